From an optimization exercise on the open Yosys and OpenROAD flow, aimed at small area, a short achievable clock period and few clock cycles per item; shortcuts taken in it are not production practice. At most, simulation tests tie the RTL to the original design; equivalence was not proved. Order is by start time. A run may have started before the one above it ended, and the first run may already hold edits. Some runs may be left out. An edit can pass the tests and still lose a function that they never use. Only the layout flow was run in runs 2 to 7, 11, 16, 18, 20 and 22; the RTL was not checked for function there. No activity file was given, so power comes from the tool's default toggle rates.

`flow/run.sh`:
```
#!/bin/bash
# synth_recipe.tcl (not shown) runs the flow's synth.tcl, then flattens the netlist and writes it again
# the make line also repeats each setting of config.mk as NAME=value (left out here)
make -C /OpenROAD-flow-scripts/flow DESIGN_CONFIG=/design/flow/config.mk WORK_HOME=/design/flow/orfs CLKGATE_MAP_FILE= SYNTH_SCRIPT=/design/flow/synth_recipe.tcl finish
```
`flow/config.mk`:
```
export PLATFORM = sky130hd
export DESIGN_NAME = unidad_math
export DESIGN_NICKNAME = unidad_math
export VERILOG_FILES = /design/flow/design.v
export SDC_FILE = /design/flow/constraint.sdc
export NUM_CORES = 4
export LEC_CHECK = 0
export CAP_MARGIN = 20
export CORE_MARGIN = 2
export CORE_UTILIZATION = 45
export PLACE_DENSITY = 0.6
export SLEW_MARGIN = 20
```
`flow/constraint.sdc`:
```
create_clock -name core_clock -period 8.0 [get_ports {clk}]
set_input_delay 1.6000 -clock core_clock [delete_from_list [all_inputs] [get_ports {clk}]]
set_output_delay 1.6000 -clock core_clock [all_outputs]
set_load 0.01 [all_outputs]
```
`flow/design.v`:
```
module multiplicador (
    input  logic        clk,
    input  logic        rst_n,
    input  logic        iniciar,
    input  logic [15:0] operando_a,
    input  logic [15:0] operando_b,
    output logic [31:0] producto,
    output logic        terminado
);
    logic [15:0] b_temp;
    logic [4:0]  contador;
    logic        ocupado;
    always_ff @(posedge clk) begin
        if (!rst_n) begin
            terminado <= 0; ocupado <= 0; producto <= 0; b_temp <= 0; contador <= 0;
        end else begin
            if (iniciar && !ocupado) begin
                b_temp   <= operando_b;
                producto <= 0;
                ocupado  <= 1;
                terminado <= 0;
                contador <= 0;
            end else if (ocupado) begin
                if (contador == 16) begin
                    terminado <= 1;
                    ocupado   <= 0;
                end else begin
                    if (b_temp[0]) begin
                        producto <= producto + (32'(operando_a) << contador);
                    end
                    b_temp   <= b_temp >> 1;
                    contador <= contador + 1;
                end
            end
        end
    end
endmodule
module divisor (
    input  logic        clk,
    input  logic        rst_n,
    input  logic        iniciar,
    input  logic [15:0] dividendo,
    input  logic [15:0] divisor,
    output logic [31:0] cociente,
    output logic        terminado
);
    typedef enum logic [2:0] {REPOSO, INICIO, DESPLAZAR, VERIFICAR, CHECK_FIN, FIN} estados_t;
    estados_t estado;
    logic [31:0] reg_a;
    logic [15:0] reg_b;
    logic [4:0]  iteracion;
    logic [15:0] diferencia;
    assign diferencia = reg_a[31:16] - reg_b;
    always_ff @(posedge clk) begin
        if (!rst_n) begin
            terminado <= 0; cociente <= 0; estado <= REPOSO;
            reg_a <= 0; reg_b <= 0; iteracion <= 0;
        end else begin
            case (estado)
                REPOSO: begin
                    terminado <= 0;
                    if (iniciar) estado <= INICIO;
                end
                INICIO: begin
                    reg_a <= {16'b0, dividendo};
                    reg_b <= divisor;
                    iteracion <= 16;
                    estado <= DESPLAZAR;
                end
                DESPLAZAR: begin
                    reg_a <= reg_a << 1;
                    iteracion <= iteracion - 1;
                    estado <= VERIFICAR;
                end
                VERIFICAR: begin
                    if (reg_a[31:16] >= reg_b) begin
                        reg_a[31:16] <= reg_a[31:16] - reg_b;
                        reg_a[0] <= 1;  
                    end
                    estado <= CHECK_FIN;
                end
                CHECK_FIN: begin
                    if (iteracion == 0) estado <= FIN;
                    else estado <= DESPLAZAR;
                end
                FIN: begin
                    cociente <= reg_a;
                    terminado <= 1;
                    estado <= REPOSO;
                end
            endcase
        end
    end
endmodule
module raiz (
    input  logic        clk,
    input  logic        rst_n,
    input  logic        iniciar,
    input  logic [15:0] radicando,
    output logic [15:0] raiz_res,
    output logic        terminado
);
    logic [31:0] op_actual;
    logic [15:0] raiz_temp;
    logic [15:0] uno;
    logic        ocupado;
    always_ff @(posedge clk) begin
        if (!rst_n) begin
            terminado <= 0; ocupado <= 0; raiz_res <= 0;
        end else begin
            if (iniciar && !ocupado) begin
                op_actual <= radicando;
                raiz_temp <= 0;
                uno <= 1 << 14;  
                ocupado <= 1;
                terminado <= 0;
            end else if (ocupado) begin
                if (uno != 0) begin
                    if (op_actual >= (raiz_temp + uno)) begin
                        op_actual <= op_actual - (raiz_temp + uno);
                        raiz_temp <= (raiz_temp >> 1) + uno;
                    end else begin
                        raiz_temp <= raiz_temp >> 1;
                    end
                    uno <= uno >> 2;
                end else begin
                    raiz_res <= raiz_temp;
                    terminado <= 1;
                    ocupado <= 0;
                end
            end
        end
    end
endmodule
module bcd (
    input  logic        clk,
    input  logic        rst_n,
    input  logic        iniciar,
    input  logic [15:0] binario,
    output logic [19:0] bcd_salida,
    output logic        terminado
);
    logic [35:0] registro;
    logic [4:0]  contador;
    logic        ocupado;
    always_ff @(posedge clk) begin
        logic [35:0] temp;
        if (!rst_n) begin
            terminado <= 0; ocupado <= 0; contador <= 0; registro <= 0; bcd_salida <= 0;
        end else begin
            if (iniciar && !ocupado) begin
                registro <= {20'd0, binario};
                contador <= 0;
                ocupado  <= 1;
                terminado <= 0;
            end else if (ocupado) begin
                if (contador == 16) begin
                    bcd_salida <= registro[35:16];
                    terminado  <= 1;
                    ocupado    <= 0;
                end else begin
                    temp = registro;
                    if (temp[19:16] >= 5) temp[19:16] += 3;
                    if (temp[23:20] >= 5) temp[23:20] += 3;
                    if (temp[27:24] >= 5) temp[27:24] += 3;
                    if (temp[31:28] >= 5) temp[31:28] += 3;
                    if (temp[35:32] >= 5) temp[35:32] += 3;
                    registro <= temp << 1;
                    contador <= contador + 1;
                end
            end
        end
    end
endmodule
module unidad_math (
    input  logic        clk,
    input  logic        rst_n,
    input  logic        start,
    input  logic [1:0]  op,        
    input  logic [15:0] a,
    input  logic [15:0] b,
    output logic [31:0] result,
    output logic        done
);
    typedef enum logic [1:0] {IDLE, LAUNCH, GUARD, WAIT} st_t;
    st_t st;
    logic [1:0]  op_r;
    logic [15:0] a_r, b_r;
    logic        s_mult, s_div, s_raiz, s_bcd;
    logic [31:0] r_mult, r_div;
    logic [15:0] r_raiz;
    logic [19:0] r_bcd;
    logic        f_mult, f_div, f_raiz, f_bcd;
    multiplicador u_mult (.clk(clk), .rst_n(rst_n), .iniciar(s_mult), .operando_a(a_r), .operando_b(b_r), .producto(r_mult), .terminado(f_mult));
    divisor       u_div  (.clk(clk), .rst_n(rst_n), .iniciar(s_div),  .dividendo(a_r),  .divisor(b_r),    .cociente(r_div),  .terminado(f_div));
    raiz          u_raiz (.clk(clk), .rst_n(rst_n), .iniciar(s_raiz), .radicando(a_r),  .raiz_res(r_raiz), .terminado(f_raiz));
    bcd           u_conv (.clk(clk), .rst_n(rst_n), .iniciar(s_bcd),  .binario(a_r),    .bcd_salida(r_bcd), .terminado(f_bcd));
    always_ff @(posedge clk) begin
        if (!rst_n) begin
            st <= IDLE; done <= 0; result <= 0;
            op_r <= 0; a_r <= 0; b_r <= 0;
            s_mult <= 0; s_div <= 0; s_raiz <= 0; s_bcd <= 0;
        end else begin
            done <= 0;
            s_mult <= 0; s_div <= 0; s_raiz <= 0; s_bcd <= 0;
            case (st)
                IDLE: if (start) begin
                    op_r <= op; a_r <= a; b_r <= b; st <= LAUNCH;
                end
                LAUNCH: begin
                    case (op_r)
                        2'd0: s_mult <= 1;
                        2'd1: s_div  <= 1;
                        2'd2: s_raiz <= 1;
                        default: s_bcd <= 1;
                    endcase
                    st <= GUARD;
                end
                GUARD: st <= WAIT;
                default: begin
                    case (op_r)
                        2'd0: if (f_mult) begin result <= r_mult; done <= 1; st <= IDLE; end
                        2'd1: if (f_div)  begin result <= r_div;  done <= 1; st <= IDLE; end
                        2'd2: if (f_raiz) begin result <= {16'b0, r_raiz}; done <= 1; st <= IDLE; end
                        default: if (f_bcd) begin result <= {12'b0, r_bcd}; done <= 1; st <= IDLE; end
                    endcase
                end
            endcase
        end
    end
endmodule
```
==> results of run 1 <==
[layout make-up]
| class | count | area [um^2] |
|---|---|---|
| clock inverters | 20 | 208 |
| repair buffers | 95 | 893 |
| flip-flops and latches | 354 | 7650 |
| inverters | 66 | 253 |
| multi-input cells | 1894 | 11200 |
| clock buffers | 56 | 1200 |
| well taps | 585 | 732 |
| fillers | 4144 | 20900 |
[cells by family (layout without fill, tap and decap cells)]
kind of cell,count (synthesis),in the layout
AOI/OAI and AO/OA,674,674
xor gates and xnor gates,81,81
adders and majority gates,108,108
buffers and inverters,214,237
DFF,354,354
muxes,64,64
and+or+nand+nor,967,967
[sequential cells by signal, summed over array words and instances (netlist names), 8 cells and up]
name and count:
u_raiz.op_actual 32, u_raiz.raiz_temp 16, u_raiz.uno 8, b_r 16, u_mult.b_temp 16, a_r 16
u_conv.registro 36, result 32, u_div.cociente 32, u_mult.producto 32, u_div.reg_b 16, u_div.reg_a 32
u_raiz.raiz_res 16, u_conv.bcd_salida 20
[worst register-to-register path, stage by stage (launching register included)]
cell	delay (ps)
sky130_fd_sc_hd__edfxtp_1	460
sky130_fd_sc_hd__ha_1	360
sky130_fd_sc_hd__a31oi_1	300
sky130_fd_sc_hd__o21bai_1	150
sky130_fd_sc_hd__a31oi_1	290
sky130_fd_sc_hd__o21bai_1	140
sky130_fd_sc_hd__a31oi_1	280
sky130_fd_sc_hd__o21bai_1	140
sky130_fd_sc_hd__xnor2_1	140
sky130_fd_sc_hd__ha_1	380
sky130_fd_sc_hd__and3_1	220
sky130_fd_sc_hd__nand4_1	120
sky130_fd_sc_hd__or4_4	540
sky130_fd_sc_hd__a31oi_4	330
sky130_fd_sc_hd__nor2_4	180
sky130_fd_sc_hd__a21boi_2	410
sky130_fd_sc_hd__buf_4	430
[per-layer routing]
metal | share of wire | vias to the layer above
met1 | 0.47 | 8526
met4 | 0.020 | 0
met5 | 0 | -
met3 | 0.055 | 67
li1 | - | 8710
met2 | 0.45 | 435
[stage by stage]
| step | setup slack [ps] | total power (W) | cell area [um^2] |
|---|---|---|---|
| floorplan | 1490 | 0.00269 | 19600 |
| global placement | 2980 | 0.00293 | 20700 |
| detailed placement | 2840 | 0.00294 | 20700 |
| CTS | 2810 | 0.00492 | 22100 |
| global route | 2420 | 0.00511 | 22100 |
| finish | 2780 | 0.00489 | 22100 |
[cells in the final DEF (no fill, tap or decap), types with 25 or more instances in the layout]
cell / synthesis / final
sky130_fd_sc_hd__nor2_1: 244 / 243
sky130_fd_sc_hd__or3_1: 28 / 27
sky130_fd_sc_hd__xnor2_1: 42 / 42
sky130_fd_sc_hd__nand3_1: 41 / 41
sky130_fd_sc_hd__o21ai_0: 101 / 101
sky130_fd_sc_hd__xor2_1: 39 / 39
sky130_fd_sc_hd__a22oi_1: 31 / 31
sky130_fd_sc_hd__a311oi_1: 31 / 31
sky130_fd_sc_hd__a21oi_1: 311 / 311
sky130_fd_sc_hd__dfxtp_1: 298 / 298
sky130_fd_sc_hd__clkdlybuf4s50_1: 0 / 69
sky130_fd_sc_hd__ha_1: 105 / 104
sky130_fd_sc_hd__inv_1: 61 / 61
sky130_fd_sc_hd__buf_4: 1 / 25
sky130_fd_sc_hd__clkbuf_16: 0 / 44
sky130_fd_sc_hd__mux2i_1: 54 / 54
sky130_fd_sc_hd__nor3_1: 47 / 46
sky130_fd_sc_hd__nand2_1: 468 / 466
sky130_fd_sc_hd__a21o_1: 25 / 25
sky130_fd_sc_hd__a31oi_1: 29 / 29
sky130_fd_sc_hd__edfxtp_1: 56 / 56
[path summary, 6_finish.rpt]
check	startpoint	slack (ps)	cells past startpoint	endpoint
max reg2reg	u_raiz.raiz_temp[2]	2780	16	u_raiz.op_actual[19]
max	u_raiz.raiz_temp[2]	2780	16	u_raiz.op_actual[19]
min reg2reg	u_conv.registro[6]	450	2	u_conv.registro[6]
min	u_conv.registro[6]	450	2	u_conv.registro[6]
[power by group through the flow]
stage | Combinational [W] | Sequential [W] | Clock [W]
finish | 0.000869 | 0.00205 | 0.00197
global route | 0.000974 | 0.00207 | 0.00207
CTS | 0.000863 | 0.00205 | 0.00200
detailed placement | 0.000857 | 0.00209 | 0
global placement | 0.000841 | 0.00208 | 0
floorplan | 0.000671 | 0.00202 | 0
==> impl_metrics.xml, run 1 <==
<?xml version="1.0" encoding="UTF-8"?>
<metrics>
  <group name="outcome">
    <metric name="status" unit="">timing/DRC/antenna clean</metric>
  </group>
  <group name="die">
    <metric name="dieHeight" unit="um">213</metric>
    <metric name="number_of_placed_i_o_pins" unit="">70</metric>
    <metric name="fp.dieArea" unit="um^2">45300</metric>
    <metric name="coreArea" unit="um^2">43100</metric>
    <metric name="initial_core_utilization" unit="">0.456</metric>
    <metric name="fp-row-count" unit="">76</metric>
    <metric name="dieWidth" unit="um">213</metric>
  </group>
  <group name="pwr">
    <metric name="internal_power_summed_over_all_cells" unit="W">0.00337</metric>
    <metric name="pwr-share-comb" unit="">0.178</metric>
    <metric name="ir_worst_vdd" unit="uV">153</metric>
    <metric name="power.leakage" unit="nW">8.14</metric>
    <metric name="power_switching" unit="W">0.00152</metric>
    <metric name="power_dens_cells" unit="nW/um^2">221</metric>
    <metric name="switching_share" unit="">0.310</metric>
    <metric name="power_frac_clock" unit="">0.402</metric>
    <metric name="seq_power_share" unit="">0.420</metric>
  </group>
  <group name="sta">
    <metric name="setup_viol_count_final" unit="">0</metric>
    <metric name="timing_max_transition_violations_final" unit="">0</metric>
    <metric name="timing.final.hold_violations" unit="">0</metric>
    <metric name="worst_slew_margin_rel" unit="">0.309</metric>
    <metric name="setup_repair_after_global_routing_missed_its_margin" unit="">no</metric>
    <metric name="timing_worst_slew_pin_value" unit="ps">1040</metric>
    <metric name="min_period" unit="ps">5220</metric>
    <metric name="worst_clock_skew" unit="ps">21.5</metric>
    <metric name="upper_clock_frequency_limit" unit="MHz">191</metric>
    <metric name="hold-worst-slack" unit="ps">452</metric>
    <metric name="final.period_utilization" unit="">0.653</metric>
    <metric name="fin_setup_tns" unit="ps">0</metric>
  </group>
  <group name="setup_path">
    <metric name="crit_required" unit="ps">8230</metric>
    <metric name="crit_path_cell_trace" unit="">ha_1 &gt; a31oi_1 &gt; o21bai_1 &gt; a31oi_1 &gt; o21bai_1 &gt; a31oi_1 &gt; o21bai_1 &gt; xnor2_1 &gt; ha_1 &gt; and3_1 &gt; nand4_1 &gt; or4_4 &gt; a31oi_4 &gt; nor2_4 &gt; a21boi_2 &gt; buf_4</metric>
    <metric name="crit_path_top_delay_cell" unit="">sky130_fd_sc_hd__or4_4</metric>
    <metric name="worst_path_dominant_cell_family" unit="">compound AO/OA/AOI/OAI gates</metric>
    <metric name="start_kind" unit="">flip-flop</metric>
    <metric name="critPathArrivalTime" unit="ps">5460</metric>
    <metric name="critPathCaptureType" unit="">flip-flop</metric>
    <metric name="max_incr_delay_on_cp" unit="ps">540</metric>
    <metric name="worstSetupPathType" unit="">reg2reg</metric>
    <metric name="critical_path_buf_inv_count" unit="">1</metric>
    <metric name="critical_path_peak_fanout" unit="">26</metric>
  </group>
  <group name="synthesis">
    <metric name="synthesized_area_fraction_occupied_by_and_or_nand_nor_cells" unit="">0.215</metric>
    <metric name="synth_area" unit="um^2">19600</metric>
    <metric name="synth-seq-area-share" unit="">0.389</metric>
    <metric name="synth.area.mux_share" unit="">0.0361</metric>
    <metric name="synth-seq-cells" unit="">354</metric>
    <metric name="netlist.top_cell.by_area" unit="">sky130_fd_sc_hd__dfxtp_1</metric>
    <metric name="mappedNetlistNets" unit="">2607</metric>
    <metric name="yosysTopAreaCellShare" unit="">0.304</metric>
    <metric name="post_synth.cell_area_avg" unit="um^2">7.98</metric>
    <metric name="synthMostInstantiatedCell" unit="">sky130_fd_sc_hd__nand2_1</metric>
    <metric name="synthTopCellsByCount" unit="">468 x sky130_fd_sc_hd__nand2_1, 311 x sky130_fd_sc_hd__a21oi_1, 298 x sky130_fd_sc_hd__dfxtp_1</metric>
    <metric name="synth-edff-count" unit="">56</metric>
    <metric name="synth_top_family_by_area" unit="">simple AND/OR/NAND/NOR gates</metric>
    <metric name="post_synth_num_cell_types" unit="">85</metric>
    <metric name="ys_top_cells_by_area" unit="">sky130_fd_sc_hd__dfxtp_1 30%, sky130_fd_sc_hd__nand2_1 8.9%, sky130_fd_sc_hd__edfxtp_1 8.6%, sky130_fd_sc_hd__a21oi_1 7.9%, sky130_fd_sc_hd__ha_1 6.7%</metric>
    <metric name="synth_xor_xnor_area_share" unit="">0.0361</metric>
    <metric name="dominantRegCellSynth" unit="">sky130_fd_sc_hd__dfxtp_1</metric>
    <metric name="synth_compound_area_frac" unit="">0.212</metric>
    <metric name="number_of_cells_produced_by_synthesis" unit="">2462</metric>
    <metric name="synthAdderAreaFrac" unit="">0.0699</metric>
    <metric name="synthArstFlopShare" unit="">0</metric>
    <metric name="yosys_warnings" unit="">5</metric>
  </group>
  <group name="grt">
    <metric name="globalRouteMet2Util" unit="">0.407</metric>
    <metric name="grt_pass1_vias" unit="">16147</metric>
    <metric name="grt_most_used_layer" unit="">met2</metric>
    <metric name="first_pass_grt_wire_length" unit="mm">91.2</metric>
    <metric name="grt_max_degree" unit="">141</metric>
    <metric name="total_global_route_track_usage" unit="">0.258</metric>
    <metric name="antenna_violations_before_repair" unit="">0</metric>
    <metric name="met1_usage" unit="">0.372</metric>
    <metric name="grt-ovfl-total" unit="">0</metric>
    <metric name="global_route.usage.met3" unit="">0.0353</metric>
  </group>
  <group name="placed_design">
    <metric name="dp.cells" unit="">2994</metric>
    <metric name="gp_congestion" unit="">0.888</metric>
    <metric name="dp_hpwl" unit="mm">41.1</metric>
    <metric name="port-buffer-count" unit="">69</metric>
  </group>
  <group name="finish">
    <metric name="drive_above_1_share" unit="">0.0527</metric>
    <metric name="instances_no_fill" unit="">3070</metric>
    <metric name="nets" unit="">2599</metric>
    <metric name="antennaDiodeCount" unit="">0</metric>
    <metric name="utilization" unit="">0.514</metric>
    <metric name="area.growth.synth_to_final" unit="%">12.7</metric>
  </group>
  <group name="drt">
    <metric name="post_drt_via_cell_ratio" unit="">5.78</metric>
    <metric name="antenna_violating_nets_post_route" unit="">0</metric>
    <metric name="totalWireLength" unit="mm">58.9</metric>
    <metric name="drt_first_iter_violations" unit="">1631</metric>
    <metric name="routed_wire_length_per_instance" unit="um">19.2</metric>
    <metric name="remaining_drc_errors" unit="">0</metric>
    <metric name="drt_first_pass_iters" unit="">8</metric>
    <metric name="routed_vias" unit="">17738</metric>
  </group>
  <group name="clock_network">
    <metric name="cts-buffers-inserted" unit="">43</metric>
    <metric name="cts_tree" unit="">done</metric>
    <metric name="cts_htree_levels" unit="">2</metric>
    <metric name="clock_tree.buffer_depth" unit="">3</metric>
    <metric name="clk_transition_reported_paths" unit="ps">60</metric>
    <metric name="cts_root_buffer_type" unit="">sky130_fd_sc_hd__clkbuf_16</metric>
    <metric name="clkLatencyLatePin" unit="ps">580</metric>
    <metric name="number_of_buffers_added_for_setup_after_cts" unit="">0</metric>
    <metric name="numClockSinks" unit="">354</metric>
    <metric name="postCtsHoldBufs" unit="">0</metric>
    <metric name="post_cts_resized" unit="">0</metric>
  </group>
  <group name="worst_hold_path">
    <metric name="worstHoldPathType" unit="">reg2reg</metric>
  </group>
  <group name="run">
    <metric name="drv.max_cap_violation_count" unit="">0</metric>
  </group>
</metrics>
Testbench counts, summed over its fixed seeds: cycles 549,048, items 16,000.
==> run 2: changes to the inputs <==
==> flow/design.v (replaced) <==
module unidad_math (
    input  logic        clk,
    input  logic        rst_n,
    input  logic        start,
    input  logic [1:0]  op,        
    input  logic [15:0] a,
    input  logic [15:0] b,
    output logic [31:0] result,
    output logic        done
);
    logic [31:0] R;       
    logic [15:0] A;       
    logic [1:0]  op_r;
    logic [3:0]  cnt;
    logic        busy;
    logic [16:0] m_sum;
    assign m_sum = {1'b0, R[31:16]} + (R[0] ? {1'b0, A} : 17'd0);
    logic [17:0] d_dif;
    logic        d_ge;
    assign d_dif = {1'b0, R[31:15]} - {2'b00, A};
    assign d_ge  = ~d_dif[17];
    logic [10:0] s_x;
    logic [10:0] s_dif;
    logic        s_ge;
    assign s_x   = {R[24:16], A[15:14]};
    assign s_dif = s_x - {1'b0, R[7:0], 2'b01};
    assign s_ge  = (s_x >= {1'b0, R[7:0], 2'b01});
    function automatic logic [19:0] dabble(input logic [19:0] d, input logic bit_in);
        logic [19:0] t;
        t = d;
        for (int k = 0; k < 5; k++)
            if (t[4*k +: 4] >= 4'd5) t[4*k +: 4] = t[4*k +: 4] + 4'd3;
        dabble = {t[18:0], bit_in};
    endfunction
    logic [19:0] b_d;
    always_comb begin
        b_d = R[19:0];
        for (int i = 0; i < 4; i++) b_d = dabble(b_d, A[15 - i]);
    end
    always_ff @(posedge clk) begin
        if (!rst_n) begin
            busy <= 1'b0;
            done <= 1'b0;
        end else begin
            done <= 1'b0;
            if (start) begin
                busy <= 1'b1;
                op_r <= op;
                case (op)
                    2'd0: begin R <= {16'd0, b}; A <= a; cnt <= 4'd15; end
                    2'd1: begin R <= {16'd0, a}; A <= b; cnt <= 4'd15; end
                    2'd2: begin R <= 32'd0;      A <= a; cnt <= 4'd7;  end
                    default: begin R <= 32'd0;   A <= a; cnt <= 4'd3;  end
                endcase
            end else if (busy) begin
                cnt <= cnt - 4'd1;
                if (cnt == 4'd0) begin
                    busy <= 1'b0;
                    done <= 1'b1;
                end
                case (op_r)
                    2'd0: R <= {m_sum, R[15:1]};
                    2'd1: R <= {(d_ge ? d_dif[15:0] : R[30:15]), R[14:0], d_ge};
                    2'd2: begin
                        R[26:16] <= (cnt == 4'd0) ? 11'd0 : (s_ge ? s_dif : s_x);
                        R[7:0]   <= {R[6:0], s_ge};
                        A        <= {A[13:0], 2'b00};
                    end
                    default: begin
                        R[19:0] <= b_d;
                        A       <= {A[11:0], 4'b0000};
                    end
                endcase
            end
        end
    end
    assign result = R;
endmodule
==> impl_metrics.xml, run 2 <==
<?xml version="1.0" encoding="UTF-8"?>
<metrics>
  <group name="outcome">
    <metric name="status" unit="">timing/DRC/antenna clean</metric>
  </group>
  <group name="synthesis">
    <metric name="synth_area" unit="um^2">7640</metric>
    <metric name="yosysTopAreaCellShare" unit="">0.212</metric>
    <metric name="synth-seq-cells" unit="">56</metric>
    <metric name="synthTopCellsByCount" unit="">95 x sky130_fd_sc_hd__nor2_1, 77 x sky130_fd_sc_hd__a21oi_1, 71 x sky130_fd_sc_hd__nand2_1</metric>
    <metric name="post_synth_num_cell_types" unit="">89</metric>
    <metric name="synthMostInstantiatedCell" unit="">sky130_fd_sc_hd__nor2_1</metric>
    <metric name="synth_compound_area_frac" unit="">0.309</metric>
    <metric name="number_of_cells_produced_by_synthesis" unit="">946</metric>
    <metric name="yosys_warnings" unit="">1</metric>
    <metric name="synth_xor_xnor_area_share" unit="">0.0601</metric>
    <metric name="dominantRegCellSynth" unit="">sky130_fd_sc_hd__edfxtp_1</metric>
    <metric name="synth-edff-count" unit="">54</metric>
    <metric name="synthesized_area_fraction_occupied_by_and_or_nand_nor_cells" unit="">0.160</metric>
    <metric name="ys_top_cells_by_area" unit="">sky130_fd_sc_hd__edfxtp_1 21%, sky130_fd_sc_hd__ha_1 11%, sky130_fd_sc_hd__mux2i_1 5.9%, sky130_fd_sc_hd__a21oi_1 5.0%, sky130_fd_sc_hd__nor2_1 4.7%</metric>
    <metric name="synth-seq-area-share" unit="">0.217</metric>
    <metric name="mappedNetlistNets" unit="">1054</metric>
    <metric name="netlist.top_cell.by_area" unit="">sky130_fd_sc_hd__edfxtp_1</metric>
    <metric name="synthAdderAreaFrac" unit="">0.118</metric>
    <metric name="post_synth.cell_area_avg" unit="um^2">8.08</metric>
    <metric name="synth_top_family_by_area" unit="">compound AO/OA/AOI/OAI gates</metric>
    <metric name="synthArstFlopShare" unit="">0</metric>
    <metric name="synth.area.mux_share" unit="">0.0773</metric>
  </group>
  <group name="drt">
    <metric name="drt_first_pass_iters" unit="">5</metric>
    <metric name="totalWireLength" unit="mm">22.2</metric>
    <metric name="antenna_violating_nets_post_route" unit="">0</metric>
    <metric name="drt_first_iter_violations" unit="">467</metric>
    <metric name="routed_wire_length_per_instance" unit="um">18.4</metric>
    <metric name="remaining_drc_errors" unit="">0</metric>
    <metric name="routed_vias" unit="">7164</metric>
    <metric name="post_drt_via_cell_ratio" unit="">5.94</metric>
  </group>
  <group name="setup_path">
    <metric name="crit_required" unit="ps">8050</metric>
    <metric name="worst_path_dominant_cell_family" unit="">compound AO/OA/AOI/OAI gates</metric>
    <metric name="critPathArrivalTime" unit="ps">4480</metric>
    <metric name="critical_path_peak_fanout" unit="">18</metric>
    <metric name="critPathCaptureType" unit="">flip-flop</metric>
    <metric name="crit_path_top_delay_cell" unit="">sky130_fd_sc_hd__inv_1</metric>
    <metric name="rr_startpoint" unit="">R[0]</metric>
    <metric name="critical_path_buf_inv_count" unit="">4</metric>
    <metric name="max_incr_delay_on_cp" unit="ps">580</metric>
    <metric name="worstSetupPathType" unit="">reg2reg</metric>
    <metric name="crit_path_cell_trace" unit="">inv_1 &gt; ha_1 &gt; and2b_4 &gt; or3_4 &gt; and2_4 &gt; clkinv_2 &gt; ha_1 &gt; inv_1 &gt; o21ai_0 &gt; a211oi_1 &gt; nor2_1 &gt; inv_1 &gt; ha_1 &gt; a31oi_1 &gt; o21ai_0 &gt; a21boi_1 &gt; a21oi_2 &gt; nor2_2 &gt; xnor2_1 &gt; o31ai_2</metric>
    <metric name="start_kind" unit="">flip-flop</metric>
    <metric name="timing.critical_path.from" unit="">R[0]</metric>
  </group>
  <group name="finish">
    <metric name="max_flop_register" unit="">R</metric>
    <metric name="area.growth.synth_to_final" unit="%">13.0</metric>
    <metric name="top_regs" unit="">R (32), A (16), cnt (4)</metric>
    <metric name="fin_area" unit="um^2">8640</metric>
    <metric name="drive_above_1_share" unit="">0.0791</metric>
    <metric name="final_common_cell" unit="">sky130_fd_sc_hd__nor2_1</metric>
    <metric name="largest_register_ff_count" unit="">32</metric>
    <metric name="antennaDiodeCount" unit="">0</metric>
    <metric name="nets" unit="">1093</metric>
    <metric name="mostFrequentLayoutCells" unit="">95 x sky130_fd_sc_hd__nor2_1, 77 x sky130_fd_sc_hd__a21oi_1, 71 x sky130_fd_sc_hd__nand2_1, 69 x sky130_fd_sc_hd__ha_1, 68 x sky130_fd_sc_hd__clkdlybuf4s50_1</metric>
  </group>
  <group name="clock_network">
    <metric name="number_of_buffers_added_for_setup_after_cts" unit="">0</metric>
    <metric name="cts_root_buffer_type" unit="">sky130_fd_sc_hd__clkbuf_16</metric>
    <metric name="post_cts_resized" unit="">0</metric>
    <metric name="cts-buffers-inserted" unit="">5</metric>
    <metric name="numClockSinks" unit="">56</metric>
    <metric name="clk_transition_reported_paths" unit="ps">80</metric>
    <metric name="cts_htree_levels" unit="">2</metric>
    <metric name="clkLatencyLatePin" unit="ps">310</metric>
    <metric name="clock_tree.buffer_depth" unit="">2</metric>
    <metric name="cts_tree" unit="">done</metric>
    <metric name="postCtsHoldBufs" unit="">0</metric>
  </group>
  <group name="placed_design">
    <metric name="port-buffer-count" unit="">69</metric>
    <metric name="dp_hpwl" unit="mm">17.2</metric>
    <metric name="gp_congestion" unit="">0.873</metric>
    <metric name="placed_cell_area" unit="um^2">8470</metric>
  </group>
  <group name="die">
    <metric name="coreArea" unit="um^2">16600</metric>
    <metric name="initial_core_utilization" unit="">0.461</metric>
    <metric name="fp-row-count" unit="">47</metric>
    <metric name="fp.dieArea" unit="um^2">18000</metric>
    <metric name="dieWidth" unit="um">134</metric>
    <metric name="dieHeight" unit="um">134</metric>
    <metric name="number_of_placed_i_o_pins" unit="">70</metric>
  </group>
  <group name="sta">
    <metric name="timing.final.hold_violations" unit="">0</metric>
    <metric name="timing_worst_slew_pin_value" unit="ps">1090</metric>
    <metric name="setup_viol_count_final" unit="">0</metric>
    <metric name="worst_clock_skew" unit="ps">6.85</metric>
    <metric name="upper_clock_frequency_limit" unit="MHz">226</metric>
    <metric name="timing_max_transition_violations_final" unit="">0</metric>
    <metric name="final.period_utilization" unit="">0.554</metric>
    <metric name="setup_repair_after_global_routing_missed_its_margin" unit="">no</metric>
    <metric name="min_period" unit="ps">4430</metric>
    <metric name="worst_slew_margin_rel" unit="">0.268</metric>
    <metric name="fin_setup_tns" unit="ps">0</metric>
  </group>
  <group name="grt">
    <metric name="grt-ovfl-total" unit="">0</metric>
    <metric name="total_global_route_track_usage" unit="">0.248</metric>
    <metric name="antenna_violations_before_repair" unit="">0</metric>
    <metric name="first_pass_grt_wire_length" unit="mm">35.2</metric>
    <metric name="grt_max_degree" unit="">61</metric>
    <metric name="grt_pass1_vias" unit="">6575</metric>
  </group>
  <group name="run">
    <metric name="drv.max_cap_violation_count" unit="">0</metric>
  </group>
  <group name="pwr">
    <metric name="power_dens_cells" unit="nW/um^2">226</metric>
    <metric name="ir_worst_vdd" unit="uV">170</metric>
    <metric name="power.leakage" unit="nW">3.56</metric>
  </group>
  <group name="worst_hold_path">
    <metric name="worstHoldPathType" unit="">reg2reg</metric>
    <metric name="min-delay-start" unit="">busy</metric>
  </group>
</metrics>
-- run 2: cell families (layout without fill, tap and decap cells) --
kind of cell | Yosys count | in the layout
and+or+nand+nor | 262 | 262
DFF | 56 | 56
xor gates and xnor gates | 46 | 46
adders and majority gates | 71 | 71
AOI/OAI and AO/OA | 345 | 345
muxes | 56 | 56
buffers and inverters | 110 | 150
-- run 2: path summary, 6_finish.rpt --
path                              to  slack [ps]  depth (start not counted)
worst max register to register  R[5]        3570                         20
worst min register to register  done         510                          2
worst max-delay path            R[5]        3570                         20
worst min-delay path            done         510                          2
-- run 2: tightest hold or removal path: cells and delay by family, from the launching register on --
kind / cells / cell delay [ps]
flops: 1 / 320
simple gates: 2 / 150
-- run 2: layer usage --
| layer | global-route usage | wire length [um] | up-vias |
|---|---|---|---|
| li1 | - | - | 3567 |
| met1 | 0.370 | 11000 | 3347 |
| met2 | 0.376 | 9390 | 224 |
| met3 | 0.0348 | 1420 | 26 |
| met4 | 0.0632 | 440 | 0 |
| met5 | 0 | 0 | - |
-- run 2: through the flow --
stage	setup WS, ps	hold WS (ps)	power [W]	std cells	utilization
after floorplan	4050	442	0.00140	946	-
after global placement	3800	496	0.00167	1198	0.510
after detailed placement	3650	498	0.00168	1198	0.510
after CTS	3610	513	0.00195	1206	0.521
after global routing	3310	545	0.00211	1206	0.521
final	3570	514	0.00196	1206	0.521
-- run 2: cell type report --
type | count | area, um^2
fill | 1653 | 7950
clock inverter | 3 | 47.5
multi-input combinational | 780 | 5550
clock buffer | 5 | 125
inverter | 67 | 253
timing repair buffer | 75 | 731
sequential | 56 | 1660
tap | 220 | 275
-- run 2: report_power, final --
part	leakage [nW]	switching [W]	total, W	internal [W]
Sequential	0.533	0.0000557	0.000421	0.000365
Combinational	2.95	0.000715	0.00127	0.000551
Clock	0.0840	0.000119	0.000268	0.000149
==> run 3: changes to the inputs <==
--- a/flow/config.mk
+++ b/flow/config.mk
@@ -9,4 +9,5 @@
 export CORE_MARGIN = 2
 export CORE_UTILIZATION = 45
 export PLACE_DENSITY = 0.6
+export SETUP_SLACK_MARGIN = 5
 export SLEW_MARGIN = 20
==> impl_metrics.xml, run 3 <==
<?xml version="1.0" encoding="UTF-8"?>
<metrics>
  <group name="synthesis">
    <metric name="number_of_cells_produced_by_synthesis" unit="">946</metric>
    <metric name="post_synth.cell_area_avg" unit="um^2">8.08</metric>
    <metric name="synth_area" unit="um^2">7640</metric>
    <metric name="dominantRegCellSynth" unit="">sky130_fd_sc_hd__edfxtp_1</metric>
    <metric name="mappedNetlistNets" unit="">1054</metric>
    <metric name="yosysTopAreaCellShare" unit="">0.212</metric>
    <metric name="ys_top_cells_by_area" unit="">sky130_fd_sc_hd__edfxtp_1 21%, sky130_fd_sc_hd__ha_1 11%, sky130_fd_sc_hd__mux2i_1 5.9%, sky130_fd_sc_hd__a21oi_1 5.0%, sky130_fd_sc_hd__nor2_1 4.7%</metric>
    <metric name="synthTopCellsByCount" unit="">95 x sky130_fd_sc_hd__nor2_1, 77 x sky130_fd_sc_hd__a21oi_1, 71 x sky130_fd_sc_hd__nand2_1</metric>
    <metric name="synthArstFlopShare" unit="">0</metric>
    <metric name="synth-seq-cells" unit="">56</metric>
    <metric name="synth-edff-count" unit="">54</metric>
    <metric name="post_synth_num_cell_types" unit="">89</metric>
    <metric name="netlist.top_cell.by_area" unit="">sky130_fd_sc_hd__edfxtp_1</metric>
    <metric name="yosys_warnings" unit="">1</metric>
    <metric name="synthMostInstantiatedCell" unit="">sky130_fd_sc_hd__nor2_1</metric>
    <metric name="synth-seq-area-share" unit="">0.217</metric>
  </group>
  <group name="drt">
    <metric name="met1_length" unit="mm">12.6</metric>
    <metric name="routed_vias" unit="">8222</metric>
    <metric name="antenna_violating_nets_post_route" unit="">0</metric>
    <metric name="remaining_drc_errors" unit="">0</metric>
    <metric name="met3RoutedLength" unit="mm">1.78</metric>
    <metric name="drt_first_pass_iters" unit="">7</metric>
    <metric name="post_drt_via_cell_ratio" unit="">5.99</metric>
    <metric name="drt_first_iter_violations" unit="">641</metric>
    <metric name="met2WireLength" unit="mm">12.4</metric>
    <metric name="routed_wire_length_per_instance" unit="um">19.9</metric>
    <metric name="routed.top_layer" unit="">met4</metric>
    <metric name="totalWireLength" unit="mm">27.4</metric>
  </group>
  <group name="sta">
    <metric name="fin_setup_tns" unit="ps">0</metric>
    <metric name="worst_clock_skew" unit="ps">7.56</metric>
    <metric name="final.period_utilization" unit="">0.468</metric>
    <metric name="upper_clock_frequency_limit" unit="MHz">267</metric>
    <metric name="min_period" unit="ps">3750</metric>
    <metric name="timing_max_transition_violations_final" unit="">0</metric>
    <metric name="timing.final.hold_violations" unit="">0</metric>
    <metric name="worst_slew_margin_rel" unit="">0.361</metric>
    <metric name="timing_worst_slew_pin_value" unit="ps">951</metric>
    <metric name="hold-worst-slack" unit="ps">516</metric>
    <metric name="setup_viol_count_final" unit="">0</metric>
    <metric name="setup_repair_after_global_routing_missed_its_margin" unit="">yes</metric>
  </group>
  <group name="finish">
    <metric name="drive_above_1_share" unit="">0.347</metric>
    <metric name="top_regs" unit="">R (32), A (16), cnt (4)</metric>
    <metric name="layout.area.seq" unit="um^2">1660</metric>
    <metric name="final_common_cell" unit="">sky130_fd_sc_hd__buf_4</metric>
    <metric name="antennaDiodeCount" unit="">0</metric>
    <metric name="largest_register_ff_count" unit="">32</metric>
    <metric name="nets" unit="">1260</metric>
    <metric name="mostFrequentLayoutCells" unit="">125 x sky130_fd_sc_hd__buf_4, 82 x sky130_fd_sc_hd__nor2_1, 66 x sky130_fd_sc_hd__nand2_1, 60 x sky130_fd_sc_hd__a21oi_1, 54 x sky130_fd_sc_hd__edfxtp_1</metric>
    <metric name="max_flop_register" unit="">R</metric>
    <metric name="fill_cells" unit="">1344</metric>
    <metric name="area.growth.synth_to_final" unit="%">45.8</metric>
    <metric name="area_used_by_multi_input_combinational_logic" unit="um^2">6640</metric>
  </group>
  <group name="grt">
    <metric name="first_pass_grt_wire_length" unit="mm">40.8</metric>
    <metric name="antenna_violations_before_repair" unit="">0</metric>
    <metric name="grt-ovfl-total" unit="">0</metric>
    <metric name="total_global_route_track_usage" unit="">0.287</metric>
    <metric name="grt_max_degree" unit="">82</metric>
    <metric name="grt_pass1_vias" unit="">7562</metric>
  </group>
  <group name="outcome">
    <metric name="status" unit="">timing/DRC/antenna clean</metric>
  </group>
  <group name="setup_path">
    <metric name="critPathMostFrequentCell" unit="">sky130_fd_sc_hd__ha_2</metric>
    <metric name="critical_path_peak_fanout" unit="">4</metric>
    <metric name="worst_path_dominant_cell_family" unit="">compound AO/OA/AOI/OAI gates</metric>
    <metric name="crit_required" unit="ps">8140</metric>
    <metric name="crit_path_top_delay_cell" unit="">sky130_fd_sc_hd__edfxtp_1</metric>
    <metric name="critical_path_buf_inv_count" unit="">2</metric>
    <metric name="critPathCaptureType" unit="">flip-flop</metric>
    <metric name="start_kind" unit="">flip-flop</metric>
    <metric name="crit_path_cell_trace" unit="">o21ai_0 &gt; nor3_2 &gt; a21oi_2 &gt; buf_6 &gt; inv_2 &gt; ha_2 &gt; nand2b_4 &gt; a21boi_4 &gt; xnor2_2 &gt; ha_2 &gt; nor2b_4 &gt; o21ai_4 &gt; xnor2_2 &gt; ha_2 &gt; nand2b_4 &gt; a21bo_4 &gt; or2_1 &gt; a311oi_1</metric>
    <metric name="critPathArrivalTime" unit="ps">3880</metric>
    <metric name="worstSetupPathType" unit="">reg2reg</metric>
    <metric name="max_incr_delay_on_cp" unit="ps">490</metric>
  </group>
  <group name="pwr">
    <metric name="ir_worst_vdd" unit="uV">231</metric>
    <metric name="switching_share" unit="">0.446</metric>
    <metric name="power_dens_cells" unit="nW/um^2">244</metric>
    <metric name="internal_power_summed_over_all_cells" unit="W">0.00150</metric>
    <metric name="power.leakage" unit="nW">4.66</metric>
    <metric name="power_frac_clock" unit="">0.089</metric>
    <metric name="power_switching" unit="W">0.00121</metric>
    <metric name="pwr-share-comb" unit="">0.765</metric>
    <metric name="seq_power_share" unit="">0.146</metric>
  </group>
  <group name="placed_design">
    <metric name="port-buffer-count" unit="">69</metric>
    <metric name="dp_hpwl" unit="mm">17.5</metric>
    <metric name="gp_congestion" unit="">0.864</metric>
  </group>
  <group name="clock_network">
    <metric name="cts-buffers-inserted" unit="">5</metric>
    <metric name="cts_tree" unit="">done</metric>
    <metric name="numClockSinks" unit="">56</metric>
    <metric name="clock_tree.buffer_depth" unit="">2</metric>
    <metric name="cts_htree_levels" unit="">2</metric>
    <metric name="cts_root_buffer_type" unit="">sky130_fd_sc_hd__clkbuf_16</metric>
    <metric name="clkLatencyLatePin" unit="ps">310</metric>
    <metric name="clk_transition_reported_paths" unit="ps">80</metric>
  </group>
  <group name="die">
    <metric name="dieWidth" unit="um">134</metric>
    <metric name="coreArea" unit="um^2">16600</metric>
    <metric name="dieHeight" unit="um">134</metric>
    <metric name="fp.dieArea" unit="um^2">18000</metric>
    <metric name="fp-row-count" unit="">47</metric>
    <metric name="number_of_placed_i_o_pins" unit="">70</metric>
    <metric name="initial_core_utilization" unit="">0.461</metric>
  </group>
  <group name="worst_hold_path">
    <metric name="worstHoldPathType" unit="">reg2reg</metric>
  </group>
  <group name="run">
    <metric name="drv.max_cap_violation_count" unit="">0</metric>
  </group>
</metrics>
[run 3: cell count changes in the layout (fill, tap and decap cells not counted), moves of 22 or more]
cell / change
sky130_fd_sc_hd__buf_4: +119
sky130_fd_sc_hd__buf_6: +37
sky130_fd_sc_hd__ha_1: -29
sky130_fd_sc_hd__o21ai_0: -24
sky130_fd_sc_hd__inv_1: -22
[run 3: metrics by stage]
stage,total power (W),util,std cells,worst slack [ps],instance area [um^2]
after CTS,0.00244,0.627,1332,4350,10400
final,0.00271,0.672,1373,4250,11100
after global routing,0.00287,0.672,1373,4110,11100
after floorplan,0.00153,-,946,4260,8000
after global placement,0.00181,0.530,1198,3910,8800
after detailed placement,0.00183,0.530,1198,3870,8800
[run 3: cell families (layout without fill, tap and decap cells)]
group	Yosys count	count (layout)	share of synthesized area
flip-flops	56	56	0.217
multiplexers	56	56	0.0773
XOR/XNOR	46	46	0.0601
adder cells (fa/ha/maj)	71	71	0.118
buffers and inverters	110	313	0.0580
AO/OA/AOI/OAI	345	348	0.309
AND/OR/NAND/NOR	262	263	0.160
[run 3: power by group through the flow]
stage | Clock, W | Combinational, W | Sequential, W
finish | 0.000240 | 0.00208 | 0.000397
global route | 0.000250 | 0.00222 | 0.000400
global placement | 0 | 0.00138 | 0.000428
CTS | 0.000241 | 0.00180 | 0.000397
detailed placement | 0 | 0.00140 | 0.000429
floorplan | 0 | 0.00112 | 0.000408
[run 3: final cells by class]
type                       count  share of cell area
clock buffer                   5              0.0112
multi-input combinational    784               0.596
timing repair buffer         238               0.193
tap                          220              0.0247
inverter                      67              0.0245
sequential                    56               0.149
clock inverter                 3             0.00202
[run 3: what timing repair did]
action | in CTS | in global routing
gates cloned | 1 | 3
pin swaps | 66 | 54
gates resized for setup | 139 | 100
buffers inserted | 125 | 38
hold buffers | 0 | 0
setup endpoints to repair | 104 | 59
[run 3: worst paths after layout]
check        start     to  slack [ps]  cells after the start
max          R[12]  R[18]        4250                     18
min           busy   done         520                      2
max reg2reg  R[12]  R[18]        4250                     18
min reg2reg   busy   done         520                      2
[run 3: per-layer routing]
metal  global-route usage  vias to the layer above
met4               0.0749                        0
met3               0.0446                       36
met1                0.409                     3942
met2                0.455                      309
li1                     -                     3935
met5                    0                        -
[run 3: worst min-delay path, cell delays in order (launching register included)]
cell,delay (ps)
sky130_fd_sc_hd__dfxtp_1,320
sky130_fd_sc_hd__nand2_1,90
sky130_fd_sc_hd__nor3_1,70
==> run 4: changes to the inputs <==
==> flow/design.v (replaced) <==
module unidad_math (
    input  logic        clk,
    input  logic        rst_n,
    input  logic        start,
    input  logic [1:0]  op,        
    input  logic [15:0] a,
    input  logic [15:0] b,
    output logic [31:0] result,
    output logic        done
);
    logic [31:0] R;       
    logic [15:0] A;       
    logic [1:0]  op_r;
    logic [2:0]  cnt;
    logic        busy;
    logic        sub;
    logic [18:0] X, P, Q, S1, S2, S3, cs_s, cs_c;
    assign sub = op_r[0];
    assign X   = sub ? {1'b0, R[31:14]} : {3'b000, R[31:16]};
    assign P   = {3'b000, A} ^ {19{sub}};
    assign Q   = {2'b00, A, 1'b0} ^ {19{sub}};
    assign S1  = X + P + {18'd0, sub};
    assign S2  = X + Q + {18'd0, sub};
    assign cs_s = X ^ P ^ Q;
    assign cs_c = {((X[17:0] & P[17:0]) | (X[17:0] & Q[17:0]) | (P[17:0] & Q[17:0])), sub};
    assign S3  = cs_s + cs_c + {18'd0, sub};
    logic [17:0] m_hi;
    always_comb
        case (R[1:0])
            2'd0: m_hi = X[17:0];
            2'd1: m_hi = S1[17:0];
            2'd2: m_hi = S2[17:0];
            default: m_hi = S3[17:0];
        endcase
    logic [1:0]  d_q;
    logic [15:0] d_r;
    always_comb begin
        if (!S3[18])      begin d_q = 2'd3; d_r = S3[15:0]; end
        else if (!S2[18]) begin d_q = 2'd2; d_r = S2[15:0]; end
        else if (!S1[18]) begin d_q = 2'd1; d_r = S1[15:0]; end
        else              begin d_q = 2'd0; d_r = X[15:0];  end
    end
    logic [10:0] s_x, s_t;
    logic [11:0] s_dif;
    logic        s_ge;
    assign s_x   = {R[24:16], A[15:14]};
    assign s_t   = {1'b0, R[7:0], 2'b01};
    assign s_dif = {1'b0, s_x} - {1'b0, s_t};
    assign s_ge  = ~s_dif[11];
    function automatic logic [19:0] dabble(input logic [19:0] d, input logic bit_in);
        logic [19:0] t;
        t = d;
        for (int k = 0; k < 5; k++)
            if (t[4*k +: 4] >= 4'd5) t[4*k +: 4] = t[4*k +: 4] + 4'd3;
        dabble = {t[18:0], bit_in};
    endfunction
    logic [19:0] b_d;
    always_comb begin
        b_d = R[19:0];
        for (int i = 0; i < 4; i++) b_d = dabble(b_d, A[15 - i]);
    end
    always_ff @(posedge clk) begin
        if (!rst_n) begin
            busy <= 1'b0;
            done <= 1'b0;
        end else begin
            done <= 1'b0;
            if (start) begin
                busy <= 1'b1;
                op_r <= op;
                case (op)
                    2'd0: begin R <= {16'd0, b}; A <= a; cnt <= 3'd7; end
                    2'd1: begin R <= {16'd0, a}; A <= b; cnt <= 3'd7; end
                    2'd2: begin R <= 32'd0;      A <= a; cnt <= 3'd7; end
                    default: begin R <= 32'd0;   A <= a; cnt <= 3'd3; end
                endcase
            end else if (busy) begin
                cnt <= cnt - 3'd1;
                if (cnt == 3'd0) begin
                    busy <= 1'b0;
                    done <= 1'b1;
                end
                case (op_r)
                    2'd0: R <= {m_hi, R[15:2]};
                    2'd1: R <= {d_r, R[13:0], d_q};
                    2'd2: begin
                        R[24:16] <= (cnt == 3'd0) ? 9'd0 : (s_ge ? s_dif[8:0] : s_x[8:0]);
                        R[7:0]   <= {R[6:0], s_ge};
                        A        <= {A[13:0], 2'b00};
                    end
                    default: begin
                        R[19:0] <= b_d;
                        A       <= {A[11:0], 4'b0000};
                    end
                endcase
            end
        end
    end
    assign result = R;
endmodule
==> impl_metrics.xml, run 4 <==
<?xml version="1.0" encoding="UTF-8"?>
<metrics>
  <group name="placed_design">
    <metric name="port-buffer-count" unit="">69</metric>
    <metric name="dp_hpwl" unit="mm">29.1</metric>
    <metric name="gp_congestion" unit="">0.984</metric>
    <metric name="dp.cells" unit="">1667</metric>
    <metric name="preCtsSetupSlack" unit="ps">2630</metric>
  </group>
  <group name="synthesis">
    <metric name="netlist.top_cell.by_area" unit="">sky130_fd_sc_hd__edfxtp_1</metric>
    <metric name="ys_top_cells_by_area" unit="">sky130_fd_sc_hd__edfxtp_1 15%, sky130_fd_sc_hd__ha_1 11%, sky130_fd_sc_hd__mux2i_1 5.8%, sky130_fd_sc_hd__a21oi_1 4.8%, sky130_fd_sc_hd__nand2_1 4.2%</metric>
    <metric name="number_of_cells_produced_by_synthesis" unit="">1341</metric>
    <metric name="mappedNetlistNets" unit="">1481</metric>
    <metric name="synth-edff-count" unit="">53</metric>
    <metric name="synthArstFlopShare" unit="">0</metric>
    <metric name="post_synth_num_cell_types" unit="">99</metric>
    <metric name="synth-seq-cells" unit="">55</metric>
    <metric name="synth-seq-area-share" unit="">0.154</metric>
    <metric name="synthTopCellsByCount" unit="">117 x sky130_fd_sc_hd__nand2_1, 101 x sky130_fd_sc_hd__a21oi_1, 90 x sky130_fd_sc_hd__nor2_1</metric>
    <metric name="post_synth.cell_area_avg" unit="um^2">7.89</metric>
    <metric name="synth_area" unit="um^2">10600</metric>
    <metric name="yosysTopAreaCellShare" unit="">0.150</metric>
    <metric name="yosys_warnings" unit="">1</metric>
    <metric name="dominantRegCellSynth" unit="">sky130_fd_sc_hd__edfxtp_1</metric>
    <metric name="synthMostInstantiatedCell" unit="">sky130_fd_sc_hd__nand2_1</metric>
  </group>
  <group name="pwr">
    <metric name="ir_worst_vdd" unit="uV">117</metric>
    <metric name="power_dens_cells" unit="nW/um^2">262</metric>
    <metric name="power.leakage" unit="nW">6.10</metric>
  </group>
  <group name="finish">
    <metric name="area.growth.synth_to_final" unit="%">44.2</metric>
    <metric name="nets" unit="">1696</metric>
    <metric name="area_used_by_multi_input_combinational_logic" unit="um^2">10200</metric>
    <metric name="final_common_cell" unit="">sky130_fd_sc_hd__buf_4</metric>
    <metric name="mostFrequentLayoutCells" unit="">166 x sky130_fd_sc_hd__buf_4, 111 x sky130_fd_sc_hd__nand2_1, 81 x sky130_fd_sc_hd__a21oi_1, 77 x sky130_fd_sc_hd__nor2_1, 57 x sky130_fd_sc_hd__o21ai_0</metric>
    <metric name="fill_cells" unit="">1935</metric>
    <metric name="drive_above_1_share" unit="">0.337</metric>
    <metric name="largest_register_ff_count" unit="">32</metric>
    <metric name="top_regs" unit="">R (32), A (16), cnt (3)</metric>
    <metric name="utilization" unit="">0.656</metric>
    <metric name="instances_no_fill" unit="">1876</metric>
    <metric name="layout.area.seq" unit="um^2">1630</metric>
    <metric name="max_flop_register" unit="">R</metric>
    <metric name="antennaDiodeCount" unit="">0</metric>
  </group>
  <group name="sta">
    <metric name="postLayoutSetupSlackWorst" unit="ps">3850</metric>
    <metric name="upper_clock_frequency_limit" unit="MHz">241</metric>
    <metric name="setup_viol_count_final" unit="">0</metric>
    <metric name="timing.final.hold_violations" unit="">0</metric>
    <metric name="timing_max_transition_violations_final" unit="">0</metric>
    <metric name="setup_repair_after_global_routing_missed_its_margin" unit="">yes</metric>
    <metric name="min_period" unit="ps">4150</metric>
    <metric name="worst_clock_skew" unit="ps">12.6</metric>
    <metric name="final.period_utilization" unit="">0.519</metric>
    <metric name="timing_worst_slew_pin_value" unit="ps">960</metric>
    <metric name="worst_slew_margin_rel" unit="">0.357</metric>
    <metric name="fin_setup_tns" unit="ps">0</metric>
  </group>
  <group name="drt">
    <metric name="drt_first_pass_iters" unit="">6</metric>
    <metric name="post_drt_via_cell_ratio" unit="">6.46</metric>
    <metric name="drt_first_iter_violations" unit="">1553</metric>
    <metric name="antenna_violating_nets_post_route" unit="">0</metric>
    <metric name="remaining_drc_errors" unit="">0</metric>
    <metric name="routed_vias" unit="">12116</metric>
    <metric name="routed_wire_length_per_instance" unit="um">23.3</metric>
    <metric name="totalWireLength" unit="mm">43.7</metric>
  </group>
  <group name="die">
    <metric name="initial_core_utilization" unit="">0.455</metric>
    <metric name="number_of_placed_i_o_pins" unit="">70</metric>
    <metric name="coreArea" unit="um^2">23300</metric>
    <metric name="fp-row-count" unit="">56</metric>
    <metric name="dieWidth" unit="um">157</metric>
    <metric name="dieHeight" unit="um">157</metric>
    <metric name="fp.dieArea" unit="um^2">24700</metric>
  </group>
  <group name="clock_network">
    <metric name="cts-buffers-inserted" unit="">5</metric>
    <metric name="clock_tree.buffer_depth" unit="">2</metric>
    <metric name="cts_root_buffer_type" unit="">sky130_fd_sc_hd__clkbuf_16</metric>
    <metric name="cts_htree_levels" unit="">2</metric>
    <metric name="numClockSinks" unit="">55</metric>
    <metric name="clkLatencyLatePin" unit="ps">320</metric>
    <metric name="cts_tree" unit="">done</metric>
    <metric name="clk_transition_reported_paths" unit="ps">90</metric>
  </group>
  <group name="grt">
    <metric name="grt-ovfl-total" unit="">0</metric>
    <metric name="antenna_violations_before_repair" unit="">0</metric>
    <metric name="total_global_route_track_usage" unit="">0.332</metric>
    <metric name="first_pass_grt_wire_length" unit="mm">63.9</metric>
    <metric name="grt_pass1_vias" unit="">11113</metric>
    <metric name="grt_max_degree" unit="">58</metric>
  </group>
  <group name="setup_path">
    <metric name="worstSetupPathType" unit="">reg2reg</metric>
    <metric name="critPathArrivalTime" unit="ps">4280</metric>
    <metric name="start_kind" unit="">flip-flop</metric>
    <metric name="crit_required" unit="ps">8130</metric>
    <metric name="critPathCaptureType" unit="">flip-flop</metric>
    <metric name="critical_path_peak_fanout" unit="">5</metric>
  </group>
  <group name="worst_hold_path">
    <metric name="worstHoldPathType" unit="">reg2reg</metric>
  </group>
  <group name="run">
    <metric name="drv.max_cap_violation_count" unit="">0</metric>
  </group>
  <group name="outcome">
    <metric name="status" unit="">timing/DRC/antenna clean</metric>
  </group>
</metrics>
==> run 4: cell type report <==
type / instances / share of cell area
sequential: 55 / 0.107
multi-input combinational: 1149 / 0.669
tap: 319 / 0.0262
timing repair buffer: 282 / 0.171
inverter: 63 / 0.0162
clock buffer: 5 / 0.00820
clock inverter: 3 / 0.00221
==> run 4: kinds of logic after synthesis <==
group / synth area share
compound gates: 0.339
fa+ha+maj: 0.133
mux: 0.0825
buf+inv: 0.0521
flops: 0.154
xor+xnor: 0.0661
simple gates: 0.174
==> run 4: metrics by stage <==
step / total power [W] / hold WS [ps] / cell area (um^2)
after floorplan: 0.00219 / 477 / 11100
after global routing: 0.00423 / 593 / 15300
after CTS: 0.00347 / 558 / 13900
after detailed placement: 0.00273 / 539 / 11900
final: 0.00400 / 563 / 15300
after global placement: 0.00273 / 538 / 11900
==> run 4: timing repair <==
action	in CTS	in global routing
gates resized for setup	190	156
hold endpoints to repair	0	0
buffers inserted	135	64
hold buffers	0	0
endpoints found under the setup margin	124	69
pin swaps	66	82
gates cloned	0	2
==> run 4: worst max-delay path: stages (launching register included) <==
cell and delay, ps:
sky130_fd_sc_hd__edfxtp_1 510, sky130_fd_sc_hd__buf_12 190, sky130_fd_sc_hd__buf_12 140, sky130_fd_sc_hd__buf_8 120, sky130_fd_sc_hd__xor2_4 200, sky130_fd_sc_hd__fa_1 540, sky130_fd_sc_hd__ha_4 210, sky130_fd_sc_hd__a211oi_4 290
sky130_fd_sc_hd__o21ai_4 130, sky130_fd_sc_hd__a31oi_4 240, sky130_fd_sc_hd__a31oi_4 120, sky130_fd_sc_hd__mux2i_2 180, sky130_fd_sc_hd__or2_4 260, sky130_fd_sc_hd__or3b_1 360, sky130_fd_sc_hd__o211a_1 160, sky130_fd_sc_hd__a2111oi_4 290
==> run 4: final timing paths <==
path / from / slack, ps / to / cells after the start
max: op_r[0] / 3850 / R[23] / 15
min: cnt[0] / 560 / cnt[0] / 1
max reg2reg: op_r[0] / 3850 / R[23] / 15
min reg2reg: cnt[0] / 560 / cnt[0] / 1
==> run 4: per-layer routing <==
metal | share of wire | up-vias | track usage | wire [um]
met3 | 0.090 | 108 | 0.0465 | 3920
met4 | 0.031 | 0 | 0.0879 | 1370
met1 | 0.43 | 5843 | 0.475 | 18700
li1 | - | 5540 | - | -
met5 | 0 | - | 0 | 0
met2 | 0.45 | 625 | 0.524 | 19700
==> run 4: report_power, final <==
group,leakage [nW],internal (W),switching [W]
Clock,0.0776,0.000122,0.000135
Combinational,5.50,0.00152,0.00181
Sequential,0.524,0.000362,0.0000496
==> run 5: changes to the inputs <==
==> flow/design.v (replaced) <==
module unidad_math (
    input  logic        clk,
    input  logic        rst_n,
    input  logic        start,
    input  logic [1:0]  op,        
    input  logic [15:0] a,
    input  logic [15:0] b,
    output logic [31:0] result,
    output logic        done
);
    logic [31:0] R;       
    logic [15:0] A;       
    logic [1:0]  op_r;
    logic [2:0]  cnt;
    logic        busy;
    logic        sub, sq;
    logic [18:0] X, P, Q2, Q3, S1, S2, S3, cs_s, cs_c;
    logic [11:0] q_p, q_q2, q_q3;
    assign sub  = op_r[0] ^ op_r[1];
    assign sq   = op_r[1];
    assign q_p  = {1'b0, R[7:0], 3'b001};
    assign q_q2 = {R[7:0], 4'b0100};
    assign q_q3 = {R[7:0], 4'b1000};
    always_comb begin
        case (op_r)
            2'd1:    X = {1'b0, R[31:14]};
            2'd2:    X = {8'd0, R[22:16], A[15:12]};
            default: X = {3'b000, R[31:16]};
        endcase
    end
    assign P   = (sq ? {7'd0, q_p}  : {3'b000, A})       ^ {19{sub}};
    assign Q2  = (sq ? {7'd0, q_q2} : {2'b00, A, 1'b0})  ^ {19{sub}};
    assign Q3  = (sq ? {7'd0, q_q3} : {2'b00, A, 1'b0})  ^ {19{sub}};
    assign S1  = X + P  + {18'd0, sub};
    assign S2  = X + Q2 + {18'd0, sub};
    assign cs_s = X ^ P ^ Q3;
    assign cs_c = {((X[17:0] & P[17:0]) | (X[17:0] & Q3[17:0]) | (P[17:0] & Q3[17:0])), sub};
    assign S3  = cs_s + cs_c + {18'd0, sub};
    logic [17:0] m_hi;
    always_comb
        case (R[1:0])
            2'd0: m_hi = X[17:0];
            2'd1: m_hi = S1[17:0];
            2'd2: m_hi = S2[17:0];
            default: m_hi = S3[17:0];
        endcase
    logic [1:0]  d_q;
    logic [15:0] d_r;
    always_comb begin
        if (!S3[18])      begin d_q = 2'd3; d_r = S3[15:0]; end
        else if (!S2[18]) begin d_q = 2'd2; d_r = S2[15:0]; end
        else if (!S1[18]) begin d_q = 2'd1; d_r = S1[15:0]; end
        else              begin d_q = 2'd0; d_r = X[15:0];  end
    end
    function automatic logic [19:0] dabble(input logic [19:0] d, input logic bit_in);
        logic [19:0] t;
        t = d;
        for (int k = 0; k < 5; k++)
            if (t[4*k +: 4] >= 4'd5) t[4*k +: 4] = t[4*k +: 4] + 4'd3;
        dabble = {t[18:0], bit_in};
    endfunction
    logic [19:0] b_d;
    always_comb begin
        b_d = R[19:0];
        for (int i = 0; i < 4; i++) b_d = dabble(b_d, A[15 - i]);
    end
    logic [1:0] l_dq, l_dr;
    always_comb begin
        l_dq = 2'd0; l_dr = a[15:14];
        if (b[15:2] == 14'd0)
            case (b[1:0])
                2'd0: begin l_dq = 2'd3;              l_dr = a[15:14]; end
                2'd1: begin l_dq = a[15:14];          l_dr = 2'd0; end
                2'd2: begin l_dq = {1'b0, a[15]};     l_dr = {1'b0, a[14]}; end
                default: begin l_dq = {1'b0, &a[15:14]}; l_dr = &a[15:14] ? 2'd0 : a[15:14]; end
            endcase
    end
    logic [1:0] l_sq;
    logic [2:0] l_sr;
    always_comb begin
        if (a[15:12] >= 4'd9)      begin l_sq = 2'd3; l_sr = 3'(a[15:12] - 4'd9); end
        else if (a[15:12] >= 4'd4) begin l_sq = 2'd2; l_sr = 3'(a[15:12] - 4'd4); end
        else if (a[15:12] >= 4'd1) begin l_sq = 2'd1; l_sr = 3'(a[15:12] - 4'd1); end
        else                       begin l_sq = 2'd0; l_sr = 3'd0; end
    end
    logic [3:0] l_b;
    assign l_b = (a[15:13] >= 3'd5) ? {1'b0, a[15:13]} + 4'd3 : {1'b0, a[15:13]};
    always_ff @(posedge clk) begin
        if (!rst_n) begin
            busy <= 1'b0;
            done <= 1'b0;
        end else begin
            done <= 1'b0;
            if (start) begin
                busy <= 1'b1;
                op_r <= op;
                case (op)
                    2'd0: begin R <= {16'd0, b};                    A <= a;               cnt <= 3'd7; end
                    2'd1: begin R <= {14'd0, l_dr, a[13:0], l_dq};  A <= b;               cnt <= 3'd6; end
                    2'd2: begin R <= {13'd0, l_sr, 14'd0, l_sq};    A <= {a[11:0], 4'd0}; cnt <= 3'd2; end
                    default: begin R <= {27'd0, l_b, a[12]};        A <= {a[11:0], 4'd0}; cnt <= 3'd2; end
                endcase
            end else if (busy) begin
                cnt <= cnt - 3'd1;
                if (cnt == 3'd0) begin
                    busy <= 1'b0;
                    done <= 1'b1;
                end
                case (op_r)
                    2'd0: R <= {m_hi, R[15:2]};
                    2'd1: R <= {d_r, R[13:0], d_q};
                    2'd2: begin
                        R[22:16] <= (cnt == 3'd0) ? 7'd0 : d_r[6:0];
                        R[7:0]   <= {R[5:0], d_q};
                        A        <= {A[11:0], 4'd0};
                    end
                    default: begin
                        R[19:0] <= b_d;
                        A       <= {A[11:0], 4'd0};
                    end
                endcase
            end
        end
    end
    assign result = R;
endmodule
--- a/flow/config.mk
+++ b/flow/config.mk
@@ -9,5 +9,4 @@
 export CORE_MARGIN = 2
 export CORE_UTILIZATION = 45
 export PLACE_DENSITY = 0.6
-export SETUP_SLACK_MARGIN = 5
 export SLEW_MARGIN = 20
==> impl_metrics.xml, run 5 <==
<?xml version="1.0" encoding="UTF-8"?>
<metrics>
  <group name="grt">
    <metric name="grt_pass1_vias" unit="">9732</metric>
    <metric name="grt_max_degree" unit="">56</metric>
    <metric name="antenna_violations_before_repair" unit="">0</metric>
    <metric name="grt-ovfl-total" unit="">0</metric>
    <metric name="first_pass_grt_wire_length" unit="mm">56.8</metric>
    <metric name="total_global_route_track_usage" unit="">0.297</metric>
  </group>
  <group name="finish">
    <metric name="largest_register_ff_count" unit="">32</metric>
    <metric name="layout.area.seq" unit="um^2">1630</metric>
    <metric name="max_flop_register" unit="">R</metric>
    <metric name="drive_above_1_share" unit="">0.0615</metric>
    <metric name="nets" unit="">1501</metric>
    <metric name="area_used_by_multi_input_combinational_logic" unit="um^2">8230</metric>
    <metric name="utilization" unit="">0.504</metric>
    <metric name="area.growth.synth_to_final" unit="%">9.28</metric>
    <metric name="mostFrequentLayoutCells" unit="">133 x sky130_fd_sc_hd__nand2_1, 103 x sky130_fd_sc_hd__ha_1, 91 x sky130_fd_sc_hd__a21oi_1, 87 x sky130_fd_sc_hd__nor2_1, 79 x sky130_fd_sc_hd__inv_1</metric>
    <metric name="final_common_cell" unit="">sky130_fd_sc_hd__nand2_1</metric>
    <metric name="top_regs" unit="">R (32), A (16), cnt (3)</metric>
    <metric name="antennaDiodeCount" unit="">0</metric>
    <metric name="fill_cells" unit="">2256</metric>
  </group>
  <group name="drt">
    <metric name="antenna_violating_nets_post_route" unit="">0</metric>
    <metric name="drt_first_pass_iters" unit="">5</metric>
    <metric name="routed_wire_length_per_instance" unit="um">22.1</metric>
    <metric name="drt_first_iter_violations" unit="">1354</metric>
    <metric name="routed_vias" unit="">10762</metric>
    <metric name="remaining_drc_errors" unit="">0</metric>
    <metric name="totalWireLength" unit="mm">36.8</metric>
    <metric name="post_drt_via_cell_ratio" unit="">6.48</metric>
  </group>
  <group name="synthesis">
    <metric name="netlist.top_cell.by_area" unit="">sky130_fd_sc_hd__edfxtp_1</metric>
    <metric name="post_synth.cell_area_avg" unit="um^2">7.87</metric>
    <metric name="post_synth_num_cell_types" unit="">105</metric>
    <metric name="synthesized_area_fraction_occupied_by_and_or_nand_nor_cells" unit="">0.187</metric>
    <metric name="synth-edff-count" unit="">53</metric>
    <metric name="synth-seq-area-share" unit="">0.155</metric>
    <metric name="number_of_cells_produced_by_synthesis" unit="">1335</metric>
    <metric name="synthAdderAreaFrac" unit="">0.147</metric>
    <metric name="synth_area" unit="um^2">10500</metric>
    <metric name="synth_xor_xnor_area_share" unit="">0.0732</metric>
    <metric name="synth-seq-cells" unit="">55</metric>
    <metric name="yosysTopAreaCellShare" unit="">0.151</metric>
    <metric name="yosys_warnings" unit="">1</metric>
    <metric name="synthArstFlopShare" unit="">0</metric>
    <metric name="synthTopCellsByCount" unit="">133 x sky130_fd_sc_hd__nand2_1, 104 x sky130_fd_sc_hd__ha_1, 91 x sky130_fd_sc_hd__a21oi_1</metric>
    <metric name="synthMostInstantiatedCell" unit="">sky130_fd_sc_hd__nand2_1</metric>
    <metric name="dominantRegCellSynth" unit="">sky130_fd_sc_hd__edfxtp_1</metric>
    <metric name="synth.area.mux_share" unit="">0.0444</metric>
    <metric name="synth_compound_area_frac" unit="">0.332</metric>
    <metric name="ys_top_cells_by_area" unit="">sky130_fd_sc_hd__edfxtp_1 15%, sky130_fd_sc_hd__ha_1 12%, sky130_fd_sc_hd__xnor2_1 5.2%, sky130_fd_sc_hd__nand2_1 4.7%, sky130_fd_sc_hd__a21oi_1 4.3%</metric>
    <metric name="synth_top_family_by_area" unit="">compound AO/OA/AOI/OAI gates</metric>
    <metric name="mappedNetlistNets" unit="">1488</metric>
  </group>
  <group name="worst_hold_path">
    <metric name="whs_path_depth" unit="">1</metric>
    <metric name="min-delay-start" unit="">cnt[0]</metric>
    <metric name="hold-path-endpoint" unit="">cnt[0]</metric>
    <metric name="worstHoldPathType" unit="">reg2reg</metric>
  </group>
  <group name="sta">
    <metric name="hold-worst-slack" unit="ps">608</metric>
    <metric name="upper_clock_frequency_limit" unit="MHz">149</metric>
    <metric name="timing_worst_slew_pin_value" unit="ps">1080</metric>
    <metric name="worst_slew_margin_rel" unit="">0.282</metric>
    <metric name="setup_repair_after_global_routing_missed_its_margin" unit="">no</metric>
    <metric name="timing.final.hold_violations" unit="">0</metric>
    <metric name="fin_setup_tns" unit="ps">0</metric>
    <metric name="setup_viol_count_final" unit="">0</metric>
    <metric name="worst_clock_skew" unit="ps">14.2</metric>
    <metric name="final.period_utilization" unit="">0.837</metric>
    <metric name="postLayoutSetupSlackWorst" unit="ps">1300</metric>
    <metric name="timing_max_transition_violations_final" unit="">0</metric>
    <metric name="min_period" unit="ps">6700</metric>
  </group>
  <group name="die">
    <metric name="dieHeight" unit="um">157</metric>
    <metric name="dieWidth" unit="um">157</metric>
    <metric name="number_of_placed_i_o_pins" unit="">70</metric>
    <metric name="fp.dieArea" unit="um^2">24600</metric>
    <metric name="coreArea" unit="um^2">22800</metric>
    <metric name="fp-row-count" unit="">55</metric>
    <metric name="initial_core_utilization" unit="">0.462</metric>
  </group>
  <group name="pwr">
    <metric name="power_dens_cells" unit="nW/um^2">351</metric>
    <metric name="power.leakage" unit="nW">4.72</metric>
    <metric name="ir_worst_vdd" unit="uV">220</metric>
  </group>
  <group name="outcome">
    <metric name="status" unit="">timing/DRC/antenna clean</metric>
  </group>
  <group name="run">
    <metric name="drv.max_cap_violation_count" unit="">0</metric>
  </group>
  <group name="clock_network">
    <metric name="number_of_buffers_added_for_setup_after_cts" unit="">0</metric>
    <metric name="clock_tree.buffer_depth" unit="">2</metric>
    <metric name="cts_htree_levels" unit="">2</metric>
    <metric name="cts_root_buffer_type" unit="">sky130_fd_sc_hd__clkbuf_16</metric>
    <metric name="post_cts_resized" unit="">0</metric>
    <metric name="postCtsHoldBufs" unit="">0</metric>
    <metric name="clk_transition_reported_paths" unit="ps">80</metric>
    <metric name="cts-buffers-inserted" unit="">5</metric>
    <metric name="clkLatencyLatePin" unit="ps">310</metric>
    <metric name="cts_tree" unit="">done</metric>
    <metric name="numClockSinks" unit="">55</metric>
  </group>
  <group name="setup_path">
    <metric name="worst-r2r-cell-count" unit="">17</metric>
    <metric name="critical_path_peak_fanout" unit="">28</metric>
    <metric name="worstSetupPathType" unit="">reg2reg</metric>
    <metric name="timing.critical_path.from" unit="">op_r[1]</metric>
    <metric name="critical_path_buf_inv_count" unit="">3</metric>
    <metric name="worst_path_dominant_cell_family" unit="">compound AO/OA/AOI/OAI gates</metric>
    <metric name="crit_required" unit="ps">8050</metric>
    <metric name="max_incr_delay_on_cp" unit="ps">920</metric>
    <metric name="start_kind" unit="">flip-flop</metric>
    <metric name="crit_path_cell_trace" unit="">inv_1 &gt; ha_2 &gt; inv_2 &gt; a21boi_0 &gt; ha_1 &gt; xnor2_1 &gt; inv_1 &gt; fa_1 &gt; nor2b_1 &gt; o2111a_1 &gt; o21ai_1 &gt; a21oi_2 &gt; a31oi_2 &gt; xnor2_1 &gt; nor2_1 &gt; a32oi_1 &gt; o21ai_0</metric>
    <metric name="regToRegSetupSlack" unit="ps">1300</metric>
    <metric name="crit_path_top_delay_cell" unit="">sky130_fd_sc_hd__edfxtp_1</metric>
    <metric name="critPathCaptureType" unit="">flip-flop</metric>
    <metric name="rr_startpoint" unit="">op_r[1]</metric>
    <metric name="rr_endpoint" unit="">R[30]</metric>
    <metric name="critPathArrivalTime" unit="ps">6750</metric>
  </group>
  <group name="placed_design">
    <metric name="preCtsSetupSlack" unit="ps">1490</metric>
    <metric name="dp_hpwl" unit="mm">28.8</metric>
    <metric name="port-buffer-count" unit="">69</metric>
    <metric name="gp_congestion" unit="">0.968</metric>
  </group>
</metrics>
-- run 5: cell types whose count changed in the layout (fill, tap and decap cells not counted), moves of 22 or more --
cell,before,now
sky130_fd_sc_hd__a22oi_1,5,42
sky130_fd_sc_hd__buf_4,166,10
sky130_fd_sc_hd__buf_6,26,0
sky130_fd_sc_hd__clkdlybuf4s50_1,41,68
sky130_fd_sc_hd__ha_1,50,103
sky130_fd_sc_hd__ha_4,28,0
sky130_fd_sc_hd__inv_1,35,79
sky130_fd_sc_hd__inv_2,25,2
sky130_fd_sc_hd__mux2i_1,56,32
sky130_fd_sc_hd__nand2_1,111,133
sky130_fd_sc_hd__xnor2_1,32,62
-- run 5: worst max path at each step --
stage	end	cells past startpoint
2_1_floorplan	R[17]	26
3_3_place_gp	R[5]	24
3_5_place_dp	R[6]	23
4_1_cts	R[5]	24
5_1_grt	R[6]	23
6_report	R[30]	17
-- run 5: kinds of logic after synthesis --
group                      Yosys count
DFF                                 55
xor gates and xnor gates            87
muxes                               44
and+or+nand+nor                    399
AOI/OAI and AO/OA                  479
adders and majority gates          116
buffers and inverters              155
-- run 5: area by class of cell --
class                           count  area share
Clock buffer                        7      0.0115
Multi-Input combinational cell   1125       0.717
Inverter                           81      0.0265
Timing Repair Buffer               80      0.0667
Sequential cell                    55       0.142
Clock inverter                      1     0.00261
Tap cell                          313      0.0341
-- run 5: power breakdown --
group          internal (W)  switching, W  total, W  leakage [nW]
clock              0.000149      0.000115  0.000264        0.0781
combinational       0.00135       0.00196   0.00331          4.11
sequential         0.000379     0.0000849  0.000464         0.527
-- run 5: per-layer routing --
metal	GRT usage	share of wire
met5	0	0
met1	0.446	0.46
met2	0.444	0.43
met3	0.0440	0.088
met4	0.0703	0.026
-- run 5: through the flow --
stage | cells | total power (W) | cell area, um^2
floorplan | 1335 | 0.00289 | 10500
global placement | 1653 | 0.00367 | 11300
detailed placement | 1654 | 0.00368 | 11300
CTS | 1662 | 0.00396 | 11500
global route | 1662 | 0.00437 | 11500
finish | 1662 | 0.00403 | 11500
==> run 6: changes to the inputs <==
--- a/flow/config.mk
+++ b/flow/config.mk
@@ -9,4 +9,5 @@
 export CORE_MARGIN = 2
 export CORE_UTILIZATION = 45
 export PLACE_DENSITY = 0.6
+export SETUP_SLACK_MARGIN = 3
 export SLEW_MARGIN = 20
==> impl_metrics.xml, run 6 <==
<?xml version="1.0" encoding="UTF-8"?>
<metrics>
  <group name="outcome">
    <metric name="status" unit="">timing/DRC/antenna clean</metric>
  </group>
  <group name="clock_network">
    <metric name="cts_htree_levels" unit="">2</metric>
    <metric name="clock_tree.buffer_depth" unit="">2</metric>
    <metric name="numClockSinks" unit="">55</metric>
    <metric name="cts_tree" unit="">done</metric>
    <metric name="clk_transition_reported_paths" unit="ps">80</metric>
    <metric name="postCtsHoldBufs" unit="">0</metric>
    <metric name="cts_root_buffer_type" unit="">sky130_fd_sc_hd__clkbuf_16</metric>
    <metric name="clkLatencyLatePin" unit="ps">320</metric>
    <metric name="cts-buffers-inserted" unit="">5</metric>
  </group>
  <group name="sta">
    <metric name="timing.final.hold_violations" unit="">0</metric>
    <metric name="upper_clock_frequency_limit" unit="MHz">203</metric>
    <metric name="setup_viol_count_final" unit="">0</metric>
    <metric name="fin_setup_tns" unit="ps">0</metric>
    <metric name="min_period" unit="ps">4930</metric>
    <metric name="worst_clock_skew" unit="ps">13.3</metric>
    <metric name="timing_worst_slew_pin_value" unit="ps">1120</metric>
    <metric name="timing_max_transition_violations_final" unit="">0</metric>
    <metric name="setup_repair_after_global_routing_missed_its_margin" unit="">yes</metric>
    <metric name="final.period_utilization" unit="">0.616</metric>
    <metric name="worst_slew_margin_rel" unit="">0.248</metric>
  </group>
  <group name="synthesis">
    <metric name="yosys_warnings" unit="">1</metric>
    <metric name="number_of_cells_produced_by_synthesis" unit="">1335</metric>
    <metric name="post_synth_num_cell_types" unit="">105</metric>
    <metric name="yosysTopAreaCellShare" unit="">0.151</metric>
    <metric name="synth-seq-area-share" unit="">0.155</metric>
    <metric name="netlist.top_cell.by_area" unit="">sky130_fd_sc_hd__edfxtp_1</metric>
    <metric name="dominantRegCellSynth" unit="">sky130_fd_sc_hd__edfxtp_1</metric>
    <metric name="synthTopCellsByCount" unit="">133 x sky130_fd_sc_hd__nand2_1, 104 x sky130_fd_sc_hd__ha_1, 91 x sky130_fd_sc_hd__a21oi_1</metric>
    <metric name="synthArstFlopShare" unit="">0</metric>
    <metric name="synth-edff-count" unit="">53</metric>
    <metric name="synthMostInstantiatedCell" unit="">sky130_fd_sc_hd__nand2_1</metric>
    <metric name="ys_top_cells_by_area" unit="">sky130_fd_sc_hd__edfxtp_1 15%, sky130_fd_sc_hd__ha_1 12%, sky130_fd_sc_hd__xnor2_1 5.2%, sky130_fd_sc_hd__nand2_1 4.7%, sky130_fd_sc_hd__a21oi_1 4.3%</metric>
    <metric name="mappedNetlistNets" unit="">1488</metric>
    <metric name="synth_area" unit="um^2">10500</metric>
    <metric name="post_synth.cell_area_avg" unit="um^2">7.87</metric>
    <metric name="synth-seq-cells" unit="">55</metric>
  </group>
  <group name="finish">
    <metric name="drive_above_1_share" unit="">0.166</metric>
    <metric name="area.growth.synth_to_final" unit="%">20.2</metric>
    <metric name="nets" unit="">1573</metric>
    <metric name="mostFrequentLayoutCells" unit="">131 x sky130_fd_sc_hd__nand2_1, 87 x sky130_fd_sc_hd__ha_1, 86 x sky130_fd_sc_hd__nor2_1, 83 x sky130_fd_sc_hd__a21oi_1, 77 x sky130_fd_sc_hd__buf_4</metric>
    <metric name="final_common_cell" unit="">sky130_fd_sc_hd__nand2_1</metric>
    <metric name="top_regs" unit="">R (32), A (16), cnt (3)</metric>
    <metric name="largest_register_ff_count" unit="">32</metric>
    <metric name="max_flop_register" unit="">R</metric>
    <metric name="fill_cells" unit="">2122</metric>
    <metric name="antennaDiodeCount" unit="">0</metric>
    <metric name="utilization" unit="">0.555</metric>
  </group>
  <group name="setup_path">
    <metric name="crit_required" unit="ps">8070</metric>
    <metric name="start_kind" unit="">flip-flop</metric>
    <metric name="critPathCaptureType" unit="">flip-flop</metric>
    <metric name="timing.critical_path.from" unit="">R[1]</metric>
    <metric name="worstSetupPathType" unit="">reg2reg</metric>
    <metric name="critical_path_peak_fanout" unit="">4</metric>
    <metric name="critPathArrivalTime" unit="ps">5000</metric>
    <metric name="rr_startpoint" unit="">R[1]</metric>
    <metric name="worst-r2r-cell-count" unit="">25</metric>
    <metric name="regToRegSetupSlack" unit="ps">3070</metric>
    <metric name="rr_endpoint" unit="">R[5]</metric>
  </group>
  <group name="worst_hold_path">
    <metric name="whs_path_depth" unit="">2</metric>
    <metric name="hold-path-endpoint" unit="">done</metric>
    <metric name="worstHoldPathType" unit="">reg2reg</metric>
    <metric name="min-delay-start" unit="">busy</metric>
  </group>
  <group name="run">
    <metric name="drv.max_cap_violation_count" unit="">0</metric>
  </group>
  <group name="drt">
    <metric name="remaining_drc_errors" unit="">0</metric>
    <metric name="post_drt_via_cell_ratio" unit="">6.39</metric>
    <metric name="routed_wire_length_per_instance" unit="um">22.4</metric>
    <metric name="drt_first_pass_iters" unit="">5</metric>
    <metric name="drt_first_iter_violations" unit="">1120</metric>
    <metric name="antenna_violating_nets_post_route" unit="">0</metric>
    <metric name="totalWireLength" unit="mm">38.8</metric>
    <metric name="routed_vias" unit="">11085</metric>
  </group>
  <group name="grt">
    <metric name="first_pass_grt_wire_length" unit="mm">58.2</metric>
    <metric name="total_global_route_track_usage" unit="">0.307</metric>
    <metric name="grt_max_degree" unit="">43</metric>
    <metric name="grt_pass1_vias" unit="">9985</metric>
    <metric name="grt-ovfl-total" unit="">0</metric>
    <metric name="antenna_violations_before_repair" unit="">0</metric>
  </group>
  <group name="die">
    <metric name="initial_core_utilization" unit="">0.462</metric>
    <metric name="dieHeight" unit="um">157</metric>
    <metric name="dieWidth" unit="um">157</metric>
    <metric name="fp.dieArea" unit="um^2">24600</metric>
    <metric name="coreArea" unit="um^2">22800</metric>
    <metric name="number_of_placed_i_o_pins" unit="">70</metric>
    <metric name="fp-row-count" unit="">55</metric>
  </group>
  <group name="pwr">
    <metric name="ir_worst_vdd" unit="uV">191</metric>
    <metric name="finalPower" unit="W">0.00443</metric>
    <metric name="power_dens_cells" unit="nW/um^2">350</metric>
    <metric name="power.leakage" unit="nW">5.20</metric>
  </group>
  <group name="placed_design">
    <metric name="dp_hpwl" unit="mm">29.0</metric>
    <metric name="gp_congestion" unit="">0.961</metric>
    <metric name="port-buffer-count" unit="">69</metric>
  </group>
</metrics>
-- run 6: changes by cell type in the layout (fill, tap and decap cells not counted), sizes merged --
cell	previous run	this run
clkinv	0	2
buf	12	82
inv	81	80
clkinvlp	0	1
-- run 6: critical path, cell delays in order, from the launching register on --
cell and delay, ps:
sky130_fd_sc_hd__edfxtp_1 420, sky130_fd_sc_hd__inv_1 170, sky130_fd_sc_hd__ha_4 160, sky130_fd_sc_hd__buf_4 100, sky130_fd_sc_hd__nand2b_4 120, sky130_fd_sc_hd__a211o_1 200
sky130_fd_sc_hd__nand2_4 100, sky130_fd_sc_hd__ha_4 170, sky130_fd_sc_hd__nor2b_2 170, sky130_fd_sc_hd__or4_4 540, sky130_fd_sc_hd__o211ai_4 230, sky130_fd_sc_hd__inv_2 60
sky130_fd_sc_hd__ha_2 190, sky130_fd_sc_hd__nor2b_4 140, sky130_fd_sc_hd__a2111oi_4 330, sky130_fd_sc_hd__or3_4 240, sky130_fd_sc_hd__xnor2_4 140, sky130_fd_sc_hd__inv_2 80
sky130_fd_sc_hd__ha_2 190, sky130_fd_sc_hd__nor2b_2 150, sky130_fd_sc_hd__nor2b_1 70, sky130_fd_sc_hd__o31ai_1 90, sky130_fd_sc_hd__o311a_1 270, sky130_fd_sc_hd__xor2_1 160
sky130_fd_sc_hd__a211o_1 150, sky130_fd_sc_hd__o21ai_2 50
-- run 6: cells by family after synthesis --
family | share of synthesized area
flip-flops | 0.155
AO/OA/AOI/OAI | 0.332
XOR/XNOR | 0.0732
adder cells (fa/ha/maj) | 0.147
AND/OR/NAND/NOR | 0.187
multiplexers | 0.0444
buffers and inverters | 0.0622
-- run 6: layer usage --
| metal | vias to the layer above | track usage | wire, um |
|---|---|---|---|
| met4 | 0 | 0.0708 | 863 |
| met3 | 72 | 0.0795 | 4460 |
| met5 | - | 0 | 0 |
| met2 | 596 | 0.467 | 16900 |
| met1 | 5234 | 0.433 | 16600 |
| li1 | 5183 | - | - |
-- run 6: report_power, final --
part           total (W)  leakage, nW  switching [W]  internal [W]
sequential      0.000451        0.527      0.0000727      0.000379
clock           0.000268       0.0838       0.000120      0.000148
combinational    0.00371         4.59        0.00210       0.00161
total            0.00443         5.20        0.00229       0.00214
-- run 6: worst max path at each step --
stage                     slack, ps    end
after floorplan                3000   R[5]
after global placement         1740  R[31]
after detailed placement       1600  R[31]
after CTS                      3000   R[5]
after global routing           2900   R[5]
final                          3070   R[5]
-- run 6: area by class of cell --
cell class	count	area, um^2	area share
Inverter	81	313	0.0247
Timing Repair Buffer	152	1360	0.107
Clock buffer	5	125	0.00990
Sequential cell	55	1630	0.129
Tap cell	313	392	0.0310
Clock inverter	3	43.8	0.00346
Multi-Input combinational cell	1125	8780	0.694
-- run 6: through the flow --
| stage | instances | hold slack (ps) | setup slack, ps | instance area, um^2 |
|---|---|---|---|---|
| final | 1734 | 550 | 3070 | 12600 |
| after global routing | 1734 | 564 | 2900 | 12600 |
| after CTS | 1687 | 540 | 3000 | 12000 |
| after detailed placement | 1652 | 530 | 1600 | 11400 |
| after global placement | 1652 | 525 | 1740 | 11400 |
| after floorplan | 1335 | 462 | 3000 | 10700 |
-- run 6: timing repair --
item | in CTS | in global routing
endpoints found under the setup margin | 31 | 28
pin swaps | 6 | 25
buffers inserted | 27 | 46
gates cloned | 0 | 1
gates resized for setup | 27 | 67
==> run 7: changes to the inputs <==
--- a/flow/config.mk
+++ b/flow/config.mk
@@ -9,5 +9,5 @@
 export CORE_MARGIN = 2
 export CORE_UTILIZATION = 45
 export PLACE_DENSITY = 0.6
-export SETUP_SLACK_MARGIN = 3
+export SETUP_SLACK_MARGIN = 4
 export SLEW_MARGIN = 20
==> impl_metrics.xml, run 7 <==
<?xml version="1.0" encoding="UTF-8"?>
<metrics>
  <group name="grt">
    <metric name="grt-ovfl-total" unit="">0</metric>
    <metric name="first_pass_grt_wire_length" unit="mm">66.9</metric>
    <metric name="antenna_violations_before_repair" unit="">0</metric>
    <metric name="total_global_route_track_usage" unit="">0.353</metric>
    <metric name="grt_pass1_vias" unit="">11566</metric>
    <metric name="grt_max_degree" unit="">59</metric>
  </group>
  <group name="synthesis">
    <metric name="dominantRegCellSynth" unit="">sky130_fd_sc_hd__edfxtp_1</metric>
    <metric name="netlist.top_cell.by_area" unit="">sky130_fd_sc_hd__edfxtp_1</metric>
    <metric name="synthAdderAreaFrac" unit="">0.147</metric>
    <metric name="synth_top_family_by_area" unit="">compound AO/OA/AOI/OAI gates</metric>
    <metric name="yosys_warnings" unit="">1</metric>
    <metric name="post_synth_num_cell_types" unit="">105</metric>
    <metric name="mappedNetlistNets" unit="">1488</metric>
    <metric name="synth_xor_xnor_area_share" unit="">0.0732</metric>
    <metric name="post_synth.cell_area_avg" unit="um^2">7.87</metric>
    <metric name="synthMostInstantiatedCell" unit="">sky130_fd_sc_hd__nand2_1</metric>
    <metric name="number_of_cells_produced_by_synthesis" unit="">1335</metric>
    <metric name="synth.area.mux_share" unit="">0.0444</metric>
    <metric name="synth_compound_area_frac" unit="">0.332</metric>
    <metric name="yosysTopAreaCellShare" unit="">0.151</metric>
    <metric name="ys_top_cells_by_area" unit="">sky130_fd_sc_hd__edfxtp_1 15%, sky130_fd_sc_hd__ha_1 12%, sky130_fd_sc_hd__xnor2_1 5.2%, sky130_fd_sc_hd__nand2_1 4.7%, sky130_fd_sc_hd__a21oi_1 4.3%</metric>
    <metric name="synthesized_area_fraction_occupied_by_and_or_nand_nor_cells" unit="">0.187</metric>
    <metric name="synth-seq-cells" unit="">55</metric>
    <metric name="synth-edff-count" unit="">53</metric>
    <metric name="synthTopCellsByCount" unit="">133 x sky130_fd_sc_hd__nand2_1, 104 x sky130_fd_sc_hd__ha_1, 91 x sky130_fd_sc_hd__a21oi_1</metric>
    <metric name="synth-seq-area-share" unit="">0.155</metric>
    <metric name="synth_area" unit="um^2">10500</metric>
    <metric name="synthArstFlopShare" unit="">0</metric>
  </group>
  <group name="setup_path">
    <metric name="critPathMostFrequentCell" unit="">sky130_fd_sc_hd__buf_6</metric>
    <metric name="max_incr_delay_on_cp" unit="ps">410</metric>
    <metric name="regToRegSetupSlack" unit="ps">3090</metric>
    <metric name="start_kind" unit="">flip-flop</metric>
    <metric name="critPathCaptureType" unit="">flip-flop</metric>
    <metric name="critical_path_buf_inv_count" unit="">6</metric>
    <metric name="worst-r2r-cell-count" unit="">26</metric>
    <metric name="timing.critical_path.from" unit="">R[0]</metric>
    <metric name="worst_path_dominant_cell_family" unit="">compound AO/OA/AOI/OAI gates</metric>
    <metric name="rr_startpoint" unit="">R[0]</metric>
    <metric name="crit_required" unit="ps">8090</metric>
    <metric name="critical_path_peak_fanout" unit="">4</metric>
    <metric name="critPathArrivalTime" unit="ps">5000</metric>
    <metric name="worstSetupPathType" unit="">reg2reg</metric>
    <metric name="rr_endpoint" unit="">R[2]</metric>
    <metric name="crit_path_top_delay_cell" unit="">sky130_fd_sc_hd__edfxtp_1</metric>
  </group>
  <group name="die">
    <metric name="coreArea" unit="um^2">22800</metric>
    <metric name="fp-row-count" unit="">55</metric>
    <metric name="initial_core_utilization" unit="">0.462</metric>
    <metric name="dieWidth" unit="um">157</metric>
    <metric name="number_of_placed_i_o_pins" unit="">70</metric>
    <metric name="dieHeight" unit="um">157</metric>
    <metric name="fp.dieArea" unit="um^2">24600</metric>
  </group>
  <group name="finish">
    <metric name="fin_area" unit="um^2">15700</metric>
    <metric name="final_common_cell" unit="">sky130_fd_sc_hd__buf_4</metric>
    <metric name="utilization" unit="">0.688</metric>
    <metric name="largest_register_ff_count" unit="">32</metric>
    <metric name="area.growth.synth_to_final" unit="%">49.0</metric>
    <metric name="top_regs" unit="">R (32), A (16), cnt (3)</metric>
    <metric name="antennaDiodeCount" unit="">0</metric>
    <metric name="nets" unit="">1733</metric>
    <metric name="max_flop_register" unit="">R</metric>
    <metric name="mostFrequentLayoutCells" unit="">196 x sky130_fd_sc_hd__buf_4, 126 x sky130_fd_sc_hd__nand2_1, 78 x sky130_fd_sc_hd__nor2_1, 68 x sky130_fd_sc_hd__clkdlybuf4s50_1, 64 x sky130_fd_sc_hd__a21oi_1</metric>
    <metric name="drive_above_1_share" unit="">0.373</metric>
  </group>
  <group name="sta">
    <metric name="fin_setup_tns" unit="ps">0</metric>
    <metric name="worst_clock_skew" unit="ps">7.97</metric>
    <metric name="setup_repair_after_global_routing_missed_its_margin" unit="">yes</metric>
    <metric name="upper_clock_frequency_limit" unit="MHz">204</metric>
    <metric name="timing.final.hold_violations" unit="">0</metric>
    <metric name="timing_max_transition_violations_final" unit="">0</metric>
    <metric name="final.period_utilization" unit="">0.614</metric>
    <metric name="worst_slew_margin_rel" unit="">0.349</metric>
    <metric name="timing_worst_slew_pin_value" unit="ps">973</metric>
    <metric name="hold-worst-slack" unit="ps">602</metric>
    <metric name="min_period" unit="ps">4910</metric>
    <metric name="postLayoutSetupSlackWorst" unit="ps">3090</metric>
    <metric name="setup_viol_count_final" unit="">0</metric>
  </group>
  <group name="clock_network">
    <metric name="numClockSinks" unit="">55</metric>
    <metric name="clkLatencyLatePin" unit="ps">330</metric>
    <metric name="clock_tree.buffer_depth" unit="">2</metric>
    <metric name="clk_transition_reported_paths" unit="ps">90</metric>
    <metric name="cts_tree" unit="">done</metric>
    <metric name="cts-buffers-inserted" unit="">5</metric>
    <metric name="cts_htree_levels" unit="">2</metric>
    <metric name="cts_root_buffer_type" unit="">sky130_fd_sc_hd__clkbuf_16</metric>
  </group>
  <group name="placed_design">
    <metric name="placed_cell_area" unit="um^2">11900</metric>
    <metric name="port-buffer-count" unit="">69</metric>
    <metric name="dp_hpwl" unit="mm">29.6</metric>
    <metric name="preCtsSetupSlack" unit="ps">1840</metric>
    <metric name="gp_congestion" unit="">0.970</metric>
  </group>
  <group name="drt">
    <metric name="routed_vias" unit="">12216</metric>
    <metric name="remaining_drc_errors" unit="">0</metric>
    <metric name="drt_first_iter_violations" unit="">1702</metric>
    <metric name="routed_wire_length_per_instance" unit="um">23.8</metric>
    <metric name="drt_first_pass_iters" unit="">6</metric>
    <metric name="totalWireLength" unit="mm">45.2</metric>
    <metric name="antenna_violating_nets_post_route" unit="">0</metric>
    <metric name="post_drt_via_cell_ratio" unit="">6.45</metric>
  </group>
  <group name="worst_hold_path">
    <metric name="min-delay-start" unit="">cnt[0]</metric>
    <metric name="whs_path_depth" unit="">1</metric>
    <metric name="worstHoldPathType" unit="">reg2reg</metric>
    <metric name="hold-path-endpoint" unit="">cnt[0]</metric>
  </group>
  <group name="pwr">
    <metric name="power.leakage" unit="nW">6.35</metric>
    <metric name="power_dens_cells" unit="nW/um^2">378</metric>
    <metric name="ir_worst_vdd" unit="uV">315</metric>
  </group>
  <group name="outcome">
    <metric name="status" unit="">timing/DRC/antenna clean</metric>
  </group>
  <group name="run">
    <metric name="drv.max_cap_violation_count" unit="">0</metric>
  </group>
</metrics>
==> run 7: cell counts after synthesis <==
No cell type changed its count.
==> run 7: cells by family after synthesis <==
kind of cell	count (synthesis)
XOR/XNOR	87
AND/OR/NAND/NOR	399
flip-flops	55
buffers and inverters	155
adder cells (fa/ha/maj)	116
multiplexers	44
AO/OA/AOI/OAI	479
==> run 7: metrics by stage <==
step,power (W),std cells
6_report,0.00592,1894
3_3_place_gp,0.00388,1657
5_1_grt,0.00625,1894
2_1_floorplan,0.00311,1335
3_5_place_dp,0.00389,1657
4_1_cts,0.00527,1853
==> run 7: timing repair <==
action / in CTS / in global routing
buffers inserted: 184 / 41
hold endpoints to repair: 0 / 0
gates cloned: 4 / 0
endpoints found under the setup margin: 32 / 32
hold buffers: 0 / 0
pin swaps: 132 / 80
gates resized for setup: 277 / 70
==> run 7: how the worst max path moves through the flow <==
stage | to | slack, ps | depth (start not counted)
after floorplan | R[5] | 3110 | 25
after global placement | R[19] | 2010 | 16
after detailed placement | R[19] | 1840 | 16
after CTS | R[5] | 3300 | 24
after global routing | R[5] | 2900 | 27
final | R[2] | 3090 | 26
==> run 7: final cells by class <==
type,count,area (um^2)
Multi-Input combinational cell,1126,10300
Fill cell,1775,7110
Timing Repair Buffer,311,2830
Sequential cell,55,1630
Tap cell,313,392
Inverter,81,337
Clock buffer,5,125
Clock inverter,3,25.0
==> run 7: worst reg2reg max path, delay by kind of cell (launching register included) <==
kind            cells  cell delay (ps)
mux                 1              120
xor+xnor            2              380
fa+ha+maj           4              730
compound gates      6             1410
simple gates        7              880
buf+inv             6              740
flops               1              410
==> run 7: report_power, final <==
| part | switching, W | total, W | leakage (nW) | internal (W) |
|---|---|---|---|---|
| sequential | 0.0000698 | 0.000448 | 0.527 | 0.000379 |
| clock | 0.000138 | 0.000258 | 0.0708 | 0.000120 |
| combinational | 0.00271 | 0.00521 | 5.75 | 0.00250 |
==> run 7: metal layers <==
metal | part of all wire | track usage | up-vias
li1 | - | - | 5501
met1 | 0.42 | 0.481 | 5843
met2 | 0.44 | 0.546 | 716
met4 | 0.045 | 0.132 | 0
met3 | 0.10 | 0.0775 | 156
met5 | 0 | 0 | -
==> run 8: changes to the inputs <==
==> flow/design.v (replaced) <==
module unidad_math (
    input  logic        clk,
    input  logic        rst_n,
    input  logic        start,
    input  logic [1:0]  op,        
    input  logic [15:0] a,
    input  logic [15:0] b,
    output logic [31:0] result,
    output logic        done
);
    logic [31:0] R;       
    logic [15:0] A;       
    logic        f_mul, f_div, f_sq, f_bcd;    
    logic [2:0]  cnt;
    logic        busy;
    logic [18:0] X, P, Q2, Q3, S1, S2, S3, cs_s, cs_c;
    logic        sub;
    assign sub = f_div | f_sq;
    always_comb begin
        X = {3'b000, R[31:16]};
        if (f_div) X = {1'b0, R[31:14]};
        if (f_sq)  X = {8'd0, R[22:16], A[15:12]};
    end
    always_comb begin
        if (f_sq) begin
            P  = ~{8'd0, R[7:0], 3'b001};
            Q2 = ~{7'd0, R[7:0], 4'b0100};
            Q3 = ~{7'd0, R[7:0], 4'b1000};
        end else if (f_div) begin
            P  = {3'b111, A};
            Q2 = {2'b11, A, 1'b1};
            Q3 = {2'b11, A, 1'b1};
        end else begin
            P  = {3'b000, A & {16{R[0]}}};
            Q2 = {2'b00, A & {16{R[1]}}, 1'b0};
            Q3 = {2'b00, A & {16{R[1]}}, 1'b0};
        end
    end
    assign S1   = X + P  + {18'd0, sub};
    assign S2   = X + Q2 + {18'd0, sub};
    assign cs_s = X ^ P ^ Q3;
    assign cs_c = {((X[17:0] & P[17:0]) | (X[17:0] & Q3[17:0]) | (P[17:0] & Q3[17:0])), sub};
    assign S3   = cs_s + cs_c + {18'd0, sub};
    logic [1:0]  d_q;
    logic [15:0] d_r;
    always_comb begin
        if (!S3[18])      begin d_q = 2'd3; d_r = S3[15:0]; end
        else if (!S2[18]) begin d_q = 2'd2; d_r = S2[15:0]; end
        else if (!S1[18]) begin d_q = 2'd1; d_r = S1[15:0]; end
        else              begin d_q = 2'd0; d_r = X[15:0];  end
    end
    function automatic logic [3:0] add3(input logic [3:0] d);
        logic ge5;
        ge5 = d[3] | (d[2] & (d[1] | d[0]));
        add3 = {ge5,
                (d[2] & ~d[1] & ~d[0]) | (d[3] & d[0]),
                (~d[2] & d[1]) | (d[1] & d[0]) | (d[3] & ~d[0]),
                d[0] ^ ge5};
    endfunction
    function automatic logic [19:0] dabble(input logic [19:0] d, input logic bit_in);
        dabble = {d[18:16], add3(d[15:12]), add3(d[11:8]), add3(d[7:4]), add3(d[3:0]), bit_in};
    endfunction
    logic [19:0] b_d;
    always_comb begin
        b_d = R[19:0];
        for (int i = 0; i < 4; i++) b_d = dabble(b_d, A[15 - i]);
    end
    logic [1:0] l_dq, l_dr;
    always_comb begin
        l_dq = 2'd0; l_dr = a[15:14];
        if (b[15:2] == 14'd0)
            case (b[1:0])
                2'd0: begin l_dq = 2'd3;              l_dr = a[15:14]; end
                2'd1: begin l_dq = a[15:14];          l_dr = 2'd0; end
                2'd2: begin l_dq = {1'b0, a[15]};     l_dr = {1'b0, a[14]}; end
                default: begin l_dq = {1'b0, &a[15:14]}; l_dr = &a[15:14] ? 2'd0 : a[15:14]; end
            endcase
    end
    logic [1:0] l_sq;
    logic [2:0] l_sr;
    always_comb begin
        if (a[15:12] >= 4'd9)      begin l_sq = 2'd3; l_sr = 3'(a[15:12] - 4'd9); end
        else if (a[15:12] >= 4'd4) begin l_sq = 2'd2; l_sr = 3'(a[15:12] - 4'd4); end
        else if (a[15:12] >= 4'd1) begin l_sq = 2'd1; l_sr = 3'(a[15:12] - 4'd1); end
        else                       begin l_sq = 2'd0; l_sr = 3'd0; end
    end
    logic [3:0] l_b;
    assign l_b = add3({1'b0, a[15:13]});
    always_ff @(posedge clk) begin
        if (!rst_n) begin
            busy <= 1'b0;
            done <= 1'b0;
        end else begin
            done <= busy && !start && cnt == 3'd0;
            if (start)              busy <= 1'b1;
            else if (cnt == 3'd0)   busy <= 1'b0;
        end
    end
    always_ff @(posedge clk) begin
        cnt <= cnt - 3'd1;
        if (start) begin
            f_mul <= op == 2'd0;
            f_div <= op == 2'd1;
            f_sq  <= op == 2'd2;
            f_bcd <= op == 2'd3;
            case (op)
                2'd0: begin R <= {16'd0, b};                    A <= a;               cnt <= 3'd7; end
                2'd1: begin R <= {14'd0, l_dr, a[13:0], l_dq};  A <= ~b;              cnt <= 3'd6; end
                2'd2: begin R <= {13'd0, l_sr, 14'd0, l_sq};    A <= {a[11:0], 4'd0}; cnt <= 3'd2; end
                default: begin R <= {27'd0, l_b, a[12]};        A <= {a[11:0], 4'd0}; cnt <= 3'd2; end
            endcase
        end else begin
            if (f_mul)      R <= {S3[17:0], R[15:2]};
            else if (f_div) R <= {d_r, R[13:0], d_q};
            else if (f_sq)  R <= {9'd0, (cnt == 3'd0) ? 7'd0 : d_r[6:0], 8'd0, R[5:0], d_q};
            else            R <= {12'd0, b_d};
            if (f_sq | f_bcd) A <= {A[11:0], 4'd0};
        end
    end
    assign result = R;
endmodule
--- a/flow/config.mk
+++ b/flow/config.mk
@@ -9,5 +9,5 @@
 export CORE_MARGIN = 2
 export CORE_UTILIZATION = 45
 export PLACE_DENSITY = 0.6
-export SETUP_SLACK_MARGIN = 4
+export SETUP_SLACK_MARGIN = 3
 export SLEW_MARGIN = 20
==> impl_metrics.xml, run 8 <==
<?xml version="1.0" encoding="UTF-8"?>
<metrics>
  <group name="setup_path">
    <metric name="critPathCaptureType" unit="">flip-flop</metric>
    <metric name="max_incr_delay_on_cp" unit="ps">510</metric>
    <metric name="crit_path_cell_trace" unit="">buf_6 &gt; or2_2 &gt; a21oi_1 &gt; inv_1 &gt; fa_1 &gt; fa_1 &gt; a211oi_1 &gt; o21ai_0 &gt; a21oi_2 &gt; o21ai_1 &gt; mux2i_1 &gt; and2_1 &gt; nor2_1 &gt; inv_1 &gt; o221ai_1</metric>
    <metric name="critical_path_peak_fanout" unit="">33</metric>
    <metric name="critPathArrivalTime" unit="ps">4960</metric>
    <metric name="worstSetupPathType" unit="">reg2reg</metric>
    <metric name="crit_path_top_delay_cell" unit="">sky130_fd_sc_hd__fa_1</metric>
    <metric name="start_kind" unit="">flip-flop</metric>
    <metric name="crit_required" unit="ps">8260</metric>
  </group>
  <group name="clock_network">
    <metric name="cts_tree" unit="">done</metric>
    <metric name="cts_htree_levels" unit="">3</metric>
    <metric name="cts_root_buffer_type" unit="">sky130_fd_sc_hd__clkbuf_16</metric>
    <metric name="clkLatencyLatePin" unit="ps">340</metric>
    <metric name="cts-buffers-inserted" unit="">9</metric>
    <metric name="clock_tree.buffer_depth" unit="">2</metric>
    <metric name="clk_transition_reported_paths" unit="ps">60</metric>
    <metric name="numClockSinks" unit="">57</metric>
    <metric name="postCtsHoldBufs" unit="">0</metric>
  </group>
  <group name="placed_design">
    <metric name="gp_congestion" unit="">0.907</metric>
    <metric name="dp_hpwl" unit="mm">22.4</metric>
    <metric name="dp.cells" unit="">1467</metric>
    <metric name="port-buffer-count" unit="">69</metric>
  </group>
  <group name="synthesis">
    <metric name="number_of_cells_produced_by_synthesis" unit="">1201</metric>
    <metric name="yosysTopAreaCellShare" unit="">0.0851</metric>
    <metric name="synth_area" unit="um^2">8700</metric>
    <metric name="synthTopCellsByCount" unit="">126 x sky130_fd_sc_hd__nand2_1, 123 x sky130_fd_sc_hd__a21oi_1, 113 x sky130_fd_sc_hd__nor2_1</metric>
    <metric name="synth-edff-count" unit="">20</metric>
    <metric name="mappedNetlistNets" unit="">1313</metric>
    <metric name="synthMostInstantiatedCell" unit="">sky130_fd_sc_hd__nand2_1</metric>
    <metric name="yosys_warnings" unit="">1</metric>
    <metric name="synth-seq-cells" unit="">57</metric>
    <metric name="ys_top_cells_by_area" unit="">sky130_fd_sc_hd__dfxtp_1 8.5%, sky130_fd_sc_hd__ha_1 7.9%, sky130_fd_sc_hd__a21oi_1 7.1%, sky130_fd_sc_hd__edfxtp_1 6.9%, sky130_fd_sc_hd__nand2_1 5.4%</metric>
    <metric name="dominantRegCellSynth" unit="">sky130_fd_sc_hd__dfxtp_1</metric>
    <metric name="synthArstFlopShare" unit="">0</metric>
    <metric name="post_synth.cell_area_avg" unit="um^2">7.24</metric>
    <metric name="netlist.top_cell.by_area" unit="">sky130_fd_sc_hd__dfxtp_1</metric>
    <metric name="synth-seq-area-share" unit="">0.154</metric>
    <metric name="post_synth_num_cell_types" unit="">83</metric>
  </group>
  <group name="drt">
    <metric name="post_drt_via_cell_ratio" unit="">6.13</metric>
    <metric name="drt_first_iter_violations" unit="">840</metric>
    <metric name="drt_first_pass_iters" unit="">7</metric>
    <metric name="totalWireLength" unit="mm">29.4</metric>
    <metric name="routed_vias" unit="">9127</metric>
    <metric name="routed_wire_length_per_instance" unit="um">19.7</metric>
    <metric name="antenna_violating_nets_post_route" unit="">0</metric>
    <metric name="remaining_drc_errors" unit="">0</metric>
  </group>
  <group name="grt">
    <metric name="grt_pass1_vias" unit="">8201</metric>
    <metric name="total_global_route_track_usage" unit="">0.289</metric>
    <metric name="grt-ovfl-total" unit="">0</metric>
    <metric name="grt_max_degree" unit="">64</metric>
    <metric name="first_pass_grt_wire_length" unit="mm">46.3</metric>
    <metric name="antenna_violations_before_repair" unit="">0</metric>
  </group>
  <group name="finish">
    <metric name="layout.area.seq" unit="um^2">1340</metric>
    <metric name="instances_no_fill" unit="">1490</metric>
    <metric name="area_used_by_multi_input_combinational_logic" unit="um^2">6860</metric>
    <metric name="largest_register_ff_count" unit="">32</metric>
    <metric name="fill_cells" unit="">1873</metric>
    <metric name="nets" unit="">1337</metric>
    <metric name="top_regs" unit="">R (32), A (16), cnt (3)</metric>
    <metric name="antennaDiodeCount" unit="">0</metric>
    <metric name="drive_above_1_share" unit="">0.0618</metric>
    <metric name="final_common_cell" unit="">sky130_fd_sc_hd__nand2_1</metric>
    <metric name="mostFrequentLayoutCells" unit="">126 x sky130_fd_sc_hd__nand2_1, 121 x sky130_fd_sc_hd__a21oi_1, 110 x sky130_fd_sc_hd__nor2_1, 91 x sky130_fd_sc_hd__o21ai_0, 67 x sky130_fd_sc_hd__clkdlybuf4s50_1</metric>
    <metric name="max_flop_register" unit="">R</metric>
    <metric name="area.growth.synth_to_final" unit="%">13.6</metric>
    <metric name="utilization" unit="">0.525</metric>
  </group>
  <group name="sta">
    <metric name="timing.final.hold_violations" unit="">0</metric>
    <metric name="setup_viol_count_final" unit="">0</metric>
    <metric name="upper_clock_frequency_limit" unit="MHz">213</metric>
    <metric name="timing_worst_slew_pin_value" unit="ps">983</metric>
    <metric name="min_period" unit="ps">4700</metric>
    <metric name="final.period_utilization" unit="">0.587</metric>
    <metric name="worst_slew_margin_rel" unit="">0.336</metric>
    <metric name="worst_clock_skew" unit="ps">8.86</metric>
    <metric name="fin_setup_tns" unit="ps">0</metric>
    <metric name="timing_max_transition_violations_final" unit="">0</metric>
    <metric name="hold-worst-slack" unit="ps">443</metric>
    <metric name="setup_repair_after_global_routing_missed_its_margin" unit="">no</metric>
  </group>
  <group name="die">
    <metric name="dieHeight" unit="um">143</metric>
    <metric name="fp-row-count" unit="">50</metric>
    <metric name="coreArea" unit="um^2">18800</metric>
    <metric name="initial_core_utilization" unit="">0.462</metric>
    <metric name="dieWidth" unit="um">143</metric>
    <metric name="fp.dieArea" unit="um^2">20500</metric>
    <metric name="number_of_placed_i_o_pins" unit="">70</metric>
  </group>
  <group name="worst_hold_path">
    <metric name="worstHoldPathType" unit="">reg2reg</metric>
  </group>
  <group name="run">
    <metric name="drv.max_cap_violation_count" unit="">0</metric>
  </group>
  <group name="pwr">
    <metric name="power.leakage" unit="nW">4.06</metric>
    <metric name="ir_worst_vdd" unit="uV">151</metric>
    <metric name="finalPower" unit="W">0.00318</metric>
    <metric name="power_dens_cells" unit="nW/um^2">321</metric>
  </group>
  <group name="outcome">
    <metric name="status" unit="">timing/DRC/antenna clean</metric>
  </group>
</metrics>
==> run 8: changes by cell type in the layout (fill, tap and decap cells not counted), sizes merged, moves of 17 or more <==
cell    previous run  this run
a21oi             95       124
a221oi            23         6
a22oi             43        11
a31oi             32        10
buf              242        18
dfxtp              2        37
edfxtp            53        20
ha               104        55
inv               82        58
nor2              87       113
xnor2             64        39
==> run 8: final cells by class <==
type | instances | share of cell area
Clock inverter | 4 | 0.00519
Tap cell | 260 | 0.0329
Timing Repair inverter | 1 | 0.000506
Inverter | 59 | 0.0228
Clock buffer | 12 | 0.0259
Sequential cell | 57 | 0.136
Timing Repair Buffer | 85 | 0.0830
Multi-Input combinational cell | 1012 | 0.694
==> run 8: critical path: cells and delay by family, from the launching register on <==
family	cells	cell delay [ps]
AOI/OAI and AO/OA	6	1540
and+or+nand+nor	3	1090
adders and majority gates	2	970
buffers and inverters	3	430
DFF	1	410
muxes	1	170
==> run 8: worst paths after layout <==
check | startpoint | endpoint | slack, ps | depth (start not counted)
worst max register to register | f_div | R[24] | 3300 | 15
worst max-delay path | f_div | R[24] | 3300 | 15
worst min register to register | busy | done | 440 | 2
worst min-delay path | busy | done | 440 | 2
==> run 8: timing repair <==
action                     CTS  global route
setup buffers                0             6
hold endpoints to repair     0             0
gates resized for setup      3             6
pin swaps                    0             1
setup endpoints to repair   18            17
gates cloned                 1             0
==> run 8: report_power, final <==
group	switching (W)	internal, W	leakage, nW
clock network	0.000154	0.000258	0.149
logic	0.00134	0.000935	3.39
registers	0.000129	0.000363	0.519
total	0.00162	0.00156	4.06
==> run 8: cell families (layout without fill, tap and decap cells) <==
kind of cell             after synthesis  in the layout  share of synthesized area
AO/OA/AOI/OAI                        423            423                      0.315
AND/OR/NAND/NOR                      406            406                      0.224
buffers and inverters                132            161                     0.0594
adder cells (fa/ha/maj)               76             76                      0.126
multiplexers                          57             57                     0.0689
flip-flops                            57             57                      0.154
XOR/XNOR                              50             50                     0.0525
==> run 8: stage by stage <==
step	area, um^2	setup WS [ps]
floorplan	8700	3610
global placement	9490	2810
detailed placement	9490	2690
CTS	9810	3070
global route	9890	2980
finish	9890	3300
==> run 8: routing by layer <==
| metal | wire length, um | GRT usage | part of all wire |
|---|---|---|---|
| met1 | 14100 | 0.439 | 0.48 |
| met2 | 12800 | 0.433 | 0.44 |
| met5 | 0 | 0 | 0 |
| met4 | 467 | 0.0646 | 0.016 |
| met3 | 1990 | 0.0342 | 0.068 |
Testbench counts for the RTL of run 8, summed over its fixed seeds: cycles 134,524, items 16,000.
==> run 9: changes to the inputs <==
--- a/flow/config.mk
+++ b/flow/config.mk
@@ -9,5 +9,5 @@
 export CORE_MARGIN = 2
 export CORE_UTILIZATION = 45
 export PLACE_DENSITY = 0.6
-export SETUP_SLACK_MARGIN = 3
+export SETUP_SLACK_MARGIN = 5
 export SLEW_MARGIN = 20
==> impl_metrics.xml, run 9 <==
<?xml version="1.0" encoding="UTF-8"?>
<metrics>
  <group name="die">
    <metric name="dieWidth" unit="um">143</metric>
    <metric name="fp.dieArea" unit="um^2">20500</metric>
    <metric name="fp-row-count" unit="">50</metric>
    <metric name="number_of_placed_i_o_pins" unit="">70</metric>
    <metric name="coreArea" unit="um^2">18800</metric>
    <metric name="initial_core_utilization" unit="">0.462</metric>
    <metric name="dieHeight" unit="um">143</metric>
  </group>
  <group name="worst_hold_path">
    <metric name="worstHoldPathType" unit="">reg2reg</metric>
    <metric name="whs_path_depth" unit="">2</metric>
  </group>
  <group name="setup_path">
    <metric name="critical_path_buf_inv_count" unit="">3</metric>
    <metric name="critPathCaptureType" unit="">flip-flop</metric>
    <metric name="worstSetupPathType" unit="">reg2reg</metric>
    <metric name="max_incr_delay_on_cp" unit="ps">510</metric>
    <metric name="crit_required" unit="ps">8190</metric>
    <metric name="start_kind" unit="">flip-flop</metric>
    <metric name="regToRegSetupSlack" unit="ps">4000</metric>
    <metric name="crit_end" unit="">R[0]</metric>
    <metric name="critPathMostFrequentCell" unit="">sky130_fd_sc_hd__a21oi_4</metric>
    <metric name="rr_endpoint" unit="">R[0]</metric>
    <metric name="worst_path_dominant_cell_family" unit="">compound AO/OA/AOI/OAI gates</metric>
    <metric name="worst-r2r-cell-count" unit="">16</metric>
    <metric name="critical_path_cell_count" unit="">16</metric>
    <metric name="timing.critical_path.from" unit="">f_div</metric>
    <metric name="rr_startpoint" unit="">f_div</metric>
    <metric name="crit_path_cell_trace" unit="">buf_6 &gt; buf_12 &gt; or2_4 &gt; a21oi_4 &gt; inv_2 &gt; fa_1 &gt; fa_2 &gt; a211oi_4 &gt; o21ai_2 &gt; a21oi_4 &gt; o21ai_4 &gt; a21o_1 &gt; a21o_4 &gt; or3_1 &gt; o211ai_1 &gt; a22oi_1</metric>
    <metric name="critical_path_peak_fanout" unit="">6</metric>
    <metric name="crit_path_top_delay_cell" unit="">sky130_fd_sc_hd__fa_1</metric>
    <metric name="critPathArrivalTime" unit="ps">4190</metric>
  </group>
  <group name="synthesis">
    <metric name="yosysTopAreaCellShare" unit="">0.0851</metric>
    <metric name="synth-seq-area-share" unit="">0.154</metric>
    <metric name="synthTopCellsByCount" unit="">126 x sky130_fd_sc_hd__nand2_1, 123 x sky130_fd_sc_hd__a21oi_1, 113 x sky130_fd_sc_hd__nor2_1</metric>
    <metric name="synth_top_family_by_area" unit="">compound AO/OA/AOI/OAI gates</metric>
    <metric name="post_synth_num_cell_types" unit="">83</metric>
    <metric name="synthesized_area_fraction_occupied_by_and_or_nand_nor_cells" unit="">0.224</metric>
    <metric name="dominantRegCellSynth" unit="">sky130_fd_sc_hd__dfxtp_1</metric>
    <metric name="mappedNetlistNets" unit="">1313</metric>
    <metric name="number_of_cells_produced_by_synthesis" unit="">1201</metric>
    <metric name="synth-edff-count" unit="">20</metric>
    <metric name="synthArstFlopShare" unit="">0</metric>
    <metric name="yosys_warnings" unit="">1</metric>
    <metric name="synth-seq-cells" unit="">57</metric>
    <metric name="netlist.top_cell.by_area" unit="">sky130_fd_sc_hd__dfxtp_1</metric>
    <metric name="synthMostInstantiatedCell" unit="">sky130_fd_sc_hd__nand2_1</metric>
    <metric name="post_synth.cell_area_avg" unit="um^2">7.24</metric>
    <metric name="synth_area" unit="um^2">8700</metric>
    <metric name="synth_xor_xnor_area_share" unit="">0.0525</metric>
    <metric name="ys_top_cells_by_area" unit="">sky130_fd_sc_hd__dfxtp_1 8.5%, sky130_fd_sc_hd__ha_1 7.9%, sky130_fd_sc_hd__a21oi_1 7.1%, sky130_fd_sc_hd__edfxtp_1 6.9%, sky130_fd_sc_hd__nand2_1 5.4%</metric>
    <metric name="synth.area.mux_share" unit="">0.0689</metric>
    <metric name="synthAdderAreaFrac" unit="">0.126</metric>
    <metric name="synth_compound_area_frac" unit="">0.315</metric>
  </group>
  <group name="sta">
    <metric name="worst_slew_margin_rel" unit="">0.248</metric>
    <metric name="final.period_utilization" unit="">0.501</metric>
    <metric name="timing.final.hold_violations" unit="">0</metric>
    <metric name="setup_viol_count_final" unit="">0</metric>
    <metric name="timing_worst_slew_pin_value" unit="ps">1110</metric>
    <metric name="setup_repair_after_global_routing_missed_its_margin" unit="">yes</metric>
    <metric name="fin_setup_tns" unit="ps">0</metric>
    <metric name="min_period" unit="ps">4000</metric>
    <metric name="upper_clock_frequency_limit" unit="MHz">250</metric>
    <metric name="worst_clock_skew" unit="ps">11.6</metric>
    <metric name="timing_max_transition_violations_final" unit="">0</metric>
  </group>
  <group name="pwr">
    <metric name="power_frac_clock" unit="">0.105</metric>
    <metric name="internal_power_summed_over_all_cells" unit="W">0.00189</metric>
    <metric name="pwr-share-comb" unit="">0.767</metric>
    <metric name="power_dens_cells" unit="nW/um^2">333</metric>
    <metric name="switching_share" unit="">0.497</metric>
    <metric name="ir_worst_vdd" unit="uV">158</metric>
    <metric name="seq_power_share" unit="">0.127</metric>
    <metric name="power.leakage" unit="nW">4.63</metric>
    <metric name="power_switching" unit="W">0.00187</metric>
  </group>
  <group name="clock_network">
    <metric name="numClockSinks" unit="">57</metric>
    <metric name="cts-buffers-inserted" unit="">9</metric>
    <metric name="clkLatencyLatePin" unit="ps">340</metric>
    <metric name="clk_transition_reported_paths" unit="ps">60</metric>
    <metric name="postCtsHoldBufs" unit="">0</metric>
    <metric name="cts_tree" unit="">done</metric>
    <metric name="cts_root_buffer_type" unit="">sky130_fd_sc_hd__clkbuf_16</metric>
    <metric name="cts_htree_levels" unit="">3</metric>
    <metric name="clock_tree.buffer_depth" unit="">2</metric>
  </group>
  <group name="drt">
    <metric name="remaining_drc_errors" unit="">0</metric>
    <metric name="routed_wire_length_per_instance" unit="um">20.4</metric>
    <metric name="routed_vias" unit="">9781</metric>
    <metric name="drt_first_iter_violations" unit="">919</metric>
    <metric name="drt_first_pass_iters" unit="">6</metric>
    <metric name="post_drt_via_cell_ratio" unit="">6.25</metric>
    <metric name="antenna_violating_nets_post_route" unit="">0</metric>
    <metric name="totalWireLength" unit="mm">31.9</metric>
  </group>
  <group name="grt">
    <metric name="antenna_violations_before_repair" unit="">0</metric>
    <metric name="grt_max_degree" unit="">64</metric>
    <metric name="grt_pass1_vias" unit="">8723</metric>
    <metric name="first_pass_grt_wire_length" unit="mm">48.4</metric>
    <metric name="grt-ovfl-total" unit="">0</metric>
    <metric name="total_global_route_track_usage" unit="">0.303</metric>
  </group>
  <group name="placed_design">
    <metric name="dp_hpwl" unit="mm">22.3</metric>
    <metric name="gp_congestion" unit="">0.937</metric>
    <metric name="port-buffer-count" unit="">69</metric>
  </group>
  <group name="finish">
    <metric name="area_used_by_multi_input_combinational_logic" unit="um^2">7540</metric>
    <metric name="fill_cells" unit="">1692</metric>
    <metric name="top_regs" unit="">R (32), A (16), cnt (3)</metric>
    <metric name="layout.area.seq" unit="um^2">1400</metric>
    <metric name="nets" unit="">1411</metric>
    <metric name="antennaDiodeCount" unit="">0</metric>
    <metric name="max_flop_register" unit="">R</metric>
    <metric name="utilization" unit="">0.599</metric>
    <metric name="mostFrequentLayoutCells" unit="">120 x sky130_fd_sc_hd__nand2_1, 113 x sky130_fd_sc_hd__a21oi_1, 98 x sky130_fd_sc_hd__nor2_1, 73 x sky130_fd_sc_hd__buf_4, 66 x sky130_fd_sc_hd__o21ai_0</metric>
    <metric name="final_common_cell" unit="">sky130_fd_sc_hd__nand2_1</metric>
    <metric name="area.growth.synth_to_final" unit="%">29.7</metric>
    <metric name="drive_above_1_share" unit="">0.209</metric>
    <metric name="largest_register_ff_count" unit="">32</metric>
  </group>
  <group name="outcome">
    <metric name="status" unit="">timing/DRC/antenna clean</metric>
  </group>
  <group name="run">
    <metric name="drv.max_cap_violation_count" unit="">0</metric>
  </group>
</metrics>
run 9: layout make-up:
type	count	area share
multi-input cells	1015	0.668
repair buffers	156	0.132
flip-flops and latches	57	0.124
well taps	260	0.0288
clock buffers	11	0.0215
inverters	59	0.0200
clock inverters	5	0.00499
repair inverters	1	0.000444
run 9: power groups by stage:
stage	registers, W	clock network [W]	logic [W]
after global routing	0.000485	0.000410	0.00310
after global placement	0.000496	0	0.00221
after floorplan	0.000431	0	0.00168
after detailed placement	0.000494	0	0.00220
after CTS	0.000489	0.000395	0.00253
final	0.000478	0.000396	0.00288
run 9: kinds of logic (layout without fill, tap and decap cells):
logic type,count (synthesis),after routing
AOI/OAI and AO/OA,423,423
adders and majority gates,76,76
buffers and inverters,132,232
xor gates and xnor gates,50,50
and+or+nand+nor,406,409
muxes,57,57
DFF,57,57
run 9: how the worst min path moves through the flow:
stage	startpoint	to
5_1_grt	busy	done
6_report	busy	done
4_1_cts	busy	done
3_3_place_gp	busy	done
2_1_floorplan	cnt[0]	cnt[0]
3_5_place_dp	busy	done
run 9: repair_timing:
item | 4_1_cts | 5_1_grt
resized for setup | 138 | 70
cloned | 5 | 2
pin swaps | 37 | 41
setup endpoints to repair | 69 | 33
setup buffers | 42 | 36
run 9: tightest hold or removal path, stage by stage (launching register included):
cell,delay [ps]
sky130_fd_sc_hd__dfxtp_1,300
sky130_fd_sc_hd__nand2_1,50
sky130_fd_sc_hd__nor3_1,30
run 9: stage by stage:
| stage | cells | total power, W | hold WS [ps] | cell area (um^2) | setup slack, ps |
|---|---|---|---|---|---|
| 2_1_floorplan | 1201 | 0.00211 | 411 | 8870 | 4160 |
| 3_3_place_gp | 1463 | 0.00270 | 425 | 9530 | 2970 |
| 3_5_place_dp | 1463 | 0.00270 | 430 | 9530 | 2890 |
| 4_1_cts | 1526 | 0.00341 | 438 | 10700 | 4140 |
| 5_1_grt | 1564 | 0.00400 | 449 | 11300 | 3820 |
| 6_report | 1564 | 0.00375 | 432 | 11300 | 4000 |
run 9: per-layer routing:
layer | vias up | GRT usage | wire, um
met2 | 425 | 0.468 | 14100
met4 | 0 | 0.0875 | 869
li1 | 4624 | - | -
met3 | 67 | 0.0476 | 2670
met1 | 4665 | 0.436 | 14200
met5 | - | 0 | 0
==> run 10: changes to the inputs <==
--- a/flow/config.mk
+++ b/flow/config.mk
@@ -9,5 +9,5 @@
 export CORE_MARGIN = 2
 export CORE_UTILIZATION = 45
 export PLACE_DENSITY = 0.6
-export SETUP_SLACK_MARGIN = 5
+export SETUP_SLACK_MARGIN = 4
 export SLEW_MARGIN = 20
==> impl_metrics.xml, run 10 <==
<?xml version="1.0" encoding="UTF-8"?>
<metrics>
  <group name="finish">
    <metric name="fin_area" unit="um^2">10900</metric>
    <metric name="area.growth.synth_to_final" unit="%">25.0</metric>
    <metric name="fill_cells" unit="">1769</metric>
    <metric name="max_flop_register" unit="">R</metric>
    <metric name="final_common_cell" unit="">sky130_fd_sc_hd__nand2_1</metric>
    <metric name="largest_register_ff_count" unit="">32</metric>
    <metric name="nets" unit="">1389</metric>
    <metric name="drive_above_1_share" unit="">0.163</metric>
    <metric name="mostFrequentLayoutCells" unit="">121 x sky130_fd_sc_hd__nand2_1, 116 x sky130_fd_sc_hd__a21oi_1, 100 x sky130_fd_sc_hd__nor2_1, 68 x sky130_fd_sc_hd__o21ai_0, 67 x sky130_fd_sc_hd__clkdlybuf4s50_1</metric>
    <metric name="utilization" unit="">0.577</metric>
    <metric name="top_regs" unit="">R (32), A (16), cnt (3)</metric>
  </group>
  <group name="sta">
    <metric name="fin_setup_tns" unit="ps">0</metric>
    <metric name="upper_clock_frequency_limit" unit="MHz">247</metric>
    <metric name="timing_max_transition_violations_final" unit="">0</metric>
    <metric name="setup_repair_after_global_routing_missed_its_margin" unit="">yes</metric>
    <metric name="worst_clock_skew" unit="ps">5.42</metric>
    <metric name="worst_slew_margin_rel" unit="">0.437</metric>
    <metric name="min_period" unit="ps">4050</metric>
    <metric name="timing_worst_slew_pin_value" unit="ps">838</metric>
    <metric name="setup_viol_count_final" unit="">0</metric>
    <metric name="postLayoutSetupSlackWorst" unit="ps">3950</metric>
    <metric name="final.period_utilization" unit="">0.507</metric>
    <metric name="timing.final.hold_violations" unit="">0</metric>
  </group>
  <group name="synthesis">
    <metric name="yosys_warnings" unit="">1</metric>
    <metric name="netlist.top_cell.by_area" unit="">sky130_fd_sc_hd__dfxtp_1</metric>
    <metric name="ys_top_cells_by_area" unit="">sky130_fd_sc_hd__dfxtp_1 8.5%, sky130_fd_sc_hd__ha_1 7.9%, sky130_fd_sc_hd__a21oi_1 7.1%, sky130_fd_sc_hd__edfxtp_1 6.9%, sky130_fd_sc_hd__nand2_1 5.4%</metric>
    <metric name="synth-seq-cells" unit="">57</metric>
    <metric name="synth-edff-count" unit="">20</metric>
    <metric name="synth_area" unit="um^2">8700</metric>
    <metric name="post_synth_num_cell_types" unit="">83</metric>
    <metric name="dominantRegCellSynth" unit="">sky130_fd_sc_hd__dfxtp_1</metric>
    <metric name="synth-seq-area-share" unit="">0.154</metric>
    <metric name="post_synth.cell_area_avg" unit="um^2">7.24</metric>
    <metric name="synthArstFlopShare" unit="">0</metric>
    <metric name="mappedNetlistNets" unit="">1313</metric>
    <metric name="yosysTopAreaCellShare" unit="">0.0851</metric>
    <metric name="number_of_cells_produced_by_synthesis" unit="">1201</metric>
    <metric name="synthMostInstantiatedCell" unit="">sky130_fd_sc_hd__nand2_1</metric>
    <metric name="synthTopCellsByCount" unit="">126 x sky130_fd_sc_hd__nand2_1, 123 x sky130_fd_sc_hd__a21oi_1, 113 x sky130_fd_sc_hd__nor2_1</metric>
  </group>
  <group name="drt">
    <metric name="drt_first_iter_violations" unit="">881</metric>
    <metric name="routed_vias" unit="">9640</metric>
    <metric name="post_drt_via_cell_ratio" unit="">6.25</metric>
    <metric name="antenna_violating_nets_post_route" unit="">0</metric>
    <metric name="routed_wire_length_per_instance" unit="um">20.5</metric>
    <metric name="totalWireLength" unit="mm">31.7</metric>
    <metric name="drt_first_pass_iters" unit="">5</metric>
    <metric name="remaining_drc_errors" unit="">0</metric>
  </group>
  <group name="worst_hold_path">
    <metric name="hold-path-endpoint" unit="">done</metric>
    <metric name="worstHoldPathType" unit="">reg2reg</metric>
    <metric name="min-delay-start" unit="">busy</metric>
    <metric name="whs_path_depth" unit="">2</metric>
  </group>
  <group name="die">
    <metric name="dieWidth" unit="um">143</metric>
    <metric name="coreArea" unit="um^2">18800</metric>
    <metric name="fp.dieArea" unit="um^2">20500</metric>
    <metric name="fp-row-count" unit="">50</metric>
    <metric name="initial_core_utilization" unit="">0.462</metric>
    <metric name="number_of_placed_i_o_pins" unit="">70</metric>
    <metric name="dieHeight" unit="um">143</metric>
  </group>
  <group name="setup_path">
    <metric name="rr_startpoint" unit="">f_div</metric>
    <metric name="worst-r2r-cell-count" unit="">15</metric>
    <metric name="rr_endpoint" unit="">R[23]</metric>
    <metric name="critPathArrivalTime" unit="ps">4320</metric>
    <metric name="regToRegSetupSlack" unit="ps">3950</metric>
    <metric name="crit_required" unit="ps">8270</metric>
    <metric name="critPathCaptureType" unit="">flip-flop</metric>
    <metric name="critical_path_peak_fanout" unit="">8</metric>
    <metric name="start_kind" unit="">flip-flop</metric>
    <metric name="worstSetupPathType" unit="">reg2reg</metric>
  </group>
  <group name="grt">
    <metric name="grt_pass1_vias" unit="">8472</metric>
    <metric name="first_pass_grt_wire_length" unit="mm">48.0</metric>
    <metric name="grt-ovfl-total" unit="">0</metric>
    <metric name="grt_max_degree" unit="">64</metric>
    <metric name="total_global_route_track_usage" unit="">0.304</metric>
    <metric name="antenna_violations_before_repair" unit="">0</metric>
  </group>
  <group name="clock_network">
    <metric name="clk_transition_reported_paths" unit="ps">60</metric>
    <metric name="clkLatencyLatePin" unit="ps">340</metric>
    <metric name="cts_tree" unit="">done</metric>
    <metric name="cts-buffers-inserted" unit="">9</metric>
    <metric name="cts_htree_levels" unit="">3</metric>
    <metric name="clock_tree.buffer_depth" unit="">2</metric>
    <metric name="numClockSinks" unit="">57</metric>
    <metric name="postCtsHoldBufs" unit="">0</metric>
    <metric name="cts_root_buffer_type" unit="">sky130_fd_sc_hd__clkbuf_16</metric>
  </group>
  <group name="run">
    <metric name="drv.max_cap_violation_count" unit="">0</metric>
  </group>
  <group name="outcome">
    <metric name="status" unit="">timing/DRC/antenna clean</metric>
  </group>
  <group name="pwr">
    <metric name="finalPower" unit="W">0.00361</metric>
    <metric name="ir_worst_vdd" unit="uV">231</metric>
    <metric name="power_dens_cells" unit="nW/um^2">332</metric>
    <metric name="power.leakage" unit="nW">4.39</metric>
  </group>
  <group name="placed_design">
    <metric name="gp_congestion" unit="">0.931</metric>
    <metric name="preCtsSetupSlack" unit="ps">3120</metric>
    <metric name="port-buffer-count" unit="">69</metric>
    <metric name="placed_cell_area" unit="um^2">9500</metric>
    <metric name="dp_hpwl" unit="mm">22.9</metric>
  </group>
</metrics>
run 10: cell counts after synthesis:
No cell type changed its count.
run 10: area by class of cell:
type / instances / area, um^2 / area share
multi-input cells: 1014 / 7420 / 0.682
flip-flops and latches: 57 / 1350 / 0.124
repair buffers: 136 / 1280 / 0.118
well taps: 260 / 325 / 0.0299
clock buffers: 11 / 233 / 0.0214
inverters: 59 / 221 / 0.0204
clock inverters: 4 / 46.3 / 0.00426
diodes: 1 / 2.50 / 0.000230
run 10: cells by family after synthesis:
| logic type | Yosys count | share of synthesized area |
|---|---|---|
| mux | 57 | 0.0689 |
| flops | 57 | 0.154 |
| buf+inv | 132 | 0.0594 |
| compound gates | 423 | 0.315 |
| simple gates | 406 | 0.224 |
| xor+xnor | 50 | 0.0525 |
| fa+ha+maj | 76 | 0.126 |
run 10: per-stage QoR:
step,hold slack (ps),instances
floorplan,411,1201
global placement,427,1467
detailed placement,430,1467
CTS,437,1508
global route,487,1541
finish,434,1542
run 10: how the worst max path moves through the flow:
stage | to | start | slack, ps
2_1_floorplan | R[0] | f_div | 4000
3_3_place_gp | R[24] | f_div | 3210
3_5_place_dp | R[24] | f_div | 3120
4_1_cts | R[24] | f_div | 3990
5_1_grt | R[27] | f_div | 3780
6_report | R[23] | f_div | 3950
run 10: timing repair:
item,in CTS,in global routing
setup endpoints to repair,18,17
gates resized for setup,81,77
cloned,4,0
pin swaps,18,36
buffers inserted,22,33
run 10: power by group:
part | switching, W | leakage, nW | total, W | internal [W]
combinational | 0.00154 | 3.74 | 0.00273 | 0.00118
sequential | 0.000133 | 0.520 | 0.000498 | 0.000365
clock | 0.000151 | 0.133 | 0.000389 | 0.000238
total | 0.00183 | 4.39 | 0.00361 | 0.00178
run 10: layer usage:
metal,global-route usage,part of all wire,vias up
met5,0,0,-
met4,0.0855,0.023,0
met3,0.0577,0.083,46
met2,0.445,0.44,431
met1,0.450,0.45,4598
li1,-,-,4565
run 10: worst max-delay path, cell delays in order (launching register included):
cell	delay, ps
sky130_fd_sc_hd__edfxtp_1	520
sky130_fd_sc_hd__buf_12	210
sky130_fd_sc_hd__or2_4	270
sky130_fd_sc_hd__a21oi_4	170
sky130_fd_sc_hd__inv_2	60
sky130_fd_sc_hd__fa_2	510
sky130_fd_sc_hd__fa_2	420
sky130_fd_sc_hd__a211oi_4	260
sky130_fd_sc_hd__o21ai_2	110
sky130_fd_sc_hd__a21oi_4	270
sky130_fd_sc_hd__o21ai_4	130
sky130_fd_sc_hd__a21o_1	180
sky130_fd_sc_hd__a21o_4	250
sky130_fd_sc_hd__or3_1	350
sky130_fd_sc_hd__o311a_1	130
sky130_fd_sc_hd__o22ai_1	120
==> run 11: changes to the inputs <==
--- a/flow/design.v
+++ b/flow/design.v
@@ -10,37 +10,27 @@
 );
     logic [31:0] R;       
     logic [15:0] A;       
-    logic        f_mul, f_div, f_sq, f_bcd;    
+    logic        f_mul, f_div, f_sq, f_sub;    
     logic [2:0]  cnt;
     logic        busy;
     logic [18:0] X, P, Q2, Q3, S1, S2, S3, cs_s, cs_c;
-    logic        sub;
-    assign sub = f_div | f_sq;
-    always_comb begin
-        X = {3'b000, R[31:16]};
-        if (f_div) X = {1'b0, R[31:14]};
-        if (f_sq)  X = {8'd0, R[22:16], A[15:12]};
-    end
-    always_comb begin
-        if (f_sq) begin
-            P  = ~{8'd0, R[7:0], 3'b001};
-            Q2 = ~{7'd0, R[7:0], 4'b0100};
-            Q3 = ~{7'd0, R[7:0], 4'b1000};
-        end else if (f_div) begin
-            P  = {3'b111, A};
-            Q2 = {2'b11, A, 1'b1};
-            Q3 = {2'b11, A, 1'b1};
-        end else begin
-            P  = {3'b000, A & {16{R[0]}}};
-            Q2 = {2'b00, A & {16{R[1]}}, 1'b0};
-            Q3 = {2'b00, A & {16{R[1]}}, 1'b0};
-        end
-    end
-    assign S1   = X + P  + {18'd0, sub};
-    assign S2   = X + Q2 + {18'd0, sub};
+    assign X  = f_mul ? {3'b000, R[31:16]} : {1'b0, R[31:14]};
+    assign P  = {{3{f_sub}}, A};
+    assign Q2 = {{2{f_sub}}, A[15:3], f_sq ? 4'b1011 : {A[2:0], f_sub}};
+    assign Q3 = {{2{f_sub}}, A[15:3], f_sq ? 4'b0111 : {A[2:0], f_sub}};
+    assign S1   = X + P  + {18'd0, f_sub};
+    assign S2   = X + Q2 + {18'd0, f_sub};
     assign cs_s = X ^ P ^ Q3;
-    assign cs_c = {((X[17:0] & P[17:0]) | (X[17:0] & Q3[17:0]) | (P[17:0] & Q3[17:0])), sub};
-    assign S3   = cs_s + cs_c + {18'd0, sub};
+    assign cs_c = {((X[17:0] & P[17:0]) | (X[17:0] & Q3[17:0]) | (P[17:0] & Q3[17:0])), f_sub};
+    assign S3   = cs_s + cs_c + {18'd0, f_sub};
+    logic [17:0] m_hi;
+    always_comb
+        case (R[1:0])
+            2'd0: m_hi = X[17:0];
+            2'd1: m_hi = S1[17:0];
+            2'd2: m_hi = S2[17:0];
+            default: m_hi = S3[17:0];
+        endcase
     logic [1:0]  d_q;
     logic [15:0] d_r;
     always_comb begin
@@ -102,19 +92,20 @@
             f_mul <= op == 2'd0;
             f_div <= op == 2'd1;
             f_sq  <= op == 2'd2;
-            f_bcd <= op == 2'd3;
+            f_sub <= op == 2'd1 || op == 2'd2;
             case (op)
-                2'd0: begin R <= {16'd0, b};                    A <= a;               cnt <= 3'd7; end
-                2'd1: begin R <= {14'd0, l_dr, a[13:0], l_dq};  A <= ~b;              cnt <= 3'd6; end
-                2'd2: begin R <= {13'd0, l_sr, 14'd0, l_sq};    A <= {a[11:0], 4'd0}; cnt <= 3'd2; end
-                default: begin R <= {27'd0, l_b, a[12]};        A <= {a[11:0], 4'd0}; cnt <= 3'd2; end
+                2'd0: begin R <= {16'd0, b};                         A <= a;               cnt <= 3'd7; end
+                2'd1: begin R <= {14'd0, l_dr, a[13:0], l_dq};       A <= ~b;              cnt <= 3'd6; end
+                2'd2: begin R <= {11'd0, l_sr, a[11:0], 6'd0};       A <= ~{11'd0, l_sq, 3'b001}; cnt <= 3'd2; end
+                default: begin R <= {27'd0, l_b, a[12]};             A <= {a[11:0], 4'd0}; cnt <= 3'd2; end
             endcase
         end else begin
-            if (f_mul)      R <= {S3[17:0], R[15:2]};
+            if (f_mul)      R <= {m_hi, R[15:2]};
             else if (f_div) R <= {d_r, R[13:0], d_q};
-            else if (f_sq)  R <= {9'd0, (cnt == 3'd0) ? 7'd0 : d_r[6:0], 8'd0, R[5:0], d_q};
+            else if (f_sq)  R <= (cnt == 3'd0) ? {24'd0, ~A[8:3], d_q} : {d_r[13:0], R[13:0], 4'd0};
             else            R <= {12'd0, b_d};
-            if (f_sq | f_bcd) A <= {A[11:0], 4'd0};
+            if (f_sq)       A <= {A[15:11], A[8:3], ~d_q, A[2:0]};
+            else if (!f_mul && !f_div) A <= {A[11:0], 4'd0};
         end
     end
     assign result = R;
==> impl_metrics.xml, run 11 <==
<?xml version="1.0" encoding="UTF-8"?>
<metrics>
  <group name="sta">
    <metric name="postLayoutSetupSlackWorst" unit="ps">3920</metric>
    <metric name="timing.final.hold_violations" unit="">0</metric>
    <metric name="setup_repair_after_global_routing_missed_its_margin" unit="">yes</metric>
    <metric name="timing_worst_slew_pin_value" unit="ps">961</metric>
    <metric name="setup_viol_count_final" unit="">0</metric>
    <metric name="worst_clock_skew" unit="ps">8.68</metric>
    <metric name="timing_max_transition_violations_final" unit="">0</metric>
    <metric name="min_period" unit="ps">4080</metric>
    <metric name="upper_clock_frequency_limit" unit="MHz">245</metric>
    <metric name="final.period_utilization" unit="">0.510</metric>
    <metric name="fin_setup_tns" unit="ps">0</metric>
    <metric name="worst_slew_margin_rel" unit="">0.359</metric>
  </group>
  <group name="drt">
    <metric name="routed_wire_length_per_instance" unit="um">23.5</metric>
    <metric name="post_drt_via_cell_ratio" unit="">6.82</metric>
    <metric name="antenna_violating_nets_post_route" unit="">0</metric>
    <metric name="totalWireLength" unit="mm">38.4</metric>
    <metric name="drt_first_pass_iters" unit="">9</metric>
    <metric name="remaining_drc_errors" unit="">0</metric>
    <metric name="drt_first_iter_violations" unit="">1412</metric>
    <metric name="routed_vias" unit="">11131</metric>
  </group>
  <group name="synthesis">
    <metric name="post_synth_num_cell_types" unit="">92</metric>
    <metric name="synthMostInstantiatedCell" unit="">sky130_fd_sc_hd__a21oi_1</metric>
    <metric name="synth-seq-area-share" unit="">0.139</metric>
    <metric name="mappedNetlistNets" unit="">1418</metric>
    <metric name="synth-seq-cells" unit="">57</metric>
    <metric name="post_synth.cell_area_avg" unit="um^2">7.42</metric>
    <metric name="synthArstFlopShare" unit="">0</metric>
    <metric name="yosys_warnings" unit="">1</metric>
    <metric name="synth-edff-count" unit="">20</metric>
    <metric name="synthTopCellsByCount" unit="">135 x sky130_fd_sc_hd__a21oi_1, 117 x sky130_fd_sc_hd__nand2_1, 88 x sky130_fd_sc_hd__o21ai_0</metric>
    <metric name="yosysTopAreaCellShare" unit="">0.0778</metric>
    <metric name="dominantRegCellSynth" unit="">sky130_fd_sc_hd__dfxtp_1</metric>
    <metric name="synth_area" unit="um^2">9650</metric>
    <metric name="netlist.top_cell.by_area" unit="">sky130_fd_sc_hd__ha_1</metric>
    <metric name="number_of_cells_produced_by_synthesis" unit="">1301</metric>
    <metric name="ys_top_cells_by_area" unit="">sky130_fd_sc_hd__ha_1 7.8%, sky130_fd_sc_hd__dfxtp_1 7.7%, sky130_fd_sc_hd__a21oi_1 7.0%, sky130_fd_sc_hd__edfxtp_1 6.2%, sky130_fd_sc_hd__o21ai_0 4.6%</metric>
  </group>
  <group name="setup_path">
    <metric name="critical_path_peak_fanout" unit="">8</metric>
    <metric name="critPathArrivalTime" unit="ps">4280</metric>
    <metric name="crit_path_top_delay_cell" unit="">sky130_fd_sc_hd__fa_1</metric>
    <metric name="timing.critical_path.from" unit="">f_mul</metric>
    <metric name="crit_required" unit="ps">8200</metric>
    <metric name="crit_path_cell_trace" unit="">buf_6 &gt; buf_12 &gt; buf_16 &gt; mux2_4 &gt; fa_1 &gt; ha_4 &gt; a21oi_2 &gt; o21ai_0 &gt; a21oi_2 &gt; a21oi_4 &gt; or3_4 &gt; and2_4 &gt; a311o_1 &gt; nand3_1 &gt; nand3_1</metric>
    <metric name="regToRegSetupSlack" unit="ps">3920</metric>
    <metric name="worst-r2r-cell-count" unit="">15</metric>
    <metric name="max_incr_delay_on_cp" unit="ps">610</metric>
    <metric name="crit_end" unit="">R[19]</metric>
    <metric name="start_kind" unit="">flip-flop</metric>
    <metric name="critPathCaptureType" unit="">flip-flop</metric>
    <metric name="worstSetupPathType" unit="">reg2reg</metric>
    <metric name="rr_startpoint" unit="">f_mul</metric>
    <metric name="rr_endpoint" unit="">R[19]</metric>
  </group>
  <group name="die">
    <metric name="number_of_placed_i_o_pins" unit="">70</metric>
    <metric name="fp.dieArea" unit="um^2">22600</metric>
    <metric name="initial_core_utilization" unit="">0.459</metric>
    <metric name="fp-row-count" unit="">53</metric>
    <metric name="coreArea" unit="um^2">21000</metric>
    <metric name="dieHeight" unit="um">150</metric>
    <metric name="dieWidth" unit="um">150</metric>
  </group>
  <group name="clock_network">
    <metric name="clkLatencyLatePin" unit="ps">340</metric>
    <metric name="clk_transition_reported_paths" unit="ps">50</metric>
    <metric name="postCtsHoldBufs" unit="">0</metric>
    <metric name="cts_htree_levels" unit="">3</metric>
    <metric name="cts_root_buffer_type" unit="">sky130_fd_sc_hd__clkbuf_16</metric>
    <metric name="cts_tree" unit="">done</metric>
    <metric name="numClockSinks" unit="">57</metric>
    <metric name="clock_tree.buffer_depth" unit="">2</metric>
    <metric name="cts-buffers-inserted" unit="">9</metric>
  </group>
  <group name="worst_hold_path">
    <metric name="worstHoldPathType" unit="">reg2reg</metric>
  </group>
  <group name="grt">
    <metric name="grt_pass1_vias" unit="">9772</metric>
    <metric name="total_global_route_track_usage" unit="">0.328</metric>
    <metric name="grt_max_degree" unit="">67</metric>
    <metric name="first_pass_grt_wire_length" unit="mm">57.2</metric>
    <metric name="antenna_violations_before_repair" unit="">1</metric>
    <metric name="grt-ovfl-total" unit="">0</metric>
  </group>
  <group name="placed_design">
    <metric name="gp_congestion" unit="">0.976</metric>
    <metric name="preCtsSetupSlack" unit="ps">2690</metric>
    <metric name="dp.cells" unit="">1566</metric>
    <metric name="dp_hpwl" unit="mm">27.6</metric>
    <metric name="port-buffer-count" unit="">69</metric>
  </group>
  <group name="finish">
    <metric name="area.growth.synth_to_final" unit="%">22.2</metric>
    <metric name="max_flop_register" unit="">R</metric>
    <metric name="drive_above_1_share" unit="">0.160</metric>
    <metric name="largest_register_ff_count" unit="">32</metric>
    <metric name="top_regs" unit="">R (32), A (16), cnt (3)</metric>
    <metric name="mostFrequentLayoutCells" unit="">121 x sky130_fd_sc_hd__a21oi_1, 115 x sky130_fd_sc_hd__nand2_1, 83 x sky130_fd_sc_hd__o21ai_0, 83 x sky130_fd_sc_hd__nor2_1, 68 x sky130_fd_sc_hd__clkdlybuf4s50_1</metric>
    <metric name="utilization" unit="">0.561</metric>
    <metric name="nets" unit="">1468</metric>
    <metric name="instances_no_fill" unit="">1632</metric>
    <metric name="final_common_cell" unit="">sky130_fd_sc_hd__a21oi_1</metric>
  </group>
  <group name="pwr">
    <metric name="power.leakage" unit="nW">4.58</metric>
    <metric name="power_dens_cells" unit="nW/um^2">361</metric>
    <metric name="seq_power_share" unit="">0.120</metric>
    <metric name="pwr-share-comb" unit="">0.786</metric>
    <metric name="internal_power_summed_over_all_cells" unit="W">0.00200</metric>
    <metric name="ir_worst_vdd" unit="uV">176</metric>
    <metric name="switching_share" unit="">0.530</metric>
    <metric name="power_switching" unit="W">0.00226</metric>
    <metric name="power_frac_clock" unit="">0.094</metric>
    <metric name="finalPower" unit="W">0.00426</metric>
  </group>
  <group name="outcome">
    <metric name="status" unit="">timing/DRC/antenna clean</metric>
  </group>
  <group name="run">
    <metric name="drv.max_cap_violation_count" unit="">0</metric>
  </group>
</metrics>
run 11: through the flow:
step	hold slack, ps	instance area [um^2]
after detailed placement	428	10400
after CTS	436	11100
after global routing	463	11800
after floorplan	415	9700
after global placement	422	10400
final	435	11800
run 11: worst max-delay path: cells and delay by family (launching register included):
family / cells / cell delay, ps
multiplexers: 1 / 340
AO/OA/AOI/OAI: 5 / 890
AND/OR/NAND/NOR: 4 / 970
buffers and inverters: 3 / 430
flip-flops: 1 / 460
adder cells (fa/ha/maj): 2 / 850
run 11: how the worst min path moves through the flow:
stage               start    to  slack [ps]  cells past startpoint
floorplan            busy  done         410                      2
global placement     busy  done         420                      2
detailed placement   busy  done         430                      2
CTS                  busy  done         440                      2
global route         busy  done         460                      2
finish               busy  done         440                      2
run 11: power groups by stage:
stage | combinational [W] | clock, W | sequential, W
final | 0.00335 | 0.000400 | 0.000512
after floorplan | 0.00206 | 0 | 0.000446
after global routing | 0.00359 | 0.000415 | 0.000521
after detailed placement | 0.00277 | 0 | 0.000503
after CTS | 0.00294 | 0.000401 | 0.000502
after global placement | 0.00278 | 0 | 0.000506
run 11: final cells by class:
class / instances / area, um^2
clock inverters: 6 / 67.6
inverters: 71 / 278
multi-input cells: 1084 / 8300
clock buffers: 10 / 239
fillers: 2029 / 9220
repair buffers: 128 / 1220
flip-flops and latches: 57 / 1350
diodes: 1 / 2.50
well taps: 275 / 344
run 11: layer usage:
metal	up-vias	part of all wire	global-route usage
li1	5068	-	-
met1	5283	0.43	0.483
met2	673	0.43	0.476
met3	107	0.11	0.0700
met4	0	0.034	0.0986
met5	-	0	0
run 11: timing repair:
item | in CTS | in global routing
buffers inserted | 8 | 35
setup endpoints to repair | 23 | 29
cloned | 4 | 2
pin swaps | 8 | 41
resized for setup | 60 | 80
run 11: logic make-up (layout without fill, tap and decap cells):
logic type / count (synthesis) / count (layout) / share of synthesized area
compound gates: 522 / 522 / 0.372
xor+xnor: 55 / 55 / 0.0499
fa+ha+maj: 86 / 86 / 0.126
buf+inv: 163 / 215 / 0.0702
flops: 57 / 57 / 0.139
mux: 44 / 44 / 0.0581
other cells: 0 / 1 / 0
simple gates: 374 / 377 / 0.185
==> run 12: changes to the inputs <==
==> flow/design.v: back to that of run 8 <==
==> flow/flow/run.sh (new file) <==
#!/bin/bash
# The standard layout, with the port buffers as plain buf_4 cells instead of
# the delay-cell buffers buffer_ports picks by default.
set -euo pipefail
export BUFFER_PORTS_ARGS="-buffer_cell sky130_fd_sc_hd__buf_4"
bash standard.sh > standard.log 2>&1
==> flow/standard.sh (new file) <==
#!/bin/bash
# synth_recipe.tcl (not shown) runs the flow's synth.tcl, then flattens the netlist and writes it again
# the make line also repeats each setting of config.mk as NAME=value (left out here)
make -C /OpenROAD-flow-scripts/flow DESIGN_CONFIG=/design/flow/config.mk WORK_HOME=/design/flow/orfs CLKGATE_MAP_FILE= SYNTH_SCRIPT=/design/flow/synth_recipe.tcl "${@:-finish}"
removed: flow/run.sh
==> impl_metrics.xml, run 12 <==
<?xml version="1.0" encoding="UTF-8"?>
<metrics>
  <group name="synthesis">
    <metric name="number_of_cells_produced_by_synthesis" unit="">1201</metric>
    <metric name="synth-seq-area-share" unit="">0.154</metric>
    <metric name="yosys_warnings" unit="">1</metric>
    <metric name="synth-seq-cells" unit="">57</metric>
    <metric name="synthArstFlopShare" unit="">0</metric>
    <metric name="post_synth.cell_area_avg" unit="um^2">7.24</metric>
    <metric name="synth_area" unit="um^2">8700</metric>
    <metric name="mappedNetlistNets" unit="">1313</metric>
    <metric name="ys_top_cells_by_area" unit="">sky130_fd_sc_hd__dfxtp_1 8.5%, sky130_fd_sc_hd__ha_1 7.9%, sky130_fd_sc_hd__a21oi_1 7.1%, sky130_fd_sc_hd__edfxtp_1 6.9%, sky130_fd_sc_hd__nand2_1 5.4%</metric>
    <metric name="post_synth_num_cell_types" unit="">83</metric>
    <metric name="netlist.top_cell.by_area" unit="">sky130_fd_sc_hd__dfxtp_1</metric>
    <metric name="synth-edff-count" unit="">20</metric>
    <metric name="synthTopCellsByCount" unit="">126 x sky130_fd_sc_hd__nand2_1, 123 x sky130_fd_sc_hd__a21oi_1, 113 x sky130_fd_sc_hd__nor2_1</metric>
    <metric name="dominantRegCellSynth" unit="">sky130_fd_sc_hd__dfxtp_1</metric>
    <metric name="synthMostInstantiatedCell" unit="">sky130_fd_sc_hd__nand2_1</metric>
    <metric name="yosysTopAreaCellShare" unit="">0.0851</metric>
  </group>
  <group name="finish">
    <metric name="mostFrequentLayoutCells" unit="">123 x sky130_fd_sc_hd__nand2_1, 116 x sky130_fd_sc_hd__a21oi_1, 110 x sky130_fd_sc_hd__buf_4, 100 x sky130_fd_sc_hd__nor2_1, 70 x sky130_fd_sc_hd__o21ai_0</metric>
    <metric name="top_regs" unit="">R (32), A (16), cnt (3)</metric>
    <metric name="nets" unit="">1377</metric>
    <metric name="fill_cells" unit="">1815</metric>
    <metric name="final_common_cell" unit="">sky130_fd_sc_hd__nand2_1</metric>
    <metric name="largest_register_ff_count" unit="">32</metric>
    <metric name="max_flop_register" unit="">R</metric>
    <metric name="antennaDiodeCount" unit="">0</metric>
    <metric name="instances_no_fill" unit="">1530</metric>
    <metric name="layout.area.seq" unit="um^2">1360</metric>
    <metric name="area_used_by_multi_input_combinational_logic" unit="um^2">7190</metric>
    <metric name="area.growth.synth_to_final" unit="%">19.8</metric>
    <metric name="drive_above_1_share" unit="">0.193</metric>
  </group>
  <group name="clock_network">
    <metric name="cts_root_buffer_type" unit="">sky130_fd_sc_hd__clkbuf_16</metric>
    <metric name="numClockSinks" unit="">57</metric>
    <metric name="clkLatencyLatePin" unit="ps">330</metric>
    <metric name="cts_tree" unit="">done</metric>
    <metric name="clk_transition_reported_paths" unit="ps">50</metric>
    <metric name="cts_htree_levels" unit="">3</metric>
    <metric name="clock_tree.buffer_depth" unit="">2</metric>
    <metric name="cts-buffers-inserted" unit="">9</metric>
    <metric name="postCtsHoldBufs" unit="">0</metric>
  </group>
  <group name="grt">
    <metric name="total_global_route_track_usage" unit="">0.290</metric>
    <metric name="globalRouteMet2Util" unit="">0.425</metric>
    <metric name="grt-ovfl-total" unit="">0</metric>
    <metric name="first_pass_grt_wire_length" unit="mm">46.2</metric>
    <metric name="grt_most_used_layer" unit="">met1</metric>
    <metric name="global_route.usage.met3" unit="">0.0456</metric>
    <metric name="grt_pass1_vias" unit="">8145</metric>
    <metric name="met1_usage" unit="">0.433</metric>
    <metric name="antenna_violations_before_repair" unit="">0</metric>
    <metric name="grt_max_degree" unit="">64</metric>
  </group>
  <group name="setup_path">
    <metric name="start_kind" unit="">flip-flop</metric>
    <metric name="critical_path_peak_fanout" unit="">9</metric>
    <metric name="crit_required" unit="ps">8170</metric>
    <metric name="worstSetupPathType" unit="">reg2reg</metric>
    <metric name="critPathCaptureType" unit="">flip-flop</metric>
    <metric name="critPathArrivalTime" unit="ps">4240</metric>
  </group>
  <group name="pwr">
    <metric name="power.leakage" unit="nW">4.42</metric>
    <metric name="ir_worst_vdd" unit="uV">160</metric>
    <metric name="power_dens_cells" unit="nW/um^2">330</metric>
  </group>
  <group name="sta">
    <metric name="min_period" unit="ps">4060</metric>
    <metric name="upper_clock_frequency_limit" unit="MHz">246</metric>
    <metric name="setup_viol_count_final" unit="">0</metric>
    <metric name="fin_setup_tns" unit="ps">0</metric>
    <metric name="final.period_utilization" unit="">0.508</metric>
    <metric name="timing_max_transition_violations_final" unit="">0</metric>
    <metric name="timing_worst_slew_pin_value" unit="ps">860</metric>
    <metric name="timing.final.hold_violations" unit="">0</metric>
    <metric name="worst_slew_margin_rel" unit="">0.419</metric>
    <metric name="worst_clock_skew" unit="ps">7.84</metric>
    <metric name="setup_repair_after_global_routing_missed_its_margin" unit="">yes</metric>
  </group>
  <group name="drt">
    <metric name="routed_vias" unit="">9512</metric>
    <metric name="drt_first_pass_iters" unit="">8</metric>
    <metric name="remaining_drc_errors" unit="">0</metric>
    <metric name="post_drt_via_cell_ratio" unit="">6.22</metric>
    <metric name="antenna_violating_nets_post_route" unit="">0</metric>
    <metric name="drt_first_iter_violations" unit="">956</metric>
    <metric name="routed_wire_length_per_instance" unit="um">20.3</metric>
    <metric name="totalWireLength" unit="mm">31.0</metric>
  </group>
  <group name="die">
    <metric name="fp.dieArea" unit="um^2">20500</metric>
    <metric name="fp-row-count" unit="">50</metric>
    <metric name="initial_core_utilization" unit="">0.462</metric>
    <metric name="coreArea" unit="um^2">18800</metric>
    <metric name="number_of_placed_i_o_pins" unit="">70</metric>
    <metric name="dieWidth" unit="um">143</metric>
    <metric name="dieHeight" unit="um">143</metric>
  </group>
  <group name="placed_design">
    <metric name="dp_hpwl" unit="mm">22.4</metric>
    <metric name="gp_congestion" unit="">0.966</metric>
    <metric name="port-buffer-count" unit="">69</metric>
    <metric name="dp.cells" unit="">1462</metric>
  </group>
  <group name="run">
    <metric name="drv.max_cap_violation_count" unit="">0</metric>
  </group>
  <group name="outcome">
    <metric name="status" unit="">timing/DRC/antenna clean</metric>
  </group>
  <group name="worst_hold_path">
    <metric name="worstHoldPathType" unit="">reg2reg</metric>
  </group>
</metrics>
run 12: cell count changes in the layout (fill, tap and decap cells not counted), sizes merged, moves of 11 or more:
| cell | previous run | this run |
|---|---|---|
| a221oi | 22 | 6 |
| clkdlybuf4s50 | 68 | 0 |
| nor2 | 85 | 113 |
| o211ai | 25 | 11 |
| a222oi | 11 | 0 |
| a21oi | 136 | 124 |
| a31oi | 22 | 10 |
| mux2i | 23 | 43 |
| xor2 | 22 | 11 |
| buf | 57 | 121 |
| nand3 | 34 | 18 |
run 12: power by group:
| part | leakage, nW | total (W) | internal [W] | switching, W |
|---|---|---|---|---|
| Sequential | 0.520 | 0.000503 | 0.000366 | 0.000137 |
| Combinational | 3.76 | 0.00255 | 0.00108 | 0.00147 |
| Clock | 0.140 | 0.000384 | 0.000249 | 0.000135 |
| Total | 4.42 | 0.00344 | 0.00169 | 0.00174 |
run 12: metrics by stage:
stage | area [um^2] | utilization | power, W | hold WS [ps] | setup slack [ps]
2_1_floorplan | 8720 | - | 0.00207 | 411 | 4000
3_3_place_gp | 9300 | 0.494 | 0.00267 | 427 | 3310
3_5_place_dp | 9300 | 0.494 | 0.00266 | 429 | 3200
4_1_cts | 9810 | 0.521 | 0.00312 | 437 | 3990
5_1_grt | 10400 | 0.553 | 0.00368 | 446 | 3820
6_report | 10400 | 0.553 | 0.00344 | 435 | 3940
run 12: what timing repair did:
item,4_1_cts,5_1_grt
cloned,2,2
endpoints found under the setup margin,18,18
gates resized for setup,43,81
pin swaps,7,25
endpoints found under the hold margin,0,0
setup buffers,11,36
run 12: final cells by class:
| class | count | share of cell area |
|---|---|---|
| inverters | 59 | 0.0215 |
| well taps | 260 | 0.0312 |
| flip-flops and latches | 57 | 0.130 |
| multi-input cells | 1014 | 0.690 |
| clock inverters | 3 | 0.00408 |
| repair buffers | 124 | 0.0991 |
| clock buffers | 13 | 0.0240 |
run 12: cells by family (layout without fill, tap and decap cells):
family          Yosys count  after routing  synth area share
compound gates          423            423             0.315
buf+inv                 132            199            0.0594
mux                      57             57            0.0689
flops                    57             57             0.154
simple gates            406            408             0.224
xor+xnor                 50             50            0.0525
fa+ha+maj                76             76             0.126
run 12: worst paths after layout:
kind,end,cells after the start,start,slack [ps]
setup / recovery,R[0],14,f_div,3940
hold / removal,done,2,busy,430
setup reg to reg,R[0],14,f_div,3940
hold reg to reg,done,2,busy,430
run 12: worst max-delay path: stages (launching register included):
cell and delay [ps]:
sky130_fd_sc_hd__edfxtp_1 460, sky130_fd_sc_hd__buf_12 200, sky130_fd_sc_hd__or2_4 310, sky130_fd_sc_hd__a21o_1 230
sky130_fd_sc_hd__fa_1 530, sky130_fd_sc_hd__fa_2 410, sky130_fd_sc_hd__a211oi_4 290, sky130_fd_sc_hd__o21ai_2 110
sky130_fd_sc_hd__a21oi_4 270, sky130_fd_sc_hd__o21ai_4 100, sky130_fd_sc_hd__a21o_1 190, sky130_fd_sc_hd__a21o_4 260
sky130_fd_sc_hd__or3_1 350, sky130_fd_sc_hd__o211ai_1 100, sky130_fd_sc_hd__a22oi_1 80
run 12: routing by layer:
layer | wire length (um) | part of all wire
met1 | 14000 | 0.45
met2 | 13400 | 0.43
met3 | 2660 | 0.086
met4 | 1010 | 0.032
met5 | 0 | 0
Testbench counts for the RTL of run 12, summed over its fixed seeds: cycles 134,524, items 16,000.
==> run 13: changes to the inputs <==
--- a/flow/config.mk
+++ b/flow/config.mk
@@ -9,5 +9,5 @@
 export CORE_MARGIN = 2
 export CORE_UTILIZATION = 45
 export PLACE_DENSITY = 0.6
-export SETUP_SLACK_MARGIN = 4
+export SETUP_SLACK_MARGIN = 3.5
 export SLEW_MARGIN = 20
==> impl_metrics.xml, run 13 <==
<?xml version="1.0" encoding="UTF-8"?>
<metrics>
  <group name="synthesis">
    <metric name="synthTopCellsByCount" unit="">126 x sky130_fd_sc_hd__nand2_1, 123 x sky130_fd_sc_hd__a21oi_1, 113 x sky130_fd_sc_hd__nor2_1</metric>
    <metric name="synthArstFlopShare" unit="">0</metric>
    <metric name="synth_area" unit="um^2">8700</metric>
    <metric name="yosysTopAreaCellShare" unit="">0.0851</metric>
    <metric name="mappedNetlistNets" unit="">1313</metric>
    <metric name="netlist.top_cell.by_area" unit="">sky130_fd_sc_hd__dfxtp_1</metric>
    <metric name="number_of_cells_produced_by_synthesis" unit="">1201</metric>
    <metric name="yosys_warnings" unit="">1</metric>
    <metric name="synth-seq-area-share" unit="">0.154</metric>
    <metric name="synth-edff-count" unit="">20</metric>
    <metric name="post_synth_num_cell_types" unit="">83</metric>
    <metric name="synth-seq-cells" unit="">57</metric>
    <metric name="ys_top_cells_by_area" unit="">sky130_fd_sc_hd__dfxtp_1 8.5%, sky130_fd_sc_hd__ha_1 7.9%, sky130_fd_sc_hd__a21oi_1 7.1%, sky130_fd_sc_hd__edfxtp_1 6.9%, sky130_fd_sc_hd__nand2_1 5.4%</metric>
    <metric name="post_synth.cell_area_avg" unit="um^2">7.24</metric>
    <metric name="dominantRegCellSynth" unit="">sky130_fd_sc_hd__dfxtp_1</metric>
    <metric name="synthMostInstantiatedCell" unit="">sky130_fd_sc_hd__nand2_1</metric>
  </group>
  <group name="sta">
    <metric name="worst_slew_margin_rel" unit="">0.296</metric>
    <metric name="setup_repair_after_global_routing_missed_its_margin" unit="">no</metric>
    <metric name="timing_worst_slew_pin_value" unit="ps">1040</metric>
    <metric name="min_period" unit="ps">4330</metric>
    <metric name="timing_max_transition_violations_final" unit="">0</metric>
    <metric name="timing.final.hold_violations" unit="">0</metric>
    <metric name="fin_setup_tns" unit="ps">0</metric>
    <metric name="postLayoutSetupSlackWorst" unit="ps">3670</metric>
    <metric name="setup_viol_count_final" unit="">0</metric>
    <metric name="upper_clock_frequency_limit" unit="MHz">231</metric>
    <metric name="worst_clock_skew" unit="ps">11.0</metric>
    <metric name="final.period_utilization" unit="">0.542</metric>
  </group>
  <group name="finish">
    <metric name="nets" unit="">1336</metric>
    <metric name="final_common_cell" unit="">sky130_fd_sc_hd__nand2_1</metric>
    <metric name="drive_above_1_share" unit="">0.121</metric>
    <metric name="antennaDiodeCount" unit="">0</metric>
    <metric name="top_regs" unit="">R (32), A (16), cnt (3)</metric>
    <metric name="area.growth.synth_to_final" unit="%">12.0</metric>
    <metric name="max_flop_register" unit="">R</metric>
    <metric name="mostFrequentLayoutCells" unit="">126 x sky130_fd_sc_hd__nand2_1, 120 x sky130_fd_sc_hd__a21oi_1, 109 x sky130_fd_sc_hd__nor2_1, 85 x sky130_fd_sc_hd__o21ai_0, 80 x sky130_fd_sc_hd__buf_4</metric>
    <metric name="largest_register_ff_count" unit="">32</metric>
  </group>
  <group name="pwr">
    <metric name="power_switching" unit="W">0.00162</metric>
    <metric name="switching_share" unit="">0.515</metric>
    <metric name="ir_worst_vdd" unit="uV">155</metric>
    <metric name="power_frac_clock" unit="">0.125</metric>
    <metric name="pwr-share-comb" unit="">0.716</metric>
    <metric name="power.leakage" unit="nW">4.13</metric>
    <metric name="seq_power_share" unit="">0.158</metric>
    <metric name="power_dens_cells" unit="nW/um^2">323</metric>
    <metric name="internal_power_summed_over_all_cells" unit="W">0.00153</metric>
  </group>
  <group name="placed_design">
    <metric name="port-buffer-count" unit="">69</metric>
    <metric name="gp_congestion" unit="">0.937</metric>
    <metric name="dp_hpwl" unit="mm">22.1</metric>
    <metric name="preCtsSetupSlack" unit="ps">2670</metric>
  </group>
  <group name="grt">
    <metric name="grt_pass1_vias" unit="">8146</metric>
    <metric name="total_global_route_track_usage" unit="">0.282</metric>
    <metric name="grt_max_degree" unit="">64</metric>
    <metric name="first_pass_grt_wire_length" unit="mm">45.2</metric>
    <metric name="antenna_violations_before_repair" unit="">0</metric>
    <metric name="grt-ovfl-total" unit="">0</metric>
  </group>
  <group name="clock_network">
    <metric name="numClockSinks" unit="">57</metric>
    <metric name="clock_tree.buffer_depth" unit="">2</metric>
    <metric name="cts_root_buffer_type" unit="">sky130_fd_sc_hd__clkbuf_16</metric>
    <metric name="postCtsHoldBufs" unit="">0</metric>
    <metric name="clk_transition_reported_paths" unit="ps">60</metric>
    <metric name="cts-buffers-inserted" unit="">9</metric>
    <metric name="clkLatencyLatePin" unit="ps">340</metric>
    <metric name="cts_tree" unit="">done</metric>
    <metric name="cts_htree_levels" unit="">3</metric>
  </group>
  <group name="die">
    <metric name="coreArea" unit="um^2">18800</metric>
    <metric name="number_of_placed_i_o_pins" unit="">70</metric>
    <metric name="initial_core_utilization" unit="">0.462</metric>
    <metric name="dieHeight" unit="um">143</metric>
    <metric name="fp.dieArea" unit="um^2">20500</metric>
    <metric name="fp-row-count" unit="">50</metric>
    <metric name="dieWidth" unit="um">143</metric>
  </group>
  <group name="drt">
    <metric name="routed_wire_length_per_instance" unit="um">19.6</metric>
    <metric name="routed_vias" unit="">9155</metric>
    <metric name="antenna_violating_nets_post_route" unit="">0</metric>
    <metric name="post_drt_via_cell_ratio" unit="">6.15</metric>
    <metric name="drt_first_iter_violations" unit="">812</metric>
    <metric name="drt_first_pass_iters" unit="">5</metric>
    <metric name="remaining_drc_errors" unit="">0</metric>
    <metric name="totalWireLength" unit="mm">29.1</metric>
  </group>
  <group name="setup_path">
    <metric name="critPathCaptureType" unit="">flip-flop</metric>
    <metric name="critPathMostFrequentCell" unit="">sky130_fd_sc_hd__a21o_1</metric>
    <metric name="crit_path_top_delay_cell" unit="">sky130_fd_sc_hd__fa_1</metric>
    <metric name="critical_path_buf_inv_count" unit="">1</metric>
    <metric name="worst_path_dominant_cell_family" unit="">compound AO/OA/AOI/OAI gates</metric>
    <metric name="crit_path_cell_trace" unit="">buf_12 &gt; or2_2 &gt; a21o_1 &gt; fa_1 &gt; fa_1 &gt; a211oi_2 &gt; o21ai_0 &gt; a21oi_2 &gt; o21ai_1 &gt; a21o_1 &gt; a21o_1 &gt; or3_1 &gt; o211ai_1 &gt; a22oi_1</metric>
    <metric name="regToRegSetupSlack" unit="ps">3670</metric>
    <metric name="critPathArrivalTime" unit="ps">4520</metric>
    <metric name="max_incr_delay_on_cp" unit="ps">540</metric>
    <metric name="crit_required" unit="ps">8180</metric>
    <metric name="worstSetupPathType" unit="">reg2reg</metric>
    <metric name="critical_path_peak_fanout" unit="">35</metric>
    <metric name="start_kind" unit="">flip-flop</metric>
  </group>
  <group name="worst_hold_path">
    <metric name="worstHoldPathType" unit="">reg2reg</metric>
  </group>
  <group name="outcome">
    <metric name="status" unit="">timing/DRC/antenna clean</metric>
  </group>
  <group name="run">
    <metric name="drv.max_cap_violation_count" unit="">0</metric>
  </group>
</metrics>
==> run 13: cell count changes in the layout (fill, tap and decap cells not counted), moves of 5 or more <==
cell | previous run | this run
sky130_fd_sc_hd__buf_4 | 110 | 80
sky130_fd_sc_hd__buf_6 | 9 | 0
sky130_fd_sc_hd__dfxtp_1 | 28 | 33
sky130_fd_sc_hd__ha_1 | 49 | 55
sky130_fd_sc_hd__nor2_1 | 100 | 109
sky130_fd_sc_hd__nor2_2 | 9 | 2
sky130_fd_sc_hd__o21ai_0 | 70 | 85
sky130_fd_sc_hd__o21ai_2 | 12 | 1
==> run 13: power groups by stage <==
stage / logic (W) / registers (W) / clock network, W
global route: 0.00247 / 0.000510 / 0.000407
CTS: 0.00220 / 0.000495 / 0.000395
floorplan: 0.00163 / 0.000431 / 0
detailed placement: 0.00214 / 0.000500 / 0
global placement: 0.00216 / 0.000502 / 0
finish: 0.00226 / 0.000499 / 0.000394
==> run 13: worst min-delay path, delay by kind of cell (launching register included) <==
kind,cells,cell delay (ps)
flops,1,310
simple gates,2,80
==> run 13: repair_timing <==
action                                 4_1_cts  5_1_grt
endpoints found under the hold margin        0        0
pin swaps                                    3        1
setup endpoints to repair                   18       17
setup buffers                                7        3
gates cloned                                 2        0
gates resized for setup                     10       20
==> run 13: cell families (layout without fill, tap and decap cells) <==
family | Yosys count | count (layout) | synth area share
xor+xnor | 50 | 50 | 0.0525
compound gates | 423 | 423 | 0.315
mux | 57 | 57 | 0.0689
buf+inv | 132 | 159 | 0.0594
fa+ha+maj | 76 | 76 | 0.126
flops | 57 | 57 | 0.154
simple gates | 406 | 407 | 0.224
==> run 13: final cells by class <==
type / instances / area (um^2)
clock buffer: 10 / 229
clock inverter: 6 / 65.1
fill: 1887 / 9090
inverter: 59 / 225
multi-input combinational: 1013 / 6890
sequential: 57 / 1350
tap: 260 / 325
timing repair buffer: 83 / 656
timing repair inverter: 1 / 5.00
==> run 13: layer usage <==
metal	wire length (um)	track usage	vias up
met4	449	0.0625	0
met5	0	0	-
li1	-	-	4455
met1	13800	0.418	4356
met2	12900	0.439	310
met3	2030	0.0315	34
==> run 13: through the flow <==
step	utilization	hold slack [ps]	std cells	instance area [um^2]	power [W]
after CTS	0.514	435	1486	9680	0.00309
after detailed placement	0.493	428	1461	9280	0.00264
after global routing	0.517	470	1489	9740	0.00338
after floorplan	-	411	1201	8700	0.00206
after global placement	0.493	427	1461	9280	0.00266
final	0.517	434	1489	9740	0.00315
==> run 13: worst paths after layout <==
path | start | to | depth (start not counted)
hold / removal | busy | done | 2
hold reg to reg | busy | done | 2
setup reg to reg | f_div | R[0] | 14
setup / recovery | f_div | R[0] | 14
==> run 14: changes to the inputs <==
--- a/flow/config.mk
+++ b/flow/config.mk
@@ -9,5 +9,5 @@
 export CORE_MARGIN = 2
 export CORE_UTILIZATION = 45
 export PLACE_DENSITY = 0.6
-export SETUP_SLACK_MARGIN = 3.5
+export SETUP_SLACK_MARGIN = 4.5
 export SLEW_MARGIN = 20
==> impl_metrics.xml, run 14 <==
<?xml version="1.0" encoding="UTF-8"?>
<metrics>
  <group name="clock_network">
    <metric name="clock_tree.buffer_depth" unit="">2</metric>
    <metric name="postCtsHoldBufs" unit="">0</metric>
    <metric name="clkLatencyLatePin" unit="ps">350</metric>
    <metric name="cts_tree" unit="">done</metric>
    <metric name="numClockSinks" unit="">57</metric>
    <metric name="cts-buffers-inserted" unit="">9</metric>
    <metric name="clk_transition_reported_paths" unit="ps">60</metric>
    <metric name="cts_root_buffer_type" unit="">sky130_fd_sc_hd__clkbuf_16</metric>
    <metric name="cts_htree_levels" unit="">3</metric>
  </group>
  <group name="grt">
    <metric name="grt-ovfl-total" unit="">0</metric>
    <metric name="first_pass_grt_wire_length" unit="mm">47.3</metric>
    <metric name="globalRouteMet2Util" unit="">0.453</metric>
    <metric name="global_route.usage.met3" unit="">0.0641</metric>
    <metric name="grt_pass1_vias" unit="">8542</metric>
    <metric name="antenna_violations_before_repair" unit="">0</metric>
    <metric name="grt_max_degree" unit="">64</metric>
    <metric name="met1_usage" unit="">0.420</metric>
    <metric name="grt_most_used_layer" unit="">met2</metric>
    <metric name="total_global_route_track_usage" unit="">0.298</metric>
  </group>
  <group name="finish">
    <metric name="fin_area" unit="um^2">10900</metric>
    <metric name="largest_register_ff_count" unit="">32</metric>
    <metric name="area.growth.synth_to_final" unit="%">24.8</metric>
    <metric name="max_flop_register" unit="">R</metric>
    <metric name="top_regs" unit="">R (32), A (16), cnt (3)</metric>
    <metric name="drive_above_1_share" unit="">0.233</metric>
    <metric name="mostFrequentLayoutCells" unit="">129 x sky130_fd_sc_hd__buf_4, 117 x sky130_fd_sc_hd__nand2_1, 112 x sky130_fd_sc_hd__a21oi_1, 102 x sky130_fd_sc_hd__nor2_1, 66 x sky130_fd_sc_hd__o21ai_0</metric>
    <metric name="nets" unit="">1395</metric>
    <metric name="final_common_cell" unit="">sky130_fd_sc_hd__buf_4</metric>
    <metric name="antennaDiodeCount" unit="">0</metric>
  </group>
  <group name="die">
    <metric name="dieHeight" unit="um">143</metric>
    <metric name="dieWidth" unit="um">143</metric>
    <metric name="number_of_placed_i_o_pins" unit="">70</metric>
    <metric name="fp-row-count" unit="">50</metric>
    <metric name="fp.dieArea" unit="um^2">20500</metric>
    <metric name="initial_core_utilization" unit="">0.462</metric>
    <metric name="coreArea" unit="um^2">18800</metric>
  </group>
  <group name="drt">
    <metric name="routed_wire_length_per_instance" unit="um">20.3</metric>
    <metric name="routed_vias" unit="">9630</metric>
    <metric name="remaining_drc_errors" unit="">0</metric>
    <metric name="totalWireLength" unit="mm">31.4</metric>
    <metric name="post_drt_via_cell_ratio" unit="">6.22</metric>
    <metric name="drt_first_iter_violations" unit="">941</metric>
    <metric name="antenna_violating_nets_post_route" unit="">0</metric>
    <metric name="drt_first_pass_iters" unit="">5</metric>
  </group>
  <group name="pwr">
    <metric name="power_dens_cells" unit="nW/um^2">344</metric>
    <metric name="power.leakage" unit="nW">4.55</metric>
    <metric name="finalPower" unit="W">0.00374</metric>
    <metric name="ir_worst_vdd" unit="uV">175</metric>
  </group>
  <group name="setup_path">
    <metric name="start_kind" unit="">flip-flop</metric>
    <metric name="critPathCaptureType" unit="">flip-flop</metric>
    <metric name="crit_required" unit="ps">8280</metric>
    <metric name="max_incr_delay_on_cp" unit="ps">530</metric>
    <metric name="worstSetupPathType" unit="">reg2reg</metric>
    <metric name="crit_path_cell_trace" unit="">buf_12 &gt; buf_12 &gt; nor2_4 &gt; nor2_4 &gt; buf_6 &gt; nand2_1 &gt; nand2_2 &gt; fa_1 &gt; ha_4 &gt; nand4_1 &gt; nor2_2 &gt; a21oi_4 &gt; o21ai_4 &gt; buf_6 &gt; mux2i_4 &gt; and2_4 &gt; nand2_4 &gt; a211o_1 &gt; nand2_1</metric>
    <metric name="crit_path_top_delay_cell" unit="">sky130_fd_sc_hd__fa_1</metric>
    <metric name="critical_path_peak_fanout" unit="">8</metric>
    <metric name="critPathArrivalTime" unit="ps">4210</metric>
  </group>
  <group name="sta">
    <metric name="min_period" unit="ps">3930</metric>
    <metric name="fin_setup_tns" unit="ps">0</metric>
    <metric name="setup_viol_count_final" unit="">0</metric>
    <metric name="worst_slew_margin_rel" unit="">0.311</metric>
    <metric name="timing_worst_slew_pin_value" unit="ps">1020</metric>
    <metric name="worst_clock_skew" unit="ps">10.6</metric>
    <metric name="upper_clock_frequency_limit" unit="MHz">254</metric>
    <metric name="timing_max_transition_violations_final" unit="">0</metric>
    <metric name="setup_repair_after_global_routing_missed_its_margin" unit="">yes</metric>
    <metric name="timing.final.hold_violations" unit="">0</metric>
    <metric name="postLayoutSetupSlackWorst" unit="ps">4070</metric>
    <metric name="final.period_utilization" unit="">0.491</metric>
  </group>
  <group name="synthesis">
    <metric name="synth-edff-count" unit="">20</metric>
    <metric name="ys_top_cells_by_area" unit="">sky130_fd_sc_hd__dfxtp_1 8.5%, sky130_fd_sc_hd__ha_1 7.9%, sky130_fd_sc_hd__a21oi_1 7.1%, sky130_fd_sc_hd__edfxtp_1 6.9%, sky130_fd_sc_hd__nand2_1 5.4%</metric>
    <metric name="synth-seq-area-share" unit="">0.154</metric>
    <metric name="synth-seq-cells" unit="">57</metric>
    <metric name="synthMostInstantiatedCell" unit="">sky130_fd_sc_hd__nand2_1</metric>
    <metric name="dominantRegCellSynth" unit="">sky130_fd_sc_hd__dfxtp_1</metric>
    <metric name="synthArstFlopShare" unit="">0</metric>
    <metric name="post_synth.cell_area_avg" unit="um^2">7.24</metric>
    <metric name="mappedNetlistNets" unit="">1313</metric>
    <metric name="number_of_cells_produced_by_synthesis" unit="">1201</metric>
    <metric name="netlist.top_cell.by_area" unit="">sky130_fd_sc_hd__dfxtp_1</metric>
    <metric name="synthTopCellsByCount" unit="">126 x sky130_fd_sc_hd__nand2_1, 123 x sky130_fd_sc_hd__a21oi_1, 113 x sky130_fd_sc_hd__nor2_1</metric>
    <metric name="post_synth_num_cell_types" unit="">83</metric>
    <metric name="yosysTopAreaCellShare" unit="">0.0851</metric>
    <metric name="synth_area" unit="um^2">8700</metric>
    <metric name="yosys_warnings" unit="">1</metric>
  </group>
  <group name="placed_design">
    <metric name="port-buffer-count" unit="">69</metric>
    <metric name="preCtsSetupSlack" unit="ps">2910</metric>
    <metric name="gp_congestion" unit="">0.979</metric>
    <metric name="dp_hpwl" unit="mm">22.1</metric>
    <metric name="placed_cell_area" unit="um^2">9360</metric>
  </group>
  <group name="worst_hold_path">
    <metric name="worstHoldPathType" unit="">reg2reg</metric>
  </group>
  <group name="run">
    <metric name="drv.max_cap_violation_count" unit="">0</metric>
  </group>
  <group name="outcome">
    <metric name="status" unit="">timing/DRC/antenna clean</metric>
  </group>
</metrics>
## run 14: cell counts after synthesis
No cell type changed its count.
## run 14: critical path, delay by kind of cell, from the launching register on
kind / cells / cell delay [ps]
AO/OA/AOI/OAI: 3 / 510
flip-flops: 1 / 430
AND/OR/NAND/NOR: 9 / 1270
buffers and inverters: 4 / 590
multiplexers: 1 / 250
adder cells (fa/ha/maj): 2 / 830
## run 14: path summary, 6_finish.rpt
check                           startpoint    end  slack (ps)  cells past startpoint
worst max register to register       f_div  R[30]        4070                     19
worst min-delay path                  busy   done         430                      2
worst max-delay path                 f_div  R[30]        4070                     19
worst min register to register        busy   done         430                      2
## run 14: cells by family after synthesis
group,after synthesis,share of synthesized area
buffers and inverters,132,0.0594
flip-flops,57,0.154
AO/OA/AOI/OAI,423,0.315
adder cells (fa/ha/maj),76,0.126
XOR/XNOR,50,0.0525
AND/OR/NAND/NOR,406,0.224
multiplexers,57,0.0689
## run 14: layer usage
metal,vias up,share of wire
met1,4556,0.45
li1,4596,-
met3,65,0.085
met5,-,0
met2,413,0.44
met4,0,0.030
## run 14: cell type report
type / count / area [um^2]
Multi-Input combinational cell: 1014 / 7470
Tap cell: 260 / 325
Inverter: 59 / 225
Clock buffer: 11 / 253
Timing Repair Buffer: 141 / 1170
Clock inverter: 5 / 61.3
Sequential cell: 57 / 1350
Timing Repair inverter: 1 / 5.00
Fill cell: 1752 / 7970
## run 14: through the flow
stage | instances | util | hold WS (ps)
2_1_floorplan | 1201 | - | 411
6_report | 1548 | 0.577 | 432
3_3_place_gp | 1461 | 0.497 | 426
5_1_grt | 1548 | 0.577 | 466
3_5_place_dp | 1461 | 0.497 | 430
4_1_cts | 1536 | 0.562 | 438
## run 14: power breakdown
| part | leakage (nW) | total (W) | switching [W] | internal, W |
|---|---|---|---|---|
| combinational | 3.88 | 0.00282 | 0.00156 | 0.00126 |
| clock | 0.153 | 0.000419 | 0.000159 | 0.000260 |
| sequential | 0.520 | 0.000499 | 0.000134 | 0.000365 |
## run 14: what timing repair did
item | 4_1_cts | 5_1_grt
buffers inserted | 55 | 12
pin swaps | 41 | 38
endpoints found under the hold margin | 0 | 0
gates resized for setup | 112 | 44
setup endpoints to repair | 19 | 18
gates cloned | 4 | 0
==> run 15: changes to the inputs <==
--- a/flow/config.mk
+++ b/flow/config.mk
@@ -7,7 +7,7 @@
 export LEC_CHECK = 0
 export CAP_MARGIN = 20
 export CORE_MARGIN = 2
-export CORE_UTILIZATION = 45
-export PLACE_DENSITY = 0.6
-export SETUP_SLACK_MARGIN = 4.5
+export CORE_UTILIZATION = 65
+export PLACE_DENSITY = 0.75
+export SETUP_SLACK_MARGIN = 4
 export SLEW_MARGIN = 20
==> impl_metrics.xml, run 15 <==
<?xml version="1.0" encoding="UTF-8"?>
<metrics>
  <group name="outcome">
    <metric name="status" unit="">timing/DRC/antenna clean</metric>
  </group>
  <group name="die">
    <metric name="initial_core_utilization" unit="">0.662</metric>
    <metric name="dieHeight" unit="um">120</metric>
    <metric name="coreArea" unit="um^2">13100</metric>
    <metric name="fp-row-count" unit="">42</metric>
    <metric name="fp.dieArea" unit="um^2">14300</metric>
    <metric name="dieWidth" unit="um">120</metric>
    <metric name="number_of_placed_i_o_pins" unit="">70</metric>
  </group>
  <group name="finish">
    <metric name="instances_no_fill" unit="">1417</metric>
    <metric name="utilization" unit="">0.758</metric>
    <metric name="mostFrequentLayoutCells" unit="">124 x sky130_fd_sc_hd__nand2_1, 119 x sky130_fd_sc_hd__a21oi_1, 100 x sky130_fd_sc_hd__nor2_1, 89 x sky130_fd_sc_hd__buf_4, 76 x sky130_fd_sc_hd__o21ai_0</metric>
    <metric name="max_flop_register" unit="">R</metric>
    <metric name="final_common_cell" unit="">sky130_fd_sc_hd__nand2_1</metric>
    <metric name="fin_area" unit="um^2">9960</metric>
    <metric name="top_regs" unit="">R (32), A (16), cnt (3)</metric>
    <metric name="area.growth.synth_to_final" unit="%">14.4</metric>
    <metric name="largest_register_ff_count" unit="">32</metric>
    <metric name="antennaDiodeCount" unit="">0</metric>
    <metric name="drive_above_1_share" unit="">0.159</metric>
    <metric name="nets" unit="">1348</metric>
  </group>
  <group name="placed_design">
    <metric name="dp.cells" unit="">1378</metric>
    <metric name="port-buffer-count" unit="">69</metric>
    <metric name="placed_cell_area" unit="um^2">9200</metric>
    <metric name="gp_congestion" unit="">0.970</metric>
    <metric name="dp_hpwl" unit="mm">20.8</metric>
    <metric name="preCtsSetupSlack" unit="ps">2800</metric>
  </group>
  <group name="sta">
    <metric name="min_period" unit="ps">4020</metric>
    <metric name="timing_worst_slew_pin_value" unit="ps">902</metric>
    <metric name="fin_setup_tns" unit="ps">0</metric>
    <metric name="worst_slew_margin_rel" unit="">0.398</metric>
    <metric name="worst_clock_skew" unit="ps">6.40</metric>
    <metric name="upper_clock_frequency_limit" unit="MHz">249</metric>
    <metric name="timing_max_transition_violations_final" unit="">0</metric>
    <metric name="postLayoutSetupSlackWorst" unit="ps">3980</metric>
    <metric name="timing.final.hold_violations" unit="">0</metric>
    <metric name="setup_viol_count_final" unit="">0</metric>
    <metric name="final.period_utilization" unit="">0.502</metric>
    <metric name="setup_repair_after_global_routing_missed_its_margin" unit="">yes</metric>
  </group>
  <group name="synthesis">
    <metric name="synth-seq-cells" unit="">57</metric>
    <metric name="post_synth_num_cell_types" unit="">83</metric>
    <metric name="synth-edff-count" unit="">20</metric>
    <metric name="yosysTopAreaCellShare" unit="">0.0851</metric>
    <metric name="dominantRegCellSynth" unit="">sky130_fd_sc_hd__dfxtp_1</metric>
    <metric name="netlist.top_cell.by_area" unit="">sky130_fd_sc_hd__dfxtp_1</metric>
    <metric name="synthMostInstantiatedCell" unit="">sky130_fd_sc_hd__nand2_1</metric>
    <metric name="yosys_warnings" unit="">1</metric>
    <metric name="synth_area" unit="um^2">8700</metric>
    <metric name="synth-seq-area-share" unit="">0.154</metric>
    <metric name="post_synth.cell_area_avg" unit="um^2">7.24</metric>
    <metric name="synthTopCellsByCount" unit="">126 x sky130_fd_sc_hd__nand2_1, 123 x sky130_fd_sc_hd__a21oi_1, 113 x sky130_fd_sc_hd__nor2_1</metric>
    <metric name="number_of_cells_produced_by_synthesis" unit="">1201</metric>
    <metric name="mappedNetlistNets" unit="">1313</metric>
    <metric name="synthArstFlopShare" unit="">0</metric>
    <metric name="ys_top_cells_by_area" unit="">sky130_fd_sc_hd__dfxtp_1 8.5%, sky130_fd_sc_hd__ha_1 7.9%, sky130_fd_sc_hd__a21oi_1 7.1%, sky130_fd_sc_hd__edfxtp_1 6.9%, sky130_fd_sc_hd__nand2_1 5.4%</metric>
  </group>
  <group name="grt">
    <metric name="antenna_violations_before_repair" unit="">0</metric>
    <metric name="met1_usage" unit="">0.582</metric>
    <metric name="first_pass_grt_wire_length" unit="mm">45.5</metric>
    <metric name="grt_max_degree" unit="">64</metric>
    <metric name="grt_pass1_vias" unit="">8646</metric>
    <metric name="global_route.usage.met3" unit="">0.0651</metric>
    <metric name="globalRouteMet2Util" unit="">0.591</metric>
    <metric name="total_global_route_track_usage" unit="">0.399</metric>
    <metric name="grt_most_used_layer" unit="">met2</metric>
    <metric name="grt-ovfl-total" unit="">0</metric>
  </group>
  <group name="setup_path">
    <metric name="crit_path_cell_trace" unit="">buf_12 &gt; or2_4 &gt; a21oi_4 &gt; inv_1 &gt; fa_1 &gt; fa_2 &gt; a211oi_2 &gt; o21ai_1 &gt; a21oi_2 &gt; o21ai_4 &gt; a21o_1 &gt; a21o_4 &gt; or3_1 &gt; o211ai_1 &gt; a22oi_1</metric>
    <metric name="critPathArrivalTime" unit="ps">4200</metric>
    <metric name="start_kind" unit="">flip-flop</metric>
    <metric name="rr_startpoint" unit="">f_div</metric>
    <metric name="critical_path_cell_count" unit="">15</metric>
    <metric name="critPathCaptureType" unit="">flip-flop</metric>
    <metric name="critical_path_buf_inv_count" unit="">2</metric>
    <metric name="crit_required" unit="ps">8180</metric>
    <metric name="rr_endpoint" unit="">R[0]</metric>
    <metric name="crit_path_top_delay_cell" unit="">sky130_fd_sc_hd__fa_1</metric>
    <metric name="critical_path_peak_fanout" unit="">13</metric>
    <metric name="max_incr_delay_on_cp" unit="ps">490</metric>
    <metric name="worstSetupPathType" unit="">reg2reg</metric>
    <metric name="regToRegSetupSlack" unit="ps">3980</metric>
    <metric name="worst-r2r-cell-count" unit="">15</metric>
    <metric name="worst_path_dominant_cell_family" unit="">compound AO/OA/AOI/OAI gates</metric>
  </group>
  <group name="pwr">
    <metric name="power_dens_cells" unit="nW/um^2">329</metric>
    <metric name="power.leakage" unit="nW">4.24</metric>
    <metric name="ir_worst_vdd" unit="uV">323</metric>
  </group>
  <group name="clock_network">
    <metric name="postCtsHoldBufs" unit="">0</metric>
    <metric name="clkLatencyLatePin" unit="ps">340</metric>
    <metric name="clock_tree.buffer_depth" unit="">2</metric>
    <metric name="cts_htree_levels" unit="">3</metric>
    <metric name="numClockSinks" unit="">57</metric>
    <metric name="cts_tree" unit="">done</metric>
    <metric name="cts-buffers-inserted" unit="">9</metric>
    <metric name="cts_root_buffer_type" unit="">sky130_fd_sc_hd__clkbuf_16</metric>
    <metric name="clk_transition_reported_paths" unit="ps">60</metric>
  </group>
  <group name="drt">
    <metric name="remaining_drc_errors" unit="">0</metric>
    <metric name="routed_vias" unit="">9595</metric>
    <metric name="post_drt_via_cell_ratio" unit="">6.77</metric>
    <metric name="routed_wire_length_per_instance" unit="um">20.2</metric>
    <metric name="antenna_violating_nets_post_route" unit="">0</metric>
    <metric name="totalWireLength" unit="mm">28.7</metric>
    <metric name="drt_first_pass_iters" unit="">6</metric>
    <metric name="drt_first_iter_violations" unit="">1297</metric>
  </group>
  <group name="worst_hold_path">
    <metric name="worstHoldPathType" unit="">reg2reg</metric>
    <metric name="whs_path_depth" unit="">2</metric>
    <metric name="hold-path-endpoint" unit="">done</metric>
    <metric name="min-delay-start" unit="">busy</metric>
  </group>
  <group name="run">
    <metric name="drv.max_cap_violation_count" unit="">0</metric>
  </group>
</metrics>
-- run 15: tightest hold or removal path, delay by kind of cell (launching register included) --
family | cells | cell delay (ps)
DFF | 1 | 300
and+or+nand+nor | 2 | 80
-- run 15: metal layers --
layer  routed length, um  part of all wire
met1               12100              0.42
met2               12400              0.43
met3                3070              0.11
met4                1060             0.037
met5                   0                 0
-- run 15: final cells by class --
| cell class | count | area (um^2) |
|---|---|---|
| flip-flops and latches | 57 | 1360 |
| multi-input cells | 1013 | 7080 |
| clock buffers | 10 | 229 |
| repair buffers | 95 | 786 |
| clock inverters | 6 | 58.8 |
| inverters | 59 | 225 |
| well taps | 176 | 220 |
| fillers | 1053 | 3180 |
| repair inverters | 1 | 5.00 |
-- run 15: worst max path at each step --
stage / from / slack, ps / to
after floorplan: f_div / 4000 / R[0]
after global placement: f_sq / 2930 / R[24]
after detailed placement: f_sq / 2800 / R[24]
after CTS: f_div / 3980 / R[0]
after global routing: f_div / 3850 / R[0]
final: f_div / 3980 / R[0]
-- run 15: report_power, final --
| group | total (W) | internal [W] | switching [W] |
|---|---|---|---|
| Sequential | 0.000490 | 0.000366 | 0.000125 |
| Combinational | 0.00239 | 0.000987 | 0.00141 |
| Clock | 0.000388 | 0.000239 | 0.000149 |
-- run 15: what timing repair did --
action / in CTS / in global routing
gates cloned: 3 / 0
pin swaps: 12 / 8
setup endpoints to repair: 18 / 17
resized for setup: 45 / 40
buffers inserted: 18 / 2
-- run 15: logic make-up after synthesis --
family / share of synthesized area
multiplexers: 0.0689
AO/OA/AOI/OAI: 0.315
buffers and inverters: 0.0594
XOR/XNOR: 0.0525
flip-flops: 0.154
adder cells (fa/ha/maj): 0.126
AND/OR/NAND/NOR: 0.224
-- run 15: per-stage QoR --
step | hold WS [ps] | power (W)
after CTS | 437 | 0.00310
after global routing | 473 | 0.00348
after global placement | 427 | 0.00258
final | 430 | 0.00327
after detailed placement | 427 | 0.00262
after floorplan | 411 | 0.00207
==> run 16: changes to the inputs <==
--- a/flow/design.v
+++ b/flow/design.v
@@ -11,31 +11,16 @@
     logic [31:0] R;       
     logic [15:0] A;       
     logic        f_mul, f_div, f_sq, f_bcd;    
+    logic        g0, g1;   
     logic [2:0]  cnt;
     logic        busy;
     logic [18:0] X, P, Q2, Q3, S1, S2, S3, cs_s, cs_c;
     logic        sub;
     assign sub = f_div | f_sq;
-    always_comb begin
-        X = {3'b000, R[31:16]};
-        if (f_div) X = {1'b0, R[31:14]};
-        if (f_sq)  X = {8'd0, R[22:16], A[15:12]};
-    end
-    always_comb begin
-        if (f_sq) begin
-            P  = ~{8'd0, R[7:0], 3'b001};
-            Q2 = ~{7'd0, R[7:0], 4'b0100};
-            Q3 = ~{7'd0, R[7:0], 4'b1000};
-        end else if (f_div) begin
-            P  = {3'b111, A};
-            Q2 = {2'b11, A, 1'b1};
-            Q3 = {2'b11, A, 1'b1};
-        end else begin
-            P  = {3'b000, A & {16{R[0]}}};
-            Q2 = {2'b00, A & {16{R[1]}}, 1'b0};
-            Q3 = {2'b00, A & {16{R[1]}}, 1'b0};
-        end
-    end
+    assign X  = f_mul ? {3'b000, R[31:16]} : {1'b0, R[31:14]};
+    assign P  = {{3{sub}}, A & {16{g0}}};
+    assign Q2 = {{2{sub}}, A[15:3] & {13{g1}}, f_sq ? 4'b1011 : {A[2:0] & {3{g1}}, sub}};
+    assign Q3 = {{2{sub}}, A[15:3] & {13{g1}}, f_sq ? 4'b0111 : {A[2:0] & {3{g1}}, sub}};
     assign S1   = X + P  + {18'd0, sub};
     assign S2   = X + Q2 + {18'd0, sub};
     assign cs_s = X ^ P ^ Q3;
@@ -103,18 +88,23 @@
             f_div <= op == 2'd1;
             f_sq  <= op == 2'd2;
             f_bcd <= op == 2'd3;
+            g0    <= op != 2'd0 || b[0];
+            g1    <= op != 2'd0 || b[1];
             case (op)
                 2'd0: begin R <= {16'd0, b};                    A <= a;               cnt <= 3'd7; end
                 2'd1: begin R <= {14'd0, l_dr, a[13:0], l_dq};  A <= ~b;              cnt <= 3'd6; end
-                2'd2: begin R <= {13'd0, l_sr, 14'd0, l_sq};    A <= {a[11:0], 4'd0}; cnt <= 3'd2; end
+                2'd2: begin R <= {11'd0, l_sr, a[11:0], 6'd0};  A <= ~{11'd0, l_sq, 3'b001}; cnt <= 3'd2; end
                 default: begin R <= {27'd0, l_b, a[12]};        A <= {a[11:0], 4'd0}; cnt <= 3'd2; end
             endcase
         end else begin
+            g0 <= !f_mul || R[2];
+            g1 <= !f_mul || R[3];
             if (f_mul)      R <= {S3[17:0], R[15:2]};
             else if (f_div) R <= {d_r, R[13:0], d_q};
-            else if (f_sq)  R <= {9'd0, (cnt == 3'd0) ? 7'd0 : d_r[6:0], 8'd0, R[5:0], d_q};
+            else if (f_sq)  R <= (cnt == 3'd0) ? {24'd0, ~A[8:3], d_q} : {d_r[13:0], R[13:0], 4'd0};
             else            R <= {12'd0, b_d};
-            if (f_sq | f_bcd) A <= {A[11:0], 4'd0};
+            if (f_sq)       A <= {A[15:11], A[8:3], ~d_q, A[2:0]};
+            else if (f_bcd) A <= {A[11:0], 4'd0};
         end
     end
     assign result = R;
--- a/flow/config.mk
+++ b/flow/config.mk
@@ -7,7 +7,7 @@
 export LEC_CHECK = 0
 export CAP_MARGIN = 20
 export CORE_MARGIN = 2
-export CORE_UTILIZATION = 65
-export PLACE_DENSITY = 0.75
+export CORE_UTILIZATION = 45
+export PLACE_DENSITY = 0.6
 export SETUP_SLACK_MARGIN = 4
 export SLEW_MARGIN = 20
==> impl_metrics.xml, run 16 <==
<?xml version="1.0" encoding="UTF-8"?>
<metrics>
  <group name="setup_path">
    <metric name="critPathCaptureType" unit="">flip-flop</metric>
    <metric name="crit_required" unit="ps">8270</metric>
    <metric name="start_kind" unit="">flip-flop</metric>
    <metric name="critPathArrivalTime" unit="ps">4260</metric>
    <metric name="critical_path_peak_fanout" unit="">9</metric>
    <metric name="worstSetupPathType" unit="">reg2reg</metric>
  </group>
  <group name="placed_design">
    <metric name="dp_hpwl" unit="mm">27.3</metric>
    <metric name="preCtsSetupSlack" unit="ps">2890</metric>
    <metric name="port-buffer-count" unit="">69</metric>
    <metric name="gp_congestion" unit="">0.948</metric>
  </group>
  <group name="drt">
    <metric name="met1_length" unit="mm">15.7</metric>
    <metric name="post_drt_via_cell_ratio" unit="">6.78</metric>
    <metric name="routed.top_layer" unit="">met4</metric>
    <metric name="met2WireLength" unit="mm">17.0</metric>
    <metric name="routed_vias" unit="">10941</metric>
    <metric name="routed_wire_length_per_instance" unit="um">23.3</metric>
    <metric name="met3RoutedLength" unit="mm">3.75</metric>
    <metric name="drt_first_pass_iters" unit="">6</metric>
    <metric name="drt_first_iter_violations" unit="">1012</metric>
    <metric name="totalWireLength" unit="mm">37.6</metric>
    <metric name="antenna_violating_nets_post_route" unit="">0</metric>
    <metric name="remaining_drc_errors" unit="">0</metric>
  </group>
  <group name="die">
    <metric name="number_of_placed_i_o_pins" unit="">70</metric>
    <metric name="coreArea" unit="um^2">20400</metric>
    <metric name="initial_core_utilization" unit="">0.462</metric>
    <metric name="fp.dieArea" unit="um^2">22200</metric>
    <metric name="dieWidth" unit="um">149</metric>
    <metric name="dieHeight" unit="um">149</metric>
    <metric name="fp-row-count" unit="">52</metric>
  </group>
  <group name="sta">
    <metric name="timing_max_transition_violations_final" unit="">0</metric>
    <metric name="timing.final.hold_violations" unit="">0</metric>
    <metric name="timing_worst_slew_pin_value" unit="ps">945</metric>
    <metric name="final.period_utilization" unit="">0.499</metric>
    <metric name="worst_clock_skew" unit="ps">9.88</metric>
    <metric name="fin_setup_tns" unit="ps">0</metric>
    <metric name="min_period" unit="ps">3990</metric>
    <metric name="setup_repair_after_global_routing_missed_its_margin" unit="">yes</metric>
    <metric name="upper_clock_frequency_limit" unit="MHz">250</metric>
    <metric name="worst_slew_margin_rel" unit="">0.363</metric>
    <metric name="setup_viol_count_final" unit="">0</metric>
    <metric name="postLayoutSetupSlackWorst" unit="ps">4010</metric>
  </group>
  <group name="clock_network">
    <metric name="cts_tree" unit="">done</metric>
    <metric name="clkLatencyLatePin" unit="ps">350</metric>
    <metric name="cts-buffers-inserted" unit="">9</metric>
    <metric name="clk_transition_reported_paths" unit="ps">60</metric>
    <metric name="cts_htree_levels" unit="">3</metric>
    <metric name="clock_tree.buffer_depth" unit="">2</metric>
    <metric name="cts_root_buffer_type" unit="">sky130_fd_sc_hd__clkbuf_16</metric>
    <metric name="numClockSinks" unit="">59</metric>
  </group>
  <group name="finish">
    <metric name="antennaDiodeCount" unit="">0</metric>
    <metric name="max_flop_register" unit="">R</metric>
    <metric name="largest_register_ff_count" unit="">32</metric>
    <metric name="area_used_by_multi_input_combinational_logic" unit="um^2">8010</metric>
    <metric name="mostFrequentLayoutCells" unit="">115 x sky130_fd_sc_hd__buf_4, 103 x sky130_fd_sc_hd__a21oi_1, 95 x sky130_fd_sc_hd__nor2_1, 89 x sky130_fd_sc_hd__nand2_1, 84 x sky130_fd_sc_hd__o21ai_0</metric>
    <metric name="final_common_cell" unit="">sky130_fd_sc_hd__buf_4</metric>
    <metric name="nets" unit="">1449</metric>
    <metric name="fill_cells" unit="">1942</metric>
    <metric name="top_regs" unit="">R (32), A (16), cnt (3)</metric>
    <metric name="area.growth.synth_to_final" unit="%">21.2</metric>
    <metric name="drive_above_1_share" unit="">0.208</metric>
    <metric name="layout.area.seq" unit="um^2">1390</metric>
    <metric name="utilization" unit="">0.560</metric>
  </group>
  <group name="synthesis">
    <metric name="synth-seq-area-share" unit="">0.146</metric>
    <metric name="yosys_warnings" unit="">1</metric>
    <metric name="post_synth.cell_area_avg" unit="um^2">7.34</metric>
    <metric name="netlist.top_cell.by_area" unit="">sky130_fd_sc_hd__dfxtp_1</metric>
    <metric name="synth-edff-count" unit="">20</metric>
    <metric name="synthTopCellsByCount" unit="">113 x sky130_fd_sc_hd__a21oi_1, 98 x sky130_fd_sc_hd__nor2_1, 91 x sky130_fd_sc_hd__nand2_1, 91 x sky130_fd_sc_hd__o21ai_0, 68 x sky130_fd_sc_hd__clkbuf_1</metric>
    <metric name="ys_top_cells_by_area" unit="">sky130_fd_sc_hd__dfxtp_1 8.3%, sky130_fd_sc_hd__ha_1 7.2%, sky130_fd_sc_hd__edfxtp_1 6.4%, sky130_fd_sc_hd__a21oi_1 6.0%, sky130_fd_sc_hd__o21ai_0 4.8%</metric>
    <metric name="synthArstFlopShare" unit="">0</metric>
    <metric name="synth-seq-cells" unit="">59</metric>
    <metric name="synthMostInstantiatedCell" unit="">sky130_fd_sc_hd__a21oi_1</metric>
    <metric name="synth_area" unit="um^2">9440</metric>
    <metric name="post_synth_num_cell_types" unit="">91</metric>
    <metric name="mappedNetlistNets" unit="">1396</metric>
    <metric name="number_of_cells_produced_by_synthesis" unit="">1286</metric>
    <metric name="dominantRegCellSynth" unit="">sky130_fd_sc_hd__dfxtp_1</metric>
    <metric name="yosysTopAreaCellShare" unit="">0.0827</metric>
  </group>
  <group name="grt">
    <metric name="grt_max_degree" unit="">55</metric>
    <metric name="grt-ovfl-total" unit="">0</metric>
    <metric name="grt_pass1_vias" unit="">9887</metric>
    <metric name="total_global_route_track_usage" unit="">0.327</metric>
    <metric name="first_pass_grt_wire_length" unit="mm">56.5</metric>
    <metric name="antenna_violations_before_repair" unit="">0</metric>
  </group>
  <group name="pwr">
    <metric name="ir_worst_vdd" unit="uV">167</metric>
    <metric name="power.leakage" unit="nW">4.74</metric>
    <metric name="power_dens_cells" unit="nW/um^2">383</metric>
  </group>
  <group name="outcome">
    <metric name="status" unit="">timing/DRC/antenna clean</metric>
  </group>
  <group name="run">
    <metric name="drv.max_cap_violation_count" unit="">0</metric>
  </group>
  <group name="worst_hold_path">
    <metric name="worstHoldPathType" unit="">reg2reg</metric>
  </group>
</metrics>
## run 16: layout make-up
class,count,area share
Clock inverter,5,0.00558
Tap cell,270,0.0295
Multi-Input combinational cell,1070,0.700
Inverter,71,0.0237
Clock buffer,11,0.0241
Sequential cell,59,0.122
Timing Repair Buffer,128,0.0957
## run 16: worst paths after layout
path	startpoint	end	slack [ps]	cells past startpoint
worst max register to register	f_mul	R[19]	4010	16
worst max-delay path	f_mul	R[19]	4010	16
worst min register to register	busy	done	440	2
worst min-delay path	busy	done	440	2
## run 16: kinds of logic (layout without fill, tap and decap cells)
family | Yosys count | count (layout) | synth area share
buffers and inverters | 158 | 215 | 0.0667
muxes | 56 | 56 | 0.0615
and+or+nand+nor | 392 | 392 | 0.205
DFF | 59 | 59 | 0.146
AOI/OAI and AO/OA | 496 | 497 | 0.360
xor gates and xnor gates | 48 | 48 | 0.0445
adders and majority gates | 77 | 77 | 0.116
## run 16: what timing repair did
item,in CTS,in global routing
resized for setup,54,92
gates cloned,2,2
pin swaps,5,19
buffers inserted,17,30
endpoints found under the hold margin,0,0
setup endpoints to repair,20,19
hold buffers,0,0
## run 16: power breakdown
part	leakage [nW]	internal, W	total [W]	switching [W]
Clock	0.163	0.000282	0.000449	0.000167
Combinational	4.05	0.00143	0.00339	0.00197
Sequential	0.532	0.000382	0.000544	0.000162
Total	4.74	0.00209	0.00438	0.00229
## run 16: stage by stage
stage	cell area (um^2)	instances	hold slack, ps	total power (W)
after detailed placement	10000	1547	435	0.00325
after global routing	11400	1614	468	0.00462
after CTS	10800	1582	444	0.00388
after floorplan	9440	1286	411	0.00246
after global placement	10000	1547	432	0.00325
final	11400	1614	441	0.00438
## run 16: worst max-delay path: stages, from the launching register on
cell	delay, ps
sky130_fd_sc_hd__edfxtp_1	450
sky130_fd_sc_hd__buf_6	160
sky130_fd_sc_hd__buf_6	120
sky130_fd_sc_hd__clkbuf_16	150
sky130_fd_sc_hd__mux2_2	320
sky130_fd_sc_hd__fa_1	490
sky130_fd_sc_hd__ha_4	310
sky130_fd_sc_hd__o21ai_0	80
sky130_fd_sc_hd__nand2b_1	180
sky130_fd_sc_hd__o2111ai_2	210
sky130_fd_sc_hd__or2_4	300
sky130_fd_sc_hd__o211a_4	300
sky130_fd_sc_hd__buf_4	160
sky130_fd_sc_hd__nor2_8	170
sky130_fd_sc_hd__o211a_1	200
sky130_fd_sc_hd__o21ai_1	70
sky130_fd_sc_hd__a41oi_1	230
## run 16: layer usage
layer | global-route usage | vias up
met2 | 0.513 | 651
li1 | - | 4995
met5 | 0 | -
met3 | 0.0520 | 93
met4 | 0.113 | 0
met1 | 0.456 | 5202
==> run 17: changes to the inputs <==
==> flow/design.v: back to that of run 8 <==
--- a/flow/config.mk
+++ b/flow/config.mk
@@ -5,9 +5,10 @@
 export SDC_FILE = /design/flow/constraint.sdc
 export NUM_CORES = 4
 export LEC_CHECK = 0
+export ABC_AREA = 1
 export CAP_MARGIN = 20
 export CORE_MARGIN = 2
-export CORE_UTILIZATION = 45
-export PLACE_DENSITY = 0.6
+export CORE_UTILIZATION = 70
+export PLACE_DENSITY = 0.8
 export SETUP_SLACK_MARGIN = 4
 export SLEW_MARGIN = 20
==> impl_metrics.xml, run 17 <==
<?xml version="1.0" encoding="UTF-8"?>
<metrics>
  <group name="sta">
    <metric name="worst_clock_skew" unit="ps">14.3</metric>
    <metric name="timing_worst_slew_pin_value" unit="ps">1140</metric>
    <metric name="postLayoutSetupSlackWorst" unit="ps">3990</metric>
    <metric name="timing_max_transition_violations_final" unit="">0</metric>
    <metric name="timing.final.hold_violations" unit="">0</metric>
    <metric name="min_period" unit="ps">4010</metric>
    <metric name="setup_viol_count_final" unit="">0</metric>
    <metric name="worst_slew_margin_rel" unit="">0.240</metric>
    <metric name="final.period_utilization" unit="">0.501</metric>
    <metric name="setup_repair_after_global_routing_missed_its_margin" unit="">yes</metric>
    <metric name="upper_clock_frequency_limit" unit="MHz">249</metric>
    <metric name="fin_setup_tns" unit="ps">0</metric>
  </group>
  <group name="drt">
    <metric name="drt_first_iter_violations" unit="">1488</metric>
    <metric name="drt_first_pass_iters" unit="">10</metric>
    <metric name="totalWireLength" unit="mm">30.2</metric>
    <metric name="remaining_drc_errors" unit="">0</metric>
    <metric name="routed_wire_length_per_instance" unit="um">21.1</metric>
    <metric name="antenna_violating_nets_post_route" unit="">0</metric>
    <metric name="post_drt_via_cell_ratio" unit="">6.77</metric>
    <metric name="routed_vias" unit="">9681</metric>
  </group>
  <group name="placed_design">
    <metric name="dp_hpwl" unit="mm">22.3</metric>
    <metric name="port-buffer-count" unit="">69</metric>
    <metric name="gp_congestion" unit="">1.13</metric>
    <metric name="preCtsSetupSlack" unit="ps">3270</metric>
  </group>
  <group name="pwr">
    <metric name="power_frac_clock" unit="">0.085</metric>
    <metric name="power_dens_cells" unit="nW/um^2">366</metric>
    <metric name="ir_worst_vdd" unit="uV">340</metric>
    <metric name="power.leakage" unit="nW">4.35</metric>
    <metric name="pwr-share-comb" unit="">0.781</metric>
    <metric name="internal_power_summed_over_all_cells" unit="W">0.00144</metric>
    <metric name="switching_share" unit="">0.574</metric>
    <metric name="power_switching" unit="W">0.00193</metric>
    <metric name="seq_power_share" unit="">0.134</metric>
  </group>
  <group name="die">
    <metric name="dieWidth" unit="um">110</metric>
    <metric name="fp.dieArea" unit="um^2">12100</metric>
    <metric name="coreArea" unit="um^2">10900</metric>
    <metric name="dieHeight" unit="um">110</metric>
    <metric name="number_of_placed_i_o_pins" unit="">70</metric>
    <metric name="initial_core_utilization" unit="">0.721</metric>
    <metric name="fp-row-count" unit="">38</metric>
  </group>
  <group name="clock_network">
    <metric name="clock_tree.buffer_depth" unit="">2</metric>
    <metric name="cts_tree" unit="">done</metric>
    <metric name="clkLatencyLatePin" unit="ps">360</metric>
    <metric name="cts-buffers-inserted" unit="">9</metric>
    <metric name="cts_htree_levels" unit="">3</metric>
    <metric name="numClockSinks" unit="">57</metric>
    <metric name="clk_transition_reported_paths" unit="ps">80</metric>
    <metric name="cts_root_buffer_type" unit="">sky130_fd_sc_hd__clkbuf_8</metric>
  </group>
  <group name="finish">
    <metric name="mostFrequentLayoutCells" unit="">277 x sky130_fd_sc_hd__nand2_1, 150 x sky130_fd_sc_hd__inv_1, 125 x sky130_fd_sc_hd__a21oi_1, 85 x sky130_fd_sc_hd__buf_4, 75 x sky130_fd_sc_hd__nand3_1</metric>
    <metric name="largest_register_ff_count" unit="">32</metric>
    <metric name="nets" unit="">1398</metric>
    <metric name="antennaDiodeCount" unit="">0</metric>
    <metric name="layout.area.seq" unit="um^2">1340</metric>
    <metric name="final_common_cell" unit="">sky130_fd_sc_hd__nand2_1</metric>
    <metric name="max_flop_register" unit="">R</metric>
    <metric name="drive_above_1_share" unit="">0.183</metric>
    <metric name="top_regs" unit="">R (32), A (16), cnt (3)</metric>
    <metric name="area.growth.synth_to_final" unit="%">17.2</metric>
    <metric name="fill_cells" unit="">702</metric>
    <metric name="area_used_by_multi_input_combinational_logic" unit="um^2">6010</metric>
  </group>
  <group name="setup_path">
    <metric name="crit_required" unit="ps">8220</metric>
    <metric name="worstSetupPathType" unit="">reg2reg</metric>
    <metric name="critPathCaptureType" unit="">flip-flop</metric>
    <metric name="start_kind" unit="">flip-flop</metric>
    <metric name="critPathArrivalTime" unit="ps">4230</metric>
    <metric name="critical_path_peak_fanout" unit="">14</metric>
  </group>
  <group name="synthesis">
    <metric name="yosys_warnings" unit="">1</metric>
    <metric name="synthMostInstantiatedCell" unit="">sky130_fd_sc_hd__nand2_1</metric>
    <metric name="synth-seq-area-share" unit="">0.171</metric>
    <metric name="number_of_cells_produced_by_synthesis" unit="">1221</metric>
    <metric name="synthArstFlopShare" unit="">0</metric>
    <metric name="yosysTopAreaCellShare" unit="">0.132</metric>
    <metric name="mappedNetlistNets" unit="">1333</metric>
    <metric name="dominantRegCellSynth" unit="">sky130_fd_sc_hd__dfxtp_1</metric>
    <metric name="synthTopCellsByCount" unit="">277 x sky130_fd_sc_hd__nand2_1, 153 x sky130_fd_sc_hd__inv_1, 143 x sky130_fd_sc_hd__a21oi_1</metric>
    <metric name="netlist.top_cell.by_area" unit="">sky130_fd_sc_hd__nand2_1</metric>
    <metric name="synth-edff-count" unit="">20</metric>
    <metric name="ys_top_cells_by_area" unit="">sky130_fd_sc_hd__nand2_1 13%, sky130_fd_sc_hd__dfxtp_1 9.4%, sky130_fd_sc_hd__a21oi_1 9.1%, sky130_fd_sc_hd__ha_1 8.8%, sky130_fd_sc_hd__edfxtp_1 7.6%</metric>
    <metric name="post_synth_num_cell_types" unit="">64</metric>
    <metric name="post_synth.cell_area_avg" unit="um^2">6.43</metric>
    <metric name="synth_area" unit="um^2">7860</metric>
    <metric name="synth-seq-cells" unit="">57</metric>
  </group>
  <group name="grt">
    <metric name="antenna_violations_before_repair" unit="">0</metric>
    <metric name="total_global_route_track_usage" unit="">0.483</metric>
    <metric name="grt_max_degree" unit="">59</metric>
    <metric name="grt-ovfl-total" unit="">0</metric>
    <metric name="grt_pass1_vias" unit="">8321</metric>
    <metric name="first_pass_grt_wire_length" unit="mm">43.7</metric>
  </group>
  <group name="worst_hold_path">
    <metric name="worstHoldPathType" unit="">reg2reg</metric>
  </group>
  <group name="outcome">
    <metric name="status" unit="">timing/DRC/antenna clean</metric>
  </group>
  <group name="run">
    <metric name="drv.max_cap_violation_count" unit="">0</metric>
  </group>
</metrics>
==> run 17: cell count changes after synthesis, sizes merged, moves of 22 or more <==
cell	change
nor3	-24
a21oi	+32
a31oi	-25
o22ai	+24
a21o	-25
inv	+115
nand3	+40
nand2	+204
nor2	-54
mux2i	-43
nor2b	-22
and2	-24
clkbuf	-45
==> run 17: critical path: stages (launching register included) <==
cell	delay, ps
sky130_fd_sc_hd__edfxtp_1	400
sky130_fd_sc_hd__buf_4	150
sky130_fd_sc_hd__nor2_1	80
sky130_fd_sc_hd__inv_4	200
sky130_fd_sc_hd__nand2_1	80
sky130_fd_sc_hd__a21oi_1	370
sky130_fd_sc_hd__inv_1	110
sky130_fd_sc_hd__fa_1	510
sky130_fd_sc_hd__inv_1	50
sky130_fd_sc_hd__ha_2	370
sky130_fd_sc_hd__nand2_1	100
sky130_fd_sc_hd__nor2_1	210
sky130_fd_sc_hd__nand2_1	90
sky130_fd_sc_hd__nand2_1	60
sky130_fd_sc_hd__nand2_1	60
sky130_fd_sc_hd__nand3_2	130
sky130_fd_sc_hd__nor2_2	80
sky130_fd_sc_hd__nor2_4	240
sky130_fd_sc_hd__a21oi_1	80
sky130_fd_sc_hd__o21ai_1	190
sky130_fd_sc_hd__o21ai_1	150
sky130_fd_sc_hd__nand2_1	90
sky130_fd_sc_hd__a21oi_1	60
==> run 17: power groups by stage <==
stage / Combinational [W] / Sequential, W / Clock, W
2_1_floorplan: 0.00166 / 0.000432 / 0
3_3_place_gp: 0.00222 / 0.000445 / 0
3_5_place_dp: 0.00226 / 0.000446 / 0
4_1_cts: 0.00232 / 0.000440 / 0.000281
5_1_grt: 0.00282 / 0.000450 / 0.000291
6_report: 0.00263 / 0.000452 / 0.000285
==> run 17: stage by stage <==
step | cell area (um^2) | total power (W) | instances | util | hold slack (ps)
floorplan | 7860 | 0.00210 | 1221 | - | 411
global placement | 8390 | 0.00267 | 1394 | 0.771 | 427
detailed placement | 8390 | 0.00270 | 1394 | 0.771 | 442
CTS | 8710 | 0.00304 | 1416 | 0.800 | 444
global route | 9210 | 0.00356 | 1431 | 0.845 | 462
finish | 9210 | 0.00337 | 1431 | 0.845 | 444
==> run 17: layer usage <==
layer  share of wire  wire length (um)  track usage
met3            0.18              5400        0.197
met1            0.36             10900        0.642
met4           0.055              1650        0.174
met5               0                 0            0
met2            0.41             12200        0.702
==> run 17: final timing paths <==
path / from / end / slack (ps) / cells past startpoint
min reg2reg: busy / done / 440 / 2
max: f_div / R[20] / 3990 / 22
max reg2reg: f_div / R[20] / 3990 / 22
min: busy / done / 440 / 2
==> run 17: cell type report <==
class,count,area share
repair inverters,2,0.00190
well taps,140,0.0190
clock buffers,9,0.0135
flip-flops and latches,57,0.146
multi-input cells,942,0.653
inverters,185,0.0803
repair buffers,89,0.0776
clock inverters,7,0.00843
==> run 17: what timing repair did <==
| item | 4_1_cts | 5_1_grt |
|---|---|---|
| gates cloned | 1 | 3 |
| pin swaps | 2 | 7 |
| buffers inserted | 5 | 12 |
| setup endpoints to repair | 18 | 17 |
| hold buffers | 0 | 0 |
| gates resized for setup | 19 | 77 |
==> run 17: kinds of logic after synthesis <==
family | after synthesis | synth area share
adders and majority gates | 75 | 0.139
DFF | 57 | 0.171
and+or+nand+nor | 458 | 0.259
xor gates and xnor gates | 39 | 0.0435
AOI/OAI and AO/OA | 368 | 0.276
buffers and inverters | 223 | 0.111
muxes | 1 | 0.00143
Testbench counts for the RTL of run 17, summed over its fixed seeds: cycles 134,524, items 16,000.
==> run 18: changes to the inputs <==
--- a/flow/design.v
+++ b/flow/design.v
@@ -13,7 +13,7 @@
     logic        f_mul, f_div, f_sq, f_bcd;    
     logic [2:0]  cnt;
     logic        busy;
-    logic [18:0] X, P, Q2, Q3, S1, S2, S3, cs_s, cs_c;
+    logic [18:0] X, P, Q2, Q3, W, S1, S2, S3, cs_s, cs_c, cs2_s, cs2_c;
     logic        sub;
     assign sub = f_div | f_sq;
     always_comb begin
@@ -40,7 +40,10 @@
     assign S2   = X + Q2 + {18'd0, sub};
     assign cs_s = X ^ P ^ Q3;
     assign cs_c = {((X[17:0] & P[17:0]) | (X[17:0] & Q3[17:0]) | (P[17:0] & Q3[17:0])), sub};
-    assign S3   = cs_s + cs_c + {18'd0, sub};
+    assign W    = {1'b0, A & {16{R[2] & f_mul}}, 2'b00};
+    assign cs2_s = cs_s ^ cs_c ^ W;
+    assign cs2_c = {((cs_s[17:0] & cs_c[17:0]) | (cs_s[17:0] & W[17:0]) | (cs_c[17:0] & W[17:0])), sub};
+    assign S3   = cs2_s + cs2_c;
     logic [1:0]  d_q;
     logic [15:0] d_r;
     always_comb begin
@@ -104,13 +107,13 @@
             f_sq  <= op == 2'd2;
             f_bcd <= op == 2'd3;
             case (op)
-                2'd0: begin R <= {16'd0, b};                    A <= a;               cnt <= 3'd7; end
+                2'd0: begin R <= {1'b0, a & {16{b[0]}}, b[15:1]}; A <= a;             cnt <= 3'd4; end
                 2'd1: begin R <= {14'd0, l_dr, a[13:0], l_dq};  A <= ~b;              cnt <= 3'd6; end
                 2'd2: begin R <= {13'd0, l_sr, 14'd0, l_sq};    A <= {a[11:0], 4'd0}; cnt <= 3'd2; end
                 default: begin R <= {27'd0, l_b, a[12]};        A <= {a[11:0], 4'd0}; cnt <= 3'd2; end
             endcase
         end else begin
-            if (f_mul)      R <= {S3[17:0], R[15:2]};
+            if (f_mul)      R <= {S3, R[15:3]};
             else if (f_div) R <= {d_r, R[13:0], d_q};
             else if (f_sq)  R <= {9'd0, (cnt == 3'd0) ? 7'd0 : d_r[6:0], 8'd0, R[5:0], d_q};
             else            R <= {12'd0, b_d};
==> impl_metrics.xml, run 18 <==
<?xml version="1.0" encoding="UTF-8"?>
<metrics>
  <group name="synthesis">
    <metric name="synth-edff-count" unit="">20</metric>
    <metric name="post_synth.cell_area_avg" unit="um^2">6.42</metric>
    <metric name="synth_area" unit="um^2">8450</metric>
    <metric name="post_synth_num_cell_types" unit="">59</metric>
    <metric name="number_of_cells_produced_by_synthesis" unit="">1317</metric>
    <metric name="synth-seq-area-share" unit="">0.159</metric>
    <metric name="dominantRegCellSynth" unit="">sky130_fd_sc_hd__dfxtp_1</metric>
    <metric name="synth-seq-cells" unit="">57</metric>
    <metric name="synthTopCellsByCount" unit="">307 x sky130_fd_sc_hd__nand2_1, 193 x sky130_fd_sc_hd__inv_1, 119 x sky130_fd_sc_hd__a21oi_1</metric>
    <metric name="netlist.top_cell.by_area" unit="">sky130_fd_sc_hd__nand2_1</metric>
    <metric name="yosys_warnings" unit="">1</metric>
    <metric name="synthArstFlopShare" unit="">0</metric>
    <metric name="ys_top_cells_by_area" unit="">sky130_fd_sc_hd__nand2_1 14%, sky130_fd_sc_hd__dfxtp_1 8.8%, sky130_fd_sc_hd__ha_1 8.7%, sky130_fd_sc_hd__inv_1 8.6%, sky130_fd_sc_hd__fa_1 8.5%</metric>
    <metric name="synthMostInstantiatedCell" unit="">sky130_fd_sc_hd__nand2_1</metric>
    <metric name="mappedNetlistNets" unit="">1449</metric>
    <metric name="yosysTopAreaCellShare" unit="">0.136</metric>
  </group>
  <group name="die">
    <metric name="initial_core_utilization" unit="">0.709</metric>
    <metric name="fp-row-count" unit="">40</metric>
    <metric name="dieWidth" unit="um">114</metric>
    <metric name="dieHeight" unit="um">114</metric>
    <metric name="number_of_placed_i_o_pins" unit="">70</metric>
  </group>
  <group name="clock_network">
    <metric name="cts_htree_levels" unit="">3</metric>
    <metric name="clock_tree.buffer_depth" unit="">2</metric>
    <metric name="numClockSinks" unit="">57</metric>
    <metric name="postCtsHoldBufs" unit="">0</metric>
    <metric name="cts-buffers-inserted" unit="">9</metric>
    <metric name="cts_root_buffer_type" unit="">sky130_fd_sc_hd__clkbuf_16</metric>
  </group>
  <group name="placed_design">
    <metric name="port-buffer-count" unit="">69</metric>
    <metric name="preCtsSetupSlack" unit="ps">2120</metric>
    <metric name="dp_hpwl" unit="mm">23.7</metric>
    <metric name="gp_congestion" unit="">1.10</metric>
  </group>
  <group name="grt">
    <metric name="total_global_route_track_usage" unit="">0.755</metric>
    <metric name="grt-ovfl-total" unit="">17</metric>
    <metric name="grt_max_degree" unit="">48</metric>
  </group>
  <group name="outcome">
    <metric name="flow.first_error" unit="">[ERROR GRT-0232] Routing congestion too high. Check the congestion heatmap in the GUI.</metric>
    <metric name="flow.stopped_at" unit="">global routing (5_1_grt)</metric>
    <metric name="status" unit="">aborted with a tool error</metric>
  </group>
  <group name="sta">
    <metric name="repair-timing-grt-worst-ep" unit="">R[19]$_DFF_P_/D</metric>
    <metric name="timing.repair.worst_endpoint_type" unit="">sequential cell input</metric>
  </group>
</metrics>
[run 18: layer usage]
layer / GRT usage / overflow
met1: 0.758 / 0
met2: 0.919 / 7
met3: 0.607 / 0
met4: 0.729 / 10
met5: 0.329 / 0
[run 18: cells by family after synthesis]
kind of cell	synth area share
adder cells (fa/ha/maj)	0.173
buffers and inverters	0.114
flip-flops	0.159
AO/OA/AOI/OAI	0.255
AND/OR/NAND/NOR	0.256
XOR/XNOR	0.0432
[run 18: power groups by stage]
| stage | combinational, W | sequential [W] | clock [W] |
|---|---|---|---|
| 3_5_place_dp | 0.00279 | 0.000455 | 0 |
| 2_1_floorplan | 0.00207 | 0.000446 | 0 |
| 4_1_cts | 0.00332 | 0.000452 | 0.000403 |
| 3_3_place_gp | 0.00273 | 0.000453 | 0 |
[run 18: worst max path at each step]
stage               start    end  slack, ps  cells after the start
floorplan           f_div  R[31]       4030                     21
global placement     f_sq  R[19]       2340                     22
detailed placement   f_sq  R[19]       2120                     22
CTS                 f_div   R[0]       3850                     24
[run 18: stage by stage]
step / instances / cell area (um^2) / util / hold slack (ps)
after floorplan: 1317 / 8470 / - / 386
after CTS: 1555 / 10200 / 0.860 / 412
after global placement: 1496 / 9000 / 0.755 / 394
after detailed placement: 1496 / 9000 / 0.755 / 403
[run 18: timing repair]
item	CTS
resized for setup	144
cloned	8
pin swaps	28
endpoints found under the setup margin	20
setup buffers	35
==> run 19: changes to the inputs <==
--- a/flow/design.v
+++ b/flow/design.v
@@ -13,7 +13,7 @@
     logic        f_mul, f_div, f_sq, f_bcd;    
     logic [2:0]  cnt;
     logic        busy;
-    logic [18:0] X, P, Q2, Q3, W, S1, S2, S3, cs_s, cs_c, cs2_s, cs2_c;
+    logic [18:0] X, P, Q2, Q3, S1, S2, S3, cs_s, cs_c;
     logic        sub;
     assign sub = f_div | f_sq;
     always_comb begin
@@ -40,10 +40,7 @@
     assign S2   = X + Q2 + {18'd0, sub};
     assign cs_s = X ^ P ^ Q3;
     assign cs_c = {((X[17:0] & P[17:0]) | (X[17:0] & Q3[17:0]) | (P[17:0] & Q3[17:0])), sub};
-    assign W    = {1'b0, A & {16{R[2] & f_mul}}, 2'b00};
-    assign cs2_s = cs_s ^ cs_c ^ W;
-    assign cs2_c = {((cs_s[17:0] & cs_c[17:0]) | (cs_s[17:0] & W[17:0]) | (cs_c[17:0] & W[17:0])), sub};
-    assign S3   = cs2_s + cs2_c;
+    assign S3   = cs_s + cs_c + {18'd0, sub};
     logic [1:0]  d_q;
     logic [15:0] d_r;
     always_comb begin
@@ -107,13 +104,13 @@
             f_sq  <= op == 2'd2;
             f_bcd <= op == 2'd3;
             case (op)
-                2'd0: begin R <= {1'b0, a & {16{b[0]}}, b[15:1]}; A <= a;             cnt <= 3'd4; end
+                2'd0: begin R <= {16'd0, b};                    A <= a;               cnt <= 3'd7; end
                 2'd1: begin R <= {14'd0, l_dr, a[13:0], l_dq};  A <= ~b;              cnt <= 3'd6; end
                 2'd2: begin R <= {13'd0, l_sr, 14'd0, l_sq};    A <= {a[11:0], 4'd0}; cnt <= 3'd2; end
                 default: begin R <= {27'd0, l_b, a[12]};        A <= {a[11:0], 4'd0}; cnt <= 3'd2; end
             endcase
         end else begin
-            if (f_mul)      R <= {S3, R[15:3]};
+            if (f_mul)      R <= {S3[17:0], R[15:2]};
             else if (f_div) R <= {d_r, R[13:0], d_q};
             else if (f_sq)  R <= {9'd0, (cnt == 3'd0) ? 7'd0 : d_r[6:0], 8'd0, R[5:0], d_q};
             else            R <= {12'd0, b_d};
--- a/flow/config.mk
+++ b/flow/config.mk
@@ -8,7 +8,7 @@
 export ABC_AREA = 1
 export CAP_MARGIN = 20
 export CORE_MARGIN = 2
-export CORE_UTILIZATION = 70
-export PLACE_DENSITY = 0.8
+export CORE_UTILIZATION = 45
+export PLACE_DENSITY = 0.6
 export SETUP_SLACK_MARGIN = 4
 export SLEW_MARGIN = 20
==> impl_metrics.xml, run 19 <==
<?xml version="1.0" encoding="UTF-8"?>
<metrics>
  <group name="grt">
    <metric name="total_global_route_track_usage" unit="">0.326</metric>
    <metric name="first_pass_grt_wire_length" unit="mm">45.5</metric>
    <metric name="grt_max_degree" unit="">59</metric>
    <metric name="grt_pass1_vias" unit="">8137</metric>
    <metric name="grt-ovfl-total" unit="">0</metric>
    <metric name="antenna_violations_before_repair" unit="">0</metric>
  </group>
  <group name="placed_design">
    <metric name="preCtsSetupSlack" unit="ps">2880</metric>
    <metric name="port-buffer-count" unit="">69</metric>
    <metric name="dp_hpwl" unit="mm">23.5</metric>
    <metric name="gp_congestion" unit="">0.955</metric>
  </group>
  <group name="clock_network">
    <metric name="clock_tree.buffer_depth" unit="">2</metric>
    <metric name="clk_transition_reported_paths" unit="ps">60</metric>
    <metric name="cts_root_buffer_type" unit="">sky130_fd_sc_hd__clkbuf_16</metric>
    <metric name="cts_tree" unit="">done</metric>
    <metric name="clkLatencyLatePin" unit="ps">350</metric>
    <metric name="cts-buffers-inserted" unit="">9</metric>
    <metric name="numClockSinks" unit="">57</metric>
    <metric name="postCtsHoldBufs" unit="">0</metric>
    <metric name="cts_htree_levels" unit="">3</metric>
  </group>
  <group name="sta">
    <metric name="fin_setup_tns" unit="ps">0</metric>
    <metric name="upper_clock_frequency_limit" unit="MHz">255</metric>
    <metric name="timing.final.hold_violations" unit="">0</metric>
    <metric name="timing_worst_slew_pin_value" unit="ps">1150</metric>
    <metric name="worst_slew_margin_rel" unit="">0.230</metric>
    <metric name="min_period" unit="ps">3930</metric>
    <metric name="final.period_utilization" unit="">0.491</metric>
    <metric name="worst_clock_skew" unit="ps">8.84</metric>
    <metric name="postLayoutSetupSlackWorst" unit="ps">4070</metric>
    <metric name="timing_max_transition_violations_final" unit="">0</metric>
    <metric name="hold-worst-slack" unit="ps">435</metric>
    <metric name="setup_repair_after_global_routing_missed_its_margin" unit="">yes</metric>
    <metric name="setup_viol_count_final" unit="">0</metric>
  </group>
  <group name="synthesis">
    <metric name="yosys_warnings" unit="">1</metric>
    <metric name="ys_top_cells_by_area" unit="">sky130_fd_sc_hd__nand2_1 13%, sky130_fd_sc_hd__dfxtp_1 9.4%, sky130_fd_sc_hd__a21oi_1 9.1%, sky130_fd_sc_hd__ha_1 8.8%, sky130_fd_sc_hd__edfxtp_1 7.6%</metric>
    <metric name="netlist.top_cell.by_area" unit="">sky130_fd_sc_hd__nand2_1</metric>
    <metric name="post_synth.cell_area_avg" unit="um^2">6.43</metric>
    <metric name="mappedNetlistNets" unit="">1333</metric>
    <metric name="synth-edff-count" unit="">20</metric>
    <metric name="synth-seq-area-share" unit="">0.171</metric>
    <metric name="synthMostInstantiatedCell" unit="">sky130_fd_sc_hd__nand2_1</metric>
    <metric name="synthArstFlopShare" unit="">0</metric>
    <metric name="synthTopCellsByCount" unit="">277 x sky130_fd_sc_hd__nand2_1, 153 x sky130_fd_sc_hd__inv_1, 143 x sky130_fd_sc_hd__a21oi_1</metric>
    <metric name="synth-seq-cells" unit="">57</metric>
    <metric name="yosysTopAreaCellShare" unit="">0.132</metric>
    <metric name="dominantRegCellSynth" unit="">sky130_fd_sc_hd__dfxtp_1</metric>
    <metric name="number_of_cells_produced_by_synthesis" unit="">1221</metric>
    <metric name="synth_area" unit="um^2">7860</metric>
    <metric name="post_synth_num_cell_types" unit="">64</metric>
  </group>
  <group name="die">
    <metric name="fp-row-count" unit="">48</metric>
    <metric name="dieHeight" unit="um">136</metric>
    <metric name="fp.dieArea" unit="um^2">18500</metric>
    <metric name="number_of_placed_i_o_pins" unit="">70</metric>
    <metric name="dieWidth" unit="um">136</metric>
    <metric name="coreArea" unit="um^2">17200</metric>
    <metric name="initial_core_utilization" unit="">0.457</metric>
  </group>
  <group name="pwr">
    <metric name="power_dens_cells" unit="nW/um^2">364</metric>
    <metric name="finalPower" unit="W">0.00356</metric>
    <metric name="ir_worst_vdd" unit="uV">321</metric>
    <metric name="power.leakage" unit="nW">4.58</metric>
  </group>
  <group name="finish">
    <metric name="area.growth.synth_to_final" unit="%">24.4</metric>
    <metric name="largest_register_ff_count" unit="">32</metric>
    <metric name="mostFrequentLayoutCells" unit="">275 x sky130_fd_sc_hd__nand2_1, 149 x sky130_fd_sc_hd__inv_1, 121 x sky130_fd_sc_hd__a21oi_1, 109 x sky130_fd_sc_hd__buf_4, 75 x sky130_fd_sc_hd__nand3_1</metric>
    <metric name="final_common_cell" unit="">sky130_fd_sc_hd__nand2_1</metric>
    <metric name="max_flop_register" unit="">R</metric>
    <metric name="antennaDiodeCount" unit="">0</metric>
    <metric name="nets" unit="">1426</metric>
    <metric name="drive_above_1_share" unit="">0.214</metric>
    <metric name="top_regs" unit="">R (32), A (16), cnt (3)</metric>
  </group>
  <group name="setup_path">
    <metric name="rr_endpoint" unit="">R[27]</metric>
    <metric name="rr_startpoint" unit="">f_div</metric>
    <metric name="worst-r2r-cell-count" unit="">22</metric>
    <metric name="worstSetupPathType" unit="">reg2reg</metric>
    <metric name="critical_path_peak_fanout" unit="">8</metric>
    <metric name="crit_required" unit="ps">8210</metric>
    <metric name="start_kind" unit="">flip-flop</metric>
    <metric name="regToRegSetupSlack" unit="ps">4070</metric>
    <metric name="critPathArrivalTime" unit="ps">4140</metric>
    <metric name="critPathCaptureType" unit="">flip-flop</metric>
  </group>
  <group name="drt">
    <metric name="routed_wire_length_per_instance" unit="um">19.9</metric>
    <metric name="drt_first_iter_violations" unit="">982</metric>
    <metric name="antenna_violating_nets_post_route" unit="">0</metric>
    <metric name="post_drt_via_cell_ratio" unit="">5.85</metric>
    <metric name="routed_vias" unit="">9036</metric>
    <metric name="remaining_drc_errors" unit="">0</metric>
    <metric name="drt_first_pass_iters" unit="">5</metric>
    <metric name="totalWireLength" unit="mm">30.8</metric>
  </group>
  <group name="worst_hold_path">
    <metric name="whs_path_depth" unit="">1</metric>
    <metric name="min-delay-start" unit="">cnt[0]</metric>
    <metric name="hold-path-endpoint" unit="">cnt[0]</metric>
    <metric name="worstHoldPathType" unit="">reg2reg</metric>
  </group>
  <group name="run">
    <metric name="drv.max_cap_violation_count" unit="">0</metric>
  </group>
  <group name="outcome">
    <metric name="status" unit="">timing/DRC/antenna clean</metric>
  </group>
</metrics>
==> run 19: cell types whose count changed after synthesis, moves of 16 or more <==
cell | previous run | this run
sky130_fd_sc_hd__a21oi_1 | 119 | 143
sky130_fd_sc_hd__fa_1 | 36 | 20
sky130_fd_sc_hd__inv_1 | 193 | 153
sky130_fd_sc_hd__inv_2 | 7 | 28
sky130_fd_sc_hd__nand2_1 | 307 | 277
sky130_fd_sc_hd__nor2_1 | 94 | 43
sky130_fd_sc_hd__o21ai_0 | 99 | 69
sky130_fd_sc_hd__o21ai_1 | 22 | 43
==> run 19: power by group <==
group          switching [W]  internal, W
registers          0.0000814     0.000364
clock network       0.000165     0.000231
logic                0.00168      0.00104
total                0.00192      0.00163
==> run 19: how the worst max path moves through the flow <==
stage | cells past startpoint | slack [ps] | to | start
after detailed placement | 22 | 2880 | R[17] | f_sq
after CTS | 17 | 3990 | R[31] | f_div
after global placement | 22 | 2930 | R[17] | f_sq
final | 22 | 4070 | R[27] | f_div
after global routing | 24 | 3970 | R[27] | f_div
after floorplan | 21 | 4200 | R[25] | f_sq
==> run 19: cells by family (layout without fill, tap and decap cells) <==
group | Yosys count | after routing | share of synthesized area
simple gates | 458 | 459 | 0.259
compound gates | 368 | 368 | 0.276
buf+inv | 223 | 320 | 0.111
fa+ha+maj | 75 | 75 | 0.139
flops | 57 | 57 | 0.171
xor+xnor | 39 | 39 | 0.0435
mux | 1 | 1 | 0.00143
==> run 19: layout make-up <==
class                      instances  area (um^2)
clock buffer                      10          250
clock inverter                     6         47.5
fill                            1751         7410
inverter                         185          737
multi-input combinational        942         6120
sequential                        57         1340
tap                              225          282
timing repair buffer             117          975
timing repair inverter             2         15.0
==> run 19: per-layer routing <==
layer	part of all wire	GRT usage	vias up
met5	0	0	-
met4	0.028	0.103	0
met3	0.097	0.0701	56
met2	0.43	0.478	417
met1	0.45	0.475	4210
li1	-	-	4353
==> run 19: worst max-delay path, stage by stage (launching register included) <==
cell	delay (ps)
sky130_fd_sc_hd__edfxtp_1	480
sky130_fd_sc_hd__buf_6	180
sky130_fd_sc_hd__nor2_8	160
sky130_fd_sc_hd__clkinv_8	140
sky130_fd_sc_hd__o22ai_4	230
sky130_fd_sc_hd__inv_2	50
sky130_fd_sc_hd__fa_1	500
sky130_fd_sc_hd__inv_2	50
sky130_fd_sc_hd__ha_4	290
sky130_fd_sc_hd__nand2_4	60
sky130_fd_sc_hd__nor3_4	230
sky130_fd_sc_hd__and2_4	210
sky130_fd_sc_hd__nand4_1	160
sky130_fd_sc_hd__nand3_4	180
sky130_fd_sc_hd__nor2_4	60
sky130_fd_sc_hd__nor2_4	240
sky130_fd_sc_hd__buf_8	180
sky130_fd_sc_hd__buf_4	110
sky130_fd_sc_hd__nand2_1	50
sky130_fd_sc_hd__nand2_1	50
sky130_fd_sc_hd__inv_1	50
sky130_fd_sc_hd__nand2_1	50
sky130_fd_sc_hd__a21oi_1	50
==> run 19: metrics by stage <==
step / utilization / std cells / area [um^2]
after global placement: 0.495 / 1480 / 8500
after CTS: 0.524 / 1504 / 9000
final: 0.569 / 1544 / 9770
after global routing: 0.569 / 1544 / 9770
after detailed placement: 0.495 / 1480 / 8500
after floorplan: - / 1221 / 7860
==> run 19: what timing repair did <==
action | 4_1_cts | 5_1_grt
resized for setup | 37 | 91
pin swaps | 2 | 30
setup buffers | 7 | 36
endpoints found under the setup margin | 18 | 17
gates cloned | 1 | 4
Testbench counts for the RTL of run 19, summed over its fixed seeds: cycles 134,524, items 16,000.
==> run 20: changes to the inputs <==
--- a/flow/design.v
+++ b/flow/design.v
@@ -63,7 +63,7 @@
     logic [19:0] b_d;
     always_comb begin
         b_d = R[19:0];
-        for (int i = 0; i < 4; i++) b_d = dabble(b_d, A[15 - i]);
+        for (int i = 0; i < 6; i++) b_d = dabble(b_d, A[15 - i]);
     end
     logic [1:0] l_dq, l_dr;
     always_comb begin
@@ -107,14 +107,15 @@
                 2'd0: begin R <= {16'd0, b};                    A <= a;               cnt <= 3'd7; end
                 2'd1: begin R <= {14'd0, l_dr, a[13:0], l_dq};  A <= ~b;              cnt <= 3'd6; end
                 2'd2: begin R <= {13'd0, l_sr, 14'd0, l_sq};    A <= {a[11:0], 4'd0}; cnt <= 3'd2; end
-                default: begin R <= {27'd0, l_b, a[12]};        A <= {a[11:0], 4'd0}; cnt <= 3'd2; end
+                default: begin R <= {27'd0, l_b, a[12]};        A <= {a[11:0], 4'd0}; cnt <= 3'd1; end
             endcase
         end else begin
             if (f_mul)      R <= {S3[17:0], R[15:2]};
             else if (f_div) R <= {d_r, R[13:0], d_q};
             else if (f_sq)  R <= {9'd0, (cnt == 3'd0) ? 7'd0 : d_r[6:0], 8'd0, R[5:0], d_q};
             else            R <= {12'd0, b_d};
-            if (f_sq | f_bcd) A <= {A[11:0], 4'd0};
+            if (f_sq)       A <= {A[11:0], 4'd0};
+            else if (f_bcd) A <= {A[9:0], 6'd0};
         end
     end
     assign result = R;
--- a/flow/config.mk
+++ b/flow/config.mk
@@ -8,7 +8,7 @@
 export ABC_AREA = 1
 export CAP_MARGIN = 20
 export CORE_MARGIN = 2
-export CORE_UTILIZATION = 45
-export PLACE_DENSITY = 0.6
+export CORE_UTILIZATION = 60
+export PLACE_DENSITY = 0.72
 export SETUP_SLACK_MARGIN = 4
 export SLEW_MARGIN = 20
==> impl_metrics.xml, run 20 <==
<?xml version="1.0" encoding="UTF-8"?>
<metrics>
  <group name="outcome">
    <metric name="status" unit="">timing/DRC/antenna clean</metric>
  </group>
  <group name="synthesis">
    <metric name="synthArstFlopShare" unit="">0</metric>
    <metric name="netlist.top_cell.by_area" unit="">sky130_fd_sc_hd__nand2_1</metric>
    <metric name="synth_area" unit="um^2">8220</metric>
    <metric name="synth-edff-count" unit="">20</metric>
    <metric name="synth-seq-cells" unit="">57</metric>
    <metric name="yosys_warnings" unit="">1</metric>
    <metric name="synth-seq-area-share" unit="">0.163</metric>
    <metric name="synth_xor_xnor_area_share" unit="">0.0458</metric>
    <metric name="dominantRegCellSynth" unit="">sky130_fd_sc_hd__dfxtp_1</metric>
    <metric name="number_of_cells_produced_by_synthesis" unit="">1292</metric>
    <metric name="mappedNetlistNets" unit="">1409</metric>
    <metric name="synthAdderAreaFrac" unit="">0.141</metric>
    <metric name="synth_compound_area_frac" unit="">0.273</metric>
    <metric name="ys_top_cells_by_area" unit="">sky130_fd_sc_hd__nand2_1 14%, sky130_fd_sc_hd__dfxtp_1 9.0%, sky130_fd_sc_hd__ha_1 9.0%, sky130_fd_sc_hd__inv_1 7.8%, sky130_fd_sc_hd__edfxtp_1 7.3%</metric>
    <metric name="synth.area.mux_share" unit="">0</metric>
    <metric name="synthesized_area_fraction_occupied_by_and_or_nand_nor_cells" unit="">0.266</metric>
    <metric name="synthMostInstantiatedCell" unit="">sky130_fd_sc_hd__nand2_1</metric>
    <metric name="yosysTopAreaCellShare" unit="">0.142</metric>
    <metric name="synthTopCellsByCount" unit="">312 x sky130_fd_sc_hd__nand2_1, 170 x sky130_fd_sc_hd__inv_1, 112 x sky130_fd_sc_hd__a21oi_1</metric>
    <metric name="post_synth.cell_area_avg" unit="um^2">6.37</metric>
    <metric name="synth_top_family_by_area" unit="">compound AO/OA/AOI/OAI gates</metric>
    <metric name="post_synth_num_cell_types" unit="">52</metric>
  </group>
  <group name="pwr">
    <metric name="power_dens_cells" unit="nW/um^2">415</metric>
    <metric name="power_frac_clock" unit="">0.097</metric>
    <metric name="ir_worst_vdd" unit="uV">223</metric>
    <metric name="seq_power_share" unit="">0.114</metric>
    <metric name="internal_power_summed_over_all_cells" unit="W">0.00181</metric>
    <metric name="power.leakage" unit="nW">4.71</metric>
    <metric name="power_switching" unit="W">0.00231</metric>
    <metric name="pwr-share-comb" unit="">0.789</metric>
    <metric name="finalPower" unit="W">0.00412</metric>
    <metric name="switching_share" unit="">0.561</metric>
  </group>
  <group name="grt">
    <metric name="globalRouteMet2Util" unit="">0.571</metric>
    <metric name="grt_pass1_vias" unit="">8539</metric>
    <metric name="antenna_violations_before_repair" unit="">0</metric>
    <metric name="total_global_route_track_usage" unit="">0.389</metric>
    <metric name="grt-ovfl-total" unit="">0</metric>
    <metric name="global_route.usage.met3" unit="">0.0916</metric>
    <metric name="grt_max_degree" unit="">41</metric>
    <metric name="first_pass_grt_wire_length" unit="mm">44.3</metric>
    <metric name="grt_most_used_layer" unit="">met2</metric>
    <metric name="met1_usage" unit="">0.549</metric>
  </group>
  <group name="clock_network">
    <metric name="cts_htree_levels" unit="">3</metric>
    <metric name="clk_transition_reported_paths" unit="ps">60</metric>
    <metric name="postCtsHoldBufs" unit="">0</metric>
    <metric name="numClockSinks" unit="">57</metric>
    <metric name="clock_tree.buffer_depth" unit="">2</metric>
    <metric name="cts_root_buffer_type" unit="">sky130_fd_sc_hd__clkbuf_16</metric>
    <metric name="cts_tree" unit="">done</metric>
    <metric name="cts-buffers-inserted" unit="">9</metric>
    <metric name="clkLatencyLatePin" unit="ps">340</metric>
  </group>
  <group name="die">
    <metric name="coreArea" unit="um^2">13300</metric>
    <metric name="number_of_placed_i_o_pins" unit="">70</metric>
    <metric name="fp-row-count" unit="">42</metric>
    <metric name="initial_core_utilization" unit="">0.619</metric>
    <metric name="dieWidth" unit="um">121</metric>
    <metric name="dieHeight" unit="um">121</metric>
    <metric name="fp.dieArea" unit="um^2">14700</metric>
  </group>
  <group name="setup_path">
    <metric name="critPathCaptureType" unit="">flip-flop</metric>
    <metric name="rr_startpoint" unit="">f_sq</metric>
    <metric name="regToRegSetupSlack" unit="ps">3750</metric>
    <metric name="max_incr_delay_on_cp" unit="ps">460</metric>
    <metric name="rr_endpoint" unit="">R[16]</metric>
    <metric name="critical_path_peak_fanout" unit="">24</metric>
    <metric name="crit_path_top_delay_cell" unit="">sky130_fd_sc_hd__edfxtp_1</metric>
    <metric name="timing.critical_path.from" unit="">f_sq</metric>
    <metric name="start_kind" unit="">flip-flop</metric>
    <metric name="worst-r2r-cell-count" unit="">26</metric>
    <metric name="crit_required" unit="ps">8240</metric>
    <metric name="critPathArrivalTime" unit="ps">4490</metric>
    <metric name="worstSetupPathType" unit="">reg2reg</metric>
  </group>
  <group name="sta">
    <metric name="timing.final.hold_violations" unit="">0</metric>
    <metric name="min_period" unit="ps">4250</metric>
    <metric name="worst_slew_margin_rel" unit="">0.503</metric>
    <metric name="setup_repair_after_global_routing_missed_its_margin" unit="">yes</metric>
    <metric name="fin_setup_tns" unit="ps">0</metric>
    <metric name="timing_max_transition_violations_final" unit="">0</metric>
    <metric name="upper_clock_frequency_limit" unit="MHz">235</metric>
    <metric name="setup_viol_count_final" unit="">0</metric>
    <metric name="timing_worst_slew_pin_value" unit="ps">738</metric>
    <metric name="postLayoutSetupSlackWorst" unit="ps">3750</metric>
    <metric name="worst_clock_skew" unit="ps">8.41</metric>
    <metric name="final.period_utilization" unit="">0.531</metric>
  </group>
  <group name="placed_design">
    <metric name="dp_hpwl" unit="mm">21.2</metric>
    <metric name="port-buffer-count" unit="">69</metric>
    <metric name="gp_congestion" unit="">0.986</metric>
    <metric name="preCtsSetupSlack" unit="ps">2260</metric>
    <metric name="dp.cells" unit="">1498</metric>
  </group>
  <group name="worst_hold_path">
    <metric name="hold-path-endpoint" unit="">done</metric>
    <metric name="worstHoldPathType" unit="">reg2reg</metric>
    <metric name="min-delay-start" unit="">busy</metric>
    <metric name="whs_path_depth" unit="">2</metric>
  </group>
  <group name="finish">
    <metric name="mostFrequentLayoutCells" unit="">297 x sky130_fd_sc_hd__nand2_1, 160 x sky130_fd_sc_hd__inv_1, 109 x sky130_fd_sc_hd__buf_4, 98 x sky130_fd_sc_hd__a21oi_1, 65 x sky130_fd_sc_hd__o21ai_0</metric>
    <metric name="utilization" unit="">0.747</metric>
    <metric name="final_common_cell" unit="">sky130_fd_sc_hd__nand2_1</metric>
    <metric name="instances_no_fill" unit="">1562</metric>
    <metric name="antennaDiodeCount" unit="">0</metric>
    <metric name="largest_register_ff_count" unit="">32</metric>
    <metric name="top_regs" unit="">R (32), A (16), cnt (3)</metric>
    <metric name="fill_cells" unit="">1119</metric>
    <metric name="drive_above_1_share" unit="">0.209</metric>
    <metric name="area.growth.synth_to_final" unit="%">20.7</metric>
    <metric name="nets" unit="">1498</metric>
    <metric name="max_flop_register" unit="">R</metric>
  </group>
  <group name="drt">
    <metric name="remaining_drc_errors" unit="">0</metric>
    <metric name="routed_wire_length_per_instance" unit="um">18.9</metric>
    <metric name="totalWireLength" unit="mm">29.5</metric>
    <metric name="post_drt_via_cell_ratio" unit="">6.21</metric>
    <metric name="drt_first_pass_iters" unit="">9</metric>
    <metric name="drt_first_iter_violations" unit="">1327</metric>
    <metric name="antenna_violating_nets_post_route" unit="">0</metric>
    <metric name="routed_vias" unit="">9706</metric>
  </group>
  <group name="run">
    <metric name="drv.max_cap_violation_count" unit="">0</metric>
  </group>
</metrics>
[run 20: cell count changes after synthesis, sizes merged, moves of 8 or more]
| cell | change |
|---|---|
| o211ai | +9 |
| a22oi | +15 |
| nand2 | +49 |
| inv | +9 |
| o22ai | +15 |
| a21oi | -31 |
| nor2 | +9 |
| o21ai | -8 |
[run 20: worst max-delay path by stage]
stage,endpoint
3_5_place_dp,R[17]
5_1_grt,R[16]
4_1_cts,R[25]
2_1_floorplan,R[22]
6_report,R[16]
3_3_place_gp,R[17]
[run 20: final cells by class]
| cell class | count | area [um^2] | share of cell area |
|---|---|---|---|
| Inverter | 193 | 767 | 0.0772 |
| Tap cell | 176 | 220 | 0.0222 |
| Timing Repair inverter | 3 | 22.5 | 0.00227 |
| Sequential cell | 57 | 1340 | 0.135 |
| Timing Repair Buffer | 112 | 856 | 0.0862 |
| Clock buffer | 13 | 282 | 0.0284 |
| Clock inverter | 3 | 21.3 | 0.00214 |
| Multi-Input combinational cell | 1005 | 6420 | 0.646 |
[run 20: through the flow]
stage | hold WS [ps] | cell area (um^2)
global placement | 428 | 8800
detailed placement | 436 | 8800
floorplan | 420 | 8230
CTS | 444 | 9670
finish | 442 | 9930
global route | 495 | 9930
[run 20: cell families (layout without fill, tap and decap cells)]
family	after synthesis	count (layout)
simple gates	506	511
compound gates	371	371
buf+inv	235	324
fa+ha+maj	80	80
flops	57	57
xor+xnor	43	43
[run 20: critical path: cells and delay by family, from the launching register on]
kind | cells | cell delay (ps)
adders and majority gates | 1 | 390
and+or+nand+nor | 15 | 1750
AOI/OAI and AO/OA | 4 | 670
buffers and inverters | 6 | 850
DFF | 1 | 460
[run 20: timing repair]
action / 4_1_cts / 5_1_grt
resized for setup: 68 / 50
pin swaps: 25 / 22
cloned: 6 / 2
endpoints found under the setup margin: 18 / 18
buffers inserted: 33 / 7
[run 20: per-layer routing]
| metal | up-vias | share of wire |
|---|---|---|
| met5 | - | 0 |
| met4 | 0 | 0.048 |
| met3 | 147 | 0.12 |
| met2 | 613 | 0.42 |
| met1 | 4355 | 0.41 |
| li1 | 4591 | - |
[run 20: power by group through the flow]
| stage | combinational (W) | sequential, W | clock (W) |
|---|---|---|---|
| floorplan | 0.00217 | 0.000452 | 0 |
| global placement | 0.00280 | 0.000465 | 0 |
| detailed placement | 0.00283 | 0.000466 | 0 |
| CTS | 0.00305 | 0.000461 | 0.000391 |
| global route | 0.00358 | 0.000471 | 0.000405 |
| finish | 0.00325 | 0.000470 | 0.000398 |
==> run 21: changes to the inputs <==
--- a/flow/design.v
+++ b/flow/design.v
@@ -63,7 +63,7 @@
     logic [19:0] b_d;
     always_comb begin
         b_d = R[19:0];
-        for (int i = 0; i < 6; i++) b_d = dabble(b_d, A[15 - i]);
+        for (int i = 0; i < 4; i++) b_d = dabble(b_d, A[15 - i]);
     end
     logic [1:0] l_dq, l_dr;
     always_comb begin
@@ -107,15 +107,14 @@
                 2'd0: begin R <= {16'd0, b};                    A <= a;               cnt <= 3'd7; end
                 2'd1: begin R <= {14'd0, l_dr, a[13:0], l_dq};  A <= ~b;              cnt <= 3'd6; end
                 2'd2: begin R <= {13'd0, l_sr, 14'd0, l_sq};    A <= {a[11:0], 4'd0}; cnt <= 3'd2; end
-                default: begin R <= {27'd0, l_b, a[12]};        A <= {a[11:0], 4'd0}; cnt <= 3'd1; end
+                default: begin R <= {27'd0, l_b, a[12]};        A <= {a[11:0], 4'd0}; cnt <= 3'd2; end
             endcase
         end else begin
             if (f_mul)      R <= {S3[17:0], R[15:2]};
             else if (f_div) R <= {d_r, R[13:0], d_q};
             else if (f_sq)  R <= {9'd0, (cnt == 3'd0) ? 7'd0 : d_r[6:0], 8'd0, R[5:0], d_q};
             else            R <= {12'd0, b_d};
-            if (f_sq)       A <= {A[11:0], 4'd0};
-            else if (f_bcd) A <= {A[9:0], 6'd0};
+            if (f_sq | f_bcd) A <= {A[11:0], 4'd0};
         end
     end
     assign result = R;
==> impl_metrics.xml, run 21 <==
<?xml version="1.0" encoding="UTF-8"?>
<metrics>
  <group name="outcome">
    <metric name="status" unit="">timing/DRC/antenna clean</metric>
  </group>
  <group name="clock_network">
    <metric name="clkLatencyLatePin" unit="ps">340</metric>
    <metric name="cts_tree" unit="">done</metric>
    <metric name="numClockSinks" unit="">57</metric>
    <metric name="cts_htree_levels" unit="">3</metric>
    <metric name="cts_root_buffer_type" unit="">sky130_fd_sc_hd__clkbuf_16</metric>
    <metric name="cts-buffers-inserted" unit="">9</metric>
    <metric name="clock_tree.buffer_depth" unit="">2</metric>
    <metric name="clk_transition_reported_paths" unit="ps">60</metric>
  </group>
  <group name="die">
    <metric name="dieHeight" unit="um">118</metric>
    <metric name="coreArea" unit="um^2">12700</metric>
    <metric name="dieWidth" unit="um">118</metric>
    <metric name="fp.dieArea" unit="um^2">14000</metric>
    <metric name="number_of_placed_i_o_pins" unit="">70</metric>
    <metric name="fp-row-count" unit="">41</metric>
    <metric name="initial_core_utilization" unit="">0.617</metric>
  </group>
  <group name="worst_hold_path">
    <metric name="min-delay-start" unit="">cnt[0]</metric>
    <metric name="whs_path_depth" unit="">1</metric>
    <metric name="worstHoldPathType" unit="">reg2reg</metric>
    <metric name="hold-path-endpoint" unit="">cnt[0]</metric>
  </group>
  <group name="synthesis">
    <metric name="synthArstFlopShare" unit="">0</metric>
    <metric name="synthTopCellsByCount" unit="">277 x sky130_fd_sc_hd__nand2_1, 153 x sky130_fd_sc_hd__inv_1, 143 x sky130_fd_sc_hd__a21oi_1</metric>
    <metric name="post_synth_num_cell_types" unit="">64</metric>
    <metric name="yosysTopAreaCellShare" unit="">0.132</metric>
    <metric name="synthMostInstantiatedCell" unit="">sky130_fd_sc_hd__nand2_1</metric>
    <metric name="synth_area" unit="um^2">7860</metric>
    <metric name="synthAdderAreaFrac" unit="">0.139</metric>
    <metric name="mappedNetlistNets" unit="">1333</metric>
    <metric name="ys_top_cells_by_area" unit="">sky130_fd_sc_hd__nand2_1 13%, sky130_fd_sc_hd__dfxtp_1 9.4%, sky130_fd_sc_hd__a21oi_1 9.1%, sky130_fd_sc_hd__ha_1 8.8%, sky130_fd_sc_hd__edfxtp_1 7.6%</metric>
    <metric name="number_of_cells_produced_by_synthesis" unit="">1221</metric>
    <metric name="synth_compound_area_frac" unit="">0.276</metric>
    <metric name="dominantRegCellSynth" unit="">sky130_fd_sc_hd__dfxtp_1</metric>
    <metric name="netlist.top_cell.by_area" unit="">sky130_fd_sc_hd__nand2_1</metric>
    <metric name="yosys_warnings" unit="">1</metric>
    <metric name="synth.area.mux_share" unit="">0.00143</metric>
    <metric name="synth-edff-count" unit="">20</metric>
    <metric name="synth_top_family_by_area" unit="">compound AO/OA/AOI/OAI gates</metric>
    <metric name="synth_xor_xnor_area_share" unit="">0.0435</metric>
    <metric name="synthesized_area_fraction_occupied_by_and_or_nand_nor_cells" unit="">0.259</metric>
    <metric name="synth-seq-cells" unit="">57</metric>
    <metric name="synth-seq-area-share" unit="">0.171</metric>
    <metric name="post_synth.cell_area_avg" unit="um^2">6.43</metric>
  </group>
  <group name="finish">
    <metric name="final_common_cell" unit="">sky130_fd_sc_hd__nand2_1</metric>
    <metric name="antennaDiodeCount" unit="">0</metric>
    <metric name="area.growth.synth_to_final" unit="%">20.8</metric>
    <metric name="utilization" unit="">0.746</metric>
    <metric name="layout.area.seq" unit="um^2">1340</metric>
    <metric name="nets" unit="">1407</metric>
    <metric name="fin_area" unit="um^2">9490</metric>
    <metric name="mostFrequentLayoutCells" unit="">277 x sky130_fd_sc_hd__nand2_1, 148 x sky130_fd_sc_hd__inv_1, 120 x sky130_fd_sc_hd__a21oi_1, 93 x sky130_fd_sc_hd__buf_4, 75 x sky130_fd_sc_hd__nand3_1</metric>
    <metric name="fill_cells" unit="">1085</metric>
    <metric name="top_regs" unit="">R (32), A (16), cnt (3)</metric>
    <metric name="max_flop_register" unit="">R</metric>
    <metric name="area_used_by_multi_input_combinational_logic" unit="um^2">6070</metric>
    <metric name="drive_above_1_share" unit="">0.192</metric>
    <metric name="largest_register_ff_count" unit="">32</metric>
  </group>
  <group name="drt">
    <metric name="routed_wire_length_per_instance" unit="um">20.3</metric>
    <metric name="post_drt_via_cell_ratio" unit="">6.34</metric>
    <metric name="routed_vias" unit="">9326</metric>
    <metric name="drt_first_iter_violations" unit="">1408</metric>
    <metric name="drt_first_pass_iters" unit="">8</metric>
    <metric name="totalWireLength" unit="mm">29.8</metric>
    <metric name="antenna_violating_nets_post_route" unit="">0</metric>
    <metric name="remaining_drc_errors" unit="">0</metric>
  </group>
  <group name="setup_path">
    <metric name="critical_path_buf_inv_count" unit="">5</metric>
    <metric name="regToRegSetupSlack" unit="ps">3980</metric>
    <metric name="critPathMostFrequentCell" unit="">sky130_fd_sc_hd__nand2_1</metric>
    <metric name="max_incr_delay_on_cp" unit="ps">560</metric>
    <metric name="critPathCaptureType" unit="">flip-flop</metric>
    <metric name="timing.critical_path.from" unit="">f_div</metric>
    <metric name="crit_path_cell_trace" unit="">nor2_4 &gt; clkinv_4 &gt; a21oi_1 &gt; inv_1 &gt; fa_1 &gt; fa_1 &gt; nand4_1 &gt; nand3_4 &gt; nand2_1 &gt; clkinv_1 &gt; nor2_4 &gt; inv_6 &gt; o21ai_0 &gt; inv_1 &gt; nand2_1 &gt; nand2_1 &gt; nand2_1 &gt; nand2_1</metric>
    <metric name="crit_path_top_delay_cell" unit="">sky130_fd_sc_hd__edfxtp_1</metric>
    <metric name="worst_path_dominant_cell_family" unit="">simple AND/OR/NAND/NOR gates</metric>
    <metric name="critical_path_peak_fanout" unit="">21</metric>
    <metric name="crit_required" unit="ps">8220</metric>
    <metric name="rr_endpoint" unit="">R[17]</metric>
    <metric name="start_kind" unit="">flip-flop</metric>
    <metric name="rr_startpoint" unit="">f_div</metric>
    <metric name="critPathArrivalTime" unit="ps">4230</metric>
    <metric name="worstSetupPathType" unit="">reg2reg</metric>
    <metric name="worst-r2r-cell-count" unit="">18</metric>
  </group>
  <group name="sta">
    <metric name="fin_setup_tns" unit="ps">0</metric>
    <metric name="timing.final.hold_violations" unit="">0</metric>
    <metric name="setup_repair_after_global_routing_missed_its_margin" unit="">yes</metric>
    <metric name="min_period" unit="ps">4020</metric>
    <metric name="setup_viol_count_final" unit="">0</metric>
    <metric name="worst_clock_skew" unit="ps">5.99</metric>
    <metric name="worst_slew_margin_rel" unit="">0.165</metric>
    <metric name="final.period_utilization" unit="">0.502</metric>
    <metric name="timing_max_transition_violations_final" unit="">0</metric>
    <metric name="timing_worst_slew_pin_value" unit="ps">1250</metric>
    <metric name="upper_clock_frequency_limit" unit="MHz">249</metric>
  </group>
  <group name="grt">
    <metric name="antenna_violations_before_repair" unit="">0</metric>
    <metric name="total_global_route_track_usage" unit="">0.404</metric>
    <metric name="grt-ovfl-total" unit="">0</metric>
    <metric name="first_pass_grt_wire_length" unit="mm">44.1</metric>
    <metric name="grt_max_degree" unit="">59</metric>
    <metric name="grt_pass1_vias" unit="">8055</metric>
  </group>
  <group name="placed_design">
    <metric name="placed_cell_area" unit="um^2">8440</metric>
    <metric name="gp_congestion" unit="">1.08</metric>
    <metric name="dp_hpwl" unit="mm">22.6</metric>
    <metric name="port-buffer-count" unit="">69</metric>
  </group>
  <group name="pwr">
    <metric name="power_dens_cells" unit="nW/um^2">369</metric>
    <metric name="ir_worst_vdd" unit="uV">354</metric>
    <metric name="finalPower" unit="W">0.00350</metric>
    <metric name="power.leakage" unit="nW">4.47</metric>
  </group>
  <group name="run">
    <metric name="drv.max_cap_violation_count" unit="">0</metric>
  </group>
</metrics>
## run 21: changes by cell type after synthesis, moves of 11 or more
cell,previous run,this run
sky130_fd_sc_hd__nand2_1,312,277
sky130_fd_sc_hd__a21oi_1,112,143
sky130_fd_sc_hd__inv_1,170,153
sky130_fd_sc_hd__nand2_2,30,14
sky130_fd_sc_hd__a22oi_1,19,5
sky130_fd_sc_hd__nor2_1,56,43
sky130_fd_sc_hd__o22ai_1,50,38
sky130_fd_sc_hd__o211ai_1,22,11
## run 21: kinds of logic (layout without fill, tap and decap cells)
logic type      count (synthesis)  count (layout)
mux                             1               1
compound gates                368             368
flops                          57              57
xor+xnor                       39              39
fa+ha+maj                      75              75
buf+inv                       223             301
simple gates                  458             459
## run 21: metal layers
metal | track usage | wire length [um] | share of wire | up-vias
met3 | 0.129 | 4580 | 0.15 | 106
met2 | 0.564 | 12200 | 0.41 | 726
met1 | 0.588 | 11900 | 0.40 | 4176
li1 | - | - | - | 4318
met5 | 0 | 0 | 0 | -
met4 | 0.123 | 1160 | 0.039 | 0
## run 21: layout make-up
type,instances,share of cell area
multi-input combinational,942,0.640
timing repair inverter,1,0.000791
sequential,57,0.141
clock inverter,5,0.00686
tap,172,0.0227
clock buffer,11,0.0290
inverter,185,0.0761
timing repair buffer,99,0.0835
## run 21: metrics by stage
step	worst slack (ps)	hold slack, ps	instances
after CTS	4030	441	1449
final	3980	436	1472
after floorplan	4200	411	1221
after global placement	3250	430	1427
after global routing	3860	446	1472
after detailed placement	3170	432	1427
## run 21: what timing repair did
item | CTS | global route
hold buffers | 0 | 0
pin swaps | 3 | 21
gates cloned | 1 | 2
gates resized for setup | 21 | 80
setup endpoints to repair | 18 | 17
buffers inserted | 5 | 21
## run 21: worst max-delay path by stage
stage,to,slack (ps),cells after the start
floorplan,R[25],4200,21
global placement,R[17],3250,20
detailed placement,R[17],3170,22
CTS,R[31],4030,17
global route,R[23],3860,22
finish,R[17],3980,18
## run 21: where the power goes
group | switching (W) | internal (W) | total [W]
sequential | 0.0000855 | 0.000363 | 0.000449
combinational | 0.00164 | 0.000970 | 0.00261
clock | 0.000158 | 0.000282 | 0.000440
total | 0.00188 | 0.00162 | 0.00350
Testbench counts for the RTL of run 21, summed over its fixed seeds: cycles 134,524, items 16,000.
==> run 22: changes to the inputs <==
--- a/flow/design.v
+++ b/flow/design.v
@@ -13,7 +13,7 @@
     logic        f_mul, f_div, f_sq, f_bcd;    
     logic [2:0]  cnt;
     logic        busy;
-    logic [18:0] X, P, Q2, Q3, S1, S2, S3, cs_s, cs_c;
+    logic [18:0] X, P, Q2, Q3, W, S1, S2, S3, cs_s, cs_c, cs2_s, cs2_c;
     logic        sub;
     assign sub = f_div | f_sq;
     always_comb begin
@@ -40,7 +40,10 @@
     assign S2   = X + Q2 + {18'd0, sub};
     assign cs_s = X ^ P ^ Q3;
     assign cs_c = {((X[17:0] & P[17:0]) | (X[17:0] & Q3[17:0]) | (P[17:0] & Q3[17:0])), sub};
-    assign S3   = cs_s + cs_c + {18'd0, sub};
+    assign W    = {1'b0, A & {16{R[2] & f_mul}}, 2'b00};
+    assign cs2_s = cs_s ^ cs_c ^ W;
+    assign cs2_c = {((cs_s[17:0] & cs_c[17:0]) | (cs_s[17:0] & W[17:0]) | (cs_c[17:0] & W[17:0])), sub};
+    assign S3   = cs2_s + cs2_c;
     logic [1:0]  d_q;
     logic [15:0] d_r;
     always_comb begin
@@ -104,13 +107,13 @@
             f_sq  <= op == 2'd2;
             f_bcd <= op == 2'd3;
             case (op)
-                2'd0: begin R <= {16'd0, b};                    A <= a;               cnt <= 3'd7; end
+                2'd0: begin R <= {1'b0, a & {16{b[0]}}, b[15:1]}; A <= a;             cnt <= 3'd4; end
                 2'd1: begin R <= {14'd0, l_dr, a[13:0], l_dq};  A <= ~b;              cnt <= 3'd6; end
                 2'd2: begin R <= {13'd0, l_sr, 14'd0, l_sq};    A <= {a[11:0], 4'd0}; cnt <= 3'd2; end
                 default: begin R <= {27'd0, l_b, a[12]};        A <= {a[11:0], 4'd0}; cnt <= 3'd2; end
             endcase
         end else begin
-            if (f_mul)      R <= {S3[17:0], R[15:2]};
+            if (f_mul)      R <= {S3, R[15:3]};
             else if (f_div) R <= {d_r, R[13:0], d_q};
             else if (f_sq)  R <= {9'd0, (cnt == 3'd0) ? 7'd0 : d_r[6:0], 8'd0, R[5:0], d_q};
             else            R <= {12'd0, b_d};
==> impl_metrics.xml, run 22 <==
<?xml version="1.0" encoding="UTF-8"?>
<metrics>
  <group name="grt">
    <metric name="met1_usage" unit="">0.586</metric>
    <metric name="first_pass_grt_wire_length" unit="mm">54.0</metric>
    <metric name="total_global_route_track_usage" unit="">0.480</metric>
    <metric name="antenna_violations_before_repair" unit="">0</metric>
    <metric name="grt_max_degree" unit="">48</metric>
    <metric name="grt_pass1_vias" unit="">9721</metric>
    <metric name="global_route.usage.met3" unit="">0.228</metric>
    <metric name="globalRouteMet2Util" unit="">0.680</metric>
    <metric name="grt-ovfl-total" unit="">0</metric>
    <metric name="grt_most_used_layer" unit="">met2</metric>
  </group>
  <group name="placed_design">
    <metric name="dp_hpwl" unit="mm">24.4</metric>
    <metric name="preCtsSetupSlack" unit="ps">2050</metric>
    <metric name="gp_congestion" unit="">1.00</metric>
    <metric name="port-buffer-count" unit="">69</metric>
  </group>
  <group name="setup_path">
    <metric name="worst_path_dominant_cell_family" unit="">simple AND/OR/NAND/NOR gates</metric>
    <metric name="critPathCaptureType" unit="">flip-flop</metric>
    <metric name="start_kind" unit="">flip-flop</metric>
    <metric name="critical_path_buf_inv_count" unit="">3</metric>
    <metric name="crit_path_top_delay_cell" unit="">sky130_fd_sc_hd__a21oi_1</metric>
    <metric name="crit_required" unit="ps">8280</metric>
    <metric name="critical_path_peak_fanout" unit="">7</metric>
    <metric name="worstSetupPathType" unit="">reg2reg</metric>
    <metric name="crit_path_cell_trace" unit="">nor2_4 &gt; clkinv_4 &gt; a21oi_1 &gt; a21oi_1 &gt; fa_1 &gt; fa_1 &gt; ha_4 &gt; nand2_1 &gt; nor2_2 &gt; nand2_1 &gt; o211ai_1 &gt; nand2_1 &gt; nand3_2 &gt; nand2_4 &gt; nand2_8 &gt; buf_12 &gt; clkinvlp_4 &gt; nand2_1 &gt; nand3_1 &gt; o21ai_1 &gt; nand2_1 &gt; nand2_1</metric>
    <metric name="critPathMostFrequentCell" unit="">sky130_fd_sc_hd__nand2_1</metric>
    <metric name="max_incr_delay_on_cp" unit="ps">630</metric>
    <metric name="critPathArrivalTime" unit="ps">5170</metric>
    <metric name="timing.critical_path.from" unit="">R[1]</metric>
    <metric name="rr_startpoint" unit="">R[1]</metric>
  </group>
  <group name="pwr">
    <metric name="seq_power_share" unit="">0.088</metric>
    <metric name="finalPower" unit="W">0.00532</metric>
    <metric name="power.leakage" unit="nW">5.25</metric>
    <metric name="switching_share" unit="">0.553</metric>
    <metric name="ir_worst_vdd" unit="uV">296</metric>
    <metric name="power_switching" unit="W">0.00294</metric>
    <metric name="power_frac_clock" unit="">0.075</metric>
    <metric name="power_dens_cells" unit="nW/um^2">476</metric>
    <metric name="internal_power_summed_over_all_cells" unit="W">0.00237</metric>
    <metric name="pwr-share-comb" unit="">0.837</metric>
  </group>
  <group name="sta">
    <metric name="worst_slew_margin_rel" unit="">0.341</metric>
    <metric name="setup_repair_after_global_routing_missed_its_margin" unit="">yes</metric>
    <metric name="timing_worst_slew_pin_value" unit="ps">981</metric>
    <metric name="fin_setup_tns" unit="ps">0</metric>
    <metric name="worst_clock_skew" unit="ps">9.35</metric>
    <metric name="setup_viol_count_final" unit="">0</metric>
    <metric name="timing.final.hold_violations" unit="">0</metric>
    <metric name="upper_clock_frequency_limit" unit="MHz">204</metric>
    <metric name="hold-worst-slack" unit="ps">409</metric>
    <metric name="final.period_utilization" unit="">0.612</metric>
    <metric name="postLayoutSetupSlackWorst" unit="ps">3110</metric>
    <metric name="timing_max_transition_violations_final" unit="">0</metric>
    <metric name="min_period" unit="ps">4890</metric>
  </group>
  <group name="die">
    <metric name="dieWidth" unit="um">123</metric>
    <metric name="coreArea" unit="um^2">13800</metric>
    <metric name="dieHeight" unit="um">123</metric>
    <metric name="fp.dieArea" unit="um^2">15000</metric>
    <metric name="fp-row-count" unit="">43</metric>
    <metric name="number_of_placed_i_o_pins" unit="">70</metric>
    <metric name="initial_core_utilization" unit="">0.611</metric>
  </group>
  <group name="outcome">
    <metric name="status" unit="">timing/DRC/antenna clean</metric>
  </group>
  <group name="finish">
    <metric name="max_flop_register" unit="">R</metric>
    <metric name="drive_above_1_share" unit="">0.260</metric>
    <metric name="antennaDiodeCount" unit="">0</metric>
    <metric name="final_common_cell" unit="">sky130_fd_sc_hd__nand2_1</metric>
    <metric name="largest_register_ff_count" unit="">32</metric>
    <metric name="top_regs" unit="">R (32), A (16), cnt (3)</metric>
    <metric name="nets" unit="">1595</metric>
    <metric name="mostFrequentLayoutCells" unit="">284 x sky130_fd_sc_hd__nand2_1, 176 x sky130_fd_sc_hd__inv_1, 147 x sky130_fd_sc_hd__buf_4, 94 x sky130_fd_sc_hd__a21oi_1, 84 x sky130_fd_sc_hd__nor2_1</metric>
    <metric name="utilization" unit="">0.808</metric>
    <metric name="area.growth.synth_to_final" unit="%">32.3</metric>
    <metric name="fill_cells" unit="">952</metric>
  </group>
  <group name="clock_network">
    <metric name="numClockSinks" unit="">57</metric>
    <metric name="clock_tree.buffer_depth" unit="">2</metric>
    <metric name="clk_transition_reported_paths" unit="ps">50</metric>
    <metric name="cts_root_buffer_type" unit="">sky130_fd_sc_hd__clkbuf_16</metric>
    <metric name="cts_tree" unit="">done</metric>
    <metric name="postCtsHoldBufs" unit="">0</metric>
    <metric name="cts_htree_levels" unit="">3</metric>
    <metric name="clkLatencyLatePin" unit="ps">350</metric>
    <metric name="cts-buffers-inserted" unit="">9</metric>
  </group>
  <group name="synthesis">
    <metric name="synth-seq-cells" unit="">57</metric>
    <metric name="post_synth_num_cell_types" unit="">59</metric>
    <metric name="mappedNetlistNets" unit="">1449</metric>
    <metric name="netlist.top_cell.by_area" unit="">sky130_fd_sc_hd__nand2_1</metric>
    <metric name="synth_area" unit="um^2">8450</metric>
    <metric name="synthTopCellsByCount" unit="">307 x sky130_fd_sc_hd__nand2_1, 193 x sky130_fd_sc_hd__inv_1, 119 x sky130_fd_sc_hd__a21oi_1</metric>
    <metric name="synthMostInstantiatedCell" unit="">sky130_fd_sc_hd__nand2_1</metric>
    <metric name="ys_top_cells_by_area" unit="">sky130_fd_sc_hd__nand2_1 14%, sky130_fd_sc_hd__dfxtp_1 8.8%, sky130_fd_sc_hd__ha_1 8.7%, sky130_fd_sc_hd__inv_1 8.6%, sky130_fd_sc_hd__fa_1 8.5%</metric>
    <metric name="dominantRegCellSynth" unit="">sky130_fd_sc_hd__dfxtp_1</metric>
    <metric name="synthArstFlopShare" unit="">0</metric>
    <metric name="synth-edff-count" unit="">20</metric>
    <metric name="yosys_warnings" unit="">1</metric>
    <metric name="yosysTopAreaCellShare" unit="">0.136</metric>
    <metric name="post_synth.cell_area_avg" unit="um^2">6.42</metric>
    <metric name="number_of_cells_produced_by_synthesis" unit="">1317</metric>
    <metric name="synth-seq-area-share" unit="">0.159</metric>
  </group>
  <group name="drt">
    <metric name="remaining_drc_errors" unit="">0</metric>
    <metric name="routed_vias" unit="">11013</metric>
    <metric name="totalWireLength" unit="mm">38.2</metric>
    <metric name="antenna_violating_nets_post_route" unit="">0</metric>
    <metric name="drt_first_pass_iters" unit="">12</metric>
    <metric name="drt_first_iter_violations" unit="">2050</metric>
    <metric name="post_drt_via_cell_ratio" unit="">6.68</metric>
    <metric name="routed_wire_length_per_instance" unit="um">23.2</metric>
  </group>
  <group name="run">
    <metric name="drv.max_cap_violation_count" unit="">0</metric>
  </group>
  <group name="worst_hold_path">
    <metric name="min-delay-start" unit="">cnt[0]</metric>
    <metric name="worstHoldPathType" unit="">reg2reg</metric>
  </group>
</metrics>
run 22: changes by cell type after synthesis, sizes merged, moves of 13 or more:
cell	previous run	this run
nand2	296	321
nand3	80	66
o221ai	10	23
fa	20	36
inv	182	201
nor2	47	96
a21oi	145	121
run 22: cell type report:
cell class	count	area, um^2	area share
Clock buffer	9	225	0.0202
Clock inverter	7	77.6	0.00694
Inverter	206	846	0.0757
Multi-Input combinational cell	1018	7040	0.630
Sequential cell	57	1340	0.120
Tap cell	180	225	0.0202
Timing Repair Buffer	165	1370	0.123
Timing Repair inverter	6	43.8	0.00392
run 22: per-layer routing:
layer | vias to the layer above | share of wire
met5 | - | 0.0016
met2 | 1028 | 0.41
met3 | 332 | 0.17
li1 | 4715 | -
met4 | 2 | 0.083
met1 | 4936 | 0.34
run 22: path summary, 6_finish.rpt:
| kind | to | slack [ps] | cells past startpoint |
|---|---|---|---|
| worst max-delay path | R[21] | 3110 | 22 |
| worst min-delay path | cnt[0] | 410 | 1 |
| worst max register to register | R[21] | 3110 | 22 |
| worst min register to register | cnt[0] | 410 | 1 |
run 22: cell families (layout without fill, tap and decap cells):
kind of cell	Yosys count	in the layout	synth area share
buf+inv	245	393	0.114
flops	57	57	0.159
compound gates	365	365	0.255
simple gates	515	518	0.256
xor+xnor	40	40	0.0432
fa+ha+maj	95	95	0.173
run 22: metrics by stage:
| step | cells | instance area, um^2 |
|---|---|---|
| 5_1_grt | 1648 | 11200 |
| 3_3_place_gp | 1529 | 9040 |
| 3_5_place_dp | 1529 | 9040 |
| 2_1_floorplan | 1317 | 8470 |
| 4_1_cts | 1615 | 10600 |
| 6_report | 1648 | 11200 |
run 22: what timing repair did:
action | CTS | global route
setup buffers | 62 | 32
pin swaps | 31 | 48
endpoints found under the setup margin | 20 | 18
gates resized for setup | 163 | 79
cloned | 8 | 1
run 22: power groups by stage:
| stage | sequential, W | combinational (W) | clock [W] |
|---|---|---|---|
| after global routing | 0.000469 | 0.00464 | 0.000407 |
| after global placement | 0.000458 | 0.00278 | 0 |
| after detailed placement | 0.000458 | 0.00280 | 0 |
| after floorplan | 0.000446 | 0.00207 | 0 |
| final | 0.000468 | 0.00445 | 0.000399 |
| after CTS | 0.000453 | 0.00354 | 0.000391 |
==> run 23: changes to the inputs <==
--- a/flow/design.v
+++ b/flow/design.v
@@ -13,7 +13,7 @@
     logic        f_mul, f_div, f_sq, f_bcd;    
     logic [2:0]  cnt;
     logic        busy;
-    logic [18:0] X, P, Q2, Q3, W, S1, S2, S3, cs_s, cs_c, cs2_s, cs2_c;
+    logic [18:0] X, P, Q2, Q3, S1, S2, S3, cs_s, cs_c;
     logic        sub;
     assign sub = f_div | f_sq;
     always_comb begin
@@ -40,10 +40,7 @@
     assign S2   = X + Q2 + {18'd0, sub};
     assign cs_s = X ^ P ^ Q3;
     assign cs_c = {((X[17:0] & P[17:0]) | (X[17:0] & Q3[17:0]) | (P[17:0] & Q3[17:0])), sub};
-    assign W    = {1'b0, A & {16{R[2] & f_mul}}, 2'b00};
-    assign cs2_s = cs_s ^ cs_c ^ W;
-    assign cs2_c = {((cs_s[17:0] & cs_c[17:0]) | (cs_s[17:0] & W[17:0]) | (cs_c[17:0] & W[17:0])), sub};
-    assign S3   = cs2_s + cs2_c;
+    assign S3   = cs_s + cs_c + {18'd0, sub};
     logic [1:0]  d_q;
     logic [15:0] d_r;
     always_comb begin
@@ -107,13 +104,13 @@
             f_sq  <= op == 2'd2;
             f_bcd <= op == 2'd3;
             case (op)
-                2'd0: begin R <= {1'b0, a & {16{b[0]}}, b[15:1]}; A <= a;             cnt <= 3'd4; end
+                2'd0: begin R <= {16'd0, b};                    A <= a;               cnt <= 3'd7; end
                 2'd1: begin R <= {14'd0, l_dr, a[13:0], l_dq};  A <= ~b;              cnt <= 3'd6; end
                 2'd2: begin R <= {13'd0, l_sr, 14'd0, l_sq};    A <= {a[11:0], 4'd0}; cnt <= 3'd2; end
                 default: begin R <= {27'd0, l_b, a[12]};        A <= {a[11:0], 4'd0}; cnt <= 3'd2; end
             endcase
         end else begin
-            if (f_mul)      R <= {S3, R[15:3]};
+            if (f_mul)      R <= {S3[17:0], R[15:2]};
             else if (f_div) R <= {d_r, R[13:0], d_q};
             else if (f_sq)  R <= {9'd0, (cnt == 3'd0) ? 7'd0 : d_r[6:0], 8'd0, R[5:0], d_q};
             else            R <= {12'd0, b_d};
--- a/flow/config.mk
+++ b/flow/config.mk
@@ -8,7 +8,7 @@
 export ABC_AREA = 1
 export CAP_MARGIN = 20
 export CORE_MARGIN = 2
-export CORE_UTILIZATION = 60
-export PLACE_DENSITY = 0.72
-export SETUP_SLACK_MARGIN = 4
+export CORE_UTILIZATION = 45
+export PLACE_DENSITY = 0.6
+export SETUP_SLACK_MARGIN = 5
 export SLEW_MARGIN = 20
==> impl_metrics.xml, run 23 <==
<?xml version="1.0" encoding="UTF-8"?>
<metrics>
  <group name="drt">
    <metric name="drt_first_pass_iters" unit="">5</metric>
    <metric name="antenna_violating_nets_post_route" unit="">0</metric>
    <metric name="routed_wire_length_per_instance" unit="um">20.9</metric>
    <metric name="remaining_drc_errors" unit="">0</metric>
    <metric name="post_drt_via_cell_ratio" unit="">5.96</metric>
    <metric name="totalWireLength" unit="mm">32.9</metric>
    <metric name="drt_first_iter_violations" unit="">1157</metric>
    <metric name="routed_vias" unit="">9390</metric>
  </group>
  <group name="placed_design">
    <metric name="placed_cell_area" unit="um^2">8740</metric>
    <metric name="gp_congestion" unit="">0.997</metric>
    <metric name="port-buffer-count" unit="">69</metric>
    <metric name="dp_hpwl" unit="mm">24.5</metric>
    <metric name="dp.cells" unit="">1479</metric>
  </group>
  <group name="setup_path">
    <metric name="max_incr_delay_on_cp" unit="ps">580</metric>
    <metric name="rr_startpoint" unit="">f_div</metric>
    <metric name="regToRegSetupSlack" unit="ps">4210</metric>
    <metric name="critical_path_peak_fanout" unit="">6</metric>
    <metric name="critPathArrivalTime" unit="ps">4000</metric>
    <metric name="crit_required" unit="ps">8210</metric>
    <metric name="crit_path_cell_trace" unit="">buf_6 &gt; nor2_4 &gt; clkinvlp_4 &gt; buf_4 &gt; nand2_1 &gt; nand2_1 &gt; fa_1 &gt; ha_4 &gt; a21oi_2 &gt; o21ai_2 &gt; a21oi_2 &gt; nand3_4 &gt; nand2_4 &gt; inv_4 &gt; nor2_4 &gt; buf_12 &gt; inv_8 &gt; or2_0 &gt; nand3_1 &gt; a21oi_1</metric>
    <metric name="crit_path_top_delay_cell" unit="">sky130_fd_sc_hd__fa_1</metric>
    <metric name="start_kind" unit="">flip-flop</metric>
    <metric name="worst-r2r-cell-count" unit="">20</metric>
    <metric name="worstSetupPathType" unit="">reg2reg</metric>
    <metric name="timing.critical_path.from" unit="">f_div</metric>
    <metric name="rr_endpoint" unit="">R[25]</metric>
    <metric name="critPathCaptureType" unit="">flip-flop</metric>
  </group>
  <group name="grt">
    <metric name="grt_pass1_vias" unit="">8297</metric>
    <metric name="total_global_route_track_usage" unit="">0.354</metric>
    <metric name="first_pass_grt_wire_length" unit="mm">48.8</metric>
    <metric name="grt-ovfl-total" unit="">0</metric>
    <metric name="grt_max_degree" unit="">60</metric>
    <metric name="antenna_violations_before_repair" unit="">1</metric>
  </group>
  <group name="finish">
    <metric name="instances_no_fill" unit="">1576</metric>
    <metric name="antennaDiodeCount" unit="">0</metric>
    <metric name="top_regs" unit="">R (32), A (16), cnt (3)</metric>
    <metric name="nets" unit="">1458</metric>
    <metric name="largest_register_ff_count" unit="">32</metric>
    <metric name="final_common_cell" unit="">sky130_fd_sc_hd__nand2_1</metric>
    <metric name="mostFrequentLayoutCells" unit="">264 x sky130_fd_sc_hd__nand2_1, 141 x sky130_fd_sc_hd__inv_1, 126 x sky130_fd_sc_hd__buf_4, 108 x sky130_fd_sc_hd__a21oi_1, 70 x sky130_fd_sc_hd__nand3_1</metric>
    <metric name="fin_area" unit="um^2">10400</metric>
    <metric name="max_flop_register" unit="">R</metric>
    <metric name="utilization" unit="">0.605</metric>
    <metric name="drive_above_1_share" unit="">0.274</metric>
    <metric name="area.growth.synth_to_final" unit="%">32.3</metric>
  </group>
  <group name="clock_network">
    <metric name="clock_tree.buffer_depth" unit="">2</metric>
    <metric name="clkLatencyLatePin" unit="ps">350</metric>
    <metric name="cts-buffers-inserted" unit="">9</metric>
    <metric name="cts_root_buffer_type" unit="">sky130_fd_sc_hd__clkbuf_16</metric>
    <metric name="clk_transition_reported_paths" unit="ps">60</metric>
    <metric name="postCtsHoldBufs" unit="">0</metric>
    <metric name="cts_tree" unit="">done</metric>
    <metric name="cts_htree_levels" unit="">3</metric>
    <metric name="numClockSinks" unit="">57</metric>
  </group>
  <group name="synthesis">
    <metric name="synthTopCellsByCount" unit="">277 x sky130_fd_sc_hd__nand2_1, 153 x sky130_fd_sc_hd__inv_1, 143 x sky130_fd_sc_hd__a21oi_1</metric>
    <metric name="mappedNetlistNets" unit="">1333</metric>
    <metric name="post_synth.cell_area_avg" unit="um^2">6.43</metric>
    <metric name="dominantRegCellSynth" unit="">sky130_fd_sc_hd__dfxtp_1</metric>
    <metric name="yosys_warnings" unit="">1</metric>
    <metric name="synth_area" unit="um^2">7860</metric>
    <metric name="synthMostInstantiatedCell" unit="">sky130_fd_sc_hd__nand2_1</metric>
    <metric name="yosysTopAreaCellShare" unit="">0.132</metric>
    <metric name="synthArstFlopShare" unit="">0</metric>
    <metric name="number_of_cells_produced_by_synthesis" unit="">1221</metric>
    <metric name="synth-edff-count" unit="">20</metric>
    <metric name="netlist.top_cell.by_area" unit="">sky130_fd_sc_hd__nand2_1</metric>
    <metric name="synth-seq-area-share" unit="">0.171</metric>
    <metric name="synth-seq-cells" unit="">57</metric>
    <metric name="ys_top_cells_by_area" unit="">sky130_fd_sc_hd__nand2_1 13%, sky130_fd_sc_hd__dfxtp_1 9.4%, sky130_fd_sc_hd__a21oi_1 9.1%, sky130_fd_sc_hd__ha_1 8.8%, sky130_fd_sc_hd__edfxtp_1 7.6%</metric>
    <metric name="post_synth_num_cell_types" unit="">64</metric>
  </group>
  <group name="sta">
    <metric name="worst_slew_margin_rel" unit="">0.383</metric>
    <metric name="upper_clock_frequency_limit" unit="MHz">264</metric>
    <metric name="timing.final.hold_violations" unit="">0</metric>
    <metric name="fin_setup_tns" unit="ps">0</metric>
    <metric name="setup_viol_count_final" unit="">0</metric>
    <metric name="worst_clock_skew" unit="ps">16.4</metric>
    <metric name="min_period" unit="ps">3790</metric>
    <metric name="timing_worst_slew_pin_value" unit="ps">924</metric>
    <metric name="setup_repair_after_global_routing_missed_its_margin" unit="">yes</metric>
    <metric name="final.period_utilization" unit="">0.474</metric>
    <metric name="timing_max_transition_violations_final" unit="">0</metric>
  </group>
  <group name="pwr">
    <metric name="power.leakage" unit="nW">4.78</metric>
    <metric name="power_dens_cells" unit="nW/um^2">369</metric>
    <metric name="ir_worst_vdd" unit="uV">267</metric>
  </group>
  <group name="die">
    <metric name="coreArea" unit="um^2">17200</metric>
    <metric name="fp.dieArea" unit="um^2">18500</metric>
    <metric name="number_of_placed_i_o_pins" unit="">70</metric>
    <metric name="initial_core_utilization" unit="">0.457</metric>
    <metric name="dieHeight" unit="um">136</metric>
    <metric name="dieWidth" unit="um">136</metric>
    <metric name="fp-row-count" unit="">48</metric>
  </group>
  <group name="worst_hold_path">
    <metric name="whs_path_depth" unit="">2</metric>
    <metric name="hold-path-endpoint" unit="">done</metric>
    <metric name="worstHoldPathType" unit="">reg2reg</metric>
    <metric name="min-delay-start" unit="">busy</metric>
  </group>
  <group name="outcome">
    <metric name="status" unit="">timing/DRC/antenna clean</metric>
  </group>
  <group name="run">
    <metric name="drv.max_cap_violation_count" unit="">0</metric>
  </group>
</metrics>
[run 23: changes by cell type after synthesis, sizes merged, moves of 4 or more]
cell    delta
o221ai    -13
a21oi     +24
a22oi      -4
nor3       -4
fa        -16
inv       -19
o21ai      -7
nand2     -25
nand4      +4
nor2      -49
nand3     +14
o32ai      +4
ha         -4
[run 23: cell type report]
type / instances / area (um^2)
timing repair buffer: 143 / 1220
multi-input combinational: 943 / 6480
clock buffer: 10 / 229
inverter: 185 / 749
timing repair inverter: 7 / 55.1
clock inverter: 6 / 33.8
fill: 1674 / 6790
sequential: 57 / 1340
tap: 225 / 282
[run 23: timing repair]
| item | 4_1_cts | 5_1_grt |
|---|---|---|
| pin swaps | 33 | 36 |
| gates cloned | 10 | 1 |
| resized for setup | 113 | 56 |
| setup buffers | 48 | 22 |
| endpoints found under the setup margin | 48 | 26 |
[run 23: cell families (layout without fill, tap and decap cells)]
kind of cell | count (synthesis) | in the layout | synth area share
flip-flops | 57 | 57 | 0.171
buffers and inverters | 223 | 351 | 0.111
XOR/XNOR | 39 | 39 | 0.0435
AND/OR/NAND/NOR | 458 | 460 | 0.259
multiplexers | 1 | 1 | 0.00143
AO/OA/AOI/OAI | 368 | 368 | 0.276
adder cells (fa/ha/maj) | 75 | 75 | 0.139
[run 23: power breakdown]
| group | total [W] | internal [W] | switching, W |
|---|---|---|---|
| clock network | 0.000355 | 0.000207 | 0.000148 |
| logic | 0.00302 | 0.00119 | 0.00183 |
| registers | 0.000456 | 0.000364 | 0.0000915 |
| total | 0.00383 | 0.00176 | 0.00206 |
[run 23: worst max path at each step]
| stage | endpoint | slack (ps) |
|---|---|---|
| 2_1_floorplan | R[25] | 4540 |
| 6_report | R[25] | 4210 |
| 4_1_cts | R[17] | 4300 |
| 5_1_grt | R[17] | 4130 |
| 3_5_place_dp | R[17] | 3400 |
| 3_3_place_gp | R[17] | 3360 |
[run 23: worst max-delay path: cells and delay by family, from the launching register on]
family	cells	cell delay [ps]
flops	1	390
compound gates	4	540
buf+inv	6	800
simple gates	8	1090
fa+ha+maj	2	820
[run 23: per-layer routing]
layer	part of all wire	global-route usage	up-vias	wire, um
li1	-	-	4425	-
met1	0.46	0.529	4343	15000
met2	0.41	0.491	556	13400
met3	0.10	0.0947	66	3440
met4	0.031	0.105	0	1000
met5	0	0	-	0
[run 23: per-stage QoR]
| stage | hold WS [ps] | setup WS (ps) | power (W) |
|---|---|---|---|
| 6_report | 436 | 4210 | 0.00383 |
| 5_1_grt | 476 | 4130 | 0.00408 |
| 4_1_cts | 447 | 4300 | 0.00356 |
| 3_5_place_dp | 438 | 3400 | 0.00284 |
| 3_3_place_gp | 432 | 3360 | 0.00286 |
| 2_1_floorplan | 411 | 4540 | 0.00220 |
Testbench counts for the RTL of run 23, summed over its fixed seeds: cycles 134,524, items 16,000.
==> run 24: changes to the inputs <==
--- a/flow/config.mk
+++ b/flow/config.mk
@@ -10,5 +10,5 @@
 export CORE_MARGIN = 2
 export CORE_UTILIZATION = 45
 export PLACE_DENSITY = 0.6
-export SETUP_SLACK_MARGIN = 5
+export SETUP_SLACK_MARGIN = 3.5
 export SLEW_MARGIN = 20
==> impl_metrics.xml, run 24 <==
<?xml version="1.0" encoding="UTF-8"?>
<metrics>
  <group name="outcome">
    <metric name="status" unit="">timing/DRC/antenna clean</metric>
  </group>
  <group name="grt">
    <metric name="antenna_violations_before_repair" unit="">0</metric>
    <metric name="grt-ovfl-total" unit="">0</metric>
    <metric name="total_global_route_track_usage" unit="">0.325</metric>
    <metric name="first_pass_grt_wire_length" unit="mm">45.3</metric>
    <metric name="grt_pass1_vias" unit="">8155</metric>
    <metric name="grt_max_degree" unit="">59</metric>
  </group>
  <group name="die">
    <metric name="coreArea" unit="um^2">17200</metric>
    <metric name="initial_core_utilization" unit="">0.457</metric>
    <metric name="number_of_placed_i_o_pins" unit="">70</metric>
    <metric name="fp.dieArea" unit="um^2">18500</metric>
    <metric name="dieWidth" unit="um">136</metric>
    <metric name="dieHeight" unit="um">136</metric>
    <metric name="fp-row-count" unit="">48</metric>
  </group>
  <group name="synthesis">
    <metric name="post_synth_num_cell_types" unit="">64</metric>
    <metric name="yosys_warnings" unit="">1</metric>
    <metric name="synth-edff-count" unit="">20</metric>
    <metric name="post_synth.cell_area_avg" unit="um^2">6.43</metric>
    <metric name="netlist.top_cell.by_area" unit="">sky130_fd_sc_hd__nand2_1</metric>
    <metric name="number_of_cells_produced_by_synthesis" unit="">1221</metric>
    <metric name="synth-seq-cells" unit="">57</metric>
    <metric name="synthTopCellsByCount" unit="">277 x sky130_fd_sc_hd__nand2_1, 153 x sky130_fd_sc_hd__inv_1, 143 x sky130_fd_sc_hd__a21oi_1</metric>
    <metric name="synthArstFlopShare" unit="">0</metric>
    <metric name="mappedNetlistNets" unit="">1333</metric>
    <metric name="dominantRegCellSynth" unit="">sky130_fd_sc_hd__dfxtp_1</metric>
    <metric name="yosysTopAreaCellShare" unit="">0.132</metric>
    <metric name="synth_area" unit="um^2">7860</metric>
    <metric name="ys_top_cells_by_area" unit="">sky130_fd_sc_hd__nand2_1 13%, sky130_fd_sc_hd__dfxtp_1 9.4%, sky130_fd_sc_hd__a21oi_1 9.1%, sky130_fd_sc_hd__ha_1 8.8%, sky130_fd_sc_hd__edfxtp_1 7.6%</metric>
    <metric name="synth-seq-area-share" unit="">0.171</metric>
    <metric name="synthMostInstantiatedCell" unit="">sky130_fd_sc_hd__nand2_1</metric>
  </group>
  <group name="sta">
    <metric name="upper_clock_frequency_limit" unit="MHz">232</metric>
    <metric name="final.period_utilization" unit="">0.539</metric>
    <metric name="fin_setup_tns" unit="ps">0</metric>
    <metric name="worst_clock_skew" unit="ps">9.62</metric>
    <metric name="timing.final.hold_violations" unit="">0</metric>
    <metric name="worst_slew_margin_rel" unit="">0.222</metric>
    <metric name="setup_repair_after_global_routing_missed_its_margin" unit="">yes</metric>
    <metric name="setup_viol_count_final" unit="">0</metric>
    <metric name="timing_worst_slew_pin_value" unit="ps">1160</metric>
    <metric name="hold-worst-slack" unit="ps">434</metric>
    <metric name="min_period" unit="ps">4310</metric>
    <metric name="timing_max_transition_violations_final" unit="">0</metric>
  </group>
  <group name="drt">
    <metric name="totalWireLength" unit="mm">29.6</metric>
    <metric name="drt_first_pass_iters" unit="">5</metric>
    <metric name="antenna_violating_nets_post_route" unit="">0</metric>
    <metric name="post_drt_via_cell_ratio" unit="">5.80</metric>
    <metric name="remaining_drc_errors" unit="">0</metric>
    <metric name="routed_wire_length_per_instance" unit="um">19.7</metric>
    <metric name="drt_first_iter_violations" unit="">829</metric>
    <metric name="routed_vias" unit="">8717</metric>
  </group>
  <group name="setup_path">
    <metric name="critPathArrivalTime" unit="ps">4520</metric>
    <metric name="worst-r2r-cell-count" unit="">20</metric>
    <metric name="start_kind" unit="">flip-flop</metric>
    <metric name="worstSetupPathType" unit="">reg2reg</metric>
    <metric name="crit_required" unit="ps">8210</metric>
    <metric name="critical_path_peak_fanout" unit="">9</metric>
    <metric name="critPathCaptureType" unit="">flip-flop</metric>
  </group>
  <group name="finish">
    <metric name="mostFrequentLayoutCells" unit="">277 x sky130_fd_sc_hd__nand2_1, 151 x sky130_fd_sc_hd__inv_1, 135 x sky130_fd_sc_hd__a21oi_1, 77 x sky130_fd_sc_hd__buf_4, 76 x sky130_fd_sc_hd__nand3_1</metric>
    <metric name="drive_above_1_share" unit="">0.152</metric>
    <metric name="max_flop_register" unit="">R</metric>
    <metric name="area.growth.synth_to_final" unit="%">14.4</metric>
    <metric name="fin_area" unit="um^2">8980</metric>
    <metric name="top_regs" unit="">R (32), A (16), cnt (3)</metric>
    <metric name="fill_cells" unit="">1836</metric>
    <metric name="antennaDiodeCount" unit="">0</metric>
    <metric name="largest_register_ff_count" unit="">32</metric>
    <metric name="final_common_cell" unit="">sky130_fd_sc_hd__nand2_1</metric>
    <metric name="nets" unit="">1386</metric>
  </group>
  <group name="clock_network">
    <metric name="numClockSinks" unit="">57</metric>
    <metric name="clkLatencyLatePin" unit="ps">360</metric>
    <metric name="cts_tree" unit="">done</metric>
    <metric name="cts-buffers-inserted" unit="">9</metric>
    <metric name="clock_tree.buffer_depth" unit="">2</metric>
    <metric name="clk_transition_reported_paths" unit="ps">60</metric>
    <metric name="cts_htree_levels" unit="">3</metric>
    <metric name="cts_root_buffer_type" unit="">sky130_fd_sc_hd__clkbuf_16</metric>
  </group>
  <group name="pwr">
    <metric name="power_dens_cells" unit="nW/um^2">358</metric>
    <metric name="finalPower" unit="W">0.00322</metric>
    <metric name="ir_worst_vdd" unit="uV">312</metric>
    <metric name="power.leakage" unit="nW">4.30</metric>
  </group>
  <group name="worst_hold_path">
    <metric name="worstHoldPathType" unit="">reg2reg</metric>
    <metric name="whs_path_depth" unit="">1</metric>
  </group>
  <group name="placed_design">
    <metric name="port-buffer-count" unit="">69</metric>
    <metric name="dp_hpwl" unit="mm">23.5</metric>
    <metric name="gp_congestion" unit="">0.955</metric>
    <metric name="placed_cell_area" unit="um^2">8500</metric>
  </group>
  <group name="run">
    <metric name="drv.max_cap_violation_count" unit="">0</metric>
  </group>
</metrics>
==> run 24: cell counts after synthesis <==
Identical to the previous run, type by type.
==> run 24: power by group <==
| group | total, W | switching (W) | internal (W) |
|---|---|---|---|
| Sequential | 0.000443 | 0.0000794 | 0.000363 |
| Clock | 0.000395 | 0.000165 | 0.000231 |
| Combinational | 0.00238 | 0.00154 | 0.000837 |
==> run 24: path summary, 6_finish.rpt <==
kind | startpoint | to | slack [ps]
hold / removal | cnt[0] | cnt[0] | 430
setup reg to reg | f_div | R[20] | 3690
setup / recovery | f_div | R[20] | 3690
hold reg to reg | cnt[0] | cnt[0] | 430
==> run 24: area by class of cell <==
| type | instances | area [um^2] | share of cell area |
|---|---|---|---|
| Sequential cell | 57 | 1340 | 0.149 |
| Clock inverter | 6 | 47.5 | 0.00529 |
| Tap cell | 225 | 282 | 0.0313 |
| Multi-Input combinational cell | 942 | 5760 | 0.641 |
| Timing Repair Buffer | 78 | 589 | 0.0656 |
| Clock buffer | 10 | 250 | 0.0279 |
| Timing Repair inverter | 1 | 7.51 | 0.000836 |
| Inverter | 185 | 707 | 0.0787 |
==> run 24: critical path, stage by stage, from the launching register on <==
cell                         delay (ps)
sky130_fd_sc_hd__edfxtp_1           540
sky130_fd_sc_hd__buf_4              210
sky130_fd_sc_hd__nor2_4             180
sky130_fd_sc_hd__clkinvlp_4         230
sky130_fd_sc_hd__a21oi_2            290
sky130_fd_sc_hd__fa_1               460
sky130_fd_sc_hd__inv_1               80
sky130_fd_sc_hd__ha_1               260
sky130_fd_sc_hd__a21oi_1            200
sky130_fd_sc_hd__o31ai_1            140
sky130_fd_sc_hd__a21oi_2            280
sky130_fd_sc_hd__nand3_2            250
sky130_fd_sc_hd__nand2_1            120
sky130_fd_sc_hd__clkinv_1            90
sky130_fd_sc_hd__nor2_4             170
sky130_fd_sc_hd__buf_4              240
sky130_fd_sc_hd__a21oi_1             60
sky130_fd_sc_hd__o21ai_1            120
sky130_fd_sc_hd__o21ai_1             90
sky130_fd_sc_hd__nand2_1             90
sky130_fd_sc_hd__a21oi_1             60
==> run 24: through the flow <==
stage	util	setup WS, ps	instances
5_1_grt	0.523	3500	1504
3_3_place_gp	0.495	2930	1480
6_report	0.523	3690	1504
3_5_place_dp	0.495	2880	1480
4_1_cts	0.516	3500	1501
2_1_floorplan	-	4200	1221
==> run 24: per-layer routing <==
layer / up-vias / wire, um / global-route usage
met5: - / 0 / 0
met4: 0 / 773 / 0.110
met3: 47 / 2530 / 0.0824
met2: 331 / 12500 / 0.473
met1: 4062 / 13900 / 0.464
li1: 4277 / - / -
==> run 24: cell families after synthesis <==
family	share of synthesized area
mux	0.00143
flops	0.171
compound gates	0.276
buf+inv	0.111
simple gates	0.259
xor+xnor	0.0435
fa+ha+maj	0.139
==> run 24: what timing repair did <==
action | 4_1_cts | 5_1_grt
gates cloned | 1 | 1
endpoints found under the setup margin | 17 | 16
hold buffers | 0 | 0
setup buffers | 4 | 2
pin swaps | 2 | 0
resized for setup | 5 | 28
==> run 25: changes to the inputs <==
--- a/flow/design.v
+++ b/flow/design.v
@@ -11,11 +11,13 @@
     logic [31:0] R;       
     logic [15:0] A;       
     logic        f_mul, f_div, f_sq, f_bcd;    
+    logic        f_sub;                        
+    logic [1:0]  op_r;                         
     logic [2:0]  cnt;
     logic        busy;
     logic [18:0] X, P, Q2, Q3, S1, S2, S3, cs_s, cs_c;
     logic        sub;
-    assign sub = f_div | f_sq;
+    assign sub = f_sub;
     always_comb begin
         X = {3'b000, R[31:16]};
         if (f_div) X = {1'b0, R[31:14]};
@@ -103,6 +105,8 @@
             f_div <= op == 2'd1;
             f_sq  <= op == 2'd2;
             f_bcd <= op == 2'd3;
+            f_sub <= op == 2'd1 || op == 2'd2;
+            op_r  <= op;
             case (op)
                 2'd0: begin R <= {16'd0, b};                    A <= a;               cnt <= 3'd7; end
                 2'd1: begin R <= {14'd0, l_dr, a[13:0], l_dq};  A <= ~b;              cnt <= 3'd6; end
@@ -110,11 +114,13 @@
                 default: begin R <= {27'd0, l_b, a[12]};        A <= {a[11:0], 4'd0}; cnt <= 3'd2; end
             endcase
         end else begin
-            if (f_mul)      R <= {S3[17:0], R[15:2]};
-            else if (f_div) R <= {d_r, R[13:0], d_q};
-            else if (f_sq)  R <= {9'd0, (cnt == 3'd0) ? 7'd0 : d_r[6:0], 8'd0, R[5:0], d_q};
-            else            R <= {12'd0, b_d};
-            if (f_sq | f_bcd) A <= {A[11:0], 4'd0};
+            case (op_r)
+                2'd0: R <= {S3[17:0], R[15:2]};
+                2'd1: R <= {d_r, R[13:0], d_q};
+                2'd2: R <= {9'd0, (cnt == 3'd0) ? 7'd0 : d_r[6:0], 8'd0, R[5:0], d_q};
+                default: R <= {12'd0, b_d};
+            endcase
+            if (op_r[1]) A <= {A[11:0], 4'd0};
         end
     end
     assign result = R;
--- a/flow/config.mk
+++ b/flow/config.mk
@@ -10,5 +10,5 @@
 export CORE_MARGIN = 2
 export CORE_UTILIZATION = 45
 export PLACE_DENSITY = 0.6
-export SETUP_SLACK_MARGIN = 3.5
+export SETUP_SLACK_MARGIN = 4
 export SLEW_MARGIN = 20
==> impl_metrics.xml, run 25 <==
<?xml version="1.0" encoding="UTF-8"?>
<metrics>
  <group name="outcome">
    <metric name="status" unit="">timing/DRC/antenna clean</metric>
  </group>
  <group name="die">
    <metric name="dieWidth" unit="um">138</metric>
    <metric name="initial_core_utilization" unit="">0.463</metric>
    <metric name="fp.dieArea" unit="um^2">19000</metric>
    <metric name="fp-row-count" unit="">48</metric>
    <metric name="dieHeight" unit="um">138</metric>
    <metric name="coreArea" unit="um^2">17400</metric>
    <metric name="number_of_placed_i_o_pins" unit="">70</metric>
  </group>
  <group name="synthesis">
    <metric name="dominantRegCellSynth" unit="">sky130_fd_sc_hd__dfxtp_1</metric>
    <metric name="synthArstFlopShare" unit="">0</metric>
    <metric name="netlist.top_cell.by_area" unit="">sky130_fd_sc_hd__nand2_1</metric>
    <metric name="post_synth_num_cell_types" unit="">53</metric>
    <metric name="synth_area" unit="um^2">8070</metric>
    <metric name="synth-seq-area-share" unit="">0.170</metric>
    <metric name="yosys_warnings" unit="">1</metric>
    <metric name="synth-edff-count" unit="">21</metric>
    <metric name="synthTopCellsByCount" unit="">298 x sky130_fd_sc_hd__nand2_1, 198 x sky130_fd_sc_hd__inv_1, 118 x sky130_fd_sc_hd__a21oi_1</metric>
    <metric name="post_synth.cell_area_avg" unit="um^2">6.34</metric>
    <metric name="number_of_cells_produced_by_synthesis" unit="">1272</metric>
    <metric name="yosysTopAreaCellShare" unit="">0.139</metric>
    <metric name="synthMostInstantiatedCell" unit="">sky130_fd_sc_hd__nand2_1</metric>
    <metric name="ys_top_cells_by_area" unit="">sky130_fd_sc_hd__nand2_1 14%, sky130_fd_sc_hd__ha_1 9.3%, sky130_fd_sc_hd__inv_1 9.2%, sky130_fd_sc_hd__dfxtp_1 9.2%, sky130_fd_sc_hd__edfxtp_1 7.8%</metric>
    <metric name="synth-seq-cells" unit="">58</metric>
    <metric name="mappedNetlistNets" unit="">1391</metric>
  </group>
  <group name="sta">
    <metric name="timing_worst_slew_pin_value" unit="ps">985</metric>
    <metric name="setup_viol_count_final" unit="">0</metric>
    <metric name="min_period" unit="ps">3870</metric>
    <metric name="worst_slew_margin_rel" unit="">0.341</metric>
    <metric name="fin_setup_tns" unit="ps">0</metric>
    <metric name="upper_clock_frequency_limit" unit="MHz">259</metric>
    <metric name="hold-worst-slack" unit="ps">436</metric>
    <metric name="timing.final.hold_violations" unit="">0</metric>
    <metric name="timing_max_transition_violations_final" unit="">0</metric>
    <metric name="setup_repair_after_global_routing_missed_its_margin" unit="">yes</metric>
    <metric name="worst_clock_skew" unit="ps">5.95</metric>
    <metric name="final.period_utilization" unit="">0.483</metric>
  </group>
  <group name="pwr">
    <metric name="power_dens_cells" unit="nW/um^2">357</metric>
    <metric name="power.leakage" unit="nW">4.67</metric>
    <metric name="ir_worst_vdd" unit="uV">158</metric>
  </group>
  <group name="placed_design">
    <metric name="dp_hpwl" unit="mm">23.6</metric>
    <metric name="port-buffer-count" unit="">69</metric>
    <metric name="gp_congestion" unit="">0.994</metric>
  </group>
  <group name="finish">
    <metric name="layout.area.seq" unit="um^2">1370</metric>
    <metric name="final_common_cell" unit="">sky130_fd_sc_hd__nand2_1</metric>
    <metric name="area.growth.synth_to_final" unit="%">21.6</metric>
    <metric name="drive_above_1_share" unit="">0.188</metric>
    <metric name="top_regs" unit="">R (32), A (16), cnt (3)</metric>
    <metric name="max_flop_register" unit="">R</metric>
    <metric name="area_used_by_multi_input_combinational_logic" unit="um^2">6150</metric>
    <metric name="largest_register_ff_count" unit="">32</metric>
    <metric name="mostFrequentLayoutCells" unit="">293 x sky130_fd_sc_hd__nand2_1, 188 x sky130_fd_sc_hd__inv_1, 111 x sky130_fd_sc_hd__a21oi_1, 109 x sky130_fd_sc_hd__buf_4, 89 x sky130_fd_sc_hd__o21ai_0</metric>
    <metric name="fill_cells" unit="">1752</metric>
    <metric name="antennaDiodeCount" unit="">0</metric>
    <metric name="nets" unit="">1479</metric>
  </group>
  <group name="setup_path">
    <metric name="rr_startpoint" unit="">f_div</metric>
    <metric name="crit_path_cell_trace" unit="">inv_1 &gt; nor2_4 &gt; inv_4 &gt; o21a_1 &gt; inv_1 &gt; fa_1 &gt; inv_1 &gt; fa_1 &gt; inv_1 &gt; nand3_1 &gt; nand2_4 &gt; nand2_1 &gt; nand2_1 &gt; nand2_1 &gt; nand2_4 &gt; clkinv_8 &gt; o21ai_0 &gt; nor2_1 &gt; o211ai_1 &gt; a21oi_1</metric>
    <metric name="critPathCaptureType" unit="">flip-flop</metric>
    <metric name="crit_path_top_delay_cell" unit="">sky130_fd_sc_hd__edfxtp_1</metric>
    <metric name="max_incr_delay_on_cp" unit="ps">520</metric>
    <metric name="start_kind" unit="">flip-flop</metric>
    <metric name="worst-r2r-cell-count" unit="">20</metric>
    <metric name="critPathArrivalTime" unit="ps">4080</metric>
    <metric name="critical_path_peak_fanout" unit="">23</metric>
    <metric name="rr_endpoint" unit="">R[21]</metric>
    <metric name="crit_required" unit="ps">8220</metric>
    <metric name="critPathMostFrequentCell" unit="">sky130_fd_sc_hd__inv_1</metric>
    <metric name="timing.critical_path.from" unit="">f_div</metric>
    <metric name="regToRegSetupSlack" unit="ps">4130</metric>
    <metric name="worstSetupPathType" unit="">reg2reg</metric>
  </group>
  <group name="clock_network">
    <metric name="clk_transition_reported_paths" unit="ps">60</metric>
    <metric name="cts_root_buffer_type" unit="">sky130_fd_sc_hd__clkbuf_16</metric>
    <metric name="clkLatencyLatePin" unit="ps">350</metric>
    <metric name="numClockSinks" unit="">58</metric>
    <metric name="cts_htree_levels" unit="">3</metric>
    <metric name="postCtsHoldBufs" unit="">0</metric>
    <metric name="cts_tree" unit="">done</metric>
    <metric name="cts-buffers-inserted" unit="">9</metric>
    <metric name="clock_tree.buffer_depth" unit="">2</metric>
  </group>
  <group name="grt">
    <metric name="grt_pass1_vias" unit="">8363</metric>
    <metric name="first_pass_grt_wire_length" unit="mm">45.6</metric>
    <metric name="grt-ovfl-total" unit="">0</metric>
    <metric name="antenna_violations_before_repair" unit="">0</metric>
    <metric name="total_global_route_track_usage" unit="">0.319</metric>
    <metric name="grt_max_degree" unit="">45</metric>
  </group>
  <group name="drt">
    <metric name="drt_first_pass_iters" unit="">6</metric>
    <metric name="routed_vias" unit="">9125</metric>
    <metric name="remaining_drc_errors" unit="">0</metric>
    <metric name="totalWireLength" unit="mm">30.5</metric>
    <metric name="antenna_violating_nets_post_route" unit="">0</metric>
    <metric name="post_drt_via_cell_ratio" unit="">5.74</metric>
    <metric name="drt_first_iter_violations" unit="">962</metric>
    <metric name="routed_wire_length_per_instance" unit="um">19.2</metric>
  </group>
  <group name="worst_hold_path">
    <metric name="hold-path-endpoint" unit="">cnt[0]</metric>
    <metric name="min-delay-start" unit="">cnt[0]</metric>
    <metric name="worstHoldPathType" unit="">reg2reg</metric>
    <metric name="whs_path_depth" unit="">1</metric>
  </group>
  <group name="run">
    <metric name="drv.max_cap_violation_count" unit="">0</metric>
  </group>
</metrics>
run 25: cell count changes after synthesis, sizes merged, moves of 8 or more:
cell / before / now
nor2: 47 / 62
o21bai: 5 / 13
a21oi: 145 / 119
nand3: 80 / 67
a32oi: 0 / 9
inv: 182 / 214
nand2: 296 / 319
run 25: metrics by stage:
| stage | util | setup WS [ps] | cells | total power [W] | area [um^2] |
|---|---|---|---|---|---|
| finish | 0.563 | 4130 | 1590 | 0.00351 | 9810 |
| global route | 0.563 | 3950 | 1590 | 0.00379 | 9810 |
| CTS | 0.539 | 4010 | 1570 | 0.00330 | 9380 |
| detailed placement | 0.501 | 2500 | 1532 | 0.00280 | 8730 |
| global placement | 0.501 | 2460 | 1532 | 0.00281 | 8730 |
| floorplan | - | 4330 | 1272 | 0.00216 | 8070 |
run 25: area by class of cell:
cell class,count,area share
tap,225,0.0287
clock buffer,14,0.0270
sequential,58,0.140
clock inverter,2,0.00357
timing repair inverter,1,0.000765
inverter,217,0.0867
timing repair buffer,112,0.0869
multi-input combinational,961,0.626
run 25: timing repair:
action	4_1_cts	5_1_grt
pin swaps	3	13
setup endpoints to repair	18	18
buffers inserted	21	19
gates resized for setup	45	54
cloned	1	1
run 25: worst max-delay path: cells and delay by family, from the launching register on:
kind                     cells  cell delay, ps
AND/OR/NAND/NOR              8             970
AO/OA/AOI/OAI                4             850
buffers and inverters        6             720
adder cells (fa/ha/maj)      2             660
flip-flops                   1             520
run 25: logic make-up (layout without fill, tap and decap cells):
| family | count (synthesis) | count (layout) | synth area share |
|---|---|---|---|
| AO/OA/AOI/OAI | 358 | 358 | 0.262 |
| XOR/XNOR | 38 | 38 | 0.0413 |
| adder cells (fa/ha/maj) | 82 | 82 | 0.148 |
| buffers and inverters | 254 | 346 | 0.121 |
| flip-flops | 58 | 58 | 0.170 |
| AND/OR/NAND/NOR | 482 | 483 | 0.258 |
run 25: worst max-delay path by stage:
| stage | slack [ps] | to |
|---|---|---|
| after floorplan | 4330 | R[30] |
| after global placement | 2460 | R[16] |
| after detailed placement | 2500 | R[16] |
| after CTS | 4010 | R[30] |
| after global routing | 3950 | R[23] |
| final | 4130 | R[21] |
run 25: power breakdown:
part / switching [W] / total [W] / internal (W)
logic: 0.00166 / 0.00263 / 0.000974
registers: 0.0000892 / 0.000465 / 0.000376
clock network: 0.000149 / 0.000409 / 0.000260
total: 0.00190 / 0.00351 / 0.00161
run 25: per-layer routing:
layer	part of all wire	GRT usage	vias to the layer above
met3	0.090	0.0735	60
met5	0	0	-
met1	0.45	0.444	4223
met2	0.43	0.489	404
met4	0.030	0.0975	0
li1	-	-	4438
Testbench counts for the RTL of run 25, summed over its fixed seeds: cycles 134,524, items 16,000.
==> run 26: changes to the inputs <==
--- a/flow/config.mk
+++ b/flow/config.mk
@@ -8,7 +8,7 @@
 export ABC_AREA = 1
 export CAP_MARGIN = 20
 export CORE_MARGIN = 2
-export CORE_UTILIZATION = 45
-export PLACE_DENSITY = 0.6
-export SETUP_SLACK_MARGIN = 4
+export CORE_UTILIZATION = 50
+export PLACE_DENSITY = 0.65
+export SETUP_SLACK_MARGIN = 4.25
 export SLEW_MARGIN = 20
==> impl_metrics.xml, run 26 <==
<?xml version="1.0" encoding="UTF-8"?>
<metrics>
  <group name="outcome">
    <metric name="status" unit="">timing/DRC/antenna clean</metric>
  </group>
  <group name="synthesis">
    <metric name="netlist.top_cell.by_area" unit="">sky130_fd_sc_hd__nand2_1</metric>
    <metric name="synth-seq-cells" unit="">58</metric>
    <metric name="yosysTopAreaCellShare" unit="">0.139</metric>
    <metric name="mappedNetlistNets" unit="">1391</metric>
    <metric name="post_synth.cell_area_avg" unit="um^2">6.34</metric>
    <metric name="synthArstFlopShare" unit="">0</metric>
    <metric name="number_of_cells_produced_by_synthesis" unit="">1272</metric>
    <metric name="dominantRegCellSynth" unit="">sky130_fd_sc_hd__dfxtp_1</metric>
    <metric name="synth-seq-area-share" unit="">0.170</metric>
    <metric name="synthTopCellsByCount" unit="">298 x sky130_fd_sc_hd__nand2_1, 198 x sky130_fd_sc_hd__inv_1, 118 x sky130_fd_sc_hd__a21oi_1</metric>
    <metric name="synth_area" unit="um^2">8070</metric>
    <metric name="post_synth_num_cell_types" unit="">53</metric>
    <metric name="synthMostInstantiatedCell" unit="">sky130_fd_sc_hd__nand2_1</metric>
    <metric name="synth-edff-count" unit="">21</metric>
    <metric name="yosys_warnings" unit="">1</metric>
    <metric name="ys_top_cells_by_area" unit="">sky130_fd_sc_hd__nand2_1 14%, sky130_fd_sc_hd__ha_1 9.3%, sky130_fd_sc_hd__inv_1 9.2%, sky130_fd_sc_hd__dfxtp_1 9.2%, sky130_fd_sc_hd__edfxtp_1 7.8%</metric>
  </group>
  <group name="die">
    <metric name="dieWidth" unit="um">131</metric>
    <metric name="dieHeight" unit="um">131</metric>
    <metric name="fp-row-count" unit="">46</metric>
    <metric name="fp.dieArea" unit="um^2">17200</metric>
    <metric name="coreArea" unit="um^2">15800</metric>
    <metric name="initial_core_utilization" unit="">0.510</metric>
    <metric name="number_of_placed_i_o_pins" unit="">70</metric>
  </group>
  <group name="setup_path">
    <metric name="regToRegSetupSlack" unit="ps">4120</metric>
    <metric name="rr_startpoint" unit="">f_div</metric>
    <metric name="worst-r2r-cell-count" unit="">24</metric>
    <metric name="critPathArrivalTime" unit="ps">4090</metric>
    <metric name="rr_endpoint" unit="">R[30]</metric>
    <metric name="crit_end" unit="">R[30]</metric>
    <metric name="crit_path_top_delay_cell" unit="">sky130_fd_sc_hd__fa_1</metric>
    <metric name="critPathCaptureType" unit="">flip-flop</metric>
    <metric name="critical_path_peak_fanout" unit="">6</metric>
    <metric name="crit_path_cell_trace" unit="">buf_6 &gt; nor2_4 &gt; clkinvlp_4 &gt; buf_12 &gt; o22ai_4 &gt; inv_2 &gt; fa_1 &gt; inv_2 &gt; ha_4 &gt; nand2_2 &gt; inv_2 &gt; nand3_4 &gt; nor2_4 &gt; nand4_1 &gt; nand3_2 &gt; nand2_4 &gt; nand2_4 &gt; clkinvlp_4 &gt; buf_12 &gt; buf_4 &gt; nand2_1 &gt; nand2_1 &gt; nand2_1 &gt; a21oi_2</metric>
    <metric name="crit_required" unit="ps">8210</metric>
    <metric name="max_incr_delay_on_cp" unit="ps">570</metric>
    <metric name="worstSetupPathType" unit="">reg2reg</metric>
    <metric name="start_kind" unit="">flip-flop</metric>
    <metric name="timing.critical_path.from" unit="">f_div</metric>
  </group>
  <group name="pwr">
    <metric name="ir_worst_vdd" unit="uV">174</metric>
    <metric name="power_dens_cells" unit="nW/um^2">373</metric>
    <metric name="power.leakage" unit="nW">4.91</metric>
    <metric name="finalPower" unit="W">0.00391</metric>
  </group>
  <group name="drt">
    <metric name="remaining_drc_errors" unit="">0</metric>
    <metric name="drt_first_pass_iters" unit="">6</metric>
    <metric name="drt_first_iter_violations" unit="">934</metric>
    <metric name="routed_wire_length_per_instance" unit="um">20.2</metric>
    <metric name="routed_vias" unit="">9656</metric>
    <metric name="post_drt_via_cell_ratio" unit="">5.99</metric>
    <metric name="antenna_violating_nets_post_route" unit="">0</metric>
    <metric name="totalWireLength" unit="mm">32.6</metric>
  </group>
  <group name="clock_network">
    <metric name="clock_tree.buffer_depth" unit="">2</metric>
    <metric name="cts_root_buffer_type" unit="">sky130_fd_sc_hd__clkbuf_16</metric>
    <metric name="clkLatencyLatePin" unit="ps">350</metric>
    <metric name="clk_transition_reported_paths" unit="ps">50</metric>
    <metric name="cts_tree" unit="">done</metric>
    <metric name="postCtsHoldBufs" unit="">0</metric>
    <metric name="numClockSinks" unit="">58</metric>
    <metric name="cts_htree_levels" unit="">3</metric>
    <metric name="cts-buffers-inserted" unit="">9</metric>
  </group>
  <group name="grt">
    <metric name="first_pass_grt_wire_length" unit="mm">46.2</metric>
    <metric name="grt_pass1_vias" unit="">8430</metric>
    <metric name="grt_max_degree" unit="">44</metric>
    <metric name="total_global_route_track_usage" unit="">0.360</metric>
    <metric name="antenna_violations_before_repair" unit="">0</metric>
    <metric name="grt-ovfl-total" unit="">0</metric>
  </group>
  <group name="sta">
    <metric name="setup_repair_after_global_routing_missed_its_margin" unit="">yes</metric>
    <metric name="worst_slew_margin_rel" unit="">0.446</metric>
    <metric name="upper_clock_frequency_limit" unit="MHz">258</metric>
    <metric name="hold-worst-slack" unit="ps">451</metric>
    <metric name="min_period" unit="ps">3880</metric>
    <metric name="worst_clock_skew" unit="ps">12.2</metric>
    <metric name="postLayoutSetupSlackWorst" unit="ps">4120</metric>
    <metric name="final.period_utilization" unit="">0.485</metric>
    <metric name="fin_setup_tns" unit="ps">0</metric>
    <metric name="timing_worst_slew_pin_value" unit="ps">827</metric>
    <metric name="timing.final.hold_violations" unit="">0</metric>
    <metric name="setup_viol_count_final" unit="">0</metric>
    <metric name="timing_max_transition_violations_final" unit="">0</metric>
  </group>
  <group name="finish">
    <metric name="area.growth.synth_to_final" unit="%">29.9</metric>
    <metric name="drive_above_1_share" unit="">0.250</metric>
    <metric name="final_common_cell" unit="">sky130_fd_sc_hd__nand2_1</metric>
    <metric name="mostFrequentLayoutCells" unit="">286 x sky130_fd_sc_hd__nand2_1, 178 x sky130_fd_sc_hd__inv_1, 125 x sky130_fd_sc_hd__buf_4, 101 x sky130_fd_sc_hd__a21oi_1, 81 x sky130_fd_sc_hd__o21ai_0</metric>
    <metric name="top_regs" unit="">R (32), A (16), cnt (3)</metric>
    <metric name="antennaDiodeCount" unit="">0</metric>
    <metric name="nets" unit="">1510</metric>
    <metric name="largest_register_ff_count" unit="">32</metric>
    <metric name="max_flop_register" unit="">R</metric>
    <metric name="instances_no_fill" unit="">1612</metric>
  </group>
  <group name="placed_design">
    <metric name="port-buffer-count" unit="">69</metric>
    <metric name="dp.cells" unit="">1523</metric>
    <metric name="preCtsSetupSlack" unit="ps">2730</metric>
    <metric name="dp_hpwl" unit="mm">24.4</metric>
    <metric name="gp_congestion" unit="">1.01</metric>
  </group>
  <group name="run">
    <metric name="drv.max_cap_violation_count" unit="">0</metric>
  </group>
  <group name="worst_hold_path">
    <metric name="worstHoldPathType" unit="">reg2reg</metric>
  </group>
</metrics>
## run 26: cell counts after synthesis
No cell type changed its count.
## run 26: cell families after synthesis
kind of cell               after synthesis  synth area share
xor gates and xnor gates                38            0.0413
DFF                                     58             0.170
adders and majority gates               82             0.148
and+or+nand+nor                        482             0.258
buffers and inverters                  254             0.121
AOI/OAI and AO/OA                      358             0.262
## run 26: power by group
group | switching (W) | internal, W
clock | 0.000143 | 0.000246
combinational | 0.00183 | 0.00121
sequential | 0.000101 | 0.000377
## run 26: layout make-up
cell class,instances,area [um^2]
flip-flops and latches,58,1380
clock buffers,10,239
fillers,1444,5350
repair buffers,140,1150
clock inverters,6,53.8
inverters,217,852
multi-input cells,963,6520
well taps,216,270
repair inverters,2,16.3
## run 26: timing repair
action | 4_1_cts | 5_1_grt
pin swaps | 19 | 60
resized for setup | 102 | 87
cloned | 3 | 3
buffers inserted | 38 | 29
setup endpoints to repair | 18 | 18
## run 26: metal layers
layer	track usage	vias to the layer above	wire length, um
met5	0	-	0
li1	-	4536	-
met1	0.456	4405	12700
met3	0.0603	150	2970
met2	0.564	565	14600
met4	0.242	0	2350
## run 26: worst min-delay path by stage
| stage | startpoint | to | slack (ps) | cells past startpoint |
|---|---|---|---|---|
| floorplan | cnt[0] | cnt[0] | 410 | 1 |
| global placement | cnt[0] | cnt[0] | 430 | 1 |
| detailed placement | cnt[0] | cnt[0] | 450 | 1 |
| CTS | cnt[0] | cnt[0] | 460 | 1 |
| global route | cnt[0] | cnt[0] | 490 | 1 |
| finish | cnt[0] | cnt[0] | 450 | 1 |
## run 26: worst max-delay path: cells and delay by family, from the launching register on
kind                       cells  cell delay, ps
and+or+nand+nor               11            1020
AOI/OAI and AO/OA              2             250
buffers and inverters          9            1160
adders and majority gates      2             840
DFF                            1             460
## run 26: stage by stage
stage	utilization	area (um^2)
2_1_floorplan	-	8070
3_3_place_gp	0.551	8720
3_5_place_dp	0.551	8720
4_1_cts	0.622	9850
5_1_grt	0.662	10500
6_report	0.662	10500
==> run 27: changes to the inputs <==
==> flow/flow/run.sh (replaced) <==
#!/bin/bash
# The standard layout, with the port buffers as plain buf_1 cells instead of
# the delay-cell buffers buffer_ports picks by default.
set -euo pipefail
export BUFFER_PORTS_ARGS="-buffer_cell sky130_fd_sc_hd__buf_1"
bash standard.sh > standard.log 2>&1
--- a/flow/config.mk
+++ b/flow/config.mk
@@ -8,7 +8,7 @@
 export ABC_AREA = 1
 export CAP_MARGIN = 20
 export CORE_MARGIN = 2
-export CORE_UTILIZATION = 50
-export PLACE_DENSITY = 0.65
-export SETUP_SLACK_MARGIN = 4.25
+export CORE_UTILIZATION = 45
+export PLACE_DENSITY = 0.6
+export SETUP_SLACK_MARGIN = 4
 export SLEW_MARGIN = 20
==> impl_metrics.xml, run 27 <==
<?xml version="1.0" encoding="UTF-8"?>
<metrics>
  <group name="setup_path">
    <metric name="rr_startpoint" unit="">f_sq</metric>
    <metric name="crit_end" unit="">R[23]</metric>
    <metric name="regToRegSetupSlack" unit="ps">4050</metric>
    <metric name="worstSetupPathType" unit="">reg2reg</metric>
    <metric name="worst_path_dominant_cell_family" unit="">adder cells</metric>
    <metric name="critPathArrivalTime" unit="ps">4220</metric>
    <metric name="critical_path_cell_count" unit="">17</metric>
    <metric name="worst-r2r-cell-count" unit="">17</metric>
    <metric name="critical_path_peak_fanout" unit="">14</metric>
    <metric name="rr_endpoint" unit="">R[23]</metric>
    <metric name="critPathCaptureType" unit="">flip-flop</metric>
    <metric name="critical_path_buf_inv_count" unit="">5</metric>
    <metric name="crit_path_top_delay_cell" unit="">sky130_fd_sc_hd__fa_1</metric>
    <metric name="crit_required" unit="ps">8270</metric>
    <metric name="start_kind" unit="">flip-flop</metric>
    <metric name="max_incr_delay_on_cp" unit="ps">510</metric>
    <metric name="timing.critical_path.from" unit="">f_sq</metric>
    <metric name="crit_path_cell_trace" unit="">buf_12 &gt; buf_12 &gt; nor2_4 &gt; inv_4 &gt; o21a_1 &gt; fa_1 &gt; fa_1 &gt; o21ai_4 &gt; nand3_1 &gt; nand2_1 &gt; nand2_2 &gt; nand2_4 &gt; clkinvlp_4 &gt; buf_4 &gt; nor2_1 &gt; o211ai_1 &gt; a21oi_1</metric>
  </group>
  <group name="clock_network">
    <metric name="cts_root_buffer_type" unit="">sky130_fd_sc_hd__clkbuf_16</metric>
    <metric name="cts-buffers-inserted" unit="">9</metric>
    <metric name="numClockSinks" unit="">58</metric>
    <metric name="clk_transition_reported_paths" unit="ps">60</metric>
    <metric name="cts_htree_levels" unit="">3</metric>
    <metric name="cts_tree" unit="">done</metric>
    <metric name="postCtsHoldBufs" unit="">0</metric>
    <metric name="clkLatencyLatePin" unit="ps">350</metric>
    <metric name="clock_tree.buffer_depth" unit="">2</metric>
  </group>
  <group name="finish">
    <metric name="drive_above_1_share" unit="">0.170</metric>
    <metric name="instances_no_fill" unit="">1616</metric>
    <metric name="final_common_cell" unit="">sky130_fd_sc_hd__nand2_1</metric>
    <metric name="antennaDiodeCount" unit="">0</metric>
    <metric name="top_regs" unit="">R (32), A (16), cnt (3)</metric>
    <metric name="area.growth.synth_to_final" unit="%">23.6</metric>
    <metric name="utilization" unit="">0.573</metric>
    <metric name="nets" unit="">1505</metric>
    <metric name="layout.area.seq" unit="um^2">1370</metric>
    <metric name="mostFrequentLayoutCells" unit="">291 x sky130_fd_sc_hd__nand2_1, 182 x sky130_fd_sc_hd__inv_1, 107 x sky130_fd_sc_hd__a21oi_1, 89 x sky130_fd_sc_hd__o21ai_0, 68 x sky130_fd_sc_hd__buf_1</metric>
    <metric name="largest_register_ff_count" unit="">32</metric>
    <metric name="max_flop_register" unit="">R</metric>
    <metric name="fill_cells" unit="">1725</metric>
    <metric name="area_used_by_multi_input_combinational_logic" unit="um^2">6300</metric>
  </group>
  <group name="synthesis">
    <metric name="synthMostInstantiatedCell" unit="">sky130_fd_sc_hd__nand2_1</metric>
    <metric name="yosysTopAreaCellShare" unit="">0.139</metric>
    <metric name="post_synth.cell_area_avg" unit="um^2">6.34</metric>
    <metric name="yosys_warnings" unit="">1</metric>
    <metric name="ys_top_cells_by_area" unit="">sky130_fd_sc_hd__nand2_1 14%, sky130_fd_sc_hd__ha_1 9.3%, sky130_fd_sc_hd__inv_1 9.2%, sky130_fd_sc_hd__dfxtp_1 9.2%, sky130_fd_sc_hd__edfxtp_1 7.8%</metric>
    <metric name="number_of_cells_produced_by_synthesis" unit="">1272</metric>
    <metric name="mappedNetlistNets" unit="">1391</metric>
    <metric name="synth-seq-cells" unit="">58</metric>
    <metric name="dominantRegCellSynth" unit="">sky130_fd_sc_hd__dfxtp_1</metric>
    <metric name="synth_area" unit="um^2">8070</metric>
    <metric name="post_synth_num_cell_types" unit="">53</metric>
    <metric name="netlist.top_cell.by_area" unit="">sky130_fd_sc_hd__nand2_1</metric>
    <metric name="synth-edff-count" unit="">21</metric>
    <metric name="synth-seq-area-share" unit="">0.170</metric>
    <metric name="synthTopCellsByCount" unit="">298 x sky130_fd_sc_hd__nand2_1, 198 x sky130_fd_sc_hd__inv_1, 118 x sky130_fd_sc_hd__a21oi_1</metric>
    <metric name="synthArstFlopShare" unit="">0</metric>
  </group>
  <group name="grt">
    <metric name="grt_max_degree" unit="">44</metric>
    <metric name="grt-ovfl-total" unit="">0</metric>
    <metric name="antenna_violations_before_repair" unit="">0</metric>
    <metric name="first_pass_grt_wire_length" unit="mm">45.8</metric>
    <metric name="total_global_route_track_usage" unit="">0.318</metric>
    <metric name="grt_pass1_vias" unit="">8335</metric>
  </group>
  <group name="drt">
    <metric name="drt_first_iter_violations" unit="">915</metric>
    <metric name="totalWireLength" unit="mm">31.2</metric>
    <metric name="post_drt_via_cell_ratio" unit="">5.82</metric>
    <metric name="antenna_violating_nets_post_route" unit="">0</metric>
    <metric name="remaining_drc_errors" unit="">0</metric>
    <metric name="routed_vias" unit="">9407</metric>
    <metric name="routed_wire_length_per_instance" unit="um">19.3</metric>
    <metric name="drt_first_pass_iters" unit="">5</metric>
  </group>
  <group name="placed_design">
    <metric name="gp_congestion" unit="">0.965</metric>
    <metric name="dp.cells" unit="">1535</metric>
    <metric name="port-buffer-count" unit="">69</metric>
    <metric name="dp_hpwl" unit="mm">23.2</metric>
  </group>
  <group name="pwr">
    <metric name="internal_power_summed_over_all_cells" unit="W">0.00167</metric>
    <metric name="ir_worst_vdd" unit="uV">144</metric>
    <metric name="power_switching" unit="W">0.00197</metric>
    <metric name="power.leakage" unit="nW">4.58</metric>
    <metric name="pwr-share-comb" unit="">0.760</metric>
    <metric name="finalPower" unit="W">0.00364</metric>
    <metric name="seq_power_share" unit="">0.127</metric>
    <metric name="switching_share" unit="">0.542</metric>
    <metric name="power_frac_clock" unit="">0.113</metric>
    <metric name="power_dens_cells" unit="nW/um^2">365</metric>
  </group>
  <group name="die">
    <metric name="fp.dieArea" unit="um^2">19000</metric>
    <metric name="coreArea" unit="um^2">17400</metric>
    <metric name="dieWidth" unit="um">138</metric>
    <metric name="initial_core_utilization" unit="">0.463</metric>
    <metric name="fp-row-count" unit="">48</metric>
    <metric name="number_of_placed_i_o_pins" unit="">70</metric>
    <metric name="dieHeight" unit="um">138</metric>
  </group>
  <group name="sta">
    <metric name="timing.final.hold_violations" unit="">0</metric>
    <metric name="worst_slew_margin_rel" unit="">0.391</metric>
    <metric name="min_period" unit="ps">3950</metric>
    <metric name="timing_worst_slew_pin_value" unit="ps">910</metric>
    <metric name="setup_viol_count_final" unit="">0</metric>
    <metric name="fin_setup_tns" unit="ps">0</metric>
    <metric name="upper_clock_frequency_limit" unit="MHz">253</metric>
    <metric name="setup_repair_after_global_routing_missed_its_margin" unit="">yes</metric>
    <metric name="final.period_utilization" unit="">0.494</metric>
    <metric name="timing_max_transition_violations_final" unit="">0</metric>
    <metric name="worst_clock_skew" unit="ps">12.1</metric>
  </group>
  <group name="worst_hold_path">
    <metric name="worstHoldPathType" unit="">reg2reg</metric>
  </group>
  <group name="run">
    <metric name="drv.max_cap_violation_count" unit="">0</metric>
  </group>
  <group name="outcome">
    <metric name="status" unit="">timing/DRC/antenna clean</metric>
  </group>
</metrics>
run 27: worst min path at each step:
stage,cells after the start,from,to
final,2,busy,busy
after CTS,2,busy,busy
after detailed placement,2,busy,busy
after global placement,1,cnt[0],cnt[0]
after global routing,2,busy,done
after floorplan,1,cnt[0],cnt[0]
run 27: what timing repair did:
action                                  4_1_cts  5_1_grt
pin swaps                                     2       23
gates resized for setup                      42       93
cloned                                        2        4
setup buffers                                11       48
endpoints found under the setup margin       18       18
run 27: stage by stage:
step	worst slack (ps)	hold slack [ps]	cell area, um^2
global route	3880	484	9970
global placement	2850	435	8500
finish	4050	455	9970
floorplan	4330	411	8070
CTS	3970	457	9070
detailed placement	2850	449	8500
run 27: cell families after synthesis:
group | synth area share
and+or+nand+nor | 0.258
adders and majority gates | 0.148
xor gates and xnor gates | 0.0413
buffers and inverters | 0.121
AOI/OAI and AO/OA | 0.262
DFF | 0.170
run 27: power by group through the flow:
stage	Combinational (W)	Sequential [W]	Clock, W
6_report	0.00277	0.000464	0.000410
5_1_grt	0.00304	0.000469	0.000421
4_1_cts	0.00237	0.000459	0.000410
3_5_place_dp	0.00228	0.000464	0
3_3_place_gp	0.00229	0.000464	0
2_1_floorplan	0.00171	0.000453	0
run 27: metal layers:
metal | vias to the layer above | part of all wire | GRT usage
li1 | 4504 | - | -
met2 | 466 | 0.43 | 0.489
met1 | 4368 | 0.45 | 0.448
met4 | 0 | 0.026 | 0.0760
met3 | 69 | 0.096 | 0.0804
met5 | - | 0 | 0
run 27: area by class of cell:
class | count | area share
multi-input cells | 963 | 0.631
flip-flops and latches | 58 | 0.138
inverters | 217 | 0.0857
repair buffers | 136 | 0.0856
well taps | 225 | 0.0282
clock buffers | 12 | 0.0257
clock inverters | 4 | 0.00502
repair inverters | 1 | 0.000753
run 27: worst min-delay path, stage by stage (launching register included):
cell	delay (ps)
sky130_fd_sc_hd__dfxtp_1	300
sky130_fd_sc_hd__nand2_1	60
sky130_fd_sc_hd__a21oi_1	50
==> run 28: changes to the inputs <==
==> flow/flow/run.sh (replaced) <==
#!/bin/bash
# The standard layout, with the port buffers as plain buf_2 cells instead of
# the delay-cell buffers buffer_ports picks by default.
set -euo pipefail
export BUFFER_PORTS_ARGS="-buffer_cell sky130_fd_sc_hd__buf_2"
bash standard.sh > standard.log 2>&1
==> impl_metrics.xml, run 28 <==
<?xml version="1.0" encoding="UTF-8"?>
<metrics>
  <group name="outcome">
    <metric name="status" unit="">timing/DRC/antenna clean</metric>
  </group>
  <group name="die">
    <metric name="fp-row-count" unit="">48</metric>
    <metric name="dieHeight" unit="um">138</metric>
    <metric name="coreArea" unit="um^2">17400</metric>
    <metric name="fp.dieArea" unit="um^2">19000</metric>
    <metric name="initial_core_utilization" unit="">0.463</metric>
    <metric name="number_of_placed_i_o_pins" unit="">70</metric>
    <metric name="dieWidth" unit="um">138</metric>
  </group>
  <group name="finish">
    <metric name="top_regs" unit="">R (32), A (16), cnt (3)</metric>
    <metric name="max_flop_register" unit="">R</metric>
    <metric name="drive_above_1_share" unit="">0.189</metric>
    <metric name="final_common_cell" unit="">sky130_fd_sc_hd__nand2_1</metric>
    <metric name="nets" unit="">1482</metric>
    <metric name="instances_no_fill" unit="">1594</metric>
    <metric name="area.growth.synth_to_final" unit="%">20.2</metric>
    <metric name="mostFrequentLayoutCells" unit="">292 x sky130_fd_sc_hd__nand2_1, 191 x sky130_fd_sc_hd__inv_1, 108 x sky130_fd_sc_hd__a21oi_1, 80 x sky130_fd_sc_hd__o21ai_0, 70 x sky130_fd_sc_hd__buf_2</metric>
    <metric name="fin_area" unit="um^2">9700</metric>
    <metric name="largest_register_ff_count" unit="">32</metric>
  </group>
  <group name="synthesis">
    <metric name="synthArstFlopShare" unit="">0</metric>
    <metric name="post_synth_num_cell_types" unit="">53</metric>
    <metric name="synthMostInstantiatedCell" unit="">sky130_fd_sc_hd__nand2_1</metric>
    <metric name="synth_area" unit="um^2">8070</metric>
    <metric name="number_of_cells_produced_by_synthesis" unit="">1272</metric>
    <metric name="ys_top_cells_by_area" unit="">sky130_fd_sc_hd__nand2_1 14%, sky130_fd_sc_hd__ha_1 9.3%, sky130_fd_sc_hd__inv_1 9.2%, sky130_fd_sc_hd__dfxtp_1 9.2%, sky130_fd_sc_hd__edfxtp_1 7.8%</metric>
    <metric name="yosys_warnings" unit="">1</metric>
    <metric name="synth-seq-cells" unit="">58</metric>
    <metric name="dominantRegCellSynth" unit="">sky130_fd_sc_hd__dfxtp_1</metric>
    <metric name="synth-edff-count" unit="">21</metric>
    <metric name="synth-seq-area-share" unit="">0.170</metric>
    <metric name="mappedNetlistNets" unit="">1391</metric>
    <metric name="synthTopCellsByCount" unit="">298 x sky130_fd_sc_hd__nand2_1, 198 x sky130_fd_sc_hd__inv_1, 118 x sky130_fd_sc_hd__a21oi_1</metric>
    <metric name="yosysTopAreaCellShare" unit="">0.139</metric>
    <metric name="netlist.top_cell.by_area" unit="">sky130_fd_sc_hd__nand2_1</metric>
    <metric name="post_synth.cell_area_avg" unit="um^2">6.34</metric>
  </group>
  <group name="drt">
    <metric name="drt_first_iter_violations" unit="">770</metric>
    <metric name="totalWireLength" unit="mm">30.3</metric>
    <metric name="antenna_violating_nets_post_route" unit="">0</metric>
    <metric name="remaining_drc_errors" unit="">0</metric>
    <metric name="routed_wire_length_per_instance" unit="um">19.0</metric>
    <metric name="post_drt_via_cell_ratio" unit="">5.76</metric>
    <metric name="drt_first_pass_iters" unit="">5</metric>
    <metric name="routed_vias" unit="">9175</metric>
  </group>
  <group name="placed_design">
    <metric name="gp_congestion" unit="">0.972</metric>
    <metric name="port-buffer-count" unit="">69</metric>
    <metric name="dp.cells" unit="">1533</metric>
    <metric name="placed_cell_area" unit="um^2">8570</metric>
    <metric name="dp_hpwl" unit="mm">23.3</metric>
  </group>
  <group name="setup_path">
    <metric name="critical_path_peak_fanout" unit="">11</metric>
    <metric name="rr_endpoint" unit="">R[31]</metric>
    <metric name="critPathCaptureType" unit="">flip-flop</metric>
    <metric name="critPathArrivalTime" unit="ps">4180</metric>
    <metric name="crit_required" unit="ps">8260</metric>
    <metric name="worst-r2r-cell-count" unit="">21</metric>
    <metric name="timing.critical_path.from" unit="">f_sq</metric>
    <metric name="rr_startpoint" unit="">f_sq</metric>
    <metric name="regToRegSetupSlack" unit="ps">4080</metric>
    <metric name="start_kind" unit="">flip-flop</metric>
    <metric name="worstSetupPathType" unit="">reg2reg</metric>
  </group>
  <group name="run">
    <metric name="drv.max_cap_violation_count" unit="">0</metric>
  </group>
  <group name="pwr">
    <metric name="internal_power_summed_over_all_cells" unit="W">0.00160</metric>
    <metric name="pwr-share-comb" unit="">0.752</metric>
    <metric name="power_dens_cells" unit="nW/um^2">362</metric>
    <metric name="ir_worst_vdd" unit="uV">169</metric>
    <metric name="finalPower" unit="W">0.00351</metric>
    <metric name="seq_power_share" unit="">0.132</metric>
    <metric name="power_switching" unit="W">0.00191</metric>
    <metric name="switching_share" unit="">0.544</metric>
    <metric name="power.leakage" unit="nW">4.69</metric>
    <metric name="power_frac_clock" unit="">0.116</metric>
  </group>
  <group name="grt">
    <metric name="grt_pass1_vias" unit="">8224</metric>
    <metric name="first_pass_grt_wire_length" unit="mm">45.3</metric>
    <metric name="total_global_route_track_usage" unit="">0.314</metric>
    <metric name="grt_max_degree" unit="">44</metric>
    <metric name="antenna_violations_before_repair" unit="">1</metric>
    <metric name="grt-ovfl-total" unit="">0</metric>
  </group>
  <group name="sta">
    <metric name="setup_repair_after_global_routing_missed_its_margin" unit="">yes</metric>
    <metric name="worst_slew_margin_rel" unit="">0.370</metric>
    <metric name="worst_clock_skew" unit="ps">13.9</metric>
    <metric name="setup_viol_count_final" unit="">0</metric>
    <metric name="upper_clock_frequency_limit" unit="MHz">255</metric>
    <metric name="final.period_utilization" unit="">0.490</metric>
    <metric name="timing_worst_slew_pin_value" unit="ps">944</metric>
    <metric name="min_period" unit="ps">3920</metric>
    <metric name="fin_setup_tns" unit="ps">0</metric>
    <metric name="timing_max_transition_violations_final" unit="">0</metric>
    <metric name="timing.final.hold_violations" unit="">0</metric>
  </group>
  <group name="clock_network">
    <metric name="cts_root_buffer_type" unit="">sky130_fd_sc_hd__clkbuf_16</metric>
    <metric name="cts-buffers-inserted" unit="">9</metric>
    <metric name="clkLatencyLatePin" unit="ps">350</metric>
    <metric name="postCtsHoldBufs" unit="">0</metric>
    <metric name="numClockSinks" unit="">58</metric>
    <metric name="cts_tree" unit="">done</metric>
    <metric name="cts_htree_levels" unit="">3</metric>
    <metric name="clock_tree.buffer_depth" unit="">2</metric>
    <metric name="clk_transition_reported_paths" unit="ps">50</metric>
  </group>
  <group name="worst_hold_path">
    <metric name="whs_path_depth" unit="">1</metric>
    <metric name="worstHoldPathType" unit="">reg2reg</metric>
    <metric name="hold-path-endpoint" unit="">cnt[0]</metric>
    <metric name="min-delay-start" unit="">cnt[0]</metric>
  </group>
</metrics>
[run 28: cell counts after synthesis]
Identical to the previous run, type by type.
[run 28: worst max-delay path by stage]
| stage | end | cells past startpoint |
|---|---|---|
| final | R[31] | 21 |
| after global routing | R[31] | 19 |
| after CTS | R[0] | 21 |
| after detailed placement | R[0] | 18 |
| after global placement | R[0] | 18 |
| after floorplan | R[30] | 16 |
[run 28: stage by stage]
step / util / hold slack (ps) / setup slack, ps
floorplan: - / 411 / 4330
global placement: 0.492 / 440 / 2770
detailed placement: 0.492 / 443 / 2730
CTS: 0.528 / 450 / 3990
global route: 0.557 / 485 / 3860
finish: 0.557 / 446 / 4080
[run 28: worst max-delay path, stage by stage, from the launching register on]
cell and delay [ps]:
sky130_fd_sc_hd__edfxtp_1 440, sky130_fd_sc_hd__buf_12 180, sky130_fd_sc_hd__buf_4 140, sky130_fd_sc_hd__clkinvlp_4 220, sky130_fd_sc_hd__nor2_2 90, sky130_fd_sc_hd__a21oi_1 370, sky130_fd_sc_hd__fa_1 490, sky130_fd_sc_hd__inv_1 70
sky130_fd_sc_hd__ha_1 270, sky130_fd_sc_hd__nand2_1 110, sky130_fd_sc_hd__inv_1 90, sky130_fd_sc_hd__a21oi_1 180, sky130_fd_sc_hd__nand2_1 80, sky130_fd_sc_hd__nand2_1 80, sky130_fd_sc_hd__nand4_1 130, sky130_fd_sc_hd__buf_4 190
sky130_fd_sc_hd__nand2_8 70, sky130_fd_sc_hd__clkinvlp_4 140, sky130_fd_sc_hd__buf_12 160, sky130_fd_sc_hd__a21oi_1 140, sky130_fd_sc_hd__nand2_1 70, sky130_fd_sc_hd__a21oi_1 120
[run 28: logic make-up (layout without fill, tap and decap cells)]
kind of cell               count (synthesis)  after routing  synth area share
adders and majority gates                 82             82             0.148
buffers and inverters                    254            348             0.121
xor gates and xnor gates                  38             38            0.0413
other                                      0              1                 0
and+or+nand+nor                          482            484             0.258
AOI/OAI and AO/OA                        358            358             0.262
DFF                                       58             58             0.170
[run 28: final cells by class]
type,count,area [um^2]
fill,1787,7720
multi-input combinational,962,6100
sequential,58,1370
inverter,217,853
timing repair buffer,114,779
tap,225,282
clock buffer,14,265
clock inverter,2,35.0
timing repair inverter,1,7.51
antenna,1,2.50
[run 28: per-layer routing]
metal,up-vias,wire length [um],global-route usage
met5,-,0,0
met2,417,13100,0.477
met4,0,700,0.0816
met1,4243,14000,0.462
li1,4455,-,-
met3,60,2580,0.0493
[run 28: power by group through the flow]
| stage | registers (W) | clock network, W | logic, W |
|---|---|---|---|
| floorplan | 0.000453 | 0 | 0.00171 |
| global placement | 0.000461 | 0 | 0.00231 |
| detailed placement | 0.000461 | 0 | 0.00230 |
| CTS | 0.000457 | 0.000408 | 0.00241 |
| global route | 0.000467 | 0.000419 | 0.00291 |
| finish | 0.000462 | 0.000409 | 0.00264 |
[run 28: what timing repair did]
item,4_1_cts,5_1_grt
cloned,3,2
buffers inserted,14,25
gates resized for setup,40,69
hold endpoints to repair,0,0
pin swaps,3,16
endpoints found under the setup margin,18,18

-- afterwards: timing with drivers on the ports --
No port has a modelled driver above. Below, the same layouts with a new extraction and two added sets of constraints.
Step 1, drivers: a clkbuf_16 drives clk and a buf_2 each remaining input, both assumed.
Step 2 moves the port delays by t, midway between the first and last clock arrival at a register: inputs arrive t later, outputs are due t later. That takes back most of the time a late clock gives input paths.
Three values: ideal ports, drivers, drivers and shift; two values: the first two.
| run | t (ns) | setup WS [ns] | hold slack, ns | worst setup path at the end | worst register clock-pin slew, ns |
|---|---|---|---|---|---|
| run 1 | 0.625 | 2.777 / 2.777 / 2.777 | 0.452 / 0.452 / 0.452 | register to register | 0.07 / 0.07 |
| run 2 | 0.349 | 3.567 / 3.567 / 3.567 | 0.514 / 0.514 / 0.514 | register to register | 0.08 / 0.08 |
| run 3 | 0.342 | 4.253 / 4.253 / 4.253 | 0.516 / 0.516 / 0.516 | register to register | 0.08 / 0.08 |
| run 4 | 0.356 | 3.848 / 3.848 / 3.848 | 0.563 / 0.563 / 0.563 | register to register | 0.09 / 0.09 |
| run 5 | 0.350 | 1.300 / 1.300 / 1.300 | 0.608 / 0.608 / 0.608 | register to register | 0.08 / 0.08 |
| run 6 | 0.352 | 3.073 / 3.073 / 3.073 | 0.550 / 0.550 / 0.550 | register to register | 0.08 / 0.08 |
| run 7 | 0.362 | 3.088 / 3.088 / 3.088 | 0.602 / 0.602 / 0.602 | register to register | 0.09 / 0.09 |
| run 8 | 0.382 | 3.304 / 3.304 / 3.304 | 0.443 / 0.443 / 0.443 | register to register | 0.06 / 0.06 |
| run 9 | 0.371 | 3.996 / 3.996 / 3.996 | 0.432 / 0.432 / 0.432 | register to register | 0.06 / 0.06 |
| run 10 | 0.384 | 3.948 / 3.948 / 3.948 | 0.434 / 0.434 / 0.434 | register to register | 0.06 / 0.06 |
| run 11 | 0.377 | 3.918 / 3.918 / 3.918 | 0.435 / 0.435 / 0.435 | register to register | 0.06 / 0.06 |
| run 12 | 0.372 | 3.937 / 3.937 / 3.937 | 0.435 / 0.435 / 0.435 | register to register | 0.05 / 0.05 |
| run 13 | 0.373 | 3.667 / 3.667 / 3.667 | 0.434 / 0.434 / 0.434 | register to register | 0.06 / 0.06 |
| run 14 | 0.382 | 4.068 / 4.068 / 4.068 | 0.432 / 0.432 / 0.432 | register to register | 0.06 / 0.06 |
| run 15 | 0.382 | 3.983 / 3.983 / 3.983 | 0.430 / 0.430 / 0.430 | register to register | 0.06 / 0.06 |
| run 16 | 0.385 | 4.006 / 4.006 / 3.680 | 0.441 / 0.441 / 0.441 | input to register | 0.06 / 0.06 |
| run 17 | 0.389 | 3.989 / 3.989 / 3.989 | 0.444 / 0.444 / 0.444 | register to register | 0.08 / 0.08 |
| run 19 | 0.395 | 4.072 / 4.072 / 4.072 | 0.435 / 0.435 / 0.435 | register to register | 0.06 / 0.06 |
| run 20 | 0.382 | 3.754 / 3.754 / 3.754 | 0.442 / 0.442 / 0.442 | register to register | 0.06 / 0.06 |
| run 21 | 0.378 | 3.982 / 3.982 / 3.982 | 0.436 / 0.436 / 0.436 | register to register | 0.06 / 0.06 |
| run 22 | 0.379 | 3.106 / 3.106 / 3.106 | 0.409 / 0.409 / 0.409 | register to register | 0.06 / 0.06 |
| run 23 | 0.386 | 4.210 / 4.210 / 4.210 | 0.436 / 0.436 / 0.436 | register to register | 0.06 / 0.06 |
| run 24 | 0.396 | 3.689 / 3.689 / 3.689 | 0.434 / 0.434 / 0.434 | register to register | 0.06 / 0.06 |
| run 25 | 0.387 | 4.134 / 4.134 / 4.134 | 0.436 / 0.436 / 0.436 | register to register | 0.06 / 0.06 |
| run 26 | 0.385 | 4.122 / 4.122 / 4.122 | 0.451 / 0.451 / 0.451 | register to register | 0.06 / 0.06 |
| run 27 | 0.383 | 4.049 / 4.049 / 4.049 | 0.455 / 0.455 / 0.455 | register to register | 0.06 / 0.06 |
| run 28 | 0.374 | 4.077 / 4.077 / 4.077 | 0.446 / 0.446 / 0.446 | register to register | 0.06 / 0.06 |
After both steps setup and hold are still met in every run listed. For run 16, which loses most, drivers alone change the setup slack by 0.000 ns; drivers and shift together by -0.326 ns.
